This design comes from an exercise in tuning for small area on the open sky130 flow, not from production work.
The RTL was checked by simulation tests, not by an equivalence proof against the original design.
Runs are listed by start time; runs that overlapped did not see each other's results, and the first one shown may already differ from the original design.
The series may have gaps, and a smaller design here may also do less where the tests do not look.

==> design.v <==
module synapse #(
    parameter DW = 16, T_DW = 4
)(
    input wire clk,
    input wire rst,
    input wire en,
    input wire [DW - 1 : 0] weights_w,
    input wire write_enable,
    output reg [DW - 1 : 0] weights_r,
    input wire read_enable,
    input wire [7:0] pre_spiking,
    output reg signed [DW - 1 : 0] spking_value,
    output reg post_en,
    input wire update_en,
    input wire signed [DW - 1 : 0] learning_rate
    );
    localparam IDLE = 2'b00, FORWARD = 2'b01, COMPUTE = 2'b10, UPDATE = 2'b11;
    reg [1:0] fsm_state;
    reg compute_finish, delay_for_mul1, delay_for_mul2;
    reg cordic_temp, cordic_init;
    reg [3:0] pre_trace, pre_trace_temp;
    reg [15:0] weights;
    wire in_compute = (fsm_state == COMPUTE);
    wire in_update  = (fsm_state == UPDATE);
    wire spike = |pre_spiking;
    always @(posedge clk)
        if (rst) fsm_state <= IDLE;
        else if (en) case (fsm_state)
            IDLE:    fsm_state <= FORWARD;
            FORWARD: if (update_en) fsm_state <= COMPUTE;
            COMPUTE: if (compute_finish) fsm_state <= UPDATE;
            default: fsm_state <= FORWARD;
        endcase
    always @(posedge clk)
        if (rst) pre_trace <= 0;
        else if (en & spike) pre_trace <= pre_trace + 1'b1;
    always @(posedge clk)
        if (rst) pre_trace_temp <= 0;
        else if (en & update_en) pre_trace_temp <= pre_trace;
    always @(posedge clk)
        if (rst) begin
            spking_value <= 0;
            post_en <= 0;
        end else if (en) begin
            if (spike) spking_value <= weights;
            post_en <= spike;
        end
    always @(posedge clk)
        if (rst) cordic_temp <= 1'b0;
        else cordic_temp <= ~in_compute;
    always @(posedge clk)
        if (rst) cordic_init <= 1'b0;
        else if (in_compute) cordic_init <= cordic_temp;
    wire load = cordic_init | ~in_compute;
    reg [4:0] iteration;
    reg repeat_3, repeat_12, done;
    always @(posedge clk)
        if (load) begin
            iteration <= 0; repeat_3 <= 0; repeat_12 <= 0;
        end else if (!repeat_3 && iteration == 3) begin
            repeat_3 <= 1;
        end else if (!repeat_12 && iteration == 12) begin
            repeat_12 <= 1;
        end else begin
            iteration <= iteration + 1'b1; repeat_3 <= 0; repeat_12 <= 0;
        end
    always @(posedge clk)
        done <= in_compute & (iteration == 5'd15);
    always @(posedge clk)
        if (rst) begin
            delay_for_mul1 <= 0; delay_for_mul2 <= 0; compute_finish <= 0;
        end else if (en) begin
            delay_for_mul1 <= done;
            delay_for_mul2 <= delay_for_mul1;
            compute_finish <= delay_for_mul2;
        end
    wire [14:0] tg =
        (iteration == 5'd0) ? 15'd17999 :
        (iteration == 5'd1) ? 15'd8369 :
        (iteration == 5'd2) ? 15'd4117 :
        (iteration == 5'd3) ? 15'd2050 :
        (iteration == 5'd4) ? 15'd1024 :
        (iteration == 5'd5) ? 15'd512 :
        (iteration == 5'd6) ? 15'd256 :
        (iteration == 5'd7) ? 15'd128 :
        (iteration == 5'd8) ? 15'd64 :
        (iteration == 5'd9) ? 15'd32 :
        (iteration == 5'd10) ? 15'd16 :
        (iteration == 5'd11) ? 15'd8 :
        (iteration == 5'd12) ? 15'd4 :
        (iteration == 5'd13) ? 15'd2 :
        (iteration == 5'd14) ? 15'd1 :
        15'd0;
    wire th_1s, th_1c;
    ha th_1u (.a(weights[0]), .b(1'b0), .s(th_1s), .co(th_1c));
    wire th_2s, th_2c;
    fa th_2u (.a(weights[1]), .b(weights[0]), .c(th_1c), .s(th_2s), .co(th_2c));
    wire th_3s, th_3c;
    fa th_3u (.a(weights[2]), .b(weights[1]), .c(th_2c), .s(th_3s), .co(th_3c));
    wire th_4s, th_4c;
    fa th_4u (.a(weights[3]), .b(weights[2]), .c(th_3c), .s(th_4s), .co(th_4c));
    wire th_5s, th_5c;
    fa th_5u (.a(weights[4]), .b(weights[3]), .c(th_4c), .s(th_5s), .co(th_5c));
    wire th_6s, th_6c;
    fa th_6u (.a(weights[5]), .b(weights[4]), .c(th_5c), .s(th_6s), .co(th_6c));
    wire th_7s, th_7c;
    fa th_7u (.a(weights[6]), .b(weights[5]), .c(th_6c), .s(th_7s), .co(th_7c));
    wire th_8s, th_8c;
    fa th_8u (.a(weights[7]), .b(weights[6]), .c(th_7c), .s(th_8s), .co(th_8c));
    wire th_9s, th_9c;
    fa th_9u (.a(weights[8]), .b(weights[7]), .c(th_8c), .s(th_9s), .co(th_9c));
    wire th_10s, th_10c;
    fa th_10u (.a(weights[9]), .b(weights[8]), .c(th_9c), .s(th_10s), .co(th_10c));
    wire th_11s, th_11c;
    fa th_11u (.a(weights[10]), .b(weights[9]), .c(th_10c), .s(th_11s), .co(th_11c));
    wire th_12s, th_12c;
    fa th_12u (.a(weights[11]), .b(weights[10]), .c(th_11c), .s(th_12s), .co(th_12c));
    wire th_13s, th_13c;
    fa th_13u (.a(weights[12]), .b(weights[11]), .c(th_12c), .s(th_13s), .co(th_13c));
    wire th_14s, th_14c;
    fa th_14u (.a(weights[13]), .b(weights[12]), .c(th_13c), .s(th_14s), .co(th_14c));
    wire th_15s, th_15c;
    fa th_15u (.a(weights[14]), .b(weights[13]), .c(th_14c), .s(th_15s), .co(th_15c));
    wire th_16s, th_16c;
    fa th_16u (.a(weights[15]), .b(weights[14]), .c(th_15c), .s(th_16s), .co(th_16c));
    wire th_17 = weights[15] ^ weights[15] ^ th_16c;
    wire th_18s, th_18c;
    ha th_18u (.a(weights[11]), .b(th_9s), .s(th_18s), .co(th_18c));
    wire th_19s, th_19c;
    fa th_19u (.a(weights[12]), .b(th_10s), .c(th_6s), .s(th_19s), .co(th_19c));
    wire th_20s, th_20c;
    fa th_20u (.a(weights[13]), .b(th_11s), .c(th_7s), .s(th_20s), .co(th_20c));
    wire th_21s, th_21c;
    fa th_21u (.a(weights[14]), .b(th_12s), .c(th_8s), .s(th_21s), .co(th_21c));
    wire th_22s, th_22c;
    fa th_22u (.a(weights[15]), .b(th_13s), .c(th_9s), .s(th_22s), .co(th_22c));
    wire th_23 = weights[15] ^ th_14s ^ th_10s;
    wire th_24s, th_24c;
    ha th_24u (.a(weights[7]), .b(th_5s), .s(th_24s), .co(th_24c));
    wire th_25s, th_25c;
    fa th_25u (.a(weights[8]), .b(th_6s), .c(th_2s), .s(th_25s), .co(th_25c));
    wire th_26s, th_26c;
    fa th_26u (.a(weights[9]), .b(th_7s), .c(th_3s), .s(th_26s), .co(th_26c));
    wire th_27s, th_27c;
    fa th_27u (.a(weights[10]), .b(th_8s), .c(th_4s), .s(th_27s), .co(th_27c));
    wire th_28s, th_28c;
    fa th_28u (.a(th_18s), .b(th_5s), .c(th_1s), .s(th_28s), .co(th_28c));
    wire th_29s, th_29c;
    fa th_29u (.a(th_18c), .b(th_19s), .c(th_2s), .s(th_29s), .co(th_29c));
    wire th_30s, th_30c;
    fa th_30u (.a(th_19c), .b(th_20s), .c(th_3s), .s(th_30s), .co(th_30c));
    wire th_31s, th_31c;
    fa th_31u (.a(th_20c), .b(th_21s), .c(th_4s), .s(th_31s), .co(th_31c));
    wire th_32s, th_32c;
    fa th_32u (.a(th_21c), .b(th_22s), .c(th_5s), .s(th_32s), .co(th_32c));
    wire th_33 = th_22c ^ th_23 ^ th_6s;
    wire th_34s, th_34c;
    ha th_34u (.a(weights[3]), .b(th_1s), .s(th_34s), .co(th_34c));
    wire th_35s, th_35c;
    fa th_35u (.a(weights[4]), .b(th_2s), .c(th_34c), .s(th_35s), .co(th_35c));
    wire th_36s, th_36c;
    fa th_36u (.a(weights[5]), .b(th_3s), .c(th_35c), .s(th_36s), .co(th_36c));
    wire th_37s, th_37c;
    fa th_37u (.a(weights[6]), .b(th_4s), .c(th_36c), .s(th_37s), .co(th_37c));
    wire th_38s, th_38c;
    fa th_38u (.a(th_24s), .b(th_1s), .c(th_37c), .s(th_38s), .co(th_38c));
    wire th_39s, th_39c;
    fa th_39u (.a(th_24c), .b(th_25s), .c(th_38c), .s(th_39s), .co(th_39c));
    wire th_40s, th_40c;
    fa th_40u (.a(th_25c), .b(th_26s), .c(th_39c), .s(th_40s), .co(th_40c));
    wire th_41s, th_41c;
    fa th_41u (.a(th_26c), .b(th_27s), .c(th_40c), .s(th_41s), .co(th_41c));
    wire th_42s, th_42c;
    fa th_42u (.a(th_27c), .b(th_28s), .c(th_41c), .s(th_42s), .co(th_42c));
    wire th_43s, th_43c;
    fa th_43u (.a(th_28c), .b(th_29s), .c(th_42c), .s(th_43s), .co(th_43c));
    wire th_44s, th_44c;
    fa th_44u (.a(th_29c), .b(th_30s), .c(th_43c), .s(th_44s), .co(th_44c));
    wire th_45s, th_45c;
    fa th_45u (.a(th_30c), .b(th_31s), .c(th_44c), .s(th_45s), .co(th_45c));
    wire th_46s, th_46c;
    fa th_46u (.a(th_31c), .b(th_32s), .c(th_45c), .s(th_46s), .co(th_46c));
    wire th_47 = th_32c ^ th_33 ^ th_46c;
    wire [16:0] theta_m = {th_47, th_46s, th_45s, th_44s, th_43s, th_42s, th_41s, th_40s, th_39s, th_38s, th_37s, th_36s, th_35s, th_34s, weights[2], weights[1], weights[0]};
    reg [17:0] x1, y1, x2, y2;
    reg [16:0] z1, z2;
    wire n1 = ~z1[16] & (|z1[15:0]) & ~cordic_temp;
    wire n2 = ~(z2[16] ^ (z2[15:0] >= 16'h6667)) & ~cordic_temp;
    wire [17:0] x1s = $signed({x1[17], x1[17:1]}) >>> iteration;
    wire [17:0] y1s = $signed({y1[17], y1[17:1]}) >>> iteration;
    wire [17:0] x2s = $signed({x2[17], x2[17:1]}) >>> iteration;
    wire [17:0] y2s = $signed({y2[17], y2[17:1]}) >>> iteration;
    wire r1_1s, r1_1c;
    fa r1_1u (.a(x1[0]), .b((y1s[0] ^ n1)), .c(n1), .s(r1_1s), .co(r1_1c));
    wire r1_2s, r1_2c;
    fa r1_2u (.a(x1[1]), .b((y1s[1] ^ n1)), .c(r1_1c), .s(r1_2s), .co(r1_2c));
    wire r1_3s, r1_3c;
    fa r1_3u (.a(x1[2]), .b((y1s[2] ^ n1)), .c(r1_2c), .s(r1_3s), .co(r1_3c));
    wire r1_4s, r1_4c;
    fa r1_4u (.a(x1[3]), .b((y1s[3] ^ n1)), .c(r1_3c), .s(r1_4s), .co(r1_4c));
    wire r1_5s, r1_5c;
    fa r1_5u (.a(x1[4]), .b((y1s[4] ^ n1)), .c(r1_4c), .s(r1_5s), .co(r1_5c));
    wire r1_6s, r1_6c;
    fa r1_6u (.a(x1[5]), .b((y1s[5] ^ n1)), .c(r1_5c), .s(r1_6s), .co(r1_6c));
    wire r1_7s, r1_7c;
    fa r1_7u (.a(x1[6]), .b((y1s[6] ^ n1)), .c(r1_6c), .s(r1_7s), .co(r1_7c));
    wire r1_8s, r1_8c;
    fa r1_8u (.a(x1[7]), .b((y1s[7] ^ n1)), .c(r1_7c), .s(r1_8s), .co(r1_8c));
    wire r1_9s, r1_9c;
    fa r1_9u (.a(x1[8]), .b((y1s[8] ^ n1)), .c(r1_8c), .s(r1_9s), .co(r1_9c));
    wire r1_10s, r1_10c;
    fa r1_10u (.a(x1[9]), .b((y1s[9] ^ n1)), .c(r1_9c), .s(r1_10s), .co(r1_10c));
    wire r1_11s, r1_11c;
    fa r1_11u (.a(x1[10]), .b((y1s[10] ^ n1)), .c(r1_10c), .s(r1_11s), .co(r1_11c));
    wire r1_12s, r1_12c;
    fa r1_12u (.a(x1[11]), .b((y1s[11] ^ n1)), .c(r1_11c), .s(r1_12s), .co(r1_12c));
    wire r1_13s, r1_13c;
    fa r1_13u (.a(x1[12]), .b((y1s[12] ^ n1)), .c(r1_12c), .s(r1_13s), .co(r1_13c));
    wire r1_14s, r1_14c;
    fa r1_14u (.a(x1[13]), .b((y1s[13] ^ n1)), .c(r1_13c), .s(r1_14s), .co(r1_14c));
    wire r1_15s, r1_15c;
    fa r1_15u (.a(x1[14]), .b((y1s[14] ^ n1)), .c(r1_14c), .s(r1_15s), .co(r1_15c));
    wire r1_16s, r1_16c;
    fa r1_16u (.a(x1[15]), .b((y1s[15] ^ n1)), .c(r1_15c), .s(r1_16s), .co(r1_16c));
    wire r1_17s, r1_17c;
    fa r1_17u (.a(x1[16]), .b((y1s[16] ^ n1)), .c(r1_16c), .s(r1_17s), .co(r1_17c));
    wire r1_18 = x1[17] ^ (y1s[17] ^ n1) ^ r1_17c;
    wire r1_19s, r1_19c;
    fa r1_19u (.a(y1[0]), .b((x1s[0] ^ n1)), .c(n1), .s(r1_19s), .co(r1_19c));
    wire r1_20s, r1_20c;
    fa r1_20u (.a(y1[1]), .b((x1s[1] ^ n1)), .c(r1_19c), .s(r1_20s), .co(r1_20c));
    wire r1_21s, r1_21c;
    fa r1_21u (.a(y1[2]), .b((x1s[2] ^ n1)), .c(r1_20c), .s(r1_21s), .co(r1_21c));
    wire r1_22s, r1_22c;
    fa r1_22u (.a(y1[3]), .b((x1s[3] ^ n1)), .c(r1_21c), .s(r1_22s), .co(r1_22c));
    wire r1_23s, r1_23c;
    fa r1_23u (.a(y1[4]), .b((x1s[4] ^ n1)), .c(r1_22c), .s(r1_23s), .co(r1_23c));
    wire r1_24s, r1_24c;
    fa r1_24u (.a(y1[5]), .b((x1s[5] ^ n1)), .c(r1_23c), .s(r1_24s), .co(r1_24c));
    wire r1_25s, r1_25c;
    fa r1_25u (.a(y1[6]), .b((x1s[6] ^ n1)), .c(r1_24c), .s(r1_25s), .co(r1_25c));
    wire r1_26s, r1_26c;
    fa r1_26u (.a(y1[7]), .b((x1s[7] ^ n1)), .c(r1_25c), .s(r1_26s), .co(r1_26c));
    wire r1_27s, r1_27c;
    fa r1_27u (.a(y1[8]), .b((x1s[8] ^ n1)), .c(r1_26c), .s(r1_27s), .co(r1_27c));
    wire r1_28s, r1_28c;
    fa r1_28u (.a(y1[9]), .b((x1s[9] ^ n1)), .c(r1_27c), .s(r1_28s), .co(r1_28c));
    wire r1_29s, r1_29c;
    fa r1_29u (.a(y1[10]), .b((x1s[10] ^ n1)), .c(r1_28c), .s(r1_29s), .co(r1_29c));
    wire r1_30s, r1_30c;
    fa r1_30u (.a(y1[11]), .b((x1s[11] ^ n1)), .c(r1_29c), .s(r1_30s), .co(r1_30c));
    wire r1_31s, r1_31c;
    fa r1_31u (.a(y1[12]), .b((x1s[12] ^ n1)), .c(r1_30c), .s(r1_31s), .co(r1_31c));
    wire r1_32s, r1_32c;
    fa r1_32u (.a(y1[13]), .b((x1s[13] ^ n1)), .c(r1_31c), .s(r1_32s), .co(r1_32c));
    wire r1_33s, r1_33c;
    fa r1_33u (.a(y1[14]), .b((x1s[14] ^ n1)), .c(r1_32c), .s(r1_33s), .co(r1_33c));
    wire r1_34s, r1_34c;
    fa r1_34u (.a(y1[15]), .b((x1s[15] ^ n1)), .c(r1_33c), .s(r1_34s), .co(r1_34c));
    wire r1_35s, r1_35c;
    fa r1_35u (.a(y1[16]), .b((x1s[16] ^ n1)), .c(r1_34c), .s(r1_35s), .co(r1_35c));
    wire r1_36 = y1[17] ^ (x1s[17] ^ n1) ^ r1_35c;
    wire r1_37s, r1_37c;
    fa r1_37u (.a(z1[0]), .b((tg[0] ^ n1)), .c(n1), .s(r1_37s), .co(r1_37c));
    wire r1_38s, r1_38c;
    fa r1_38u (.a(z1[1]), .b((tg[1] ^ n1)), .c(r1_37c), .s(r1_38s), .co(r1_38c));
    wire r1_39s, r1_39c;
    fa r1_39u (.a(z1[2]), .b((tg[2] ^ n1)), .c(r1_38c), .s(r1_39s), .co(r1_39c));
    wire r1_40s, r1_40c;
    fa r1_40u (.a(z1[3]), .b((tg[3] ^ n1)), .c(r1_39c), .s(r1_40s), .co(r1_40c));
    wire r1_41s, r1_41c;
    fa r1_41u (.a(z1[4]), .b((tg[4] ^ n1)), .c(r1_40c), .s(r1_41s), .co(r1_41c));
    wire r1_42s, r1_42c;
    fa r1_42u (.a(z1[5]), .b((tg[5] ^ n1)), .c(r1_41c), .s(r1_42s), .co(r1_42c));
    wire r1_43s, r1_43c;
    fa r1_43u (.a(z1[6]), .b((tg[6] ^ n1)), .c(r1_42c), .s(r1_43s), .co(r1_43c));
    wire r1_44s, r1_44c;
    fa r1_44u (.a(z1[7]), .b((tg[7] ^ n1)), .c(r1_43c), .s(r1_44s), .co(r1_44c));
    wire r1_45s, r1_45c;
    fa r1_45u (.a(z1[8]), .b((tg[8] ^ n1)), .c(r1_44c), .s(r1_45s), .co(r1_45c));
    wire r1_46s, r1_46c;
    fa r1_46u (.a(z1[9]), .b((tg[9] ^ n1)), .c(r1_45c), .s(r1_46s), .co(r1_46c));
    wire r1_47s, r1_47c;
    fa r1_47u (.a(z1[10]), .b((tg[10] ^ n1)), .c(r1_46c), .s(r1_47s), .co(r1_47c));
    wire r1_48s, r1_48c;
    fa r1_48u (.a(z1[11]), .b((tg[11] ^ n1)), .c(r1_47c), .s(r1_48s), .co(r1_48c));
    wire r1_49s, r1_49c;
    fa r1_49u (.a(z1[12]), .b((tg[12] ^ n1)), .c(r1_48c), .s(r1_49s), .co(r1_49c));
    wire r1_50s, r1_50c;
    fa r1_50u (.a(z1[13]), .b((tg[13] ^ n1)), .c(r1_49c), .s(r1_50s), .co(r1_50c));
    wire r1_51s, r1_51c;
    fa r1_51u (.a(z1[14]), .b((tg[14] ^ n1)), .c(r1_50c), .s(r1_51s), .co(r1_51c));
    wire r1_52s, r1_52c;
    fa r1_52u (.a(z1[15]), .b(n1), .c(r1_51c), .s(r1_52s), .co(r1_52c));
    wire r1_53 = z1[16] ^ n1 ^ r1_52c;
    wire [17:0] x1n = {r1_18, r1_17s, r1_16s, r1_15s, r1_14s, r1_13s, r1_12s, r1_11s, r1_10s, r1_9s, r1_8s, r1_7s, r1_6s, r1_5s, r1_4s, r1_3s, r1_2s, r1_1s};
    wire [17:0] y1n = {r1_36, r1_35s, r1_34s, r1_33s, r1_32s, r1_31s, r1_30s, r1_29s, r1_28s, r1_27s, r1_26s, r1_25s, r1_24s, r1_23s, r1_22s, r1_21s, r1_20s, r1_19s};
    wire [16:0] z1n = {r1_53, r1_52s, r1_51s, r1_50s, r1_49s, r1_48s, r1_47s, r1_46s, r1_45s, r1_44s, r1_43s, r1_42s, r1_41s, r1_40s, r1_39s, r1_38s, r1_37s};
    wire r2_1s, r2_1c;
    fa r2_1u (.a(x2[0]), .b((y2s[0] ^ n2)), .c(n2), .s(r2_1s), .co(r2_1c));
    wire r2_2s, r2_2c;
    fa r2_2u (.a(x2[1]), .b((y2s[1] ^ n2)), .c(r2_1c), .s(r2_2s), .co(r2_2c));
    wire r2_3s, r2_3c;
    fa r2_3u (.a(x2[2]), .b((y2s[2] ^ n2)), .c(r2_2c), .s(r2_3s), .co(r2_3c));
    wire r2_4s, r2_4c;
    fa r2_4u (.a(x2[3]), .b((y2s[3] ^ n2)), .c(r2_3c), .s(r2_4s), .co(r2_4c));
    wire r2_5s, r2_5c;
    fa r2_5u (.a(x2[4]), .b((y2s[4] ^ n2)), .c(r2_4c), .s(r2_5s), .co(r2_5c));
    wire r2_6s, r2_6c;
    fa r2_6u (.a(x2[5]), .b((y2s[5] ^ n2)), .c(r2_5c), .s(r2_6s), .co(r2_6c));
    wire r2_7s, r2_7c;
    fa r2_7u (.a(x2[6]), .b((y2s[6] ^ n2)), .c(r2_6c), .s(r2_7s), .co(r2_7c));
    wire r2_8s, r2_8c;
    fa r2_8u (.a(x2[7]), .b((y2s[7] ^ n2)), .c(r2_7c), .s(r2_8s), .co(r2_8c));
    wire r2_9s, r2_9c;
    fa r2_9u (.a(x2[8]), .b((y2s[8] ^ n2)), .c(r2_8c), .s(r2_9s), .co(r2_9c));
    wire r2_10s, r2_10c;
    fa r2_10u (.a(x2[9]), .b((y2s[9] ^ n2)), .c(r2_9c), .s(r2_10s), .co(r2_10c));
    wire r2_11s, r2_11c;
    fa r2_11u (.a(x2[10]), .b((y2s[10] ^ n2)), .c(r2_10c), .s(r2_11s), .co(r2_11c));
    wire r2_12s, r2_12c;
    fa r2_12u (.a(x2[11]), .b((y2s[11] ^ n2)), .c(r2_11c), .s(r2_12s), .co(r2_12c));
    wire r2_13s, r2_13c;
    fa r2_13u (.a(x2[12]), .b((y2s[12] ^ n2)), .c(r2_12c), .s(r2_13s), .co(r2_13c));
    wire r2_14s, r2_14c;
    fa r2_14u (.a(x2[13]), .b((y2s[13] ^ n2)), .c(r2_13c), .s(r2_14s), .co(r2_14c));
    wire r2_15s, r2_15c;
    fa r2_15u (.a(x2[14]), .b((y2s[14] ^ n2)), .c(r2_14c), .s(r2_15s), .co(r2_15c));
    wire r2_16s, r2_16c;
    fa r2_16u (.a(x2[15]), .b((y2s[15] ^ n2)), .c(r2_15c), .s(r2_16s), .co(r2_16c));
    wire r2_17s, r2_17c;
    fa r2_17u (.a(x2[16]), .b((y2s[16] ^ n2)), .c(r2_16c), .s(r2_17s), .co(r2_17c));
    wire r2_18 = x2[17] ^ (y2s[17] ^ n2) ^ r2_17c;
    wire r2_19s, r2_19c;
    fa r2_19u (.a(y2[0]), .b((x2s[0] ^ n2)), .c(n2), .s(r2_19s), .co(r2_19c));
    wire r2_20s, r2_20c;
    fa r2_20u (.a(y2[1]), .b((x2s[1] ^ n2)), .c(r2_19c), .s(r2_20s), .co(r2_20c));
    wire r2_21s, r2_21c;
    fa r2_21u (.a(y2[2]), .b((x2s[2] ^ n2)), .c(r2_20c), .s(r2_21s), .co(r2_21c));
    wire r2_22s, r2_22c;
    fa r2_22u (.a(y2[3]), .b((x2s[3] ^ n2)), .c(r2_21c), .s(r2_22s), .co(r2_22c));
    wire r2_23s, r2_23c;
    fa r2_23u (.a(y2[4]), .b((x2s[4] ^ n2)), .c(r2_22c), .s(r2_23s), .co(r2_23c));
    wire r2_24s, r2_24c;
    fa r2_24u (.a(y2[5]), .b((x2s[5] ^ n2)), .c(r2_23c), .s(r2_24s), .co(r2_24c));
    wire r2_25s, r2_25c;
    fa r2_25u (.a(y2[6]), .b((x2s[6] ^ n2)), .c(r2_24c), .s(r2_25s), .co(r2_25c));
    wire r2_26s, r2_26c;
    fa r2_26u (.a(y2[7]), .b((x2s[7] ^ n2)), .c(r2_25c), .s(r2_26s), .co(r2_26c));
    wire r2_27s, r2_27c;
    fa r2_27u (.a(y2[8]), .b((x2s[8] ^ n2)), .c(r2_26c), .s(r2_27s), .co(r2_27c));
    wire r2_28s, r2_28c;
    fa r2_28u (.a(y2[9]), .b((x2s[9] ^ n2)), .c(r2_27c), .s(r2_28s), .co(r2_28c));
    wire r2_29s, r2_29c;
    fa r2_29u (.a(y2[10]), .b((x2s[10] ^ n2)), .c(r2_28c), .s(r2_29s), .co(r2_29c));
    wire r2_30s, r2_30c;
    fa r2_30u (.a(y2[11]), .b((x2s[11] ^ n2)), .c(r2_29c), .s(r2_30s), .co(r2_30c));
    wire r2_31s, r2_31c;
    fa r2_31u (.a(y2[12]), .b((x2s[12] ^ n2)), .c(r2_30c), .s(r2_31s), .co(r2_31c));
    wire r2_32s, r2_32c;
    fa r2_32u (.a(y2[13]), .b((x2s[13] ^ n2)), .c(r2_31c), .s(r2_32s), .co(r2_32c));
    wire r2_33s, r2_33c;
    fa r2_33u (.a(y2[14]), .b((x2s[14] ^ n2)), .c(r2_32c), .s(r2_33s), .co(r2_33c));
    wire r2_34s, r2_34c;
    fa r2_34u (.a(y2[15]), .b((x2s[15] ^ n2)), .c(r2_33c), .s(r2_34s), .co(r2_34c));
    wire r2_35s, r2_35c;
    fa r2_35u (.a(y2[16]), .b((x2s[16] ^ n2)), .c(r2_34c), .s(r2_35s), .co(r2_35c));
    wire r2_36 = y2[17] ^ (x2s[17] ^ n2) ^ r2_35c;
    wire r2_37s, r2_37c;
    fa r2_37u (.a(z2[0]), .b((tg[0] ^ ~n2)), .c(~n2), .s(r2_37s), .co(r2_37c));
    wire r2_38s, r2_38c;
    fa r2_38u (.a(z2[1]), .b((tg[1] ^ ~n2)), .c(r2_37c), .s(r2_38s), .co(r2_38c));
    wire r2_39s, r2_39c;
    fa r2_39u (.a(z2[2]), .b((tg[2] ^ ~n2)), .c(r2_38c), .s(r2_39s), .co(r2_39c));
    wire r2_40s, r2_40c;
    fa r2_40u (.a(z2[3]), .b((tg[3] ^ ~n2)), .c(r2_39c), .s(r2_40s), .co(r2_40c));
    wire r2_41s, r2_41c;
    fa r2_41u (.a(z2[4]), .b((tg[4] ^ ~n2)), .c(r2_40c), .s(r2_41s), .co(r2_41c));
    wire r2_42s, r2_42c;
    fa r2_42u (.a(z2[5]), .b((tg[5] ^ ~n2)), .c(r2_41c), .s(r2_42s), .co(r2_42c));
    wire r2_43s, r2_43c;
    fa r2_43u (.a(z2[6]), .b((tg[6] ^ ~n2)), .c(r2_42c), .s(r2_43s), .co(r2_43c));
    wire r2_44s, r2_44c;
    fa r2_44u (.a(z2[7]), .b((tg[7] ^ ~n2)), .c(r2_43c), .s(r2_44s), .co(r2_44c));
    wire r2_45s, r2_45c;
    fa r2_45u (.a(z2[8]), .b((tg[8] ^ ~n2)), .c(r2_44c), .s(r2_45s), .co(r2_45c));
    wire r2_46s, r2_46c;
    fa r2_46u (.a(z2[9]), .b((tg[9] ^ ~n2)), .c(r2_45c), .s(r2_46s), .co(r2_46c));
    wire r2_47s, r2_47c;
    fa r2_47u (.a(z2[10]), .b((tg[10] ^ ~n2)), .c(r2_46c), .s(r2_47s), .co(r2_47c));
    wire r2_48s, r2_48c;
    fa r2_48u (.a(z2[11]), .b((tg[11] ^ ~n2)), .c(r2_47c), .s(r2_48s), .co(r2_48c));
    wire r2_49s, r2_49c;
    fa r2_49u (.a(z2[12]), .b((tg[12] ^ ~n2)), .c(r2_48c), .s(r2_49s), .co(r2_49c));
    wire r2_50s, r2_50c;
    fa r2_50u (.a(z2[13]), .b((tg[13] ^ ~n2)), .c(r2_49c), .s(r2_50s), .co(r2_50c));
    wire r2_51s, r2_51c;
    fa r2_51u (.a(z2[14]), .b((tg[14] ^ ~n2)), .c(r2_50c), .s(r2_51s), .co(r2_51c));
    wire r2_52s, r2_52c;
    fa r2_52u (.a(z2[15]), .b(~n2), .c(r2_51c), .s(r2_52s), .co(r2_52c));
    wire r2_53 = z2[16] ^ ~n2 ^ r2_52c;
    wire [17:0] x2n = {r2_18, r2_17s, r2_16s, r2_15s, r2_14s, r2_13s, r2_12s, r2_11s, r2_10s, r2_9s, r2_8s, r2_7s, r2_6s, r2_5s, r2_4s, r2_3s, r2_2s, r2_1s};
    wire [17:0] y2n = {r2_36, r2_35s, r2_34s, r2_33s, r2_32s, r2_31s, r2_30s, r2_29s, r2_28s, r2_27s, r2_26s, r2_25s, r2_24s, r2_23s, r2_22s, r2_21s, r2_20s, r2_19s};
    wire [16:0] z2n = {r2_53, r2_52s, r2_51s, r2_50s, r2_49s, r2_48s, r2_47s, r2_46s, r2_45s, r2_44s, r2_43s, r2_42s, r2_41s, r2_40s, r2_39s, r2_38s, r2_37s};
    always @(posedge clk)
        if (load) begin
            x1 <= 18'd39567; y1 <= 0; z1 <= theta_m;
            x2 <= 18'd39567; y2 <= 0; z2 <= {theta_m[16] ^ weights[15], theta_m[15:0]};
        end else begin
            x1 <= x1n; y1 <= y1n; z1 <= z1n;
            x2 <= x2n; y2 <= y2n; z2 <= z2n;
        end
    wire up_1s, up_1c;
    ha up_1u (.a(x1[1]), .b(y1[1]), .s(up_1s), .co(up_1c));
    wire up_2s, up_2c;
    ha up_2u (.a(x1[2]), .b(y1[2]), .s(up_2s), .co(up_2c));
    wire up_3s, up_3c;
    ha up_3u (.a(x1[3]), .b(y1[3]), .s(up_3s), .co(up_3c));
    wire up_4s, up_4c;
    ha up_4u (.a(x1[4]), .b(y1[4]), .s(up_4s), .co(up_4c));
    wire up_5s, up_5c;
    ha up_5u (.a(x1[5]), .b(y1[5]), .s(up_5s), .co(up_5c));
    wire up_6s, up_6c;
    ha up_6u (.a(x1[6]), .b(y1[6]), .s(up_6s), .co(up_6c));
    wire up_7s, up_7c;
    ha up_7u (.a(x1[7]), .b(y1[7]), .s(up_7s), .co(up_7c));
    wire up_8s, up_8c;
    ha up_8u (.a(x1[8]), .b(y1[8]), .s(up_8s), .co(up_8c));
    wire up_9s, up_9c;
    ha up_9u (.a(x1[9]), .b(y1[9]), .s(up_9s), .co(up_9c));
    wire up_10s, up_10c;
    ha up_10u (.a(x1[10]), .b(y1[10]), .s(up_10s), .co(up_10c));
    wire up_11s, up_11c;
    ha up_11u (.a(x1[11]), .b(y1[11]), .s(up_11s), .co(up_11c));
    wire up_12s, up_12c;
    ha up_12u (.a(x1[12]), .b(y1[12]), .s(up_12s), .co(up_12c));
    wire up_13s, up_13c;
    ha up_13u (.a(x1[13]), .b(y1[13]), .s(up_13s), .co(up_13c));
    wire up_14s, up_14c;
    ha up_14u (.a(x1[14]), .b(y1[14]), .s(up_14s), .co(up_14c));
    wire up_15 = x1[15] ^ y1[15];
    wire up_16s, up_16c;
    ha up_16u (.a(x1[0]), .b(y1[0]), .s(up_16s), .co(up_16c));
    wire up_17s, up_17c;
    fa up_17u (.a(up_1s), .b(~x2[1]), .c(~y2[1]), .s(up_17s), .co(up_17c));
    wire up_18s, up_18c;
    fa up_18u (.a(up_1c), .b(up_2s), .c(~x2[2]), .s(up_18s), .co(up_18c));
    wire up_19s, up_19c;
    fa up_19u (.a(up_2c), .b(up_3s), .c(~x2[3]), .s(up_19s), .co(up_19c));
    wire up_20s, up_20c;
    fa up_20u (.a(up_3c), .b(up_4s), .c(~x2[4]), .s(up_20s), .co(up_20c));
    wire up_21s, up_21c;
    fa up_21u (.a(up_4c), .b(up_5s), .c(~x2[5]), .s(up_21s), .co(up_21c));
    wire up_22s, up_22c;
    fa up_22u (.a(up_5c), .b(up_6s), .c(~x2[6]), .s(up_22s), .co(up_22c));
    wire up_23s, up_23c;
    fa up_23u (.a(up_6c), .b(up_7s), .c(~x2[7]), .s(up_23s), .co(up_23c));
    wire up_24s, up_24c;
    fa up_24u (.a(up_7c), .b(up_8s), .c(~x2[8]), .s(up_24s), .co(up_24c));
    wire up_25s, up_25c;
    fa up_25u (.a(up_8c), .b(up_9s), .c(~x2[9]), .s(up_25s), .co(up_25c));
    wire up_26s, up_26c;
    fa up_26u (.a(up_9c), .b(up_10s), .c(~x2[10]), .s(up_26s), .co(up_26c));
    wire up_27s, up_27c;
    fa up_27u (.a(up_10c), .b(up_11s), .c(~x2[11]), .s(up_27s), .co(up_27c));
    wire up_28s, up_28c;
    fa up_28u (.a(up_11c), .b(up_12s), .c(~x2[12]), .s(up_28s), .co(up_28c));
    wire up_29s, up_29c;
    fa up_29u (.a(up_12c), .b(up_13s), .c(~x2[13]), .s(up_29s), .co(up_29c));
    wire up_30s, up_30c;
    fa up_30u (.a(up_13c), .b(up_14s), .c(~x2[14]), .s(up_30s), .co(up_30c));
    wire up_31 = up_14c ^ up_15 ^ ~x2[15];
    wire up_32s, up_32c;
    ha up_32u (.a(up_16s), .b(~x2[0]), .s(up_32s), .co(up_32c));
    wire up_33s, up_33c;
    fa up_33u (.a(up_16c), .b(up_17s), .c(1'b1), .s(up_33s), .co(up_33c));
    wire up_34s, up_34c;
    fa up_34u (.a(up_17c), .b(up_18s), .c(~y2[2]), .s(up_34s), .co(up_34c));
    wire up_35s, up_35c;
    fa up_35u (.a(up_18c), .b(up_19s), .c(~y2[3]), .s(up_35s), .co(up_35c));
    wire up_36s, up_36c;
    fa up_36u (.a(up_19c), .b(up_20s), .c(~y2[4]), .s(up_36s), .co(up_36c));
    wire up_37s, up_37c;
    fa up_37u (.a(up_20c), .b(up_21s), .c(~y2[5]), .s(up_37s), .co(up_37c));
    wire up_38s, up_38c;
    fa up_38u (.a(up_21c), .b(up_22s), .c(~y2[6]), .s(up_38s), .co(up_38c));
    wire up_39s, up_39c;
    fa up_39u (.a(up_22c), .b(up_23s), .c(~y2[7]), .s(up_39s), .co(up_39c));
    wire up_40s, up_40c;
    fa up_40u (.a(up_23c), .b(up_24s), .c(~y2[8]), .s(up_40s), .co(up_40c));
    wire up_41s, up_41c;
    fa up_41u (.a(up_24c), .b(up_25s), .c(~y2[9]), .s(up_41s), .co(up_41c));
    wire up_42s, up_42c;
    fa up_42u (.a(up_25c), .b(up_26s), .c(~y2[10]), .s(up_42s), .co(up_42c));
    wire up_43s, up_43c;
    fa up_43u (.a(up_26c), .b(up_27s), .c(~y2[11]), .s(up_43s), .co(up_43c));
    wire up_44s, up_44c;
    fa up_44u (.a(up_27c), .b(up_28s), .c(~y2[12]), .s(up_44s), .co(up_44c));
    wire up_45s, up_45c;
    fa up_45u (.a(up_28c), .b(up_29s), .c(~y2[13]), .s(up_45s), .co(up_45c));
    wire up_46s, up_46c;
    fa up_46u (.a(up_29c), .b(up_30s), .c(~y2[14]), .s(up_46s), .co(up_46c));
    wire up_47 = up_30c ^ up_31 ^ ~y2[15];
    wire up_48s, up_48c;
    ha up_48u (.a(up_32s), .b(~y2[0]), .s(up_48s), .co(up_48c));
    wire up_49s, up_49c;
    fa up_49u (.a(up_32c), .b(up_33s), .c(up_48c), .s(up_49s), .co(up_49c));
    wire up_50s, up_50c;
    fa up_50u (.a(up_33c), .b(up_34s), .c(up_49c), .s(up_50s), .co(up_50c));
    wire up_51s, up_51c;
    fa up_51u (.a(up_34c), .b(up_35s), .c(up_50c), .s(up_51s), .co(up_51c));
    wire up_52s, up_52c;
    fa up_52u (.a(up_35c), .b(up_36s), .c(up_51c), .s(up_52s), .co(up_52c));
    wire up_53s, up_53c;
    fa up_53u (.a(up_36c), .b(up_37s), .c(up_52c), .s(up_53s), .co(up_53c));
    wire up_54s, up_54c;
    fa up_54u (.a(up_37c), .b(up_38s), .c(up_53c), .s(up_54s), .co(up_54c));
    wire up_55s, up_55c;
    fa up_55u (.a(up_38c), .b(up_39s), .c(up_54c), .s(up_55s), .co(up_55c));
    wire up_56s, up_56c;
    fa up_56u (.a(up_39c), .b(up_40s), .c(up_55c), .s(up_56s), .co(up_56c));
    wire up_57s, up_57c;
    fa up_57u (.a(up_40c), .b(up_41s), .c(up_56c), .s(up_57s), .co(up_57c));
    wire up_58s, up_58c;
    fa up_58u (.a(up_41c), .b(up_42s), .c(up_57c), .s(up_58s), .co(up_58c));
    wire up_59s, up_59c;
    fa up_59u (.a(up_42c), .b(up_43s), .c(up_58c), .s(up_59s), .co(up_59c));
    wire up_60s, up_60c;
    fa up_60u (.a(up_43c), .b(up_44s), .c(up_59c), .s(up_60s), .co(up_60c));
    wire up_61s, up_61c;
    fa up_61u (.a(up_44c), .b(up_45s), .c(up_60c), .s(up_61s), .co(up_61c));
    wire up_62s, up_62c;
    fa up_62u (.a(up_45c), .b(up_46s), .c(up_61c), .s(up_62s), .co(up_62c));
    wire up_63 = up_46c ^ up_47 ^ up_62c;
    wire up_64s, up_64c;
    ha up_64u (.a((pre_trace_temp[3] & up_60s)), .b((pre_trace_temp[2] & up_61s)), .s(up_64s), .co(up_64c));
    wire up_65s, up_65c;
    ha up_65u (.a((pre_trace_temp[3] & up_48s)), .b((pre_trace_temp[2] & up_49s)), .s(up_65s), .co(up_65c));
    wire up_66s, up_66c;
    fa up_66u (.a((pre_trace_temp[3] & up_49s)), .b((pre_trace_temp[2] & up_50s)), .c((pre_trace_temp[1] & up_51s)), .s(up_66s), .co(up_66c));
    wire up_67s, up_67c;
    fa up_67u (.a((pre_trace_temp[3] & up_50s)), .b((pre_trace_temp[2] & up_51s)), .c((pre_trace_temp[1] & up_52s)), .s(up_67s), .co(up_67c));
    wire up_68s, up_68c;
    fa up_68u (.a((pre_trace_temp[3] & up_51s)), .b((pre_trace_temp[2] & up_52s)), .c((pre_trace_temp[1] & up_53s)), .s(up_68s), .co(up_68c));
    wire up_69s, up_69c;
    fa up_69u (.a((pre_trace_temp[3] & up_52s)), .b((pre_trace_temp[2] & up_53s)), .c((pre_trace_temp[1] & up_54s)), .s(up_69s), .co(up_69c));
    wire up_70s, up_70c;
    fa up_70u (.a((pre_trace_temp[3] & up_53s)), .b((pre_trace_temp[2] & up_54s)), .c((pre_trace_temp[1] & up_55s)), .s(up_70s), .co(up_70c));
    wire up_71s, up_71c;
    fa up_71u (.a((pre_trace_temp[3] & up_54s)), .b((pre_trace_temp[2] & up_55s)), .c((pre_trace_temp[1] & up_56s)), .s(up_71s), .co(up_71c));
    wire up_72s, up_72c;
    fa up_72u (.a((pre_trace_temp[3] & up_55s)), .b((pre_trace_temp[2] & up_56s)), .c((pre_trace_temp[1] & up_57s)), .s(up_72s), .co(up_72c));
    wire up_73s, up_73c;
    fa up_73u (.a((pre_trace_temp[3] & up_56s)), .b((pre_trace_temp[2] & up_57s)), .c((pre_trace_temp[1] & up_58s)), .s(up_73s), .co(up_73c));
    wire up_74s, up_74c;
    fa up_74u (.a((pre_trace_temp[3] & up_57s)), .b((pre_trace_temp[2] & up_58s)), .c((pre_trace_temp[1] & up_59s)), .s(up_74s), .co(up_74c));
    wire up_75s, up_75c;
    fa up_75u (.a((pre_trace_temp[3] & up_58s)), .b((pre_trace_temp[2] & up_59s)), .c((pre_trace_temp[1] & up_60s)), .s(up_75s), .co(up_75c));
    wire up_76s, up_76c;
    fa up_76u (.a((pre_trace_temp[3] & up_59s)), .b((pre_trace_temp[2] & up_60s)), .c((pre_trace_temp[1] & up_61s)), .s(up_76s), .co(up_76c));
    wire up_77s, up_77c;
    fa up_77u (.a(up_64s), .b((pre_trace_temp[1] & up_62s)), .c(~(pre_trace_temp[0] & up_63)), .s(up_77s), .co(up_77c));
    wire up_78s, up_78c;
    fa up_78u (.a(up_64c), .b((pre_trace_temp[3] & up_61s)), .c((pre_trace_temp[2] & up_62s)), .s(up_78s), .co(up_78c));
    wire up_79s, up_79c;
    ha up_79u (.a((pre_trace_temp[2] & up_48s)), .b((pre_trace_temp[1] & up_49s)), .s(up_79s), .co(up_79c));
    wire up_80s, up_80c;
    fa up_80u (.a(up_65s), .b((pre_trace_temp[1] & up_50s)), .c((pre_trace_temp[0] & up_51s)), .s(up_80s), .co(up_80c));
    wire up_81s, up_81c;
    fa up_81u (.a(up_65c), .b(up_66s), .c((pre_trace_temp[0] & up_52s)), .s(up_81s), .co(up_81c));
    wire up_82s, up_82c;
    fa up_82u (.a(up_66c), .b(up_67s), .c((pre_trace_temp[0] & up_53s)), .s(up_82s), .co(up_82c));
    wire up_83s, up_83c;
    fa up_83u (.a(up_67c), .b(up_68s), .c((pre_trace_temp[0] & up_54s)), .s(up_83s), .co(up_83c));
    wire up_84s, up_84c;
    fa up_84u (.a(up_68c), .b(up_69s), .c((pre_trace_temp[0] & up_55s)), .s(up_84s), .co(up_84c));
    wire up_85s, up_85c;
    fa up_85u (.a(up_69c), .b(up_70s), .c((pre_trace_temp[0] & up_56s)), .s(up_85s), .co(up_85c));
    wire up_86s, up_86c;
    fa up_86u (.a(up_70c), .b(up_71s), .c((pre_trace_temp[0] & up_57s)), .s(up_86s), .co(up_86c));
    wire up_87s, up_87c;
    fa up_87u (.a(up_71c), .b(up_72s), .c((pre_trace_temp[0] & up_58s)), .s(up_87s), .co(up_87c));
    wire up_88s, up_88c;
    fa up_88u (.a(up_72c), .b(up_73s), .c((pre_trace_temp[0] & up_59s)), .s(up_88s), .co(up_88c));
    wire up_89s, up_89c;
    fa up_89u (.a(up_73c), .b(up_74s), .c((pre_trace_temp[0] & up_60s)), .s(up_89s), .co(up_89c));
    wire up_90s, up_90c;
    fa up_90u (.a(up_74c), .b(up_75s), .c((pre_trace_temp[0] & up_61s)), .s(up_90s), .co(up_90c));
    wire up_91s, up_91c;
    fa up_91u (.a(up_75c), .b(up_76s), .c((pre_trace_temp[0] & up_62s)), .s(up_91s), .co(up_91c));
    wire up_92s, up_92c;
    fa up_92u (.a(up_76c), .b(up_77s), .c(1'b1), .s(up_92s), .co(up_92c));
    wire up_93s, up_93c;
    fa up_93u (.a(up_77c), .b(up_78s), .c(~(pre_trace_temp[1] & up_63)), .s(up_93s), .co(up_93c));
    wire up_94s, up_94c;
    fa up_94u (.a(up_78c), .b((pre_trace_temp[3] & up_62s)), .c(~(pre_trace_temp[2] & up_63)), .s(up_94s), .co(up_94c));
    wire up_95s, up_95c;
    ha up_95u (.a((pre_trace_temp[1] & up_48s)), .b((pre_trace_temp[0] & up_49s)), .s(up_95s), .co(up_95c));
    wire up_96s, up_96c;
    fa up_96u (.a(up_79s), .b((pre_trace_temp[0] & up_50s)), .c(up_95c), .s(up_96s), .co(up_96c));
    wire up_97s, up_97c;
    fa up_97u (.a(up_79c), .b(up_80s), .c(up_96c), .s(up_97s), .co(up_97c));
    wire up_98s, up_98c;
    fa up_98u (.a(up_80c), .b(up_81s), .c(up_97c), .s(up_98s), .co(up_98c));
    wire up_99s, up_99c;
    fa up_99u (.a(up_81c), .b(up_82s), .c(up_98c), .s(up_99s), .co(up_99c));
    wire up_100s, up_100c;
    fa up_100u (.a(up_82c), .b(up_83s), .c(up_99c), .s(up_100s), .co(up_100c));
    wire up_101s, up_101c;
    fa up_101u (.a(up_83c), .b(up_84s), .c(up_100c), .s(up_101s), .co(up_101c));
    wire up_102s, up_102c;
    fa up_102u (.a(up_84c), .b(up_85s), .c(up_101c), .s(up_102s), .co(up_102c));
    wire up_103s, up_103c;
    fa up_103u (.a(up_85c), .b(up_86s), .c(up_102c), .s(up_103s), .co(up_103c));
    wire up_104s, up_104c;
    fa up_104u (.a(up_86c), .b(up_87s), .c(up_103c), .s(up_104s), .co(up_104c));
    wire up_105s, up_105c;
    fa up_105u (.a(up_87c), .b(up_88s), .c(up_104c), .s(up_105s), .co(up_105c));
    wire up_106s, up_106c;
    fa up_106u (.a(up_88c), .b(up_89s), .c(up_105c), .s(up_106s), .co(up_106c));
    wire up_107s, up_107c;
    fa up_107u (.a(up_89c), .b(up_90s), .c(up_106c), .s(up_107s), .co(up_107c));
    wire up_108s, up_108c;
    fa up_108u (.a(up_90c), .b(up_91s), .c(up_107c), .s(up_108s), .co(up_108c));
    wire up_109s, up_109c;
    fa up_109u (.a(up_91c), .b(up_92s), .c(up_108c), .s(up_109s), .co(up_109c));
    wire up_110s, up_110c;
    fa up_110u (.a(up_92c), .b(up_93s), .c(up_109c), .s(up_110s), .co(up_110c));
    wire up_111s, up_111c;
    fa up_111u (.a(up_93c), .b(up_94s), .c(up_110c), .s(up_111s), .co(up_111c));
    wire up_112s, up_112c;
    fa up_112u (.a(up_94c), .b(~(pre_trace_temp[3] & up_63)), .c(up_111c), .s(up_112s), .co(up_112c));
    wire up_113s, up_113c;
    ha up_113u (.a(1'b1), .b(up_112c), .s(up_113s), .co(up_113c));
    wire up_114s, up_114c;
    ha up_114u (.a(1'b1), .b(up_113c), .s(up_114s), .co(up_114c));
    wire up_115 = 1'b1 ^ up_114c;
    wire up_116s, up_116c;
    ha up_116u (.a(weights[12]), .b((up_100s & learning_rate[12])), .s(up_116s), .co(up_116c));
    wire up_117s, up_117c;
    fa up_117u (.a(weights[13]), .b((up_100s & learning_rate[13])), .c((up_101s & learning_rate[12])), .s(up_117s), .co(up_117c));
    wire up_118s, up_118c;
    ha up_118u (.a((up_102s & learning_rate[11])), .b((up_103s & learning_rate[10])), .s(up_118s), .co(up_118c));
    wire up_119s, up_119c;
    fa up_119u (.a(weights[14]), .b((up_100s & learning_rate[14])), .c((up_101s & learning_rate[13])), .s(up_119s), .co(up_119c));
    wire up_120s, up_120c;
    fa up_120u (.a((up_102s & learning_rate[12])), .b((up_103s & learning_rate[11])), .c((up_104s & learning_rate[10])), .s(up_120s), .co(up_120c));
    wire up_121s, up_121c;
    ha up_121u (.a((up_105s & learning_rate[9])), .b((up_106s & learning_rate[8])), .s(up_121s), .co(up_121c));
    wire up_122 = weights[15] ^ (up_100s & learning_rate[15]) ^ (up_101s & learning_rate[14]);
    wire up_123 = (up_102s & learning_rate[13]) ^ (up_103s & learning_rate[12]) ^ (up_104s & learning_rate[11]);
    wire up_124 = (up_105s & learning_rate[10]) ^ (up_106s & learning_rate[9]) ^ (up_107s & learning_rate[8]);
    wire up_125 = (up_108s & learning_rate[7]) ^ (up_109s & learning_rate[6]);
    wire up_126s, up_126c;
    ha up_126u (.a(weights[8]), .b((up_100s & learning_rate[8])), .s(up_126s), .co(up_126c));
    wire up_127s, up_127c;
    fa up_127u (.a(weights[9]), .b((up_100s & learning_rate[9])), .c((up_101s & learning_rate[8])), .s(up_127s), .co(up_127c));
    wire up_128s, up_128c;
    ha up_128u (.a((up_102s & learning_rate[7])), .b((up_103s & learning_rate[6])), .s(up_128s), .co(up_128c));
    wire up_129s, up_129c;
    fa up_129u (.a(weights[10]), .b((up_100s & learning_rate[10])), .c((up_101s & learning_rate[9])), .s(up_129s), .co(up_129c));
    wire up_130s, up_130c;
    fa up_130u (.a((up_102s & learning_rate[8])), .b((up_103s & learning_rate[7])), .c((up_104s & learning_rate[6])), .s(up_130s), .co(up_130c));
    wire up_131s, up_131c;
    ha up_131u (.a((up_105s & learning_rate[5])), .b((up_106s & learning_rate[4])), .s(up_131s), .co(up_131c));
    wire up_132s, up_132c;
    fa up_132u (.a(weights[11]), .b((up_100s & learning_rate[11])), .c((up_101s & learning_rate[10])), .s(up_132s), .co(up_132c));
    wire up_133s, up_133c;
    fa up_133u (.a((up_102s & learning_rate[9])), .b((up_103s & learning_rate[8])), .c((up_104s & learning_rate[7])), .s(up_133s), .co(up_133c));
    wire up_134s, up_134c;
    fa up_134u (.a((up_105s & learning_rate[6])), .b((up_106s & learning_rate[5])), .c((up_107s & learning_rate[4])), .s(up_134s), .co(up_134c));
    wire up_135s, up_135c;
    ha up_135u (.a((up_108s & learning_rate[3])), .b((up_109s & learning_rate[2])), .s(up_135s), .co(up_135c));
    wire up_136s, up_136c;
    fa up_136u (.a(up_116s), .b((up_101s & learning_rate[11])), .c((up_102s & learning_rate[10])), .s(up_136s), .co(up_136c));
    wire up_137s, up_137c;
    fa up_137u (.a((up_103s & learning_rate[9])), .b((up_104s & learning_rate[8])), .c((up_105s & learning_rate[7])), .s(up_137s), .co(up_137c));
    wire up_138s, up_138c;
    fa up_138u (.a((up_106s & learning_rate[6])), .b((up_107s & learning_rate[5])), .c((up_108s & learning_rate[4])), .s(up_138s), .co(up_138c));
    wire up_139s, up_139c;
    fa up_139u (.a((up_109s & learning_rate[3])), .b((up_110s & learning_rate[2])), .c((up_111s & learning_rate[1])), .s(up_139s), .co(up_139c));
    wire up_140s, up_140c;
    fa up_140u (.a(up_116c), .b(up_117s), .c(up_118s), .s(up_140s), .co(up_140c));
    wire up_141s, up_141c;
    fa up_141u (.a((up_104s & learning_rate[9])), .b((up_105s & learning_rate[8])), .c((up_106s & learning_rate[7])), .s(up_141s), .co(up_141c));
    wire up_142s, up_142c;
    fa up_142u (.a((up_107s & learning_rate[6])), .b((up_108s & learning_rate[5])), .c((up_109s & learning_rate[4])), .s(up_142s), .co(up_142c));
    wire up_143s, up_143c;
    fa up_143u (.a((up_110s & learning_rate[3])), .b((up_111s & learning_rate[2])), .c((up_112s & learning_rate[1])), .s(up_143s), .co(up_143c));
    wire up_144s, up_144c;
    fa up_144u (.a(up_117c), .b(up_118c), .c(up_119s), .s(up_144s), .co(up_144c));
    wire up_145s, up_145c;
    fa up_145u (.a(up_120s), .b(up_121s), .c((up_107s & learning_rate[7])), .s(up_145s), .co(up_145c));
    wire up_146s, up_146c;
    fa up_146u (.a((up_108s & learning_rate[6])), .b((up_109s & learning_rate[5])), .c((up_110s & learning_rate[4])), .s(up_146s), .co(up_146c));
    wire up_147s, up_147c;
    fa up_147u (.a((up_111s & learning_rate[3])), .b((up_112s & learning_rate[2])), .c((up_113s & learning_rate[1])), .s(up_147s), .co(up_147c));
    wire up_148 = up_119c ^ up_120c ^ up_121c;
    wire up_149 = up_122 ^ up_123 ^ up_124;
    wire up_150 = up_125 ^ (up_110s & learning_rate[5]) ^ (up_111s & learning_rate[4]);
    wire up_151 = (up_112s & learning_rate[3]) ^ (up_113s & learning_rate[2]) ^ (up_114s & learning_rate[1]);
    wire up_152s, up_152c;
    ha up_152u (.a(weights[5]), .b((up_100s & learning_rate[5])), .s(up_152s), .co(up_152c));
    wire up_153s, up_153c;
    fa up_153u (.a(weights[6]), .b((up_100s & learning_rate[6])), .c((up_101s & learning_rate[5])), .s(up_153s), .co(up_153c));
    wire up_154s, up_154c;
    ha up_154u (.a((up_102s & learning_rate[4])), .b((up_103s & learning_rate[3])), .s(up_154s), .co(up_154c));
    wire up_155s, up_155c;
    fa up_155u (.a(weights[7]), .b((up_100s & learning_rate[7])), .c((up_101s & learning_rate[6])), .s(up_155s), .co(up_155c));
    wire up_156s, up_156c;
    fa up_156u (.a((up_102s & learning_rate[5])), .b((up_103s & learning_rate[4])), .c((up_104s & learning_rate[3])), .s(up_156s), .co(up_156c));
    wire up_157s, up_157c;
    ha up_157u (.a((up_105s & learning_rate[2])), .b((up_106s & learning_rate[1])), .s(up_157s), .co(up_157c));
    wire up_158s, up_158c;
    fa up_158u (.a(up_126s), .b((up_101s & learning_rate[7])), .c((up_102s & learning_rate[6])), .s(up_158s), .co(up_158c));
    wire up_159s, up_159c;
    fa up_159u (.a((up_103s & learning_rate[5])), .b((up_104s & learning_rate[4])), .c((up_105s & learning_rate[3])), .s(up_159s), .co(up_159c));
    wire up_160s, up_160c;
    fa up_160u (.a((up_106s & learning_rate[2])), .b((up_107s & learning_rate[1])), .c((up_108s & learning_rate[0])), .s(up_160s), .co(up_160c));
    wire up_161s, up_161c;
    fa up_161u (.a(up_126c), .b(up_127s), .c(up_128s), .s(up_161s), .co(up_161c));
    wire up_162s, up_162c;
    fa up_162u (.a((up_104s & learning_rate[5])), .b((up_105s & learning_rate[4])), .c((up_106s & learning_rate[3])), .s(up_162s), .co(up_162c));
    wire up_163s, up_163c;
    fa up_163u (.a((up_107s & learning_rate[2])), .b((up_108s & learning_rate[1])), .c((up_109s & learning_rate[0])), .s(up_163s), .co(up_163c));
    wire up_164s, up_164c;
    fa up_164u (.a(up_127c), .b(up_128c), .c(up_129s), .s(up_164s), .co(up_164c));
    wire up_165s, up_165c;
    fa up_165u (.a(up_130s), .b(up_131s), .c((up_107s & learning_rate[3])), .s(up_165s), .co(up_165c));
    wire up_166s, up_166c;
    fa up_166u (.a((up_108s & learning_rate[2])), .b((up_109s & learning_rate[1])), .c((up_110s & learning_rate[0])), .s(up_166s), .co(up_166c));
    wire up_167s, up_167c;
    fa up_167u (.a(up_129c), .b(up_130c), .c(up_131c), .s(up_167s), .co(up_167c));
    wire up_168s, up_168c;
    fa up_168u (.a(up_132s), .b(up_133s), .c(up_134s), .s(up_168s), .co(up_168c));
    wire up_169s, up_169c;
    fa up_169u (.a(up_135s), .b((up_110s & learning_rate[1])), .c((up_111s & learning_rate[0])), .s(up_169s), .co(up_169c));
    wire up_170s, up_170c;
    fa up_170u (.a(up_132c), .b(up_133c), .c(up_134c), .s(up_170s), .co(up_170c));
    wire up_171s, up_171c;
    fa up_171u (.a(up_135c), .b(up_136s), .c(up_137s), .s(up_171s), .co(up_171c));
    wire up_172s, up_172c;
    fa up_172u (.a(up_138s), .b(up_139s), .c((up_112s & learning_rate[0])), .s(up_172s), .co(up_172c));
    wire up_173s, up_173c;
    fa up_173u (.a(up_136c), .b(up_137c), .c(up_138c), .s(up_173s), .co(up_173c));
    wire up_174s, up_174c;
    fa up_174u (.a(up_139c), .b(up_140s), .c(up_141s), .s(up_174s), .co(up_174c));
    wire up_175s, up_175c;
    fa up_175u (.a(up_142s), .b(up_143s), .c((up_113s & learning_rate[0])), .s(up_175s), .co(up_175c));
    wire up_176s, up_176c;
    fa up_176u (.a(up_140c), .b(up_141c), .c(up_142c), .s(up_176s), .co(up_176c));
    wire up_177s, up_177c;
    fa up_177u (.a(up_143c), .b(up_144s), .c(up_145s), .s(up_177s), .co(up_177c));
    wire up_178s, up_178c;
    fa up_178u (.a(up_146s), .b(up_147s), .c((up_114s & learning_rate[0])), .s(up_178s), .co(up_178c));
    wire up_179 = up_144c ^ up_145c ^ up_146c;
    wire up_180 = up_147c ^ up_148 ^ up_149;
    wire up_181 = up_150 ^ up_151 ^ (up_115 & learning_rate[0]);
    wire up_182s, up_182c;
    ha up_182u (.a(weights[3]), .b((up_100s & learning_rate[3])), .s(up_182s), .co(up_182c));
    wire up_183s, up_183c;
    fa up_183u (.a(weights[4]), .b((up_100s & learning_rate[4])), .c((up_101s & learning_rate[3])), .s(up_183s), .co(up_183c));
    wire up_184s, up_184c;
    ha up_184u (.a((up_102s & learning_rate[2])), .b((up_103s & learning_rate[1])), .s(up_184s), .co(up_184c));
    wire up_185s, up_185c;
    fa up_185u (.a(up_152s), .b((up_101s & learning_rate[4])), .c((up_102s & learning_rate[3])), .s(up_185s), .co(up_185c));
    wire up_186s, up_186c;
    fa up_186u (.a((up_103s & learning_rate[2])), .b((up_104s & learning_rate[1])), .c((up_105s & learning_rate[0])), .s(up_186s), .co(up_186c));
    wire up_187s, up_187c;
    fa up_187u (.a(up_152c), .b(up_153s), .c(up_154s), .s(up_187s), .co(up_187c));
    wire up_188s, up_188c;
    fa up_188u (.a((up_104s & learning_rate[2])), .b((up_105s & learning_rate[1])), .c((up_106s & learning_rate[0])), .s(up_188s), .co(up_188c));
    wire up_189s, up_189c;
    fa up_189u (.a(up_153c), .b(up_154c), .c(up_155s), .s(up_189s), .co(up_189c));
    wire up_190s, up_190c;
    fa up_190u (.a(up_156s), .b(up_157s), .c((up_107s & learning_rate[0])), .s(up_190s), .co(up_190c));
    wire up_191s, up_191c;
    fa up_191u (.a(up_155c), .b(up_156c), .c(up_157c), .s(up_191s), .co(up_191c));
    wire up_192s, up_192c;
    fa up_192u (.a(up_158s), .b(up_159s), .c(up_160s), .s(up_192s), .co(up_192c));
    wire up_193s, up_193c;
    fa up_193u (.a(up_158c), .b(up_159c), .c(up_160c), .s(up_193s), .co(up_193c));
    wire up_194s, up_194c;
    fa up_194u (.a(up_161s), .b(up_162s), .c(up_163s), .s(up_194s), .co(up_194c));
    wire up_195s, up_195c;
    fa up_195u (.a(up_161c), .b(up_162c), .c(up_163c), .s(up_195s), .co(up_195c));
    wire up_196s, up_196c;
    fa up_196u (.a(up_164s), .b(up_165s), .c(up_166s), .s(up_196s), .co(up_196c));
    wire up_197s, up_197c;
    fa up_197u (.a(up_164c), .b(up_165c), .c(up_166c), .s(up_197s), .co(up_197c));
    wire up_198s, up_198c;
    fa up_198u (.a(up_167s), .b(up_168s), .c(up_169s), .s(up_198s), .co(up_198c));
    wire up_199s, up_199c;
    fa up_199u (.a(up_167c), .b(up_168c), .c(up_169c), .s(up_199s), .co(up_199c));
    wire up_200s, up_200c;
    fa up_200u (.a(up_170s), .b(up_171s), .c(up_172s), .s(up_200s), .co(up_200c));
    wire up_201s, up_201c;
    fa up_201u (.a(up_170c), .b(up_171c), .c(up_172c), .s(up_201s), .co(up_201c));
    wire up_202s, up_202c;
    fa up_202u (.a(up_173s), .b(up_174s), .c(up_175s), .s(up_202s), .co(up_202c));
    wire up_203s, up_203c;
    fa up_203u (.a(up_173c), .b(up_174c), .c(up_175c), .s(up_203s), .co(up_203c));
    wire up_204s, up_204c;
    fa up_204u (.a(up_176s), .b(up_177s), .c(up_178s), .s(up_204s), .co(up_204c));
    wire up_205 = up_176c ^ up_177c ^ up_178c;
    wire up_206 = up_179 ^ up_180 ^ up_181;
    wire up_207s, up_207c;
    ha up_207u (.a(weights[2]), .b((up_100s & learning_rate[2])), .s(up_207s), .co(up_207c));
    wire up_208s, up_208c;
    fa up_208u (.a(up_182s), .b((up_101s & learning_rate[2])), .c((up_102s & learning_rate[1])), .s(up_208s), .co(up_208c));
    wire up_209s, up_209c;
    fa up_209u (.a(up_182c), .b(up_183s), .c(up_184s), .s(up_209s), .co(up_209c));
    wire up_210s, up_210c;
    fa up_210u (.a(up_183c), .b(up_184c), .c(up_185s), .s(up_210s), .co(up_210c));
    wire up_211s, up_211c;
    fa up_211u (.a(up_185c), .b(up_186c), .c(up_187s), .s(up_211s), .co(up_211c));
    wire up_212s, up_212c;
    fa up_212u (.a(up_187c), .b(up_188c), .c(up_189s), .s(up_212s), .co(up_212c));
    wire up_213s, up_213c;
    fa up_213u (.a(up_189c), .b(up_190c), .c(up_191s), .s(up_213s), .co(up_213c));
    wire up_214s, up_214c;
    fa up_214u (.a(up_191c), .b(up_192c), .c(up_193s), .s(up_214s), .co(up_214c));
    wire up_215s, up_215c;
    fa up_215u (.a(up_193c), .b(up_194c), .c(up_195s), .s(up_215s), .co(up_215c));
    wire up_216s, up_216c;
    fa up_216u (.a(up_195c), .b(up_196c), .c(up_197s), .s(up_216s), .co(up_216c));
    wire up_217s, up_217c;
    fa up_217u (.a(up_197c), .b(up_198c), .c(up_199s), .s(up_217s), .co(up_217c));
    wire up_218s, up_218c;
    fa up_218u (.a(up_199c), .b(up_200c), .c(up_201s), .s(up_218s), .co(up_218c));
    wire up_219s, up_219c;
    fa up_219u (.a(up_201c), .b(up_202c), .c(up_203s), .s(up_219s), .co(up_219c));
    wire up_220 = up_203c ^ up_204c ^ up_205;
    wire up_221s, up_221c;
    ha up_221u (.a(weights[1]), .b((up_100s & learning_rate[1])), .s(up_221s), .co(up_221c));
    wire up_222s, up_222c;
    fa up_222u (.a(up_207s), .b((up_101s & learning_rate[1])), .c((up_102s & learning_rate[0])), .s(up_222s), .co(up_222c));
    wire up_223s, up_223c;
    fa up_223u (.a(up_207c), .b(up_208s), .c((up_103s & learning_rate[0])), .s(up_223s), .co(up_223c));
    wire up_224s, up_224c;
    fa up_224u (.a(up_208c), .b(up_209s), .c((up_104s & learning_rate[0])), .s(up_224s), .co(up_224c));
    wire up_225s, up_225c;
    fa up_225u (.a(up_209c), .b(up_210s), .c(up_186s), .s(up_225s), .co(up_225c));
    wire up_226s, up_226c;
    fa up_226u (.a(up_210c), .b(up_211s), .c(up_188s), .s(up_226s), .co(up_226c));
    wire up_227s, up_227c;
    fa up_227u (.a(up_211c), .b(up_212s), .c(up_190s), .s(up_227s), .co(up_227c));
    wire up_228s, up_228c;
    fa up_228u (.a(up_212c), .b(up_213s), .c(up_192s), .s(up_228s), .co(up_228c));
    wire up_229s, up_229c;
    fa up_229u (.a(up_213c), .b(up_214s), .c(up_194s), .s(up_229s), .co(up_229c));
    wire up_230s, up_230c;
    fa up_230u (.a(up_214c), .b(up_215s), .c(up_196s), .s(up_230s), .co(up_230c));
    wire up_231s, up_231c;
    fa up_231u (.a(up_215c), .b(up_216s), .c(up_198s), .s(up_231s), .co(up_231c));
    wire up_232s, up_232c;
    fa up_232u (.a(up_216c), .b(up_217s), .c(up_200s), .s(up_232s), .co(up_232c));
    wire up_233s, up_233c;
    fa up_233u (.a(up_217c), .b(up_218s), .c(up_202s), .s(up_233s), .co(up_233c));
    wire up_234s, up_234c;
    fa up_234u (.a(up_218c), .b(up_219s), .c(up_204s), .s(up_234s), .co(up_234c));
    wire up_235 = up_219c ^ up_220 ^ up_206;
    wire up_236s, up_236c;
    ha up_236u (.a(weights[0]), .b((up_100s & learning_rate[0])), .s(up_236s), .co(up_236c));
    wire up_237s, up_237c;
    fa up_237u (.a(up_221s), .b((up_101s & learning_rate[0])), .c(up_236c), .s(up_237s), .co(up_237c));
    wire up_238s, up_238c;
    fa up_238u (.a(up_221c), .b(up_222s), .c(up_237c), .s(up_238s), .co(up_238c));
    wire up_239s, up_239c;
    fa up_239u (.a(up_222c), .b(up_223s), .c(up_238c), .s(up_239s), .co(up_239c));
    wire up_240s, up_240c;
    fa up_240u (.a(up_223c), .b(up_224s), .c(up_239c), .s(up_240s), .co(up_240c));
    wire up_241s, up_241c;
    fa up_241u (.a(up_224c), .b(up_225s), .c(up_240c), .s(up_241s), .co(up_241c));
    wire up_242s, up_242c;
    fa up_242u (.a(up_225c), .b(up_226s), .c(up_241c), .s(up_242s), .co(up_242c));
    wire up_243s, up_243c;
    fa up_243u (.a(up_226c), .b(up_227s), .c(up_242c), .s(up_243s), .co(up_243c));
    wire up_244s, up_244c;
    fa up_244u (.a(up_227c), .b(up_228s), .c(up_243c), .s(up_244s), .co(up_244c));
    wire up_245s, up_245c;
    fa up_245u (.a(up_228c), .b(up_229s), .c(up_244c), .s(up_245s), .co(up_245c));
    wire up_246s, up_246c;
    fa up_246u (.a(up_229c), .b(up_230s), .c(up_245c), .s(up_246s), .co(up_246c));
    wire up_247s, up_247c;
    fa up_247u (.a(up_230c), .b(up_231s), .c(up_246c), .s(up_247s), .co(up_247c));
    wire up_248s, up_248c;
    fa up_248u (.a(up_231c), .b(up_232s), .c(up_247c), .s(up_248s), .co(up_248c));
    wire up_249s, up_249c;
    fa up_249u (.a(up_232c), .b(up_233s), .c(up_248c), .s(up_249s), .co(up_249c));
    wire up_250s, up_250c;
    fa up_250u (.a(up_233c), .b(up_234s), .c(up_249c), .s(up_250s), .co(up_250c));
    wire up_251 = up_234c ^ up_235 ^ up_250c;
    wire [15:0] weights_upd = {up_251, up_250s, up_249s, up_248s, up_247s, up_246s, up_245s, up_244s, up_243s, up_242s, up_241s, up_240s, up_239s, up_238s, up_237s, up_236s};
    always @(posedge clk)
        if (rst) weights <= 0;
        else if (en) begin
            if (in_update) weights <= weights_upd;
            else if (read_enable) weights_r <= weights;
        end else if (write_enable) weights <= weights_w;
endmodule
module fa(input a, b, c, output s, co);
    assign s = a ^ b ^ c;
    assign co = (a & b) | (a & c) | (b & c);
endmodule
module ha(input a, b, output s, co);
    assign s = a ^ b;
    assign co = a & b;
endmodule
==> run.sh <==
#!/bin/bash
# synth_recipe.tcl (not shown) runs the flow's synth.tcl, then flattens the netlist and writes it again
# the make line also repeats each setting of config.mk as NAME=value (left out here)
make -C /OpenROAD-flow-scripts/flow DESIGN_CONFIG=/design/flow/config.mk WORK_HOME=/design/flow/orfs CLKGATE_MAP_FILE= SYNTH_SCRIPT=/design/flow/synth_recipe.tcl finish
==> config.mk <==
export PLATFORM = sky130hd
export DESIGN_NAME = synapse
export DESIGN_NICKNAME = synapse
export VERILOG_FILES = /design/flow/design.v
export SDC_FILE = /design/flow/constraint.sdc
export NUM_CORES = 4
export LEC_CHECK = 0
export CAP_MARGIN = 20
export CORE_MARGIN = 2
export CORE_UTILIZATION = 65
export SLEW_MARGIN = 20
export SYNTH_HIERARCHICAL = 1
export SYNTH_MINIMUM_KEEP_SIZE = 0
==> constraint.sdc <==
create_clock -name core_clock -period 14.0 [get_ports {clk}]
set_input_delay 2.8000 -clock core_clock [delete_from_list [all_inputs] [get_ports {clk}]]
set_output_delay 2.8000 -clock core_clock [all_outputs]
set_load 0.01 [all_outputs]
==> out/qor.txt, run 1 <==
Routed Antenna Nets = 0
Place WS = -0.563 ns
status = complete, no violations
post-synth top area share = 34.8%
largest stage delay on the critical path = 0.57 ns
clk_skew = 0.0198 ns
Clk pin slew, worst setup/hold paths = 0.08 ns
global-route usage over all layers = 33.3%
clock latency on the worst-skew pair = 0.45 ns
Final Max Tran Viols = 0
critical path peak fanout = 3
Synth Register Bits = 178
Req. time, crit path = 14.36 ns
synth warn = 7
count leader, synth = fa_1
WL/cell = 21.7 um
Placement Cell Area = 0.0201 mm^2
Arr. time, crit path = 14.16 ns
slowest CP cell = fa_1
Hold WS = 0.474 ns
TritonRoute pass-1 iters = 6
RSZ-0062 raised after global routing = yes
Worst Setup Start Kind = flip-flop
DRT Wirelength = 47400 um
normalized max-slew margin = 31.1%
Fillers = 2159
via count = 13178
TritonCTS Buffers = 17
clock root buffer master = clkbuf_16
Sink Count = 178
wire length of the first global-routing pass = 77300 um
H-Tree Depth = 4
final worst setup slack = 0.197 ns
vias per cell = 6.03
slew at the pin closest to its max-slew limit = 1.03 ns
asr flop ratio synth = 0%
post-route cell area = 0.0208 mm^2
synthesized instance count = 1740
Starting Density = 65.9%
largest net degree at the start of global routing = 83
number of standard cells in the final layout excluding fillers = 2185
ranking of synthesized cells by area = fa_1 35%, dfxtp_1 17%, and2_1 7.8%
overall die height = 175 um
Tmin final = 13.80 ns
Buffers on Ports = 78
Avg Inst Size Synth = 10.9 um^2
synthesized area = 0.0189 mm^2
# IOs = 79
Critical Path Sink Type = flip-flop
dpl hpwl = 36100 um
Synth top cells by count = 329 x fa_1, 236 x and2_1, 177 x nand2_1, 162 x dfxtp_1, 101 x xnor2_1
Peak Freq = 0.0724 GHz
Synth-to-Final Area Change = 10.0%
CTS tree = done
final hold vios = 0
Main synth FF type = dfxtp_1
register area share after synthesis = 19.7%
share of cells above drive strength 1 = 11.7%
max-cap violations = 0
fin crit share = 98.6%
R2R Setup Slk = 0.20 ns
synth unique cells = 63
dominant cell type by area after synthesis = fa_1
DRC = 0
Tightest Hold Check Type = flip-flop to flip-flop
# rows = 62
DIE WIDTH = 175 um
DR iter-0 viols = 1028
Final Setup Violations = 0
Setup CP Type = flip-flop to flip-flop
initial antenna violation count = 1
RD Place Congestion = 0.911
Post-synth EDFFs = 16
area of the core = 0.0287 mm^2
number of global-route vias before repair = 14104
final net count = 2213
grt total ovfl = 0
dpl cells = 2143
clk buf depth = 2
die area = 0.0305 mm^2
Worst path most repeated cell = fa_2
==> area by class of cell <==
type | count | area [um^2] | area share (%)
Antenna cell | 1 | 2.50 | 0.0120
Clock buffer | 17 | 425 | 2.05
Clock inverter | 15 | 164 | 0.788
Inverter | 41 | 154 | 0.740
Multi-Input combinational cell | 1424 | 14700 | 70.7
Sequential cell | 178 | 3740 | 18.0
Tap cell | 384 | 480 | 2.31
Timing Repair Buffer | 125 | 1140 | 5.46
==> logic make-up after synthesis <==
group,count (synthesis),synth area share [%]
xor gates and xnor gates,158,7.39
buffers and inverters,141,3.30
AOI/OAI and AO/OA,185,5.85
muxes,125,10.1
and+or+nand+nor,571,15.4
DFF,178,19.7
adders and majority gates,380,38.2
other,2,0.0397
==> what timing repair did <==
action | CTS | global route
endpoints found under the setup margin | 1 | 1
pin swaps | 15 | 17
hold buffers | 0 | 0
buffers inserted | 7 | 1
resized for setup | 17 | 12
==> flip-flops by register name, indices dropped and copies added, names as in the netlist, 2 cells and up <==
name	flops
fsm_state	2
iteration	5
pre_trace	4
pre_trace_temp	4
spking_value	16
weights	16
weights_r	16
x1	18
x2	18
y1	18
y2	18
z1	17
z2	17
==> cells in the final DEF, fill, tap and decap left out, drive strengths merged, types with 4 or more instances in the layout <==
master	count
o22ai	7
dfxtp	162
nor3b	4
nor2	88
xor2	56
inv	47
xnor2	101
and2	236
conb	5
clkdlybuf4s50	77
mux4	52
o22a	4
or2	20
nand2	177
nor4	8
nand2b	8
a211oi	18
clkbuf	17
a21oi	69
nor3	5
clkinv	9
o21bai	4
a22oi	4
edfxtp	16
fa	329
mux2	11
ha	51
nand3	12
buf	48
mux2i	62
o21ai	58
==> modules after synthesis (local to each module, per instance) <==
module | cells inside | area, um^2 | flip-flops and latches
synapse | 1369 | 11800 | 178
fa | 1 | 20.0 | 0
ha | 1 | 12.5 | 0
==> metrics by stage <==
| stage | TNS [ns] | utilization (%) |
|---|---|---|
| 4_1_cts | 0 | 72.2 |
| 2_1_floorplan | 0 | - |
| 5_1_grt | -0.161 | 72.5 |
| 6_report | 0 | 72.5 |
| 3_5_place_dp | -0.563 | 69.9 |
| 3_3_place_gp | -0.406 | 69.9 |
==> critical path: cells and delay by family (launching register included) <==
family                     cells  cell delay [ns]
AOI/OAI and AO/OA              1             0.23
xor gates and xnor gates       8             1.44
adders and majority gates     29            11.42
DFF                            1             0.32
and+or+nand+nor                2             0.30
==> metal layers <==
metal	vias up	share of wire [%]	GRT usage (%)
met3	130	5.4	4.86
li1	5810	-	-
met2	528	51	57.1
met1	6710	40	42.6
met5	-	0	0
met4	0	4.1	13.8
==> path summary, 6_finish.rpt <==
check	from	to	cells after the start
setup / recovery	x1[1]	weights[15]	40
hold / removal	post_en	post_en	2
setup reg to reg	x1[1]	weights[15]	40
hold reg to reg	post_en	post_en	2
Power of run 1 is not shown: the default activity estimate is doubtful for this run.
==> run 2: changes to the inputs <==
==> design.v (replaced) <==
module synapse #(
    parameter DW = 16, T_DW = 4
)(
    input wire clk,
    input wire rst,
    input wire en,
    input wire [DW - 1 : 0] weights_w,
    input wire write_enable,
    output reg [DW - 1 : 0] weights_r,
    input wire read_enable,
    input wire [7:0] pre_spiking,
    output reg signed [DW - 1 : 0] spking_value,
    output reg post_en,
    input wire update_en,
    input wire signed [DW - 1 : 0] learning_rate
    );
    localparam IDLE = 2'b00, FORWARD = 2'b01, COMPUTE = 2'b10, UPDATE = 2'b11;
    reg [1:0] fsm_state;
    reg compute_finish, delay_for_mul1, delay_for_mul2;
    reg cordic_temp, cordic_init;
    reg [3:0] pre_trace, pre_trace_temp;
    reg [15:0] weights;
    wire in_compute = (fsm_state == COMPUTE);
    wire in_update  = (fsm_state == UPDATE);
    wire spike = |pre_spiking;
    always @(posedge clk)
        if (rst) fsm_state <= IDLE;
        else if (en) case (fsm_state)
            IDLE:    fsm_state <= FORWARD;
            FORWARD: if (update_en) fsm_state <= COMPUTE;
            COMPUTE: if (compute_finish) fsm_state <= UPDATE;
            default: fsm_state <= FORWARD;
        endcase
    always @(posedge clk)
        if (rst) pre_trace <= 0;
        else if (en & spike) pre_trace <= pre_trace + 1'b1;
    always @(posedge clk)
        if (rst) pre_trace_temp <= 0;
        else if (en & update_en) pre_trace_temp <= pre_trace;
    always @(posedge clk)
        if (rst) begin
            spking_value <= 0;
            post_en <= 0;
        end else if (en) begin
            if (spike) spking_value <= weights;
            post_en <= spike;
        end
    always @(posedge clk)
        if (rst) cordic_temp <= 1'b0;
        else cordic_temp <= ~in_compute;
    always @(posedge clk)
        if (rst) cordic_init <= 1'b0;
        else if (in_compute) cordic_init <= cordic_temp;
    wire load = cordic_init | ~in_compute;
    reg [4:0] iteration;
    reg repeat_3, repeat_12, done;
    always @(posedge clk)
        if (load) begin
            iteration <= 0; repeat_3 <= 0; repeat_12 <= 0;
        end else if (!repeat_3 && iteration == 3) begin
            repeat_3 <= 1;
        end else if (!repeat_12 && iteration == 12) begin
            repeat_12 <= 1;
        end else begin
            iteration <= iteration + 1'b1; repeat_3 <= 0; repeat_12 <= 0;
        end
    always @(posedge clk)
        done <= in_compute & (iteration == 5'd15);
    always @(posedge clk)
        if (rst) begin
            delay_for_mul1 <= 0; delay_for_mul2 <= 0; compute_finish <= 0;
        end else if (en) begin
            delay_for_mul1 <= done;
            delay_for_mul2 <= delay_for_mul1;
            compute_finish <= delay_for_mul2;
        end
    wire [14:0] tg =
        (iteration == 5'd0) ? 15'd17999 :
        (iteration == 5'd1) ? 15'd8369 :
        (iteration == 5'd2) ? 15'd4117 :
        (iteration == 5'd3) ? 15'd2050 :
        (iteration == 5'd4) ? 15'd1024 :
        (iteration == 5'd5) ? 15'd512 :
        (iteration == 5'd6) ? 15'd256 :
        (iteration == 5'd7) ? 15'd128 :
        (iteration == 5'd8) ? 15'd64 :
        (iteration == 5'd9) ? 15'd32 :
        (iteration == 5'd10) ? 15'd16 :
        (iteration == 5'd11) ? 15'd8 :
        (iteration == 5'd12) ? 15'd4 :
        (iteration == 5'd13) ? 15'd2 :
        (iteration == 5'd14) ? 15'd1 :
        15'd0;
    wire th_1s, th_1c;
    ha th_1u (.a(weights[1]), .b(weights[0]), .s(th_1s), .co(th_1c));
    wire th_2s, th_2c;
    fa th_2u (.a(weights[2]), .b(weights[1]), .c(th_1c), .s(th_2s), .co(th_2c));
    wire th_3s, th_3c;
    fa th_3u (.a(weights[3]), .b(weights[2]), .c(th_2c), .s(th_3s), .co(th_3c));
    wire th_4s, th_4c;
    fa th_4u (.a(weights[4]), .b(weights[3]), .c(th_3c), .s(th_4s), .co(th_4c));
    wire th_5s, th_5c;
    fa th_5u (.a(weights[5]), .b(weights[4]), .c(th_4c), .s(th_5s), .co(th_5c));
    wire th_6s, th_6c;
    fa th_6u (.a(weights[6]), .b(weights[5]), .c(th_5c), .s(th_6s), .co(th_6c));
    wire th_7s, th_7c;
    fa th_7u (.a(weights[7]), .b(weights[6]), .c(th_6c), .s(th_7s), .co(th_7c));
    wire th_8s, th_8c;
    fa th_8u (.a(weights[8]), .b(weights[7]), .c(th_7c), .s(th_8s), .co(th_8c));
    wire th_9s, th_9c;
    fa th_9u (.a(weights[9]), .b(weights[8]), .c(th_8c), .s(th_9s), .co(th_9c));
    wire th_10s, th_10c;
    fa th_10u (.a(weights[10]), .b(weights[9]), .c(th_9c), .s(th_10s), .co(th_10c));
    wire th_11s, th_11c;
    fa th_11u (.a(weights[11]), .b(weights[10]), .c(th_10c), .s(th_11s), .co(th_11c));
    wire th_12s, th_12c;
    fa th_12u (.a(weights[12]), .b(weights[11]), .c(th_11c), .s(th_12s), .co(th_12c));
    wire th_13s, th_13c;
    fa th_13u (.a(weights[13]), .b(weights[12]), .c(th_12c), .s(th_13s), .co(th_13c));
    wire th_14s, th_14c;
    fa th_14u (.a(weights[14]), .b(weights[13]), .c(th_13c), .s(th_14s), .co(th_14c));
    wire th_15s, th_15c;
    fa th_15u (.a(weights[15]), .b(weights[14]), .c(th_14c), .s(th_15s), .co(th_15c));
    wire th_16 = weights[15] ^ weights[15] ^ th_15c;
    wire th_17s, th_17c;
    ha th_17u (.a(weights[11]), .b(th_8s), .s(th_17s), .co(th_17c));
    wire th_18s, th_18c;
    fa th_18u (.a(weights[12]), .b(th_9s), .c(th_5s), .s(th_18s), .co(th_18c));
    wire th_19s, th_19c;
    fa th_19u (.a(weights[13]), .b(th_10s), .c(th_6s), .s(th_19s), .co(th_19c));
    wire th_20s, th_20c;
    fa th_20u (.a(weights[14]), .b(th_11s), .c(th_7s), .s(th_20s), .co(th_20c));
    wire th_21s, th_21c;
    fa th_21u (.a(weights[15]), .b(th_12s), .c(th_8s), .s(th_21s), .co(th_21c));
    wire th_22 = weights[15] ^ th_13s ^ th_9s;
    wire th_23s, th_23c;
    ha th_23u (.a(weights[7]), .b(th_4s), .s(th_23s), .co(th_23c));
    wire th_24s, th_24c;
    fa th_24u (.a(weights[8]), .b(th_5s), .c(th_1s), .s(th_24s), .co(th_24c));
    wire th_25s, th_25c;
    fa th_25u (.a(weights[9]), .b(th_6s), .c(th_2s), .s(th_25s), .co(th_25c));
    wire th_26s, th_26c;
    fa th_26u (.a(weights[10]), .b(th_7s), .c(th_3s), .s(th_26s), .co(th_26c));
    wire th_27s, th_27c;
    fa th_27u (.a(th_17s), .b(th_4s), .c(weights[0]), .s(th_27s), .co(th_27c));
    wire th_28s, th_28c;
    fa th_28u (.a(th_17c), .b(th_18s), .c(th_1s), .s(th_28s), .co(th_28c));
    wire th_29s, th_29c;
    fa th_29u (.a(th_18c), .b(th_19s), .c(th_2s), .s(th_29s), .co(th_29c));
    wire th_30s, th_30c;
    fa th_30u (.a(th_19c), .b(th_20s), .c(th_3s), .s(th_30s), .co(th_30c));
    wire th_31s, th_31c;
    fa th_31u (.a(th_20c), .b(th_21s), .c(th_4s), .s(th_31s), .co(th_31c));
    wire th_32 = th_21c ^ th_22 ^ th_5s;
    wire th_33s, th_33c;
    ha th_33u (.a(weights[3]), .b(weights[0]), .s(th_33s), .co(th_33c));
    wire th_34s, th_34c;
    fa th_34u (.a(weights[4]), .b(th_1s), .c(th_33c), .s(th_34s), .co(th_34c));
    wire th_35s, th_35c;
    fa th_35u (.a(weights[5]), .b(th_2s), .c(th_34c), .s(th_35s), .co(th_35c));
    wire th_36s, th_36c;
    fa th_36u (.a(weights[6]), .b(th_3s), .c(th_35c), .s(th_36s), .co(th_36c));
    wire th_37s, th_37c;
    fa th_37u (.a(th_23s), .b(weights[0]), .c(th_36c), .s(th_37s), .co(th_37c));
    wire th_38s, th_38c;
    fa th_38u (.a(th_23c), .b(th_24s), .c(th_37c), .s(th_38s), .co(th_38c));
    wire th_39s, th_39c;
    fa th_39u (.a(th_24c), .b(th_25s), .c(th_38c), .s(th_39s), .co(th_39c));
    wire th_40s, th_40c;
    fa th_40u (.a(th_25c), .b(th_26s), .c(th_39c), .s(th_40s), .co(th_40c));
    wire th_41s, th_41c;
    fa th_41u (.a(th_26c), .b(th_27s), .c(th_40c), .s(th_41s), .co(th_41c));
    wire th_42s, th_42c;
    fa th_42u (.a(th_27c), .b(th_28s), .c(th_41c), .s(th_42s), .co(th_42c));
    wire th_43s, th_43c;
    fa th_43u (.a(th_28c), .b(th_29s), .c(th_42c), .s(th_43s), .co(th_43c));
    wire th_44s, th_44c;
    fa th_44u (.a(th_29c), .b(th_30s), .c(th_43c), .s(th_44s), .co(th_44c));
    wire th_45s, th_45c;
    fa th_45u (.a(th_30c), .b(th_31s), .c(th_44c), .s(th_45s), .co(th_45c));
    wire th_46 = th_31c ^ th_32 ^ th_45c;
    wire [16:0] theta_m = {th_46, th_45s, th_44s, th_43s, th_42s, th_41s, th_40s, th_39s, th_38s, th_37s, th_36s, th_35s, th_34s, th_33s, weights[2], weights[1], weights[0]};
    reg [17:0] x1, y1, x2c, y2c;
    reg [16:0] z1, z2;
    wire n1 = ~z1[16] & (|z1[15:0]) & ~cordic_temp;
    wire n2 = ~(z2[16] ^ (z2[15:0] >= 16'h6667)) & ~cordic_temp;
    wire [17:0] x1s = $signed({x1[17], x1[17:1]}) >>> iteration;
    wire [17:0] y1s = $signed({y1[17], y1[17:1]}) >>> iteration;
    wire [17:0] x2s = $signed({x2c[17], x2c[17:1]}) >>> iteration;
    wire [17:0] y2s = $signed({y2c[17], y2c[17:1]}) >>> iteration;
    wire r1_1s, r1_1c;
    fa r1_1u (.a(x1[0]), .b((y1s[0] ^ n1)), .c(n1), .s(r1_1s), .co(r1_1c));
    wire r1_2s, r1_2c;
    fa r1_2u (.a(x1[1]), .b((y1s[1] ^ n1)), .c(r1_1c), .s(r1_2s), .co(r1_2c));
    wire r1_3s, r1_3c;
    fa r1_3u (.a(x1[2]), .b((y1s[2] ^ n1)), .c(r1_2c), .s(r1_3s), .co(r1_3c));
    wire r1_4s, r1_4c;
    fa r1_4u (.a(x1[3]), .b((y1s[3] ^ n1)), .c(r1_3c), .s(r1_4s), .co(r1_4c));
    wire r1_5s, r1_5c;
    fa r1_5u (.a(x1[4]), .b((y1s[4] ^ n1)), .c(r1_4c), .s(r1_5s), .co(r1_5c));
    wire r1_6s, r1_6c;
    fa r1_6u (.a(x1[5]), .b((y1s[5] ^ n1)), .c(r1_5c), .s(r1_6s), .co(r1_6c));
    wire r1_7s, r1_7c;
    fa r1_7u (.a(x1[6]), .b((y1s[6] ^ n1)), .c(r1_6c), .s(r1_7s), .co(r1_7c));
    wire r1_8s, r1_8c;
    fa r1_8u (.a(x1[7]), .b((y1s[7] ^ n1)), .c(r1_7c), .s(r1_8s), .co(r1_8c));
    wire r1_9s, r1_9c;
    fa r1_9u (.a(x1[8]), .b((y1s[8] ^ n1)), .c(r1_8c), .s(r1_9s), .co(r1_9c));
    wire r1_10s, r1_10c;
    fa r1_10u (.a(x1[9]), .b((y1s[9] ^ n1)), .c(r1_9c), .s(r1_10s), .co(r1_10c));
    wire r1_11s, r1_11c;
    fa r1_11u (.a(x1[10]), .b((y1s[10] ^ n1)), .c(r1_10c), .s(r1_11s), .co(r1_11c));
    wire r1_12s, r1_12c;
    fa r1_12u (.a(x1[11]), .b((y1s[11] ^ n1)), .c(r1_11c), .s(r1_12s), .co(r1_12c));
    wire r1_13s, r1_13c;
    fa r1_13u (.a(x1[12]), .b((y1s[12] ^ n1)), .c(r1_12c), .s(r1_13s), .co(r1_13c));
    wire r1_14s, r1_14c;
    fa r1_14u (.a(x1[13]), .b((y1s[13] ^ n1)), .c(r1_13c), .s(r1_14s), .co(r1_14c));
    wire r1_15s, r1_15c;
    fa r1_15u (.a(x1[14]), .b((y1s[14] ^ n1)), .c(r1_14c), .s(r1_15s), .co(r1_15c));
    wire r1_16s, r1_16c;
    fa r1_16u (.a(x1[15]), .b((y1s[15] ^ n1)), .c(r1_15c), .s(r1_16s), .co(r1_16c));
    wire r1_17s, r1_17c;
    fa r1_17u (.a(x1[16]), .b((y1s[16] ^ n1)), .c(r1_16c), .s(r1_17s), .co(r1_17c));
    wire r1_18 = x1[17] ^ (y1s[17] ^ n1) ^ r1_17c;
    wire r1_19s, r1_19c;
    fa r1_19u (.a(y1[0]), .b((x1s[0] ^ n1)), .c(n1), .s(r1_19s), .co(r1_19c));
    wire r1_20s, r1_20c;
    fa r1_20u (.a(y1[1]), .b((x1s[1] ^ n1)), .c(r1_19c), .s(r1_20s), .co(r1_20c));
    wire r1_21s, r1_21c;
    fa r1_21u (.a(y1[2]), .b((x1s[2] ^ n1)), .c(r1_20c), .s(r1_21s), .co(r1_21c));
    wire r1_22s, r1_22c;
    fa r1_22u (.a(y1[3]), .b((x1s[3] ^ n1)), .c(r1_21c), .s(r1_22s), .co(r1_22c));
    wire r1_23s, r1_23c;
    fa r1_23u (.a(y1[4]), .b((x1s[4] ^ n1)), .c(r1_22c), .s(r1_23s), .co(r1_23c));
    wire r1_24s, r1_24c;
    fa r1_24u (.a(y1[5]), .b((x1s[5] ^ n1)), .c(r1_23c), .s(r1_24s), .co(r1_24c));
    wire r1_25s, r1_25c;
    fa r1_25u (.a(y1[6]), .b((x1s[6] ^ n1)), .c(r1_24c), .s(r1_25s), .co(r1_25c));
    wire r1_26s, r1_26c;
    fa r1_26u (.a(y1[7]), .b((x1s[7] ^ n1)), .c(r1_25c), .s(r1_26s), .co(r1_26c));
    wire r1_27s, r1_27c;
    fa r1_27u (.a(y1[8]), .b((x1s[8] ^ n1)), .c(r1_26c), .s(r1_27s), .co(r1_27c));
    wire r1_28s, r1_28c;
    fa r1_28u (.a(y1[9]), .b((x1s[9] ^ n1)), .c(r1_27c), .s(r1_28s), .co(r1_28c));
    wire r1_29s, r1_29c;
    fa r1_29u (.a(y1[10]), .b((x1s[10] ^ n1)), .c(r1_28c), .s(r1_29s), .co(r1_29c));
    wire r1_30s, r1_30c;
    fa r1_30u (.a(y1[11]), .b((x1s[11] ^ n1)), .c(r1_29c), .s(r1_30s), .co(r1_30c));
    wire r1_31s, r1_31c;
    fa r1_31u (.a(y1[12]), .b((x1s[12] ^ n1)), .c(r1_30c), .s(r1_31s), .co(r1_31c));
    wire r1_32s, r1_32c;
    fa r1_32u (.a(y1[13]), .b((x1s[13] ^ n1)), .c(r1_31c), .s(r1_32s), .co(r1_32c));
    wire r1_33s, r1_33c;
    fa r1_33u (.a(y1[14]), .b((x1s[14] ^ n1)), .c(r1_32c), .s(r1_33s), .co(r1_33c));
    wire r1_34s, r1_34c;
    fa r1_34u (.a(y1[15]), .b((x1s[15] ^ n1)), .c(r1_33c), .s(r1_34s), .co(r1_34c));
    wire r1_35s, r1_35c;
    fa r1_35u (.a(y1[16]), .b((x1s[16] ^ n1)), .c(r1_34c), .s(r1_35s), .co(r1_35c));
    wire r1_36 = y1[17] ^ (x1s[17] ^ n1) ^ r1_35c;
    wire r1_37s, r1_37c;
    fa r1_37u (.a(z1[0]), .b((tg[0] ^ n1)), .c(n1), .s(r1_37s), .co(r1_37c));
    wire r1_38s, r1_38c;
    fa r1_38u (.a(z1[1]), .b((tg[1] ^ n1)), .c(r1_37c), .s(r1_38s), .co(r1_38c));
    wire r1_39s, r1_39c;
    fa r1_39u (.a(z1[2]), .b((tg[2] ^ n1)), .c(r1_38c), .s(r1_39s), .co(r1_39c));
    wire r1_40s, r1_40c;
    fa r1_40u (.a(z1[3]), .b((tg[3] ^ n1)), .c(r1_39c), .s(r1_40s), .co(r1_40c));
    wire r1_41s, r1_41c;
    fa r1_41u (.a(z1[4]), .b((tg[4] ^ n1)), .c(r1_40c), .s(r1_41s), .co(r1_41c));
    wire r1_42s, r1_42c;
    fa r1_42u (.a(z1[5]), .b((tg[5] ^ n1)), .c(r1_41c), .s(r1_42s), .co(r1_42c));
    wire r1_43s, r1_43c;
    fa r1_43u (.a(z1[6]), .b((tg[6] ^ n1)), .c(r1_42c), .s(r1_43s), .co(r1_43c));
    wire r1_44s, r1_44c;
    fa r1_44u (.a(z1[7]), .b((tg[7] ^ n1)), .c(r1_43c), .s(r1_44s), .co(r1_44c));
    wire r1_45s, r1_45c;
    fa r1_45u (.a(z1[8]), .b((tg[8] ^ n1)), .c(r1_44c), .s(r1_45s), .co(r1_45c));
    wire r1_46s, r1_46c;
    fa r1_46u (.a(z1[9]), .b((tg[9] ^ n1)), .c(r1_45c), .s(r1_46s), .co(r1_46c));
    wire r1_47s, r1_47c;
    fa r1_47u (.a(z1[10]), .b((tg[10] ^ n1)), .c(r1_46c), .s(r1_47s), .co(r1_47c));
    wire r1_48s, r1_48c;
    fa r1_48u (.a(z1[11]), .b((tg[11] ^ n1)), .c(r1_47c), .s(r1_48s), .co(r1_48c));
    wire r1_49s, r1_49c;
    fa r1_49u (.a(z1[12]), .b((tg[12] ^ n1)), .c(r1_48c), .s(r1_49s), .co(r1_49c));
    wire r1_50s, r1_50c;
    fa r1_50u (.a(z1[13]), .b((tg[13] ^ n1)), .c(r1_49c), .s(r1_50s), .co(r1_50c));
    wire r1_51s, r1_51c;
    fa r1_51u (.a(z1[14]), .b((tg[14] ^ n1)), .c(r1_50c), .s(r1_51s), .co(r1_51c));
    wire r1_52s, r1_52c;
    fa r1_52u (.a(z1[15]), .b(n1), .c(r1_51c), .s(r1_52s), .co(r1_52c));
    wire r1_53 = z1[16] ^ n1 ^ r1_52c;
    wire [17:0] x1n = {r1_18, r1_17s, r1_16s, r1_15s, r1_14s, r1_13s, r1_12s, r1_11s, r1_10s, r1_9s, r1_8s, r1_7s, r1_6s, r1_5s, r1_4s, r1_3s, r1_2s, r1_1s};
    wire [17:0] y1n = {r1_36, r1_35s, r1_34s, r1_33s, r1_32s, r1_31s, r1_30s, r1_29s, r1_28s, r1_27s, r1_26s, r1_25s, r1_24s, r1_23s, r1_22s, r1_21s, r1_20s, r1_19s};
    wire [16:0] z1n = {r1_53, r1_52s, r1_51s, r1_50s, r1_49s, r1_48s, r1_47s, r1_46s, r1_45s, r1_44s, r1_43s, r1_42s, r1_41s, r1_40s, r1_39s, r1_38s, r1_37s};
    wire r2_1s, r2_1c;
    fa r2_1u (.a(x2c[0]), .b((y2s[0] ^ n2)), .c(~n2), .s(r2_1s), .co(r2_1c));
    wire r2_2s, r2_2c;
    fa r2_2u (.a(x2c[1]), .b((y2s[1] ^ n2)), .c(r2_1c), .s(r2_2s), .co(r2_2c));
    wire r2_3s, r2_3c;
    fa r2_3u (.a(x2c[2]), .b((y2s[2] ^ n2)), .c(r2_2c), .s(r2_3s), .co(r2_3c));
    wire r2_4s, r2_4c;
    fa r2_4u (.a(x2c[3]), .b((y2s[3] ^ n2)), .c(r2_3c), .s(r2_4s), .co(r2_4c));
    wire r2_5s, r2_5c;
    fa r2_5u (.a(x2c[4]), .b((y2s[4] ^ n2)), .c(r2_4c), .s(r2_5s), .co(r2_5c));
    wire r2_6s, r2_6c;
    fa r2_6u (.a(x2c[5]), .b((y2s[5] ^ n2)), .c(r2_5c), .s(r2_6s), .co(r2_6c));
    wire r2_7s, r2_7c;
    fa r2_7u (.a(x2c[6]), .b((y2s[6] ^ n2)), .c(r2_6c), .s(r2_7s), .co(r2_7c));
    wire r2_8s, r2_8c;
    fa r2_8u (.a(x2c[7]), .b((y2s[7] ^ n2)), .c(r2_7c), .s(r2_8s), .co(r2_8c));
    wire r2_9s, r2_9c;
    fa r2_9u (.a(x2c[8]), .b((y2s[8] ^ n2)), .c(r2_8c), .s(r2_9s), .co(r2_9c));
    wire r2_10s, r2_10c;
    fa r2_10u (.a(x2c[9]), .b((y2s[9] ^ n2)), .c(r2_9c), .s(r2_10s), .co(r2_10c));
    wire r2_11s, r2_11c;
    fa r2_11u (.a(x2c[10]), .b((y2s[10] ^ n2)), .c(r2_10c), .s(r2_11s), .co(r2_11c));
    wire r2_12s, r2_12c;
    fa r2_12u (.a(x2c[11]), .b((y2s[11] ^ n2)), .c(r2_11c), .s(r2_12s), .co(r2_12c));
    wire r2_13s, r2_13c;
    fa r2_13u (.a(x2c[12]), .b((y2s[12] ^ n2)), .c(r2_12c), .s(r2_13s), .co(r2_13c));
    wire r2_14s, r2_14c;
    fa r2_14u (.a(x2c[13]), .b((y2s[13] ^ n2)), .c(r2_13c), .s(r2_14s), .co(r2_14c));
    wire r2_15s, r2_15c;
    fa r2_15u (.a(x2c[14]), .b((y2s[14] ^ n2)), .c(r2_14c), .s(r2_15s), .co(r2_15c));
    wire r2_16s, r2_16c;
    fa r2_16u (.a(x2c[15]), .b((y2s[15] ^ n2)), .c(r2_15c), .s(r2_16s), .co(r2_16c));
    wire r2_17s, r2_17c;
    fa r2_17u (.a(x2c[16]), .b((y2s[16] ^ n2)), .c(r2_16c), .s(r2_17s), .co(r2_17c));
    wire r2_18 = x2c[17] ^ (y2s[17] ^ n2) ^ r2_17c;
    wire r2_19s, r2_19c;
    fa r2_19u (.a(y2c[0]), .b((x2s[0] ^ n2)), .c(~n2), .s(r2_19s), .co(r2_19c));
    wire r2_20s, r2_20c;
    fa r2_20u (.a(y2c[1]), .b((x2s[1] ^ n2)), .c(r2_19c), .s(r2_20s), .co(r2_20c));
    wire r2_21s, r2_21c;
    fa r2_21u (.a(y2c[2]), .b((x2s[2] ^ n2)), .c(r2_20c), .s(r2_21s), .co(r2_21c));
    wire r2_22s, r2_22c;
    fa r2_22u (.a(y2c[3]), .b((x2s[3] ^ n2)), .c(r2_21c), .s(r2_22s), .co(r2_22c));
    wire r2_23s, r2_23c;
    fa r2_23u (.a(y2c[4]), .b((x2s[4] ^ n2)), .c(r2_22c), .s(r2_23s), .co(r2_23c));
    wire r2_24s, r2_24c;
    fa r2_24u (.a(y2c[5]), .b((x2s[5] ^ n2)), .c(r2_23c), .s(r2_24s), .co(r2_24c));
    wire r2_25s, r2_25c;
    fa r2_25u (.a(y2c[6]), .b((x2s[6] ^ n2)), .c(r2_24c), .s(r2_25s), .co(r2_25c));
    wire r2_26s, r2_26c;
    fa r2_26u (.a(y2c[7]), .b((x2s[7] ^ n2)), .c(r2_25c), .s(r2_26s), .co(r2_26c));
    wire r2_27s, r2_27c;
    fa r2_27u (.a(y2c[8]), .b((x2s[8] ^ n2)), .c(r2_26c), .s(r2_27s), .co(r2_27c));
    wire r2_28s, r2_28c;
    fa r2_28u (.a(y2c[9]), .b((x2s[9] ^ n2)), .c(r2_27c), .s(r2_28s), .co(r2_28c));
    wire r2_29s, r2_29c;
    fa r2_29u (.a(y2c[10]), .b((x2s[10] ^ n2)), .c(r2_28c), .s(r2_29s), .co(r2_29c));
    wire r2_30s, r2_30c;
    fa r2_30u (.a(y2c[11]), .b((x2s[11] ^ n2)), .c(r2_29c), .s(r2_30s), .co(r2_30c));
    wire r2_31s, r2_31c;
    fa r2_31u (.a(y2c[12]), .b((x2s[12] ^ n2)), .c(r2_30c), .s(r2_31s), .co(r2_31c));
    wire r2_32s, r2_32c;
    fa r2_32u (.a(y2c[13]), .b((x2s[13] ^ n2)), .c(r2_31c), .s(r2_32s), .co(r2_32c));
    wire r2_33s, r2_33c;
    fa r2_33u (.a(y2c[14]), .b((x2s[14] ^ n2)), .c(r2_32c), .s(r2_33s), .co(r2_33c));
    wire r2_34s, r2_34c;
    fa r2_34u (.a(y2c[15]), .b((x2s[15] ^ n2)), .c(r2_33c), .s(r2_34s), .co(r2_34c));
    wire r2_35s, r2_35c;
    fa r2_35u (.a(y2c[16]), .b((x2s[16] ^ n2)), .c(r2_34c), .s(r2_35s), .co(r2_35c));
    wire r2_36 = y2c[17] ^ (x2s[17] ^ n2) ^ r2_35c;
    wire r2_37s, r2_37c;
    fa r2_37u (.a(z2[0]), .b((tg[0] ^ ~n2)), .c(~n2), .s(r2_37s), .co(r2_37c));
    wire r2_38s, r2_38c;
    fa r2_38u (.a(z2[1]), .b((tg[1] ^ ~n2)), .c(r2_37c), .s(r2_38s), .co(r2_38c));
    wire r2_39s, r2_39c;
    fa r2_39u (.a(z2[2]), .b((tg[2] ^ ~n2)), .c(r2_38c), .s(r2_39s), .co(r2_39c));
    wire r2_40s, r2_40c;
    fa r2_40u (.a(z2[3]), .b((tg[3] ^ ~n2)), .c(r2_39c), .s(r2_40s), .co(r2_40c));
    wire r2_41s, r2_41c;
    fa r2_41u (.a(z2[4]), .b((tg[4] ^ ~n2)), .c(r2_40c), .s(r2_41s), .co(r2_41c));
    wire r2_42s, r2_42c;
    fa r2_42u (.a(z2[5]), .b((tg[5] ^ ~n2)), .c(r2_41c), .s(r2_42s), .co(r2_42c));
    wire r2_43s, r2_43c;
    fa r2_43u (.a(z2[6]), .b((tg[6] ^ ~n2)), .c(r2_42c), .s(r2_43s), .co(r2_43c));
    wire r2_44s, r2_44c;
    fa r2_44u (.a(z2[7]), .b((tg[7] ^ ~n2)), .c(r2_43c), .s(r2_44s), .co(r2_44c));
    wire r2_45s, r2_45c;
    fa r2_45u (.a(z2[8]), .b((tg[8] ^ ~n2)), .c(r2_44c), .s(r2_45s), .co(r2_45c));
    wire r2_46s, r2_46c;
    fa r2_46u (.a(z2[9]), .b((tg[9] ^ ~n2)), .c(r2_45c), .s(r2_46s), .co(r2_46c));
    wire r2_47s, r2_47c;
    fa r2_47u (.a(z2[10]), .b((tg[10] ^ ~n2)), .c(r2_46c), .s(r2_47s), .co(r2_47c));
    wire r2_48s, r2_48c;
    fa r2_48u (.a(z2[11]), .b((tg[11] ^ ~n2)), .c(r2_47c), .s(r2_48s), .co(r2_48c));
    wire r2_49s, r2_49c;
    fa r2_49u (.a(z2[12]), .b((tg[12] ^ ~n2)), .c(r2_48c), .s(r2_49s), .co(r2_49c));
    wire r2_50s, r2_50c;
    fa r2_50u (.a(z2[13]), .b((tg[13] ^ ~n2)), .c(r2_49c), .s(r2_50s), .co(r2_50c));
    wire r2_51s, r2_51c;
    fa r2_51u (.a(z2[14]), .b((tg[14] ^ ~n2)), .c(r2_50c), .s(r2_51s), .co(r2_51c));
    wire r2_52s, r2_52c;
    fa r2_52u (.a(z2[15]), .b(~n2), .c(r2_51c), .s(r2_52s), .co(r2_52c));
    wire r2_53 = z2[16] ^ ~n2 ^ r2_52c;
    wire [17:0] x2n = {r2_18, r2_17s, r2_16s, r2_15s, r2_14s, r2_13s, r2_12s, r2_11s, r2_10s, r2_9s, r2_8s, r2_7s, r2_6s, r2_5s, r2_4s, r2_3s, r2_2s, r2_1s};
    wire [17:0] y2n = {r2_36, r2_35s, r2_34s, r2_33s, r2_32s, r2_31s, r2_30s, r2_29s, r2_28s, r2_27s, r2_26s, r2_25s, r2_24s, r2_23s, r2_22s, r2_21s, r2_20s, r2_19s};
    wire [16:0] z2n = {r2_53, r2_52s, r2_51s, r2_50s, r2_49s, r2_48s, r2_47s, r2_46s, r2_45s, r2_44s, r2_43s, r2_42s, r2_41s, r2_40s, r2_39s, r2_38s, r2_37s};
    always @(posedge clk)
        if (load) begin
            x1 <= 18'd39567; y1 <= 0; z1 <= theta_m;
            x2c <= ~18'd39567; y2c <= ~18'd0; z2 <= {theta_m[16] ^ weights[15], theta_m[15:0]};
        end else begin
            x1 <= x1n; y1 <= y1n; z1 <= z1n;
            x2c <= x2n; y2c <= y2n; z2 <= z2n;
        end
    wire [3:0] ptt_n = ~pre_trace_temp;
    wire [15:0] lr_n = ~learning_rate;
    wire up_1s, up_1c;
    ha up_1u (.a(x1[2]), .b(y1[2]), .s(up_1s), .co(up_1c));
    wire up_2s, up_2c;
    ha up_2u (.a(x1[3]), .b(y1[3]), .s(up_2s), .co(up_2c));
    wire up_3s, up_3c;
    ha up_3u (.a(x1[4]), .b(y1[4]), .s(up_3s), .co(up_3c));
    wire up_4s, up_4c;
    ha up_4u (.a(x1[5]), .b(y1[5]), .s(up_4s), .co(up_4c));
    wire up_5s, up_5c;
    ha up_5u (.a(x1[6]), .b(y1[6]), .s(up_5s), .co(up_5c));
    wire up_6s, up_6c;
    ha up_6u (.a(x1[7]), .b(y1[7]), .s(up_6s), .co(up_6c));
    wire up_7s, up_7c;
    ha up_7u (.a(x1[8]), .b(y1[8]), .s(up_7s), .co(up_7c));
    wire up_8s, up_8c;
    ha up_8u (.a(x1[9]), .b(y1[9]), .s(up_8s), .co(up_8c));
    wire up_9s, up_9c;
    ha up_9u (.a(x1[10]), .b(y1[10]), .s(up_9s), .co(up_9c));
    wire up_10s, up_10c;
    ha up_10u (.a(x1[11]), .b(y1[11]), .s(up_10s), .co(up_10c));
    wire up_11s, up_11c;
    ha up_11u (.a(x1[12]), .b(y1[12]), .s(up_11s), .co(up_11c));
    wire up_12s, up_12c;
    ha up_12u (.a(x1[13]), .b(y1[13]), .s(up_12s), .co(up_12c));
    wire up_13s, up_13c;
    ha up_13u (.a(x1[14]), .b(y1[14]), .s(up_13s), .co(up_13c));
    wire up_14 = x1[15] ^ y1[15];
    wire up_15s, up_15c;
    ha up_15u (.a(x1[0]), .b(y1[0]), .s(up_15s), .co(up_15c));
    wire up_16s, up_16c;
    fa up_16u (.a(y1[1]), .b(x2c[1]), .c(y2c[1]), .s(up_16s), .co(up_16c));
    wire up_17s, up_17c;
    fa up_17u (.a(x1[1]), .b(up_1s), .c(x2c[2]), .s(up_17s), .co(up_17c));
    wire up_18s, up_18c;
    fa up_18u (.a(up_1c), .b(up_2s), .c(x2c[3]), .s(up_18s), .co(up_18c));
    wire up_19s, up_19c;
    fa up_19u (.a(up_2c), .b(up_3s), .c(x2c[4]), .s(up_19s), .co(up_19c));
    wire up_20s, up_20c;
    fa up_20u (.a(up_3c), .b(up_4s), .c(x2c[5]), .s(up_20s), .co(up_20c));
    wire up_21s, up_21c;
    fa up_21u (.a(up_4c), .b(up_5s), .c(x2c[6]), .s(up_21s), .co(up_21c));
    wire up_22s, up_22c;
    fa up_22u (.a(up_5c), .b(up_6s), .c(x2c[7]), .s(up_22s), .co(up_22c));
    wire up_23s, up_23c;
    fa up_23u (.a(up_6c), .b(up_7s), .c(x2c[8]), .s(up_23s), .co(up_23c));
    wire up_24s, up_24c;
    fa up_24u (.a(up_7c), .b(up_8s), .c(x2c[9]), .s(up_24s), .co(up_24c));
    wire up_25s, up_25c;
    fa up_25u (.a(up_8c), .b(up_9s), .c(x2c[10]), .s(up_25s), .co(up_25c));
    wire up_26s, up_26c;
    fa up_26u (.a(up_9c), .b(up_10s), .c(x2c[11]), .s(up_26s), .co(up_26c));
    wire up_27s, up_27c;
    fa up_27u (.a(up_10c), .b(up_11s), .c(x2c[12]), .s(up_27s), .co(up_27c));
    wire up_28s, up_28c;
    fa up_28u (.a(up_11c), .b(up_12s), .c(x2c[13]), .s(up_28s), .co(up_28c));
    wire up_29s, up_29c;
    fa up_29u (.a(up_12c), .b(up_13s), .c(x2c[14]), .s(up_29s), .co(up_29c));
    wire up_30 = up_13c ^ up_14 ^ x2c[15];
    wire up_31s, up_31c;
    ha up_31u (.a(up_15s), .b(x2c[0]), .s(up_31s), .co(up_31c));
    wire up_32 = ~x1[1];
    wire up_33s, up_33c;
    fa up_33u (.a(up_15c), .b(up_16s), .c(up_32), .s(up_33s), .co(up_33c));
    wire up_34s, up_34c;
    fa up_34u (.a(up_16c), .b(up_17s), .c(y2c[2]), .s(up_34s), .co(up_34c));
    wire up_35s, up_35c;
    fa up_35u (.a(up_17c), .b(up_18s), .c(y2c[3]), .s(up_35s), .co(up_35c));
    wire up_36s, up_36c;
    fa up_36u (.a(up_18c), .b(up_19s), .c(y2c[4]), .s(up_36s), .co(up_36c));
    wire up_37s, up_37c;
    fa up_37u (.a(up_19c), .b(up_20s), .c(y2c[5]), .s(up_37s), .co(up_37c));
    wire up_38s, up_38c;
    fa up_38u (.a(up_20c), .b(up_21s), .c(y2c[6]), .s(up_38s), .co(up_38c));
    wire up_39s, up_39c;
    fa up_39u (.a(up_21c), .b(up_22s), .c(y2c[7]), .s(up_39s), .co(up_39c));
    wire up_40s, up_40c;
    fa up_40u (.a(up_22c), .b(up_23s), .c(y2c[8]), .s(up_40s), .co(up_40c));
    wire up_41s, up_41c;
    fa up_41u (.a(up_23c), .b(up_24s), .c(y2c[9]), .s(up_41s), .co(up_41c));
    wire up_42s, up_42c;
    fa up_42u (.a(up_24c), .b(up_25s), .c(y2c[10]), .s(up_42s), .co(up_42c));
    wire up_43s, up_43c;
    fa up_43u (.a(up_25c), .b(up_26s), .c(y2c[11]), .s(up_43s), .co(up_43c));
    wire up_44s, up_44c;
    fa up_44u (.a(up_26c), .b(up_27s), .c(y2c[12]), .s(up_44s), .co(up_44c));
    wire up_45s, up_45c;
    fa up_45u (.a(up_27c), .b(up_28s), .c(y2c[13]), .s(up_45s), .co(up_45c));
    wire up_46s, up_46c;
    fa up_46u (.a(up_28c), .b(up_29s), .c(y2c[14]), .s(up_46s), .co(up_46c));
    wire up_47 = up_29c ^ up_30 ^ y2c[15];
    wire up_48s, up_48c;
    ha up_48u (.a(up_31s), .b(y2c[0]), .s(up_48s), .co(up_48c));
    wire up_49s, up_49c;
    fa up_49u (.a(up_31c), .b(up_33s), .c(up_48c), .s(up_49s), .co(up_49c));
    wire up_50s, up_50c;
    fa up_50u (.a(up_33c), .b(up_34s), .c(up_49c), .s(up_50s), .co(up_50c));
    wire up_51s, up_51c;
    fa up_51u (.a(up_34c), .b(up_35s), .c(up_50c), .s(up_51s), .co(up_51c));
    wire up_52s, up_52c;
    fa up_52u (.a(up_35c), .b(up_36s), .c(up_51c), .s(up_52s), .co(up_52c));
    wire up_53s, up_53c;
    fa up_53u (.a(up_36c), .b(up_37s), .c(up_52c), .s(up_53s), .co(up_53c));
    wire up_54s, up_54c;
    fa up_54u (.a(up_37c), .b(up_38s), .c(up_53c), .s(up_54s), .co(up_54c));
    wire up_55s, up_55c;
    fa up_55u (.a(up_38c), .b(up_39s), .c(up_54c), .s(up_55s), .co(up_55c));
    wire up_56s, up_56c;
    fa up_56u (.a(up_39c), .b(up_40s), .c(up_55c), .s(up_56s), .co(up_56c));
    wire up_57s, up_57c;
    fa up_57u (.a(up_40c), .b(up_41s), .c(up_56c), .s(up_57s), .co(up_57c));
    wire up_58s, up_58c;
    fa up_58u (.a(up_41c), .b(up_42s), .c(up_57c), .s(up_58s), .co(up_58c));
    wire up_59s, up_59c;
    fa up_59u (.a(up_42c), .b(up_43s), .c(up_58c), .s(up_59s), .co(up_59c));
    wire up_60s, up_60c;
    fa up_60u (.a(up_43c), .b(up_44s), .c(up_59c), .s(up_60s), .co(up_60c));
    wire up_61s, up_61c;
    fa up_61u (.a(up_44c), .b(up_45s), .c(up_60c), .s(up_61s), .co(up_61c));
    wire up_62s, up_62c;
    fa up_62u (.a(up_45c), .b(up_46s), .c(up_61c), .s(up_62s), .co(up_62c));
    wire up_63 = up_46c ^ up_47 ^ up_62c;
    wire up_64 = ~(up_48s & pre_trace_temp[0]);
    wire up_65 = ~(up_48s & pre_trace_temp[1]);
    wire up_66 = ~(up_48s & pre_trace_temp[2]);
    wire up_67 = ~(up_48s & pre_trace_temp[3]);
    wire up_68 = ~(up_49s & pre_trace_temp[0]);
    wire up_69 = ~(up_49s & pre_trace_temp[1]);
    wire up_70 = ~(up_49s & pre_trace_temp[2]);
    wire up_71 = ~(up_49s & pre_trace_temp[3]);
    wire up_72 = ~(up_50s & pre_trace_temp[0]);
    wire up_73 = ~(up_50s & pre_trace_temp[1]);
    wire up_74 = ~(up_50s & pre_trace_temp[2]);
    wire up_75 = ~(up_50s & pre_trace_temp[3]);
    wire up_76 = ~(up_51s & pre_trace_temp[0]);
    wire up_77 = ~(up_51s & pre_trace_temp[1]);
    wire up_78 = ~(up_51s & pre_trace_temp[2]);
    wire up_79 = ~(up_51s & pre_trace_temp[3]);
    wire up_80 = ~(up_52s & pre_trace_temp[0]);
    wire up_81 = ~(up_52s & pre_trace_temp[1]);
    wire up_82 = ~(up_52s & pre_trace_temp[2]);
    wire up_83 = ~(up_52s & pre_trace_temp[3]);
    wire up_84 = ~(up_53s & pre_trace_temp[0]);
    wire up_85 = ~(up_53s & pre_trace_temp[1]);
    wire up_86 = ~(up_53s & pre_trace_temp[2]);
    wire up_87 = ~(up_53s & pre_trace_temp[3]);
    wire up_88 = ~(up_54s & pre_trace_temp[0]);
    wire up_89 = ~(up_54s & pre_trace_temp[1]);
    wire up_90 = ~(up_54s & pre_trace_temp[2]);
    wire up_91 = ~(up_54s & pre_trace_temp[3]);
    wire up_92 = ~(up_55s & pre_trace_temp[0]);
    wire up_93 = ~(up_55s & pre_trace_temp[1]);
    wire up_94 = ~(up_55s & pre_trace_temp[2]);
    wire up_95 = ~(up_55s & pre_trace_temp[3]);
    wire up_96 = ~(up_56s & pre_trace_temp[0]);
    wire up_97 = ~(up_56s & pre_trace_temp[1]);
    wire up_98 = ~(up_56s & pre_trace_temp[2]);
    wire up_99 = ~(up_56s & pre_trace_temp[3]);
    wire up_100 = ~(up_57s & pre_trace_temp[0]);
    wire up_101 = ~(up_57s & pre_trace_temp[1]);
    wire up_102 = ~(up_57s & pre_trace_temp[2]);
    wire up_103 = ~(up_57s & pre_trace_temp[3]);
    wire up_104 = ~(up_58s & pre_trace_temp[0]);
    wire up_105 = ~(up_58s & pre_trace_temp[1]);
    wire up_106 = ~(up_58s & pre_trace_temp[2]);
    wire up_107 = ~(up_58s & pre_trace_temp[3]);
    wire up_108 = ~(up_59s & pre_trace_temp[0]);
    wire up_109 = ~(up_59s & pre_trace_temp[1]);
    wire up_110 = ~(up_59s & pre_trace_temp[2]);
    wire up_111 = ~(up_59s & pre_trace_temp[3]);
    wire up_112 = ~(up_60s & pre_trace_temp[0]);
    wire up_113 = ~(up_60s & pre_trace_temp[1]);
    wire up_114 = ~(up_60s & pre_trace_temp[2]);
    wire up_115 = ~(up_60s & pre_trace_temp[3]);
    wire up_116 = ~(up_61s & pre_trace_temp[0]);
    wire up_117 = ~(up_61s & pre_trace_temp[1]);
    wire up_118 = ~(up_61s & pre_trace_temp[2]);
    wire up_119 = ~(up_61s & pre_trace_temp[3]);
    wire up_120 = ~(up_62s & pre_trace_temp[0]);
    wire up_121 = ~(up_62s & pre_trace_temp[1]);
    wire up_122 = ~(up_62s & pre_trace_temp[2]);
    wire up_123 = ~(up_62s & pre_trace_temp[3]);
    wire up_124 = ~(pre_trace_temp[0] & up_63);
    wire up_125 = ~(pre_trace_temp[1] & up_63);
    wire up_126 = ~(pre_trace_temp[2] & up_63);
    wire up_127 = ~(pre_trace_temp[3] & up_63);
    wire up_128 = up_67 ^ up_70;
    wire up_129 = ~(up_67 | up_70);
    wire up_130s, up_130c;
    fa up_130u (.a(up_71), .b(up_74), .c(up_77), .s(up_130s), .co(up_130c));
    wire up_131s, up_131c;
    fa up_131u (.a(up_75), .b(up_78), .c(up_81), .s(up_131s), .co(up_131c));
    wire up_132s, up_132c;
    fa up_132u (.a(up_79), .b(up_82), .c(up_85), .s(up_132s), .co(up_132c));
    wire up_133s, up_133c;
    fa up_133u (.a(up_83), .b(up_86), .c(up_89), .s(up_133s), .co(up_133c));
    wire up_134s, up_134c;
    fa up_134u (.a(up_87), .b(up_90), .c(up_93), .s(up_134s), .co(up_134c));
    wire up_135s, up_135c;
    fa up_135u (.a(up_91), .b(up_94), .c(up_97), .s(up_135s), .co(up_135c));
    wire up_136s, up_136c;
    fa up_136u (.a(up_95), .b(up_98), .c(up_101), .s(up_136s), .co(up_136c));
    wire up_137s, up_137c;
    fa up_137u (.a(up_99), .b(up_102), .c(up_105), .s(up_137s), .co(up_137c));
    wire up_138s, up_138c;
    fa up_138u (.a(up_103), .b(up_106), .c(up_109), .s(up_138s), .co(up_138c));
    wire up_139s, up_139c;
    fa up_139u (.a(up_107), .b(up_110), .c(up_113), .s(up_139s), .co(up_139c));
    wire up_140s, up_140c;
    fa up_140u (.a(up_111), .b(up_114), .c(up_117), .s(up_140s), .co(up_140c));
    wire up_141 = ~up_115;
    wire up_142s, up_142c;
    fa up_142u (.a(up_141), .b(up_118), .c(up_121), .s(up_142s), .co(up_142c));
    wire up_143s, up_143c;
    fa up_143u (.a(up_115), .b(up_119), .c(up_122), .s(up_143s), .co(up_143c));
    wire up_144 = up_66 ^ up_69;
    wire up_145 = ~(up_66 | up_69);
    wire up_146 = ~up_128;
    wire up_147s, up_147c;
    fa up_147u (.a(up_146), .b(up_73), .c(up_76), .s(up_147s), .co(up_147c));
    wire up_148 = ~up_129;
    wire up_149s, up_149c;
    fa up_149u (.a(up_148), .b(up_130s), .c(up_80), .s(up_149s), .co(up_149c));
    wire up_150s, up_150c;
    fa up_150u (.a(up_130c), .b(up_131s), .c(up_84), .s(up_150s), .co(up_150c));
    wire up_151s, up_151c;
    fa up_151u (.a(up_131c), .b(up_132s), .c(up_88), .s(up_151s), .co(up_151c));
    wire up_152s, up_152c;
    fa up_152u (.a(up_132c), .b(up_133s), .c(up_92), .s(up_152s), .co(up_152c));
    wire up_153s, up_153c;
    fa up_153u (.a(up_133c), .b(up_134s), .c(up_96), .s(up_153s), .co(up_153c));
    wire up_154s, up_154c;
    fa up_154u (.a(up_134c), .b(up_135s), .c(up_100), .s(up_154s), .co(up_154c));
    wire up_155s, up_155c;
    fa up_155u (.a(up_135c), .b(up_136s), .c(up_104), .s(up_155s), .co(up_155c));
    wire up_156s, up_156c;
    fa up_156u (.a(up_136c), .b(up_137s), .c(up_108), .s(up_156s), .co(up_156c));
    wire up_157s, up_157c;
    fa up_157u (.a(up_137c), .b(up_138s), .c(up_112), .s(up_157s), .co(up_157c));
    wire up_158s, up_158c;
    fa up_158u (.a(up_138c), .b(up_139s), .c(up_116), .s(up_158s), .co(up_158c));
    wire up_159s, up_159c;
    fa up_159u (.a(up_139c), .b(up_140s), .c(up_120), .s(up_159s), .co(up_159c));
    wire up_160 = ~up_124;
    wire up_161s, up_161c;
    fa up_161u (.a(up_140c), .b(up_142s), .c(up_160), .s(up_161s), .co(up_161c));
    wire up_162 = ~up_125;
    wire up_163s, up_163c;
    fa up_163u (.a(up_142c), .b(up_143s), .c(up_162), .s(up_163s), .co(up_163c));
    wire up_164 = ~up_126;
    wire up_165s, up_165c;
    fa up_165u (.a(up_143c), .b(up_123), .c(up_164), .s(up_165s), .co(up_165c));
    wire up_166 = up_65 ^ up_68;
    wire up_167 = ~(up_65 | up_68);
    wire up_168 = ~up_72;
    wire up_169s, up_169c;
    fa up_169u (.a(up_144), .b(up_168), .c(up_167), .s(up_169s), .co(up_169c));
    wire up_170 = ~up_147s;
    wire up_171s, up_171c;
    fa up_171u (.a(up_145), .b(up_170), .c(up_169c), .s(up_171s), .co(up_171c));
    wire up_172 = ~up_171c;
    wire up_173s, up_173c;
    fa up_173u (.a(up_147c), .b(up_149s), .c(up_172), .s(up_173s), .co(up_173c));
    wire up_174s, up_174c;
    fa up_174u (.a(up_149c), .b(up_150s), .c(up_173c), .s(up_174s), .co(up_174c));
    wire up_175s, up_175c;
    fa up_175u (.a(up_150c), .b(up_151s), .c(up_174c), .s(up_175s), .co(up_175c));
    wire up_176s, up_176c;
    fa up_176u (.a(up_151c), .b(up_152s), .c(up_175c), .s(up_176s), .co(up_176c));
    wire up_177s, up_177c;
    fa up_177u (.a(up_152c), .b(up_153s), .c(up_176c), .s(up_177s), .co(up_177c));
    wire up_178s, up_178c;
    fa up_178u (.a(up_153c), .b(up_154s), .c(up_177c), .s(up_178s), .co(up_178c));
    wire up_179s, up_179c;
    fa up_179u (.a(up_154c), .b(up_155s), .c(up_178c), .s(up_179s), .co(up_179c));
    wire up_180s, up_180c;
    fa up_180u (.a(up_155c), .b(up_156s), .c(up_179c), .s(up_180s), .co(up_180c));
    wire up_181s, up_181c;
    fa up_181u (.a(up_156c), .b(up_157s), .c(up_180c), .s(up_181s), .co(up_181c));
    wire up_182s, up_182c;
    fa up_182u (.a(up_157c), .b(up_158s), .c(up_181c), .s(up_182s), .co(up_182c));
    wire up_183s, up_183c;
    fa up_183u (.a(up_158c), .b(up_159s), .c(up_182c), .s(up_183s), .co(up_183c));
    wire up_184s, up_184c;
    fa up_184u (.a(up_159c), .b(up_161s), .c(up_183c), .s(up_184s), .co(up_184c));
    wire up_185s, up_185c;
    fa up_185u (.a(up_161c), .b(up_163s), .c(up_184c), .s(up_185s), .co(up_185c));
    wire up_186s, up_186c;
    fa up_186u (.a(up_163c), .b(up_165s), .c(up_185c), .s(up_186s), .co(up_186c));
    wire up_187 = ~up_127;
    wire up_188s, up_188c;
    fa up_188u (.a(up_165c), .b(up_187), .c(up_186c), .s(up_188s), .co(up_188c));
    wire up_189 = ~(up_175s | lr_n[0]);
    wire up_190 = ~(up_175s | lr_n[1]);
    wire up_191 = ~(up_175s | lr_n[2]);
    wire up_192 = ~(up_175s | lr_n[3]);
    wire up_193 = ~(up_175s | lr_n[4]);
    wire up_194 = ~(up_175s | lr_n[5]);
    wire up_195 = ~(up_175s | lr_n[6]);
    wire up_196 = ~(up_175s | lr_n[7]);
    wire up_197 = ~(up_175s | lr_n[8]);
    wire up_198 = ~(up_175s | lr_n[9]);
    wire up_199 = ~(up_175s | lr_n[10]);
    wire up_200 = ~(up_175s | lr_n[11]);
    wire up_201 = ~(up_175s | lr_n[12]);
    wire up_202 = ~(up_175s | lr_n[13]);
    wire up_203 = ~(up_175s | lr_n[14]);
    wire up_204 = ~(up_175s | lr_n[15]);
    wire up_205 = ~(up_176s | lr_n[0]);
    wire up_206 = ~(up_176s | lr_n[1]);
    wire up_207 = ~(up_176s | lr_n[2]);
    wire up_208 = ~(up_176s | lr_n[3]);
    wire up_209 = ~(up_176s | lr_n[4]);
    wire up_210 = ~(up_176s | lr_n[5]);
    wire up_211 = ~(up_176s | lr_n[6]);
    wire up_212 = ~(up_176s | lr_n[7]);
    wire up_213 = ~(up_176s | lr_n[8]);
    wire up_214 = ~(up_176s | lr_n[9]);
    wire up_215 = ~(up_176s | lr_n[10]);
    wire up_216 = ~(up_176s | lr_n[11]);
    wire up_217 = ~(up_176s | lr_n[12]);
    wire up_218 = ~(up_176s | lr_n[13]);
    wire up_219 = ~(up_176s | lr_n[14]);
    wire up_220 = ~(up_177s | lr_n[0]);
    wire up_221 = ~(up_177s | lr_n[1]);
    wire up_222 = ~(up_177s | lr_n[2]);
    wire up_223 = ~(up_177s | lr_n[3]);
    wire up_224 = ~(up_177s | lr_n[4]);
    wire up_225 = ~(up_177s | lr_n[5]);
    wire up_226 = ~(up_177s | lr_n[6]);
    wire up_227 = ~(up_177s | lr_n[7]);
    wire up_228 = ~(up_177s | lr_n[8]);
    wire up_229 = ~(up_177s | lr_n[9]);
    wire up_230 = ~(up_177s | lr_n[10]);
    wire up_231 = ~(up_177s | lr_n[11]);
    wire up_232 = ~(up_177s | lr_n[12]);
    wire up_233 = ~(up_177s | lr_n[13]);
    wire up_234 = ~(up_178s | lr_n[0]);
    wire up_235 = ~(up_178s | lr_n[1]);
    wire up_236 = ~(up_178s | lr_n[2]);
    wire up_237 = ~(up_178s | lr_n[3]);
    wire up_238 = ~(up_178s | lr_n[4]);
    wire up_239 = ~(up_178s | lr_n[5]);
    wire up_240 = ~(up_178s | lr_n[6]);
    wire up_241 = ~(up_178s | lr_n[7]);
    wire up_242 = ~(up_178s | lr_n[8]);
    wire up_243 = ~(up_178s | lr_n[9]);
    wire up_244 = ~(up_178s | lr_n[10]);
    wire up_245 = ~(up_178s | lr_n[11]);
    wire up_246 = ~(up_178s | lr_n[12]);
    wire up_247 = ~(up_179s | lr_n[0]);
    wire up_248 = ~(up_179s | lr_n[1]);
    wire up_249 = ~(up_179s | lr_n[2]);
    wire up_250 = ~(up_179s | lr_n[3]);
    wire up_251 = ~(up_179s | lr_n[4]);
    wire up_252 = ~(up_179s | lr_n[5]);
    wire up_253 = ~(up_179s | lr_n[6]);
    wire up_254 = ~(up_179s | lr_n[7]);
    wire up_255 = ~(up_179s | lr_n[8]);
    wire up_256 = ~(up_179s | lr_n[9]);
    wire up_257 = ~(up_179s | lr_n[10]);
    wire up_258 = ~(up_179s | lr_n[11]);
    wire up_259 = ~(up_180s | lr_n[0]);
    wire up_260 = ~(up_180s | lr_n[1]);
    wire up_261 = ~(up_180s | lr_n[2]);
    wire up_262 = ~(up_180s | lr_n[3]);
    wire up_263 = ~(up_180s | lr_n[4]);
    wire up_264 = ~(up_180s | lr_n[5]);
    wire up_265 = ~(up_180s | lr_n[6]);
    wire up_266 = ~(up_180s | lr_n[7]);
    wire up_267 = ~(up_180s | lr_n[8]);
    wire up_268 = ~(up_180s | lr_n[9]);
    wire up_269 = ~(up_180s | lr_n[10]);
    wire up_270 = ~(up_181s | lr_n[0]);
    wire up_271 = ~(up_181s | lr_n[1]);
    wire up_272 = ~(up_181s | lr_n[2]);
    wire up_273 = ~(up_181s | lr_n[3]);
    wire up_274 = ~(up_181s | lr_n[4]);
    wire up_275 = ~(up_181s | lr_n[5]);
    wire up_276 = ~(up_181s | lr_n[6]);
    wire up_277 = ~(up_181s | lr_n[7]);
    wire up_278 = ~(up_181s | lr_n[8]);
    wire up_279 = ~(up_181s | lr_n[9]);
    wire up_280 = ~(up_182s | lr_n[0]);
    wire up_281 = ~(up_182s | lr_n[1]);
    wire up_282 = ~(up_182s | lr_n[2]);
    wire up_283 = ~(up_182s | lr_n[3]);
    wire up_284 = ~(up_182s | lr_n[4]);
    wire up_285 = ~(up_182s | lr_n[5]);
    wire up_286 = ~(up_182s | lr_n[6]);
    wire up_287 = ~(up_182s | lr_n[7]);
    wire up_288 = ~(up_182s | lr_n[8]);
    wire up_289 = ~(up_183s | lr_n[0]);
    wire up_290 = ~(up_183s | lr_n[1]);
    wire up_291 = ~(up_183s | lr_n[2]);
    wire up_292 = ~(up_183s | lr_n[3]);
    wire up_293 = ~(up_183s | lr_n[4]);
    wire up_294 = ~(up_183s | lr_n[5]);
    wire up_295 = ~(up_183s | lr_n[6]);
    wire up_296 = ~(up_183s | lr_n[7]);
    wire up_297 = ~(up_184s | lr_n[0]);
    wire up_298 = ~(up_184s | lr_n[1]);
    wire up_299 = ~(up_184s | lr_n[2]);
    wire up_300 = ~(up_184s | lr_n[3]);
    wire up_301 = ~(up_184s | lr_n[4]);
    wire up_302 = ~(up_184s | lr_n[5]);
    wire up_303 = ~(up_184s | lr_n[6]);
    wire up_304 = ~(up_185s | lr_n[0]);
    wire up_305 = ~(up_185s | lr_n[1]);
    wire up_306 = ~(up_185s | lr_n[2]);
    wire up_307 = ~(up_185s | lr_n[3]);
    wire up_308 = ~(up_185s | lr_n[4]);
    wire up_309 = ~(up_185s | lr_n[5]);
    wire up_310 = ~(up_186s | lr_n[0]);
    wire up_311 = ~(up_186s | lr_n[1]);
    wire up_312 = ~(up_186s | lr_n[2]);
    wire up_313 = ~(up_186s | lr_n[3]);
    wire up_314 = ~(up_186s | lr_n[4]);
    wire up_315 = ~(up_188s | lr_n[0]);
    wire up_316 = ~(up_188s | lr_n[1]);
    wire up_317 = ~(up_188s | lr_n[2]);
    wire up_318 = ~(up_188s | lr_n[3]);
    wire up_319 = ~(up_188c & learning_rate[0]);
    wire up_320 = ~(up_188c & learning_rate[1]);
    wire up_321 = ~(up_188c & learning_rate[2]);
    wire up_322 = ~(up_188c & learning_rate[0]);
    wire up_323 = ~(up_188c & learning_rate[1]);
    wire up_324 = ~(up_188c & learning_rate[0]);
    wire up_325s, up_325c;
    ha up_325u (.a(weights[12]), .b(up_201), .s(up_325s), .co(up_325c));
    wire up_326s, up_326c;
    fa up_326u (.a(weights[13]), .b(up_202), .c(up_217), .s(up_326s), .co(up_326c));
    wire up_327s, up_327c;
    ha up_327u (.a(up_231), .b(up_244), .s(up_327s), .co(up_327c));
    wire up_328s, up_328c;
    fa up_328u (.a(weights[14]), .b(up_203), .c(up_218), .s(up_328s), .co(up_328c));
    wire up_329s, up_329c;
    fa up_329u (.a(up_232), .b(up_245), .c(up_257), .s(up_329s), .co(up_329c));
    wire up_330s, up_330c;
    ha up_330u (.a(up_268), .b(up_278), .s(up_330s), .co(up_330c));
    wire up_331 = weights[15] ^ up_204 ^ up_219;
    wire up_332 = up_233 ^ up_246 ^ up_258;
    wire up_333 = up_269 ^ up_279 ^ up_288;
    wire up_334 = up_296 ^ up_303;
    wire up_335s, up_335c;
    ha up_335u (.a(weights[8]), .b(up_197), .s(up_335s), .co(up_335c));
    wire up_336s, up_336c;
    fa up_336u (.a(weights[9]), .b(up_198), .c(up_213), .s(up_336s), .co(up_336c));
    wire up_337s, up_337c;
    ha up_337u (.a(up_227), .b(up_240), .s(up_337s), .co(up_337c));
    wire up_338s, up_338c;
    fa up_338u (.a(weights[10]), .b(up_199), .c(up_214), .s(up_338s), .co(up_338c));
    wire up_339s, up_339c;
    fa up_339u (.a(up_228), .b(up_241), .c(up_253), .s(up_339s), .co(up_339c));
    wire up_340s, up_340c;
    ha up_340u (.a(up_264), .b(up_274), .s(up_340s), .co(up_340c));
    wire up_341s, up_341c;
    fa up_341u (.a(weights[11]), .b(up_200), .c(up_215), .s(up_341s), .co(up_341c));
    wire up_342s, up_342c;
    fa up_342u (.a(up_229), .b(up_242), .c(up_254), .s(up_342s), .co(up_342c));
    wire up_343s, up_343c;
    fa up_343u (.a(up_265), .b(up_275), .c(up_284), .s(up_343s), .co(up_343c));
    wire up_344s, up_344c;
    ha up_344u (.a(up_292), .b(up_299), .s(up_344s), .co(up_344c));
    wire up_345s, up_345c;
    fa up_345u (.a(up_325s), .b(up_216), .c(up_230), .s(up_345s), .co(up_345c));
    wire up_346s, up_346c;
    fa up_346u (.a(up_243), .b(up_255), .c(up_266), .s(up_346s), .co(up_346c));
    wire up_347s, up_347c;
    fa up_347u (.a(up_276), .b(up_285), .c(up_293), .s(up_347s), .co(up_347c));
    wire up_348s, up_348c;
    fa up_348u (.a(up_300), .b(up_306), .c(up_311), .s(up_348s), .co(up_348c));
    wire up_349s, up_349c;
    fa up_349u (.a(up_325c), .b(up_326s), .c(up_327s), .s(up_349s), .co(up_349c));
    wire up_350s, up_350c;
    fa up_350u (.a(up_256), .b(up_267), .c(up_277), .s(up_350s), .co(up_350c));
    wire up_351s, up_351c;
    fa up_351u (.a(up_286), .b(up_294), .c(up_301), .s(up_351s), .co(up_351c));
    wire up_352s, up_352c;
    fa up_352u (.a(up_307), .b(up_312), .c(up_316), .s(up_352s), .co(up_352c));
    wire up_353s, up_353c;
    fa up_353u (.a(up_326c), .b(up_327c), .c(up_328s), .s(up_353s), .co(up_353c));
    wire up_354s, up_354c;
    fa up_354u (.a(up_329s), .b(up_330s), .c(up_287), .s(up_354s), .co(up_354c));
    wire up_355s, up_355c;
    fa up_355u (.a(up_295), .b(up_302), .c(up_308), .s(up_355s), .co(up_355c));
    wire up_356 = ~up_320;
    wire up_357s, up_357c;
    fa up_357u (.a(up_313), .b(up_317), .c(up_356), .s(up_357s), .co(up_357c));
    wire up_358 = up_328c ^ up_329c ^ up_330c;
    wire up_359 = up_331 ^ up_332 ^ up_333;
    wire up_360 = up_334 ^ up_309 ^ up_314;
    wire up_361 = up_321 ^ up_323 ^ up_324;
    wire up_362s, up_362c;
    ha up_362u (.a(weights[5]), .b(up_194), .s(up_362s), .co(up_362c));
    wire up_363s, up_363c;
    fa up_363u (.a(weights[6]), .b(up_195), .c(up_210), .s(up_363s), .co(up_363c));
    wire up_364s, up_364c;
    ha up_364u (.a(up_224), .b(up_237), .s(up_364s), .co(up_364c));
    wire up_365s, up_365c;
    fa up_365u (.a(weights[7]), .b(up_196), .c(up_211), .s(up_365s), .co(up_365c));
    wire up_366s, up_366c;
    fa up_366u (.a(up_225), .b(up_238), .c(up_250), .s(up_366s), .co(up_366c));
    wire up_367s, up_367c;
    ha up_367u (.a(up_261), .b(up_271), .s(up_367s), .co(up_367c));
    wire up_368s, up_368c;
    fa up_368u (.a(up_335s), .b(up_212), .c(up_226), .s(up_368s), .co(up_368c));
    wire up_369s, up_369c;
    fa up_369u (.a(up_239), .b(up_251), .c(up_262), .s(up_369s), .co(up_369c));
    wire up_370s, up_370c;
    fa up_370u (.a(up_272), .b(up_281), .c(up_289), .s(up_370s), .co(up_370c));
    wire up_371s, up_371c;
    fa up_371u (.a(up_335c), .b(up_336s), .c(up_337s), .s(up_371s), .co(up_371c));
    wire up_372s, up_372c;
    fa up_372u (.a(up_252), .b(up_263), .c(up_273), .s(up_372s), .co(up_372c));
    wire up_373s, up_373c;
    fa up_373u (.a(up_282), .b(up_290), .c(up_297), .s(up_373s), .co(up_373c));
    wire up_374s, up_374c;
    fa up_374u (.a(up_336c), .b(up_337c), .c(up_338s), .s(up_374s), .co(up_374c));
    wire up_375s, up_375c;
    fa up_375u (.a(up_339s), .b(up_340s), .c(up_283), .s(up_375s), .co(up_375c));
    wire up_376s, up_376c;
    fa up_376u (.a(up_291), .b(up_298), .c(up_304), .s(up_376s), .co(up_376c));
    wire up_377s, up_377c;
    fa up_377u (.a(up_338c), .b(up_339c), .c(up_340c), .s(up_377s), .co(up_377c));
    wire up_378s, up_378c;
    fa up_378u (.a(up_341s), .b(up_342s), .c(up_343s), .s(up_378s), .co(up_378c));
    wire up_379s, up_379c;
    fa up_379u (.a(up_344s), .b(up_305), .c(up_310), .s(up_379s), .co(up_379c));
    wire up_380s, up_380c;
    fa up_380u (.a(up_341c), .b(up_342c), .c(up_343c), .s(up_380s), .co(up_380c));
    wire up_381s, up_381c;
    fa up_381u (.a(up_344c), .b(up_345s), .c(up_346s), .s(up_381s), .co(up_381c));
    wire up_382s, up_382c;
    fa up_382u (.a(up_347s), .b(up_348s), .c(up_315), .s(up_382s), .co(up_382c));
    wire up_383s, up_383c;
    fa up_383u (.a(up_345c), .b(up_346c), .c(up_347c), .s(up_383s), .co(up_383c));
    wire up_384s, up_384c;
    fa up_384u (.a(up_348c), .b(up_349s), .c(up_350s), .s(up_384s), .co(up_384c));
    wire up_385 = ~up_319;
    wire up_386s, up_386c;
    fa up_386u (.a(up_351s), .b(up_352s), .c(up_385), .s(up_386s), .co(up_386c));
    wire up_387s, up_387c;
    fa up_387u (.a(up_349c), .b(up_350c), .c(up_351c), .s(up_387s), .co(up_387c));
    wire up_388s, up_388c;
    fa up_388u (.a(up_352c), .b(up_353s), .c(up_354s), .s(up_388s), .co(up_388c));
    wire up_389 = ~up_322;
    wire up_390s, up_390c;
    fa up_390u (.a(up_355s), .b(up_357s), .c(up_389), .s(up_390s), .co(up_390c));
    wire up_391 = up_353c ^ up_354c ^ up_355c;
    wire up_392 = up_357c ^ up_358 ^ up_359;
    wire up_393 = ~up_361;
    wire up_394 = up_360 ^ up_393 ^ up_318;
    wire up_395s, up_395c;
    ha up_395u (.a(weights[3]), .b(up_192), .s(up_395s), .co(up_395c));
    wire up_396s, up_396c;
    fa up_396u (.a(weights[4]), .b(up_193), .c(up_208), .s(up_396s), .co(up_396c));
    wire up_397s, up_397c;
    ha up_397u (.a(up_222), .b(up_235), .s(up_397s), .co(up_397c));
    wire up_398s, up_398c;
    fa up_398u (.a(up_362s), .b(up_209), .c(up_223), .s(up_398s), .co(up_398c));
    wire up_399s, up_399c;
    fa up_399u (.a(up_236), .b(up_248), .c(up_259), .s(up_399s), .co(up_399c));
    wire up_400s, up_400c;
    fa up_400u (.a(up_362c), .b(up_363s), .c(up_364s), .s(up_400s), .co(up_400c));
    wire up_401s, up_401c;
    fa up_401u (.a(up_249), .b(up_260), .c(up_270), .s(up_401s), .co(up_401c));
    wire up_402s, up_402c;
    fa up_402u (.a(up_363c), .b(up_364c), .c(up_365s), .s(up_402s), .co(up_402c));
    wire up_403s, up_403c;
    fa up_403u (.a(up_366s), .b(up_367s), .c(up_280), .s(up_403s), .co(up_403c));
    wire up_404s, up_404c;
    fa up_404u (.a(up_365c), .b(up_366c), .c(up_367c), .s(up_404s), .co(up_404c));
    wire up_405s, up_405c;
    fa up_405u (.a(up_368s), .b(up_369s), .c(up_370s), .s(up_405s), .co(up_405c));
    wire up_406s, up_406c;
    fa up_406u (.a(up_368c), .b(up_369c), .c(up_370c), .s(up_406s), .co(up_406c));
    wire up_407s, up_407c;
    fa up_407u (.a(up_371s), .b(up_372s), .c(up_373s), .s(up_407s), .co(up_407c));
    wire up_408s, up_408c;
    fa up_408u (.a(up_371c), .b(up_372c), .c(up_373c), .s(up_408s), .co(up_408c));
    wire up_409s, up_409c;
    fa up_409u (.a(up_374s), .b(up_375s), .c(up_376s), .s(up_409s), .co(up_409c));
    wire up_410s, up_410c;
    fa up_410u (.a(up_374c), .b(up_375c), .c(up_376c), .s(up_410s), .co(up_410c));
    wire up_411s, up_411c;
    fa up_411u (.a(up_377s), .b(up_378s), .c(up_379s), .s(up_411s), .co(up_411c));
    wire up_412s, up_412c;
    fa up_412u (.a(up_377c), .b(up_378c), .c(up_379c), .s(up_412s), .co(up_412c));
    wire up_413s, up_413c;
    fa up_413u (.a(up_380s), .b(up_381s), .c(up_382s), .s(up_413s), .co(up_413c));
    wire up_414s, up_414c;
    fa up_414u (.a(up_380c), .b(up_381c), .c(up_382c), .s(up_414s), .co(up_414c));
    wire up_415s, up_415c;
    fa up_415u (.a(up_383s), .b(up_384s), .c(up_386s), .s(up_415s), .co(up_415c));
    wire up_416s, up_416c;
    fa up_416u (.a(up_383c), .b(up_384c), .c(up_386c), .s(up_416s), .co(up_416c));
    wire up_417s, up_417c;
    fa up_417u (.a(up_387s), .b(up_388s), .c(up_390s), .s(up_417s), .co(up_417c));
    wire up_418 = up_387c ^ up_388c ^ up_390c;
    wire up_419 = up_391 ^ up_392 ^ up_394;
    wire up_420s, up_420c;
    ha up_420u (.a(weights[2]), .b(up_191), .s(up_420s), .co(up_420c));
    wire up_421s, up_421c;
    fa up_421u (.a(up_395s), .b(up_207), .c(up_221), .s(up_421s), .co(up_421c));
    wire up_422s, up_422c;
    fa up_422u (.a(up_395c), .b(up_396s), .c(up_397s), .s(up_422s), .co(up_422c));
    wire up_423s, up_423c;
    fa up_423u (.a(up_396c), .b(up_397c), .c(up_398s), .s(up_423s), .co(up_423c));
    wire up_424s, up_424c;
    fa up_424u (.a(up_398c), .b(up_399c), .c(up_400s), .s(up_424s), .co(up_424c));
    wire up_425s, up_425c;
    fa up_425u (.a(up_400c), .b(up_401c), .c(up_402s), .s(up_425s), .co(up_425c));
    wire up_426s, up_426c;
    fa up_426u (.a(up_402c), .b(up_403c), .c(up_404s), .s(up_426s), .co(up_426c));
    wire up_427s, up_427c;
    fa up_427u (.a(up_404c), .b(up_405c), .c(up_406s), .s(up_427s), .co(up_427c));
    wire up_428s, up_428c;
    fa up_428u (.a(up_406c), .b(up_407c), .c(up_408s), .s(up_428s), .co(up_428c));
    wire up_429s, up_429c;
    fa up_429u (.a(up_408c), .b(up_409c), .c(up_410s), .s(up_429s), .co(up_429c));
    wire up_430s, up_430c;
    fa up_430u (.a(up_410c), .b(up_411c), .c(up_412s), .s(up_430s), .co(up_430c));
    wire up_431s, up_431c;
    fa up_431u (.a(up_412c), .b(up_413c), .c(up_414s), .s(up_431s), .co(up_431c));
    wire up_432s, up_432c;
    fa up_432u (.a(up_414c), .b(up_415c), .c(up_416s), .s(up_432s), .co(up_432c));
    wire up_433 = up_416c ^ up_417c ^ up_418;
    wire up_434s, up_434c;
    ha up_434u (.a(weights[1]), .b(up_190), .s(up_434s), .co(up_434c));
    wire up_435s, up_435c;
    fa up_435u (.a(up_420s), .b(up_206), .c(up_220), .s(up_435s), .co(up_435c));
    wire up_436s, up_436c;
    fa up_436u (.a(up_420c), .b(up_421s), .c(up_234), .s(up_436s), .co(up_436c));
    wire up_437s, up_437c;
    fa up_437u (.a(up_421c), .b(up_422s), .c(up_247), .s(up_437s), .co(up_437c));
    wire up_438s, up_438c;
    fa up_438u (.a(up_422c), .b(up_423s), .c(up_399s), .s(up_438s), .co(up_438c));
    wire up_439s, up_439c;
    fa up_439u (.a(up_423c), .b(up_424s), .c(up_401s), .s(up_439s), .co(up_439c));
    wire up_440s, up_440c;
    fa up_440u (.a(up_424c), .b(up_425s), .c(up_403s), .s(up_440s), .co(up_440c));
    wire up_441s, up_441c;
    fa up_441u (.a(up_425c), .b(up_426s), .c(up_405s), .s(up_441s), .co(up_441c));
    wire up_442s, up_442c;
    fa up_442u (.a(up_426c), .b(up_427s), .c(up_407s), .s(up_442s), .co(up_442c));
    wire up_443s, up_443c;
    fa up_443u (.a(up_427c), .b(up_428s), .c(up_409s), .s(up_443s), .co(up_443c));
    wire up_444s, up_444c;
    fa up_444u (.a(up_428c), .b(up_429s), .c(up_411s), .s(up_444s), .co(up_444c));
    wire up_445s, up_445c;
    fa up_445u (.a(up_429c), .b(up_430s), .c(up_413s), .s(up_445s), .co(up_445c));
    wire up_446s, up_446c;
    fa up_446u (.a(up_430c), .b(up_431s), .c(up_415s), .s(up_446s), .co(up_446c));
    wire up_447s, up_447c;
    fa up_447u (.a(up_431c), .b(up_432s), .c(up_417s), .s(up_447s), .co(up_447c));
    wire up_448 = up_432c ^ up_433 ^ up_419;
    wire up_449s, up_449c;
    ha up_449u (.a(weights[0]), .b(up_189), .s(up_449s), .co(up_449c));
    wire up_450s, up_450c;
    fa up_450u (.a(up_434s), .b(up_205), .c(up_449c), .s(up_450s), .co(up_450c));
    wire up_451s, up_451c;
    fa up_451u (.a(up_434c), .b(up_435s), .c(up_450c), .s(up_451s), .co(up_451c));
    wire up_452s, up_452c;
    fa up_452u (.a(up_435c), .b(up_436s), .c(up_451c), .s(up_452s), .co(up_452c));
    wire up_453s, up_453c;
    fa up_453u (.a(up_436c), .b(up_437s), .c(up_452c), .s(up_453s), .co(up_453c));
    wire up_454s, up_454c;
    fa up_454u (.a(up_437c), .b(up_438s), .c(up_453c), .s(up_454s), .co(up_454c));
    wire up_455s, up_455c;
    fa up_455u (.a(up_438c), .b(up_439s), .c(up_454c), .s(up_455s), .co(up_455c));
    wire up_456s, up_456c;
    fa up_456u (.a(up_439c), .b(up_440s), .c(up_455c), .s(up_456s), .co(up_456c));
    wire up_457s, up_457c;
    fa up_457u (.a(up_440c), .b(up_441s), .c(up_456c), .s(up_457s), .co(up_457c));
    wire up_458s, up_458c;
    fa up_458u (.a(up_441c), .b(up_442s), .c(up_457c), .s(up_458s), .co(up_458c));
    wire up_459s, up_459c;
    fa up_459u (.a(up_442c), .b(up_443s), .c(up_458c), .s(up_459s), .co(up_459c));
    wire up_460s, up_460c;
    fa up_460u (.a(up_443c), .b(up_444s), .c(up_459c), .s(up_460s), .co(up_460c));
    wire up_461s, up_461c;
    fa up_461u (.a(up_444c), .b(up_445s), .c(up_460c), .s(up_461s), .co(up_461c));
    wire up_462s, up_462c;
    fa up_462u (.a(up_445c), .b(up_446s), .c(up_461c), .s(up_462s), .co(up_462c));
    wire up_463s, up_463c;
    fa up_463u (.a(up_446c), .b(up_447s), .c(up_462c), .s(up_463s), .co(up_463c));
    wire up_464 = up_447c ^ up_448 ^ up_463c;
    wire [15:0] weights_upd = {up_464, up_463s, up_462s, up_461s, up_460s, up_459s, up_458s, up_457s, up_456s, up_455s, up_454s, up_453s, up_452s, up_451s, up_450s, up_449s};
    always @(posedge clk)
        if (rst) weights <= 0;
        else if (en) begin
            if (in_update) weights <= weights_upd;
            else if (read_enable) weights_r <= weights;
        end else if (write_enable) weights <= weights_w;
endmodule
module fa(input a, b, c, output s, co);
    assign s = a ^ b ^ c;
    assign co = (a & b) | (a & c) | (b & c);
endmodule
module ha(input a, b, output s, co);
    assign s = a ^ b;
    assign co = a & b;
endmodule
==> run 2 against run 1 <==
Still clean on timing, DRC and antenna. Wire length fell by 3.2%. Hold slack better by 0.020 ns. Count of clock-buffer cells in the layout did not move.
==> out/qor.txt, run 2 <==
TritonCTS Buffers = 17 (unchanged)
Synth top cells by count = 328 x fa_1, 191 x nand2_1, 162 x dfxtp_1, 129 x nor2b_1, 118 x xnor2_1
wire length on met3 = 2920 um (+13%)
Post-synth EDFFs = 16 (unchanged)
Tmin final = 13.55 ns (-0.250 ns)
Starting Density = 65.5% (-0.33 points)
area of the core = 0.0285 mm^2 (-0.81%)
synthesized instance count = 1680 (-3.4%)
Hold Crit Depth = 2 (unchanged)
Worst Setup Start Kind = flip-flop
count leader, synth = fa_1
clock latency on the worst-skew pair = 0.46 ns (about the same)
Critical Path Sink Type = flip-flop
max-cap violations = 0 (unchanged)
overall die height = 173 um (-0.64%)
Req. time, crit path = 14.36 ns (about the same)
dpl hpwl = 34900 um (-3.4%)
Clk pin slew, worst setup/hold paths = 0.08 ns (about the same)
met2 routed WL = 22500 um (-6.4%)
Avg Inst Size Synth = 11.1 um^2 (+2.2%)
asr flop ratio synth = 0% (unchanged)
Sink Count = 178 (unchanged)
wire length of the first global-routing pass = 75000 um (-3.0%)
post-synth top area share = 35.2% (+0.36 points)
Final Max Tran Viols = 0 (unchanged)
CTS tree = done
Synth-to-Final Area Change = 10.4%
clk buf depth = 2 (unchanged)
worst r2r src = x2c[1]
Arr. time, crit path = 13.92 ns (-0.24 ns)
largest net degree at the start of global routing = 70 (-16%)
final core utilization = 72.4% (-0.080 points)
R2R Setup Slk = 0.45 ns (+0.25 ns)
Buffers on Ports = 78 (unchanged)
DIE WIDTH = 173 um (-0.64%)
RD Place Congestion = 0.956 (+4.9%)
ranking of synthesized cells by area = fa_1 35%, dfxtp_1 17%, mux4_2 6.5%
largest stage delay on the critical path = 0.59 ns (+0.02 ns)
share of cells above drive strength 1 = 13.5% (+1.9 points)
Final Setup Violations = 0 (unchanged)
synth warn = 7 (unchanged)
Bufs and invs on worst path = 0 (unchanged)
number of global-route vias before repair = 13366 (-5.2%)
via count = 12811 (-2.8%)
M1 WL = 19500 um (+3.6%)
register area share after synthesis = 20.0% (+0.26 points)
slowest CP cell = fa_2
die area = 0.0301 mm^2 (-1.3%)
vias per cell = 6.02 (-0.13%)
hold_buf cts = 0 (unchanged)
# IOs = 79 (unchanged)
clk_skew = 0.0130 ns (-0.00679 ns)
worst hold endpoint = delay_for_mul1
Synth Register Bits = 178 (unchanged)
Top delay family on crit path = adder cells
final net count = 2149 (-2.9%)
Worst path most repeated cell = fa_2
grt total ovfl = 0 (unchanged)
initial antenna violation count = 0 (-1)
final hold vios = 0 (unchanged)
DRC = 0 (unchanged)
synth unique cells = 52 (-17%)
TritonRoute pass-1 iters = 5 (-1)
WL/cell = 21.6 um (-0.56%)
# rows = 62 (unchanged)
Top Layer Used = met4
critical path peak fanout = 3 (unchanged)
worst r2r path cells = 36 (-10%)
Routed Antenna Nets = 0 (unchanged)
DR iter-0 viols = 1165 (+13%)
status = complete, no violations
normalized max-slew margin = 28.1% (-3.0 points)
DRT Wirelength = 45800 um (-3.2%)
H-Tree Depth = 4 (unchanged)
slew at the pin closest to its max-slew limit = 1.08 ns (+0.0426 ns)
most frequent cells in the layout = 304 x fa_1, 191 x nand2_1, 159 x dfxtp_1
global-route usage over all layers = 32.4% (-0.90 points)
fin crit share = 96.8% (-1.8 points)
Main synth FF type = dfxtp_1
most common cell after layout, fill and taps aside = fa_1
clock root buffer master = clkbuf_16
dominant cell type by area after synthesis = fa_1
synthesized area = 0.0187 mm^2 (-1.3%)
reg2reg end = weights[15]
Peak Freq = 0.0738 GHz (+1.8%)
Tightest Hold Check Type = flip-flop to flip-flop
Setup CP Type = flip-flop to flip-flop
hold wc startpoint = done
==> run 2: cell count changes after synthesis, moves of 12 or more <==
cell     before  now
nor2b_1       2  129
xor2_1       56   35
and2_1      236   51
o21ai_0      53   40
mux2i_1      62   74
xnor2_1     101  118
nand2_1     177  191
or2_2        19   35
inv_1        37   21
==> run 2: how the worst max path moves through the flow <==
stage | cells past startpoint | startpoint | end | slack, ns
2_1_floorplan | 36 | y1[1] | weights[15] | 0.28
3_3_place_gp | 36 | y1[1] | weights[15] | 0.02
3_5_place_dp | 36 | y1[1] | weights[15] | -0.26
4_1_cts | 36 | y1[1] | weights[15] | 0.04
5_1_grt | 36 | x2c[1] | weights[15] | -0.02
6_report | 36 | x2c[1] | weights[15] | 0.45
==> run 2: through the flow <==
| stage | instance area (um^2) | worst slack [ns] | hold slack (ns) | cells | TNS (ns) |
|---|---|---|---|---|---|
| after global routing | 20600 | -0.0240 | 0.518 | 2126 | -0.0240 |
| after CTS | 20500 | 0.0368 | 0.502 | 2120 | 0 |
| final | 20600 | 0.447 | 0.494 | 2127 | 0 |
| after detailed placement | 19800 | -0.257 | 0.476 | 2083 | -0.257 |
| after floorplan | 18700 | 0.284 | 0.440 | 1680 | 0 |
| after global placement | 19800 | 0.0152 | 0.458 | 2083 | 0 |
==> run 2: routing by layer <==
metal	global-route usage, %	vias up
li1	-	5662
met1	46.3	6624
met2	51.7	458
met3	5.96	67
met4	8.55	0
met5	0	-
==> run 2: repair_timing <==
| action | in CTS | in global routing |
|---|---|---|
| cloned | 0 | 0 |
| endpoints found under the hold margin | 0 | 0 |
| resized for setup | 9 | 21 |
| buffers inserted | 5 | 5 |
| pin swaps | 15 | 24 |
| endpoints found under the setup margin | 1 | 1 |
==> run 2: logic make-up after synthesis <==
group / Yosys count / synth area share (%)
and+or+nand+nor: 535 / 14.3
adders and majority gates: 374 / 38.3
AOI/OAI and AO/OA: 165 / 5.33
buffers and inverters: 126 / 3.04
DFF: 178 / 20.0
muxes: 146 / 11.6
xor gates and xnor gates: 156 / 7.54
==> run 2: layout make-up <==
| cell class | count | area [um^2] |
|---|---|---|
| Antenna cell | 1 | 2.50 |
| Clock buffer | 17 | 425 |
| Clock inverter | 15 | 205 |
| Fill cell | 2128 | 7860 |
| Inverter | 24 | 95.1 |
| Multi-Input combinational cell | 1376 | 14500 |
| Sequential cell | 178 | 3730 |
| Tap cell | 384 | 480 |
| Timing Repair Buffer | 132 | 1180 |
==> run 2: worst min-delay path: cells and delay by family, from the launching register on <==
kind	cells	cell delay, ns
and+or+nand+nor	1	0.08
muxes	1	0.06
DFF	1	0.32
==> run 2: per-module statistics from Yosys, one instance, submodules excluded <==
module   flip-flops and latches  cells
fa                            0      1
ha                            0      1
synapse                     178   1317
Power of run 2 is not shown: the default activity estimate is doubtful for this run.
==> run 3: changes to the inputs <==
==> flow/run.sh (new file) <==
#!/bin/bash
# The standard layout, with the port buffers made from the smallest
# buffer cell instead of the default one.
set -euo pipefail
bash standard.sh "BUFFER_PORTS_ARGS=-buffer_cell sky130_fd_sc_hd__buf_1" finish > standard.log 2>&1
==> standard.sh (new file) <==
#!/bin/bash
# synth_recipe.tcl (not shown) runs the flow's synth.tcl, then flattens the netlist and writes it again
# the make line also repeats each setting of config.mk as NAME=value (left out here)
make -C /OpenROAD-flow-scripts/flow DESIGN_CONFIG=/design/flow/config.mk WORK_HOME=/design/flow/orfs CLKGATE_MAP_FILE= SYNTH_SCRIPT=/design/flow/synth_recipe.tcl "${@:-finish}"
removed: run.sh
==> run 3 against run 2 <==
Worst setup slack improved by 0.072 ns. Critical path type unchanged. Hold slack got worse by 0.012 ns. Largest cell class unchanged. Cell area fell by 2.4%.
==> out/qor.txt, run 3 <==
final net count = 2152 (+0.14%)
Main synth FF type = dfxtp_1
vias per cell = 5.99 (-0.57%)
wire length of the first global-routing pass = 74600 um (-0.56%)
normalized max-slew margin = 32.0% (+3.9 points)
asr flop ratio synth = 0% (unchanged)
final hold vios = 0 (unchanged)
R2R Setup Slk = 0.52 ns (+0.07 ns)
GRT busiest layer = met2
Starting Density = 65.5% (unchanged)
# IOs = 79 (unchanged)
Setup CP Type = flip-flop to flip-flop
mux share of post-synthesis cell area = 11.6% (unchanged)
Final Setup Violations = 0 (unchanged)
clock latency on the worst-skew pair = 0.46 ns (about the same)
hold wc startpoint = done
CP startpoint = y1[1]
# rows = 62 (unchanged)
Fillers = 2160 (+1.5%)
Routed Antenna Nets = 0 (unchanged)
TritonCTS Buffers = 17 (unchanged)
Synth Register Bits = 178 (unchanged)
Tightest Hold Check Type = flip-flop to flip-flop
Sink Count = 178 (unchanged)
post-synth top area share = 35.2% (unchanged)
synthesized instance count = 1680 (unchanged)
initial antenna violation count = 0 (unchanged)
Tmin final = 13.48 ns (-0.0723 ns)
number of global-route vias before repair = 13383 (+0.13%)
dominant cell type by area after synthesis = fa_1
synth unique cells = 52 (unchanged)
largest family of logic cells by synthesized area = adder cells
overall die height = 173 um (unchanged)
most frequent cells in the layout = 302 x fa_1, 190 x nand2_1, 159 x dfxtp_1
DRC = 0 (unchanged)
global-route usage over all layers = 32.3% (-0.090 points)
share of cells above drive strength 1 = 13.9% (+0.32 points)
Buffers on Ports = 78 (unchanged)
Hold Crit Depth = 2 (unchanged)
Compound-Gate Fraction of Synth Area = 5.33% (unchanged)
clk_skew = 0.0136 ns (+0.000615 ns)
synth warn = 7 (unchanged)
DIE WIDTH = 173 um (unchanged)
slowest CP cell = fa_2
Critical Path Sink Type = flip-flop
worst r2r path cells = 36 (unchanged)
slew at the pin closest to its max-slew limit = 1.02 ns (-0.0555 ns)
largest stage delay on the critical path = 0.58 ns (about the same)
H-Tree Depth = 4 (unchanged)
clock root buffer master = clkbuf_16
fin crit share = 96.3% (-0.52 points)
synthesized area = 0.0187 mm^2 (unchanged)
Clk pin slew, worst setup/hold paths = 0.08 ns (about the same)
largest net degree at the start of global routing = 70 (unchanged)
Final Max Tran Viols = 0 (unchanged)
Post-Synth XOR/XNOR Area = 7.54% (unchanged)
Req. time, crit path = 14.37 ns (about the same)
via count = 12750 (-0.48%)
most common cell after layout, fill and taps aside = fa_1
worst hold endpoint = delay_for_mul1
Ant. Diodes = 0 (-1)
Final TNS setup = 0 ns (unchanged)
Avg Inst Size Synth = 11.1 um^2 (unchanged)
M1 GR Usage = 46.2% (about the same)
Arr. time, crit path = 13.85 ns (-0.07 ns)
CTS tree = done
GR Util met2 = 50.1% (-1.6 points)
Synth Area in Simple Gates = 14.3% (unchanged)
Synth-to-Final Area Change = 7.82%
Synth top cells by count = 328 x fa_1, 191 x nand2_1, 162 x dfxtp_1, 129 x nor2b_1, 118 x xnor2_1
Post-synth EDFFs = 16 (unchanged)
met3 Resource Use GR = 7.15% (+1.2 points)
grt total ovfl = 0 (unchanged)
Worst path most repeated cell = fa_2
post-synthesis adder-cell area fraction = 38.3% (unchanged)
Peak Freq = 0.0742 GHz (+0.54%)
worst r2r src = y1[1]
max-cap violations = 0 (unchanged)
reg2reg end = weights[15]
dpl hpwl = 34600 um (-0.80%)
RSZ-0062 raised after global routing = no
DR iter-0 viols = 1171 (+0.52%)
WL/cell = 21.3 um (-1.1%)
status = complete, no violations
Worst Setup Start Kind = flip-flop
RD Place Congestion = 0.928 (-2.9%)
DRT Wirelength = 45400 um (-1.0%)
die area = 0.0301 mm^2 (unchanged)
register area share after synthesis = 20.0% (unchanged)
critical path peak fanout = 4 (+1)
area of the core = 0.0285 mm^2 (unchanged)
clk buf depth = 2 (unchanged)
ranking of synthesized cells by area = fa_1 35%, dfxtp_1 17%, mux4_2 6.5%
count leader, synth = fa_1
TritonRoute pass-1 iters = 6 (+1)
==> run 3: stage by stage <==
stage	worst slack (ns)	util [%]	std cells	hold WS [ns]	cell area, um^2
5_1_grt	0.0448	70.7	2129	0.523	20100
3_5_place_dp	-0.216	67.9	2084	0.462	19300
2_1_floorplan	0.284	-	1680	0.440	18700
3_3_place_gp	0.00825	67.9	2084	0.451	19300
6_report	0.519	70.7	2129	0.482	20100
4_1_cts	0.0123	70.4	2126	0.481	20000
==> run 3: layer usage <==
layer | share of wire (%) | vias up
met4 | 2.8 | 0
met2 | 48 | 484
met1 | 42 | 6520
met5 | 0 | -
met3 | 7.2 | 86
li1 | - | 5660
==> run 3: cells by family after synthesis <==
group	count (synthesis)
AND/OR/NAND/NOR	535
adder cells (fa/ha/maj)	374
flip-flops	178
AO/OA/AOI/OAI	165
XOR/XNOR	156
multiplexers	146
buffers and inverters	126
==> run 3: worst max-delay path, delay by kind of cell, from the launching register on <==
family          cells  cell delay, ns
simple gates        2            0.14
fa+ha+maj          28           11.68
xor+xnor            5            0.97
compound gates      1            0.25
flops               1            0.33
==> run 3: repair_timing <==
item / CTS / global route
endpoints found under the setup margin: 1 / 1
pin swaps: 21 / 33
setup buffers: 10 / 2
gates resized for setup: 16 / 15
hold buffers: 0 / 0
==> run 3: cell type report <==
cell class | instances | area [um^2] | share of cell area, %
Clock inverter | 15 | 174 | 0.864
Timing Repair Buffer | 135 | 723 | 3.59
Sequential cell | 178 | 3730 | 18.5
Multi-Input combinational cell | 1376 | 14500 | 72.0
Tap cell | 384 | 480 | 2.39
Inverter | 24 | 95.1 | 0.473
Clock buffer | 17 | 425 | 2.11
==> run 3: how the worst max path moves through the flow <==
stage / end / slack [ns] / cells after the start
after floorplan: weights[15] / 0.28 / 36
after global placement: weights[15] / 0.008 / 36
after detailed placement: weights[15] / -0.22 / 36
after CTS: weights[15] / 0.01 / 36
after global routing: weights[15] / 0.04 / 38
final: weights[15] / 0.52 / 36
==> run 3: modules after synthesis (local to each module, per instance) <==
module | cells | area [um^2] | copies in the design | flip-flops and latches
fa | 1 | 20.0 | 328 | 0
ha | 1 | 12.5 | 35 | 0
synapse | 1317 | 11700 | 1 | 178
Power of run 3 is not shown: the default activity estimate is doubtful for this run.
==> run 4: changes to the inputs <==
--- a/design.v
+++ b/design.v
@@ -531,66 +531,126 @@
     wire up_62s, up_62c;
     fa up_62u (.a(up_45c), .b(up_46s), .c(up_61c), .s(up_62s), .co(up_62c));
     wire up_63 = up_46c ^ up_47 ^ up_62c;
-    wire up_64 = ~(up_48s & pre_trace_temp[0]);
-    wire up_65 = ~(up_48s & pre_trace_temp[1]);
-    wire up_66 = ~(up_48s & pre_trace_temp[2]);
-    wire up_67 = ~(up_48s & pre_trace_temp[3]);
-    wire up_68 = ~(up_49s & pre_trace_temp[0]);
-    wire up_69 = ~(up_49s & pre_trace_temp[1]);
-    wire up_70 = ~(up_49s & pre_trace_temp[2]);
-    wire up_71 = ~(up_49s & pre_trace_temp[3]);
-    wire up_72 = ~(up_50s & pre_trace_temp[0]);
-    wire up_73 = ~(up_50s & pre_trace_temp[1]);
-    wire up_74 = ~(up_50s & pre_trace_temp[2]);
-    wire up_75 = ~(up_50s & pre_trace_temp[3]);
-    wire up_76 = ~(up_51s & pre_trace_temp[0]);
-    wire up_77 = ~(up_51s & pre_trace_temp[1]);
-    wire up_78 = ~(up_51s & pre_trace_temp[2]);
-    wire up_79 = ~(up_51s & pre_trace_temp[3]);
-    wire up_80 = ~(up_52s & pre_trace_temp[0]);
-    wire up_81 = ~(up_52s & pre_trace_temp[1]);
-    wire up_82 = ~(up_52s & pre_trace_temp[2]);
-    wire up_83 = ~(up_52s & pre_trace_temp[3]);
-    wire up_84 = ~(up_53s & pre_trace_temp[0]);
-    wire up_85 = ~(up_53s & pre_trace_temp[1]);
-    wire up_86 = ~(up_53s & pre_trace_temp[2]);
-    wire up_87 = ~(up_53s & pre_trace_temp[3]);
-    wire up_88 = ~(up_54s & pre_trace_temp[0]);
-    wire up_89 = ~(up_54s & pre_trace_temp[1]);
-    wire up_90 = ~(up_54s & pre_trace_temp[2]);
-    wire up_91 = ~(up_54s & pre_trace_temp[3]);
-    wire up_92 = ~(up_55s & pre_trace_temp[0]);
-    wire up_93 = ~(up_55s & pre_trace_temp[1]);
-    wire up_94 = ~(up_55s & pre_trace_temp[2]);
-    wire up_95 = ~(up_55s & pre_trace_temp[3]);
-    wire up_96 = ~(up_56s & pre_trace_temp[0]);
-    wire up_97 = ~(up_56s & pre_trace_temp[1]);
-    wire up_98 = ~(up_56s & pre_trace_temp[2]);
-    wire up_99 = ~(up_56s & pre_trace_temp[3]);
-    wire up_100 = ~(up_57s & pre_trace_temp[0]);
-    wire up_101 = ~(up_57s & pre_trace_temp[1]);
-    wire up_102 = ~(up_57s & pre_trace_temp[2]);
-    wire up_103 = ~(up_57s & pre_trace_temp[3]);
-    wire up_104 = ~(up_58s & pre_trace_temp[0]);
-    wire up_105 = ~(up_58s & pre_trace_temp[1]);
-    wire up_106 = ~(up_58s & pre_trace_temp[2]);
-    wire up_107 = ~(up_58s & pre_trace_temp[3]);
-    wire up_108 = ~(up_59s & pre_trace_temp[0]);
-    wire up_109 = ~(up_59s & pre_trace_temp[1]);
-    wire up_110 = ~(up_59s & pre_trace_temp[2]);
-    wire up_111 = ~(up_59s & pre_trace_temp[3]);
-    wire up_112 = ~(up_60s & pre_trace_temp[0]);
-    wire up_113 = ~(up_60s & pre_trace_temp[1]);
-    wire up_114 = ~(up_60s & pre_trace_temp[2]);
-    wire up_115 = ~(up_60s & pre_trace_temp[3]);
-    wire up_116 = ~(up_61s & pre_trace_temp[0]);
-    wire up_117 = ~(up_61s & pre_trace_temp[1]);
-    wire up_118 = ~(up_61s & pre_trace_temp[2]);
-    wire up_119 = ~(up_61s & pre_trace_temp[3]);
-    wire up_120 = ~(up_62s & pre_trace_temp[0]);
-    wire up_121 = ~(up_62s & pre_trace_temp[1]);
-    wire up_122 = ~(up_62s & pre_trace_temp[2]);
-    wire up_123 = ~(up_62s & pre_trace_temp[3]);
+    wire up_64;
+    pnand up_64u (.a(up_48s), .b(pre_trace_temp[0]), .y(up_64));
+    wire up_65;
+    pnand up_65u (.a(up_48s), .b(pre_trace_temp[1]), .y(up_65));
+    wire up_66;
+    pnand up_66u (.a(up_48s), .b(pre_trace_temp[2]), .y(up_66));
+    wire up_67;
+    pnand up_67u (.a(up_48s), .b(pre_trace_temp[3]), .y(up_67));
+    wire up_68;
+    pnand up_68u (.a(up_49s), .b(pre_trace_temp[0]), .y(up_68));
+    wire up_69;
+    pnand up_69u (.a(up_49s), .b(pre_trace_temp[1]), .y(up_69));
+    wire up_70;
+    pnand up_70u (.a(up_49s), .b(pre_trace_temp[2]), .y(up_70));
+    wire up_71;
+    pnand up_71u (.a(up_49s), .b(pre_trace_temp[3]), .y(up_71));
+    wire up_72;
+    pnand up_72u (.a(up_50s), .b(pre_trace_temp[0]), .y(up_72));
+    wire up_73;
+    pnand up_73u (.a(up_50s), .b(pre_trace_temp[1]), .y(up_73));
+    wire up_74;
+    pnand up_74u (.a(up_50s), .b(pre_trace_temp[2]), .y(up_74));
+    wire up_75;
+    pnand up_75u (.a(up_50s), .b(pre_trace_temp[3]), .y(up_75));
+    wire up_76;
+    pnand up_76u (.a(up_51s), .b(pre_trace_temp[0]), .y(up_76));
+    wire up_77;
+    pnand up_77u (.a(up_51s), .b(pre_trace_temp[1]), .y(up_77));
+    wire up_78;
+    pnand up_78u (.a(up_51s), .b(pre_trace_temp[2]), .y(up_78));
+    wire up_79;
+    pnand up_79u (.a(up_51s), .b(pre_trace_temp[3]), .y(up_79));
+    wire up_80;
+    pnand up_80u (.a(up_52s), .b(pre_trace_temp[0]), .y(up_80));
+    wire up_81;
+    pnand up_81u (.a(up_52s), .b(pre_trace_temp[1]), .y(up_81));
+    wire up_82;
+    pnand up_82u (.a(up_52s), .b(pre_trace_temp[2]), .y(up_82));
+    wire up_83;
+    pnand up_83u (.a(up_52s), .b(pre_trace_temp[3]), .y(up_83));
+    wire up_84;
+    pnand up_84u (.a(up_53s), .b(pre_trace_temp[0]), .y(up_84));
+    wire up_85;
+    pnand up_85u (.a(up_53s), .b(pre_trace_temp[1]), .y(up_85));
+    wire up_86;
+    pnand up_86u (.a(up_53s), .b(pre_trace_temp[2]), .y(up_86));
+    wire up_87;
+    pnand up_87u (.a(up_53s), .b(pre_trace_temp[3]), .y(up_87));
+    wire up_88;
+    pnand up_88u (.a(up_54s), .b(pre_trace_temp[0]), .y(up_88));
+    wire up_89;
+    pnand up_89u (.a(up_54s), .b(pre_trace_temp[1]), .y(up_89));
+    wire up_90;
+    pnand up_90u (.a(up_54s), .b(pre_trace_temp[2]), .y(up_90));
+    wire up_91;
+    pnand up_91u (.a(up_54s), .b(pre_trace_temp[3]), .y(up_91));
+    wire up_92;
+    pnand up_92u (.a(up_55s), .b(pre_trace_temp[0]), .y(up_92));
+    wire up_93;
+    pnand up_93u (.a(up_55s), .b(pre_trace_temp[1]), .y(up_93));
+    wire up_94;
+    pnand up_94u (.a(up_55s), .b(pre_trace_temp[2]), .y(up_94));
+    wire up_95;
+    pnand up_95u (.a(up_55s), .b(pre_trace_temp[3]), .y(up_95));
+    wire up_96;
+    pnand up_96u (.a(up_56s), .b(pre_trace_temp[0]), .y(up_96));
+    wire up_97;
+    pnand up_97u (.a(up_56s), .b(pre_trace_temp[1]), .y(up_97));
+    wire up_98;
+    pnand up_98u (.a(up_56s), .b(pre_trace_temp[2]), .y(up_98));
+    wire up_99;
+    pnand up_99u (.a(up_56s), .b(pre_trace_temp[3]), .y(up_99));
+    wire up_100;
+    pnand up_100u (.a(up_57s), .b(pre_trace_temp[0]), .y(up_100));
+    wire up_101;
+    pnand up_101u (.a(up_57s), .b(pre_trace_temp[1]), .y(up_101));
+    wire up_102;
+    pnand up_102u (.a(up_57s), .b(pre_trace_temp[2]), .y(up_102));
+    wire up_103;
+    pnand up_103u (.a(up_57s), .b(pre_trace_temp[3]), .y(up_103));
+    wire up_104;
+    pnand up_104u (.a(up_58s), .b(pre_trace_temp[0]), .y(up_104));
+    wire up_105;
+    pnand up_105u (.a(up_58s), .b(pre_trace_temp[1]), .y(up_105));
+    wire up_106;
+    pnand up_106u (.a(up_58s), .b(pre_trace_temp[2]), .y(up_106));
+    wire up_107;
+    pnand up_107u (.a(up_58s), .b(pre_trace_temp[3]), .y(up_107));
+    wire up_108;
+    pnand up_108u (.a(up_59s), .b(pre_trace_temp[0]), .y(up_108));
+    wire up_109;
+    pnand up_109u (.a(up_59s), .b(pre_trace_temp[1]), .y(up_109));
+    wire up_110;
+    pnand up_110u (.a(up_59s), .b(pre_trace_temp[2]), .y(up_110));
+    wire up_111;
+    pnand up_111u (.a(up_59s), .b(pre_trace_temp[3]), .y(up_111));
+    wire up_112;
+    pnand up_112u (.a(up_60s), .b(pre_trace_temp[0]), .y(up_112));
+    wire up_113;
+    pnand up_113u (.a(up_60s), .b(pre_trace_temp[1]), .y(up_113));
+    wire up_114;
+    pnand up_114u (.a(up_60s), .b(pre_trace_temp[2]), .y(up_114));
+    wire up_115;
+    pnand up_115u (.a(up_60s), .b(pre_trace_temp[3]), .y(up_115));
+    wire up_116;
+    pnand up_116u (.a(up_61s), .b(pre_trace_temp[0]), .y(up_116));
+    wire up_117;
+    pnand up_117u (.a(up_61s), .b(pre_trace_temp[1]), .y(up_117));
+    wire up_118;
+    pnand up_118u (.a(up_61s), .b(pre_trace_temp[2]), .y(up_118));
+    wire up_119;
+    pnand up_119u (.a(up_61s), .b(pre_trace_temp[3]), .y(up_119));
+    wire up_120;
+    pnand up_120u (.a(up_62s), .b(pre_trace_temp[0]), .y(up_120));
+    wire up_121;
+    pnand up_121u (.a(up_62s), .b(pre_trace_temp[1]), .y(up_121));
+    wire up_122;
+    pnand up_122u (.a(up_62s), .b(pre_trace_temp[2]), .y(up_122));
+    wire up_123;
+    pnand up_123u (.a(up_62s), .b(pre_trace_temp[3]), .y(up_123));
     wire up_124 = ~(pre_trace_temp[0] & up_63);
     wire up_125 = ~(pre_trace_temp[1] & up_63);
     wire up_126 = ~(pre_trace_temp[2] & up_63);
@@ -701,142 +761,278 @@
     wire up_187 = ~up_127;
     wire up_188s, up_188c;
     fa up_188u (.a(up_165c), .b(up_187), .c(up_186c), .s(up_188s), .co(up_188c));
-    wire up_189 = ~(up_175s | lr_n[0]);
-    wire up_190 = ~(up_175s | lr_n[1]);
-    wire up_191 = ~(up_175s | lr_n[2]);
-    wire up_192 = ~(up_175s | lr_n[3]);
-    wire up_193 = ~(up_175s | lr_n[4]);
-    wire up_194 = ~(up_175s | lr_n[5]);
-    wire up_195 = ~(up_175s | lr_n[6]);
-    wire up_196 = ~(up_175s | lr_n[7]);
-    wire up_197 = ~(up_175s | lr_n[8]);
-    wire up_198 = ~(up_175s | lr_n[9]);
-    wire up_199 = ~(up_175s | lr_n[10]);
-    wire up_200 = ~(up_175s | lr_n[11]);
-    wire up_201 = ~(up_175s | lr_n[12]);
-    wire up_202 = ~(up_175s | lr_n[13]);
-    wire up_203 = ~(up_175s | lr_n[14]);
-    wire up_204 = ~(up_175s | lr_n[15]);
-    wire up_205 = ~(up_176s | lr_n[0]);
-    wire up_206 = ~(up_176s | lr_n[1]);
-    wire up_207 = ~(up_176s | lr_n[2]);
-    wire up_208 = ~(up_176s | lr_n[3]);
-    wire up_209 = ~(up_176s | lr_n[4]);
-    wire up_210 = ~(up_176s | lr_n[5]);
-    wire up_211 = ~(up_176s | lr_n[6]);
-    wire up_212 = ~(up_176s | lr_n[7]);
-    wire up_213 = ~(up_176s | lr_n[8]);
-    wire up_214 = ~(up_176s | lr_n[9]);
-    wire up_215 = ~(up_176s | lr_n[10]);
-    wire up_216 = ~(up_176s | lr_n[11]);
-    wire up_217 = ~(up_176s | lr_n[12]);
-    wire up_218 = ~(up_176s | lr_n[13]);
-    wire up_219 = ~(up_176s | lr_n[14]);
-    wire up_220 = ~(up_177s | lr_n[0]);
-    wire up_221 = ~(up_177s | lr_n[1]);
-    wire up_222 = ~(up_177s | lr_n[2]);
-    wire up_223 = ~(up_177s | lr_n[3]);
-    wire up_224 = ~(up_177s | lr_n[4]);
-    wire up_225 = ~(up_177s | lr_n[5]);
-    wire up_226 = ~(up_177s | lr_n[6]);
-    wire up_227 = ~(up_177s | lr_n[7]);
-    wire up_228 = ~(up_177s | lr_n[8]);
-    wire up_229 = ~(up_177s | lr_n[9]);
-    wire up_230 = ~(up_177s | lr_n[10]);
-    wire up_231 = ~(up_177s | lr_n[11]);
-    wire up_232 = ~(up_177s | lr_n[12]);
-    wire up_233 = ~(up_177s | lr_n[13]);
-    wire up_234 = ~(up_178s | lr_n[0]);
-    wire up_235 = ~(up_178s | lr_n[1]);
-    wire up_236 = ~(up_178s | lr_n[2]);
-    wire up_237 = ~(up_178s | lr_n[3]);
-    wire up_238 = ~(up_178s | lr_n[4]);
-    wire up_239 = ~(up_178s | lr_n[5]);
-    wire up_240 = ~(up_178s | lr_n[6]);
-    wire up_241 = ~(up_178s | lr_n[7]);
-    wire up_242 = ~(up_178s | lr_n[8]);
-    wire up_243 = ~(up_178s | lr_n[9]);
-    wire up_244 = ~(up_178s | lr_n[10]);
-    wire up_245 = ~(up_178s | lr_n[11]);
-    wire up_246 = ~(up_178s | lr_n[12]);
-    wire up_247 = ~(up_179s | lr_n[0]);
-    wire up_248 = ~(up_179s | lr_n[1]);
-    wire up_249 = ~(up_179s | lr_n[2]);
-    wire up_250 = ~(up_179s | lr_n[3]);
-    wire up_251 = ~(up_179s | lr_n[4]);
-    wire up_252 = ~(up_179s | lr_n[5]);
-    wire up_253 = ~(up_179s | lr_n[6]);
-    wire up_254 = ~(up_179s | lr_n[7]);
-    wire up_255 = ~(up_179s | lr_n[8]);
-    wire up_256 = ~(up_179s | lr_n[9]);
-    wire up_257 = ~(up_179s | lr_n[10]);
-    wire up_258 = ~(up_179s | lr_n[11]);
-    wire up_259 = ~(up_180s | lr_n[0]);
-    wire up_260 = ~(up_180s | lr_n[1]);
-    wire up_261 = ~(up_180s | lr_n[2]);
-    wire up_262 = ~(up_180s | lr_n[3]);
-    wire up_263 = ~(up_180s | lr_n[4]);
-    wire up_264 = ~(up_180s | lr_n[5]);
-    wire up_265 = ~(up_180s | lr_n[6]);
-    wire up_266 = ~(up_180s | lr_n[7]);
-    wire up_267 = ~(up_180s | lr_n[8]);
-    wire up_268 = ~(up_180s | lr_n[9]);
-    wire up_269 = ~(up_180s | lr_n[10]);
-    wire up_270 = ~(up_181s | lr_n[0]);
-    wire up_271 = ~(up_181s | lr_n[1]);
-    wire up_272 = ~(up_181s | lr_n[2]);
-    wire up_273 = ~(up_181s | lr_n[3]);
-    wire up_274 = ~(up_181s | lr_n[4]);
-    wire up_275 = ~(up_181s | lr_n[5]);
-    wire up_276 = ~(up_181s | lr_n[6]);
-    wire up_277 = ~(up_181s | lr_n[7]);
-    wire up_278 = ~(up_181s | lr_n[8]);
-    wire up_279 = ~(up_181s | lr_n[9]);
-    wire up_280 = ~(up_182s | lr_n[0]);
-    wire up_281 = ~(up_182s | lr_n[1]);
-    wire up_282 = ~(up_182s | lr_n[2]);
-    wire up_283 = ~(up_182s | lr_n[3]);
-    wire up_284 = ~(up_182s | lr_n[4]);
-    wire up_285 = ~(up_182s | lr_n[5]);
-    wire up_286 = ~(up_182s | lr_n[6]);
-    wire up_287 = ~(up_182s | lr_n[7]);
-    wire up_288 = ~(up_182s | lr_n[8]);
-    wire up_289 = ~(up_183s | lr_n[0]);
-    wire up_290 = ~(up_183s | lr_n[1]);
-    wire up_291 = ~(up_183s | lr_n[2]);
-    wire up_292 = ~(up_183s | lr_n[3]);
-    wire up_293 = ~(up_183s | lr_n[4]);
-    wire up_294 = ~(up_183s | lr_n[5]);
-    wire up_295 = ~(up_183s | lr_n[6]);
-    wire up_296 = ~(up_183s | lr_n[7]);
-    wire up_297 = ~(up_184s | lr_n[0]);
-    wire up_298 = ~(up_184s | lr_n[1]);
-    wire up_299 = ~(up_184s | lr_n[2]);
-    wire up_300 = ~(up_184s | lr_n[3]);
-    wire up_301 = ~(up_184s | lr_n[4]);
-    wire up_302 = ~(up_184s | lr_n[5]);
-    wire up_303 = ~(up_184s | lr_n[6]);
-    wire up_304 = ~(up_185s | lr_n[0]);
-    wire up_305 = ~(up_185s | lr_n[1]);
-    wire up_306 = ~(up_185s | lr_n[2]);
-    wire up_307 = ~(up_185s | lr_n[3]);
-    wire up_308 = ~(up_185s | lr_n[4]);
-    wire up_309 = ~(up_185s | lr_n[5]);
-    wire up_310 = ~(up_186s | lr_n[0]);
-    wire up_311 = ~(up_186s | lr_n[1]);
-    wire up_312 = ~(up_186s | lr_n[2]);
-    wire up_313 = ~(up_186s | lr_n[3]);
-    wire up_314 = ~(up_186s | lr_n[4]);
-    wire up_315 = ~(up_188s | lr_n[0]);
-    wire up_316 = ~(up_188s | lr_n[1]);
-    wire up_317 = ~(up_188s | lr_n[2]);
-    wire up_318 = ~(up_188s | lr_n[3]);
-    wire up_319 = ~(up_188c & learning_rate[0]);
-    wire up_320 = ~(up_188c & learning_rate[1]);
-    wire up_321 = ~(up_188c & learning_rate[2]);
-    wire up_322 = ~(up_188c & learning_rate[0]);
-    wire up_323 = ~(up_188c & learning_rate[1]);
-    wire up_324 = ~(up_188c & learning_rate[0]);
+    wire up_189;
+    pnor up_189u (.a(up_175s), .b(lr_n[0]), .y(up_189));
+    wire up_190;
+    pnor up_190u (.a(up_175s), .b(lr_n[1]), .y(up_190));
+    wire up_191;
+    pnor up_191u (.a(up_175s), .b(lr_n[2]), .y(up_191));
+    wire up_192;
+    pnor up_192u (.a(up_175s), .b(lr_n[3]), .y(up_192));
+    wire up_193;
+    pnor up_193u (.a(up_175s), .b(lr_n[4]), .y(up_193));
+    wire up_194;
+    pnor up_194u (.a(up_175s), .b(lr_n[5]), .y(up_194));
+    wire up_195;
+    pnor up_195u (.a(up_175s), .b(lr_n[6]), .y(up_195));
+    wire up_196;
+    pnor up_196u (.a(up_175s), .b(lr_n[7]), .y(up_196));
+    wire up_197;
+    pnor up_197u (.a(up_175s), .b(lr_n[8]), .y(up_197));
+    wire up_198;
+    pnor up_198u (.a(up_175s), .b(lr_n[9]), .y(up_198));
+    wire up_199;
+    pnor up_199u (.a(up_175s), .b(lr_n[10]), .y(up_199));
+    wire up_200;
+    pnor up_200u (.a(up_175s), .b(lr_n[11]), .y(up_200));
+    wire up_201;
+    pnor up_201u (.a(up_175s), .b(lr_n[12]), .y(up_201));
+    wire up_202;
+    pnor up_202u (.a(up_175s), .b(lr_n[13]), .y(up_202));
+    wire up_203;
+    pnor up_203u (.a(up_175s), .b(lr_n[14]), .y(up_203));
+    wire up_204;
+    pnor up_204u (.a(up_175s), .b(lr_n[15]), .y(up_204));
+    wire up_205;
+    pnor up_205u (.a(up_176s), .b(lr_n[0]), .y(up_205));
+    wire up_206;
+    pnor up_206u (.a(up_176s), .b(lr_n[1]), .y(up_206));
+    wire up_207;
+    pnor up_207u (.a(up_176s), .b(lr_n[2]), .y(up_207));
+    wire up_208;
+    pnor up_208u (.a(up_176s), .b(lr_n[3]), .y(up_208));
+    wire up_209;
+    pnor up_209u (.a(up_176s), .b(lr_n[4]), .y(up_209));
+    wire up_210;
+    pnor up_210u (.a(up_176s), .b(lr_n[5]), .y(up_210));
+    wire up_211;
+    pnor up_211u (.a(up_176s), .b(lr_n[6]), .y(up_211));
+    wire up_212;
+    pnor up_212u (.a(up_176s), .b(lr_n[7]), .y(up_212));
+    wire up_213;
+    pnor up_213u (.a(up_176s), .b(lr_n[8]), .y(up_213));
+    wire up_214;
+    pnor up_214u (.a(up_176s), .b(lr_n[9]), .y(up_214));
+    wire up_215;
+    pnor up_215u (.a(up_176s), .b(lr_n[10]), .y(up_215));
+    wire up_216;
+    pnor up_216u (.a(up_176s), .b(lr_n[11]), .y(up_216));
+    wire up_217;
+    pnor up_217u (.a(up_176s), .b(lr_n[12]), .y(up_217));
+    wire up_218;
+    pnor up_218u (.a(up_176s), .b(lr_n[13]), .y(up_218));
+    wire up_219;
+    pnor up_219u (.a(up_176s), .b(lr_n[14]), .y(up_219));
+    wire up_220;
+    pnor up_220u (.a(up_177s), .b(lr_n[0]), .y(up_220));
+    wire up_221;
+    pnor up_221u (.a(up_177s), .b(lr_n[1]), .y(up_221));
+    wire up_222;
+    pnor up_222u (.a(up_177s), .b(lr_n[2]), .y(up_222));
+    wire up_223;
+    pnor up_223u (.a(up_177s), .b(lr_n[3]), .y(up_223));
+    wire up_224;
+    pnor up_224u (.a(up_177s), .b(lr_n[4]), .y(up_224));
+    wire up_225;
+    pnor up_225u (.a(up_177s), .b(lr_n[5]), .y(up_225));
+    wire up_226;
+    pnor up_226u (.a(up_177s), .b(lr_n[6]), .y(up_226));
+    wire up_227;
+    pnor up_227u (.a(up_177s), .b(lr_n[7]), .y(up_227));
+    wire up_228;
+    pnor up_228u (.a(up_177s), .b(lr_n[8]), .y(up_228));
+    wire up_229;
+    pnor up_229u (.a(up_177s), .b(lr_n[9]), .y(up_229));
+    wire up_230;
+    pnor up_230u (.a(up_177s), .b(lr_n[10]), .y(up_230));
+    wire up_231;
+    pnor up_231u (.a(up_177s), .b(lr_n[11]), .y(up_231));
+    wire up_232;
+    pnor up_232u (.a(up_177s), .b(lr_n[12]), .y(up_232));
+    wire up_233;
+    pnor up_233u (.a(up_177s), .b(lr_n[13]), .y(up_233));
+    wire up_234;
+    pnor up_234u (.a(up_178s), .b(lr_n[0]), .y(up_234));
+    wire up_235;
+    pnor up_235u (.a(up_178s), .b(lr_n[1]), .y(up_235));
+    wire up_236;
+    pnor up_236u (.a(up_178s), .b(lr_n[2]), .y(up_236));
+    wire up_237;
+    pnor up_237u (.a(up_178s), .b(lr_n[3]), .y(up_237));
+    wire up_238;
+    pnor up_238u (.a(up_178s), .b(lr_n[4]), .y(up_238));
+    wire up_239;
+    pnor up_239u (.a(up_178s), .b(lr_n[5]), .y(up_239));
+    wire up_240;
+    pnor up_240u (.a(up_178s), .b(lr_n[6]), .y(up_240));
+    wire up_241;
+    pnor up_241u (.a(up_178s), .b(lr_n[7]), .y(up_241));
+    wire up_242;
+    pnor up_242u (.a(up_178s), .b(lr_n[8]), .y(up_242));
+    wire up_243;
+    pnor up_243u (.a(up_178s), .b(lr_n[9]), .y(up_243));
+    wire up_244;
+    pnor up_244u (.a(up_178s), .b(lr_n[10]), .y(up_244));
+    wire up_245;
+    pnor up_245u (.a(up_178s), .b(lr_n[11]), .y(up_245));
+    wire up_246;
+    pnor up_246u (.a(up_178s), .b(lr_n[12]), .y(up_246));
+    wire up_247;
+    pnor up_247u (.a(up_179s), .b(lr_n[0]), .y(up_247));
+    wire up_248;
+    pnor up_248u (.a(up_179s), .b(lr_n[1]), .y(up_248));
+    wire up_249;
+    pnor up_249u (.a(up_179s), .b(lr_n[2]), .y(up_249));
+    wire up_250;
+    pnor up_250u (.a(up_179s), .b(lr_n[3]), .y(up_250));
+    wire up_251;
+    pnor up_251u (.a(up_179s), .b(lr_n[4]), .y(up_251));
+    wire up_252;
+    pnor up_252u (.a(up_179s), .b(lr_n[5]), .y(up_252));
+    wire up_253;
+    pnor up_253u (.a(up_179s), .b(lr_n[6]), .y(up_253));
+    wire up_254;
+    pnor up_254u (.a(up_179s), .b(lr_n[7]), .y(up_254));
+    wire up_255;
+    pnor up_255u (.a(up_179s), .b(lr_n[8]), .y(up_255));
+    wire up_256;
+    pnor up_256u (.a(up_179s), .b(lr_n[9]), .y(up_256));
+    wire up_257;
+    pnor up_257u (.a(up_179s), .b(lr_n[10]), .y(up_257));
+    wire up_258;
+    pnor up_258u (.a(up_179s), .b(lr_n[11]), .y(up_258));
+    wire up_259;
+    pnor up_259u (.a(up_180s), .b(lr_n[0]), .y(up_259));
+    wire up_260;
+    pnor up_260u (.a(up_180s), .b(lr_n[1]), .y(up_260));
+    wire up_261;
+    pnor up_261u (.a(up_180s), .b(lr_n[2]), .y(up_261));
+    wire up_262;
+    pnor up_262u (.a(up_180s), .b(lr_n[3]), .y(up_262));
+    wire up_263;
+    pnor up_263u (.a(up_180s), .b(lr_n[4]), .y(up_263));
+    wire up_264;
+    pnor up_264u (.a(up_180s), .b(lr_n[5]), .y(up_264));
+    wire up_265;
+    pnor up_265u (.a(up_180s), .b(lr_n[6]), .y(up_265));
+    wire up_266;
+    pnor up_266u (.a(up_180s), .b(lr_n[7]), .y(up_266));
+    wire up_267;
+    pnor up_267u (.a(up_180s), .b(lr_n[8]), .y(up_267));
+    wire up_268;
+    pnor up_268u (.a(up_180s), .b(lr_n[9]), .y(up_268));
+    wire up_269;
+    pnor up_269u (.a(up_180s), .b(lr_n[10]), .y(up_269));
+    wire up_270;
+    pnor up_270u (.a(up_181s), .b(lr_n[0]), .y(up_270));
+    wire up_271;
+    pnor up_271u (.a(up_181s), .b(lr_n[1]), .y(up_271));
+    wire up_272;
+    pnor up_272u (.a(up_181s), .b(lr_n[2]), .y(up_272));
+    wire up_273;
+    pnor up_273u (.a(up_181s), .b(lr_n[3]), .y(up_273));
+    wire up_274;
+    pnor up_274u (.a(up_181s), .b(lr_n[4]), .y(up_274));
+    wire up_275;
+    pnor up_275u (.a(up_181s), .b(lr_n[5]), .y(up_275));
+    wire up_276;
+    pnor up_276u (.a(up_181s), .b(lr_n[6]), .y(up_276));
+    wire up_277;
+    pnor up_277u (.a(up_181s), .b(lr_n[7]), .y(up_277));
+    wire up_278;
+    pnor up_278u (.a(up_181s), .b(lr_n[8]), .y(up_278));
+    wire up_279;
+    pnor up_279u (.a(up_181s), .b(lr_n[9]), .y(up_279));
+    wire up_280;
+    pnor up_280u (.a(up_182s), .b(lr_n[0]), .y(up_280));
+    wire up_281;
+    pnor up_281u (.a(up_182s), .b(lr_n[1]), .y(up_281));
+    wire up_282;
+    pnor up_282u (.a(up_182s), .b(lr_n[2]), .y(up_282));
+    wire up_283;
+    pnor up_283u (.a(up_182s), .b(lr_n[3]), .y(up_283));
+    wire up_284;
+    pnor up_284u (.a(up_182s), .b(lr_n[4]), .y(up_284));
+    wire up_285;
+    pnor up_285u (.a(up_182s), .b(lr_n[5]), .y(up_285));
+    wire up_286;
+    pnor up_286u (.a(up_182s), .b(lr_n[6]), .y(up_286));
+    wire up_287;
+    pnor up_287u (.a(up_182s), .b(lr_n[7]), .y(up_287));
+    wire up_288;
+    pnor up_288u (.a(up_182s), .b(lr_n[8]), .y(up_288));
+    wire up_289;
+    pnor up_289u (.a(up_183s), .b(lr_n[0]), .y(up_289));
+    wire up_290;
+    pnor up_290u (.a(up_183s), .b(lr_n[1]), .y(up_290));
+    wire up_291;
+    pnor up_291u (.a(up_183s), .b(lr_n[2]), .y(up_291));
+    wire up_292;
+    pnor up_292u (.a(up_183s), .b(lr_n[3]), .y(up_292));
+    wire up_293;
+    pnor up_293u (.a(up_183s), .b(lr_n[4]), .y(up_293));
+    wire up_294;
+    pnor up_294u (.a(up_183s), .b(lr_n[5]), .y(up_294));
+    wire up_295;
+    pnor up_295u (.a(up_183s), .b(lr_n[6]), .y(up_295));
+    wire up_296;
+    pnor up_296u (.a(up_183s), .b(lr_n[7]), .y(up_296));
+    wire up_297;
+    pnor up_297u (.a(up_184s), .b(lr_n[0]), .y(up_297));
+    wire up_298;
+    pnor up_298u (.a(up_184s), .b(lr_n[1]), .y(up_298));
+    wire up_299;
+    pnor up_299u (.a(up_184s), .b(lr_n[2]), .y(up_299));
+    wire up_300;
+    pnor up_300u (.a(up_184s), .b(lr_n[3]), .y(up_300));
+    wire up_301;
+    pnor up_301u (.a(up_184s), .b(lr_n[4]), .y(up_301));
+    wire up_302;
+    pnor up_302u (.a(up_184s), .b(lr_n[5]), .y(up_302));
+    wire up_303;
+    pnor up_303u (.a(up_184s), .b(lr_n[6]), .y(up_303));
+    wire up_304;
+    pnor up_304u (.a(up_185s), .b(lr_n[0]), .y(up_304));
+    wire up_305;
+    pnor up_305u (.a(up_185s), .b(lr_n[1]), .y(up_305));
+    wire up_306;
+    pnor up_306u (.a(up_185s), .b(lr_n[2]), .y(up_306));
+    wire up_307;
+    pnor up_307u (.a(up_185s), .b(lr_n[3]), .y(up_307));
+    wire up_308;
+    pnor up_308u (.a(up_185s), .b(lr_n[4]), .y(up_308));
+    wire up_309;
+    pnor up_309u (.a(up_185s), .b(lr_n[5]), .y(up_309));
+    wire up_310;
+    pnor up_310u (.a(up_186s), .b(lr_n[0]), .y(up_310));
+    wire up_311;
+    pnor up_311u (.a(up_186s), .b(lr_n[1]), .y(up_311));
+    wire up_312;
+    pnor up_312u (.a(up_186s), .b(lr_n[2]), .y(up_312));
+    wire up_313;
+    pnor up_313u (.a(up_186s), .b(lr_n[3]), .y(up_313));
+    wire up_314;
+    pnor up_314u (.a(up_186s), .b(lr_n[4]), .y(up_314));
+    wire up_315;
+    pnor up_315u (.a(up_188s), .b(lr_n[0]), .y(up_315));
+    wire up_316;
+    pnor up_316u (.a(up_188s), .b(lr_n[1]), .y(up_316));
+    wire up_317;
+    pnor up_317u (.a(up_188s), .b(lr_n[2]), .y(up_317));
+    wire up_318;
+    pnor up_318u (.a(up_188s), .b(lr_n[3]), .y(up_318));
+    wire up_319;
+    pnand up_319u (.a(up_188c), .b(learning_rate[0]), .y(up_319));
+    wire up_320;
+    pnand up_320u (.a(up_188c), .b(learning_rate[1]), .y(up_320));
+    wire up_321;
+    pnand up_321u (.a(up_188c), .b(learning_rate[2]), .y(up_321));
+    wire up_322;
+    pnand up_322u (.a(up_188c), .b(learning_rate[0]), .y(up_322));
+    wire up_323;
+    pnand up_323u (.a(up_188c), .b(learning_rate[1]), .y(up_323));
+    wire up_324;
+    pnand up_324u (.a(up_188c), .b(learning_rate[0]), .y(up_324));
     wire up_325s, up_325c;
     ha up_325u (.a(weights[12]), .b(up_201), .s(up_325s), .co(up_325c));
     wire up_326s, up_326c;
@@ -1113,3 +1309,9 @@
     assign s = a ^ b;
     assign co = a & b;
 endmodule
+module pnand(input a, b, output y);
+    assign y = ~(a & b);
+endmodule
+module pnor(input a, b, output y);
+    assign y = ~(a | b);
+endmodule
--- a/config.mk
+++ b/config.mk
@@ -8,6 +8,9 @@
 export CAP_MARGIN = 20
 export CORE_MARGIN = 2
 export CORE_UTILIZATION = 65
+export CTS_CLUSTER_DIAMETER = 150
+export CTS_CLUSTER_SIZE = 40
+export GPL_TIMING_DRIVEN = 0
 export SLEW_MARGIN = 20
 export SYNTH_HIERARCHICAL = 1
 export SYNTH_MINIMUM_KEEP_SIZE = 0
==> run 4 against run 3 <==
Synthesized area decreased by 0.92%. Critical path depth unchanged. Clock skew increased by 0.0053 ns. Via count increased by 6.2%. Die area decreased by 0.90%. Synthesized cell count increased by 1.3%. Global-route usage increased by 4.3 points. Cell area about the same. Sequential cell count unchanged. Final cell count increased by 3.5%. Critical endpoint unchanged. Non-clock buffer count increased by 41. Still clean. First-iteration DRC count decreased by 5.1%.
==> out/qor.txt, run 4 <==
status = complete, no violations
critical path peak fanout = 5 (+1)
post-synth top area share = 35.5% (+0.33 points)
synthesized instance count = 1701 (+1.3%)
grt total ovfl = 0 (unchanged)
RSZ-0062 raised after global routing = no
die area = 0.0298 mm^2 (-0.90%)
clk_skew = 0.0190 ns (+0.00531 ns)
synth unique cells = 55 (+5.8%)
DRT Wirelength = 51500 um (+14%)
DR iter-0 viols = 1111 (-5.1%)
register area share after synthesis = 20.1% (+0.19 points)
worst r2r src = y1[1]
Peak Freq = 0.0732 GHz (-1.3%)
global-route usage over all layers = 36.5% (+4.3 points)
Synth top cells by count = 328 x fa_1, 222 x nor2_1, 204 x nand2_1, 162 x dfxtp_1, 84 x xnor2_1
overall die height = 173 um (-0.45%)
vias per cell = 6.14 (+2.6%)
DRC = 0 (unchanged)
fin crit share = 97.5% (+1.2 points)
most frequent cells in the layout = 302 x fa_1, 222 x nor2_1, 204 x nand2_1
# IOs = 79 (unchanged)
Synth-to-Final Area Change = 8.71%
Sink Count = 178 (unchanged)
synthesized area = 0.0185 mm^2 (-0.92%)
Clk pin slew, worst setup/hold paths = 0.09 ns (about the same)
Avg Inst Size Synth = 10.9 um^2 (-2.1%)
Worst path most repeated cell = fa_1
most common cell after layout, fill and taps aside = fa_1
DIE WIDTH = 173 um (-0.45%)
dpl hpwl = 40900 um (+18%)
H-Tree Depth = 4 (unchanged)
slew at the pin closest to its max-slew limit = 1.06 ns (+0.0386 ns)
WL/cell = 23.4 um (+9.7%)
Tightest Hold Check Type = flip-flop to flip-flop
Placement Cell Area = 0.0193 mm^2 (-0.28%)
Arr. time, crit path = 13.99 ns (+0.14 ns)
via count = 13535 (+6.2%)
Routed Antenna Nets = 0 (unchanged)
count leader, synth = fa_1
CP startpoint = y1[1]
Worst Setup Start Kind = flip-flop
Starting Density = 66.4% (+0.82 points)
post-route cell area = 0.0201 mm^2 (about the same)
Req. time, crit path = 14.34 ns (-0.03 ns)
Synth Register Bits = 178 (unchanged)
slowest CP cell = fa_2
clock root buffer master = clkbuf_16
number of global-route vias before repair = 14517 (+8.5%)
hold wc startpoint = done
normalized max-slew margin = 29.1% (-2.8 points)
synth warn = 7 (unchanged)
final hold vios = 0 (unchanged)
Tmin final = 13.65 ns (+0.172 ns)
dominant cell type by area after synthesis = fa_1
Post-synth EDFFs = 16 (unchanged)
clk buf depth = 2 (unchanged)
max-cap violations = 0 (unchanged)
initial antenna violation count = 1 (+1)
# rows = 61 (-1.6%)
CTS tree = done
Setup CP Type = flip-flop to flip-flop
area of the core = 0.0279 mm^2 (-2.1%)
Final Setup Violations = 0 (unchanged)
clock latency on the worst-skew pair = 0.46 ns (about the same)
RD Place Congestion = 1.05 (+13%)
TritonCTS Buffers = 17 (unchanged)
ranking of synthesized cells by area = fa_1 36%, dfxtp_1 18%, mux4_2 6.7%
wire length of the first global-routing pass = 82700 um (+11%)
Main synth FF type = dfxtp_1
hold_buf cts = 0 (unchanged)
largest stage delay on the critical path = 0.61 ns (+0.03 ns)
Buffers on Ports = 78 (unchanged)
Critical Path Sink Type = flip-flop
Final Max Tran Viols = 0 (unchanged)
asr flop ratio synth = 0% (unchanged)
Ant. Diodes = 0 (unchanged)
largest net degree at the start of global routing = 19 (-73%)
final net count = 2232 (+3.7%)
share of cells above drive strength 1 = 12.9% (-0.94 points)
TritonRoute pass-1 iters = 6 (unchanged)
[run 4: cell types whose count changed in the layout (fill, tap and decap cells not counted), sizes merged, moves of 5 or more]
cell	before	now
a211oi	29	23
xor2	35	57
o22ai	6	1
inv	31	52
clkbuf	18	66
nor2b	129	2
clkinv	7	2
nand2	191	204
nor2	83	222
o31ai	0	7
xnor2	118	102
[run 4: area by class of cell]
class	instances	area, um^2
multi-input cells	1396	14300
fillers	2071	7760
flip-flops and latches	178	3730
clock buffers	20	478
well taps	378	473
repair buffers	92	402
plain buffers	84	387
inverters	43	161
clock inverters	12	146
[run 4: worst paths after layout]
kind,slack (ns),cells after the start,endpoint
min,0.46,2,delay_for_mul1
max,0.35,36,weights[15]
min reg2reg,0.46,2,delay_for_mul1
max reg2reg,0.35,36,weights[15]
[run 4: kinds of logic after synthesis]
kind of cell             Yosys count  share of synthesized area [%]
AND/OR/NAND/NOR                  553                           13.0
adder cells (fa/ha/maj)          374                           38.6
flip-flops                       178                           20.1
AO/OA/AOI/OAI                    167                           5.44
XOR/XNOR                         159                           8.26
multiplexers                     143                           11.6
buffers and inverters            127                           2.96
[run 4: per-layer routing]
metal	up-vias	routed length, um	track usage, %
met5	-	32	0
met4	4	2130	14.3
met3	138	4800	9.89
met2	650	23800	55.9
met1	6919	20800	50.4
li1	5824	-	-
[run 4: worst max-delay path, delay by kind of cell (launching register included)]
family,cells,cell delay (ns)
flops,1,0.37
compound gates,1,0.10
simple gates,2,0.17
xor+xnor,5,0.98
fa+ha+maj,28,11.87
[run 4: stage by stage]
stage / setup slack [ns] / cells / hold WS [ns] / utilization (%) / TNS (ns)
3_3_place_gp: -0.431 / 2157 / 0.464 / 69.1 / -0.431
5_1_grt: 0.00202 / 2203 / 0.510 / 72.1 / 0
2_1_floorplan: 0.687 / 1701 / 0.440 / - / 0
4_1_cts: 0.0302 / 2198 / 0.470 / 71.9 / 0
6_report: 0.347 / 2203 / 0.462 / 72.1 / 0
3_5_place_dp: -0.585 / 2158 / 0.468 / 69.2 / -0.585
[run 4: what timing repair did]
item | in CTS | in global routing
cloned | 0 | 0
resized for setup | 19 | 17
pin swaps | 16 | 22
buffers inserted | 8 | 5
setup endpoints to repair | 1 | 1
[run 4: modules after synthesis (local to each module, per instance)]
module,flip-flops and latches,cells,copies in the design
synapse,178,1143,1
fa,0,1,328
pnand,0,1,65
ha,0,1,35
pnor,0,1,130
Power of run 4 is not shown: the default activity estimate is doubtful for this run.
==> run 5: changes to the inputs <==
--- a/config.mk
+++ b/config.mk
@@ -8,9 +8,6 @@
 export CAP_MARGIN = 20
 export CORE_MARGIN = 2
 export CORE_UTILIZATION = 65
-export CTS_CLUSTER_DIAMETER = 150
-export CTS_CLUSTER_SIZE = 40
-export GPL_TIMING_DRIVEN = 0
 export SLEW_MARGIN = 20
 export SYNTH_HIERARCHICAL = 1
 export SYNTH_MINIMUM_KEEP_SIZE = 0
==> run 5 against run 4 <==
Still clean on timing, DRC and antenna. Largest cell class unchanged. Cell area down 1.5%. Non-clock buffer count is 72 lower. Sequential cell count stayed put. Utilization shrank 1.1 points. Hold slack improved by 0.0014 ns. Final cell count shrank 3.3%.
==> out/qor.txt, run 5 <==
normalized max-slew margin = 32.2% (+3.0 points)
DR iter-0 viols = 1305 (+17%)
slowest CP cell = fa_2
Synth Register Bits = 178 (unchanged)
synthesized instance count = 1701 (unchanged)
clk_skew = 0.0177 ns (-0.00128 ns)
slew at the pin closest to its max-slew limit = 1.02 ns (-0.0430 ns)
Sink Count = 178 (unchanged)
DRT Wirelength = 44100 um (-14%)
dpl hpwl = 33700 um (-18%)
met2 routed WL = 21200 um (-11%)
Peak Freq = 0.0734 GHz (+0.18%)
most common cell after layout, fill and taps aside = fa_1
final core utilization = 71.1% (-1.1 points)
asr flop ratio synth = 0% (unchanged)
final hold vios = 0 (unchanged)
share of cells above drive strength 1 = 12.1% (-0.84 points)
synth unique cells = 55 (unchanged)
number of global-route vias before repair = 13195 (-9.1%)
dominant cell type by area after synthesis = fa_1
Fillers = 2083 (+0.58%)
TritonRoute pass-1 iters = 6 (unchanged)
Final Setup Violations = 0 (unchanged)
count leader, synth = fa_1
status = complete, no violations
overall die height = 173 um (unchanged)
Worst path most repeated cell = fa_1
post-synth top area share = 35.5% (unchanged)
area of the core = 0.0279 mm^2 (unchanged)
H-Tree Depth = 4 (unchanged)
final net count = 2160 (-3.2%)
grt total ovfl = 0 (unchanged)
Main synth FF type = dfxtp_1
most frequent cells in the layout = 317 x fa_1, 221 x nor2_1, 203 x nand2_1
Tightest Hold Check Type = flip-flop to flip-flop
TritonCTS Buffers = 17 (unchanged)
Top Layer Used = met4
Critical Path Sink Type = flip-flop
vias per cell = 6.01 (-2.2%)
dpl cells = 2095 (-2.9%)
max-cap violations = 0 (unchanged)
M1 WL = 18400 um (-11%)
hold_buf cts = 0 (unchanged)
Routed Antenna Nets = 0 (unchanged)
initial antenna violation count = 0 (-1)
critical path peak fanout = 4 (-1)
clk buf depth = 2 (unchanged)
Synth top cells by count = 328 x fa_1, 222 x nor2_1, 204 x nand2_1, 162 x dfxtp_1, 84 x xnor2_1
register area = 0.00373 mm^2 (unchanged)
worst r2r src = y1[2]
wire length of the first global-routing pass = 72400 um (-12%)
Setup CP Type = flip-flop to flip-flop
# rows = 61 (unchanged)
synthesized area = 0.0185 mm^2 (unchanged)
register area share after synthesis = 20.1% (unchanged)
synth warn = 7 (unchanged)
wire length on met3 = 3400 um (-29%)
global-route usage over all layers = 31.3% (-5.2 points)
clock root buffer master = clkbuf_16
Hold WS = 0.463 ns (+0.00135 ns)
ranking of synthesized cells by area = fa_1 36%, dfxtp_1 18%, mux4_2 6.7%
Synth-to-Final Area Change = 7.12%
DIE WIDTH = 173 um (unchanged)
Avg Inst Size Synth = 10.9 um^2 (unchanged)
hold wc startpoint = done
Clk pin slew, worst setup/hold paths = 0.09 ns (about the same)
Starting Density = 66.4% (unchanged)
Final Max Tran Viols = 0 (unchanged)
number of standard cells in the final layout excluding fillers = 2131 (-3.3%)
die area = 0.0298 mm^2 (unchanged)
clock latency on the worst-skew pair = 0.47 ns (about the same)
fin crit share = 97.3% (-0.18 points)
Post-synth EDFFs = 16 (unchanged)
CP startpoint = y1[2]
Req. time, crit path = 14.33 ns (about the same)
DRC = 0 (unchanged)
Worst Setup Start Kind = flip-flop
RD Place Congestion = 0.914 (-13%)
largest net degree at the start of global routing = 69 (+50)
largest stage delay on the critical path = 0.59 ns (-0.02 ns)
Buffers on Ports = 78 (unchanged)
via count = 12811 (-5.3%)
area of the multi-input gates = 0.0143 mm^2 (about the same)
WL/cell = 20.7 um (-12%)
Tmin final = 13.63 ns (-0.0248 ns)
Ant. Diodes = 0 (unchanged)
CTS tree = done
Arr. time, crit path = 13.96 ns (-0.03 ns)
# IOs = 79 (unchanged)
-- run 5: cells by family after synthesis --
logic type	count (synthesis)	synth area share (%)
buf+inv	127	2.96
xor+xnor	159	8.26
fa+ha+maj	374	38.6
simple gates	553	13.0
mux	143	11.6
compound gates	167	5.44
flops	178	20.1
-- run 5: layout make-up --
type                       instances  share of cell area [%]
tap                              378                    2.39
timing repair buffer             104                    2.48
multi-input combinational       1396                    72.2
clock inverter                    15                    1.09
inverter                          43                   0.815
sequential                       178                    18.8
clock buffer                      17                    2.15
-- run 5: final timing paths --
| path | end | cells past startpoint | slack (ns) |
|---|---|---|---|
| setup / recovery | weights[15] | 36 | 0.37 |
| hold reg to reg | delay_for_mul1 | 2 | 0.46 |
| hold / removal | delay_for_mul1 | 2 | 0.46 |
| setup reg to reg | weights[15] | 36 | 0.37 |
-- run 5: worst max-delay path: cells and delay by family (launching register included) --
kind,cells,cell delay (ns)
adder cells (fa/ha/maj),28,11.99
XOR/XNOR,5,0.80
flip-flops,1,0.42
AND/OR/NAND/NOR,2,0.14
AO/OA/AOI/OAI,1,0.10
-- run 5: per-layer routing --
layer | track usage (%) | vias up
li1 | - | 5698
met1 | 44.5 | 6554
met2 | 48.8 | 487
met3 | 7.28 | 72
met4 | 9.43 | 0
met5 | 0 | -
-- run 5: per-module statistics from Yosys, one instance, submodules excluded --
module / cell area, um^2 / times used / flops+latches / cells inside
synapse: 10800 / 1 / 178 / 1143
pnor: 3.75 / 130 / 0 / 1
fa: 20.0 / 328 / 0 / 1
ha: 12.5 / 35 / 0 / 1
pnand: 3.75 / 65 / 0 / 1
-- run 5: through the flow --
stage                     setup TNS (ns)  area [um^2]  setup slack, ns
after floorplan                        0        18500            0.687
after global placement                 0        19100            0.341
after detailed placement               0        19100            0.111
after CTS                              0        19700           0.0889
after global routing             -0.0105        19800          -0.0105
final                                  0        19800            0.372
-- run 5: repair_timing --
action                     in CTS  in global routing
setup endpoints to repair       0                  1
buffers inserted                0                  4
gates resized for setup         0                 15
Power of run 5 is not shown: the default activity estimate is doubtful for this run.
==> run 6: changes to the inputs <==
--- a/config.mk
+++ b/config.mk
@@ -7,7 +7,7 @@
 export LEC_CHECK = 0
 export CAP_MARGIN = 20
 export CORE_MARGIN = 2
-export CORE_UTILIZATION = 65
+export CORE_UTILIZATION = 80
 export SLEW_MARGIN = 20
 export SYNTH_HIERARCHICAL = 1
 export SYNTH_MINIMUM_KEEP_SIZE = 0
==> run 6 against run 5 <==
Synthesized area unchanged. Hold slack improved by 0.022 ns. Cell area decreased by 0.69%. Highest routed layer unchanged. Clock skew increased by 0.0020 ns. Critical endpoint unchanged. Count of clock-buffer cells in the layout unchanged. Global-route usage increased by 11 points.
==> out/qor.txt, run 6 <==
clk_skew = 0.0196 ns (+0.00196 ns)
Peak Freq = 0.0724 GHz (-1.3%)
synth warn = 7 (unchanged)
DIE WIDTH = 156 um (-9.6%)
DR iter-0 viols = 1427 (+9.3%)
Critical Path Sink Type = flip-flop
H-Tree Depth = 4 (unchanged)
Buffers on Ports = 78 (unchanged)
R2R Setup Slk = 0.19 ns (-0.18 ns)
Routed Antenna Nets = 0 (unchanged)
DRT Wirelength = 47700 um (+8.1%)
Main synth FF type = dfxtp_1
grt total ovfl = 0 (unchanged)
via count = 13758 (+7.4%)
share of cells above drive strength 1 = 12.2% (+0.078 points)
wire length of the first global-routing pass = 77700 um (+7.4%)
Worst Setup Start Kind = flip-flop
global-route usage over all layers = 42.2% (+11 points)
Sink Count = 178 (unchanged)
die area = 0.0243 mm^2 (-18%)
max-cap violations = 0 (unchanged)
# IOs = 79 (unchanged)
overall die height = 156 um (-9.6%)
Fillers = 1162 (-44%)
reg2reg end = weights[15]
Top Layer Used = met4
hold wc startpoint = post_en
number of global-route vias before repair = 14731 (+12%)
# rows = 55 (-9.8%)
CTS tree = done
Avg Inst Size Synth = 10.9 um^2 (unchanged)
Synth Register Bits = 178 (unchanged)
fin crit share = 98.6% (+1.3 points)
Req. time, crit path = 14.33 ns (about the same)
slowest CP cell = fa_2
Synth top cells by count = 328 x fa_1, 222 x nor2_1, 204 x nand2_1, 162 x dfxtp_1, 84 x xnor2_1
clk buf depth = 2 (unchanged)
Tmin final = 13.81 ns (+0.181 ns)
Clk pin slew, worst setup/hold paths = 0.09 ns (about the same)
asr flop ratio synth = 0% (unchanged)
dpl cells = 2000 (-4.5%)
final hold vios = 0 (unchanged)
register area = 0.00373 mm^2 (about the same)
clock root buffer master = clkbuf_16
TritonCTS Buffers = 17 (unchanged)
Post-synth EDFFs = 16 (unchanged)
synth unique cells = 55 (unchanged)
Final Max Tran Viols = 0 (unchanged)
final net count = 2157 (-0.14%)
ranking of synthesized cells by area = fa_1 36%, dfxtp_1 18%, mux4_2 6.7%
Arr. time, crit path = 14.14 ns (+0.18 ns)
met2 routed WL = 23200 um (+9.7%)
register area share after synthesis = 20.1% (unchanged)
slew at the pin closest to its max-slew limit = 1.09 ns (+0.0715 ns)
wire length on met3 = 5130 um (+51%)
largest stage delay on the critical path = 0.59 ns (about the same)
Ant. Diodes = 0 (unchanged)
Worst path most repeated cell = fa_1
worst r2r path cells = 36 (unchanged)
Setup CP Type = flip-flop to flip-flop
largest net degree at the start of global routing = 69 (unchanged)
dominant cell type by area after synthesis = fa_1
dpl hpwl = 34100 um (+1.3%)
RD Place Congestion = 0.943 (+3.2%)
M1 WL = 16600 um (-9.9%)
post-synth top area share = 35.5% (unchanged)
vias per cell = 6.76 (+12%)
WL/cell = 23.4 um (+13%)
count leader, synth = fa_1
initial antenna violation count = 0 (unchanged)
Tightest Hold Check Type = flip-flop to flip-flop
number of standard cells in the final layout excluding fillers = 2035 (-4.5%)
Final Setup Violations = 0 (unchanged)
most frequent cells in the layout = 311 x fa_1, 221 x nor2_1, 204 x nand2_1
Starting Density = 81.7% (+15 points)
synthesized area = 0.0185 mm^2 (unchanged)
clock latency on the worst-skew pair = 0.46 ns (about the same)
area of the core = 0.0226 mm^2 (-19%)
TritonRoute pass-1 iters = 5 (-1)
worst hold endpoint = post_en
most common cell after layout, fill and taps aside = fa_1
status = complete, no violations
DRC = 0 (unchanged)
normalized max-slew margin = 27.3% (-4.8 points)
Synth-to-Final Area Change = 6.38%
hold_buf cts = 0 (unchanged)
synthesized instance count = 1701 (unchanged)
worst r2r src = y1[1]
critical path peak fanout = 4 (unchanged)
Hold Crit Depth = 2 (unchanged)
area of the multi-input gates = 0.0143 mm^2 (about the same)
==> run 6: final cells by class <==
class / instances / area share (%)
clock buffer: 17 / 2.16
clock inverter: 15 / 1.12
inverter: 43 / 0.821
multi-input combinational: 1396 / 72.7
sequential: 178 / 19.0
tap: 285 / 1.81
timing repair buffer: 101 / 2.38
==> run 6: layer usage <==
metal  vias up  track usage (%)
met4         0             20.7
met5         -                0
met2      1001             67.3
met1      6820             54.6
li1       5699                -
met3       238             11.1
==> run 6: kinds of logic (layout without fill, tap and decap cells) <==
| family | Yosys count | count (layout) | share of synthesized area, % |
|---|---|---|---|
| buf+inv | 127 | 176 | 2.96 |
| xor+xnor | 159 | 159 | 8.26 |
| mux | 143 | 143 | 11.6 |
| flops | 178 | 178 | 20.1 |
| fa+ha+maj | 374 | 374 | 38.6 |
| simple gates | 553 | 553 | 13.0 |
| compound gates | 167 | 167 | 5.44 |
==> run 6: stage by stage <==
step	setup WS [ns]	instance area [um^2]	TNS, ns	utilization (%)	hold WS, ns
6_report	0.190	19700	0	86.9	0.485
5_1_grt	-0.101	19700	-0.101	86.9	0.527
4_1_cts	0.0496	19600	0	86.6	0.483
3_5_place_dp	0.104	19000	0	83.7	0.463
3_3_place_gp	0.383	19000	0	83.7	0.448
2_1_floorplan	0.687	18500	0	-	0.440
==> run 6: modules after synthesis (local to each module, per instance) <==
module / copies in the design / flops+latches / cells inside / area, um^2
fa: 328 / 0 / 1 / 20.0
synapse: 1 / 178 / 1143 / 10800
ha: 35 / 0 / 1 / 12.5
pnor: 130 / 0 / 1 / 3.75
pnand: 65 / 0 / 1 / 3.75
==> run 6: what timing repair did <==
| action | in CTS | in global routing |
|---|---|---|
| hold endpoints to repair | 0 | 0 |
| resized for setup | 0 | 20 |
| setup buffers | 0 | 3 |
| setup endpoints to repair | 0 | 1 |
==> run 6: worst max-delay path by stage <==
stage / cells after the start / to / slack, ns / startpoint
after floorplan: 36 / weights[15] / 0.69 / y1[1]
after global placement: 36 / weights[15] / 0.38 / y1[1]
after detailed placement: 36 / weights[15] / 0.10 / y1[1]
after CTS: 36 / weights[15] / 0.05 / y1[1]
after global routing: 36 / weights[15] / -0.10 / y1[1]
final: 36 / weights[15] / 0.19 / y1[1]
==> run 6: critical path, delay by kind of cell (launching register included) <==
| family | cells | cell delay (ns) |
|---|---|---|
| fa+ha+maj | 28 | 12.13 |
| xor+xnor | 5 | 0.93 |
| flops | 1 | 0.36 |
| simple gates | 2 | 0.16 |
| compound gates | 1 | 0.10 |
Power of run 6 is not shown: the default activity estimate is doubtful for this run.
==> run 7: changes to the inputs <==
--- a/design.v
+++ b/design.v
@@ -188,218 +188,354 @@
     wire [17:0] y1s = $signed({y1[17], y1[17:1]}) >>> iteration;
     wire [17:0] x2s = $signed({x2c[17], x2c[17:1]}) >>> iteration;
     wire [17:0] y2s = $signed({y2c[17], y2c[17:1]}) >>> iteration;
-    wire r1_1s, r1_1c;
-    fa r1_1u (.a(x1[0]), .b((y1s[0] ^ n1)), .c(n1), .s(r1_1s), .co(r1_1c));
-    wire r1_2s, r1_2c;
-    fa r1_2u (.a(x1[1]), .b((y1s[1] ^ n1)), .c(r1_1c), .s(r1_2s), .co(r1_2c));
-    wire r1_3s, r1_3c;
-    fa r1_3u (.a(x1[2]), .b((y1s[2] ^ n1)), .c(r1_2c), .s(r1_3s), .co(r1_3c));
-    wire r1_4s, r1_4c;
-    fa r1_4u (.a(x1[3]), .b((y1s[3] ^ n1)), .c(r1_3c), .s(r1_4s), .co(r1_4c));
-    wire r1_5s, r1_5c;
-    fa r1_5u (.a(x1[4]), .b((y1s[4] ^ n1)), .c(r1_4c), .s(r1_5s), .co(r1_5c));
-    wire r1_6s, r1_6c;
-    fa r1_6u (.a(x1[5]), .b((y1s[5] ^ n1)), .c(r1_5c), .s(r1_6s), .co(r1_6c));
-    wire r1_7s, r1_7c;
-    fa r1_7u (.a(x1[6]), .b((y1s[6] ^ n1)), .c(r1_6c), .s(r1_7s), .co(r1_7c));
-    wire r1_8s, r1_8c;
-    fa r1_8u (.a(x1[7]), .b((y1s[7] ^ n1)), .c(r1_7c), .s(r1_8s), .co(r1_8c));
-    wire r1_9s, r1_9c;
-    fa r1_9u (.a(x1[8]), .b((y1s[8] ^ n1)), .c(r1_8c), .s(r1_9s), .co(r1_9c));
-    wire r1_10s, r1_10c;
-    fa r1_10u (.a(x1[9]), .b((y1s[9] ^ n1)), .c(r1_9c), .s(r1_10s), .co(r1_10c));
-    wire r1_11s, r1_11c;
-    fa r1_11u (.a(x1[10]), .b((y1s[10] ^ n1)), .c(r1_10c), .s(r1_11s), .co(r1_11c));
-    wire r1_12s, r1_12c;
-    fa r1_12u (.a(x1[11]), .b((y1s[11] ^ n1)), .c(r1_11c), .s(r1_12s), .co(r1_12c));
-    wire r1_13s, r1_13c;
-    fa r1_13u (.a(x1[12]), .b((y1s[12] ^ n1)), .c(r1_12c), .s(r1_13s), .co(r1_13c));
-    wire r1_14s, r1_14c;
-    fa r1_14u (.a(x1[13]), .b((y1s[13] ^ n1)), .c(r1_13c), .s(r1_14s), .co(r1_14c));
-    wire r1_15s, r1_15c;
-    fa r1_15u (.a(x1[14]), .b((y1s[14] ^ n1)), .c(r1_14c), .s(r1_15s), .co(r1_15c));
-    wire r1_16s, r1_16c;
-    fa r1_16u (.a(x1[15]), .b((y1s[15] ^ n1)), .c(r1_15c), .s(r1_16s), .co(r1_16c));
-    wire r1_17s, r1_17c;
-    fa r1_17u (.a(x1[16]), .b((y1s[16] ^ n1)), .c(r1_16c), .s(r1_17s), .co(r1_17c));
-    wire r1_18 = x1[17] ^ (y1s[17] ^ n1) ^ r1_17c;
-    wire r1_19s, r1_19c;
-    fa r1_19u (.a(y1[0]), .b((x1s[0] ^ n1)), .c(n1), .s(r1_19s), .co(r1_19c));
-    wire r1_20s, r1_20c;
-    fa r1_20u (.a(y1[1]), .b((x1s[1] ^ n1)), .c(r1_19c), .s(r1_20s), .co(r1_20c));
-    wire r1_21s, r1_21c;
-    fa r1_21u (.a(y1[2]), .b((x1s[2] ^ n1)), .c(r1_20c), .s(r1_21s), .co(r1_21c));
-    wire r1_22s, r1_22c;
-    fa r1_22u (.a(y1[3]), .b((x1s[3] ^ n1)), .c(r1_21c), .s(r1_22s), .co(r1_22c));
-    wire r1_23s, r1_23c;
-    fa r1_23u (.a(y1[4]), .b((x1s[4] ^ n1)), .c(r1_22c), .s(r1_23s), .co(r1_23c));
-    wire r1_24s, r1_24c;
-    fa r1_24u (.a(y1[5]), .b((x1s[5] ^ n1)), .c(r1_23c), .s(r1_24s), .co(r1_24c));
-    wire r1_25s, r1_25c;
-    fa r1_25u (.a(y1[6]), .b((x1s[6] ^ n1)), .c(r1_24c), .s(r1_25s), .co(r1_25c));
-    wire r1_26s, r1_26c;
-    fa r1_26u (.a(y1[7]), .b((x1s[7] ^ n1)), .c(r1_25c), .s(r1_26s), .co(r1_26c));
-    wire r1_27s, r1_27c;
-    fa r1_27u (.a(y1[8]), .b((x1s[8] ^ n1)), .c(r1_26c), .s(r1_27s), .co(r1_27c));
-    wire r1_28s, r1_28c;
-    fa r1_28u (.a(y1[9]), .b((x1s[9] ^ n1)), .c(r1_27c), .s(r1_28s), .co(r1_28c));
-    wire r1_29s, r1_29c;
-    fa r1_29u (.a(y1[10]), .b((x1s[10] ^ n1)), .c(r1_28c), .s(r1_29s), .co(r1_29c));
-    wire r1_30s, r1_30c;
-    fa r1_30u (.a(y1[11]), .b((x1s[11] ^ n1)), .c(r1_29c), .s(r1_30s), .co(r1_30c));
-    wire r1_31s, r1_31c;
-    fa r1_31u (.a(y1[12]), .b((x1s[12] ^ n1)), .c(r1_30c), .s(r1_31s), .co(r1_31c));
-    wire r1_32s, r1_32c;
-    fa r1_32u (.a(y1[13]), .b((x1s[13] ^ n1)), .c(r1_31c), .s(r1_32s), .co(r1_32c));
-    wire r1_33s, r1_33c;
-    fa r1_33u (.a(y1[14]), .b((x1s[14] ^ n1)), .c(r1_32c), .s(r1_33s), .co(r1_33c));
-    wire r1_34s, r1_34c;
-    fa r1_34u (.a(y1[15]), .b((x1s[15] ^ n1)), .c(r1_33c), .s(r1_34s), .co(r1_34c));
+    wire r1_1;
+    pxor r1_1u (.a(y1s[0]), .b(n1), .y(r1_1));
+    wire r1_2;
+    pxor r1_2u (.a(y1s[1]), .b(n1), .y(r1_2));
+    wire r1_3;
+    pxor r1_3u (.a(y1s[2]), .b(n1), .y(r1_3));
+    wire r1_4;
+    pxor r1_4u (.a(y1s[3]), .b(n1), .y(r1_4));
+    wire r1_5;
+    pxor r1_5u (.a(y1s[4]), .b(n1), .y(r1_5));
+    wire r1_6;
+    pxor r1_6u (.a(y1s[5]), .b(n1), .y(r1_6));
+    wire r1_7;
+    pxor r1_7u (.a(y1s[6]), .b(n1), .y(r1_7));
+    wire r1_8;
+    pxor r1_8u (.a(y1s[7]), .b(n1), .y(r1_8));
+    wire r1_9;
+    pxor r1_9u (.a(y1s[8]), .b(n1), .y(r1_9));
+    wire r1_10;
+    pxor r1_10u (.a(y1s[9]), .b(n1), .y(r1_10));
+    wire r1_11;
+    pxor r1_11u (.a(y1s[10]), .b(n1), .y(r1_11));
+    wire r1_12;
+    pxor r1_12u (.a(y1s[11]), .b(n1), .y(r1_12));
+    wire r1_13;
+    pxor r1_13u (.a(y1s[12]), .b(n1), .y(r1_13));
+    wire r1_14;
+    pxor r1_14u (.a(y1s[13]), .b(n1), .y(r1_14));
+    wire r1_15;
+    pxor r1_15u (.a(y1s[14]), .b(n1), .y(r1_15));
+    wire r1_16;
+    pxor r1_16u (.a(y1s[15]), .b(n1), .y(r1_16));
+    wire r1_17;
+    pxor r1_17u (.a(y1s[16]), .b(n1), .y(r1_17));
+    wire r1_18;
+    pxor r1_18u (.a(x1s[0]), .b(n1), .y(r1_18));
+    wire r1_19;
+    pxor r1_19u (.a(x1s[1]), .b(n1), .y(r1_19));
+    wire r1_20;
+    pxor r1_20u (.a(x1s[2]), .b(n1), .y(r1_20));
+    wire r1_21;
+    pxor r1_21u (.a(x1s[3]), .b(n1), .y(r1_21));
+    wire r1_22;
+    pxor r1_22u (.a(x1s[4]), .b(n1), .y(r1_22));
+    wire r1_23;
+    pxor r1_23u (.a(x1s[5]), .b(n1), .y(r1_23));
+    wire r1_24;
+    pxor r1_24u (.a(x1s[6]), .b(n1), .y(r1_24));
+    wire r1_25;
+    pxor r1_25u (.a(x1s[7]), .b(n1), .y(r1_25));
+    wire r1_26;
+    pxor r1_26u (.a(x1s[8]), .b(n1), .y(r1_26));
+    wire r1_27;
+    pxor r1_27u (.a(x1s[9]), .b(n1), .y(r1_27));
+    wire r1_28;
+    pxor r1_28u (.a(x1s[10]), .b(n1), .y(r1_28));
+    wire r1_29;
+    pxor r1_29u (.a(x1s[11]), .b(n1), .y(r1_29));
+    wire r1_30;
+    pxor r1_30u (.a(x1s[12]), .b(n1), .y(r1_30));
+    wire r1_31;
+    pxor r1_31u (.a(x1s[13]), .b(n1), .y(r1_31));
+    wire r1_32;
+    pxor r1_32u (.a(x1s[14]), .b(n1), .y(r1_32));
+    wire r1_33;
+    pxor r1_33u (.a(x1s[15]), .b(n1), .y(r1_33));
+    wire r1_34;
+    pxor r1_34u (.a(x1s[16]), .b(n1), .y(r1_34));
     wire r1_35s, r1_35c;
-    fa r1_35u (.a(y1[16]), .b((x1s[16] ^ n1)), .c(r1_34c), .s(r1_35s), .co(r1_35c));
-    wire r1_36 = y1[17] ^ (x1s[17] ^ n1) ^ r1_35c;
+    fa r1_35u (.a(x1[0]), .b(r1_1), .c(n1), .s(r1_35s), .co(r1_35c));
+    wire r1_36s, r1_36c;
+    fa r1_36u (.a(x1[1]), .b(r1_2), .c(r1_35c), .s(r1_36s), .co(r1_36c));
     wire r1_37s, r1_37c;
-    fa r1_37u (.a(z1[0]), .b((tg[0] ^ n1)), .c(n1), .s(r1_37s), .co(r1_37c));
+    fa r1_37u (.a(x1[2]), .b(r1_3), .c(r1_36c), .s(r1_37s), .co(r1_37c));
     wire r1_38s, r1_38c;
-    fa r1_38u (.a(z1[1]), .b((tg[1] ^ n1)), .c(r1_37c), .s(r1_38s), .co(r1_38c));
+    fa r1_38u (.a(x1[3]), .b(r1_4), .c(r1_37c), .s(r1_38s), .co(r1_38c));
     wire r1_39s, r1_39c;
-    fa r1_39u (.a(z1[2]), .b((tg[2] ^ n1)), .c(r1_38c), .s(r1_39s), .co(r1_39c));
+    fa r1_39u (.a(x1[4]), .b(r1_5), .c(r1_38c), .s(r1_39s), .co(r1_39c));
     wire r1_40s, r1_40c;
-    fa r1_40u (.a(z1[3]), .b((tg[3] ^ n1)), .c(r1_39c), .s(r1_40s), .co(r1_40c));
+    fa r1_40u (.a(x1[5]), .b(r1_6), .c(r1_39c), .s(r1_40s), .co(r1_40c));
     wire r1_41s, r1_41c;
-    fa r1_41u (.a(z1[4]), .b((tg[4] ^ n1)), .c(r1_40c), .s(r1_41s), .co(r1_41c));
+    fa r1_41u (.a(x1[6]), .b(r1_7), .c(r1_40c), .s(r1_41s), .co(r1_41c));
     wire r1_42s, r1_42c;
-    fa r1_42u (.a(z1[5]), .b((tg[5] ^ n1)), .c(r1_41c), .s(r1_42s), .co(r1_42c));
+    fa r1_42u (.a(x1[7]), .b(r1_8), .c(r1_41c), .s(r1_42s), .co(r1_42c));
     wire r1_43s, r1_43c;
-    fa r1_43u (.a(z1[6]), .b((tg[6] ^ n1)), .c(r1_42c), .s(r1_43s), .co(r1_43c));
+    fa r1_43u (.a(x1[8]), .b(r1_9), .c(r1_42c), .s(r1_43s), .co(r1_43c));
     wire r1_44s, r1_44c;
-    fa r1_44u (.a(z1[7]), .b((tg[7] ^ n1)), .c(r1_43c), .s(r1_44s), .co(r1_44c));
+    fa r1_44u (.a(x1[9]), .b(r1_10), .c(r1_43c), .s(r1_44s), .co(r1_44c));
     wire r1_45s, r1_45c;
-    fa r1_45u (.a(z1[8]), .b((tg[8] ^ n1)), .c(r1_44c), .s(r1_45s), .co(r1_45c));
+    fa r1_45u (.a(x1[10]), .b(r1_11), .c(r1_44c), .s(r1_45s), .co(r1_45c));
     wire r1_46s, r1_46c;
-    fa r1_46u (.a(z1[9]), .b((tg[9] ^ n1)), .c(r1_45c), .s(r1_46s), .co(r1_46c));
+    fa r1_46u (.a(x1[11]), .b(r1_12), .c(r1_45c), .s(r1_46s), .co(r1_46c));
     wire r1_47s, r1_47c;
-    fa r1_47u (.a(z1[10]), .b((tg[10] ^ n1)), .c(r1_46c), .s(r1_47s), .co(r1_47c));
+    fa r1_47u (.a(x1[12]), .b(r1_13), .c(r1_46c), .s(r1_47s), .co(r1_47c));
     wire r1_48s, r1_48c;
-    fa r1_48u (.a(z1[11]), .b((tg[11] ^ n1)), .c(r1_47c), .s(r1_48s), .co(r1_48c));
+    fa r1_48u (.a(x1[13]), .b(r1_14), .c(r1_47c), .s(r1_48s), .co(r1_48c));
     wire r1_49s, r1_49c;
-    fa r1_49u (.a(z1[12]), .b((tg[12] ^ n1)), .c(r1_48c), .s(r1_49s), .co(r1_49c));
+    fa r1_49u (.a(x1[14]), .b(r1_15), .c(r1_48c), .s(r1_49s), .co(r1_49c));
     wire r1_50s, r1_50c;
-    fa r1_50u (.a(z1[13]), .b((tg[13] ^ n1)), .c(r1_49c), .s(r1_50s), .co(r1_50c));
+    fa r1_50u (.a(x1[15]), .b(r1_16), .c(r1_49c), .s(r1_50s), .co(r1_50c));
     wire r1_51s, r1_51c;
-    fa r1_51u (.a(z1[14]), .b((tg[14] ^ n1)), .c(r1_50c), .s(r1_51s), .co(r1_51c));
-    wire r1_52s, r1_52c;
-    fa r1_52u (.a(z1[15]), .b(n1), .c(r1_51c), .s(r1_52s), .co(r1_52c));
-    wire r1_53 = z1[16] ^ n1 ^ r1_52c;
-    wire [17:0] x1n = {r1_18, r1_17s, r1_16s, r1_15s, r1_14s, r1_13s, r1_12s, r1_11s, r1_10s, r1_9s, r1_8s, r1_7s, r1_6s, r1_5s, r1_4s, r1_3s, r1_2s, r1_1s};
-    wire [17:0] y1n = {r1_36, r1_35s, r1_34s, r1_33s, r1_32s, r1_31s, r1_30s, r1_29s, r1_28s, r1_27s, r1_26s, r1_25s, r1_24s, r1_23s, r1_22s, r1_21s, r1_20s, r1_19s};
-    wire [16:0] z1n = {r1_53, r1_52s, r1_51s, r1_50s, r1_49s, r1_48s, r1_47s, r1_46s, r1_45s, r1_44s, r1_43s, r1_42s, r1_41s, r1_40s, r1_39s, r1_38s, r1_37s};
-    wire r2_1s, r2_1c;
-    fa r2_1u (.a(x2c[0]), .b((y2s[0] ^ n2)), .c(~n2), .s(r2_1s), .co(r2_1c));
-    wire r2_2s, r2_2c;
-    fa r2_2u (.a(x2c[1]), .b((y2s[1] ^ n2)), .c(r2_1c), .s(r2_2s), .co(r2_2c));
-    wire r2_3s, r2_3c;
-    fa r2_3u (.a(x2c[2]), .b((y2s[2] ^ n2)), .c(r2_2c), .s(r2_3s), .co(r2_3c));
-    wire r2_4s, r2_4c;
-    fa r2_4u (.a(x2c[3]), .b((y2s[3] ^ n2)), .c(r2_3c), .s(r2_4s), .co(r2_4c));
-    wire r2_5s, r2_5c;
-    fa r2_5u (.a(x2c[4]), .b((y2s[4] ^ n2)), .c(r2_4c), .s(r2_5s), .co(r2_5c));
-    wire r2_6s, r2_6c;
-    fa r2_6u (.a(x2c[5]), .b((y2s[5] ^ n2)), .c(r2_5c), .s(r2_6s), .co(r2_6c));
-    wire r2_7s, r2_7c;
-    fa r2_7u (.a(x2c[6]), .b((y2s[6] ^ n2)), .c(r2_6c), .s(r2_7s), .co(r2_7c));
-    wire r2_8s, r2_8c;
-    fa r2_8u (.a(x2c[7]), .b((y2s[7] ^ n2)), .c(r2_7c), .s(r2_8s), .co(r2_8c));
-    wire r2_9s, r2_9c;
-    fa r2_9u (.a(x2c[8]), .b((y2s[8] ^ n2)), .c(r2_8c), .s(r2_9s), .co(r2_9c));
-    wire r2_10s, r2_10c;
-    fa r2_10u (.a(x2c[9]), .b((y2s[9] ^ n2)), .c(r2_9c), .s(r2_10s), .co(r2_10c));
-    wire r2_11s, r2_11c;
-    fa r2_11u (.a(x2c[10]), .b((y2s[10] ^ n2)), .c(r2_10c), .s(r2_11s), .co(r2_11c));
-    wire r2_12s, r2_12c;
-    fa r2_12u (.a(x2c[11]), .b((y2s[11] ^ n2)), .c(r2_11c), .s(r2_12s), .co(r2_12c));
-    wire r2_13s, r2_13c;
-    fa r2_13u (.a(x2c[12]), .b((y2s[12] ^ n2)), .c(r2_12c), .s(r2_13s), .co(r2_13c));
-    wire r2_14s, r2_14c;
-    fa r2_14u (.a(x2c[13]), .b((y2s[13] ^ n2)), .c(r2_13c), .s(r2_14s), .co(r2_14c));
-    wire r2_15s, r2_15c;
-    fa r2_15u (.a(x2c[14]), .b((y2s[14] ^ n2)), .c(r2_14c), .s(r2_15s), .co(r2_15c));
-    wire r2_16s, r2_16c;
-    fa r2_16u (.a(x2c[15]), .b((y2s[15] ^ n2)), .c(r2_15c), .s(r2_16s), .co(r2_16c));
-    wire r2_17s, r2_17c;
-    fa r2_17u (.a(x2c[16]), .b((y2s[16] ^ n2)), .c(r2_16c), .s(r2_17s), .co(r2_17c));
-    wire r2_18 = x2c[17] ^ (y2s[17] ^ n2) ^ r2_17c;
-    wire r2_19s, r2_19c;
-    fa r2_19u (.a(y2c[0]), .b((x2s[0] ^ n2)), .c(~n2), .s(r2_19s), .co(r2_19c));
-    wire r2_20s, r2_20c;
-    fa r2_20u (.a(y2c[1]), .b((x2s[1] ^ n2)), .c(r2_19c), .s(r2_20s), .co(r2_20c));
-    wire r2_21s, r2_21c;
-    fa r2_21u (.a(y2c[2]), .b((x2s[2] ^ n2)), .c(r2_20c), .s(r2_21s), .co(r2_21c));
-    wire r2_22s, r2_22c;
-    fa r2_22u (.a(y2c[3]), .b((x2s[3] ^ n2)), .c(r2_21c), .s(r2_22s), .co(r2_22c));
-    wire r2_23s, r2_23c;
-    fa r2_23u (.a(y2c[4]), .b((x2s[4] ^ n2)), .c(r2_22c), .s(r2_23s), .co(r2_23c));
-    wire r2_24s, r2_24c;
-    fa r2_24u (.a(y2c[5]), .b((x2s[5] ^ n2)), .c(r2_23c), .s(r2_24s), .co(r2_24c));
-    wire r2_25s, r2_25c;
-    fa r2_25u (.a(y2c[6]), .b((x2s[6] ^ n2)), .c(r2_24c), .s(r2_25s), .co(r2_25c));
-    wire r2_26s, r2_26c;
-    fa r2_26u (.a(y2c[7]), .b((x2s[7] ^ n2)), .c(r2_25c), .s(r2_26s), .co(r2_26c));
-    wire r2_27s, r2_27c;
-    fa r2_27u (.a(y2c[8]), .b((x2s[8] ^ n2)), .c(r2_26c), .s(r2_27s), .co(r2_27c));
-    wire r2_28s, r2_28c;
-    fa r2_28u (.a(y2c[9]), .b((x2s[9] ^ n2)), .c(r2_27c), .s(r2_28s), .co(r2_28c));
-    wire r2_29s, r2_29c;
-    fa r2_29u (.a(y2c[10]), .b((x2s[10] ^ n2)), .c(r2_28c), .s(r2_29s), .co(r2_29c));
-    wire r2_30s, r2_30c;
-    fa r2_30u (.a(y2c[11]), .b((x2s[11] ^ n2)), .c(r2_29c), .s(r2_30s), .co(r2_30c));
-    wire r2_31s, r2_31c;
-    fa r2_31u (.a(y2c[12]), .b((x2s[12] ^ n2)), .c(r2_30c), .s(r2_31s), .co(r2_31c));
-    wire r2_32s, r2_32c;
-    fa r2_32u (.a(y2c[13]), .b((x2s[13] ^ n2)), .c(r2_31c), .s(r2_32s), .co(r2_32c));
-    wire r2_33s, r2_33c;
-    fa r2_33u (.a(y2c[14]), .b((x2s[14] ^ n2)), .c(r2_32c), .s(r2_33s), .co(r2_33c));
-    wire r2_34s, r2_34c;
-    fa r2_34u (.a(y2c[15]), .b((x2s[15] ^ n2)), .c(r2_33c), .s(r2_34s), .co(r2_34c));
+    fa r1_51u (.a(x1[16]), .b(r1_17), .c(r1_50c), .s(r1_51s), .co(r1_51c));
+    wire r1_52 = x1[17] ^ r1_17 ^ r1_51c;
+    wire r1_53s, r1_53c;
+    fa r1_53u (.a(y1[0]), .b(r1_18), .c(n1), .s(r1_53s), .co(r1_53c));
+    wire r1_54s, r1_54c;
+    fa r1_54u (.a(y1[1]), .b(r1_19), .c(r1_53c), .s(r1_54s), .co(r1_54c));
+    wire r1_55s, r1_55c;
+    fa r1_55u (.a(y1[2]), .b(r1_20), .c(r1_54c), .s(r1_55s), .co(r1_55c));
+    wire r1_56s, r1_56c;
+    fa r1_56u (.a(y1[3]), .b(r1_21), .c(r1_55c), .s(r1_56s), .co(r1_56c));
+    wire r1_57s, r1_57c;
+    fa r1_57u (.a(y1[4]), .b(r1_22), .c(r1_56c), .s(r1_57s), .co(r1_57c));
+    wire r1_58s, r1_58c;
+    fa r1_58u (.a(y1[5]), .b(r1_23), .c(r1_57c), .s(r1_58s), .co(r1_58c));
+    wire r1_59s, r1_59c;
+    fa r1_59u (.a(y1[6]), .b(r1_24), .c(r1_58c), .s(r1_59s), .co(r1_59c));
+    wire r1_60s, r1_60c;
+    fa r1_60u (.a(y1[7]), .b(r1_25), .c(r1_59c), .s(r1_60s), .co(r1_60c));
+    wire r1_61s, r1_61c;
+    fa r1_61u (.a(y1[8]), .b(r1_26), .c(r1_60c), .s(r1_61s), .co(r1_61c));
+    wire r1_62s, r1_62c;
+    fa r1_62u (.a(y1[9]), .b(r1_27), .c(r1_61c), .s(r1_62s), .co(r1_62c));
+    wire r1_63s, r1_63c;
+    fa r1_63u (.a(y1[10]), .b(r1_28), .c(r1_62c), .s(r1_63s), .co(r1_63c));
+    wire r1_64s, r1_64c;
+    fa r1_64u (.a(y1[11]), .b(r1_29), .c(r1_63c), .s(r1_64s), .co(r1_64c));
+    wire r1_65s, r1_65c;
+    fa r1_65u (.a(y1[12]), .b(r1_30), .c(r1_64c), .s(r1_65s), .co(r1_65c));
+    wire r1_66s, r1_66c;
+    fa r1_66u (.a(y1[13]), .b(r1_31), .c(r1_65c), .s(r1_66s), .co(r1_66c));
+    wire r1_67s, r1_67c;
+    fa r1_67u (.a(y1[14]), .b(r1_32), .c(r1_66c), .s(r1_67s), .co(r1_67c));
+    wire r1_68s, r1_68c;
+    fa r1_68u (.a(y1[15]), .b(r1_33), .c(r1_67c), .s(r1_68s), .co(r1_68c));
+    wire r1_69s, r1_69c;
+    fa r1_69u (.a(y1[16]), .b(r1_34), .c(r1_68c), .s(r1_69s), .co(r1_69c));
+    wire r1_70 = y1[17] ^ r1_34 ^ r1_69c;
+    wire r1_71s, r1_71c;
+    fa r1_71u (.a(z1[0]), .b((tg[0] ^ n1)), .c(n1), .s(r1_71s), .co(r1_71c));
+    wire r1_72s, r1_72c;
+    fa r1_72u (.a(z1[1]), .b((tg[1] ^ n1)), .c(r1_71c), .s(r1_72s), .co(r1_72c));
+    wire r1_73s, r1_73c;
+    fa r1_73u (.a(z1[2]), .b((tg[2] ^ n1)), .c(r1_72c), .s(r1_73s), .co(r1_73c));
+    wire r1_74s, r1_74c;
+    fa r1_74u (.a(z1[3]), .b((tg[3] ^ n1)), .c(r1_73c), .s(r1_74s), .co(r1_74c));
+    wire r1_75s, r1_75c;
+    fa r1_75u (.a(z1[4]), .b((tg[4] ^ n1)), .c(r1_74c), .s(r1_75s), .co(r1_75c));
+    wire r1_76s, r1_76c;
+    fa r1_76u (.a(z1[5]), .b((tg[5] ^ n1)), .c(r1_75c), .s(r1_76s), .co(r1_76c));
+    wire r1_77s, r1_77c;
+    fa r1_77u (.a(z1[6]), .b((tg[6] ^ n1)), .c(r1_76c), .s(r1_77s), .co(r1_77c));
+    wire r1_78s, r1_78c;
+    fa r1_78u (.a(z1[7]), .b((tg[7] ^ n1)), .c(r1_77c), .s(r1_78s), .co(r1_78c));
+    wire r1_79s, r1_79c;
+    fa r1_79u (.a(z1[8]), .b((tg[8] ^ n1)), .c(r1_78c), .s(r1_79s), .co(r1_79c));
+    wire r1_80s, r1_80c;
+    fa r1_80u (.a(z1[9]), .b((tg[9] ^ n1)), .c(r1_79c), .s(r1_80s), .co(r1_80c));
+    wire r1_81s, r1_81c;
+    fa r1_81u (.a(z1[10]), .b((tg[10] ^ n1)), .c(r1_80c), .s(r1_81s), .co(r1_81c));
+    wire r1_82s, r1_82c;
+    fa r1_82u (.a(z1[11]), .b((tg[11] ^ n1)), .c(r1_81c), .s(r1_82s), .co(r1_82c));
+    wire r1_83s, r1_83c;
+    fa r1_83u (.a(z1[12]), .b((tg[12] ^ n1)), .c(r1_82c), .s(r1_83s), .co(r1_83c));
+    wire r1_84s, r1_84c;
+    fa r1_84u (.a(z1[13]), .b((tg[13] ^ n1)), .c(r1_83c), .s(r1_84s), .co(r1_84c));
+    wire r1_85s, r1_85c;
+    fa r1_85u (.a(z1[14]), .b((tg[14] ^ n1)), .c(r1_84c), .s(r1_85s), .co(r1_85c));
+    wire r1_86s, r1_86c;
+    fa r1_86u (.a(z1[15]), .b(n1), .c(r1_85c), .s(r1_86s), .co(r1_86c));
+    wire r1_87 = z1[16] ^ n1 ^ r1_86c;
+    wire [17:0] x1n = {r1_52, r1_51s, r1_50s, r1_49s, r1_48s, r1_47s, r1_46s, r1_45s, r1_44s, r1_43s, r1_42s, r1_41s, r1_40s, r1_39s, r1_38s, r1_37s, r1_36s, r1_35s};
+    wire [17:0] y1n = {r1_70, r1_69s, r1_68s, r1_67s, r1_66s, r1_65s, r1_64s, r1_63s, r1_62s, r1_61s, r1_60s, r1_59s, r1_58s, r1_57s, r1_56s, r1_55s, r1_54s, r1_53s};
+    wire [16:0] z1n = {r1_87, r1_86s, r1_85s, r1_84s, r1_83s, r1_82s, r1_81s, r1_80s, r1_79s, r1_78s, r1_77s, r1_76s, r1_75s, r1_74s, r1_73s, r1_72s, r1_71s};
+    wire r2_1;
+    pxor r2_1u (.a(y2s[0]), .b(n2), .y(r2_1));
+    wire r2_2;
+    pxor r2_2u (.a(y2s[1]), .b(n2), .y(r2_2));
+    wire r2_3;
+    pxor r2_3u (.a(y2s[2]), .b(n2), .y(r2_3));
+    wire r2_4;
+    pxor r2_4u (.a(y2s[3]), .b(n2), .y(r2_4));
+    wire r2_5;
+    pxor r2_5u (.a(y2s[4]), .b(n2), .y(r2_5));
+    wire r2_6;
+    pxor r2_6u (.a(y2s[5]), .b(n2), .y(r2_6));
+    wire r2_7;
+    pxor r2_7u (.a(y2s[6]), .b(n2), .y(r2_7));
+    wire r2_8;
+    pxor r2_8u (.a(y2s[7]), .b(n2), .y(r2_8));
+    wire r2_9;
+    pxor r2_9u (.a(y2s[8]), .b(n2), .y(r2_9));
+    wire r2_10;
+    pxor r2_10u (.a(y2s[9]), .b(n2), .y(r2_10));
+    wire r2_11;
+    pxor r2_11u (.a(y2s[10]), .b(n2), .y(r2_11));
+    wire r2_12;
+    pxor r2_12u (.a(y2s[11]), .b(n2), .y(r2_12));
+    wire r2_13;
+    pxor r2_13u (.a(y2s[12]), .b(n2), .y(r2_13));
+    wire r2_14;
+    pxor r2_14u (.a(y2s[13]), .b(n2), .y(r2_14));
+    wire r2_15;
+    pxor r2_15u (.a(y2s[14]), .b(n2), .y(r2_15));
+    wire r2_16;
+    pxor r2_16u (.a(y2s[15]), .b(n2), .y(r2_16));
+    wire r2_17;
+    pxor r2_17u (.a(y2s[16]), .b(n2), .y(r2_17));
+    wire r2_18;
+    pxor r2_18u (.a(x2s[0]), .b(n2), .y(r2_18));
+    wire r2_19;
+    pxor r2_19u (.a(x2s[1]), .b(n2), .y(r2_19));
+    wire r2_20;
+    pxor r2_20u (.a(x2s[2]), .b(n2), .y(r2_20));
+    wire r2_21;
+    pxor r2_21u (.a(x2s[3]), .b(n2), .y(r2_21));
+    wire r2_22;
+    pxor r2_22u (.a(x2s[4]), .b(n2), .y(r2_22));
+    wire r2_23;
+    pxor r2_23u (.a(x2s[5]), .b(n2), .y(r2_23));
+    wire r2_24;
+    pxor r2_24u (.a(x2s[6]), .b(n2), .y(r2_24));
+    wire r2_25;
+    pxor r2_25u (.a(x2s[7]), .b(n2), .y(r2_25));
+    wire r2_26;
+    pxor r2_26u (.a(x2s[8]), .b(n2), .y(r2_26));
+    wire r2_27;
+    pxor r2_27u (.a(x2s[9]), .b(n2), .y(r2_27));
+    wire r2_28;
+    pxor r2_28u (.a(x2s[10]), .b(n2), .y(r2_28));
+    wire r2_29;
+    pxor r2_29u (.a(x2s[11]), .b(n2), .y(r2_29));
+    wire r2_30;
+    pxor r2_30u (.a(x2s[12]), .b(n2), .y(r2_30));
+    wire r2_31;
+    pxor r2_31u (.a(x2s[13]), .b(n2), .y(r2_31));
+    wire r2_32;
+    pxor r2_32u (.a(x2s[14]), .b(n2), .y(r2_32));
+    wire r2_33;
+    pxor r2_33u (.a(x2s[15]), .b(n2), .y(r2_33));
+    wire r2_34;
+    pxor r2_34u (.a(x2s[16]), .b(n2), .y(r2_34));
     wire r2_35s, r2_35c;
-    fa r2_35u (.a(y2c[16]), .b((x2s[16] ^ n2)), .c(r2_34c), .s(r2_35s), .co(r2_35c));
-    wire r2_36 = y2c[17] ^ (x2s[17] ^ n2) ^ r2_35c;
+    fa r2_35u (.a(x2c[0]), .b(r2_1), .c(~n2), .s(r2_35s), .co(r2_35c));
+    wire r2_36s, r2_36c;
+    fa r2_36u (.a(x2c[1]), .b(r2_2), .c(r2_35c), .s(r2_36s), .co(r2_36c));
     wire r2_37s, r2_37c;
-    fa r2_37u (.a(z2[0]), .b((tg[0] ^ ~n2)), .c(~n2), .s(r2_37s), .co(r2_37c));
+    fa r2_37u (.a(x2c[2]), .b(r2_3), .c(r2_36c), .s(r2_37s), .co(r2_37c));
     wire r2_38s, r2_38c;
-    fa r2_38u (.a(z2[1]), .b((tg[1] ^ ~n2)), .c(r2_37c), .s(r2_38s), .co(r2_38c));
+    fa r2_38u (.a(x2c[3]), .b(r2_4), .c(r2_37c), .s(r2_38s), .co(r2_38c));
     wire r2_39s, r2_39c;
-    fa r2_39u (.a(z2[2]), .b((tg[2] ^ ~n2)), .c(r2_38c), .s(r2_39s), .co(r2_39c));
+    fa r2_39u (.a(x2c[4]), .b(r2_5), .c(r2_38c), .s(r2_39s), .co(r2_39c));
     wire r2_40s, r2_40c;
-    fa r2_40u (.a(z2[3]), .b((tg[3] ^ ~n2)), .c(r2_39c), .s(r2_40s), .co(r2_40c));
+    fa r2_40u (.a(x2c[5]), .b(r2_6), .c(r2_39c), .s(r2_40s), .co(r2_40c));
     wire r2_41s, r2_41c;
-    fa r2_41u (.a(z2[4]), .b((tg[4] ^ ~n2)), .c(r2_40c), .s(r2_41s), .co(r2_41c));
+    fa r2_41u (.a(x2c[6]), .b(r2_7), .c(r2_40c), .s(r2_41s), .co(r2_41c));
     wire r2_42s, r2_42c;
-    fa r2_42u (.a(z2[5]), .b((tg[5] ^ ~n2)), .c(r2_41c), .s(r2_42s), .co(r2_42c));
+    fa r2_42u (.a(x2c[7]), .b(r2_8), .c(r2_41c), .s(r2_42s), .co(r2_42c));
     wire r2_43s, r2_43c;
-    fa r2_43u (.a(z2[6]), .b((tg[6] ^ ~n2)), .c(r2_42c), .s(r2_43s), .co(r2_43c));
+    fa r2_43u (.a(x2c[8]), .b(r2_9), .c(r2_42c), .s(r2_43s), .co(r2_43c));
     wire r2_44s, r2_44c;
-    fa r2_44u (.a(z2[7]), .b((tg[7] ^ ~n2)), .c(r2_43c), .s(r2_44s), .co(r2_44c));
+    fa r2_44u (.a(x2c[9]), .b(r2_10), .c(r2_43c), .s(r2_44s), .co(r2_44c));
     wire r2_45s, r2_45c;
-    fa r2_45u (.a(z2[8]), .b((tg[8] ^ ~n2)), .c(r2_44c), .s(r2_45s), .co(r2_45c));
+    fa r2_45u (.a(x2c[10]), .b(r2_11), .c(r2_44c), .s(r2_45s), .co(r2_45c));
     wire r2_46s, r2_46c;
-    fa r2_46u (.a(z2[9]), .b((tg[9] ^ ~n2)), .c(r2_45c), .s(r2_46s), .co(r2_46c));
+    fa r2_46u (.a(x2c[11]), .b(r2_12), .c(r2_45c), .s(r2_46s), .co(r2_46c));
     wire r2_47s, r2_47c;
-    fa r2_47u (.a(z2[10]), .b((tg[10] ^ ~n2)), .c(r2_46c), .s(r2_47s), .co(r2_47c));
+    fa r2_47u (.a(x2c[12]), .b(r2_13), .c(r2_46c), .s(r2_47s), .co(r2_47c));
     wire r2_48s, r2_48c;
-    fa r2_48u (.a(z2[11]), .b((tg[11] ^ ~n2)), .c(r2_47c), .s(r2_48s), .co(r2_48c));
+    fa r2_48u (.a(x2c[13]), .b(r2_14), .c(r2_47c), .s(r2_48s), .co(r2_48c));
     wire r2_49s, r2_49c;
-    fa r2_49u (.a(z2[12]), .b((tg[12] ^ ~n2)), .c(r2_48c), .s(r2_49s), .co(r2_49c));
+    fa r2_49u (.a(x2c[14]), .b(r2_15), .c(r2_48c), .s(r2_49s), .co(r2_49c));
     wire r2_50s, r2_50c;
-    fa r2_50u (.a(z2[13]), .b((tg[13] ^ ~n2)), .c(r2_49c), .s(r2_50s), .co(r2_50c));
+    fa r2_50u (.a(x2c[15]), .b(r2_16), .c(r2_49c), .s(r2_50s), .co(r2_50c));
     wire r2_51s, r2_51c;
-    fa r2_51u (.a(z2[14]), .b((tg[14] ^ ~n2)), .c(r2_50c), .s(r2_51s), .co(r2_51c));
-    wire r2_52s, r2_52c;
-    fa r2_52u (.a(z2[15]), .b(~n2), .c(r2_51c), .s(r2_52s), .co(r2_52c));
-    wire r2_53 = z2[16] ^ ~n2 ^ r2_52c;
-    wire [17:0] x2n = {r2_18, r2_17s, r2_16s, r2_15s, r2_14s, r2_13s, r2_12s, r2_11s, r2_10s, r2_9s, r2_8s, r2_7s, r2_6s, r2_5s, r2_4s, r2_3s, r2_2s, r2_1s};
-    wire [17:0] y2n = {r2_36, r2_35s, r2_34s, r2_33s, r2_32s, r2_31s, r2_30s, r2_29s, r2_28s, r2_27s, r2_26s, r2_25s, r2_24s, r2_23s, r2_22s, r2_21s, r2_20s, r2_19s};
-    wire [16:0] z2n = {r2_53, r2_52s, r2_51s, r2_50s, r2_49s, r2_48s, r2_47s, r2_46s, r2_45s, r2_44s, r2_43s, r2_42s, r2_41s, r2_40s, r2_39s, r2_38s, r2_37s};
+    fa r2_51u (.a(x2c[16]), .b(r2_17), .c(r2_50c), .s(r2_51s), .co(r2_51c));
+    wire r2_52 = x2c[17] ^ r2_17 ^ r2_51c;
+    wire r2_53s, r2_53c;
+    fa r2_53u (.a(y2c[0]), .b(r2_18), .c(~n2), .s(r2_53s), .co(r2_53c));
+    wire r2_54s, r2_54c;
+    fa r2_54u (.a(y2c[1]), .b(r2_19), .c(r2_53c), .s(r2_54s), .co(r2_54c));
+    wire r2_55s, r2_55c;
+    fa r2_55u (.a(y2c[2]), .b(r2_20), .c(r2_54c), .s(r2_55s), .co(r2_55c));
+    wire r2_56s, r2_56c;
+    fa r2_56u (.a(y2c[3]), .b(r2_21), .c(r2_55c), .s(r2_56s), .co(r2_56c));
+    wire r2_57s, r2_57c;
+    fa r2_57u (.a(y2c[4]), .b(r2_22), .c(r2_56c), .s(r2_57s), .co(r2_57c));
+    wire r2_58s, r2_58c;
+    fa r2_58u (.a(y2c[5]), .b(r2_23), .c(r2_57c), .s(r2_58s), .co(r2_58c));
+    wire r2_59s, r2_59c;
+    fa r2_59u (.a(y2c[6]), .b(r2_24), .c(r2_58c), .s(r2_59s), .co(r2_59c));
+    wire r2_60s, r2_60c;
+    fa r2_60u (.a(y2c[7]), .b(r2_25), .c(r2_59c), .s(r2_60s), .co(r2_60c));
+    wire r2_61s, r2_61c;
+    fa r2_61u (.a(y2c[8]), .b(r2_26), .c(r2_60c), .s(r2_61s), .co(r2_61c));
+    wire r2_62s, r2_62c;
+    fa r2_62u (.a(y2c[9]), .b(r2_27), .c(r2_61c), .s(r2_62s), .co(r2_62c));
+    wire r2_63s, r2_63c;
+    fa r2_63u (.a(y2c[10]), .b(r2_28), .c(r2_62c), .s(r2_63s), .co(r2_63c));
+    wire r2_64s, r2_64c;
+    fa r2_64u (.a(y2c[11]), .b(r2_29), .c(r2_63c), .s(r2_64s), .co(r2_64c));
+    wire r2_65s, r2_65c;
+    fa r2_65u (.a(y2c[12]), .b(r2_30), .c(r2_64c), .s(r2_65s), .co(r2_65c));
+    wire r2_66s, r2_66c;
+    fa r2_66u (.a(y2c[13]), .b(r2_31), .c(r2_65c), .s(r2_66s), .co(r2_66c));
+    wire r2_67s, r2_67c;
+    fa r2_67u (.a(y2c[14]), .b(r2_32), .c(r2_66c), .s(r2_67s), .co(r2_67c));
+    wire r2_68s, r2_68c;
+    fa r2_68u (.a(y2c[15]), .b(r2_33), .c(r2_67c), .s(r2_68s), .co(r2_68c));
+    wire r2_69s, r2_69c;
+    fa r2_69u (.a(y2c[16]), .b(r2_34), .c(r2_68c), .s(r2_69s), .co(r2_69c));
+    wire r2_70 = y2c[17] ^ r2_34 ^ r2_69c;
+    wire r2_71s, r2_71c;
+    fa r2_71u (.a(z2[0]), .b((tg[0] ^ ~n2)), .c(~n2), .s(r2_71s), .co(r2_71c));
+    wire r2_72s, r2_72c;
+    fa r2_72u (.a(z2[1]), .b((tg[1] ^ ~n2)), .c(r2_71c), .s(r2_72s), .co(r2_72c));
+    wire r2_73s, r2_73c;
+    fa r2_73u (.a(z2[2]), .b((tg[2] ^ ~n2)), .c(r2_72c), .s(r2_73s), .co(r2_73c));
+    wire r2_74s, r2_74c;
+    fa r2_74u (.a(z2[3]), .b((tg[3] ^ ~n2)), .c(r2_73c), .s(r2_74s), .co(r2_74c));
+    wire r2_75s, r2_75c;
+    fa r2_75u (.a(z2[4]), .b((tg[4] ^ ~n2)), .c(r2_74c), .s(r2_75s), .co(r2_75c));
+    wire r2_76s, r2_76c;
+    fa r2_76u (.a(z2[5]), .b((tg[5] ^ ~n2)), .c(r2_75c), .s(r2_76s), .co(r2_76c));
+    wire r2_77s, r2_77c;
+    fa r2_77u (.a(z2[6]), .b((tg[6] ^ ~n2)), .c(r2_76c), .s(r2_77s), .co(r2_77c));
+    wire r2_78s, r2_78c;
+    fa r2_78u (.a(z2[7]), .b((tg[7] ^ ~n2)), .c(r2_77c), .s(r2_78s), .co(r2_78c));
+    wire r2_79s, r2_79c;
+    fa r2_79u (.a(z2[8]), .b((tg[8] ^ ~n2)), .c(r2_78c), .s(r2_79s), .co(r2_79c));
+    wire r2_80s, r2_80c;
+    fa r2_80u (.a(z2[9]), .b((tg[9] ^ ~n2)), .c(r2_79c), .s(r2_80s), .co(r2_80c));
+    wire r2_81s, r2_81c;
+    fa r2_81u (.a(z2[10]), .b((tg[10] ^ ~n2)), .c(r2_80c), .s(r2_81s), .co(r2_81c));
+    wire r2_82s, r2_82c;
+    fa r2_82u (.a(z2[11]), .b((tg[11] ^ ~n2)), .c(r2_81c), .s(r2_82s), .co(r2_82c));
+    wire r2_83s, r2_83c;
+    fa r2_83u (.a(z2[12]), .b((tg[12] ^ ~n2)), .c(r2_82c), .s(r2_83s), .co(r2_83c));
+    wire r2_84s, r2_84c;
+    fa r2_84u (.a(z2[13]), .b((tg[13] ^ ~n2)), .c(r2_83c), .s(r2_84s), .co(r2_84c));
+    wire r2_85s, r2_85c;
+    fa r2_85u (.a(z2[14]), .b((tg[14] ^ ~n2)), .c(r2_84c), .s(r2_85s), .co(r2_85c));
+    wire r2_86s, r2_86c;
+    fa r2_86u (.a(z2[15]), .b(~n2), .c(r2_85c), .s(r2_86s), .co(r2_86c));
+    wire r2_87 = z2[16] ^ ~n2 ^ r2_86c;
+    wire [17:0] x2n = {r2_52, r2_51s, r2_50s, r2_49s, r2_48s, r2_47s, r2_46s, r2_45s, r2_44s, r2_43s, r2_42s, r2_41s, r2_40s, r2_39s, r2_38s, r2_37s, r2_36s, r2_35s};
+    wire [17:0] y2n = {r2_70, r2_69s, r2_68s, r2_67s, r2_66s, r2_65s, r2_64s, r2_63s, r2_62s, r2_61s, r2_60s, r2_59s, r2_58s, r2_57s, r2_56s, r2_55s, r2_54s, r2_53s};
+    wire [16:0] z2n = {r2_87, r2_86s, r2_85s, r2_84s, r2_83s, r2_82s, r2_81s, r2_80s, r2_79s, r2_78s, r2_77s, r2_76s, r2_75s, r2_74s, r2_73s, r2_72s, r2_71s};
     always @(posedge clk)
         if (load) begin
             x1 <= 18'd39567; y1 <= 0; z1 <= theta_m;
@@ -1315,3 +1451,6 @@
 module pnor(input a, b, output y);
     assign y = ~(a | b);
 endmodule
+module pxor(input a, b, output y);
+    assign y = a ^ b;
+endmodule
--- a/config.mk
+++ b/config.mk
@@ -7,7 +7,7 @@
 export LEC_CHECK = 0
 export CAP_MARGIN = 20
 export CORE_MARGIN = 2
-export CORE_UTILIZATION = 80
+export CORE_UTILIZATION = 65
 export SLEW_MARGIN = 20
 export SYNTH_HIERARCHICAL = 1
 export SYNTH_MINIMUM_KEEP_SIZE = 0
==> run 7 against run 6 <==
Still clean on timing, DRC and antenna. Final cell count is 5.2% higher. Clock skew down 0.0062 ns. Hold slack got worse by 0.011 ns. Cell area up 0.25%. Synthesized cell count is 0.53% lower. Sequential cell count unchanged. Via count shrank 6.0%. Synthesized area shrank 1.3%. Utilization shrank 16 points. Critical path type unchanged. Critical endpoint unchanged. Highest routed layer is now met5.
==> out/qor.txt, run 7 <==
Starting Density = 65.9% (-16 points)
Setup CP Type = flip-flop to flip-flop
slowest CP cell = fa_2
# rows = 61 (+11%)
largest family of logic cells by synthesized area = adder cells
Ant. Diodes = 0 (unchanged)
overall die height = 172 um (+10%)
Buffers on Ports = 78 (unchanged)
Req. time, crit path = 14.35 ns (+0.02 ns)
number of global-route vias before repair = 13303 (-9.7%)
global-route usage over all layers = 33.0% (-9.3 points)
Synth Register Bits = 178 (unchanged)
Worst Setup Start Kind = flip-flop
synthesized instance count = 1692 (-0.53%)
dominant cell type by area after synthesis = fa_1
slew at the pin closest to its max-slew limit = 1.09 ns (+0.00104 ns)
vias per cell = 6.04 (-11%)
synth unique cells = 44 (-20%)
DRC = 0 (unchanged)
Clk pin slew, worst setup/hold paths = 0.09 ns (about the same)
clk buf depth = 2 (unchanged)
DIE WIDTH = 172 um (+10%)
clock root buffer master = clkbuf_16
largest net degree at the start of global routing = 71 (+2.9%)
dpl hpwl = 34200 um (+0.26%)
via count = 12927 (-6.0%)
Final Max Tran Viols = 0 (unchanged)
Tmin final = 13.49 ns (-0.324 ns)
Main synth FF type = dfxtp_1
critical path peak fanout = 4 (unchanged)
Synth Area in Simple Gates = 14.1% (+1.1 points)
clk_skew = 0.0134 ns (-0.00624 ns)
die area = 0.0294 mm^2 (+21%)
area of the core = 0.0277 mm^2 (+22%)
TritonCTS Buffers = 17 (unchanged)
largest stage delay on the critical path = 0.58 ns (about the same)
Arr. time, crit path = 13.83 ns (-0.31 ns)
wire length of the first global-routing pass = 73100 um (-6.0%)
Post-synth EDFFs = 16 (unchanged)
TritonRoute pass-1 iters = 6 (+1)
ranking of synthesized cells by area = fa_1 36%, dfxtp_1 18%, mux4_2 8.3%
CTS tree = done
Final Setup Violations = 0 (unchanged)
DRT Wirelength = 44800 um (-5.9%)
fin crit share = 96.3% (-2.3 points)
H-Tree Depth = 4 (unchanged)
Peak Freq = 0.0742 GHz (+2.4%)
Post-Synth XOR/XNOR Area = 7.53% (-0.73 points)
synth warn = 7 (unchanged)
Routed Antenna Nets = 0 (unchanged)
# IOs = 79 (unchanged)
clock latency on the worst-skew pair = 0.46 ns (about the same)
post-synth top area share = 36.0% (+0.45 points)
RSZ-0062 raised after global routing = no
most frequent cells in the layout = 305 x fa_1, 257 x nand2_1, 217 x nor2_1
grt total ovfl = 0 (unchanged)
Synth top cells by count = 328 x fa_1, 257 x nand2_1, 218 x nor2_1, 162 x dfxtp_1, 93 x xor2_1
WL/cell = 20.9 um (-11%)
synthesized area = 0.0183 mm^2 (-1.3%)
Critical Path Sink Type = flip-flop
most common cell after layout, fill and taps aside = fa_1
final hold vios = 0 (unchanged)
DR iter-0 viols = 1226 (-14%)
max-cap violations = 0 (unchanged)
Sink Count = 178 (unchanged)
normalized max-slew margin = 27.3% (about the same)
register area share after synthesis = 20.4% (+0.26 points)
Final TNS setup = 0 ns (unchanged)
Avg Inst Size Synth = 10.8 um^2 (-0.73%)
status = complete, no violations
share of cells above drive strength 1 = 12.5% (+0.31 points)
RD Place Congestion = 0.946 (+0.35%)
asr flop ratio synth = 0% (unchanged)
Tightest Hold Check Type = flip-flop to flip-flop
count leader, synth = fa_1
Compound-Gate Fraction of Synth Area = 4.13% (-1.3 points)
final net count = 2170 (+0.60%)
mux share of post-synthesis cell area = 12.0% (+0.42 points)
initial antenna violation count = 0 (unchanged)
post-synthesis adder-cell area fraction = 39.1% (+0.49 points)
Synth-to-Final Area Change = 8.01%
## run 7: changes by cell type after synthesis, sizes merged, moves of 7 or more
cell,before,now
a21oi,64,46
mux2,17,9
buf,38,25
and2,49,40
xnor2,102,64
mux4,55,67
xor2,57,93
mux2i,71,58
o31ai,7,0
nand2,204,257
## run 7: kinds of logic (layout without fill, tap and decap cells)
| logic type | count (synthesis) | in the layout |
|---|---|---|
| AO/OA/AOI/OAI | 124 | 124 |
| flip-flops | 178 | 178 |
| buffers and inverters | 122 | 193 |
| AND/OR/NAND/NOR | 603 | 603 |
| multiplexers | 134 | 134 |
| adder cells (fa/ha/maj) | 374 | 374 |
| XOR/XNOR | 157 | 157 |
## run 7: routing by layer
metal  track usage [%]  up-vias  routed length, um
met1              44.7     6593              18100
met2              51.9      552              21500
li1                  -     5686                  -
met4              9.76        2               1180
met5              3.48        -                105
met3              9.25       94               3930
## run 7: path summary, 6_finish.rpt
path / end / cells past startpoint / from / slack [ns]
hold reg to reg: post_en / 2 / post_en / 0.47
hold / removal: post_en / 2 / post_en / 0.47
setup / recovery: weights[15] / 36 / y1[1] / 0.51
setup reg to reg: weights[15] / 36 / y1[1] / 0.51
## run 7: critical path, delay by kind of cell (launching register included)
| kind | cells | cell delay [ns] |
|---|---|---|
| AND/OR/NAND/NOR | 2 | 0.14 |
| flip-flops | 1 | 0.35 |
| XOR/XNOR | 5 | 0.76 |
| AO/OA/AOI/OAI | 1 | 0.33 |
| adder cells (fa/ha/maj) | 28 | 11.79 |
## run 7: area by class of cell
| cell class | count | area (um^2) |
|---|---|---|
| fillers | 2098 | 7990 |
| repair buffers | 115 | 573 |
| inverters | 46 | 173 |
| well taps | 378 | 473 |
| clock buffers | 17 | 425 |
| clock inverters | 15 | 209 |
| multi-input cells | 1392 | 14100 |
| flip-flops and latches | 178 | 3730 |
## run 7: what timing repair did
action	in CTS	in global routing
setup buffers	7	4
pin swaps	7	23
setup endpoints to repair	1	1
gates resized for setup	5	23
hold buffers	0	0
## run 7: metrics by stage
step / instance area [um^2] / std cells / hold WS (ns) / util [%] / worst slack (ns)
after floorplan: 18300 / 1692 / 0.440 / - / 0.621
after global placement: 18900 / 2098 / 0.453 / 68.3 / 0.280
after detailed placement: 18900 / 2098 / 0.467 / 68.3 / 0.0183
after CTS: 19600 / 2137 / 0.484 / 70.8 / 0.0269
after global routing: 19700 / 2141 / 0.506 / 71.2 / 0.0164
final: 19700 / 2141 / 0.474 / 71.2 / 0.514
## run 7: per-module statistics from Yosys, one instance, submodules excluded
module	copies in the design	cells inside	area (um^2)
pnor	130	1	3.75
synapse	1	1066	9920
ha	35	1	12.5
pxor	68	1	8.76
fa	328	1	20.0
pnand	65	1	3.75
Power of run 7 is not shown: the default activity estimate is doubtful for this run.
==> run 8: changes to the inputs <==
--- a/config.mk
+++ b/config.mk
@@ -7,7 +7,7 @@
 export LEC_CHECK = 0
 export CAP_MARGIN = 20
 export CORE_MARGIN = 2
-export CORE_UTILIZATION = 65
+export CORE_UTILIZATION = 75
 export SLEW_MARGIN = 20
 export SYNTH_HIERARCHICAL = 1
 export SYNTH_MINIMUM_KEEP_SIZE = 0
==> run 8 against run 7 <==
Synthesized area unchanged. First-iteration DRC count increased by 23%. Utilization increased by 10 points. Via count up 3.1%. Largest cell class unchanged. Critical endpoint unchanged. Fmax shrank 0.93%. Still clean.
==> out/qor.txt, run 8 <==
CTS tree = done
clk buf depth = 2 (unchanged)
Worst Setup Start Kind = flip-flop
Synth Register Bits = 178 (unchanged)
Peak Freq = 0.0735 GHz (-0.93%)
Starting Density = 75.7% (+9.8 points)
synth warn = 7 (unchanged)
largest stage delay on the critical path = 0.60 ns (+0.02 ns)
clock latency on the worst-skew pair = 0.45 ns (about the same)
Synth top cells by count = 328 x fa_1, 257 x nand2_1, 218 x nor2_1, 162 x dfxtp_1, 93 x xor2_1
register area = 0.00373 mm^2 (about the same)
status = complete, no violations
asr flop ratio synth = 0% (unchanged)
clk_skew = 0.0147 ns (+0.00125 ns)
Final Max Tran Viols = 0 (unchanged)
area of the multi-input gates = 0.0141 mm^2 (about the same)
Final TNS setup = 0 ns (unchanged)
synth unique cells = 44 (unchanged)
H-Tree Depth = 4 (unchanged)
TritonCTS Buffers = 17 (unchanged)
Synth-to-Final Area Change = 7.50%
synthesized instance count = 1692 (unchanged)
overall die height = 160 um (-6.7%)
slew at the pin closest to its max-slew limit = 1.11 ns (+0.0177 ns)
fin crit share = 97.2% (+0.91 points)
Critical Path Sink Type = flip-flop
Tightest Hold Check Type = flip-flop to flip-flop
final hold vios = 0 (unchanged)
initial antenna violation count = 0 (unchanged)
global-route usage over all layers = 37.8% (+4.9 points)
dpl hpwl = 33600 um (-1.7%)
Clk pin slew, worst setup/hold paths = 0.09 ns (about the same)
DRT Wirelength = 45500 um (+1.5%)
TritonRoute pass-1 iters = 8 (+2)
final net count = 2166 (-0.18%)
vias per cell = 6.40 (+6.0%)
WL/cell = 21.9 um (+4.4%)
most common cell after layout, fill and taps aside = fa_1
RD Place Congestion = 0.967 (+2.2%)
Ant. Diodes = 0 (unchanged)
Tmin final = 13.61 ns (+0.127 ns)
max-cap violations = 0 (unchanged)
Sink Count = 178 (unchanged)
post-synth top area share = 36.0% (unchanged)
die area = 0.0256 mm^2 (-13%)
Arr. time, crit path = 13.95 ns (+0.12 ns)
Fillers = 1483 (-29%)
ranking of synthesized cells by area = fa_1 36%, dfxtp_1 18%, mux4_2 8.3%
count leader, synth = fa_1
Setup CP Type = flip-flop to flip-flop
critical path peak fanout = 3 (-1)
DRC = 0 (unchanged)
Main synth FF type = dfxtp_1
RSZ-0062 raised after global routing = no
clock root buffer master = clkbuf_16
Avg Inst Size Synth = 10.8 um^2 (unchanged)
CP startpoint = y1[1]
Buffers on Ports = 78 (unchanged)
slowest CP cell = fa_2
dominant cell type by area after synthesis = fa_1
Final Setup Violations = 0 (unchanged)
Worst path most repeated cell = fa_2
via count = 13333 (+3.1%)
Post-synth EDFFs = 16 (unchanged)
worst r2r src = y1[1]
area of the core = 0.0241 mm^2 (-13%)
synthesized area = 0.0183 mm^2 (unchanged)
share of cells above drive strength 1 = 12.1% (-0.37 points)
DR iter-0 viols = 1504 (+23%)
Req. time, crit path = 14.34 ns (about the same)
register area share after synthesis = 20.4% (unchanged)
wire length of the first global-routing pass = 74500 um (+2.0%)
normalized max-slew margin = 26.3% (-1.1 points)
largest net degree at the start of global routing = 71 (unchanged)
Routed Antenna Nets = 0 (unchanged)
hold wc startpoint = post_en
# rows = 57 (-6.6%)
number of global-route vias before repair = 13778 (+3.6%)
most frequent cells in the layout = 307 x fa_1, 257 x nand2_1, 216 x nor2_1
# IOs = 79 (unchanged)
grt total ovfl = 0 (unchanged)
DIE WIDTH = 160 um (-6.7%)
==> run 8: worst paths after layout <==
check	to	slack, ns	cells after the start
max	weights[15]	0.39	36
min	post_en	0.48	2
max reg2reg	weights[15]	0.39	36
min reg2reg	post_en	0.48	2
==> run 8: final cells by class <==
cell class                 count  area share [%]
sequential                   178            19.0
tap                          324            2.07
timing repair buffer         111            2.77
inverter                      46           0.880
clock inverter                15            1.13
clock buffer                  17            2.17
multi-input combinational   1392            72.0
==> run 8: kinds of logic (layout without fill, tap and decap cells) <==
group	after synthesis	count (layout)	synth area share (%)
multiplexers	134	134	12.0
buffers and inverters	122	189	2.72
XOR/XNOR	157	157	7.53
adder cells (fa/ha/maj)	374	374	39.1
AO/OA/AOI/OAI	124	124	4.13
AND/OR/NAND/NOR	603	603	14.1
flip-flops	178	178	20.4
==> run 8: Yosys stat by module, one instance, submodules excluded <==
module | copies in the design | flops+latches | area [um^2] | cells
ha | 35 | 0 | 12.5 | 1
pxor | 68 | 0 | 8.76 | 1
fa | 328 | 0 | 20.0 | 1
pnor | 130 | 0 | 3.75 | 1
pnand | 65 | 0 | 3.75 | 1
synapse | 1 | 178 | 9920 | 1066
==> run 8: repair_timing <==
item / in CTS / in global routing
hold buffers: 0 / 0
endpoints found under the hold margin: 0 / 0
gates resized for setup: 1 / 24
pin swaps: 0 / 22
setup buffers: 0 / 7
endpoints found under the setup margin: 1 / 1
==> run 8: metrics by stage <==
stage / utilization [%] / area, um^2 / hold slack [ns] / instances / setup slack [ns]
floorplan: - / 18300 / 0.440 / 1692 / 0.621
global placement: 78.2 / 18900 / 0.450 / 2043 / 0.300
detailed placement: 78.2 / 18900 / 0.464 / 2043 / 0.0114
CTS: 80.9 / 19500 / 0.478 / 2075 / 0.00141
global route: 81.4 / 19600 / 0.507 / 2083 / 0.0188
finish: 81.4 / 19600 / 0.476 / 2083 / 0.387
==> run 8: worst max-delay path, delay by kind of cell, from the launching register on <==
kind	cells	cell delay [ns]
adders and majority gates	28	11.95
xor gates and xnor gates	5	0.74
DFF	1	0.35
AOI/OAI and AO/OA	1	0.31
and+or+nand+nor	2	0.16
==> run 8: layer usage <==
metal | routed length (um) | vias to the layer above | global-route usage [%]
met4 | 1850 | 0 | 14.2
met1 | 17500 | 6721 | 52.9
met3 | 4320 | 148 | 8.94
li1 | - | 5675 | -
met2 | 21800 | 789 | 59.1
met5 | 0 | - | 0
Power of run 8 is not shown: the default activity estimate is doubtful for this run.
==> run 9: changes to the inputs <==
==> config.mk (replaced) <==
export PLATFORM = sky130hd
export DESIGN_NAME = synapse
export DESIGN_NICKNAME = synapse
export VERILOG_FILES = /design/flow/design.v
export SDC_FILE = /design/flow/constraint.sdc
export NUM_CORES = 4
export LEC_CHECK = 0
export CAP_MARGIN = 0
export CORE_MARGIN = 2
export CORE_UTILIZATION = 65
export SLEW_MARGIN = 0
export SYNTH_HIERARCHICAL = 1
export SYNTH_MINIMUM_KEEP_SIZE = 0
==> run 9 against run 8 <==
Still clean on timing, DRC and antenna. Synthesized area is the same. Final cell count grew 2.8%. First-iteration DRC count shrank 27%. Critical path depth is the same. Wire length shrank 1.8%. Hold slack lost 0.0026 ns. Sequential share of layout area shrank 0.073 points. Die area grew 15%. Cell area grew 0.45%. Count of clock-buffer cells in the layout is the same. Critical path type unchanged. Largest cell class unchanged.
==> out/qor.txt, run 9 <==
wire length on met3 = 3910 um (-9.4%)
H-Tree Depth = 4 (unchanged)
slew at the pin closest to its max-slew limit = 1.21 ns (+0.103 ns)
via count = 12871 (-3.5%)
Synth top cells by count = 328 x fa_1, 257 x nand2_1, 218 x nor2_1, 162 x dfxtp_1, 93 x xor2_1
Clk pin slew, worst setup/hold paths = 0.09 ns (about the same)
largest stage delay on the critical path = 0.58 ns (-0.02 ns)
hold_buf cts = 0 (unchanged)
Tmin final = 13.49 ns (-0.122 ns)
worst r2r src = y1[1]
fin crit share = 96.4% (-0.87 points)
register area share after synthesis = 20.4% (unchanged)
CP Capture Point = weights[15]
grt total ovfl = 0 (unchanged)
Req. time, crit path = 14.35 ns (about the same)
number of global-route vias before repair = 13303 (-3.4%)
Tightest Hold Check Type = flip-flop to flip-flop
Post-synth EDFFs = 16 (unchanged)
Final Setup Violations = 0 (unchanged)
slowest CP cell = fa_2
clock root buffer master = clkbuf_16
overall die height = 172 um (+7.2%)
Worst path depth = 36 (unchanged)
synthesized area = 0.0183 mm^2 (unchanged)
Bufs and invs on worst path = 0 (unchanged)
CP startpoint = y1[1]
Starting Density = 65.9% (-9.8 points)
largest net degree at the start of global routing = 71 (unchanged)
Top Layer Used = met5
max-cap violations = 0 (unchanged)
TritonCTS Buffers = 17 (unchanged)
Setup CP Type = flip-flop to flip-flop
Avg Inst Size Synth = 10.8 um^2 (unchanged)
DRT Wirelength = 44700 um (-1.8%)
Final TNS setup = 0 ns (unchanged)
Ant. Diodes = 0 (unchanged)
Synth-to-Final Area Change = 7.99%
worst r2r path cells = 36 (unchanged)
TritonRoute pass-1 iters = 5 (-3)
final worst setup slack = 0.509 ns (+0.122 ns)
Main synth FF type = dfxtp_1
post-synth top area share = 36.0% (unchanged)
Place WS = 0.0183 ns (+0.00686 ns)
critical path peak fanout = 4 (+1)
global-route usage over all layers = 33.0% (-4.9 points)
Synth Register Bits = 178 (unchanged)
DIE WIDTH = 172 um (+7.2%)
Routed Antenna Nets = 0 (unchanged)
dominant cell type by area after synthesis = fa_1
dpl hpwl = 34200 um (+1.7%)
Peak Freq = 0.0741 GHz (+0.90%)
most frequent cells in the layout = 305 x fa_1, 257 x nand2_1, 217 x nor2_1
area of the core = 0.0277 mm^2 (+15%)
final hold vios = 0 (unchanged)
reg2reg end = weights[15]
CTS tree = done
synth warn = 7 (unchanged)
synthesized instance count = 1692 (unchanged)
clock latency on the worst-skew pair = 0.47 ns (+0.02 ns)
vias per cell = 6.01 (-6.1%)
Top delay family on crit path = adder cells
WL/cell = 20.9 um (-4.4%)
Worst Setup Start Kind = flip-flop
die area = 0.0294 mm^2 (+15%)
clk_skew = 0.0131 ns (-0.00152 ns)
Arr. time, crit path = 13.84 ns (-0.11 ns)
DRC = 0 (unchanged)
# rows = 61 (+7.0%)
synth unique cells = 44 (unchanged)
asr flop ratio synth = 0% (unchanged)
RD Place Congestion = 0.946 (-2.2%)
R2R Setup Slk = 0.51 ns (+0.12 ns)
Buffers on Ports = 78 (unchanged)
count leader, synth = fa_1
wire length of the first global-routing pass = 73100 um (-2.0%)
initial antenna violation count = 0 (unchanged)
normalized max-slew margin = 19.4% (-6.8 points)
met2 routed WL = 21400 um (-2.1%)
status = complete, no violations
Fillers = 2099 (+42%)
RSZ-0062 raised after global routing = no
most common cell after layout, fill and taps aside = fa_1
Critical Path Sink Type = flip-flop
DR iter-0 viols = 1093 (-27%)
share of cells above drive strength 1 = 12.5% (+0.37 points)
clk buf depth = 2 (unchanged)
Sink Count = 178 (unchanged)
ranking of synthesized cells by area = fa_1 36%, dfxtp_1 18%, mux4_2 8.3%
M1 WL = 18100 um (+3.1%)
final net count = 2170 (+0.18%)
Final Max Tran Viols = 0 (unchanged)
# IOs = 79 (unchanged)
-- run 9: cell families (layout without fill, tap and decap cells) --
family / Yosys count / count (layout) / share of synthesized area [%]
flip-flops: 178 / 178 / 20.4
XOR/XNOR: 157 / 157 / 7.53
multiplexers: 134 / 134 / 12.0
buffers and inverters: 122 / 193 / 2.72
adder cells (fa/ha/maj): 374 / 374 / 39.1
AND/OR/NAND/NOR: 603 / 603 / 14.1
AO/OA/AOI/OAI: 124 / 124 / 4.13
-- run 9: worst min path at each step --
| stage | startpoint | to | slack (ns) | cells past startpoint |
|---|---|---|---|---|
| 5_1_grt | post_en | post_en | 0.51 | 2 |
| 2_1_floorplan | done | delay_for_mul1 | 0.44 | 2 |
| 3_3_place_gp | done | delay_for_mul1 | 0.45 | 2 |
| 3_5_place_dp | done | delay_for_mul1 | 0.47 | 2 |
| 4_1_cts | post_en | post_en | 0.48 | 2 |
| 6_report | post_en | post_en | 0.47 | 2 |
-- run 9: Yosys stat by module, one instance, submodules excluded --
module | area [um^2] | times used
ha | 12.5 | 35
synapse | 9920 | 1
fa | 20.0 | 328
pnor | 3.75 | 130
pxor | 8.76 | 68
pnand | 3.75 | 65
-- run 9: layout make-up --
| type | instances | area [um^2] | area share, % |
|---|---|---|---|
| sequential | 178 | 3730 | 18.9 |
| clock buffer | 17 | 425 | 2.16 |
| timing repair buffer | 115 | 573 | 2.91 |
| multi-input combinational | 1392 | 14100 | 71.7 |
| clock inverter | 15 | 209 | 1.06 |
| inverter | 46 | 173 | 0.876 |
| tap | 378 | 473 | 2.40 |
-- run 9: repair_timing --
| action | in CTS | in global routing |
|---|---|---|
| setup buffers | 7 | 4 |
| pin swaps | 7 | 23 |
| setup endpoints to repair | 1 | 1 |
| resized for setup | 5 | 23 |
-- run 9: through the flow --
stage / hold WS, ns / utilization [%] / cells / area [um^2]
floorplan: 0.440 / - / 1692 / 18300
global placement: 0.453 / 68.3 / 2098 / 18900
detailed placement: 0.467 / 68.3 / 2098 / 18900
CTS: 0.484 / 70.8 / 2137 / 19600
global route: 0.506 / 71.2 / 2141 / 19700
finish: 0.474 / 71.2 / 2141 / 19700
-- run 9: metal layers --
layer / global-route usage, % / up-vias
met5: 3.48 / -
met3: 9.25 / 87
met2: 51.9 / 533
met1: 44.7 / 6571
met4: 9.76 / 2
li1: - / 5678
-- run 9: tightest hold or removal path, delay by kind of cell, from the launching register on --
family	cells	cell delay, ns
AO/OA/AOI/OAI	1	0.06
AND/OR/NAND/NOR	1	0.06
flip-flops	1	0.31
Power of run 9 is not shown: the default activity estimate is doubtful for this run.
## Run 10: large edit since run 9, in outline
design.v: 1456 -> 1429 lines; modules unchanged: 5
  synapse: edited, 1439 -> 1412 lines, shown in part
==> module synapse, changes in run 10, first 30 of 1502 lines <==
@@ -123,35 +123,35 @@
     fa th_15u (.a(weights[15]), .b(weights[14]), .c(th_14c), .s(th_15s), .co(th_15c));
     wire th_16 = weights[15] ^ weights[15] ^ th_15c;
     wire th_17s, th_17c;
-    ha th_17u (.a(weights[11]), .b(th_8s), .s(th_17s), .co(th_17c));
+    fa th_17u (.a(weights[7]), .b(th_4s), .c(weights[0]), .s(th_17s), .co(th_17c));
     wire th_18s, th_18c;
-    fa th_18u (.a(weights[12]), .b(th_9s), .c(th_5s), .s(th_18s), .co(th_18c));
+    fa th_18u (.a(weights[8]), .b(th_5s), .c(th_1s), .s(th_18s), .co(th_18c));
     wire th_19s, th_19c;
-    fa th_19u (.a(weights[13]), .b(th_10s), .c(th_6s), .s(th_19s), .co(th_19c));
+    fa th_19u (.a(weights[9]), .b(th_6s), .c(th_2s), .s(th_19s), .co(th_19c));
     wire th_20s, th_20c;
-    fa th_20u (.a(weights[14]), .b(th_11s), .c(th_7s), .s(th_20s), .co(th_20c));
+    fa th_20u (.a(weights[10]), .b(th_7s), .c(th_3s), .s(th_20s), .co(th_20c));
     wire th_21s, th_21c;
-    fa th_21u (.a(weights[15]), .b(th_12s), .c(th_8s), .s(th_21s), .co(th_21c));
-    wire th_22 = weights[15] ^ th_13s ^ th_9s;
+    fa th_21u (.a(weights[11]), .b(th_8s), .c(th_4s), .s(th_21s), .co(th_21c));
+    wire th_22s, th_22c;
+    fa th_22u (.a(weights[12]), .b(th_9s), .c(th_5s), .s(th_22s), .co(th_22c));
     wire th_23s, th_23c;
-    ha th_23u (.a(weights[7]), .b(th_4s), .s(th_23s), .co(th_23c));
+    fa th_23u (.a(weights[13]), .b(th_10s), .c(th_6s), .s(th_23s), .co(th_23c));
     wire th_24s, th_24c;
-    fa th_24u (.a(weights[8]), .b(th_5s), .c(th_1s), .s(th_24s), .co(th_24c));
+    fa th_24u (.a(weights[14]), .b(th_11s), .c(th_7s), .s(th_24s), .co(th_24c));
     wire th_25s, th_25c;
-    fa th_25u (.a(weights[9]), .b(th_6s), .c(th_2s), .s(th_25s), .co(th_25c));
-    wire th_26s, th_26c;
--- a/config.mk
+++ b/config.mk
@@ -5,9 +5,9 @@
 export SDC_FILE = /design/flow/constraint.sdc
 export NUM_CORES = 4
 export LEC_CHECK = 0
-export CAP_MARGIN = 0
+export CAP_MARGIN = 20
 export CORE_MARGIN = 2
 export CORE_UTILIZATION = 65
-export SLEW_MARGIN = 0
+export SLEW_MARGIN = 20
 export SYNTH_HIERARCHICAL = 1
 export SYNTH_MINIMUM_KEEP_SIZE = 0
==> run 10 against run 9 <==
Highest routed layer unchanged. Register-to-register slack improved by 0.02 ns. First-iteration DRC count fell by 3.1%. Wire length fell by 2.9%. Fmax rose by 0.17%.
==> out/qor.txt, run 10 <==
H-Tree Depth = 4 (unchanged)
max-cap violations = 0 (unchanged)
Avg Inst Size Synth = 10.5 um^2 (-2.9%)
synth warn = 7 (unchanged)
post-synth top area share = 36.4% (+0.45 points)
CP startpoint = x1[0]
Req. time, crit path = 14.34 ns (about the same)
Placement Cell Area = 0.0186 mm^2 (-1.6%)
wire length of the first global-routing pass = 70800 um (-3.1%)
die area = 0.0290 mm^2 (-1.5%)
Worst path most repeated cell = fa_2
dpl cells = 2085 (-0.62%)
critical path peak fanout = 2 (-2)
hold wc startpoint = post_en
# rows = 60 (-1.6%)
DRT Wirelength = 43400 um (-2.9%)
TritonCTS Buffers = 17 (unchanged)
Critical Path Sink Type = flip-flop
Worst Setup Start Kind = flip-flop
Post-synth EDFFs = 16 (unchanged)
hold_buf cts = 0 (unchanged)
largest net degree at the start of global routing = 71 (unchanged)
initial antenna violation count = 0 (unchanged)
dominant cell type by area after synthesis = fa_1
Hold Crit Depth = 2 (unchanged)
Routed Antenna Nets = 0 (unchanged)
largest stage delay on the critical path = 0.57 ns (about the same)
most common cell after layout, fill and taps aside = fa_1
worst r2r src = x1[0]
# IOs = 79 (unchanged)
share of cells above drive strength 1 = 11.4% (-1.1 points)
area of the core = 0.0270 mm^2 (-2.5%)
Final Max Tran Viols = 0 (unchanged)
status = complete, no violations
Final TNS setup = 0 ns (unchanged)
Setup CP Type = flip-flop to flip-flop
DRC = 0 (unchanged)
synthesized area = 0.0180 mm^2 (-1.5%)
worst r2r path cells = 39 (+8.3%)
Peak Freq = 0.0743 GHz (+0.17%)
Top delay family on crit path = adder cells
count leader, synth = fa_1
final worst setup slack = 0.532 ns (+0.0235 ns)
Synth-to-Final Area Change = 7.59%
Final Setup Violations = 0 (unchanged)
Place WS = -0.192 ns (-0.210 ns)
Worst path depth = 39 (+8.3%)
Main synth FF type = dfxtp_1
grt total ovfl = 0 (unchanged)
Clk pin slew, worst setup/hold paths = 0.08 ns (about the same)
final hold vios = 0 (unchanged)
dpl hpwl = 33400 um (-2.4%)
synth unique cells = 53 (+20%)
Ant. Diodes = 0 (unchanged)
global-route usage over all layers = 32.1% (-0.90 points)
asr flop ratio synth = 0% (unchanged)
RD Place Congestion = 0.979 (+3.5%)
normalized max-slew margin = 27.8% (+8.4 points)
WL/cell = 20.4 um (-2.1%)
fin crit share = 96.2% (-0.17 points)
vias per cell = 5.97 (-0.70%)
most frequent cells in the layout = 299 x fa_1, 251 x nand2_1, 215 x nor2_1
final net count = 2174 (+0.18%)
clk_skew = 0.0131 ns (+0.00000730 ns)
clock latency on the worst-skew pair = 0.45 ns (-0.02 ns)
Buffers on Ports = 78 (unchanged)
number of global-route vias before repair = 12922 (-2.9%)
reg2reg end = weights[15]
TritonRoute pass-1 iters = 5 (unchanged)
Sink Count = 178 (unchanged)
Bufs and invs on worst path = 2 (+2)
post-route cell area = 0.0193 mm^2 (-1.9%)
Arr. time, crit path = 13.81 ns (-0.03 ns)
via count = 12674 (-1.5%)
synthesized instance count = 1715 (+1.4%)
Synth top cells by count = 327 x fa_1, 251 x nand2_1, 217 x nor2_1, 162 x dfxtp_1, 104 x mux2i_1
R2R Setup Slk = 0.53 ns (+0.02 ns)
Tightest Hold Check Type = flip-flop to flip-flop
register area share after synthesis = 20.7% (+0.32 points)
clk buf depth = 2 (unchanged)
CP Capture Point = weights[15]
number of standard cells in the final layout excluding fillers = 2123 (-0.84%)
DIE WIDTH = 170 um (-0.76%)
Synth Register Bits = 178 (unchanged)
overall die height = 170 um (-0.76%)
slew at the pin closest to its max-slew limit = 1.08 ns (-0.126 ns)
Starting Density = 66.5% (+0.61 points)
RSZ-0062 raised after global routing = no
slowest CP cell = fa_1
DR iter-0 viols = 1059 (-3.1%)
clock root buffer master = clkbuf_16
ranking of synthesized cells by area = fa_1 36%, dfxtp_1 18%, mux2i_1 5.8%
CTS tree = done
Tmin final = 13.47 ns (-0.0235 ns)
-- run 10: logic make-up (layout without fill, tap and decap cells) --
group	after synthesis	after routing	synth area share, %
AO/OA/AOI/OAI	145	145	4.86
XOR/XNOR	156	156	7.60
adder cells (fa/ha/maj)	359	359	38.7
buffers and inverters	119	186	2.71
flip-flops	178	178	20.7
multiplexers	158	158	11.1
AND/OR/NAND/NOR	600	600	14.3
-- run 10: worst min path at each step --
stage	endpoint	slack, ns
2_1_floorplan	delay_for_mul1	0.44
3_3_place_gp	delay_for_mul1	0.45
3_5_place_dp	post_en	0.46
4_1_cts	post_en	0.48
5_1_grt	post_en	0.52
6_report	post_en	0.48
-- run 10: cell type report --
class | instances | area [um^2]
clock buffers | 17 | 425
clock inverters | 15 | 159
fillers | 2080 | 7690
inverters | 42 | 158
multi-input cells | 1418 | 13900
flip-flops and latches | 178 | 3730
well taps | 341 | 427
repair buffers | 112 | 551
-- run 10: worst register-to-register path: cells and delay by family (launching register included) --
kind	cells	cell delay (ns)
fa+ha+maj	29	11.73
xor+xnor	5	0.76
flops	1	0.33
compound gates	1	0.26
simple gates	2	0.12
buf+inv	2	0.12
-- run 10: what timing repair did --
action | 4_1_cts | 5_1_grt
setup buffers | 1 | 5
gates resized for setup | 2 | 29
pin swaps | 6 | 31
setup endpoints to repair | 1 | 1
-- run 10: metrics by stage --
stage               util (%)  hold slack, ns
global route            71.5           0.515
CTS                     71.1           0.476
finish                  71.5           0.478
detailed placement      68.9           0.463
global placement        68.9           0.454
floorplan                  -           0.440
-- run 10: layer usage --
metal | share of wire, % | track usage, % | up-vias
li1 | - | - | 5709
met3 | 7.1 | 6.56 | 63
met2 | 48 | 50.8 | 491
met1 | 43 | 46.1 | 6409
met5 | 0.10 | 1.22 | -
met4 | 1.6 | 7.17 | 2
-- run 10: modules after synthesis (local to each module, per instance) --
module	cells	copies in the design
fa	1	327
ha	1	21
pnor	1	123
synapse	1104	1
pnand	1	72
pxor	1	68
Power of run 10 is not shown: the default activity estimate is doubtful for this run.
==> run 11: changes to the inputs <==
==> design.v (replaced) <==
module synapse #(
    parameter DW = 16, T_DW = 4
)(
    input wire clk,
    input wire rst,
    input wire en,
    input wire [DW - 1 : 0] weights_w,
    input wire write_enable,
    output reg [DW - 1 : 0] weights_r,
    input wire read_enable,
    input wire [7:0] pre_spiking,
    output reg signed [DW - 1 : 0] spking_value,
    output reg post_en,
    input wire update_en,
    input wire signed [DW - 1 : 0] learning_rate
    );
    localparam IDLE = 2'b00, FORWARD = 2'b01, COMPUTE = 2'b10, UPDATE = 2'b11;
    reg [1:0] fsm_state;
    reg compute_finish, delay_for_mul1, delay_for_mul2;
    reg cordic_temp, cordic_init;
    reg [3:0] pre_trace, pre_trace_temp;
    reg [15:0] weights;
    wire in_compute = (fsm_state == COMPUTE);
    wire in_update  = (fsm_state == UPDATE);
    wire spike = |pre_spiking;
    always @(posedge clk)
        if (rst) fsm_state <= IDLE;
        else if (en) case (fsm_state)
            IDLE:    fsm_state <= FORWARD;
            FORWARD: if (update_en) fsm_state <= COMPUTE;
            COMPUTE: if (compute_finish) fsm_state <= UPDATE;
            default: fsm_state <= FORWARD;
        endcase
    always @(posedge clk)
        if (rst) pre_trace <= 0;
        else if (en & spike) pre_trace <= pre_trace + 1'b1;
    always @(posedge clk)
        if (rst) pre_trace_temp <= 0;
        else if (en & update_en) pre_trace_temp <= pre_trace;
    always @(posedge clk)
        if (rst) begin
            spking_value <= 0;
            post_en <= 0;
        end else if (en) begin
            if (spike) spking_value <= weights;
            post_en <= spike;
        end
    always @(posedge clk)
        if (rst) cordic_temp <= 1'b0;
        else cordic_temp <= ~in_compute;
    always @(posedge clk)
        if (rst) cordic_init <= 1'b0;
        else if (in_compute) cordic_init <= cordic_temp;
    wire load = cordic_init | ~in_compute;
    reg [4:0] iteration;
    reg repeat_3, repeat_12, done;
    always @(posedge clk)
        if (load) begin
            iteration <= 0; repeat_3 <= 0; repeat_12 <= 0;
        end else if (!repeat_3 && iteration == 3) begin
            repeat_3 <= 1;
        end else if (!repeat_12 && iteration == 12) begin
            repeat_12 <= 1;
        end else begin
            iteration <= iteration + 1'b1; repeat_3 <= 0; repeat_12 <= 0;
        end
    always @(posedge clk)
        done <= in_compute & (iteration == 5'd15);
    always @(posedge clk)
        if (rst) begin
            delay_for_mul1 <= 0; delay_for_mul2 <= 0; compute_finish <= 0;
        end else if (en) begin
            delay_for_mul1 <= done;
            delay_for_mul2 <= delay_for_mul1;
            compute_finish <= delay_for_mul2;
        end
    wire [14:0] tg =
        (iteration == 5'd0) ? 15'd17999 :
        (iteration == 5'd1) ? 15'd8369 :
        (iteration == 5'd2) ? 15'd4117 :
        (iteration == 5'd3) ? 15'd2050 :
        (iteration == 5'd4) ? 15'd1024 :
        (iteration == 5'd5) ? 15'd512 :
        (iteration == 5'd6) ? 15'd256 :
        (iteration == 5'd7) ? 15'd128 :
        (iteration == 5'd8) ? 15'd64 :
        (iteration == 5'd9) ? 15'd32 :
        (iteration == 5'd10) ? 15'd16 :
        (iteration == 5'd11) ? 15'd8 :
        (iteration == 5'd12) ? 15'd4 :
        (iteration == 5'd13) ? 15'd2 :
        (iteration == 5'd14) ? 15'd1 :
        15'd0;
    wire th_1s, th_1c;
    ha th_1u (.a(weights[1]), .b(weights[0]), .s(th_1s), .co(th_1c));
    wire th_2s, th_2c;
    fa th_2u (.a(weights[2]), .b(weights[1]), .c(th_1c), .s(th_2s), .co(th_2c));
    wire th_3s, th_3c;
    fa th_3u (.a(weights[3]), .b(weights[2]), .c(th_2c), .s(th_3s), .co(th_3c));
    wire th_4s, th_4c;
    fa th_4u (.a(weights[4]), .b(weights[3]), .c(th_3c), .s(th_4s), .co(th_4c));
    wire th_5s, th_5c;
    fa th_5u (.a(weights[5]), .b(weights[4]), .c(th_4c), .s(th_5s), .co(th_5c));
    wire th_6s, th_6c;
    fa th_6u (.a(weights[6]), .b(weights[5]), .c(th_5c), .s(th_6s), .co(th_6c));
    wire th_7s, th_7c;
    fa th_7u (.a(weights[7]), .b(weights[6]), .c(th_6c), .s(th_7s), .co(th_7c));
    wire th_8s, th_8c;
    fa th_8u (.a(weights[8]), .b(weights[7]), .c(th_7c), .s(th_8s), .co(th_8c));
    wire th_9s, th_9c;
    fa th_9u (.a(weights[9]), .b(weights[8]), .c(th_8c), .s(th_9s), .co(th_9c));
    wire th_10s, th_10c;
    fa th_10u (.a(weights[10]), .b(weights[9]), .c(th_9c), .s(th_10s), .co(th_10c));
    wire th_11s, th_11c;
    fa th_11u (.a(weights[11]), .b(weights[10]), .c(th_10c), .s(th_11s), .co(th_11c));
    wire th_12s, th_12c;
    fa th_12u (.a(weights[12]), .b(weights[11]), .c(th_11c), .s(th_12s), .co(th_12c));
    wire th_13s, th_13c;
    fa th_13u (.a(weights[13]), .b(weights[12]), .c(th_12c), .s(th_13s), .co(th_13c));
    wire th_14s, th_14c;
    fa th_14u (.a(weights[14]), .b(weights[13]), .c(th_13c), .s(th_14s), .co(th_14c));
    wire th_15s, th_15c;
    fa th_15u (.a(weights[15]), .b(weights[14]), .c(th_14c), .s(th_15s), .co(th_15c));
    wire th_16 = weights[15] ^ weights[15] ^ th_15c;
    wire th_17s, th_17c;
    fa th_17u (.a(weights[7]), .b(th_4s), .c(weights[0]), .s(th_17s), .co(th_17c));
    wire th_18s, th_18c;
    fa th_18u (.a(weights[8]), .b(th_5s), .c(th_1s), .s(th_18s), .co(th_18c));
    wire th_19s, th_19c;
    fa th_19u (.a(weights[9]), .b(th_6s), .c(th_2s), .s(th_19s), .co(th_19c));
    wire th_20s, th_20c;
    fa th_20u (.a(weights[10]), .b(th_7s), .c(th_3s), .s(th_20s), .co(th_20c));
    wire th_21s, th_21c;
    fa th_21u (.a(weights[11]), .b(th_8s), .c(th_4s), .s(th_21s), .co(th_21c));
    wire th_22s, th_22c;
    fa th_22u (.a(weights[0]), .b(th_20c), .c(th_21s), .s(th_22s), .co(th_22c));
    wire th_23s, th_23c;
    fa th_23u (.a(weights[12]), .b(th_9s), .c(th_5s), .s(th_23s), .co(th_23c));
    wire th_24s, th_24c;
    fa th_24u (.a(th_1s), .b(th_21c), .c(th_23s), .s(th_24s), .co(th_24c));
    wire th_25s, th_25c;
    fa th_25u (.a(weights[13]), .b(th_10s), .c(th_6s), .s(th_25s), .co(th_25c));
    wire th_26s, th_26c;
    fa th_26u (.a(th_2s), .b(th_23c), .c(th_25s), .s(th_26s), .co(th_26c));
    wire th_27s, th_27c;
    fa th_27u (.a(weights[14]), .b(th_11s), .c(th_7s), .s(th_27s), .co(th_27c));
    wire th_28s, th_28c;
    fa th_28u (.a(th_3s), .b(th_25c), .c(th_27s), .s(th_28s), .co(th_28c));
    wire th_29s, th_29c;
    fa th_29u (.a(weights[15]), .b(th_12s), .c(th_8s), .s(th_29s), .co(th_29c));
    wire th_30s, th_30c;
    fa th_30u (.a(th_4s), .b(th_27c), .c(th_29s), .s(th_30s), .co(th_30c));
    wire th_31 = weights[15] ^ th_13s ^ th_9s;
    wire th_32 = th_5s ^ th_29c ^ th_31;
    wire th_33s, th_33c;
    ha th_33u (.a(weights[3]), .b(weights[0]), .s(th_33s), .co(th_33c));
    wire th_34s, th_34c;
    fa th_34u (.a(weights[4]), .b(th_1s), .c(th_33c), .s(th_34s), .co(th_34c));
    wire th_35s, th_35c;
    fa th_35u (.a(weights[5]), .b(th_2s), .c(th_34c), .s(th_35s), .co(th_35c));
    wire th_36s, th_36c;
    fa th_36u (.a(weights[6]), .b(th_3s), .c(th_35c), .s(th_36s), .co(th_36c));
    wire th_37s, th_37c;
    ha th_37u (.a(th_17s), .b(th_36c), .s(th_37s), .co(th_37c));
    wire th_38s, th_38c;
    fa th_38u (.a(th_17c), .b(th_18s), .c(th_37c), .s(th_38s), .co(th_38c));
    wire th_39s, th_39c;
    fa th_39u (.a(th_18c), .b(th_19s), .c(th_38c), .s(th_39s), .co(th_39c));
    wire th_40s, th_40c;
    fa th_40u (.a(th_19c), .b(th_20s), .c(th_39c), .s(th_40s), .co(th_40c));
    wire th_41s, th_41c;
    ha th_41u (.a(th_22s), .b(th_40c), .s(th_41s), .co(th_41c));
    wire th_42s, th_42c;
    fa th_42u (.a(th_22c), .b(th_24s), .c(th_41c), .s(th_42s), .co(th_42c));
    wire th_43s, th_43c;
    fa th_43u (.a(th_24c), .b(th_26s), .c(th_42c), .s(th_43s), .co(th_43c));
    wire th_44s, th_44c;
    fa th_44u (.a(th_26c), .b(th_28s), .c(th_43c), .s(th_44s), .co(th_44c));
    wire th_45s, th_45c;
    fa th_45u (.a(th_28c), .b(th_30s), .c(th_44c), .s(th_45s), .co(th_45c));
    wire th_46 = th_30c ^ th_32 ^ th_45c;
    wire [16:0] theta_m = {th_46, th_45s, th_44s, th_43s, th_42s, th_41s, th_40s, th_39s, th_38s, th_37s, th_36s, th_35s, th_34s, th_33s, weights[2], weights[1], weights[0]};
    reg [17:0] x1, y1, x2c, y2c;
    reg [16:0] z1, z2;
    wire n1 = ~z1[16] & (|z1[15:0]) & ~cordic_temp;
    wire n2 = ~(z2[16] ^ (z2[15:0] >= 16'h6667)) & ~cordic_temp;
    wire [17:0] x1s = $signed({x1[17], x1[17:1]}) >>> iteration;
    wire [17:0] y1s = $signed({y1[17], y1[17:1]}) >>> iteration;
    wire [17:0] x2s = $signed({x2c[17], x2c[17:1]}) >>> iteration;
    wire [17:0] y2s = $signed({y2c[17], y2c[17:1]}) >>> iteration;
    wire r1_1;
    pxor r1_1u (.a(y1s[0]), .b(n1), .y(r1_1));
    wire r1_2;
    pxor r1_2u (.a(y1s[1]), .b(n1), .y(r1_2));
    wire r1_3;
    pxor r1_3u (.a(y1s[2]), .b(n1), .y(r1_3));
    wire r1_4;
    pxor r1_4u (.a(y1s[3]), .b(n1), .y(r1_4));
    wire r1_5;
    pxor r1_5u (.a(y1s[4]), .b(n1), .y(r1_5));
    wire r1_6;
    pxor r1_6u (.a(y1s[5]), .b(n1), .y(r1_6));
    wire r1_7;
    pxor r1_7u (.a(y1s[6]), .b(n1), .y(r1_7));
    wire r1_8;
    pxor r1_8u (.a(y1s[7]), .b(n1), .y(r1_8));
    wire r1_9;
    pxor r1_9u (.a(y1s[8]), .b(n1), .y(r1_9));
    wire r1_10;
    pxor r1_10u (.a(y1s[9]), .b(n1), .y(r1_10));
    wire r1_11;
    pxor r1_11u (.a(y1s[10]), .b(n1), .y(r1_11));
    wire r1_12;
    pxor r1_12u (.a(y1s[11]), .b(n1), .y(r1_12));
    wire r1_13;
    pxor r1_13u (.a(y1s[12]), .b(n1), .y(r1_13));
    wire r1_14;
    pxor r1_14u (.a(y1s[13]), .b(n1), .y(r1_14));
    wire r1_15;
    pxor r1_15u (.a(y1s[14]), .b(n1), .y(r1_15));
    wire r1_16;
    pxor r1_16u (.a(y1s[15]), .b(n1), .y(r1_16));
    wire r1_17;
    pxor r1_17u (.a(y1s[16]), .b(n1), .y(r1_17));
    wire r1_18;
    pxor r1_18u (.a(x1s[0]), .b(n1), .y(r1_18));
    wire r1_19;
    pxor r1_19u (.a(x1s[1]), .b(n1), .y(r1_19));
    wire r1_20;
    pxor r1_20u (.a(x1s[2]), .b(n1), .y(r1_20));
    wire r1_21;
    pxor r1_21u (.a(x1s[3]), .b(n1), .y(r1_21));
    wire r1_22;
    pxor r1_22u (.a(x1s[4]), .b(n1), .y(r1_22));
    wire r1_23;
    pxor r1_23u (.a(x1s[5]), .b(n1), .y(r1_23));
    wire r1_24;
    pxor r1_24u (.a(x1s[6]), .b(n1), .y(r1_24));
    wire r1_25;
    pxor r1_25u (.a(x1s[7]), .b(n1), .y(r1_25));
    wire r1_26;
    pxor r1_26u (.a(x1s[8]), .b(n1), .y(r1_26));
    wire r1_27;
    pxor r1_27u (.a(x1s[9]), .b(n1), .y(r1_27));
    wire r1_28;
    pxor r1_28u (.a(x1s[10]), .b(n1), .y(r1_28));
    wire r1_29;
    pxor r1_29u (.a(x1s[11]), .b(n1), .y(r1_29));
    wire r1_30;
    pxor r1_30u (.a(x1s[12]), .b(n1), .y(r1_30));
    wire r1_31;
    pxor r1_31u (.a(x1s[13]), .b(n1), .y(r1_31));
    wire r1_32;
    pxor r1_32u (.a(x1s[14]), .b(n1), .y(r1_32));
    wire r1_33;
    pxor r1_33u (.a(x1s[15]), .b(n1), .y(r1_33));
    wire r1_34;
    pxor r1_34u (.a(x1s[16]), .b(n1), .y(r1_34));
    wire r1_35s, r1_35c;
    fa r1_35u (.a(x1[0]), .b(r1_1), .c(n1), .s(r1_35s), .co(r1_35c));
    wire r1_36s, r1_36c;
    fa r1_36u (.a(x1[1]), .b(r1_2), .c(r1_35c), .s(r1_36s), .co(r1_36c));
    wire r1_37s, r1_37c;
    fa r1_37u (.a(x1[2]), .b(r1_3), .c(r1_36c), .s(r1_37s), .co(r1_37c));
    wire r1_38s, r1_38c;
    fa r1_38u (.a(x1[3]), .b(r1_4), .c(r1_37c), .s(r1_38s), .co(r1_38c));
    wire r1_39s, r1_39c;
    fa r1_39u (.a(x1[4]), .b(r1_5), .c(r1_38c), .s(r1_39s), .co(r1_39c));
    wire r1_40s, r1_40c;
    fa r1_40u (.a(x1[5]), .b(r1_6), .c(r1_39c), .s(r1_40s), .co(r1_40c));
    wire r1_41s, r1_41c;
    fa r1_41u (.a(x1[6]), .b(r1_7), .c(r1_40c), .s(r1_41s), .co(r1_41c));
    wire r1_42s, r1_42c;
    fa r1_42u (.a(x1[7]), .b(r1_8), .c(r1_41c), .s(r1_42s), .co(r1_42c));
    wire r1_43s, r1_43c;
    fa r1_43u (.a(x1[8]), .b(r1_9), .c(r1_42c), .s(r1_43s), .co(r1_43c));
    wire r1_44s, r1_44c;
    fa r1_44u (.a(x1[9]), .b(r1_10), .c(r1_43c), .s(r1_44s), .co(r1_44c));
    wire r1_45s, r1_45c;
    fa r1_45u (.a(x1[10]), .b(r1_11), .c(r1_44c), .s(r1_45s), .co(r1_45c));
    wire r1_46s, r1_46c;
    fa r1_46u (.a(x1[11]), .b(r1_12), .c(r1_45c), .s(r1_46s), .co(r1_46c));
    wire r1_47s, r1_47c;
    fa r1_47u (.a(x1[12]), .b(r1_13), .c(r1_46c), .s(r1_47s), .co(r1_47c));
    wire r1_48s, r1_48c;
    fa r1_48u (.a(x1[13]), .b(r1_14), .c(r1_47c), .s(r1_48s), .co(r1_48c));
    wire r1_49s, r1_49c;
    fa r1_49u (.a(x1[14]), .b(r1_15), .c(r1_48c), .s(r1_49s), .co(r1_49c));
    wire r1_50s, r1_50c;
    fa r1_50u (.a(x1[15]), .b(r1_16), .c(r1_49c), .s(r1_50s), .co(r1_50c));
    wire r1_51s, r1_51c;
    fa r1_51u (.a(x1[16]), .b(r1_17), .c(r1_50c), .s(r1_51s), .co(r1_51c));
    wire r1_52 = x1[17] ^ r1_17 ^ r1_51c;
    wire r1_53s, r1_53c;
    fa r1_53u (.a(y1[0]), .b(r1_18), .c(n1), .s(r1_53s), .co(r1_53c));
    wire r1_54s, r1_54c;
    fa r1_54u (.a(y1[1]), .b(r1_19), .c(r1_53c), .s(r1_54s), .co(r1_54c));
    wire r1_55s, r1_55c;
    fa r1_55u (.a(y1[2]), .b(r1_20), .c(r1_54c), .s(r1_55s), .co(r1_55c));
    wire r1_56s, r1_56c;
    fa r1_56u (.a(y1[3]), .b(r1_21), .c(r1_55c), .s(r1_56s), .co(r1_56c));
    wire r1_57s, r1_57c;
    fa r1_57u (.a(y1[4]), .b(r1_22), .c(r1_56c), .s(r1_57s), .co(r1_57c));
    wire r1_58s, r1_58c;
    fa r1_58u (.a(y1[5]), .b(r1_23), .c(r1_57c), .s(r1_58s), .co(r1_58c));
    wire r1_59s, r1_59c;
    fa r1_59u (.a(y1[6]), .b(r1_24), .c(r1_58c), .s(r1_59s), .co(r1_59c));
    wire r1_60s, r1_60c;
    fa r1_60u (.a(y1[7]), .b(r1_25), .c(r1_59c), .s(r1_60s), .co(r1_60c));
    wire r1_61s, r1_61c;
    fa r1_61u (.a(y1[8]), .b(r1_26), .c(r1_60c), .s(r1_61s), .co(r1_61c));
    wire r1_62s, r1_62c;
    fa r1_62u (.a(y1[9]), .b(r1_27), .c(r1_61c), .s(r1_62s), .co(r1_62c));
    wire r1_63s, r1_63c;
    fa r1_63u (.a(y1[10]), .b(r1_28), .c(r1_62c), .s(r1_63s), .co(r1_63c));
    wire r1_64s, r1_64c;
    fa r1_64u (.a(y1[11]), .b(r1_29), .c(r1_63c), .s(r1_64s), .co(r1_64c));
    wire r1_65s, r1_65c;
    fa r1_65u (.a(y1[12]), .b(r1_30), .c(r1_64c), .s(r1_65s), .co(r1_65c));
    wire r1_66s, r1_66c;
    fa r1_66u (.a(y1[13]), .b(r1_31), .c(r1_65c), .s(r1_66s), .co(r1_66c));
    wire r1_67s, r1_67c;
    fa r1_67u (.a(y1[14]), .b(r1_32), .c(r1_66c), .s(r1_67s), .co(r1_67c));
    wire r1_68s, r1_68c;
    fa r1_68u (.a(y1[15]), .b(r1_33), .c(r1_67c), .s(r1_68s), .co(r1_68c));
    wire r1_69s, r1_69c;
    fa r1_69u (.a(y1[16]), .b(r1_34), .c(r1_68c), .s(r1_69s), .co(r1_69c));
    wire r1_70 = y1[17] ^ r1_34 ^ r1_69c;
    wire r1_71s, r1_71c;
    fa r1_71u (.a(z1[0]), .b((tg[0] ^ n1)), .c(n1), .s(r1_71s), .co(r1_71c));
    wire r1_72s, r1_72c;
    fa r1_72u (.a(z1[1]), .b((tg[1] ^ n1)), .c(r1_71c), .s(r1_72s), .co(r1_72c));
    wire r1_73s, r1_73c;
    fa r1_73u (.a(z1[2]), .b((tg[2] ^ n1)), .c(r1_72c), .s(r1_73s), .co(r1_73c));
    wire r1_74s, r1_74c;
    fa r1_74u (.a(z1[3]), .b((tg[3] ^ n1)), .c(r1_73c), .s(r1_74s), .co(r1_74c));
    wire r1_75s, r1_75c;
    fa r1_75u (.a(z1[4]), .b((tg[4] ^ n1)), .c(r1_74c), .s(r1_75s), .co(r1_75c));
    wire r1_76s, r1_76c;
    fa r1_76u (.a(z1[5]), .b((tg[5] ^ n1)), .c(r1_75c), .s(r1_76s), .co(r1_76c));
    wire r1_77s, r1_77c;
    fa r1_77u (.a(z1[6]), .b((tg[6] ^ n1)), .c(r1_76c), .s(r1_77s), .co(r1_77c));
    wire r1_78s, r1_78c;
    fa r1_78u (.a(z1[7]), .b((tg[7] ^ n1)), .c(r1_77c), .s(r1_78s), .co(r1_78c));
    wire r1_79s, r1_79c;
    fa r1_79u (.a(z1[8]), .b((tg[8] ^ n1)), .c(r1_78c), .s(r1_79s), .co(r1_79c));
    wire r1_80s, r1_80c;
    fa r1_80u (.a(z1[9]), .b((tg[9] ^ n1)), .c(r1_79c), .s(r1_80s), .co(r1_80c));
    wire r1_81s, r1_81c;
    fa r1_81u (.a(z1[10]), .b((tg[10] ^ n1)), .c(r1_80c), .s(r1_81s), .co(r1_81c));
    wire r1_82s, r1_82c;
    fa r1_82u (.a(z1[11]), .b((tg[11] ^ n1)), .c(r1_81c), .s(r1_82s), .co(r1_82c));
    wire r1_83s, r1_83c;
    fa r1_83u (.a(z1[12]), .b((tg[12] ^ n1)), .c(r1_82c), .s(r1_83s), .co(r1_83c));
    wire r1_84s, r1_84c;
    fa r1_84u (.a(z1[13]), .b((tg[13] ^ n1)), .c(r1_83c), .s(r1_84s), .co(r1_84c));
    wire r1_85s, r1_85c;
    fa r1_85u (.a(z1[14]), .b((tg[14] ^ n1)), .c(r1_84c), .s(r1_85s), .co(r1_85c));
    wire r1_86s, r1_86c;
    fa r1_86u (.a(z1[15]), .b(n1), .c(r1_85c), .s(r1_86s), .co(r1_86c));
    wire r1_87 = z1[16] ^ n1 ^ r1_86c;
    wire [17:0] x1n = {r1_52, r1_51s, r1_50s, r1_49s, r1_48s, r1_47s, r1_46s, r1_45s, r1_44s, r1_43s, r1_42s, r1_41s, r1_40s, r1_39s, r1_38s, r1_37s, r1_36s, r1_35s};
    wire [17:0] y1n = {r1_70, r1_69s, r1_68s, r1_67s, r1_66s, r1_65s, r1_64s, r1_63s, r1_62s, r1_61s, r1_60s, r1_59s, r1_58s, r1_57s, r1_56s, r1_55s, r1_54s, r1_53s};
    wire [16:0] z1n = {r1_87, r1_86s, r1_85s, r1_84s, r1_83s, r1_82s, r1_81s, r1_80s, r1_79s, r1_78s, r1_77s, r1_76s, r1_75s, r1_74s, r1_73s, r1_72s, r1_71s};
    wire r2_1;
    pxor r2_1u (.a(y2s[0]), .b(n2), .y(r2_1));
    wire r2_2;
    pxor r2_2u (.a(y2s[1]), .b(n2), .y(r2_2));
    wire r2_3;
    pxor r2_3u (.a(y2s[2]), .b(n2), .y(r2_3));
    wire r2_4;
    pxor r2_4u (.a(y2s[3]), .b(n2), .y(r2_4));
    wire r2_5;
    pxor r2_5u (.a(y2s[4]), .b(n2), .y(r2_5));
    wire r2_6;
    pxor r2_6u (.a(y2s[5]), .b(n2), .y(r2_6));
    wire r2_7;
    pxor r2_7u (.a(y2s[6]), .b(n2), .y(r2_7));
    wire r2_8;
    pxor r2_8u (.a(y2s[7]), .b(n2), .y(r2_8));
    wire r2_9;
    pxor r2_9u (.a(y2s[8]), .b(n2), .y(r2_9));
    wire r2_10;
    pxor r2_10u (.a(y2s[9]), .b(n2), .y(r2_10));
    wire r2_11;
    pxor r2_11u (.a(y2s[10]), .b(n2), .y(r2_11));
    wire r2_12;
    pxor r2_12u (.a(y2s[11]), .b(n2), .y(r2_12));
    wire r2_13;
    pxor r2_13u (.a(y2s[12]), .b(n2), .y(r2_13));
    wire r2_14;
    pxor r2_14u (.a(y2s[13]), .b(n2), .y(r2_14));
    wire r2_15;
    pxor r2_15u (.a(y2s[14]), .b(n2), .y(r2_15));
    wire r2_16;
    pxor r2_16u (.a(y2s[15]), .b(n2), .y(r2_16));
    wire r2_17;
    pxor r2_17u (.a(y2s[16]), .b(n2), .y(r2_17));
    wire r2_18;
    pxor r2_18u (.a(x2s[0]), .b(n2), .y(r2_18));
    wire r2_19;
    pxor r2_19u (.a(x2s[1]), .b(n2), .y(r2_19));
    wire r2_20;
    pxor r2_20u (.a(x2s[2]), .b(n2), .y(r2_20));
    wire r2_21;
    pxor r2_21u (.a(x2s[3]), .b(n2), .y(r2_21));
    wire r2_22;
    pxor r2_22u (.a(x2s[4]), .b(n2), .y(r2_22));
    wire r2_23;
    pxor r2_23u (.a(x2s[5]), .b(n2), .y(r2_23));
    wire r2_24;
    pxor r2_24u (.a(x2s[6]), .b(n2), .y(r2_24));
    wire r2_25;
    pxor r2_25u (.a(x2s[7]), .b(n2), .y(r2_25));
    wire r2_26;
    pxor r2_26u (.a(x2s[8]), .b(n2), .y(r2_26));
    wire r2_27;
    pxor r2_27u (.a(x2s[9]), .b(n2), .y(r2_27));
    wire r2_28;
    pxor r2_28u (.a(x2s[10]), .b(n2), .y(r2_28));
    wire r2_29;
    pxor r2_29u (.a(x2s[11]), .b(n2), .y(r2_29));
    wire r2_30;
    pxor r2_30u (.a(x2s[12]), .b(n2), .y(r2_30));
    wire r2_31;
    pxor r2_31u (.a(x2s[13]), .b(n2), .y(r2_31));
    wire r2_32;
    pxor r2_32u (.a(x2s[14]), .b(n2), .y(r2_32));
    wire r2_33;
    pxor r2_33u (.a(x2s[15]), .b(n2), .y(r2_33));
    wire r2_34;
    pxor r2_34u (.a(x2s[16]), .b(n2), .y(r2_34));
    wire r2_35s, r2_35c;
    fa r2_35u (.a(x2c[0]), .b(r2_1), .c(~n2), .s(r2_35s), .co(r2_35c));
    wire r2_36s, r2_36c;
    fa r2_36u (.a(x2c[1]), .b(r2_2), .c(r2_35c), .s(r2_36s), .co(r2_36c));
    wire r2_37s, r2_37c;
    fa r2_37u (.a(x2c[2]), .b(r2_3), .c(r2_36c), .s(r2_37s), .co(r2_37c));
    wire r2_38s, r2_38c;
    fa r2_38u (.a(x2c[3]), .b(r2_4), .c(r2_37c), .s(r2_38s), .co(r2_38c));
    wire r2_39s, r2_39c;
    fa r2_39u (.a(x2c[4]), .b(r2_5), .c(r2_38c), .s(r2_39s), .co(r2_39c));
    wire r2_40s, r2_40c;
    fa r2_40u (.a(x2c[5]), .b(r2_6), .c(r2_39c), .s(r2_40s), .co(r2_40c));
    wire r2_41s, r2_41c;
    fa r2_41u (.a(x2c[6]), .b(r2_7), .c(r2_40c), .s(r2_41s), .co(r2_41c));
    wire r2_42s, r2_42c;
    fa r2_42u (.a(x2c[7]), .b(r2_8), .c(r2_41c), .s(r2_42s), .co(r2_42c));
    wire r2_43s, r2_43c;
    fa r2_43u (.a(x2c[8]), .b(r2_9), .c(r2_42c), .s(r2_43s), .co(r2_43c));
    wire r2_44s, r2_44c;
    fa r2_44u (.a(x2c[9]), .b(r2_10), .c(r2_43c), .s(r2_44s), .co(r2_44c));
    wire r2_45s, r2_45c;
    fa r2_45u (.a(x2c[10]), .b(r2_11), .c(r2_44c), .s(r2_45s), .co(r2_45c));
    wire r2_46s, r2_46c;
    fa r2_46u (.a(x2c[11]), .b(r2_12), .c(r2_45c), .s(r2_46s), .co(r2_46c));
    wire r2_47s, r2_47c;
    fa r2_47u (.a(x2c[12]), .b(r2_13), .c(r2_46c), .s(r2_47s), .co(r2_47c));
    wire r2_48s, r2_48c;
    fa r2_48u (.a(x2c[13]), .b(r2_14), .c(r2_47c), .s(r2_48s), .co(r2_48c));
    wire r2_49s, r2_49c;
    fa r2_49u (.a(x2c[14]), .b(r2_15), .c(r2_48c), .s(r2_49s), .co(r2_49c));
    wire r2_50s, r2_50c;
    fa r2_50u (.a(x2c[15]), .b(r2_16), .c(r2_49c), .s(r2_50s), .co(r2_50c));
    wire r2_51s, r2_51c;
    fa r2_51u (.a(x2c[16]), .b(r2_17), .c(r2_50c), .s(r2_51s), .co(r2_51c));
    wire r2_52 = x2c[17] ^ r2_17 ^ r2_51c;
    wire r2_53s, r2_53c;
    fa r2_53u (.a(y2c[0]), .b(r2_18), .c(~n2), .s(r2_53s), .co(r2_53c));
    wire r2_54s, r2_54c;
    fa r2_54u (.a(y2c[1]), .b(r2_19), .c(r2_53c), .s(r2_54s), .co(r2_54c));
    wire r2_55s, r2_55c;
    fa r2_55u (.a(y2c[2]), .b(r2_20), .c(r2_54c), .s(r2_55s), .co(r2_55c));
    wire r2_56s, r2_56c;
    fa r2_56u (.a(y2c[3]), .b(r2_21), .c(r2_55c), .s(r2_56s), .co(r2_56c));
    wire r2_57s, r2_57c;
    fa r2_57u (.a(y2c[4]), .b(r2_22), .c(r2_56c), .s(r2_57s), .co(r2_57c));
    wire r2_58s, r2_58c;
    fa r2_58u (.a(y2c[5]), .b(r2_23), .c(r2_57c), .s(r2_58s), .co(r2_58c));
    wire r2_59s, r2_59c;
    fa r2_59u (.a(y2c[6]), .b(r2_24), .c(r2_58c), .s(r2_59s), .co(r2_59c));
    wire r2_60s, r2_60c;
    fa r2_60u (.a(y2c[7]), .b(r2_25), .c(r2_59c), .s(r2_60s), .co(r2_60c));
    wire r2_61s, r2_61c;
    fa r2_61u (.a(y2c[8]), .b(r2_26), .c(r2_60c), .s(r2_61s), .co(r2_61c));
    wire r2_62s, r2_62c;
    fa r2_62u (.a(y2c[9]), .b(r2_27), .c(r2_61c), .s(r2_62s), .co(r2_62c));
    wire r2_63s, r2_63c;
    fa r2_63u (.a(y2c[10]), .b(r2_28), .c(r2_62c), .s(r2_63s), .co(r2_63c));
    wire r2_64s, r2_64c;
    fa r2_64u (.a(y2c[11]), .b(r2_29), .c(r2_63c), .s(r2_64s), .co(r2_64c));
    wire r2_65s, r2_65c;
    fa r2_65u (.a(y2c[12]), .b(r2_30), .c(r2_64c), .s(r2_65s), .co(r2_65c));
    wire r2_66s, r2_66c;
    fa r2_66u (.a(y2c[13]), .b(r2_31), .c(r2_65c), .s(r2_66s), .co(r2_66c));
    wire r2_67s, r2_67c;
    fa r2_67u (.a(y2c[14]), .b(r2_32), .c(r2_66c), .s(r2_67s), .co(r2_67c));
    wire r2_68s, r2_68c;
    fa r2_68u (.a(y2c[15]), .b(r2_33), .c(r2_67c), .s(r2_68s), .co(r2_68c));
    wire r2_69s, r2_69c;
    fa r2_69u (.a(y2c[16]), .b(r2_34), .c(r2_68c), .s(r2_69s), .co(r2_69c));
    wire r2_70 = y2c[17] ^ r2_34 ^ r2_69c;
    wire r2_71s, r2_71c;
    fa r2_71u (.a(z2[0]), .b((tg[0] ^ ~n2)), .c(~n2), .s(r2_71s), .co(r2_71c));
    wire r2_72s, r2_72c;
    fa r2_72u (.a(z2[1]), .b((tg[1] ^ ~n2)), .c(r2_71c), .s(r2_72s), .co(r2_72c));
    wire r2_73s, r2_73c;
    fa r2_73u (.a(z2[2]), .b((tg[2] ^ ~n2)), .c(r2_72c), .s(r2_73s), .co(r2_73c));
    wire r2_74s, r2_74c;
    fa r2_74u (.a(z2[3]), .b((tg[3] ^ ~n2)), .c(r2_73c), .s(r2_74s), .co(r2_74c));
    wire r2_75s, r2_75c;
    fa r2_75u (.a(z2[4]), .b((tg[4] ^ ~n2)), .c(r2_74c), .s(r2_75s), .co(r2_75c));
    wire r2_76s, r2_76c;
    fa r2_76u (.a(z2[5]), .b((tg[5] ^ ~n2)), .c(r2_75c), .s(r2_76s), .co(r2_76c));
    wire r2_77s, r2_77c;
    fa r2_77u (.a(z2[6]), .b((tg[6] ^ ~n2)), .c(r2_76c), .s(r2_77s), .co(r2_77c));
    wire r2_78s, r2_78c;
    fa r2_78u (.a(z2[7]), .b((tg[7] ^ ~n2)), .c(r2_77c), .s(r2_78s), .co(r2_78c));
    wire r2_79s, r2_79c;
    fa r2_79u (.a(z2[8]), .b((tg[8] ^ ~n2)), .c(r2_78c), .s(r2_79s), .co(r2_79c));
    wire r2_80s, r2_80c;
    fa r2_80u (.a(z2[9]), .b((tg[9] ^ ~n2)), .c(r2_79c), .s(r2_80s), .co(r2_80c));
    wire r2_81s, r2_81c;
    fa r2_81u (.a(z2[10]), .b((tg[10] ^ ~n2)), .c(r2_80c), .s(r2_81s), .co(r2_81c));
    wire r2_82s, r2_82c;
    fa r2_82u (.a(z2[11]), .b((tg[11] ^ ~n2)), .c(r2_81c), .s(r2_82s), .co(r2_82c));
    wire r2_83s, r2_83c;
    fa r2_83u (.a(z2[12]), .b((tg[12] ^ ~n2)), .c(r2_82c), .s(r2_83s), .co(r2_83c));
    wire r2_84s, r2_84c;
    fa r2_84u (.a(z2[13]), .b((tg[13] ^ ~n2)), .c(r2_83c), .s(r2_84s), .co(r2_84c));
    wire r2_85s, r2_85c;
    fa r2_85u (.a(z2[14]), .b((tg[14] ^ ~n2)), .c(r2_84c), .s(r2_85s), .co(r2_85c));
    wire r2_86s, r2_86c;
    fa r2_86u (.a(z2[15]), .b(~n2), .c(r2_85c), .s(r2_86s), .co(r2_86c));
    wire r2_87 = z2[16] ^ ~n2 ^ r2_86c;
    wire [17:0] x2n = {r2_52, r2_51s, r2_50s, r2_49s, r2_48s, r2_47s, r2_46s, r2_45s, r2_44s, r2_43s, r2_42s, r2_41s, r2_40s, r2_39s, r2_38s, r2_37s, r2_36s, r2_35s};
    wire [17:0] y2n = {r2_70, r2_69s, r2_68s, r2_67s, r2_66s, r2_65s, r2_64s, r2_63s, r2_62s, r2_61s, r2_60s, r2_59s, r2_58s, r2_57s, r2_56s, r2_55s, r2_54s, r2_53s};
    wire [16:0] z2n = {r2_87, r2_86s, r2_85s, r2_84s, r2_83s, r2_82s, r2_81s, r2_80s, r2_79s, r2_78s, r2_77s, r2_76s, r2_75s, r2_74s, r2_73s, r2_72s, r2_71s};
    always @(posedge clk)
        if (load) begin
            x1 <= 18'd39567; y1 <= 0; z1 <= theta_m;
            x2c <= ~18'd39567; y2c <= ~18'd0; z2 <= {theta_m[16] ^ weights[15], theta_m[15:0]};
        end else begin
            x1 <= x1n; y1 <= y1n; z1 <= z1n;
            x2c <= x2n; y2c <= y2n; z2 <= z2n;
        end
    wire [3:0] ptt_n = ~pre_trace_temp;
    wire [15:0] lr_n = ~learning_rate;
    wire up_1s, up_1c;
    fa up_1u (.a(x1[0]), .b(y1[0]), .c(x2c[0]), .s(up_1s), .co(up_1c));
    wire up_2 = x1[1] ^ y1[1];
    wire up_3 = x1[1] | y1[1];
    wire up_4s, up_4c;
    fa up_4u (.a(x2c[1]), .b(y2c[1]), .c(up_1c), .s(up_4s), .co(up_4c));
    wire up_5s, up_5c;
    fa up_5u (.a(x1[2]), .b(y1[2]), .c(x2c[2]), .s(up_5s), .co(up_5c));
    wire up_6s, up_6c;
    fa up_6u (.a(y2c[2]), .b(up_3), .c(up_5s), .s(up_6s), .co(up_6c));
    wire up_7s, up_7c;
    fa up_7u (.a(x1[3]), .b(y1[3]), .c(x2c[3]), .s(up_7s), .co(up_7c));
    wire up_8s, up_8c;
    fa up_8u (.a(y2c[3]), .b(up_5c), .c(up_7s), .s(up_8s), .co(up_8c));
    wire up_9s, up_9c;
    fa up_9u (.a(x1[4]), .b(y1[4]), .c(x2c[4]), .s(up_9s), .co(up_9c));
    wire up_10s, up_10c;
    fa up_10u (.a(y2c[4]), .b(up_7c), .c(up_9s), .s(up_10s), .co(up_10c));
    wire up_11s, up_11c;
    fa up_11u (.a(x1[5]), .b(y1[5]), .c(x2c[5]), .s(up_11s), .co(up_11c));
    wire up_12s, up_12c;
    fa up_12u (.a(y2c[5]), .b(up_9c), .c(up_11s), .s(up_12s), .co(up_12c));
    wire up_13s, up_13c;
    fa up_13u (.a(x1[6]), .b(y1[6]), .c(x2c[6]), .s(up_13s), .co(up_13c));
    wire up_14s, up_14c;
    fa up_14u (.a(y2c[6]), .b(up_11c), .c(up_13s), .s(up_14s), .co(up_14c));
    wire up_15s, up_15c;
    fa up_15u (.a(x1[7]), .b(y1[7]), .c(x2c[7]), .s(up_15s), .co(up_15c));
    wire up_16s, up_16c;
    fa up_16u (.a(y2c[7]), .b(up_13c), .c(up_15s), .s(up_16s), .co(up_16c));
    wire up_17s, up_17c;
    fa up_17u (.a(x1[8]), .b(y1[8]), .c(x2c[8]), .s(up_17s), .co(up_17c));
    wire up_18s, up_18c;
    fa up_18u (.a(y2c[8]), .b(up_15c), .c(up_17s), .s(up_18s), .co(up_18c));
    wire up_19s, up_19c;
    fa up_19u (.a(x1[9]), .b(y1[9]), .c(x2c[9]), .s(up_19s), .co(up_19c));
    wire up_20s, up_20c;
    fa up_20u (.a(y2c[9]), .b(up_17c), .c(up_19s), .s(up_20s), .co(up_20c));
    wire up_21s, up_21c;
    fa up_21u (.a(x1[10]), .b(y1[10]), .c(x2c[10]), .s(up_21s), .co(up_21c));
    wire up_22s, up_22c;
    fa up_22u (.a(y2c[10]), .b(up_19c), .c(up_21s), .s(up_22s), .co(up_22c));
    wire up_23s, up_23c;
    fa up_23u (.a(x1[11]), .b(y1[11]), .c(x2c[11]), .s(up_23s), .co(up_23c));
    wire up_24s, up_24c;
    fa up_24u (.a(y2c[11]), .b(up_21c), .c(up_23s), .s(up_24s), .co(up_24c));
    wire up_25s, up_25c;
    fa up_25u (.a(x1[12]), .b(y1[12]), .c(x2c[12]), .s(up_25s), .co(up_25c));
    wire up_26s, up_26c;
    fa up_26u (.a(y2c[12]), .b(up_23c), .c(up_25s), .s(up_26s), .co(up_26c));
    wire up_27s, up_27c;
    fa up_27u (.a(x1[13]), .b(y1[13]), .c(x2c[13]), .s(up_27s), .co(up_27c));
    wire up_28s, up_28c;
    fa up_28u (.a(y2c[13]), .b(up_25c), .c(up_27s), .s(up_28s), .co(up_28c));
    wire up_29s, up_29c;
    fa up_29u (.a(x1[14]), .b(y1[14]), .c(x2c[14]), .s(up_29s), .co(up_29c));
    wire up_30s, up_30c;
    fa up_30u (.a(y2c[14]), .b(up_27c), .c(up_29s), .s(up_30s), .co(up_30c));
    wire up_31 = x1[15] ^ y1[15] ^ x2c[15];
    wire up_32 = y2c[15] ^ up_29c ^ up_31;
    wire up_33s, up_33c;
    ha up_33u (.a(y2c[0]), .b(up_1s), .s(up_33s), .co(up_33c));
    wire up_34 = ~up_2;
    wire up_35s, up_35c;
    fa up_35u (.a(up_34), .b(up_4s), .c(up_33c), .s(up_35s), .co(up_35c));
    wire up_36s, up_36c;
    fa up_36u (.a(up_4c), .b(up_6s), .c(up_35c), .s(up_36s), .co(up_36c));
    wire up_37s, up_37c;
    fa up_37u (.a(up_6c), .b(up_8s), .c(up_36c), .s(up_37s), .co(up_37c));
    wire up_38s, up_38c;
    fa up_38u (.a(up_8c), .b(up_10s), .c(up_37c), .s(up_38s), .co(up_38c));
    wire up_39s, up_39c;
    fa up_39u (.a(up_10c), .b(up_12s), .c(up_38c), .s(up_39s), .co(up_39c));
    wire up_40s, up_40c;
    fa up_40u (.a(up_12c), .b(up_14s), .c(up_39c), .s(up_40s), .co(up_40c));
    wire up_41s, up_41c;
    fa up_41u (.a(up_14c), .b(up_16s), .c(up_40c), .s(up_41s), .co(up_41c));
    wire up_42s, up_42c;
    fa up_42u (.a(up_16c), .b(up_18s), .c(up_41c), .s(up_42s), .co(up_42c));
    wire up_43s, up_43c;
    fa up_43u (.a(up_18c), .b(up_20s), .c(up_42c), .s(up_43s), .co(up_43c));
    wire up_44s, up_44c;
    fa up_44u (.a(up_20c), .b(up_22s), .c(up_43c), .s(up_44s), .co(up_44c));
    wire up_45s, up_45c;
    fa up_45u (.a(up_22c), .b(up_24s), .c(up_44c), .s(up_45s), .co(up_45c));
    wire up_46s, up_46c;
    fa up_46u (.a(up_24c), .b(up_26s), .c(up_45c), .s(up_46s), .co(up_46c));
    wire up_47s, up_47c;
    fa up_47u (.a(up_26c), .b(up_28s), .c(up_46c), .s(up_47s), .co(up_47c));
    wire up_48s, up_48c;
    fa up_48u (.a(up_28c), .b(up_30s), .c(up_47c), .s(up_48s), .co(up_48c));
    wire up_49 = up_30c ^ up_32 ^ up_48c;
    wire up_50;
    pnand up_50u (.a(up_33s), .b(pre_trace_temp[0]), .y(up_50));
    wire up_51;
    pnand up_51u (.a(up_33s), .b(pre_trace_temp[1]), .y(up_51));
    wire up_52;
    pnand up_52u (.a(up_33s), .b(pre_trace_temp[2]), .y(up_52));
    wire up_53;
    pnand up_53u (.a(up_33s), .b(pre_trace_temp[3]), .y(up_53));
    wire up_54;
    pnand up_54u (.a(up_35s), .b(pre_trace_temp[0]), .y(up_54));
    wire up_55;
    pnand up_55u (.a(up_35s), .b(pre_trace_temp[1]), .y(up_55));
    wire up_56;
    pnand up_56u (.a(up_35s), .b(pre_trace_temp[2]), .y(up_56));
    wire up_57;
    pnand up_57u (.a(up_35s), .b(pre_trace_temp[3]), .y(up_57));
    wire up_58;
    pnand up_58u (.a(up_36s), .b(pre_trace_temp[0]), .y(up_58));
    wire up_59;
    pnand up_59u (.a(up_36s), .b(pre_trace_temp[1]), .y(up_59));
    wire up_60;
    pnand up_60u (.a(up_36s), .b(pre_trace_temp[2]), .y(up_60));
    wire up_61;
    pnand up_61u (.a(up_36s), .b(pre_trace_temp[3]), .y(up_61));
    wire up_62;
    pnand up_62u (.a(up_37s), .b(pre_trace_temp[0]), .y(up_62));
    wire up_63;
    pnand up_63u (.a(up_37s), .b(pre_trace_temp[1]), .y(up_63));
    wire up_64;
    pnand up_64u (.a(up_37s), .b(pre_trace_temp[2]), .y(up_64));
    wire up_65;
    pnand up_65u (.a(up_37s), .b(pre_trace_temp[3]), .y(up_65));
    wire up_66;
    pnand up_66u (.a(up_38s), .b(pre_trace_temp[0]), .y(up_66));
    wire up_67;
    pnand up_67u (.a(up_38s), .b(pre_trace_temp[1]), .y(up_67));
    wire up_68;
    pnand up_68u (.a(up_38s), .b(pre_trace_temp[2]), .y(up_68));
    wire up_69;
    pnand up_69u (.a(up_38s), .b(pre_trace_temp[3]), .y(up_69));
    wire up_70;
    pnand up_70u (.a(up_39s), .b(pre_trace_temp[0]), .y(up_70));
    wire up_71;
    pnand up_71u (.a(up_39s), .b(pre_trace_temp[1]), .y(up_71));
    wire up_72;
    pnand up_72u (.a(up_39s), .b(pre_trace_temp[2]), .y(up_72));
    wire up_73;
    pnand up_73u (.a(up_39s), .b(pre_trace_temp[3]), .y(up_73));
    wire up_74;
    pnand up_74u (.a(up_40s), .b(pre_trace_temp[0]), .y(up_74));
    wire up_75;
    pnand up_75u (.a(up_40s), .b(pre_trace_temp[1]), .y(up_75));
    wire up_76;
    pnand up_76u (.a(up_40s), .b(pre_trace_temp[2]), .y(up_76));
    wire up_77;
    pnand up_77u (.a(up_40s), .b(pre_trace_temp[3]), .y(up_77));
    wire up_78;
    pnand up_78u (.a(up_41s), .b(pre_trace_temp[0]), .y(up_78));
    wire up_79;
    pnand up_79u (.a(up_41s), .b(pre_trace_temp[1]), .y(up_79));
    wire up_80;
    pnand up_80u (.a(up_41s), .b(pre_trace_temp[2]), .y(up_80));
    wire up_81;
    pnand up_81u (.a(up_41s), .b(pre_trace_temp[3]), .y(up_81));
    wire up_82;
    pnand up_82u (.a(up_42s), .b(pre_trace_temp[0]), .y(up_82));
    wire up_83;
    pnand up_83u (.a(up_42s), .b(pre_trace_temp[1]), .y(up_83));
    wire up_84;
    pnand up_84u (.a(up_42s), .b(pre_trace_temp[2]), .y(up_84));
    wire up_85;
    pnand up_85u (.a(up_42s), .b(pre_trace_temp[3]), .y(up_85));
    wire up_86;
    pnand up_86u (.a(up_43s), .b(pre_trace_temp[0]), .y(up_86));
    wire up_87;
    pnand up_87u (.a(up_43s), .b(pre_trace_temp[1]), .y(up_87));
    wire up_88;
    pnand up_88u (.a(up_43s), .b(pre_trace_temp[2]), .y(up_88));
    wire up_89;
    pnand up_89u (.a(up_43s), .b(pre_trace_temp[3]), .y(up_89));
    wire up_90;
    pnand up_90u (.a(up_44s), .b(pre_trace_temp[0]), .y(up_90));
    wire up_91;
    pnand up_91u (.a(up_44s), .b(pre_trace_temp[1]), .y(up_91));
    wire up_92;
    pnand up_92u (.a(up_44s), .b(pre_trace_temp[2]), .y(up_92));
    wire up_93;
    pnand up_93u (.a(up_44s), .b(pre_trace_temp[3]), .y(up_93));
    wire up_94;
    pnand up_94u (.a(up_45s), .b(pre_trace_temp[0]), .y(up_94));
    wire up_95;
    pnand up_95u (.a(up_45s), .b(pre_trace_temp[1]), .y(up_95));
    wire up_96;
    pnand up_96u (.a(up_45s), .b(pre_trace_temp[2]), .y(up_96));
    wire up_97;
    pnand up_97u (.a(up_45s), .b(pre_trace_temp[3]), .y(up_97));
    wire up_98;
    pnand up_98u (.a(up_46s), .b(pre_trace_temp[0]), .y(up_98));
    wire up_99;
    pnand up_99u (.a(up_46s), .b(pre_trace_temp[1]), .y(up_99));
    wire up_100;
    pnand up_100u (.a(up_46s), .b(pre_trace_temp[2]), .y(up_100));
    wire up_101;
    pnand up_101u (.a(up_46s), .b(pre_trace_temp[3]), .y(up_101));
    wire up_102;
    pnand up_102u (.a(up_47s), .b(pre_trace_temp[0]), .y(up_102));
    wire up_103;
    pnand up_103u (.a(up_47s), .b(pre_trace_temp[1]), .y(up_103));
    wire up_104;
    pnand up_104u (.a(up_47s), .b(pre_trace_temp[2]), .y(up_104));
    wire up_105;
    pnand up_105u (.a(up_47s), .b(pre_trace_temp[3]), .y(up_105));
    wire up_106;
    pnand up_106u (.a(up_48s), .b(pre_trace_temp[0]), .y(up_106));
    wire up_107;
    pnand up_107u (.a(up_48s), .b(pre_trace_temp[1]), .y(up_107));
    wire up_108;
    pnand up_108u (.a(up_48s), .b(pre_trace_temp[2]), .y(up_108));
    wire up_109;
    pnand up_109u (.a(up_48s), .b(pre_trace_temp[3]), .y(up_109));
    wire up_110 = ~(pre_trace_temp[0] & up_49);
    wire up_111 = ~(pre_trace_temp[1] & up_49);
    wire up_112 = ~(pre_trace_temp[2] & up_49);
    wire up_113 = ~(pre_trace_temp[3] & up_49);
    wire up_114s, up_114c;
    fa up_114u (.a(up_52), .b(up_55), .c(up_58), .s(up_114s), .co(up_114c));
    wire up_115s, up_115c;
    fa up_115u (.a(up_53), .b(up_56), .c(up_59), .s(up_115s), .co(up_115c));
    wire up_116s, up_116c;
    fa up_116u (.a(up_62), .b(up_114c), .c(up_115s), .s(up_116s), .co(up_116c));
    wire up_117s, up_117c;
    fa up_117u (.a(up_57), .b(up_60), .c(up_63), .s(up_117s), .co(up_117c));
    wire up_118s, up_118c;
    fa up_118u (.a(up_115c), .b(up_66), .c(up_116c), .s(up_118s), .co(up_118c));
    wire up_119s, up_119c;
    fa up_119u (.a(up_61), .b(up_64), .c(up_67), .s(up_119s), .co(up_119c));
    wire up_120s, up_120c;
    fa up_120u (.a(up_117c), .b(up_70), .c(up_118c), .s(up_120s), .co(up_120c));
    wire up_121s, up_121c;
    fa up_121u (.a(up_65), .b(up_68), .c(up_71), .s(up_121s), .co(up_121c));
    wire up_122s, up_122c;
    fa up_122u (.a(up_119c), .b(up_74), .c(up_120c), .s(up_122s), .co(up_122c));
    wire up_123s, up_123c;
    fa up_123u (.a(up_69), .b(up_72), .c(up_75), .s(up_123s), .co(up_123c));
    wire up_124s, up_124c;
    fa up_124u (.a(up_121c), .b(up_78), .c(up_122c), .s(up_124s), .co(up_124c));
    wire up_125s, up_125c;
    fa up_125u (.a(up_73), .b(up_76), .c(up_79), .s(up_125s), .co(up_125c));
    wire up_126s, up_126c;
    fa up_126u (.a(up_123c), .b(up_82), .c(up_124c), .s(up_126s), .co(up_126c));
    wire up_127s, up_127c;
    fa up_127u (.a(up_77), .b(up_80), .c(up_83), .s(up_127s), .co(up_127c));
    wire up_128s, up_128c;
    fa up_128u (.a(up_125c), .b(up_86), .c(up_126c), .s(up_128s), .co(up_128c));
    wire up_129s, up_129c;
    fa up_129u (.a(up_81), .b(up_84), .c(up_87), .s(up_129s), .co(up_129c));
    wire up_130s, up_130c;
    fa up_130u (.a(up_127c), .b(up_90), .c(up_128c), .s(up_130s), .co(up_130c));
    wire up_131s, up_131c;
    fa up_131u (.a(up_85), .b(up_88), .c(up_91), .s(up_131s), .co(up_131c));
    wire up_132s, up_132c;
    fa up_132u (.a(up_129c), .b(up_94), .c(up_130c), .s(up_132s), .co(up_132c));
    wire up_133s, up_133c;
    fa up_133u (.a(up_89), .b(up_92), .c(up_95), .s(up_133s), .co(up_133c));
    wire up_134s, up_134c;
    fa up_134u (.a(up_131c), .b(up_98), .c(up_132c), .s(up_134s), .co(up_134c));
    wire up_135s, up_135c;
    fa up_135u (.a(up_93), .b(up_96), .c(up_99), .s(up_135s), .co(up_135c));
    wire up_136s, up_136c;
    fa up_136u (.a(up_133c), .b(up_102), .c(up_134c), .s(up_136s), .co(up_136c));
    wire up_137s, up_137c;
    fa up_137u (.a(up_97), .b(up_100), .c(up_103), .s(up_137s), .co(up_137c));
    wire up_138s, up_138c;
    fa up_138u (.a(up_135c), .b(up_106), .c(up_136c), .s(up_138s), .co(up_138c));
    wire up_139s, up_139c;
    ha up_139u (.a(up_101), .b(up_104), .s(up_139s), .co(up_139c));
    wire up_140s, up_140c;
    fa up_140u (.a(up_107), .b(up_137c), .c(up_139s), .s(up_140s), .co(up_140c));
    wire up_141 = ~up_110;
    wire up_142s, up_142c;
    fa up_142u (.a(up_141), .b(up_138c), .c(up_140s), .s(up_142s), .co(up_142c));
    wire up_143s, up_143c;
    fa up_143u (.a(up_105), .b(up_108), .c(up_139c), .s(up_143s), .co(up_143c));
    wire up_144s, up_144c;
    fa up_144u (.a(up_140c), .b(up_143s), .c(up_142c), .s(up_144s), .co(up_144c));
    wire up_145s, up_145c;
    fa up_145u (.a(up_109), .b(up_143c), .c(up_144c), .s(up_145s), .co(up_145c));
    wire up_146 = up_51 ^ up_54;
    wire up_147 = ~(up_51 | up_54);
    wire up_148 = up_147 ^ up_114s;
    wire up_149 = up_147 & ~up_114s;
    wire up_150 = up_149 ^ up_116s;
    wire up_151 = up_149 & ~up_116s;
    wire up_152 = ~up_151;
    wire up_153s, up_153c;
    fa up_153u (.a(up_117s), .b(up_118s), .c(up_152), .s(up_153s), .co(up_153c));
    wire up_154s, up_154c;
    fa up_154u (.a(up_119s), .b(up_120s), .c(up_153c), .s(up_154s), .co(up_154c));
    wire up_155s, up_155c;
    fa up_155u (.a(up_121s), .b(up_122s), .c(up_154c), .s(up_155s), .co(up_155c));
    wire up_156s, up_156c;
    fa up_156u (.a(up_123s), .b(up_124s), .c(up_155c), .s(up_156s), .co(up_156c));
    wire up_157s, up_157c;
    fa up_157u (.a(up_125s), .b(up_126s), .c(up_156c), .s(up_157s), .co(up_157c));
    wire up_158s, up_158c;
    fa up_158u (.a(up_127s), .b(up_128s), .c(up_157c), .s(up_158s), .co(up_158c));
    wire up_159s, up_159c;
    fa up_159u (.a(up_129s), .b(up_130s), .c(up_158c), .s(up_159s), .co(up_159c));
    wire up_160s, up_160c;
    fa up_160u (.a(up_131s), .b(up_132s), .c(up_159c), .s(up_160s), .co(up_160c));
    wire up_161s, up_161c;
    fa up_161u (.a(up_133s), .b(up_134s), .c(up_160c), .s(up_161s), .co(up_161c));
    wire up_162s, up_162c;
    fa up_162u (.a(up_135s), .b(up_136s), .c(up_161c), .s(up_162s), .co(up_162c));
    wire up_163s, up_163c;
    fa up_163u (.a(up_137s), .b(up_138s), .c(up_162c), .s(up_163s), .co(up_163c));
    wire up_164 = up_142s ^ up_163c;
    wire up_165 = ~(up_142s | up_163c);
    wire up_166 = ~up_144s;
    wire up_167s, up_167c;
    fa up_167u (.a(up_111), .b(up_166), .c(up_165), .s(up_167s), .co(up_167c));
    wire up_168 = ~up_145s;
    wire up_169s, up_169c;
    fa up_169u (.a(up_112), .b(up_168), .c(up_167c), .s(up_169s), .co(up_169c));
    wire up_170 = ~up_145c;
    wire up_171s, up_171c;
    fa up_171u (.a(up_113), .b(up_170), .c(up_169c), .s(up_171s), .co(up_171c));
    wire up_172;
    pnor up_172u (.a(up_155s), .b(lr_n[0]), .y(up_172));
    wire up_173;
    pnor up_173u (.a(up_155s), .b(lr_n[1]), .y(up_173));
    wire up_174;
    pnor up_174u (.a(up_155s), .b(lr_n[2]), .y(up_174));
    wire up_175;
    pnor up_175u (.a(up_155s), .b(lr_n[3]), .y(up_175));
    wire up_176;
    pnor up_176u (.a(up_155s), .b(lr_n[4]), .y(up_176));
    wire up_177;
    pnor up_177u (.a(up_155s), .b(lr_n[5]), .y(up_177));
    wire up_178;
    pnor up_178u (.a(up_155s), .b(lr_n[6]), .y(up_178));
    wire up_179;
    pnor up_179u (.a(up_155s), .b(lr_n[7]), .y(up_179));
    wire up_180;
    pnor up_180u (.a(up_155s), .b(lr_n[8]), .y(up_180));
    wire up_181;
    pnor up_181u (.a(up_155s), .b(lr_n[9]), .y(up_181));
    wire up_182;
    pnor up_182u (.a(up_155s), .b(lr_n[10]), .y(up_182));
    wire up_183;
    pnor up_183u (.a(up_155s), .b(lr_n[11]), .y(up_183));
    wire up_184;
    pnor up_184u (.a(up_155s), .b(lr_n[12]), .y(up_184));
    wire up_185;
    pnor up_185u (.a(up_155s), .b(lr_n[13]), .y(up_185));
    wire up_186;
    pnor up_186u (.a(up_155s), .b(lr_n[14]), .y(up_186));
    wire up_187;
    pnor up_187u (.a(up_155s), .b(lr_n[15]), .y(up_187));
    wire up_188;
    pnor up_188u (.a(up_156s), .b(lr_n[0]), .y(up_188));
    wire up_189;
    pnor up_189u (.a(up_156s), .b(lr_n[1]), .y(up_189));
    wire up_190;
    pnor up_190u (.a(up_156s), .b(lr_n[2]), .y(up_190));
    wire up_191;
    pnor up_191u (.a(up_156s), .b(lr_n[3]), .y(up_191));
    wire up_192;
    pnor up_192u (.a(up_156s), .b(lr_n[4]), .y(up_192));
    wire up_193;
    pnor up_193u (.a(up_156s), .b(lr_n[5]), .y(up_193));
    wire up_194;
    pnor up_194u (.a(up_156s), .b(lr_n[6]), .y(up_194));
    wire up_195;
    pnor up_195u (.a(up_156s), .b(lr_n[7]), .y(up_195));
    wire up_196;
    pnor up_196u (.a(up_156s), .b(lr_n[8]), .y(up_196));
    wire up_197;
    pnor up_197u (.a(up_156s), .b(lr_n[9]), .y(up_197));
    wire up_198;
    pnor up_198u (.a(up_156s), .b(lr_n[10]), .y(up_198));
    wire up_199;
    pnor up_199u (.a(up_156s), .b(lr_n[11]), .y(up_199));
    wire up_200;
    pnor up_200u (.a(up_156s), .b(lr_n[12]), .y(up_200));
    wire up_201;
    pnor up_201u (.a(up_156s), .b(lr_n[13]), .y(up_201));
    wire up_202;
    pnor up_202u (.a(up_156s), .b(lr_n[14]), .y(up_202));
    wire up_203;
    pnor up_203u (.a(up_157s), .b(lr_n[0]), .y(up_203));
    wire up_204;
    pnor up_204u (.a(up_157s), .b(lr_n[1]), .y(up_204));
    wire up_205;
    pnor up_205u (.a(up_157s), .b(lr_n[2]), .y(up_205));
    wire up_206;
    pnor up_206u (.a(up_157s), .b(lr_n[3]), .y(up_206));
    wire up_207;
    pnor up_207u (.a(up_157s), .b(lr_n[4]), .y(up_207));
    wire up_208;
    pnor up_208u (.a(up_157s), .b(lr_n[5]), .y(up_208));
    wire up_209;
    pnor up_209u (.a(up_157s), .b(lr_n[6]), .y(up_209));
    wire up_210;
    pnor up_210u (.a(up_157s), .b(lr_n[7]), .y(up_210));
    wire up_211;
    pnor up_211u (.a(up_157s), .b(lr_n[8]), .y(up_211));
    wire up_212;
    pnor up_212u (.a(up_157s), .b(lr_n[9]), .y(up_212));
    wire up_213;
    pnor up_213u (.a(up_157s), .b(lr_n[10]), .y(up_213));
    wire up_214;
    pnor up_214u (.a(up_157s), .b(lr_n[11]), .y(up_214));
    wire up_215;
    pnor up_215u (.a(up_157s), .b(lr_n[12]), .y(up_215));
    wire up_216;
    pnor up_216u (.a(up_157s), .b(lr_n[13]), .y(up_216));
    wire up_217;
    pnor up_217u (.a(up_158s), .b(lr_n[0]), .y(up_217));
    wire up_218;
    pnor up_218u (.a(up_158s), .b(lr_n[1]), .y(up_218));
    wire up_219;
    pnor up_219u (.a(up_158s), .b(lr_n[2]), .y(up_219));
    wire up_220;
    pnor up_220u (.a(up_158s), .b(lr_n[3]), .y(up_220));
    wire up_221;
    pnor up_221u (.a(up_158s), .b(lr_n[4]), .y(up_221));
    wire up_222;
    pnor up_222u (.a(up_158s), .b(lr_n[5]), .y(up_222));
    wire up_223;
    pnor up_223u (.a(up_158s), .b(lr_n[6]), .y(up_223));
    wire up_224;
    pnor up_224u (.a(up_158s), .b(lr_n[7]), .y(up_224));
    wire up_225;
    pnor up_225u (.a(up_158s), .b(lr_n[8]), .y(up_225));
    wire up_226;
    pnor up_226u (.a(up_158s), .b(lr_n[9]), .y(up_226));
    wire up_227;
    pnor up_227u (.a(up_158s), .b(lr_n[10]), .y(up_227));
    wire up_228;
    pnor up_228u (.a(up_158s), .b(lr_n[11]), .y(up_228));
    wire up_229;
    pnor up_229u (.a(up_158s), .b(lr_n[12]), .y(up_229));
    wire up_230;
    pnor up_230u (.a(up_159s), .b(lr_n[0]), .y(up_230));
    wire up_231;
    pnor up_231u (.a(up_159s), .b(lr_n[1]), .y(up_231));
    wire up_232;
    pnor up_232u (.a(up_159s), .b(lr_n[2]), .y(up_232));
    wire up_233;
    pnor up_233u (.a(up_159s), .b(lr_n[3]), .y(up_233));
    wire up_234;
    pnor up_234u (.a(up_159s), .b(lr_n[4]), .y(up_234));
    wire up_235;
    pnor up_235u (.a(up_159s), .b(lr_n[5]), .y(up_235));
    wire up_236;
    pnor up_236u (.a(up_159s), .b(lr_n[6]), .y(up_236));
    wire up_237;
    pnor up_237u (.a(up_159s), .b(lr_n[7]), .y(up_237));
    wire up_238;
    pnor up_238u (.a(up_159s), .b(lr_n[8]), .y(up_238));
    wire up_239;
    pnor up_239u (.a(up_159s), .b(lr_n[9]), .y(up_239));
    wire up_240;
    pnor up_240u (.a(up_159s), .b(lr_n[10]), .y(up_240));
    wire up_241;
    pnor up_241u (.a(up_159s), .b(lr_n[11]), .y(up_241));
    wire up_242;
    pnor up_242u (.a(up_160s), .b(lr_n[0]), .y(up_242));
    wire up_243;
    pnor up_243u (.a(up_160s), .b(lr_n[1]), .y(up_243));
    wire up_244;
    pnor up_244u (.a(up_160s), .b(lr_n[2]), .y(up_244));
    wire up_245;
    pnor up_245u (.a(up_160s), .b(lr_n[3]), .y(up_245));
    wire up_246;
    pnor up_246u (.a(up_160s), .b(lr_n[4]), .y(up_246));
    wire up_247;
    pnor up_247u (.a(up_160s), .b(lr_n[5]), .y(up_247));
    wire up_248;
    pnor up_248u (.a(up_160s), .b(lr_n[6]), .y(up_248));
    wire up_249;
    pnor up_249u (.a(up_160s), .b(lr_n[7]), .y(up_249));
    wire up_250;
    pnor up_250u (.a(up_160s), .b(lr_n[8]), .y(up_250));
    wire up_251;
    pnor up_251u (.a(up_160s), .b(lr_n[9]), .y(up_251));
    wire up_252;
    pnor up_252u (.a(up_160s), .b(lr_n[10]), .y(up_252));
    wire up_253;
    pnor up_253u (.a(up_161s), .b(lr_n[0]), .y(up_253));
    wire up_254;
    pnor up_254u (.a(up_161s), .b(lr_n[1]), .y(up_254));
    wire up_255;
    pnor up_255u (.a(up_161s), .b(lr_n[2]), .y(up_255));
    wire up_256;
    pnor up_256u (.a(up_161s), .b(lr_n[3]), .y(up_256));
    wire up_257;
    pnor up_257u (.a(up_161s), .b(lr_n[4]), .y(up_257));
    wire up_258;
    pnor up_258u (.a(up_161s), .b(lr_n[5]), .y(up_258));
    wire up_259;
    pnor up_259u (.a(up_161s), .b(lr_n[6]), .y(up_259));
    wire up_260;
    pnor up_260u (.a(up_161s), .b(lr_n[7]), .y(up_260));
    wire up_261;
    pnor up_261u (.a(up_161s), .b(lr_n[8]), .y(up_261));
    wire up_262;
    pnor up_262u (.a(up_161s), .b(lr_n[9]), .y(up_262));
    wire up_263;
    pnor up_263u (.a(up_162s), .b(lr_n[0]), .y(up_263));
    wire up_264;
    pnor up_264u (.a(up_162s), .b(lr_n[1]), .y(up_264));
    wire up_265;
    pnor up_265u (.a(up_162s), .b(lr_n[2]), .y(up_265));
    wire up_266;
    pnor up_266u (.a(up_162s), .b(lr_n[3]), .y(up_266));
    wire up_267;
    pnor up_267u (.a(up_162s), .b(lr_n[4]), .y(up_267));
    wire up_268;
    pnor up_268u (.a(up_162s), .b(lr_n[5]), .y(up_268));
    wire up_269;
    pnor up_269u (.a(up_162s), .b(lr_n[6]), .y(up_269));
    wire up_270;
    pnor up_270u (.a(up_162s), .b(lr_n[7]), .y(up_270));
    wire up_271;
    pnor up_271u (.a(up_162s), .b(lr_n[8]), .y(up_271));
    wire up_272;
    pnor up_272u (.a(up_163s), .b(lr_n[0]), .y(up_272));
    wire up_273;
    pnor up_273u (.a(up_163s), .b(lr_n[1]), .y(up_273));
    wire up_274;
    pnor up_274u (.a(up_163s), .b(lr_n[2]), .y(up_274));
    wire up_275;
    pnor up_275u (.a(up_163s), .b(lr_n[3]), .y(up_275));
    wire up_276;
    pnor up_276u (.a(up_163s), .b(lr_n[4]), .y(up_276));
    wire up_277;
    pnor up_277u (.a(up_163s), .b(lr_n[5]), .y(up_277));
    wire up_278;
    pnor up_278u (.a(up_163s), .b(lr_n[6]), .y(up_278));
    wire up_279;
    pnor up_279u (.a(up_163s), .b(lr_n[7]), .y(up_279));
    wire up_280;
    pnand up_280u (.a(up_164), .b(learning_rate[0]), .y(up_280));
    wire up_281;
    pnand up_281u (.a(up_164), .b(learning_rate[1]), .y(up_281));
    wire up_282;
    pnand up_282u (.a(up_164), .b(learning_rate[2]), .y(up_282));
    wire up_283;
    pnand up_283u (.a(up_164), .b(learning_rate[3]), .y(up_283));
    wire up_284;
    pnand up_284u (.a(up_164), .b(learning_rate[4]), .y(up_284));
    wire up_285;
    pnand up_285u (.a(up_164), .b(learning_rate[5]), .y(up_285));
    wire up_286;
    pnand up_286u (.a(up_164), .b(learning_rate[6]), .y(up_286));
    wire up_287;
    pnand up_287u (.a(up_167s), .b(learning_rate[0]), .y(up_287));
    wire up_288;
    pnand up_288u (.a(up_167s), .b(learning_rate[1]), .y(up_288));
    wire up_289;
    pnand up_289u (.a(up_167s), .b(learning_rate[2]), .y(up_289));
    wire up_290;
    pnand up_290u (.a(up_167s), .b(learning_rate[3]), .y(up_290));
    wire up_291;
    pnand up_291u (.a(up_167s), .b(learning_rate[4]), .y(up_291));
    wire up_292;
    pnand up_292u (.a(up_167s), .b(learning_rate[5]), .y(up_292));
    wire up_293;
    pnand up_293u (.a(up_169s), .b(learning_rate[0]), .y(up_293));
    wire up_294;
    pnand up_294u (.a(up_169s), .b(learning_rate[1]), .y(up_294));
    wire up_295;
    pnand up_295u (.a(up_169s), .b(learning_rate[2]), .y(up_295));
    wire up_296;
    pnand up_296u (.a(up_169s), .b(learning_rate[3]), .y(up_296));
    wire up_297;
    pnand up_297u (.a(up_169s), .b(learning_rate[4]), .y(up_297));
    wire up_298;
    pnand up_298u (.a(up_171s), .b(learning_rate[0]), .y(up_298));
    wire up_299;
    pnand up_299u (.a(up_171s), .b(learning_rate[1]), .y(up_299));
    wire up_300;
    pnand up_300u (.a(up_171s), .b(learning_rate[2]), .y(up_300));
    wire up_301;
    pnand up_301u (.a(up_171s), .b(learning_rate[3]), .y(up_301));
    wire up_302;
    pnor up_302u (.a(up_171c), .b(lr_n[0]), .y(up_302));
    wire up_303;
    pnor up_303u (.a(up_171c), .b(lr_n[1]), .y(up_303));
    wire up_304;
    pnor up_304u (.a(up_171c), .b(lr_n[2]), .y(up_304));
    wire up_305;
    pnor up_305u (.a(up_171c), .b(lr_n[0]), .y(up_305));
    wire up_306;
    pnor up_306u (.a(up_171c), .b(lr_n[1]), .y(up_306));
    wire up_307;
    pnor up_307u (.a(up_171c), .b(lr_n[0]), .y(up_307));
    wire up_308s, up_308c;
    ha up_308u (.a(weights[12]), .b(up_184), .s(up_308s), .co(up_308c));
    wire up_309s, up_309c;
    fa up_309u (.a(weights[13]), .b(up_185), .c(up_200), .s(up_309s), .co(up_309c));
    wire up_310s, up_310c;
    ha up_310u (.a(up_214), .b(up_227), .s(up_310s), .co(up_310c));
    wire up_311s, up_311c;
    fa up_311u (.a(weights[14]), .b(up_186), .c(up_201), .s(up_311s), .co(up_311c));
    wire up_312s, up_312c;
    fa up_312u (.a(up_215), .b(up_228), .c(up_240), .s(up_312s), .co(up_312c));
    wire up_313s, up_313c;
    ha up_313u (.a(up_251), .b(up_261), .s(up_313s), .co(up_313c));
    wire up_314 = weights[15] ^ up_187 ^ up_202;
    wire up_315 = up_216 ^ up_229 ^ up_241;
    wire up_316 = up_252 ^ up_262 ^ up_271;
    wire up_317 = up_279 ^ up_304;
    wire up_318s, up_318c;
    ha up_318u (.a(weights[8]), .b(up_180), .s(up_318s), .co(up_318c));
    wire up_319s, up_319c;
    fa up_319u (.a(weights[9]), .b(up_181), .c(up_196), .s(up_319s), .co(up_319c));
    wire up_320s, up_320c;
    ha up_320u (.a(up_210), .b(up_223), .s(up_320s), .co(up_320c));
    wire up_321s, up_321c;
    fa up_321u (.a(weights[10]), .b(up_182), .c(up_197), .s(up_321s), .co(up_321c));
    wire up_322s, up_322c;
    fa up_322u (.a(up_211), .b(up_224), .c(up_236), .s(up_322s), .co(up_322c));
    wire up_323s, up_323c;
    ha up_323u (.a(up_247), .b(up_257), .s(up_323s), .co(up_323c));
    wire up_324s, up_324c;
    fa up_324u (.a(weights[11]), .b(up_183), .c(up_198), .s(up_324s), .co(up_324c));
    wire up_325s, up_325c;
    fa up_325u (.a(up_212), .b(up_225), .c(up_237), .s(up_325s), .co(up_325c));
    wire up_326s, up_326c;
    fa up_326u (.a(up_248), .b(up_258), .c(up_267), .s(up_326s), .co(up_326c));
    wire up_327 = up_282 ^ up_288;
    wire up_328 = ~(up_282 | up_288);
    wire up_329s, up_329c;
    fa up_329u (.a(up_308s), .b(up_199), .c(up_213), .s(up_329s), .co(up_329c));
    wire up_330s, up_330c;
    fa up_330u (.a(up_226), .b(up_238), .c(up_249), .s(up_330s), .co(up_330c));
    wire up_331s, up_331c;
    fa up_331u (.a(up_259), .b(up_268), .c(up_276), .s(up_331s), .co(up_331c));
    wire up_332s, up_332c;
    fa up_332u (.a(up_283), .b(up_289), .c(up_294), .s(up_332s), .co(up_332c));
    wire up_333s, up_333c;
    fa up_333u (.a(up_308c), .b(up_309s), .c(up_310s), .s(up_333s), .co(up_333c));
    wire up_334s, up_334c;
    fa up_334u (.a(up_239), .b(up_250), .c(up_260), .s(up_334s), .co(up_334c));
    wire up_335s, up_335c;
    fa up_335u (.a(up_269), .b(up_277), .c(up_302), .s(up_335s), .co(up_335c));
    wire up_336s, up_336c;
    fa up_336u (.a(up_284), .b(up_290), .c(up_295), .s(up_336s), .co(up_336c));
    wire up_337s, up_337c;
    fa up_337u (.a(up_309c), .b(up_310c), .c(up_311s), .s(up_337s), .co(up_337c));
    wire up_338s, up_338c;
    fa up_338u (.a(up_312s), .b(up_313s), .c(up_270), .s(up_338s), .co(up_338c));
    wire up_339s, up_339c;
    fa up_339u (.a(up_278), .b(up_303), .c(up_305), .s(up_339s), .co(up_339c));
    wire up_340s, up_340c;
    fa up_340u (.a(up_285), .b(up_291), .c(up_296), .s(up_340s), .co(up_340c));
    wire up_341 = up_311c ^ up_312c ^ up_313c;
    wire up_342 = up_314 ^ up_315 ^ up_316;
    wire up_343 = up_317 ^ up_306 ^ up_307;
    wire up_344 = up_286 ^ up_292 ^ up_297;
    wire up_345s, up_345c;
    ha up_345u (.a(weights[5]), .b(up_177), .s(up_345s), .co(up_345c));
    wire up_346s, up_346c;
    fa up_346u (.a(weights[6]), .b(up_178), .c(up_193), .s(up_346s), .co(up_346c));
    wire up_347s, up_347c;
    ha up_347u (.a(up_207), .b(up_220), .s(up_347s), .co(up_347c));
    wire up_348s, up_348c;
    fa up_348u (.a(weights[7]), .b(up_179), .c(up_194), .s(up_348s), .co(up_348c));
    wire up_349s, up_349c;
    fa up_349u (.a(up_208), .b(up_221), .c(up_233), .s(up_349s), .co(up_349c));
    wire up_350s, up_350c;
    ha up_350u (.a(up_244), .b(up_254), .s(up_350s), .co(up_350c));
    wire up_351s, up_351c;
    fa up_351u (.a(up_318s), .b(up_195), .c(up_209), .s(up_351s), .co(up_351c));
    wire up_352s, up_352c;
    fa up_352u (.a(up_222), .b(up_234), .c(up_245), .s(up_352s), .co(up_352c));
    wire up_353s, up_353c;
    fa up_353u (.a(up_255), .b(up_264), .c(up_272), .s(up_353s), .co(up_353c));
    wire up_354s, up_354c;
    fa up_354u (.a(up_318c), .b(up_319s), .c(up_320s), .s(up_354s), .co(up_354c));
    wire up_355s, up_355c;
    fa up_355u (.a(up_235), .b(up_246), .c(up_256), .s(up_355s), .co(up_355c));
    wire up_356 = ~up_280;
    wire up_357s, up_357c;
    fa up_357u (.a(up_265), .b(up_273), .c(up_356), .s(up_357s), .co(up_357c));
    wire up_358s, up_358c;
    fa up_358u (.a(up_319c), .b(up_320c), .c(up_321s), .s(up_358s), .co(up_358c));
    wire up_359s, up_359c;
    fa up_359u (.a(up_322s), .b(up_323s), .c(up_266), .s(up_359s), .co(up_359c));
    wire up_360 = ~up_274;
    wire up_361s, up_361c;
    fa up_361u (.a(up_360), .b(up_281), .c(up_287), .s(up_361s), .co(up_361c));
    wire up_362s, up_362c;
    fa up_362u (.a(up_321c), .b(up_322c), .c(up_323c), .s(up_362s), .co(up_362c));
    wire up_363s, up_363c;
    fa up_363u (.a(up_324s), .b(up_325s), .c(up_326s), .s(up_363s), .co(up_363c));
    wire up_364 = ~up_293;
    wire up_365s, up_365c;
    fa up_365u (.a(up_327), .b(up_275), .c(up_364), .s(up_365s), .co(up_365c));
    wire up_366s, up_366c;
    fa up_366u (.a(up_324c), .b(up_325c), .c(up_326c), .s(up_366s), .co(up_366c));
    wire up_367s, up_367c;
    fa up_367u (.a(up_328), .b(up_329s), .c(up_330s), .s(up_367s), .co(up_367c));
    wire up_368 = ~up_331s;
    wire up_369s, up_369c;
    fa up_369u (.a(up_368), .b(up_332s), .c(up_298), .s(up_369s), .co(up_369c));
    wire up_370s, up_370c;
    fa up_370u (.a(up_329c), .b(up_330c), .c(up_331c), .s(up_370s), .co(up_370c));
    wire up_371s, up_371c;
    fa up_371u (.a(up_333s), .b(up_334s), .c(up_335s), .s(up_371s), .co(up_371c));
    wire up_372s, up_372c;
    fa up_372u (.a(up_332c), .b(up_336s), .c(up_299), .s(up_372s), .co(up_372c));
    wire up_373s, up_373c;
    fa up_373u (.a(up_333c), .b(up_334c), .c(up_335c), .s(up_373s), .co(up_373c));
    wire up_374s, up_374c;
    fa up_374u (.a(up_337s), .b(up_338s), .c(up_339s), .s(up_374s), .co(up_374c));
    wire up_375s, up_375c;
    fa up_375u (.a(up_336c), .b(up_340s), .c(up_300), .s(up_375s), .co(up_375c));
    wire up_376 = up_337c ^ up_338c ^ up_339c;
    wire up_377 = up_341 ^ up_342 ^ up_343;
    wire up_378 = up_340c ^ up_344 ^ up_301;
    wire up_379s, up_379c;
    ha up_379u (.a(weights[3]), .b(up_175), .s(up_379s), .co(up_379c));
    wire up_380s, up_380c;
    fa up_380u (.a(weights[4]), .b(up_176), .c(up_191), .s(up_380s), .co(up_380c));
    wire up_381s, up_381c;
    ha up_381u (.a(up_205), .b(up_218), .s(up_381s), .co(up_381c));
    wire up_382s, up_382c;
    fa up_382u (.a(up_345s), .b(up_192), .c(up_206), .s(up_382s), .co(up_382c));
    wire up_383s, up_383c;
    fa up_383u (.a(up_219), .b(up_231), .c(up_242), .s(up_383s), .co(up_383c));
    wire up_384s, up_384c;
    fa up_384u (.a(up_345c), .b(up_346s), .c(up_347s), .s(up_384s), .co(up_384c));
    wire up_385s, up_385c;
    fa up_385u (.a(up_232), .b(up_243), .c(up_253), .s(up_385s), .co(up_385c));
    wire up_386s, up_386c;
    fa up_386u (.a(up_346c), .b(up_347c), .c(up_348s), .s(up_386s), .co(up_386c));
    wire up_387s, up_387c;
    fa up_387u (.a(up_349s), .b(up_350s), .c(up_263), .s(up_387s), .co(up_387c));
    wire up_388s, up_388c;
    fa up_388u (.a(up_348c), .b(up_349c), .c(up_350c), .s(up_388s), .co(up_388c));
    wire up_389s, up_389c;
    fa up_389u (.a(up_351s), .b(up_352s), .c(up_353s), .s(up_389s), .co(up_389c));
    wire up_390s, up_390c;
    fa up_390u (.a(up_351c), .b(up_352c), .c(up_353c), .s(up_390s), .co(up_390c));
    wire up_391s, up_391c;
    fa up_391u (.a(up_354s), .b(up_355s), .c(up_357s), .s(up_391s), .co(up_391c));
    wire up_392s, up_392c;
    fa up_392u (.a(up_354c), .b(up_355c), .c(up_357c), .s(up_392s), .co(up_392c));
    wire up_393 = ~up_361s;
    wire up_394s, up_394c;
    fa up_394u (.a(up_358s), .b(up_359s), .c(up_393), .s(up_394s), .co(up_394c));
    wire up_395s, up_395c;
    fa up_395u (.a(up_358c), .b(up_359c), .c(up_362s), .s(up_395s), .co(up_395c));
    wire up_396 = ~up_361c;
    wire up_397s, up_397c;
    fa up_397u (.a(up_396), .b(up_363s), .c(up_365s), .s(up_397s), .co(up_397c));
    wire up_398s, up_398c;
    fa up_398u (.a(up_362c), .b(up_363c), .c(up_365c), .s(up_398s), .co(up_398c));
    wire up_399 = ~up_369s;
    wire up_400s, up_400c;
    fa up_400u (.a(up_366s), .b(up_367s), .c(up_399), .s(up_400s), .co(up_400c));
    wire up_401s, up_401c;
    fa up_401u (.a(up_366c), .b(up_367c), .c(up_370s), .s(up_401s), .co(up_401c));
    wire up_402 = ~up_371s;
    wire up_403s, up_403c;
    fa up_403u (.a(up_369c), .b(up_402), .c(up_372s), .s(up_403s), .co(up_403c));
    wire up_404s, up_404c;
    fa up_404u (.a(up_370c), .b(up_371c), .c(up_373s), .s(up_404s), .co(up_404c));
    wire up_405 = ~up_374s;
    wire up_406s, up_406c;
    fa up_406u (.a(up_372c), .b(up_405), .c(up_375s), .s(up_406s), .co(up_406c));
    wire up_407 = up_373c ^ up_374c ^ up_376;
    wire up_408 = ~up_377;
    wire up_409 = up_375c ^ up_408 ^ up_378;
    wire up_410s, up_410c;
    ha up_410u (.a(weights[2]), .b(up_174), .s(up_410s), .co(up_410c));
    wire up_411s, up_411c;
    fa up_411u (.a(up_379s), .b(up_190), .c(up_204), .s(up_411s), .co(up_411c));
    wire up_412s, up_412c;
    fa up_412u (.a(up_379c), .b(up_380s), .c(up_381s), .s(up_412s), .co(up_412c));
    wire up_413s, up_413c;
    fa up_413u (.a(up_380c), .b(up_381c), .c(up_382s), .s(up_413s), .co(up_413c));
    wire up_414s, up_414c;
    fa up_414u (.a(up_382c), .b(up_383c), .c(up_384s), .s(up_414s), .co(up_414c));
    wire up_415s, up_415c;
    fa up_415u (.a(up_384c), .b(up_385c), .c(up_386s), .s(up_415s), .co(up_415c));
    wire up_416s, up_416c;
    fa up_416u (.a(up_386c), .b(up_387c), .c(up_388s), .s(up_416s), .co(up_416c));
    wire up_417s, up_417c;
    fa up_417u (.a(up_388c), .b(up_389c), .c(up_390s), .s(up_417s), .co(up_417c));
    wire up_418s, up_418c;
    fa up_418u (.a(up_390c), .b(up_391c), .c(up_392s), .s(up_418s), .co(up_418c));
    wire up_419s, up_419c;
    fa up_419u (.a(up_392c), .b(up_394c), .c(up_395s), .s(up_419s), .co(up_419c));
    wire up_420s, up_420c;
    fa up_420u (.a(up_395c), .b(up_397c), .c(up_398s), .s(up_420s), .co(up_420c));
    wire up_421s, up_421c;
    fa up_421u (.a(up_398c), .b(up_400c), .c(up_401s), .s(up_421s), .co(up_421c));
    wire up_422 = ~up_403c;
    wire up_423s, up_423c;
    fa up_423u (.a(up_401c), .b(up_422), .c(up_404s), .s(up_423s), .co(up_423c));
    wire up_424 = ~up_406c;
    wire up_425 = up_404c ^ up_424 ^ up_407;
    wire up_426s, up_426c;
    ha up_426u (.a(weights[1]), .b(up_173), .s(up_426s), .co(up_426c));
    wire up_427s, up_427c;
    fa up_427u (.a(up_410s), .b(up_189), .c(up_203), .s(up_427s), .co(up_427c));
    wire up_428s, up_428c;
    fa up_428u (.a(up_410c), .b(up_411s), .c(up_217), .s(up_428s), .co(up_428c));
    wire up_429s, up_429c;
    fa up_429u (.a(up_411c), .b(up_412s), .c(up_230), .s(up_429s), .co(up_429c));
    wire up_430s, up_430c;
    fa up_430u (.a(up_412c), .b(up_413s), .c(up_383s), .s(up_430s), .co(up_430c));
    wire up_431s, up_431c;
    fa up_431u (.a(up_413c), .b(up_414s), .c(up_385s), .s(up_431s), .co(up_431c));
    wire up_432s, up_432c;
    fa up_432u (.a(up_414c), .b(up_415s), .c(up_387s), .s(up_432s), .co(up_432c));
    wire up_433s, up_433c;
    fa up_433u (.a(up_415c), .b(up_416s), .c(up_389s), .s(up_433s), .co(up_433c));
    wire up_434s, up_434c;
    fa up_434u (.a(up_416c), .b(up_417s), .c(up_391s), .s(up_434s), .co(up_434c));
    wire up_435s, up_435c;
    fa up_435u (.a(up_417c), .b(up_418s), .c(up_394s), .s(up_435s), .co(up_435c));
    wire up_436s, up_436c;
    fa up_436u (.a(up_418c), .b(up_419s), .c(up_397s), .s(up_436s), .co(up_436c));
    wire up_437s, up_437c;
    fa up_437u (.a(up_419c), .b(up_420s), .c(up_400s), .s(up_437s), .co(up_437c));
    wire up_438 = ~up_403s;
    wire up_439s, up_439c;
    fa up_439u (.a(up_420c), .b(up_421s), .c(up_438), .s(up_439s), .co(up_439c));
    wire up_440 = ~up_406s;
    wire up_441s, up_441c;
    fa up_441u (.a(up_421c), .b(up_423s), .c(up_440), .s(up_441s), .co(up_441c));
    wire up_442 = ~up_409;
    wire up_443 = up_423c ^ up_425 ^ up_442;
    wire up_444s, up_444c;
    ha up_444u (.a(weights[0]), .b(up_172), .s(up_444s), .co(up_444c));
    wire up_445s, up_445c;
    fa up_445u (.a(up_426s), .b(up_188), .c(up_444c), .s(up_445s), .co(up_445c));
    wire up_446s, up_446c;
    fa up_446u (.a(up_426c), .b(up_427s), .c(up_445c), .s(up_446s), .co(up_446c));
    wire up_447s, up_447c;
    fa up_447u (.a(up_427c), .b(up_428s), .c(up_446c), .s(up_447s), .co(up_447c));
    wire up_448s, up_448c;
    fa up_448u (.a(up_428c), .b(up_429s), .c(up_447c), .s(up_448s), .co(up_448c));
    wire up_449s, up_449c;
    fa up_449u (.a(up_429c), .b(up_430s), .c(up_448c), .s(up_449s), .co(up_449c));
    wire up_450s, up_450c;
    fa up_450u (.a(up_430c), .b(up_431s), .c(up_449c), .s(up_450s), .co(up_450c));
    wire up_451s, up_451c;
    fa up_451u (.a(up_431c), .b(up_432s), .c(up_450c), .s(up_451s), .co(up_451c));
    wire up_452s, up_452c;
    fa up_452u (.a(up_432c), .b(up_433s), .c(up_451c), .s(up_452s), .co(up_452c));
    wire up_453s, up_453c;
    fa up_453u (.a(up_433c), .b(up_434s), .c(up_452c), .s(up_453s), .co(up_453c));
    wire up_454s, up_454c;
    fa up_454u (.a(up_434c), .b(up_435s), .c(up_453c), .s(up_454s), .co(up_454c));
    wire up_455s, up_455c;
    fa up_455u (.a(up_435c), .b(up_436s), .c(up_454c), .s(up_455s), .co(up_455c));
    wire up_456s, up_456c;
    fa up_456u (.a(up_436c), .b(up_437s), .c(up_455c), .s(up_456s), .co(up_456c));
    wire up_457s, up_457c;
    fa up_457u (.a(up_437c), .b(up_439s), .c(up_456c), .s(up_457s), .co(up_457c));
    wire up_458s, up_458c;
    fa up_458u (.a(up_439c), .b(up_441s), .c(up_457c), .s(up_458s), .co(up_458c));
    wire up_459 = up_441c ^ up_443 ^ up_458c;
    wire [15:0] weights_upd = {up_459, up_458s, up_457s, up_456s, up_455s, up_454s, up_453s, up_452s, up_451s, up_450s, up_449s, up_448s, up_447s, up_446s, up_445s, up_444s};
    always @(posedge clk)
        if (rst) weights <= 0;
        else if (en) begin
            if (in_update) weights <= weights_upd;
            else if (read_enable) weights_r <= weights;
        end else if (write_enable) weights <= weights_w;
endmodule
module fa(input a, b, c, output s, co);
    assign s = a ^ b ^ c;
    assign co = (a & b) | (a & c) | (b & c);
endmodule
module ha(input a, b, output s, co);
    assign s = a ^ b;
    assign co = a & b;
endmodule
module pnand(input a, b, output y);
    assign y = ~(a & b);
endmodule
module pnor(input a, b, output y);
    assign y = ~(a | b);
endmodule
module pxor(input a, b, output y);
    assign y = a ^ b;
endmodule
==> run 11 against run 10 <==
Synthesized cell count is 0.64% higher. Non-clock buffer count is 8 lower. Highest routed layer is now met4. Sequential share of layout area hardly changed. Final cell count is 1.6% higher.
==> out/qor.txt, run 11 <==
Avg Inst Size Synth = 10.4 um^2 (-0.49%)
number of global-route vias before repair = 13453 (+4.1%)
DR iter-0 viols = 1212 (+14%)
worst hold endpoint = post_en
slew at the pin closest to its max-slew limit = 1.11 ns (+0.0243 ns)
Main synth FF type = dfxtp_1
Synth top cells by count = 327 x fa_1, 249 x nand2_1, 213 x nor2_1, 162 x dfxtp_1, 103 x mux2i_1
initial antenna violation count = 0 (unchanged)
RSZ-0062 raised after global routing = no
most common cell after layout, fill and taps aside = fa_1
share of cells above drive strength 1 = 10.0% (-1.4 points)
wire length on met3 = 2950 um (-4.3%)
Fillers = 2083 (+0.14%)
met2 routed WL = 20000 um (-3.7%)
via count = 12579 (-0.75%)
Compound-Gate Fraction of Synth Area = 5.25% (+0.39 points)
status = complete, no violations
ranking of synthesized cells by area = fa_1 36%, dfxtp_1 18%, mux2i_1 5.7%
register area share after synthesis = 20.7% (-0.032 points)
wire length of the first global-routing pass = 71100 um (+0.37%)
clk buf depth = 2 (unchanged)
reg2reg end = weights[15]
Tmin final = 13.49 ns (+0.0245 ns)
Synth Register Bits = 178 (unchanged)
DIE WIDTH = 170 um (about the same)
final net count = 2176 (+0.092%)
Final TNS setup = 0 ns (unchanged)
Final Max Tran Viols = 0 (unchanged)
grt total ovfl = 0 (unchanged)
fin crit share = 96.4% (+0.17 points)
Routed Antenna Nets = 0 (unchanged)
Worst path most repeated cell = fa_1
CTS tree = done
worst r2r src = x1[0]
TritonCTS Buffers = 17 (unchanged)
Synth Area in Simple Gates = 14.1% (-0.27 points)
Req. time, crit path = 14.32 ns (-0.02 ns)
slowest CP cell = fa_2
Post-synth EDFFs = 16 (unchanged)
# rows = 60 (unchanged)
vias per cell = 5.83 (-2.3%)
dpl cells = 2121 (+1.7%)
most frequent cells in the layout = 313 x fa_1, 249 x nand2_1, 212 x nor2_1
Arr. time, crit path = 13.81 ns (about the same)
post-synthesis adder-cell area fraction = 38.6% (-0.059 points)
global-route usage over all layers = 32.1% (about the same)
synth warn = 7 (unchanged)
Critical Path Sink Type = flip-flop
post-synth top area share = 36.4% (-0.056 points)
Final Setup Violations = 0 (unchanged)
post-route cell area = 0.0193 mm^2 (about the same)
Worst Setup Start Kind = flip-flop
RD Place Congestion = 0.988 (+0.89%)
clock latency on the worst-skew pair = 0.45 ns (about the same)
max-cap violations = 0 (unchanged)
die area = 0.0290 mm^2 (+0.15%)
Starting Density = 66.4% (-0.083 points)
H-Tree Depth = 4 (unchanged)
clock root buffer master = clkbuf_16
Synth-to-Final Area Change = 7.42%
synthesized area = 0.0180 mm^2 (+0.15%)
synth unique cells = 54 (+1.9%)
TritonRoute pass-1 iters = 6 (+1)
largest net degree at the start of global routing = 71 (unchanged)
Hold WS = 0.480 ns (+0.00241 ns)
count leader, synth = fa_1
Placement Cell Area = 0.0186 mm^2 (+0.12%)
largest family of logic cells by synthesized area = adder cells
hold wc startpoint = post_en
critical path peak fanout = 4 (+2)
mux share of post-synthesis cell area = 10.9% (-0.26 points)
Buffers on Ports = 78 (unchanged)
Setup CP Type = flip-flop to flip-flop
number of standard cells in the final layout excluding fillers = 2156 (+1.6%)
M1 WL = 18300 um (-2.4%)
area of the multi-input gates = 0.0138 mm^2 (-0.50%)
normalized max-slew margin = 26.0% (-1.8 points)
Clk pin slew, worst setup/hold paths = 0.08 ns (about the same)
largest stage delay on the critical path = 0.59 ns (+0.02 ns)
synthesized instance count = 1726 (+0.64%)
DRT Wirelength = 42500 um (-2.0%)
dpl hpwl = 33000 um (-1.3%)
Ant. Diodes = 0 (unchanged)
Top Layer Used = met4
Tightest Hold Check Type = flip-flop to flip-flop
area of the core = 0.0271 mm^2 (+0.28%)
R2R Setup Slk = 0.51 ns (-0.02 ns)
Peak Freq = 0.0741 GHz (-0.18%)
Post-Synth XOR/XNOR Area = 7.63% (+0.023 points)
DRC = 0 (unchanged)
overall die height = 170 um (about the same)
asr flop ratio synth = 0% (unchanged)
Sink Count = 178 (unchanged)
Hold Crit Depth = 2 (unchanged)
dominant cell type by area after synthesis = fa_1
worst r2r path cells = 38 (-2.6%)
register area = 0.00373 mm^2 (about the same)
final hold vios = 0 (unchanged)
clk_skew = 0.00984 ns (-0.00330 ns)
WL/cell = 19.7 um (-3.5%)
# IOs = 79 (unchanged)
[run 11: cell types whose count changed in the layout (fill, tap and decap cells not counted), sizes merged, moves of 4 or more]
cell / delta
nor2: -4
xnor2: -4
buf: -8
inv: +10
and2: -4
[run 11: what timing repair did]
item                                   4_1_cts  5_1_grt
gates resized for setup                      0       16
buffers inserted                             0        3
hold buffers                                 0        0
endpoints found under the hold margin        0        0
setup endpoints to repair                    0        1
[run 11: how the worst max path moves through the flow]
stage	depth (start not counted)	slack, ns	to	startpoint
2_1_floorplan	38	0.67	weights[15]	x1[0]
3_3_place_gp	38	0.34	weights[15]	x1[0]
3_5_place_dp	38	0.09	weights[15]	x1[0]
4_1_cts	38	0.06	weights[15]	x1[0]
5_1_grt	38	0.04	weights[15]	x1[0]
6_report	38	0.51	weights[15]	x1[0]
[run 11: logic make-up (layout without fill, tap and decap cells)]
| family | Yosys count | count (layout) |
|---|---|---|
| flip-flops | 178 | 178 |
| AO/OA/AOI/OAI | 156 | 156 |
| buffers and inverters | 131 | 189 |
| AND/OR/NAND/NOR | 590 | 590 |
| multiplexers | 157 | 157 |
| XOR/XNOR | 155 | 155 |
| adder cells (fa/ha/maj) | 359 | 359 |
[run 11: per-layer routing]
metal	global-route usage, %	up-vias
met5	0	-
met4	9.92	0
met3	6.40	81
met2	50.8	449
met1	45.0	6332
li1	-	5717
[run 11: layout make-up]
class                   instances  share of cell area [%]
multi-input cells            1417                    71.5
clock buffers                  17                    2.20
repair buffers                104                    2.54
well taps                     372                    2.41
flip-flops and latches        178                    19.3
clock inverters                15                    1.06
inverters                      53                    1.03
[run 11: critical path: cells and delay by family, from the launching register on]
family / cells / cell delay (ns)
fa+ha+maj: 28 / 11.85
flops: 1 / 0.34
compound gates: 1 / 0.10
xor+xnor: 5 / 0.78
simple gates: 2 / 0.15
buf+inv: 2 / 0.10
[run 11: stage by stage]
step | utilization [%] | setup WS (ns)
final | 71.3 | 0.508
after global routing | 71.3 | 0.0381
after CTS | 71.1 | 0.0616
after detailed placement | 68.8 | 0.0878
after global placement | 68.8 | 0.337
after floorplan | - | 0.671
[run 11: Yosys stat by module (local to each module, per instance)]
module   flip-flops and latches  cells
ha                            0      1
synapse                     178   1116
pnor                          0      1
pxor                          0      1
fa                            0      1
pnand                         0      1
Power of run 11 is not shown: the default activity estimate is doubtful for this run.
==> run 12: changes to the inputs <==
--- a/config.mk
+++ b/config.mk
@@ -7,7 +7,7 @@
 export LEC_CHECK = 0
 export CAP_MARGIN = 20
 export CORE_MARGIN = 2
-export CORE_UTILIZATION = 65
+export CORE_UTILIZATION = 75
 export SLEW_MARGIN = 20
 export SYNTH_HIERARCHICAL = 1
 export SYNTH_MINIMUM_KEEP_SIZE = 0
==> run 12 against run 11 <==
Cell area decreased by 0.39%. Count of clock-buffer cells in the layout unchanged. Utilization increased by 10 points. Critical endpoint unchanged.
==> out/qor.txt, run 12 <==
Main synth FF type = dfxtp_1
Req. time, crit path = 14.31 ns (about the same)
Starting Density = 76.5% (+10 points)
Sink Count = 178 (unchanged)
Setup CP Type = flip-flop to flip-flop
DRT Wirelength = 42900 um (+0.99%)
asr flop ratio synth = 0% (unchanged)
max-cap violations = 0 (unchanged)
slowest CP cell = fa_2
clk buf depth = 2 (unchanged)
DR iter-0 viols = 1270 (+4.8%)
area of the core = 0.0235 mm^2 (-13%)
ranking of synthesized cells by area = fa_1 36%, dfxtp_1 18%, mux2i_1 5.7%
synthesized instance count = 1726 (unchanged)
share of cells above drive strength 1 = 9.82% (-0.21 points)
RD Place Congestion = 0.968 (-2.0%)
Buffers on Ports = 78 (unchanged)
worst r2r path cells = 38 (unchanged)
DRC = 0 (unchanged)
die area = 0.0253 mm^2 (-13%)
Hold Crit Depth = 2 (unchanged)
Critical Path Sink Type = flip-flop
TritonRoute pass-1 iters = 6 (unchanged)
global-route usage over all layers = 36.3% (+4.2 points)
count leader, synth = fa_1
H-Tree Depth = 4 (unchanged)
Final Setup Violations = 0 (unchanged)
slew at the pin closest to its max-slew limit = 1.04 ns (-0.0698 ns)
clock latency on the worst-skew pair = 0.44 ns (about the same)
via count = 13049 (+3.7%)
grt total ovfl = 0 (unchanged)
dpl hpwl = 32800 um (-0.70%)
critical path peak fanout = 4 (unchanged)
DIE WIDTH = 159 um (-6.7%)
largest net degree at the start of global routing = 71 (unchanged)
overall die height = 159 um (-6.7%)
status = complete, no violations
synth unique cells = 54 (unchanged)
final hold vios = 0 (unchanged)
Synth top cells by count = 327 x fa_1, 249 x nand2_1, 213 x nor2_1, 162 x dfxtp_1, 103 x mux2i_1
Synth Register Bits = 178 (unchanged)
Ant. Diodes = 0 (unchanged)
dominant cell type by area after synthesis = fa_1
number of global-route vias before repair = 13836 (+2.8%)
normalized max-slew margin = 30.7% (+4.7 points)
post-synth top area share = 36.4% (unchanged)
synth warn = 7 (unchanged)
final net count = 2174 (-0.092%)
Routed Antenna Nets = 0 (unchanged)
Avg Inst Size Synth = 10.4 um^2 (unchanged)
largest stage delay on the critical path = 0.57 ns (-0.02 ns)
Tightest Hold Check Type = flip-flop to flip-flop
most common cell after layout, fill and taps aside = fa_1
# rows = 56 (-6.7%)
clk_skew = 0.0146 ns (+0.00471 ns)
Arr. time, crit path = 13.93 ns (+0.12 ns)
synthesized area = 0.0180 mm^2 (unchanged)
final worst setup slack = 0.383 ns (-0.125 ns)
Clk pin slew, worst setup/hold paths = 0.09 ns (about the same)
Tmin final = 13.62 ns (+0.125 ns)
wire length of the first global-routing pass = 71900 um (+1.2%)
Post-synth EDFFs = 16 (unchanged)
clock root buffer master = clkbuf_16
Final Max Tran Viols = 0 (unchanged)
Worst path most repeated cell = fa_1
TritonCTS Buffers = 17 (unchanged)
Synth-to-Final Area Change = 7.00%
Hold WS = 0.490 ns (+0.00965 ns)
Peak Freq = 0.0734 GHz (-0.92%)
initial antenna violation count = 0 (unchanged)
WL/cell = 20.4 um (+3.6%)
most frequent cells in the layout = 314 x fa_1, 249 x nand2_1, 212 x nor2_1
CTS tree = done
register area share after synthesis = 20.7% (unchanged)
vias per cell = 6.21 (+6.5%)
Place WS = 0.0605 ns (-0.0273 ns)
# IOs = 79 (unchanged)
Worst Setup Start Kind = flip-flop
fin crit share = 97.3% (+0.89 points)
==> run 12: cell count changes in the layout (fill, tap and decap cells not counted), moves of 2 or more <==
| cell | previous run | this run |
|---|---|---|
| inv_8 | 5 | 2 |
| buf_4 | 26 | 24 |
| inv_12 | 1 | 4 |
| inv_6 | 1 | 3 |
==> run 12: cell type report <==
type	instances	area, um^2
Tap cell	319	399
Clock buffer	17	425
Timing Repair Buffer	102	475
Sequential cell	178	3730
Clock inverter	15	215
Fill cell	1466	4280
Inverter	53	199
Multi-Input combinational cell	1417	13800
==> run 12: layer usage <==
layer | routed length [um] | GRT usage [%] | up-vias
met3 | 3620 | 6.90 | 126
met4 | 1560 | 13.5 | 0
met5 | 0 | 0 | -
met1 | 16900 | 50.6 | 6517
met2 | 20900 | 57.8 | 688
li1 | - | - | 5718
==> run 12: Yosys stat by module (local to each module, per instance) <==
module / cells inside / flops+latches / cell area (um^2) / times used
synapse: 1116 / 178 / 9880 / 1
fa: 1 / 0 / 20.0 / 327
ha: 1 / 0 / 12.5 / 20
pxor: 1 / 0 / 8.76 / 68
pnand: 1 / 0 / 3.75 / 81
pnor: 1 / 0 / 3.75 / 114
==> run 12: cells by family after synthesis <==
logic type / share of synthesized area [%]
and+or+nand+nor: 14.1
adders and majority gates: 38.6
DFF: 20.7
muxes: 10.9
AOI/OAI and AO/OA: 5.25
xor gates and xnor gates: 7.63
buffers and inverters: 2.91
==> run 12: critical path: cells and delay by family (launching register included) <==
kind	cells	cell delay, ns
fa+ha+maj	28	11.97
xor+xnor	5	0.80
flops	1	0.35
simple gates	2	0.17
buf+inv	2	0.12
compound gates	1	0.10
==> run 12: worst paths after layout <==
| kind | start | end | slack (ns) |
|---|---|---|---|
| max | x1[0] | weights[15] | 0.38 |
| min reg2reg | done | delay_for_mul1 | 0.49 |
| min | done | delay_for_mul1 | 0.49 |
| max reg2reg | x1[0] | weights[15] | 0.38 |
==> run 12: per-stage QoR <==
stage / std cells / instance area [um^2] / util, % / TNS (ns)
after floorplan: 1726 / 18000 / - / 0
after global routing: 2101 / 19300 / 81.8 / -0.0119
after global placement: 2066 / 18600 / 78.9 / 0
after CTS: 2098 / 19200 / 81.6 / 0
final: 2101 / 19300 / 81.8 / 0
after detailed placement: 2066 / 18600 / 78.9 / 0
==> run 12: what timing repair did <==
item                                    CTS  global route
hold endpoints to repair                  0             0
buffers inserted                          0             3
hold buffers                              0             0
gates resized for setup                   0            14
endpoints found under the setup margin    0             1
Power of run 12 is not shown: the default activity estimate is doubtful for this run.
==> run 13: changes to the inputs <==
==> run.sh (new file) <==
#!/bin/bash
# synth_recipe.tcl (not shown) runs the flow's synth.tcl, then flattens the netlist and writes it again
# the make line also repeats each setting of config.mk as NAME=value (left out here)
make -C /OpenROAD-flow-scripts/flow DESIGN_CONFIG=/design/flow/config.mk WORK_HOME=/design/flow/orfs CLKGATE_MAP_FILE= SYNTH_SCRIPT=/design/flow/synth_recipe.tcl finish
--- a/config.mk
+++ b/config.mk
@@ -7,7 +7,7 @@
 export LEC_CHECK = 0
 export CAP_MARGIN = 20
 export CORE_MARGIN = 2
-export CORE_UTILIZATION = 75
+export CORE_UTILIZATION = 65
 export SLEW_MARGIN = 20
 export SYNTH_HIERARCHICAL = 1
 export SYNTH_MINIMUM_KEEP_SIZE = 0
removed: flow/run.sh
removed: standard.sh
==> run 13 against run 12 <==
Synthesized area did not move. Sequential share of layout area fell by 0.54 points. Highest routed layer unchanged. Final cell count rose by 2.5%. Critical endpoint unchanged. Non-clock buffer count did not move. Count of clock-buffer cells in the layout rose by 1. Cell area rose by 2.9%. Fmax barely moved. First-iteration DRC count rose by 3.1%. Synthesized cell count did not move. Critical path type unchanged. Sequential cell count did not move. Hold slack got worse by 0.0067 ns. Die area rose by 15%. Still clean.
==> out/qor.txt, run 13 <==
DRC = 0 (unchanged)
global-route usage over all layers = 31.9% (-4.4 points)
clock root buffer master = clkbuf_16
Peak Freq = 0.0735 GHz (about the same)
largest stage delay on the critical path = 0.58 ns (about the same)
Final Setup Violations = 0 (unchanged)
count leader, synth = fa_1
Bufs and invs on worst path = 2 (unchanged)
Ant. Diodes = 0 (unchanged)
Critical Path Sink Type = flip-flop
# rows = 60 (+7.1%)
max-cap violations = 0 (unchanged)
post-synth top area share = 36.4% (unchanged)
register area share after synthesis = 20.7% (unchanged)
final net count = 2174 (unchanged)
H-Tree Depth = 4 (unchanged)
Synth-to-Final Area Change = 10.1%
Avg Inst Size Synth = 10.4 um^2 (unchanged)
most frequent cells in the layout = 308 x fa_1, 248 x nand2_1, 212 x nor2_1
Tmin final = 13.61 ns (-0.00923 ns)
reg2reg end = weights[15]
vias per cell = 5.88 (-5.3%)
Sink Count = 178 (unchanged)
fin crit share = 97.2% (about the same)
Top delay family on crit path = adder cells
Worst path most repeated cell = fa_1
Synth Register Bits = 178 (unchanged)
slowest CP cell = fa_2
CTS tree = done
via count = 12671 (-2.9%)
overall die height = 170 um (+7.2%)
final hold vios = 0 (unchanged)
grt total ovfl = 0 (unchanged)
share of cells above drive strength 1 = 10.2% (+0.39 points)
ranking of synthesized cells by area = fa_1 36%, dfxtp_1 18%, mux2i_1 5.7%
Clk pin slew, worst setup/hold paths = 0.08 ns (about the same)
R2R Setup Slk = 0.39 ns (about the same)
critical path peak fanout = 4 (unchanged)
initial antenna violation count = 0 (unchanged)
most common cell after layout, fill and taps aside = fa_1
Main synth FF type = dfxtp_1
Buffers on Ports = 78 (unchanged)
worst hold endpoint = delay_for_mul1
Setup CP Type = flip-flop to flip-flop
Top Layer Used = met4
area of the core = 0.0271 mm^2 (+15%)
dpl hpwl = 33200 um (+1.4%)
dominant cell type by area after synthesis = fa_1
wire length on met3 = 3120 um (-14%)
synthesized instance count = 1726 (unchanged)
Routed Antenna Nets = 0 (unchanged)
number of global-route vias before repair = 13213 (-4.5%)
post-route cell area = 0.0198 mm^2 (+2.9%)
TritonCTS Buffers = 17 (unchanged)
DIE WIDTH = 170 um (+7.2%)
clock latency on the worst-skew pair = 0.45 ns (about the same)
asr flop ratio synth = 0% (unchanged)
Final Max Tran Viols = 0 (unchanged)
Starting Density = 66.4% (-10 points)
DRT Wirelength = 42800 um (-0.26%)
Req. time, crit path = 14.31 ns (about the same)
DR iter-0 viols = 1309 (+3.1%)
dpl cells = 2120 (+2.6%)
CP startpoint = x1[0]
Synth top cells by count = 327 x fa_1, 249 x nand2_1, 213 x nor2_1, 162 x dfxtp_1, 103 x mux2i_1
synth unique cells = 54 (unchanged)
Hold Crit Depth = 2 (unchanged)
met2 routed WL = 20500 um (-2.0%)
synthesized area = 0.0180 mm^2 (unchanged)
M1 WL = 18100 um (+7.4%)
normalized max-slew margin = 27.9% (-2.8 points)
TritonRoute pass-1 iters = 6 (unchanged)
status = complete, no violations
worst r2r path cells = 38 (unchanged)
die area = 0.0290 mm^2 (+15%)
clk_skew = 0.0128 ns (-0.00178 ns)
slew at the pin closest to its max-slew limit = 1.08 ns (+0.0423 ns)
WL/cell = 19.9 um (-2.7%)
Arr. time, crit path = 13.91 ns (-0.02 ns)
Placement Cell Area = 0.0191 mm^2 (+3.0%)
largest net degree at the start of global routing = 71 (unchanged)
Tightest Hold Check Type = flip-flop to flip-flop
Post-synth EDFFs = 16 (unchanged)
worst r2r src = x1[0]
clk buf depth = 2 (unchanged)
number of standard cells in the final layout excluding fillers = 2154 (+2.5%)
# IOs = 79 (unchanged)
hold wc startpoint = done
Fillers = 1956 (+33%)
Worst Setup Start Kind = flip-flop
synth warn = 7 (unchanged)
wire length of the first global-routing pass = 70700 um (-1.7%)
RD Place Congestion = 0.960 (-0.85%)
run 13: timing repair:
action	CTS	global route
endpoints found under the setup margin	1	1
resized for setup	4	17
pin swaps	4	13
endpoints found under the hold margin	0	0
setup buffers	1	1
hold buffers	0	0
run 13: per-module statistics from Yosys, one instance, submodules excluded:
module | cells inside | flip-flops and latches
fa | 1 | 0
pxor | 1 | 0
pnor | 1 | 0
pnand | 1 | 0
ha | 1 | 0
synapse | 1116 | 178
run 13: worst min-delay path, delay by kind of cell, from the launching register on:
kind,cells,cell delay [ns]
multiplexers,1,0.06
flip-flops,1,0.31
AND/OR/NAND/NOR,1,0.08
run 13: worst max path at each step:
stage / slack, ns / to / cells after the start
after floorplan: 0.67 / weights[15] / 38
after global placement: 0.30 / weights[15] / 38
after detailed placement: -0.07 / weights[15] / 38
after CTS: 0.004 / weights[15] / 40
after global routing: -0.02 / weights[15] / 36
final: 0.39 / weights[15] / 38
run 13: cell type report:
cell class	instances	area (um^2)	share of cell area [%]
multi-input cells	1417	13800	69.9
flip-flops and latches	178	3730	18.8
repair buffers	102	956	4.82
well taps	372	465	2.35
clock buffers	18	450	2.27
inverters	53	199	1.00
clock inverters	14	175	0.884
run 13: per-layer routing:
| metal | up-vias | global-route usage [%] |
|---|---|---|
| met2 | 487 | 50.8 |
| met4 | 0 | 9.36 |
| met5 | - | 1.22 |
| met3 | 80 | 6.60 |
| li1 | 5716 | - |
| met1 | 6388 | 44.5 |
run 13: kinds of logic after synthesis:
logic type / Yosys count / synth area share, %
flip-flops: 178 / 20.7
buffers and inverters: 131 / 2.91
XOR/XNOR: 155 / 7.63
AO/OA/AOI/OAI: 156 / 5.25
AND/OR/NAND/NOR: 590 / 14.1
multiplexers: 157 / 10.9
adder cells (fa/ha/maj): 359 / 38.6
run 13: metrics by stage:
stage / utilization, % / setup slack, ns / hold WS (ns) / TNS [ns]
after floorplan: - / 0.671 / 0.440 / 0
after global placement: 70.5 / 0.304 / 0.450 / 0
after detailed placement: 70.5 / -0.0661 / 0.470 / -0.0661
after CTS: 72.9 / 0.00398 / 0.488 / 0
after global routing: 73.1 / -0.0169 / 0.520 / -0.0169
final: 73.1 / 0.392 / 0.483 / 0
Power of run 13 is not shown: the default activity estimate is doubtful for this run.

## static timing again, ports no longer ideal
Ports are ideal in the flow. The routed layouts listed here were re-timed in OpenROAD.
Step 1 sets driving cells, clkbuf_16 on the clock port and buf_2 on the other inputs (assumed; they add their load-dependent delay and slew).
Step 2 times the ports against the registers' clock, not the clock port: input delays grow and output delays shrink by t, the midpoint of the rising clock arrivals with the driver on.
a / b / c = ideal ports / drivers / drivers and shift; a / b = the first two.
run	t, ns	slack for setup (ns)	slew at the worst register clock pin (ns)
run 1	0.493	0.197 / 0.197 / 0.197	0.08 / 0.08
run 2	0.505	0.447 / 0.447 / 0.447	0.08 / 0.08
run 3	0.507	0.519 / 0.519 / 0.519	0.08 / 0.08
run 4	0.504	0.347 / 0.347 / 0.347	0.09 / 0.09
run 5	0.514	0.372 / 0.372 / 0.372	0.09 / 0.09
run 6	0.500	0.190 / 0.190 / 0.190	0.09 / 0.09
run 7	0.510	0.514 / 0.514 / 0.514	0.09 / 0.09
run 8	0.498	0.387 / 0.387 / 0.387	0.09 / 0.09
run 9	0.514	0.509 / 0.509 / 0.509	0.09 / 0.09
run 10	0.492	0.532 / 0.532 / 0.532	0.08 / 0.08
run 11	0.496	0.508 / 0.508 / 0.508	0.08 / 0.08
run 12	0.481	0.383 / 0.383 / 0.383	0.09 / 0.09
run 13	0.499	0.392 / 0.392 / 0.392	0.08 / 0.08
After both steps every run listed still meets setup and hold.
